From an optimization exercise on the open Yosys and OpenROAD flow, aimed at small area, a short achievable clock period and few clock cycles; shortcuts taken in it are not production practice.
At most, simulation tests tie the RTL to the original design; equivalence was not proved.
Runs are listed by start time; runs that overlapped did not see each other's results, and the first one shown may already differ from the original design.
The series may have gaps, and a smaller design here may also do less where the tests do not look.
No functional check of the RTL was part of runs 2 to 12, 15 to 22, 28, 37 and 38.
Power and IR drop assume default switching activity.

===== design.v =====
module ECE564MyDesign
	    (
            input  wire               xxx__dut__run            ,             
            output reg                dut__xxx__busy           ,  
            input  wire               clk                      ,
            input  wire               reset_b                  ,
            output reg  [11:0]        dut__sram__write_address  ,
            output reg  [15:0]        dut__sram__write_data     ,
            output reg                dut__sram__write_enable   ,
            output reg  [11:0]        dut__sram__read_address   ,
            input  wire [15:0]        sram__dut__read_data      ,
            output reg  [11:0]        dut__gmem__read_address   ,
            input  wire [15:0]        gmem__dut__read_data      ,   
            output reg  [11:0]        dut__tanhmem__read_address     ,
            input  wire [15:0]        tanhmem__dut__read_data            
            );
reg [51:0] tanh_op_intermediate;
reg [51:0] tanh_op;
reg [35:0] tanhAddr_higher;
reg [35:0] tanhAddr_lower;
reg [35:0] pre_tanh_calc;
reg [35:0] tanh_post_negative;
reg [35:0] tanhAddr_calc;
reg [15:0] post_tanh_op;
reg [35:0] accumulator; 
reg [31:0] product;
reg [3:0] sram_address_increment;
reg [7:0] gmem_counter;
reg [3:0] accumulator_counter;
reg [8:0] tanh_counter;
reg [3:0] sram_counter;
reg [3:0] counter_inner;
reg	restart_calculation;
reg halt_tanh_calc;
reg begin_tanh;
reg tanh_write;
reg halt_op;
reg acc_full;
always@(posedge clk)
begin
	if(!reset_b)
		begin
		pre_tanh_calc <= 0;
		begin_tanh <= 0;
		dut__xxx__busy <= 1'b0;
		sram_counter <= 4'b0;
		tanh_op <= 0;
		restart_calculation <= 1;
		tanh_write <= 0;
		tanh_counter <= 0;
		accumulator_counter <= 4'b0;
		sram_address_increment <= 4'b0;
		accumulator <= 0;
		halt_tanh_calc <= 1;
		halt_op <= 1'b1;
		acc_full <= 1'b0;
		dut__sram__read_address <= 12'b0;
		dut__gmem__read_address <= 12'b0;
		end
	else
		begin
		if(dut__xxx__busy == 1)
			begin
			dut__sram__read_address <= 12'd32 * {8'h00, sram_address_increment};
			if(sram_counter != 0)
				begin
				dut__sram__read_address <= dut__sram__read_address + 2;
				end
			if(gmem_counter >= 255)
				begin
				sram_address_increment <= sram_address_increment + 1;
				end
			if(accumulator_counter == 4'd15)
				begin
				acc_full <= 1'b1;
				end
			sram_counter <= sram_counter + 1;
			if(accumulator_counter > 0)
			begin
				accumulator <= {{4{product[31]}}, product[31:0]} + accumulator;
			end	
			else
			begin
				accumulator <= {{4{product[31]}}, product[31:0]};
			end
			if(accumulator_counter > 0)
			begin
				halt_tanh_calc <= 1;
			end
			else
			begin
				if(acc_full)
				begin
					halt_tanh_calc <= 0;
				end
			end
			if(accumulator_counter == 0 && acc_full)
			begin
				pre_tanh_calc <= accumulator;
			end
			if(halt_tanh_calc == 0)
				begin
				begin_tanh <= 1'b1;
				end
			else
				begin
				begin_tanh <= 1'b0;
				end
			if(begin_tanh == 0)
				begin
				tanh_op <= tanh_op + (64*(tanhmem__dut__read_data*(tanhAddr_calc - tanhAddr_lower)));
				halt_op <= 1'b1;
				end
			else
				begin
				tanh_op <= 64*(tanhmem__dut__read_data*(tanhAddr_higher - tanhAddr_calc));
				halt_op <= 1'b0;
				end
			tanh_write <= ~halt_op;
			if (gmem_counter > 0)
				begin
				restart_calculation <= 0;
				end
end
			if (restart_calculation == 0) 
				begin
				accumulator_counter <= accumulator_counter + 1;
				end
			else 
				begin
				accumulator_counter <= 0;
				end
		end
		if(tanh_counter > 255)
			begin
			dut__xxx__busy <= 1'b0;
			end	
	if(!reset_b)
		begin
		dut__sram__write_address <= 12'b0;
		dut__sram__write_enable <= 1'b0;
		end
	else
		begin	
			if(xxx__dut__run == 1)
			begin
			dut__xxx__busy <= 1'b1;
			dut__sram__write_address <= 12'b000111111110;
			end
			if(tanh_write == 0)
				begin
				dut__sram__write_enable <= 1'b0;    
				end
			else if(tanh_write ==1)
				begin
				dut__sram__write_enable <= 1'b1;    
				end
			else
				begin
			    dut__sram__write_enable <= dut__sram__write_enable;
			    end
			if(tanh_write == 1)
			begin
			dut__sram__write_data <= post_tanh_op;
			end
			if(tanh_write == 1)
			begin
			dut__sram__write_address <= dut__sram__write_address + 2;
			end
			if(tanh_write == 1)
			begin
			tanh_counter <= tanh_counter + 1;    
			end
		end
	if(!reset_b)
		begin
		gmem_counter <= 8'b0;
		end
	else if(dut__xxx__busy == 1)
			begin
			if(gmem_counter > 0)
				begin
				dut__gmem__read_address <= dut__gmem__read_address + 2;
				end
			else
				begin
				dut__gmem__read_address <= 12'b0;
				end
			gmem_counter <= gmem_counter + 1;
			end	
 end
always@(*)
begin
dut__tanhmem__read_address = 0;
tanhAddr_higher = 0;
tanhAddr_lower = 0;
post_tanh_op = 0;
product = 32'b0;
tanh_post_negative = 36'b0;
tanhAddr_calc = 36'b0;
tanh_op_intermediate = 52'b0;
	if(dut__xxx__busy == 1)
		begin
			if (restart_calculation == 0)
			begin
			product = {{16{sram__dut__read_data[15]}}, sram__dut__read_data[15:0]} * {{16{gmem__dut__read_data[15]}}, gmem__dut__read_data[15:0]};
			end
		else 
			begin
			product = 32'b0;
			end
			if(halt_tanh_calc == 1 && pre_tanh_calc[35] == 0)
		        begin
				tanh_post_negative = pre_tanh_calc;
				end
			  else
				begin
				tanh_post_negative = ~pre_tanh_calc + 1;
				 end
              if(halt_tanh_calc == 1 && tanh_post_negative[34:23] > 12'h1ff)
				begin
				dut__tanhmem__read_address = 12'h1ff;
				end
			else if(halt_tanh_calc == 1 && tanh_post_negative[34:23] <= 12'h1ff)
				begin
				dut__tanhmem__read_address = tanh_post_negative[34:23] + 2;
				end			
				if(halt_tanh_calc == 0 && pre_tanh_calc[35] == 0)
				begin
				tanh_post_negative = pre_tanh_calc;
				end
			else
				begin
				tanh_post_negative = ~pre_tanh_calc[35:0] + 1;
				end
				if(halt_tanh_calc == 0 && tanh_post_negative[34:23] > 12'h1ff)
				begin
				dut__tanhmem__read_address = 12'h1ff;
				end
			else if(halt_tanh_calc == 0 && tanh_post_negative[34:23] <= 12'h1ff)
				begin
				dut__tanhmem__read_address = tanh_post_negative[34:23];
				end
			end
	else
		begin
	product = 32'b0;
		end
		if(begin_tanh == 0)
			begin
				if(pre_tanh_calc[35] == 0)
				begin
				tanhAddr_calc = pre_tanh_calc;
				end
			else
				begin
				tanhAddr_calc = ~pre_tanh_calc[35:0] + 1;
				end
			tanhAddr_lower = {tanhAddr_calc[35:24], 24'b0};
			end
		else
			begin
			if(pre_tanh_calc[35] == 0)
				begin
				tanhAddr_calc = pre_tanh_calc;
				end
			else
				begin
				tanhAddr_calc = ~pre_tanh_calc[35:0] + 1;
				end
			tanhAddr_higher = {(tanhAddr_calc[35:24] + 12'd1), 24'b0};
			end
		if(tanh_write == 1)
			begin
			if(pre_tanh_calc[35] == 0)
				begin
				post_tanh_op = tanh_op[45:30];
				end
			else
				begin
				tanh_op_intermediate = ~tanh_op + 1;
				post_tanh_op = tanh_op_intermediate[45:30];
				end
			end
end
endmodule

===== run.sh =====
#!/bin/bash
# synth_recipe.tcl (not shown) runs the flow's synth.tcl, then flattens the netlist and writes it again
# the make line also repeats each setting of config.mk as NAME=value (left out here)
make -C /OpenROAD-flow-scripts/flow DESIGN_CONFIG=/design/flow/config.mk WORK_HOME=/design/flow/orfs CLKGATE_MAP_FILE= SYNTH_SCRIPT=/design/flow/synth_recipe.tcl finish

===== config.mk =====
export PLATFORM = sky130hd
export DESIGN_NAME = ECE564MyDesign
export DESIGN_NICKNAME = ECE564MyDesign
export VERILOG_FILES = /design/flow/design.v
export SDC_FILE = /design/flow/constraint.sdc
export NUM_CORES = 4
export LEC_CHECK = 0
export CAP_MARGIN = 20
export CORE_MARGIN = 2
export CORE_UTILIZATION = 40
export SLEW_MARGIN = 20

===== constraint.sdc =====
create_clock -name core_clock -period 11.0 [get_ports {clk}]
set_input_delay 2.2000 -clock core_clock [delete_from_list [all_inputs] [get_ports {clk}]]
set_output_delay 2.2000 -clock core_clock [all_outputs]
set_load 0.01 [all_outputs]

==> flow_metrics.tcl, run 1 <==
set metrics [dict create \
    clock_sinks 199 \
    nets 8034 \
    antenna_found_initial 8 \
    ys_ff_latch 199 \
    crit_required_ns 11.41 \
    grtUsageTotal_pct 22.9 \
    drtIter0Drc 2936 \
    drive_gt1_share_pct 7.07 \
    path_delay_family "adder cells" \
    tns_ns 0 \
    gr-total-overflow 0 \
    yosysMostFrequentCell "inv_1" \
    path_buf_inv 5 \
    status "finished clean" \
    synthDistinctLibCells 100 \
    area_delta_synth_final_pct 9.69 \
    ys_top_cells_by_count "1162 x inv_1, 1136 x nand2_1, 1096 x fa_1" \
    synth_top_cell_area_share_pct 40.4 \
    vias 43559 \
    post-route-period-util_pct 96.1 \
    synth_top_family_by_area "adder cells" \
    clk_pin_slew_ns 0.10 \
    tightest_slew_ns 1.07 \
    vias_per_cell 5.21 \
    num-fill-cells 13402 \
    crit_path_max_fanout 13 \
    yosys.area_share.adder_pct 47.9 \
    antenna_left 0 \
    yosys.area_share.simple_pct 18.9 \
    yosys_warnings 1 \
    grt_pass1_vias 45391 \
    finalClockSkew_ns 0.0323 \
    vdd_ir_drop_max_v 0.000460 \
    io_pins 117 \
    maxSlewViolCount 0 \
    ys_seq_area_share_pct 7.66 \
    seq_area_um2 4160 \
    start_kind "register" \
    synth_area_leaders "fa_1 40%, inv_1 8.0%, nand2_1 7.9%" \
    crit_top_cell "fa_1" \
    cts_root_buffer "clkbuf_16" \
    worstPathArrival_ns 10.98 \
    ys_async_sr_fraction_pct 0 \
    final_util_pct 44.0 \
    fp.dieH_um 372 \
    dp_hpwl_um 127000 \
    avgRoutedWirePerCell_um 18.3 \
    drc_errors 0 \
    avgSynthCellArea_um2 8.42 \
    rows 135 \
    cap_violations 0 \
    muxShareOfSynthArea_pct 0.263 \
    synth_ff_type "dfxtp_1" \
    drt_wl_total_um 153000 \
    synth-compound-area-share_pct 9.37 \
    cp_slowest_cell "or4_4" \
    multi_input_area_um2 44600 \
    slew_headroom_pct 27.7 \
    powerDensity_nw_per_um2 134 \
    p_leak_nw 26.7 \
    grt_max_degree 78 \
    cts.htree.levels 4 \
    gp_congestion 0.911 \
    syn-instance-count 6443 \
    die_x_um 372 \
    cts_max_path_buffers 2 \
    io_buffers 112 \
    min_path_type "reg2reg" \
    synth_area_leader_cell "fa_1" \
    syn_area_um2 54300 \
    fmax_mhz 94.6 \
    endpoint_kind "register" \
    clk-insertion-delay-late_ns 0.51 \
    setup_viol 0 \
    fin_ws_ns 0.425 \
    core_area_um2 135000 \
    pre_cts_ws_ns -0.240 \
    synth_edf_count 17 \
    grt_pass1_wl_um 251000 \
    start_util_pct 40.2 \
    fp.dieArea_um2 139000 \
    cts_buffers 17 \
    first_pass_iters 6 \
    period_needed_ns 10.58 \
    crit_type "reg2reg" \
    synth_xor_area_share_pct 5.52 \
    critPathMaxStageDelay_ns 0.58 \
    finalHoldViolCount 0 \
    cts_tree "done" \
]
==> worst register-to-register path: cells and delay by family (launching register included) <==
family,cells,cell delay [ns]
xor gates and xnor gates,2,0.47
AOI/OAI and AO/OA,15,3.46
buffers and inverters,5,0.52
DFF,1,0.32
adders and majority gates,8,3.56
and+or+nand+nor,7,2.17
==> kinds of logic (layout without fill, tap and decap cells) <==
group	count (synthesis)	after routing
muxes	14	14
DFF	199	199
AOI/OAI and AO/OA	788	788
adders and majority gates	1418	1418
buffers and inverters	1492	1623
and+or+nand+nor	2198	2198
xor gates and xnor gates	332	332
other	2	11
==> metal layers <==
metal	vias up	part of all wire, %	GRT usage, %
met1	22075	44	31.7
met4	0	2.6	5.89
met5	-	0	0
met2	1239	47	37.9
met3	175	6.1	2.75
li1	20070	-	-
==> final timing paths <==
kind	from	endpoint	slack, ns	cells past startpoint
min reg2reg	accumulator[7]	pre_tanh_calc[7]	0.46	2
max	pre_tanh_calc[0]	tanh_op[45]	0.42	37
min	accumulator[7]	pre_tanh_calc[7]	0.46	2
max reg2reg	pre_tanh_calc[0]	tanh_op[45]	0.42	37
==> power breakdown <==
group	internal, mW	total, mW	switching [mW]
clock	0.338	0.665	0.327
sequential	0.773	0.831	0.0586
combinational	3.03	6.49	3.46
==> metrics by stage <==
stage | cells | cell area (um2) | hold slack [ns] | power (mW)
5_1_grt | 8362 | 59500 | 0.499 | 8.94
3_3_place_gp | 8323 | 58700 | 0.449 | 7.24
4_1_cts | 8355 | 59300 | 0.468 | 8.06
2_1_floorplan | 6447 | 54300 | 0.430 | 5.44
3_5_place_dp | 8323 | 58700 | 0.459 | 7.34
6_report | 8364 | 59500 | 0.460 | 7.99
==> placed cells by master, fill, tap and decap left out, types with 23 or more instances in the layout <==
cell type / netlist / layout
nor2_1: 262 / 261
or3_1: 34 / 34
a21o_1: 65 / 65
nor3_1: 83 / 79
buf_4: 4 / 304
o21a_1: 23 / 23
and3_1: 48 / 48
a31oi_1: 30 / 30
and2_1: 369 / 369
nand2b_1: 54 / 54
xnor2_1: 213 / 201
a211oi_1: 39 / 39
inv_1: 1162 / 1160
ha_1: 322 / 321
o21ai_0: 170 / 164
nand3_1: 61 / 61
clkdlybuf4s50_1: 0 / 93
a21oi_1: 262 / 259
xor2_1: 110 / 108
nand2_1: 1136 / 1136
dfxtp_1: 182 / 179
fa_1: 1096 / 1096
nor2b_1: 37 / 37
==> flip-flops by register name, indices dropped and copies added, names as in the netlist <==
register	count
dut__sram__write_data	16
dut__xxx__busy	1
gmem_counter	8
pre_tanh_calc	36
tanh_counter	9
dut__sram__write_address	11
restart_calculation	1
sram_counter	4
begin_tanh	1
tanh_op	40
sram_address_increment	4
halt_tanh_calc	1
acc_full	1
accumulator_counter	4
halt_op	1
dut__sram__read_address	11
dut__gmem__read_address	12
accumulator	36
tanh_write	1
dut__sram__write_enable	1
==> timing repair <==
item / 4_1_cts / 5_1_grt
hold buffers: 0 / 0
buffers inserted: 0 / 4
endpoints found under the setup margin: 0 / 12
resized for setup: 0 / 39
==> final cells by class <==
class | instances | share of cell area [%]
Inverter | 1164 | 7.35
Antenna cell | 5 | 0.0210
Tap cell | 1781 | 3.74
Clock buffer | 19 | 0.727
Sequential cell | 199 | 6.99
Clock inverter | 13 | 0.246
Timing Repair Buffer | 427 | 5.90
Multi-Input combinational cell | 4756 | 75.0
Testbench counts, summed over its fixed seeds: cycles 98,544.
==> run 2: changes to the inputs <==
==> design.v (replaced) <==
module ECE564MyDesign
	    (
            input  wire               xxx__dut__run            ,
            output reg                dut__xxx__busy           ,
            input  wire               clk                      ,
            input  wire               reset_b                  ,
            output reg  [11:0]        dut__sram__write_address  ,
            output reg  [15:0]        dut__sram__write_data     ,
            output reg                dut__sram__write_enable   ,
            output wire [11:0]        dut__sram__read_address   ,
            input  wire [15:0]        sram__dut__read_data      ,
            output wire [11:0]        dut__gmem__read_address   ,
            input  wire [15:0]        gmem__dut__read_data      ,
            output wire [11:0]        dut__tanhmem__read_address     ,
            input  wire [15:0]        tanhmem__dut__read_data
            );
reg  [12:0] n;
wire [3:0]  p = n[3:0];
wire [8:0]  q = n[12:4];
always @(posedge clk)
	if (!reset_b)
		n <= 13'd0;
	else if (xxx__dut__run | dut__xxx__busy)
		n <= n + 13'd1;
assign dut__sram__read_address = {3'b000, n[11:8], n[3:0], 1'b0};
assign dut__gmem__read_address = {3'b000, n[7:4],  n[3:0], 1'b0};
reg signed [15:0] xr, gr;
reg        [15:0] tr;
always @(posedge clk) begin
	xr <= sram__dut__read_data;
	gr <= gmem__dut__read_data;
	tr <= tanhmem__dut__read_data;
end
reg signed [23:0] ph, pl;
reg signed [35:0] acc;
always @(posedge clk) begin
	ph  <= xr * $signed(gr[15:8]);
	pl  <= xr * $signed({1'b0, gr[7:0]});
	acc <= ((p == 4'd3) ? 36'sd0 : acc) + {{4{ph[23]}}, ph, 8'd0} + {{12{pl[23]}}, pl};
end
wire [35:0] A   = acc[35] ? -acc : acc;
wire        sat = |A[35:32];
reg         neg, sat_r;
reg  [23:0] F;
reg  [8:0]  taddr;
reg  [15:0] tL;
assign dut__tanhmem__read_address = {2'b00, taddr, 1'b0};
always @(posedge clk) begin
	if (p == 4'd3) begin
		neg   <= acc[35];
		sat_r <= sat;
		F     <= A[23:0];
		taddr <= sat ? 9'd255 : {1'b0, A[31:24]};
	end
	if (p == 4'd4 && !sat_r)
		taddr <= taddr + 9'd1;
	if (p == 4'd6)
		tL <= tr;
end
reg  [18:0] Dsh;
reg  signed [24:0] H;
reg         sticky;
wire signed [25:0] Fs = {2'b00, F};
reg  signed [26:0] bm;
always @(*) begin
	case (Dsh[2:0])
		3'b001, 3'b010: bm = Fs;
		3'b011:         bm = Fs <<< 1;
		3'b100:         bm = -(Fs <<< 1);
		3'b101, 3'b110: bm = -Fs;
		default:        bm = 27'sd0;
	endcase
end
wire signed [26:0] T = H + bm;
always @(posedge clk) begin
	if (p == 4'd7) begin
		Dsh    <= {{2{1'b0}}, tr, 1'b0} - {{2{1'b0}}, tL, 1'b0};
		H      <= 25'sd0;
		sticky <= 1'b0;
	end else if (p[3] || p == 4'd0) begin
		Dsh    <= {{2{Dsh[18]}}, Dsh[18:2]};
		H      <= T[26:2];
		sticky <= sticky | (|T[1:0]);
	end
end
wire [15:0] Wh = tL + H[21:6];
wire        st = sticky | (|H[5:0]);
wire [15:0] R  = neg ? ~(Wh + {16{~st}}) : Wh;
always @(posedge clk) begin
	if (!reset_b) begin
		dut__xxx__busy          <= 1'b0;
		dut__sram__write_enable <= 1'b0;
	end else begin
		if (xxx__dut__run)
			dut__xxx__busy <= 1'b1;
		else if (q == 9'd257 && p == 4'd2)
			dut__xxx__busy <= 1'b0;
		dut__sram__write_enable <= dut__xxx__busy && p == 4'd1 && q >= 9'd2 && q <= 9'd257;
	end
	if (p == 4'd1) begin
		dut__sram__write_data    <= R;
		dut__sram__write_address <= {3'b001, q[7:0] - 8'd2, 1'b0};
	end
end
endmodule
==> run 2 against run 1 <==
  * Still clean on timing, DRC and antenna
  * Synthesized cell count decreased by 58%
  * Final area decreased by 54%
  * Utilization increased by 0.87 points
  * Sequential share of layout area increased by 16 points
  * Die area decreased by 54%
  * Worst hold slack got worse by 0.020 ns
  * Clock skew decreased by 0.0028 ns
  * Register-to-register slack improved by 4.3 ns
  * Area after synthesis decreased by 54%
  * Setup slack improved by 4.3 ns
  * Non-clock buffer count decreased by 316
  * Critical endpoint is now acc[35]
==> flow_metrics.tcl, run 2 <==
set metrics [dict create \
    grtUsageTotal_pct 17.9 \
    start_util_pct 40.4 \
    area_delta_synth_final_pct 11.3 \
    synthDistinctLibCells 73 \
    cap_violations 0 \
    cts_root_buffer "clkbuf_16" \
    setup_viol 0 \
    antenna_left 0 \
    rows 91 \
    drive_gt1_share_pct 3.44 \
    tightest_slew_ns 1.02 \
    grt_pass1_vias 19044 \
    clock_sinks 267 \
    most-common-layout-cells "371 x inv_1, 235 x fa_1, 218 x nand2_1" \
    ys_ff_latch 267 \
    layout.cells.most_common "inv_1" \
    cts_tree "done" \
    path_cells "ha_1 -> nand2_1 -> inv_1 -> nor2_1 -> ha_1 -> ha_1 -> fa_1 -> a211oi_1 -> o21ai_0 -> a211oi_1 -> a211oi_1 -> o21ai_1 -> a21oi_1 -> a221oi_1 -> mux2i_1 -> nand4_1" \
    maxSlewViolCount 0 \
    diodes 0 \
    min_path_type "reg2reg" \
    worstPathArrival_ns 6.66 \
    final_util_pct 44.9 \
    finalHoldViolCount 0 \
    synth_area_leader_cell "fa_1" \
    core_area_um2 61500 \
    dp_hpwl_um 43800 \
    path_delay_family "compound AO/OA/AOI/OAI gates" \
    cts_max_path_buffers 3 \
    avgSynthCellArea_um2 9.16 \
    cts_buffers 38 \
    first_pass_iters 5 \
    yosysMostFrequentCell "inv_1" \
    crit_type "reg2reg" \
    fp.dieArea_um2 64000 \
    vias 18338 \
    synth_edf_count 94 \
    ys_top_cells_by_count "371 x inv_1, 235 x fa_1, 218 x nand2_1" \
    io_buffers 101 \
    post-route-period-util_pct 56.7 \
    ys_seq_area_share_pct 25.3 \
    drtIter0Drc 843 \
    gp_congestion 0.881 \
    io_pins 117 \
    crit_path_max_fanout 36 \
    syn-instance-count 2707 \
    syn_area_um2 24800 \
    cp_slowest_cell "inv_1" \
    tns_ns 0 \
    gr-total-overflow 0 \
    die_x_um 253 \
    clk_pin_slew_ns 0.06 \
    rsz0062_at_grt "no" \
    finalClockSkew_ns 0.0295 \
    grtUsageMet3_pct 2.67 \
    antenna_found_initial 0 \
    drc_errors 0 \
    cts_resized 0 \
    nets 3263 \
    grt_util_met2_pct 32.5 \
    avgRoutedWirePerCell_um 15.5 \
    start_kind "register" \
    yosys_warnings 1 \
    path_buf_inv 1 \
    vias_per_cell 5.13 \
    largest_reg_flops 36 \
    synth_area_leaders "fa_1 19%, dfxtp_1 14%, edfxtp_1 11%" \
    grt_pass1_wl_um 94300 \
    drt_wl_total_um 55500 \
    endpoint_kind "register" \
    num-fill-cells 5923 \
    met1_usage_pct 21.3 \
    crit_required_ns 11.42 \
    top_register "acc" \
    fmax_mhz 160 \
    top_usage_layer "met2" \
    slew_headroom_pct 32.1 \
    period_needed_ns 6.23 \
    post_cts_buffers 0 \
    synth_top_cell_area_share_pct 19.0 \
    synth_ff_type "dfxtp_1" \
    ys_async_sr_fraction_pct 0 \
    cts.hold.buffers_added 0 \
    fp.dieH_um 253 \
    status "finished clean" \
    grt_max_degree 44 \
    clk-insertion-delay-late_ns 0.57 \
    critPathMaxStageDelay_ns 0.97 \
    cts.htree.levels 2 \
]
-- run 2: stage by stage --
step	setup slack [ns]	cell area, um2	hold WS [ns]	cells
floorplan	6.08	24900	0.406	2720
global placement	4.88	26400	0.436	3510
detailed placement	4.75	26400	0.441	3510
CTS	4.69	27600	0.448	3577
global route	4.06	27600	0.449	3577
finish	4.77	27600	0.440	3577
-- run 2: worst paths after layout --
kind              cells past startpoint      end  start  slack, ns
hold reg to reg                       0    tL[6]  tr[6]       0.44
hold / removal                        0    tL[6]  tr[6]       0.44
setup reg to reg                     16  acc[35]   n[0]       4.77
setup / recovery                     16  acc[35]   n[0]       4.77
-- run 2: cell families after synthesis --
logic type / Yosys count / synth area share [%]
compound gates: 515 / 13.3
xor+xnor: 213 / 7.52
fa+ha+maj: 452 / 29.9
buf+inv: 482 / 7.82
flops: 267 / 25.3
mux: 8 / 0.338
other cells: 2 / 0.0303
simple gates: 768 / 15.8
-- run 2: worst register-to-register path: stages (launching register included) --
cell and delay (ns):
dfxtp_1 0.47, ha_1 0.30, nand2_1 0.57, inv_1 0.98
nor2_1 0.10, ha_1 0.31, ha_1 0.24, fa_1 0.43
a211oi_1 0.28, o21ai_0 0.15, a211oi_1 0.56, a211oi_1 0.25
o21ai_1 0.31, a21oi_1 0.16, a221oi_1 0.63, mux2i_1 0.28
nand4_1 0.09
-- run 2: cell type report --
cell class              instances  area (um2)  share of cell area (%)
inverters                     371        1390                    5.04
multi-input cells            1971       16600                    60.3
repair buffers                111        1090                    3.93
clock inverters                17         193                   0.698
well taps                     790         988                    3.58
clock buffers                  50        1030                    3.72
flip-flops and latches        267        6290                    22.8
-- run 2: routing by layer --
metal  share of wire [%]  vias to the layer above
li1                    -                     9069
met1                  43                     8822
met2                  50                      353
met3                 3.7                       94
met4                 3.6                        0
met5                   0                        -
Power of run 2 is not shown: the default activity estimate is doubtful for this run.
==> run 3: changes to the inputs <==
--- a/design.v
+++ b/design.v
@@ -15,4 +15,28 @@
             input  wire [15:0]        tanhmem__dut__read_data
             );
+function [23:0] booth4;
+	input [15:0] x;
+	input [8:0]  y;
+	integer k;
+	reg [2:0]  d;
+	reg        ng;
+	reg [16:0] mag, pk;
+	reg [23:0] s;
+	begin
+		s = 24'd0 - 24'h550000;
+		for (k = 0; k < 4; k = k + 1) begin
+			d  = y[2*k +: 3];
+			ng = d[2] & ~(d[1] & d[0]);
+			case (d)
+				3'b001, 3'b010, 3'b101, 3'b110: mag = {x[15], x};
+				3'b011, 3'b100:                 mag = {x, 1'b0};
+				default:                        mag = 17'd0;
+			endcase
+			pk = mag ^ {17{ng}};
+			s  = s + ({7'd0, ~pk[16], pk[15:0]} << (2*k)) + ({23'd0, ng} << (2*k));
+		end
+		booth4 = s;
+	end
+endfunction
 reg  [12:0] n;
 wire [3:0]  p = n[3:0];
@@ -25,6 +49,15 @@
 assign dut__sram__read_address = {3'b000, n[11:8], n[3:0], 1'b0};
 assign dut__gmem__read_address = {3'b000, n[7:4],  n[3:0], 1'b0};
-reg signed [15:0] xr, gr;
-reg        [15:0] tr;
+reg ph_first, ph_cap, ph_up, ph_tl, ph_ld, ph_step, ph_wr;
+always @(posedge clk) begin
+	ph_first <= (p == 4'd2);                
+	ph_cap   <= (p == 4'd2);                
+	ph_up    <= (p == 4'd3);
+	ph_tl    <= (p == 4'd5);
+	ph_ld    <= (p == 4'd6);
+	ph_step  <= p[3] | (p == 4'd7);
+	ph_wr    <= (p == 4'd0);
+end
+reg [15:0] xr, gr, tr;
 always @(posedge clk) begin
 	xr <= sram__dut__read_data;
@@ -32,12 +65,12 @@
 	tr <= tanhmem__dut__read_data;
 end
-reg signed [23:0] ph, pl;
-reg signed [35:0] acc;
+reg  [23:0] h0, h1;
+reg  [35:0] acc;
 always @(posedge clk) begin
-	ph  <= xr * $signed(gr[15:8]);
-	pl  <= xr * $signed({1'b0, gr[7:0]});
-	acc <= ((p == 4'd3) ? 36'sd0 : acc) + {{4{ph[23]}}, ph, 8'd0} + {{12{pl[23]}}, pl};
+	h0  <= booth4(xr, {gr[7:0], 1'b0});
+	h1  <= booth4(xr, gr[15:7]);
+	acc <= (ph_first ? 36'd0 : acc) + {{4{h1[23]}}, h1, 8'd0} + {{12{h0[23]}}, h0};
 end
-wire [35:0] A   = acc[35] ? -acc : acc;
+wire [35:0] A   = acc[35] ? (36'd0 - acc) : acc;
 wire        sat = |A[35:32];
 reg         neg, sat_r;
@@ -47,5 +80,5 @@
 assign dut__tanhmem__read_address = {2'b00, taddr, 1'b0};
 always @(posedge clk) begin
-	if (p == 4'd3) begin
+	if (ph_cap) begin
 		neg   <= acc[35];
 		sat_r <= sat;
@@ -53,7 +86,7 @@
 		taddr <= sat ? 9'd255 : {1'b0, A[31:24]};
 	end
-	if (p == 4'd4 && !sat_r)
+	if (ph_up && !sat_r)
 		taddr <= taddr + 9'd1;
-	if (p == 4'd6)
+	if (ph_tl)
 		tL <= tr;
 end
@@ -74,9 +107,9 @@
 wire signed [26:0] T = H + bm;
 always @(posedge clk) begin
-	if (p == 4'd7) begin
-		Dsh    <= {{2{1'b0}}, tr, 1'b0} - {{2{1'b0}}, tL, 1'b0};
+	if (ph_ld) begin
+		Dsh    <= {2'b00, tr, 1'b0} - {2'b00, tL, 1'b0};
 		H      <= 25'sd0;
 		sticky <= 1'b0;
-	end else if (p[3] || p == 4'd0) begin
+	end else if (ph_step) begin
 		Dsh    <= {{2{Dsh[18]}}, Dsh[18:2]};
 		H      <= T[26:2];
@@ -98,5 +131,5 @@
 		dut__sram__write_enable <= dut__xxx__busy && p == 4'd1 && q >= 9'd2 && q <= 9'd257;
 	end
-	if (p == 4'd1) begin
+	if (ph_wr) begin
 		dut__sram__write_data    <= R;
 		dut__sram__write_address <= {3'b001, q[7:0] - 8'd2, 1'b0};
--- a/config.mk
+++ b/config.mk
@@ -6,6 +6,8 @@
 export NUM_CORES = 4
 export LEC_CHECK = 0
+export ABC_CLOCK_PERIOD_IN_PS = 3500
 export CAP_MARGIN = 20
 export CORE_MARGIN = 2
 export CORE_UTILIZATION = 40
+export SETUP_SLACK_MARGIN = 5
 export SLEW_MARGIN = 20
==> run 3 against run 2 <==
  * Critical path depth increased by 2
  * Sequential cell count increased by 6
  * Global-route usage decreased by 0.88 points
  * Final area decreased by 8.3%
  * Clock-buffer cell count decreased by 4
  * Synthesized cell count decreased by 8.3%
  * Clock skew decreased by 0.013 ns
  * Utilization increased by 0.17 points
  * Maximum frequency increased by 13%
  * Routed wire length decreased by 8.9%
==> flow_metrics.tcl, run 3 <==
set metrics [dict create \
    tns_ns 0 \
    core_area_um2 56200 \
    first_pass_iters 8 \
    nets 2874 \
    internal-power_mw 4.53 \
    fp.dieH_um 242 \
    slew_headroom_pct 27.4 \
    regToRegEndpoint "h1[22]" \
    drive_gt1_share_pct 4.84 \
    r2r_cells 18 \
    p_leak_nw 10.6 \
    combPwrFrac_pct 64.1 \
    rows 87 \
    clk-insertion-delay-late_ns 0.54 \
    gr-total-overflow 0 \
    p_switching_mw 3.47 \
    io_buffers 101 \
    num-fill-cells 5429 \
    ys_ff_latch 273 \
    grtUsageTotal_pct 17.1 \
    fp.dieArea_um2 58500 \
    fmax_mhz 181 \
    rsz0062_at_grt "no" \
    cts_root_buffer "clkbuf_16" \
    cts.htree.levels 2 \
    cts_tree "done" \
    endpoint "h1[22]" \
    finalHoldViolCount 0 \
    ys_top_cells_by_count "239 x ha_1, 219 x xnor2_1, 180 x inv_1" \
    synth_top_cell_area_share_pct 15.8 \
    synth_edf_count 94 \
    grt_pass1_wl_um 84500 \
    powerDensity_nw_per_um2 316 \
    yosys_warnings 1 \
    drc_errors 0 \
    avgSynthCellArea_um2 9.12 \
    area_delta_synth_final_pct 11.9 \
    r2r_setup_slack_ns 5.48 \
    maxSlewViolCount 0 \
    hold_start "tr[15]" \
    switching_share_pct 43.3 \
    top_register "acc" \
    fin_ws_ns 5.48 \
    vdd_ir_drop_max_v 0.000156 \
    gp_congestion 0.857 \
    p_seq_share_pct 20.7 \
    syn_area_um2 22600 \
    pre_cts_ws_ns 4.82 \
    cts_buffers 35 \
    synth_area_leader_cell "dfxtp_1" \
    startpoint "gr[7]" \
    post-route-period-util_pct 50.2 \
    ys_seq_area_share_pct 28.3 \
    setup_viol 0 \
    avgRoutedWirePerCell_um 15.4 \
    crit_path_max_fanout 18 \
    start_util_pct 40.3 \
    crit_required_ns 11.43 \
    stdcell_count 3277 \
    period_needed_ns 5.52 \
    syn-instance-count 2481 \
    layout.cells.most_common "ha_1" \
    antenna_found_initial 0 \
    synth_ff_type "dfxtp_1" \
    drtIter0Drc 912 \
    synthDistinctLibCells 77 \
    p_clk_share_pct 15.2 \
    synth_area_leaders "dfxtp_1 16%, ha_1 13%, edfxtp_1 12%" \
    die_x_um 242 \
    vias_per_cell 5.26 \
    io_pins 117 \
    r2r-start "gr[7]" \
    endpoint_kind "register" \
    diodes 0 \
    grt_max_degree 64 \
    dp_cells 3213 \
    min_path_type "reg2reg" \
    tightest_slew_ns 1.09 \
    crit_type "reg2reg" \
    most-common-layout-cells "238 x ha_1, 219 x xnor2_1, 180 x inv_1" \
    antenna_left 0 \
    finalClockSkew_ns 0.0168 \
    dp_hpwl_um 39000 \
    drt_wl_total_um 50500 \
    cts_max_path_buffers 3 \
    cts.hold.buffers_added 0 \
    clock_sinks 273 \
    vias 17226 \
    ys_async_sr_fraction_pct 0 \
    clk_pin_slew_ns 0.06 \
    largest_reg_flops 36 \
    yosysMostFrequentCell "ha_1" \
    cap_violations 0 \
    grt_pass1_vias 17366 \
    status "finished clean" \
    worstPathArrival_ns 5.96 \
    start_kind "register" \
]
run 3: cell count changes after synthesis, moves of 46 or more:
| cell | change |
|---|---|
| fa_1 | -145 |
| and2_1 | -186 |
| inv_1 | -191 |
| a22oi_1 | +113 |
| xnor2_1 | +73 |
| nand2_1 | -70 |
| xor2_1 | +46 |
run 3: power by group through the flow:
stage	combinational (mW)	sequential, mW	clock, mW
4_1_cts	5.12	1.67	1.25
6_report	5.13	1.66	1.21
5_1_grt	5.81	1.70	1.29
3_3_place_gp	4.99	1.68	0
3_5_place_dp	5.07	1.69	0
2_1_floorplan	4.10	1.62	0
run 3: how the worst min path moves through the flow:
| stage | endpoint | cells past startpoint | slack (ns) |
|---|---|---|---|
| after floorplan | neg | 0 | 0.41 |
| after global placement | tL[14] | 0 | 0.43 |
| after detailed placement | tL[15] | 0 | 0.43 |
| after CTS | tL[15] | 0 | 0.44 |
| after global routing | tL[14] | 0 | 0.46 |
| final | tL[15] | 0 | 0.44 |
run 3: routing by layer:
layer	part of all wire [%]	GRT usage (%)	vias to the layer above
li1	-	-	8707
met1	43	20.2	8117
met2	51	31.7	317
met5	0	0	-
met3	3.3	2.14	85
met4	2.7	5.79	0
run 3: metrics by stage:
| step | utilization [%] | hold WS [ns] | instance area [um2] | total power [mW] |
|---|---|---|---|---|
| after floorplan | - | 0.406 | 22700 | 5.72 |
| after global placement | 42.8 | 0.430 | 24100 | 6.67 |
| after detailed placement | 42.8 | 0.426 | 24100 | 6.76 |
| after CTS | 45.1 | 0.443 | 25300 | 8.04 |
| after global routing | 45.1 | 0.455 | 25300 | 8.80 |
| final | 45.1 | 0.441 | 25300 | 8.00 |
run 3: cell families after synthesis:
kind of cell,share of synthesized area (%)
AOI/OAI and AO/OA,17.6
xor gates and xnor gates,12.9
adders and majority gates,21.2
buffers and inverters,6.04
DFF,28.3
muxes,1.47
other,0.0332
and+or+nand+nor,12.4
run 3: critical path, cell delays in order, from the launching register on:
cell,delay (ns)
dfxtp_1,0.34
ha_1,0.23
nor2_2,0.82
xnor2_1,0.22
fa_1,0.57
inv_1,0.05
fa_1,0.47
fa_1,0.54
inv_1,0.04
ha_1,0.34
a21oi_1,0.16
a21oi_1,0.12
a311o_1,0.40
o22ai_1,0.31
o211ai_1,0.20
a31o_2,0.27
nand4_1,0.09
nand3_1,0.09
xor2_1,0.15
run 3: cell type report:
| type | count | area (um2) | share of cell area, % |
|---|---|---|---|
| multi-input cells | 1890 | 14900 | 59.0 |
| flip-flops and latches | 273 | 6410 | 25.3 |
| inverters | 180 | 676 | 2.67 |
| repair buffers | 114 | 1110 | 4.38 |
| well taps | 756 | 946 | 3.74 |
| clock buffers | 46 | 1030 | 4.07 |
| clock inverters | 18 | 218 | 0.860 |
run 3: timing repair:
item | CTS | global route
setup endpoints to repair | 2 | 3
buffers inserted | 0 | 0
resized for setup | 1 | 4
==> run 4: changes to the inputs <==
--- a/config.mk
+++ b/config.mk
@@ -6,8 +6,6 @@
 export NUM_CORES = 4
 export LEC_CHECK = 0
-export ABC_CLOCK_PERIOD_IN_PS = 3500
 export CAP_MARGIN = 20
 export CORE_MARGIN = 2
 export CORE_UTILIZATION = 40
-export SETUP_SLACK_MARGIN = 5
 export SLEW_MARGIN = 20
==> run 4 against run 3 <==
  * Area after synthesis unchanged
  * Power decreased by 1.3%
  * Via count rose by 0.50%
  * Largest cell class unchanged
  * Global-route usage rose by 0.29 points
==> flow_metrics.tcl, run 4 <==
set metrics [dict create \
    finalHoldViolCount 0 \
    grtUsageTotal_pct 17.3 \
    area_delta_synth_final_pct 11.4 \
    clk-insertion-delay-late_ns 0.55 \
    ys_seq_area_share_pct 28.3 \
    muxShareOfSynthArea_pct 1.47 \
    core_area_um2 56200 \
    gr-total-overflow 0 \
    drt_wl_total_um 50900 \
    synth_top_family_by_area "adder cells" \
    ys_ff_latch 273 \
    grt_pass1_vias 17421 \
    gp_congestion 0.862 \
    maxSlewViolCount 0 \
    p_leak_nw 10.6 \
    p_clk_share_pct 14.2 \
    synth_xor_area_share_pct 12.9 \
    pre_cts_ws_ns 4.84 \
    syn-instance-count 2481 \
    synth_area_leader_cell "dfxtp_1" \
    rsz0062_at_grt "no" \
    vias 17312 \
    fp.dieArea_um2 58500 \
    hold_slack_ns 0.442 \
    avgRoutedWirePerCell_um 15.5 \
    synth_top_cell_area_share_pct 15.8 \
    switching_share_pct 43.9 \
    grt_pass1_wl_um 85600 \
    vias_per_cell 5.28 \
    avgSynthCellArea_um2 9.12 \
    cap_violations 0 \
    synth-compound-area-share_pct 17.6 \
    hold_start "tr[15]" \
    largest_reg_flops 36 \
    synth_edf_count 94 \
    drtIter0Drc 933 \
    status "finished clean" \
    start_util_pct 40.3 \
    r2r-start "gr[1]" \
    p_switching_mw 3.46 \
    syn_area_um2 22600 \
    slew_headroom_pct 25.7 \
    crit_path_max_fanout 20 \
    rows 87 \
    period_needed_ns 6.22 \
    cts_resized 0 \
    powerDensity_nw_per_um2 313 \
    fin_ws_ns 4.78 \
    num-fill-cells 5416 \
    ys_async_sr_fraction_pct 0 \
    yosysMostFrequentCell "ha_1" \
    synth_ff_type "dfxtp_1" \
    endpoint_kind "register" \
    first_pass_iters 6 \
    io_buffers 101 \
    post_cts_buffers 0 \
    top_register "acc" \
    cts_tree "done" \
    ys_top_cells_by_count "239 x ha_1, 219 x xnor2_1, 180 x inv_1" \
    layout.cells.most_common "ha_1" \
    tns_ns 0 \
    nets 2875 \
    yosys.area_share.simple_pct 12.4 \
    die_x_um 242 \
    p_seq_share_pct 20.9 \
    synthDistinctLibCells 77 \
    most-common-layout-cells "239 x ha_1, 219 x xnor2_1, 180 x inv_1" \
    grt_max_degree 64 \
    internal-power_mw 4.43 \
    crit_required_ns 11.48 \
    min_path_type "reg2reg" \
    clock_sinks 273 \
    drive_gt1_share_pct 4.60 \
    clk_pin_slew_ns 0.06 \
    antenna_found_initial 0 \
    yosys.area_share.adder_pct 21.2 \
    post-route-period-util_pct 56.5 \
    cts_buffers 34 \
    yosys_warnings 1 \
    vdd_ir_drop_max_v 0.000162 \
    cts.htree.levels 2 \
    cts_max_path_buffers 3 \
    crit_type "reg2reg" \
    dp_hpwl_um 39100 \
    fp.dieH_um 242 \
    cts_root_buffer "clkbuf_16" \
    worstPathArrival_ns 6.70 \
    fmax_mhz 161 \
    tightest_slew_ns 1.11 \
    cts.hold.buffers_added 0 \
    finalClockSkew_ns 0.0246 \
    combPwrFrac_pct 64.9 \
    startpoint "gr[1]" \
    synth_area_leaders "dfxtp_1 16%, ha_1 13%, edfxtp_1 12%" \
    drc_errors 0 \
    diodes 0 \
    io_pins 117 \
    start_kind "register" \
    antenna_left 0 \
    setup_viol 0 \
    final_util_pct 44.9 \
]
==> run 4: worst max-delay path: stages (launching register included) <==
cell       delay (ns)
dfxtp_1          0.92
inv_1            0.17
ha_1             0.68
a22oi_1          0.19
xnor2_1          0.19
fa_1             0.51
inv_1            0.05
fa_1             0.48
fa_1             0.55
inv_1            0.05
ha_1             0.35
a21oi_1          0.16
a21boi_0         0.13
a311oi_1         0.53
a211oi_1         0.21
o41ai_1          0.35
o2bb2ai_1        0.22
o21bai_1         0.10
a21oi_1          0.18
xnor2_1          0.13
==> run 4: path summary, 6_finish.rpt <==
check | end | slack (ns) | cells past startpoint
max reg2reg | h0[20] | 4.78 | 19
min reg2reg | tL[15] | 0.44 | 0
max | h0[20] | 4.78 | 19
min | tL[15] | 0.44 | 0
==> run 4: final cells by class <==
type | count | area [um2] | share of cell area, %
timing repair buffer | 116 | 1130 | 4.47
clock buffer | 45 | 1010 | 4.00
inverter | 180 | 676 | 2.68
clock inverter | 17 | 125 | 0.496
multi-input combinational | 1890 | 14900 | 59.2
sequential | 273 | 6410 | 25.4
tap | 756 | 946 | 3.75
==> run 4: metal layers <==
metal	GRT usage [%]	wire length, um
met3	2.20	1710
met4	6.23	1500
met5	0	0
met2	31.5	25600
met1	21.0	22100
==> run 4: power by group through the flow <==
stage,Combinational (mW),Clock (mW),Sequential (mW)
finish,5.12,1.12,1.65
global route,5.84,1.20,1.69
CTS,5.13,1.16,1.67
detailed placement,5.07,0,1.69
global placement,4.98,0,1.68
floorplan,4.10,0,1.62
==> run 4: metrics by stage <==
| step | cell area (um2) | instances | total power [mW] |
|---|---|---|---|
| after CTS | 25200 | 3276 | 7.95 |
| after detailed placement | 24100 | 3214 | 6.76 |
| after global routing | 25200 | 3277 | 8.72 |
| after global placement | 24100 | 3214 | 6.67 |
| final | 25200 | 3277 | 7.89 |
| after floorplan | 22700 | 2494 | 5.72 |
==> run 4: logic make-up after synthesis <==
logic type      count (synthesis)
xor+xnor                      333
buf+inv                       331
fa+ha+maj                     329
mux                            31
other cells                     2
simple gates                  569
flops                         273
compound gates                613
==> run 5: changes to the inputs <==
==> flow/run.sh (new file) <==
#!/bin/bash
set -euo pipefail
bash standard.sh SETUP_SLACK_MARGIN=7 finish > flow_standard.log 2>&1
==> standard.sh (new file) <==
#!/bin/bash
# synth_recipe.tcl (not shown) runs the flow's synth.tcl, then flattens the netlist and writes it again
# the make line also repeats each setting of config.mk as NAME=value (left out here)
make -C /OpenROAD-flow-scripts/flow DESIGN_CONFIG=/design/flow/config.mk WORK_HOME=/design/flow/orfs CLKGATE_MAP_FILE= SYNTH_SCRIPT=/design/flow/synth_recipe.tcl "${@:-finish}"
--- a/config.mk
+++ b/config.mk
@@ -6,4 +6,5 @@
 export NUM_CORES = 4
 export LEC_CHECK = 0
+export ABC_CLOCK_PERIOD_IN_PS = 3500
 export CAP_MARGIN = 20
 export CORE_MARGIN = 2
removed: run.sh
==> run 5 against run 4 <==
  * Still clean
  * Routed wire length increased by 9.9%
  * Clock-buffer cell count down 2
  * Die area unchanged
  * Maximum frequency is 32% higher
  * Register-to-register slack gained 1.5 ns
  * Final area increased by 10%
  * Area after synthesis is the same
  * Critical path depth rose by 1
  * Synthesized cell count did not move
  * Non-clock buffer count rose by 152
  * Sequential cell count did not move
  * Setup slack gained 1.5 ns
  * Critical path type unchanged
  * Highest routed layer unchanged
==> flow_metrics.tcl, run 5 <==
set metrics [dict create \
    gp_congestion 0.882 \
    cts.htree.levels 2 \
    antenna_left 0 \
    final_area_um2 27800 \
    drive_gt1_share_pct 18.3 \
    tightest_slew_ns 0.832 \
    yosysMostFrequentCell "ha_1" \
    startpoint "gr[3]" \
    crit_top_cell "fa_1" \
    num-fill-cells 5156 \
    synth_area_leader_cell "dfxtp_1" \
    synth_top_cell_area_share_pct 15.8 \
    drt_wl_total_um 55900 \
    avgRoutedWirePerCell_um 16.3 \
    r2r_setup_slack_ns 6.29 \
    grt_pass1_wl_um 90700 \
    dp_hpwl_um 39200 \
    ys_top_cells_by_count "239 x ha_1, 219 x xnor2_1, 180 x inv_1" \
    ys_ff_latch 273 \
    avgSynthCellArea_um2 9.12 \
    period_needed_ns 4.71 \
    synth_ff_type "dfxtp_1" \
    endpoint "h0[20]" \
    finalHoldViolCount 0 \
    ys_seq_area_share_pct 28.3 \
    crit_required_ns 11.45 \
    syn_area_um2 22600 \
    seq_area_um2 6450 \
    synth_edf_count 94 \
    rows 87 \
    r2r_cells 20 \
    setup_viol 0 \
    start_util_pct 40.3 \
    path_delay_family "adder cells" \
    cts_root_buffer "clkbuf_16" \
    grtUsageTotal_pct 18.4 \
    crit_type "reg2reg" \
    grt_max_degree 39 \
    drtIter0Drc 1078 \
    vias_per_cell 5.34 \
    synthDistinctLibCells 77 \
    path_cells "inv_4 -> ha_4 -> mux2_4 -> a22oi_2 -> xnor2_2 -> fa_1 -> inv_1 -> fa_1 -> fa_1 -> inv_2 -> ha_4 -> a21oi_2 -> a21boi_2 -> a311oi_2 -> a211oi_2 -> o41ai_2 -> o2bb2ai_2 -> o21bai_1 -> a21oi_1 -> xnor2_1" \
    clock_sinks 273 \
    tns_ns 0 \
    min_path_type "reg2reg" \
    place_area_um2 24200 \
    worstPathArrival_ns 5.16 \
    stdcell_count 3433 \
    vias 18324 \
    path_depth 20 \
    yosys_warnings 1 \
    hold_slack_ns 0.438 \
    critPathMaxStageDelay_ns 0.53 \
    top_register "acc" \
    clk-insertion-delay-late_ns 0.56 \
    most-common-layout-cells "208 x ha_1, 204 x xnor2_1, 166 x inv_1" \
    cts_tree "done" \
    layout.cells.most_common "ha_1" \
    clk_pin_slew_ns 0.06 \
    drc_errors 0 \
    crit_path_max_fanout 6 \
    core_area_um2 56200 \
    cts_buffers 35 \
    ys_async_sr_fraction_pct 0 \
    io_pins 117 \
    cap_violations 0 \
    first_pass_iters 5 \
    io_buffers 101 \
    regToRegEndpoint "h0[20]" \
    start_kind "register" \
    fmax_mhz 213 \
    gr-total-overflow 0 \
    path_buf_inv 3 \
    rsz0062_at_grt "yes" \
    status "finished clean" \
    multi_input_area_um2 16100 \
    area_delta_synth_final_pct 22.8 \
    diodes 0 \
    largest_reg_flops 36 \
    grt_pass1_vias 18395 \
    r2r-start "gr[3]" \
    antenna_found_initial 0 \
    cts_max_path_buffers 3 \
    syn-instance-count 2481 \
    die_x_um 242 \
    nets 3032 \
    hold_start "tr[15]" \
    dp_cells 3207 \
    cp_slowest_cell "fa_1" \
    post-route-period-util_pct 42.8 \
    fp.dieH_um 242 \
    endpoint_kind "register" \
    slew_headroom_pct 44.4 \
    finalClockSkew_ns 0.0309 \
    synth_area_leaders "dfxtp_1 16%, ha_1 13%, edfxtp_1 12%" \
    maxSlewViolCount 0 \
    fp.dieArea_um2 58500 \
]
==> run 5: worst min path at each step <==
stage / cells past startpoint / to / slack (ns)
final: 0 / tL[15] / 0.44
after global routing: 0 / tL[14] / 0.46
after CTS: 0 / tL[13] / 0.44
after detailed placement: 0 / tL[10] / 0.43
after global placement: 0 / tL[15] / 0.43
after floorplan: 0 / neg / 0.41
==> run 5: routing by layer <==
metal	vias up	share of wire (%)	track usage, %	wire length, um
met5	-	0	0	0
met4	0	3.1	6.72	1730
met3	121	3.9	2.35	2180
met2	443	51	34.1	28400
met1	8720	42	21.7	23500
li1	9040	-	-	-
==> run 5: area by class of cell <==
cell class	instances	share of cell area [%]
Clock buffer	43	3.48
Clock inverter	19	0.851
Inverter	180	2.50
Multi-Input combinational cell	1894	58.1
Sequential cell	273	23.2
Tap cell	756	3.40
Timing Repair Buffer	268	8.46
==> run 5: through the flow <==
| stage | setup WS, ns | utilization, % |
|---|---|---|
| after floorplan | 6.24 | - |
| after global placement | 5.79 | 43.1 |
| after detailed placement | 5.74 | 43.1 |
| after CTS | 6.32 | 47.9 |
| after global routing | 6.07 | 49.5 |
| final | 6.29 | 49.5 |
==> run 5: cells by family (layout without fill, tap and decap cells) <==
family                   Yosys count  in the layout  synth area share, %
AO/OA/AOI/OAI                    613            613                 17.6
AND/OR/NAND/NOR                  569            569                 12.4
XOR/XNOR                         333            333                 12.9
buffers and inverters            331            510                 6.04
adder cells (fa/ha/maj)          329            329                 21.2
flip-flops                       273            273                 28.3
multiplexers                      31             35                 1.47
other                              2             15               0.0332
==> run 5: what timing repair did <==
| action | CTS | global route |
|---|---|---|
| hold buffers | 0 | 0 |
| cloned | 4 | 0 |
| resized for setup | 160 | 110 |
| pin swaps | 107 | 78 |
| buffers inserted | 108 | 52 |
| setup endpoints to repair | 54 | 49 |
Power of run 5 is not shown: the default activity estimate is doubtful for this run.
==> run 6: changes to the inputs <==
==> design.v (replaced) <==
module ECE564MyDesign
	    (
            input  wire               xxx__dut__run            ,
            output reg                dut__xxx__busy           ,
            input  wire               clk                      ,
            input  wire               reset_b                  ,
            output reg  [11:0]        dut__sram__write_address  ,
            output reg  [15:0]        dut__sram__write_data     ,
            output reg                dut__sram__write_enable   ,
            output wire [11:0]        dut__sram__read_address   ,
            input  wire [15:0]        sram__dut__read_data      ,
            output wire [11:0]        dut__gmem__read_address   ,
            input  wire [15:0]        gmem__dut__read_data      ,
            output wire [11:0]        dut__tanhmem__read_address     ,
            input  wire [15:0]        tanhmem__dut__read_data
            );
function [23:0] booth4;
	input [15:0] x;
	input [8:0]  y;
	integer k;
	reg [2:0]  d;
	reg        ng;
	reg [16:0] mag, pk;
	reg [23:0] s;
	begin
		s = 24'd0 - 24'h550000;
		for (k = 0; k < 4; k = k + 1) begin
			d  = y[2*k +: 3];
			ng = d[2] & ~(d[1] & d[0]);
			case (d)
				3'b001, 3'b010, 3'b101, 3'b110: mag = {x[15], x};
				3'b011, 3'b100:                 mag = {x, 1'b0};
				default:                        mag = 17'd0;
			endcase
			pk = mag ^ {17{ng}};
			s  = s + ({7'd0, ~pk[16], pk[15:0]} << (2*k)) + ({23'd0, ng} << (2*k));
		end
		booth4 = s;
	end
endfunction
function [26:0] bsel;
	input [23:0] f;
	input [2:0]  d;
	begin
		case (d)
			3'b001, 3'b010: bsel = {3'b000, f};
			3'b011:         bsel = {2'b00, f, 1'b0};
			3'b100:         bsel = 27'd0 - {2'b00, f, 1'b0};
			3'b101, 3'b110: bsel = 27'd0 - {3'b000, f};
			default:        bsel = 27'd0;
		endcase
	end
endfunction
reg  [11:0] n;
wire [4:0]  p = n[4:0];
always @(posedge clk)
	if (!reset_b)
		n <= 12'd0;
	else if (xxx__dut__run | dut__xxx__busy)
		n <= n + 12'd1;
assign dut__sram__read_address = {3'b000, n[10:8], n[0], n[4:1], 1'b0};
assign dut__gmem__read_address = {3'b000, n[7:5],  n[0], n[4:1], 1'b0};
reg first0, first1, ld_q12, ld_q3;
reg ph_cap, ph_up, ph_tl, ph_ld, ph_step, ph_wr;
always @(posedge clk) begin
	first0  <= (p == 5'd2) | (p == 5'd3);    
	first1  <= (p == 5'd3) | (p == 5'd4);    
	ld_q12  <= (p == 5'd3);
	ld_q3   <= (p == 5'd4);
	ph_cap  <= (p[2:0] == 3'd2);
	ph_up   <= (p[2:0] == 3'd3);
	ph_tl   <= (p[2:0] == 3'd5);
	ph_ld   <= (p[2:0] == 3'd6);
	ph_step <= (p[2:0] == 3'd7) | (p[2:0] <= 3'd3);
	ph_wr   <= (p[2:0] == 3'd4);
end
reg [15:0] a0, b0, a1, b1, g0h, tr;
always @(posedge clk) begin
	if (n[0]) begin
		a0  <= sram__dut__read_data;
		g0h <= gmem__dut__read_data;
		b1  <= g0h;
	end else begin
		a1  <= sram__dut__read_data;
		b1  <= gmem__dut__read_data;
	end
	b0 <= gmem__dut__read_data;
	tr <= tanhmem__dut__read_data;
end
reg  [23:0] h00, h01, h10, h11;
reg  [35:0] r0a, r0b, r1a, r1b;
always @(posedge clk) begin
	h00 <= booth4(a0, {b0[7:0], 1'b0});
	h01 <= booth4(a0, b0[15:7]);
	h10 <= booth4(a1, {b1[7:0], 1'b0});
	h11 <= booth4(a1, b1[15:7]);
	r0a <= r0b;
	r0b <= (first0 ? 36'd0 : r0a) + {{4{h01[23]}}, h01, 8'd0} + {{12{h00[23]}}, h00};
	r1a <= r1b;
	r1b <= (first1 ? 36'd0 : r1a) + {{4{h11[23]}}, h11, 8'd0} + {{12{h10[23]}}, h10};
end
reg [35:0] q1, q2, q3;
always @(posedge clk) begin
	if (ld_q12) begin
		q1 <= r0a;           
		q2 <= r1a;           
	end
	if (ld_q3)
		q3 <= r1a;           
end
reg [35:0] S;
always @(*) begin
	case (p[4:3])
		2'd0:    S = r0a;    
		2'd1:    S = q1;
		2'd2:    S = q2;
		default: S = q3;
	endcase
end
wire [35:0] A   = S[35] ? (36'd0 - S) : S;
wire        sat = |A[35:32];
reg         neg, sat_r;
reg  [23:0] F;
reg  [8:0]  taddr;
reg  [15:0] tL;
assign dut__tanhmem__read_address = {2'b00, taddr, 1'b0};
always @(posedge clk) begin
	if (ph_cap) begin
		neg   <= S[35];
		sat_r <= sat;
		F     <= A[23:0];
		taddr <= sat ? 9'd255 : {1'b0, A[31:24]};
	end
	if (ph_up && !sat_r)
		taddr <= taddr + 9'd1;
	if (ph_tl)
		tL <= tr;
end
reg  [20:0] Dsh;
reg  [24:0] H;
reg  [23:0] Fb;
reg         negb, sticky;
wire [26:0] bm0 = bsel(Fb, Dsh[2:0]);
wire [26:0] bm1 = bsel(Fb, Dsh[4:2]);
wire [28:0] T   = {{4{H[24]}}, H} + {{2{bm0[26]}}, bm0} + {bm1, 2'b00};
always @(posedge clk) begin
	if (ph_ld) begin
		Dsh    <= {4'b0000, tr, 1'b0} - {4'b0000, tL, 1'b0};
		H      <= 25'd0;
		Fb     <= F;
		negb   <= neg;
		sticky <= 1'b0;
	end else if (ph_step) begin
		Dsh    <= {{4{Dsh[20]}}, Dsh[20:4]};
		H      <= T[28:4];
		sticky <= sticky | (|T[3:0]);
	end
end
wire [15:0] Wh = tL + H[19:4];
wire        st = sticky | (|H[3:0]);
wire [15:0] R  = negb ? ~(Wh + {16{~st}}) : Wh;
wire [1:0] wr_r = p[4:3] - 2'd1;
wire [5:0] wr_B = n[10:5] - 6'd1 - {5'd0, (p[4:3] == 2'd0)};
wire [3:0] wr_i = {wr_B[5:3], wr_r[1]};
wire [3:0] wr_j = {wr_B[2:0], wr_r[1] ^ wr_r[0]};
always @(posedge clk) begin
	if (!reset_b) begin
		dut__xxx__busy          <= 1'b0;
		dut__sram__write_enable <= 1'b0;
	end else begin
		if (xxx__dut__run)
			dut__xxx__busy <= 1'b1;
		else if (n == 12'd2086)
			dut__xxx__busy <= 1'b0;
		dut__sram__write_enable <= dut__xxx__busy && p[2:0] == 3'd5 && n >= 12'd45 && n <= 12'd2085;
	end
	if (ph_wr) begin
		dut__sram__write_data    <= R;
		dut__sram__write_address <= {3'b001, wr_i, wr_j, 1'b0};
	end
end
endmodule
==> run.sh (new file) <==
#!/bin/bash
# synth_recipe.tcl (not shown) runs the flow's synth.tcl, then flattens the netlist and writes it again
# the make line also repeats each setting of config.mk as NAME=value (left out here)
make -C /OpenROAD-flow-scripts/flow DESIGN_CONFIG=/design/flow/config.mk WORK_HOME=/design/flow/orfs CLKGATE_MAP_FILE= SYNTH_SCRIPT=/design/flow/synth_recipe.tcl finish
--- a/config.mk
+++ b/config.mk
@@ -10,3 +10,4 @@
 export CORE_MARGIN = 2
 export CORE_UTILIZATION = 40
+export SETUP_SLACK_MARGIN = 5
 export SLEW_MARGIN = 20
removed: flow/run.sh
removed: standard.sh
==> run 6 against run 5 <==
  * Clock-buffer cell count grew 54
  * Clock skew is 0.0014 ns higher
  * Utilization is 5.0 points lower
  * Routed wire length grew 92%
  * Die area up 91%
  * Critical path type unchanged
  * Critical endpoint is now H[22]
  * Highest routed layer unchanged
==> flow_metrics.tcl, run 6 <==
set metrics [dict create \
    grt_pass1_vias 30928 \
    finalHoldViolCount 0 \
    synth_area_leaders "edfxtp_1 19%, dfxtp_1 15%, ha_1 12%" \
    period_needed_ns 5.75 \
    worstPathArrival_ns 6.31 \
    dp_hpwl_um 79900 \
    start_kind "register" \
    crit_type "reg2reg" \
    tns_ns 0 \
    drt_wl_total_um 107000 \
    fp.dieH_um 335 \
    rsz0062_at_grt "yes" \
    grt_max_degree 73 \
    avgRoutedWirePerCell_um 18.5 \
    ys_top_cells_by_count "429 x ha_1, 378 x xnor2_1, 338 x dfxtp_1" \
    vias_per_cell 5.48 \
    synth_top_family_by_area "adder cells" \
    area_delta_synth_final_pct 10.6 \
    io_buffers 101 \
    core_area_um2 109000 \
    synth_area_leader_cell "edfxtp_1" \
    clk-insertion-delay-late_ns 0.65 \
    yosys.area_share.adder_pct 20.4 \
    avgSynthCellArea_um2 10.0 \
    syn_area_um2 43700 \
    finalClockSkew_ns 0.0323 \
    diodes 0 \
    gr-total-overflow 0 \
    post-route-period-util_pct 52.3 \
    setup_viol 0 \
    min_path_type "reg2reg" \
    yosysMostFrequentCell "ha_1" \
    synth_top_cell_area_share_pct 18.9 \
    cts.htree.levels 3 \
    fp.dieArea_um2 112000 \
    cts_tree "done" \
    nets 4993 \
    cts_root_buffer "clkbuf_16" \
    io_pins 117 \
    cts_buffers 71 \
    syn-instance-count 4357 \
    first_pass_iters 7 \
    drtIter0Drc 2458 \
    tightest_slew_ns 0.995 \
    clk_pin_slew_ns 0.06 \
    gp_congestion 0.861 \
    crit_required_ns 11.55 \
    synth_ff_type "dfxtp_1" \
    crit_path_max_fanout 8 \
    ys_async_sr_fraction_pct 0 \
    antenna_found_initial 0 \
    cp_slowest_cell "edfxtp_1" \
    cts.hold.buffers_added 0 \
    cts_max_path_buffers 3 \
    clock_sinks 613 \
    endpoint_kind "register" \
    drive_gt1_share_pct 7.37 \
    die_x_um 335 \
    muxShareOfSynthArea_pct 2.08 \
    r2r_setup_slack_ns 5.25 \
    start_util_pct 40.2 \
    synth_edf_count 275 \
    synthDistinctLibCells 97 \
    drc_errors 0 \
    grt_pass1_wl_um 171000 \
    yosys_warnings 1 \
    cap_violations 0 \
    synth-compound-area-share_pct 17.3 \
    rows 121 \
    most-common-layout-cells "420 x ha_1, 376 x xnor2_1, 332 x dfxtp_1" \
    synth_xor_area_share_pct 10.9 \
    yosys.area_share.simple_pct 9.98 \
    grtUsageTotal_pct 19.0 \
    fmax_mhz 174 \
    ys_ff_latch 613 \
    status "finished clean" \
    layout.cells.most_common "ha_1" \
    slew_headroom_pct 33.6 \
    maxSlewViolCount 0 \
    antenna_left 0 \
    critPathMaxStageDelay_ns 0.47 \
    ys_seq_area_share_pct 34.4 \
    vias 31845 \
]
run 6: cell types whose count changed after synthesis, moves of 125 or more:
cell,delta
ha_1,+190
edfxtp_1,+181
dfxtp_1,+159
xnor2_1,+159
a21oi_1,+133
a22oi_1,+125
run 6: path summary, 6_finish.rpt:
check | endpoint | cells past startpoint | from
min reg2reg | r0a[34] | 0 | r0b[34]
min | r0a[34] | 0 | r0b[34]
max reg2reg | H[22] | 25 | Fb[0]
max | H[22] | 25 | Fb[0]
run 6: worst max-delay path, delay by kind of cell, from the launching register on:
kind / cells / cell delay [ns]
flip-flops: 1 / 0.47
adder cells (fa/ha/maj): 3 / 0.69
AO/OA/AOI/OAI: 11 / 2.43
buffers and inverters: 1 / 0.14
AND/OR/NAND/NOR: 8 / 1.77
XOR/XNOR: 2 / 0.17
run 6: what timing repair did:
item                       in CTS  in global routing
resized for setup              16                 48
pin swaps                       0                  5
gates cloned                    1                  0
buffers inserted                6                 15
setup endpoints to repair      21                 23
run 6: logic make-up (layout without fill, tap and decap cells):
group,Yosys count,in the layout
xor gates and xnor gates,543,543
buffers and inverters,528,552
and+or+nand+nor,877,877
other,2,15
adders and majority gates,606,606
muxes,86,86
DFF,613,613
AOI/OAI and AO/OA,1102,1102
run 6: final cells by class:
type / instances / area [um2]
inverters: 259 / 976
clock inverters: 34 / 255
multi-input cells: 3229 / 26800
repair inverters: 1 / 5.00
repair buffers: 161 / 1470
clock buffers: 97 / 2010
flip-flops and latches: 613 / 15000
well taps: 1414 / 1770
fillers: 10376 / 60400
run 6: metrics by stage:
step	setup WS, ns	utilization, %	hold slack (ns)	area [um2]	std cells
floorplan	5.22	-	0.310	43800	4370
global placement	3.99	42.0	0.310	45700	5655
detailed placement	3.94	42.0	0.312	45700	5655
CTS	4.98	44.2	0.306	48000	5793
global route	4.90	44.5	0.320	48400	5808
finish	5.25	44.5	0.306	48400	5808
run 6: metal layers:
layer / track usage, % / part of all wire (%) / up-vias
li1: - / - / 15511
met1: 25.3 / 45 / 15275
met2: 31.7 / 47 / 884
met3: 2.31 / 4.5 / 175
met4: 6.64 / 3.3 / 0
met5: 0 / 0 / -
Power of run 6 is not shown: default switching activity piles up to over one toggle a cycle in this logic, so the estimate is an artifact.
==> run 7: changes to the inputs <==
--- a/design.v
+++ b/design.v
@@ -15,17 +15,23 @@
             input  wire [15:0]        tanhmem__dut__read_data
             );
-function [23:0] booth4;
+function [71:0] csa;
+	input [35:0] x, y, z;
+	begin
+		csa = {(x & y) | (x & z) | (y & z), x ^ y ^ z};
+	end
+endfunction
+function [71:0] booth8;
 	input [15:0] x;
-	input [8:0]  y;
+	input [15:0] y;
 	integer k;
 	reg [2:0]  d;
-	reg        ng;
+	reg [7:0]  ng;
 	reg [16:0] mag, pk;
-	reg [23:0] s;
-	begin
-		s = 24'd0 - 24'h550000;
-		for (k = 0; k < 4; k = k + 1) begin
-			d  = y[2*k +: 3];
-			ng = d[2] & ~(d[1] & d[0]);
+	reg [35:0] r0, r1, r2, r3, r4, r5, r6, r7, r8, rk;
+	reg [71:0] a1, a2, a3, b1, b2, c1, e1;
+	begin
+		for (k = 0; k < 8; k = k + 1) begin
+			d  = (k == 0) ? {y[1:0], 1'b0} : y[2*k-1 +: 3];
+			ng[k] = d[2] & ~(d[1] & d[0]);
 			case (d)
 				3'b001, 3'b010, 3'b101, 3'b110: mag = {x[15], x};
@@ -33,21 +39,39 @@
 				default:                        mag = 17'd0;
 			endcase
-			pk = mag ^ {17{ng}};
-			s  = s + ({7'd0, ~pk[16], pk[15:0]} << (2*k)) + ({23'd0, ng} << (2*k));
+			pk = mag ^ {17{ng[k]}};
+			rk = {19'd0, ~pk[16], pk[15:0]} << (2*k);
+			if (k > 0)
+				rk = rk | ({35'd0, ng[k-1]} << (2*k-2));
+			case (k)
+				0: r0 = rk;  1: r1 = rk;  2: r2 = rk;  3: r3 = rk;
+				4: r4 = rk;  5: r5 = rk;  6: r6 = rk;  default: r7 = rk;
+			endcase
 		end
-		booth4 = s;
-	end
-endfunction
-function [26:0] bsel;
+		r8 = 36'hFAAAB0000 | {21'd0, ng[7], 14'd0};
+		a1 = csa(r0, r1, r2);
+		a2 = csa(r3, r4, r5);
+		a3 = csa(r6, r7, r8);
+		b1 = csa(a1[35:0], {a1[70:36], 1'b0}, a2[35:0]);
+		b2 = csa({a2[70:36], 1'b0}, a3[35:0], {a3[70:36], 1'b0});
+		c1 = csa(b1[35:0], {b1[70:36], 1'b0}, b2[35:0]);
+		e1 = csa(c1[35:0], {c1[70:36], 1'b0}, {b2[70:36], 1'b0});
+		booth8 = {e1[70:36], 1'b0, e1[35:0]};
+	end
+endfunction
+function [24:0] bmag;
 	input [23:0] f;
 	input [2:0]  d;
 	begin
 		case (d)
-			3'b001, 3'b010: bsel = {3'b000, f};
-			3'b011:         bsel = {2'b00, f, 1'b0};
-			3'b100:         bsel = 27'd0 - {2'b00, f, 1'b0};
-			3'b101, 3'b110: bsel = 27'd0 - {3'b000, f};
-			default:        bsel = 27'd0;
+			3'b001, 3'b010, 3'b101, 3'b110: bmag = {1'b0, f};
+			3'b011, 3'b100:                 bmag = {f, 1'b0};
+			default:                        bmag = 25'd0;
 		endcase
+	end
+endfunction
+function bneg;
+	input [2:0] d;
+	begin
+		bneg = d[2] & ~(d[1] & d[0]);
 	end
 endfunction
@@ -88,15 +112,13 @@
 	tr <= tanhmem__dut__read_data;
 end
-reg  [23:0] h00, h01, h10, h11;
+reg  [35:0] ms0, mc0, ms1, mc1;
 reg  [35:0] r0a, r0b, r1a, r1b;
 always @(posedge clk) begin
-	h00 <= booth4(a0, {b0[7:0], 1'b0});
-	h01 <= booth4(a0, b0[15:7]);
-	h10 <= booth4(a1, {b1[7:0], 1'b0});
-	h11 <= booth4(a1, b1[15:7]);
+	{mc0, ms0} <= booth8(a0, b0);
+	{mc1, ms1} <= booth8(a1, b1);
 	r0a <= r0b;
-	r0b <= (first0 ? 36'd0 : r0a) + {{4{h01[23]}}, h01, 8'd0} + {{12{h00[23]}}, h00};
+	r0b <= (first0 ? 36'd0 : r0a) + ms0 + mc0;
 	r1a <= r1b;
-	r1b <= (first1 ? 36'd0 : r1a) + {{4{h11[23]}}, h11, 8'd0} + {{12{h10[23]}}, h10};
+	r1b <= (first1 ? 36'd0 : r1a) + ms1 + mc1;
 end
 reg [35:0] q1, q2, q3;
@@ -141,7 +163,9 @@
 reg  [23:0] Fb;
 reg         negb, sticky;
-wire [26:0] bm0 = bsel(Fb, Dsh[2:0]);
-wire [26:0] bm1 = bsel(Fb, Dsh[4:2]);
-wire [28:0] T   = {{4{H[24]}}, H} + {{2{bm0[26]}}, bm0} + {bm1, 2'b00};
+wire        ng0 = bneg(Dsh[2:0]);
+wire        ng1 = bneg(Dsh[4:2]);
+wire [28:0] m0  = {4'd0, bmag(Fb, Dsh[2:0])} ^ {29{ng0}};
+wire [26:0] m1  = {2'd0, bmag(Fb, Dsh[4:2])} ^ {27{ng1}};
+wire [28:0] T   = {{4{H[24]}}, H} + m0 + {m1, 2'b00} + {26'd0, ng1, 1'b0, ng0};
 always @(posedge clk) begin
 	if (ph_ld) begin
@@ -157,7 +181,6 @@
 	end
 end
-wire [15:0] Wh = tL + H[19:4];
 wire        st = sticky | (|H[3:0]);
-wire [15:0] R  = negb ? ~(Wh + {16{~st}}) : Wh;
+wire [15:0] R  = (tL + H[19:4] + {16{negb & ~st}}) ^ {16{negb}};
 wire [1:0] wr_r = p[4:3] - 2'd1;
 wire [5:0] wr_B = n[10:5] - 6'd1 - {5'd0, (p[4:3] == 2'd0)};
==> flow/run.sh (new file) <==
#!/bin/bash
set -euo pipefail
bash standard.sh SETUP_SLACK_MARGIN=7 finish > flow_standard.log 2>&1
==> standard.sh (new file) <==
#!/bin/bash
# synth_recipe.tcl (not shown) runs the flow's synth.tcl, then flattens the netlist and writes it again
# the make line also repeats each setting of config.mk as NAME=value (left out here)
make -C /OpenROAD-flow-scripts/flow DESIGN_CONFIG=/design/flow/config.mk WORK_HOME=/design/flow/orfs CLKGATE_MAP_FILE= SYNTH_SCRIPT=/design/flow/synth_recipe.tcl "${@:-finish}"
--- a/config.mk
+++ b/config.mk
@@ -10,4 +10,3 @@
 export CORE_MARGIN = 2
 export CORE_UTILIZATION = 40
-export SETUP_SLACK_MARGIN = 5
 export SLEW_MARGIN = 20
removed: run.sh
==> run 7 against run 6 <==
  * Still clean
  * First-iteration DRC count shrank 26%
  * Clock skew down 0.0026 ns
  * Worst hold slack worse by 0.0014 ns
  * Clock-buffer cell count increased by 3
  * Maximum frequency increased by 30%
  * Sequential share of layout area up 2.7 points
  * Global-route usage shrank 0.29 points
  * Critical path type unchanged
  * Critical endpoint is now H[19]
==> flow_metrics.tcl, run 7 <==
set metrics [dict create \
    fmax_mhz 226 \
    r2r_cells 18 \
    core_area_um2 99900 \
    ys_ff_latch 637 \
    tns_ns 0 \
    synthDistinctLibCells 81 \
    io_pins 117 \
    endpoint_kind "register" \
    dp_hpwl_um 69600 \
    period_needed_ns 4.42 \
    crit_path_max_fanout 5 \
    ys_async_sr_fraction_pct 0 \
    clock_sinks 637 \
    post-route-period-util_pct 40.1 \
    worstPathArrival_ns 4.94 \
    hold_start "r0b[30]" \
    layout.cells.most_common "dfxtp_1" \
    maxSlewViolCount 0 \
    syn_area_um2 40200 \
    finalClockSkew_ns 0.0297 \
    status "finished clean" \
    finalHoldViolCount 0 \
    drtIter0Drc 1822 \
    setup_viol 0 \
    start_kind "register" \
    io_buffers 101 \
    regToRegEndpoint "H[19]" \
    drive_gt1_share_pct 10.5 \
    clk-insertion-delay-late_ns 0.64 \
    start_util_pct 40.3 \
    ys_seq_area_share_pct 38.6 \
    area_delta_synth_final_pct 14.3 \
    ys_top_cells_by_count "362 x dfxtp_1, 348 x xnor2_1, 321 x ha_1" \
    grt_pass1_wl_um 151000 \
    vias 26391 \
    die_x_um 321 \
    avgRoutedWirePerCell_um 19.2 \
    slew_headroom_pct 24.5 \
    fp.dieArea_um2 103000 \
    fp.dieH_um 321 \
    yosysMostFrequentCell "dfxtp_1" \
    grt_max_degree 73 \
    holdPathEnd "r0a[30]" \
    crit_type "reg2reg" \
    clk_pin_slew_ns 0.06 \
    num-fill-cells 9170 \
    yosys_warnings 1 \
    drt_wl_total_um 97100 \
    cap_violations 0 \
    rsz0062_at_grt "yes" \
    antenna_found_initial 0 \
    cts_root_buffer "clkbuf_16" \
    vias_per_cell 5.21 \
    grtUsageTotal_pct 18.7 \
    antenna_left 0 \
    multi_input_area_um2 23200 \
    nets 4349 \
    gp_congestion 0.877 \
    syn-instance-count 3662 \
    drc_errors 0 \
    synth_edf_count 275 \
    seq_area_um2 15500 \
    synth_area_leader_cell "edfxtp_1" \
    hold_depth 0 \
    min_path_type "reg2reg" \
    synth_ff_type "dfxtp_1" \
    cts_max_path_buffers 3 \
    avgSynthCellArea_um2 11.0 \
    rows 116 \
    gr-total-overflow 0 \
    synth_area_leaders "edfxtp_1 21%, dfxtp_1 18%, fa_1 13%" \
    crit_required_ns 11.52 \
    synth_top_cell_area_share_pct 20.5 \
    first_pass_iters 7 \
    most-common-layout-cells "352 x dfxtp_1, 346 x xnor2_1, 308 x inv_1" \
    r2r-start "Dsh[2]" \
    cts_buffers 74 \
    tightest_slew_ns 1.13 \
    cts.htree.levels 3 \
    r2r_setup_slack_ns 6.58 \
    grt_pass1_vias 26169 \
    cts_tree "done" \
]
-- run 7: cell types whose count changed after synthesis, moves of 35 or more --
cell and change:
a221oi_1 -35, fa_1 +90, nor2_1 -86, ha_1 -108, o21ai_0 -61, inv_1 +58
nand2_1 -77, a21oi_1 -137
-- run 7: cell families (layout without fill, tap and decap cells) --
family / Yosys count / in the layout / synth area share [%]
and+or+nand+nor: 578 / 579 / 7.16
adders and majority gates: 588 / 588 / 23.3
AOI/OAI and AO/OA: 748 / 748 / 13.0
buffers and inverters: 552 / 644 / 5.52
muxes: 68 / 71 / 1.84
other: 2 / 16 / 0.0187
DFF: 637 / 637 / 38.6
xor gates and xnor gates: 489 / 489 / 10.7
-- run 7: worst max-delay path: stages (launching register included) --
cell and delay (ns):
edfxtp_1 0.47, buf_6 0.17, mux2_4 0.33, bufbuf_16 0.28, a22oi_2 0.18, xnor2_2 0.15, fa_1 0.47, ha_4 0.30
ha_4 0.21, a2111oi_4 0.29, o21ai_1 0.13, o21ai_2 0.23, a211oi_4 0.11, o31ai_4 0.31, buf_4 0.17, buf_6 0.10
o31ai_2 0.06, xor2_1 0.14, a22o_1 0.20
-- run 7: routing by layer --
metal  track usage (%)  part of all wire [%]
met5                 0                     0
met3              2.74                   5.1
met4              7.18                   3.9
met2              31.0                    47
met1              24.7                    44
-- run 7: area by class of cell --
type,count,share of cell area (%)
timing repair inverter,1,0.0109
timing repair buffer,184,3.83
multi-input combinational,2490,50.5
clock inverter,37,1.00
tap,1298,3.53
sequential,637,33.8
inverter,322,2.67
clock buffer,100,4.62
antenna,1,0.00545
-- run 7: per-stage QoR --
stage | setup WS (ns) | utilization (%) | hold slack (ns) | instance area (um2) | instances
floorplan | 6.77 | - | 0.310 | 40500 | 3675
finish | 6.58 | 46.0 | 0.304 | 45900 | 5070
global placement | 6.16 | 42.4 | 0.310 | 42300 | 4870
detailed placement | 6.13 | 42.4 | 0.312 | 42300 | 4870
CTS | 6.65 | 45.6 | 0.306 | 45500 | 5038
global route | 6.42 | 46.0 | 0.312 | 45900 | 5069
-- run 7: what timing repair did --
action	CTS	global route
hold endpoints to repair	0	0
hold buffers	0	0
pin swaps	26	28
setup buffers	26	29
endpoints found under the setup margin	128	76
resized for setup	73	49
gates cloned	5	2
-- run 7: worst max-delay path by stage --
stage          startpoint    end  slack [ns]  depth (start not counted)
3_3_place_gp       Dsh[0]  H[22]        6.16                         19
2_1_floorplan      Dsh[1]  H[18]        6.77                         19
4_1_cts            Dsh[2]  H[22]        6.65                         19
5_1_grt            Dsh[2]  H[19]        6.42                         18
6_report           Dsh[2]  H[19]        6.58                         18
3_5_place_dp       Dsh[0]  H[22]        6.13                         19
Power of run 7 is not shown: the default activity estimate is doubtful for this run.
==> run 8: changes to the inputs <==
==> design.v (replaced) <==
module ECE564MyDesign
	    (
            input  wire               xxx__dut__run            ,
            output reg                dut__xxx__busy           ,
            input  wire               clk                      ,
            input  wire               reset_b                  ,
            output reg  [11:0]        dut__sram__write_address  ,
            output reg  [15:0]        dut__sram__write_data     ,
            output reg                dut__sram__write_enable   ,
            output wire [11:0]        dut__sram__read_address   ,
            input  wire [15:0]        sram__dut__read_data      ,
            output wire [11:0]        dut__gmem__read_address   ,
            input  wire [15:0]        gmem__dut__read_data      ,
            output wire [11:0]        dut__tanhmem__read_address     ,
            input  wire [15:0]        tanhmem__dut__read_data
            );
function [71:0] csa;
	input [35:0] x, y, z;
	begin
		csa = {(x & y) | (x & z) | (y & z), x ^ y ^ z};
	end
endfunction
function [71:0] booth8;
	input [15:0] x;
	input [15:0] y;
	integer k;
	reg [2:0]  d;
	reg [7:0]  ng;
	reg [16:0] mag, pk;
	reg [35:0] r0, r1, r2, r3, r4, r5, r6, r7, r8, rk;
	reg [71:0] a1, a2, a3, b1, b2, c1, e1;
	begin
		for (k = 0; k < 8; k = k + 1) begin
			d  = (k == 0) ? {y[1:0], 1'b0} : y[2*k-1 +: 3];
			ng[k] = d[2] & ~(d[1] & d[0]);
			case (d)
				3'b001, 3'b010, 3'b101, 3'b110: mag = {x[15], x};
				3'b011, 3'b100:                 mag = {x, 1'b0};
				default:                        mag = 17'd0;
			endcase
			pk = mag ^ {17{ng[k]}};
			rk = {19'd0, ~pk[16], pk[15:0]} << (2*k);
			if (k > 0)
				rk = rk | ({35'd0, ng[k-1]} << (2*k-2));
			case (k)
				0: r0 = rk;  1: r1 = rk;  2: r2 = rk;  3: r3 = rk;
				4: r4 = rk;  5: r5 = rk;  6: r6 = rk;  default: r7 = rk;
			endcase
		end
		r8 = 36'hFAAAB0000 | {21'd0, ng[7], 14'd0};
		a1 = csa(r0, r1, r2);
		a2 = csa(r3, r4, r5);
		a3 = csa(r6, r7, r8);
		b1 = csa(a1[35:0], {a1[70:36], 1'b0}, a2[35:0]);
		b2 = csa({a2[70:36], 1'b0}, a3[35:0], {a3[70:36], 1'b0});
		c1 = csa(b1[35:0], {b1[70:36], 1'b0}, b2[35:0]);
		e1 = csa(c1[35:0], {c1[70:36], 1'b0}, {b2[70:36], 1'b0});
		booth8 = {e1[70:36], 1'b0, e1[35:0]};
	end
endfunction
reg  [12:0] n;
wire [3:0]  p = n[3:0];
wire [8:0]  q = n[12:4];
always @(posedge clk)
	if (!reset_b)
		n <= 13'd0;
	else if (xxx__dut__run | dut__xxx__busy)
		n <= n + 13'd1;
assign dut__sram__read_address = {3'b000, n[11:8], n[3:0], 1'b0};
assign dut__gmem__read_address = {3'b000, n[7:4],  n[3:0], 1'b0};
reg ph_first, ph_cap, ph_up, ph_tl, ph_ld, ph_step, ph_wr;
always @(posedge clk) begin
	ph_first <= (p == 4'd2);                
	ph_cap   <= (p == 4'd2);                
	ph_up    <= (p == 4'd3);
	ph_tl    <= (p == 4'd5);
	ph_ld    <= (p == 4'd6);
	ph_step  <= p[3] | (p == 4'd7);
	ph_wr    <= (p == 4'd0);
end
reg [15:0] xr, gr, tr;
always @(posedge clk) begin
	xr <= sram__dut__read_data;
	gr <= gmem__dut__read_data;
	tr <= tanhmem__dut__read_data;
end
reg  [35:0] ms, mc;
reg  [35:0] acc;
always @(posedge clk) begin
	{mc, ms} <= booth8(xr, gr);
	acc <= (ph_first ? 36'd0 : acc) + ms + mc;
end
wire [35:0] A   = acc[35] ? (36'd0 - acc) : acc;
wire        sat = |A[35:32];
reg         neg, sat_r;
reg  [23:0] F;
reg  [8:0]  taddr;
reg  [15:0] tL;
assign dut__tanhmem__read_address = {2'b00, taddr, 1'b0};
always @(posedge clk) begin
	if (ph_cap) begin
		neg   <= acc[35];
		sat_r <= sat;
		F     <= A[23:0];
		taddr <= sat ? 9'd255 : {1'b0, A[31:24]};
	end
	if (ph_up && !sat_r)
		taddr <= taddr + 9'd1;
	if (ph_tl)
		tL <= tr;
end
reg  [18:0] Dsh;
reg  [24:0] H;
reg         sticky;
wire        ng0 = Dsh[2] & ~(Dsh[1] & Dsh[0]);
wire [24:0] mg0 = (Dsh[2:0] == 3'b011 || Dsh[2:0] == 3'b100) ? {F, 1'b0} :
                  (Dsh[1] ^ Dsh[0]) ? {1'b0, F} : 25'd0;
wire [26:0] T   = {{2{H[24]}}, H} + ({2'd0, mg0} ^ {27{ng0}}) + {26'd0, ng0};
always @(posedge clk) begin
	if (ph_ld) begin
		Dsh    <= {2'b00, tr, 1'b0} - {2'b00, tL, 1'b0};
		H      <= 25'd0;
		sticky <= 1'b0;
	end else if (ph_step) begin
		Dsh    <= {{2{Dsh[18]}}, Dsh[18:2]};
		H      <= T[26:2];
		sticky <= sticky | (|T[1:0]);
	end
end
wire        st = sticky | (|H[5:0]);
wire [15:0] R  = (tL + H[21:6] + {16{neg & ~st}}) ^ {16{neg}};
always @(posedge clk) begin
	if (!reset_b) begin
		dut__xxx__busy          <= 1'b0;
		dut__sram__write_enable <= 1'b0;
	end else begin
		if (xxx__dut__run)
			dut__xxx__busy <= 1'b1;
		else if (q == 9'd257 && p == 4'd2)
			dut__xxx__busy <= 1'b0;
		dut__sram__write_enable <= dut__xxx__busy && p == 4'd1 && q >= 9'd2 && q <= 9'd257;
	end
	if (ph_wr) begin
		dut__sram__write_data    <= R;
		dut__sram__write_address <= {3'b001, q[7:0] - 8'd2, 1'b0};
	end
end
endmodule
==> run 8 against run 7 <==
  * Still clean on timing, DRC and antenna
  * Sequential cell count down 352
  * Die area is 47% lower
  * Worst hold slack better by 0.14 ns
  * Register-to-register slack gained 0.61 ns
  * Global-route usage down 1.7 points
  * Routed wire length is 53% lower
  * Final area down 48%
  * Non-clock buffer count shrank 67
  * Sequential share of layout area decreased by 6.0 points
  * Synthesized cell count decreased by 42%
  * Largest cell class unchanged
==> flow_metrics.tcl, run 8 <==
set metrics [dict create \
    multi_input_area_um2 13400 \
    antenna_left 0 \
    setup_viol 0 \
    cts_root_buffer "clkbuf_16" \
    diodes 0 \
    worstPathArrival_ns 1.74 \
    drc_errors 0 \
    synth_ff_type "dfxtp_1" \
    status "finished clean" \
    rows 84 \
    first_pass_iters 5 \
    syn-instance-count 2141 \
    synth_top_cell_area_share_pct 18.0 \
    post-route-period-util_pct 35.8 \
    yosys.area_share.simple_pct 10.5 \
    clk_pin_slew_ns 0.06 \
    avgSynthCellArea_um2 9.90 \
    synthDistinctLibCells 84 \
    powerDensity_nw_per_um2 279 \
    avgRoutedWirePerCell_um 16.0 \
    clk-insertion-delay-late_ns 0.58 \
    yosys.area_share.adder_pct 22.5 \
    final_util_pct 45.7 \
    synth_xor_area_share_pct 12.3 \
    finalHoldViolCount 0 \
    period_needed_ns 3.94 \
    fmax_mhz 254 \
    dp_hpwl_um 35400 \
    path_cells "clkdlybuf4s50_1" \
    vias_per_cell 5.19 \
    cts_max_path_buffers 3 \
    critPathMaxStageDelay_ns 0.62 \
    path_delay_family "buffers and inverters" \
    slew_headroom_pct 39.0 \
    synth_area_leaders "dfxtp_1 18%, edfxtp_1 13%, fa_1 12%" \
    path_buf_inv 1 \
    fp.dieH_um 234 \
    rsz0062_at_grt "yes" \
    cts.htree.levels 2 \
    muxShareOfSynthArea_pct 1.41 \
    top_register "acc" \
    finalClockSkew_ns 0.0333 \
    syn_area_um2 21200 \
    core_area_um2 52400 \
    vdd_ir_drop_max_v 0.000171 \
    area_delta_synth_final_pct 13.0 \
    crit_type "reg2out" \
    ys_top_cells_by_count "212 x xnor2_1, 191 x dfxtp_1, 175 x ha_1" \
    grt_pass1_wl_um 75900 \
    clock_sinks 285 \
    cts_buffers 37 \
    gp_congestion 0.882 \
    seq_area_um2 6650 \
    ys_seq_area_share_pct 31.4 \
    maxSlewViolCount 0 \
    layout.cells.most_common "xnor2_1" \
    most-common-layout-cells "212 x xnor2_1, 188 x dfxtp_1, 171 x inv_1" \
    met3_length_um 1770 \
    antenna_found_initial 0 \
    top_layer_used "met4" \
    synth_top_family_by_area "adder cells" \
    largest_reg_flops 36 \
    drive_gt1_share_pct 6.98 \
    io_pins 117 \
    synth-compound-area-share_pct 15.6 \
    crit_path_max_fanout 10 \
    yosysMostFrequentCell "xnor2_1" \
    synth_area_leader_cell "dfxtp_1" \
    fp.dieArea_um2 54800 \
    start_util_pct 40.4 \
    tns_ns 0 \
    dr_wl_met2_um 21900 \
    cts_tree "done" \
    vias 14935 \
    gr-total-overflow 0 \
    yosys_warnings 1 \
    crit_required_ns 8.80 \
    nets 2518 \
    synth_edf_count 94 \
    ys_async_sr_fraction_pct 0 \
    p_leak_nw 9.99 \
    grt_max_degree 64 \
    ys_ff_latch 285 \
    wl_met1_um 20600 \
    die_x_um 234 \
    tightest_slew_ns 0.914 \
    grt_pass1_vias 15193 \
    grtUsageTotal_pct 17.0 \
    min_path_type "reg2reg" \
    num-fill-cells 4940 \
    cp_slowest_cell "clkdlybuf4s50_1" \
    io_buffers 101 \
    start_kind "register" \
    drt_wl_total_um 46000 \
    drtIter0Drc 712 \
    endpoint_kind "output port" \
    cap_violations 0 \
]
run 8: stage by stage:
step | hold slack, ns | instance area, um2 | power (mW) | std cells | worst slack [ns]
final | 0.441 | 23900 | 6.69 | 2879 | 7.06
after detailed placement | 0.430 | 22500 | 5.45 | 2805 | 6.29
after floorplan | 0.408 | 21200 | 4.59 | 2154 | 7.00
after global placement | 0.434 | 22500 | 5.36 | 2805 | 6.42
after global routing | 0.457 | 23900 | 7.35 | 2879 | 6.96
after CTS | 0.444 | 23800 | 6.71 | 2875 | 7.01
run 8: path summary, 6_finish.rpt:
kind / end / startpoint / depth (start not counted) / slack (ns)
max reg2reg: acc[29] / ph_first / 13 / 7.19
min: tL[7] / tr[7] / 0 / 0.44
min reg2reg: tL[7] / tr[7] / 0 / 0.44
max: dut__gmem__read_address[3] / n[2] / 1 / 7.06
run 8: cell families after synthesis:
logic type / after synthesis
adder cells (fa/ha/maj): 304
flip-flops: 285
AO/OA/AOI/OAI: 482
multiplexers: 28
other: 2
XOR/XNOR: 297
buffers and inverters: 323
AND/OR/NAND/NOR: 420
run 8: report_power, final:
| group | total, mW | internal (mW) | switching, mW |
|---|---|---|---|
| sequential | 1.68 | 1.46 | 0.223 |
| clock | 1.19 | 0.707 | 0.488 |
| combinational | 3.81 | 1.70 | 2.11 |
| total | 6.69 | 3.86 | 2.82 |
run 8: cell type report:
type / instances / area share [%]
flip-flops and latches: 285 / 27.8
clock inverters: 15 / 0.669
clock buffers: 52 / 4.44
multi-input cells: 1546 / 56.0
inverters: 176 / 2.78
well taps: 688 / 3.60
repair buffers: 117 / 4.78
run 8: timing repair:
| item | CTS | global route |
|---|---|---|
| hold buffers | 0 | 0 |
| pin swaps | 1 | 3 |
| buffers inserted | 3 | 4 |
| resized for setup | 14 | 23 |
| endpoints found under the setup margin | 59 | 29 |
run 8: routing by layer:
| metal | up-vias | track usage (%) |
|---|---|---|
| met2 | 295 | 29.5 |
| met3 | 86 | 2.30 |
| met4 | 0 | 7.48 |
| li1 | 7435 | - |
| met1 | 7119 | 21.0 |
| met5 | - | 0 |
==> run 9: changes to the inputs <==
--- a/design.v
+++ b/design.v
@@ -65,9 +65,9 @@
 	if (!reset_b)
 		n <= 13'd0;
-	else if (xxx__dut__run | dut__xxx__busy)
-		n <= n + 13'd1;
+	else
+		n <= (n + 13'd1) & {13{xxx__dut__run | dut__xxx__busy}};
 assign dut__sram__read_address = {3'b000, n[11:8], n[3:0], 1'b0};
 assign dut__gmem__read_address = {3'b000, n[7:4],  n[3:0], 1'b0};
-reg ph_first, ph_cap, ph_up, ph_tl, ph_ld, ph_step, ph_wr;
+reg ph_first, ph_cap, ph_up, ph_tl, ph_ld, ph_step;
 always @(posedge clk) begin
 	ph_first <= (p == 4'd2);                
@@ -77,5 +77,4 @@
 	ph_ld    <= (p == 4'd6);
 	ph_step  <= p[3] | (p == 4'd7);
-	ph_wr    <= (p == 4'd0);
 end
 reg [15:0] xr, gr, tr;
@@ -141,8 +140,6 @@
 		dut__sram__write_enable <= dut__xxx__busy && p == 4'd1 && q >= 9'd2 && q <= 9'd257;
 	end
-	if (ph_wr) begin
-		dut__sram__write_data    <= R;
-		dut__sram__write_address <= {3'b001, q[7:0] - 8'd2, 1'b0};
-	end
+	dut__sram__write_data    <= R;
+	dut__sram__write_address <= {3'b001, q[7:0] - 8'd2, 1'b0};
 end
 endmodule
==> run 9 against run 8 <==
  * Clock power hardly changed
  * Setup slack better by 0.045 ns
  * Critical endpoint unchanged
  * Global-route usage hardly changed
  * Worst hold slack worse by 0.0058 ns
  * Routed wire length is 1.5% lower
  * Sequential share of layout area is 0.33 points lower
  * Critical path depth stayed put
  * Maximum frequency is 1.2% higher
  * Sequential cell count is 1 lower
  * Synthesized cell count is 1.3% lower
  * Die area is 2.9% lower
==> flow_metrics.tcl, run 9 <==
set metrics [dict create \
    diodes 0 \
    post-route-period-util_pct 35.4 \
    dp_hpwl_um 34800 \
    synth_area_leader_cell "dfxtp_1" \
    ys_seq_area_share_pct 31.1 \
    final_area_um2 23300 \
    grt_max_degree 64 \
    die_x_um 231 \
    gp_congestion 0.888 \
    slew_headroom_pct 36.3 \
    vdd_ir_drop_max_v 0.000158 \
    layout.cells.most_common "dfxtp_1" \
    finalClockSkew_ns 0.0267 \
    clk_pin_slew_ns 0.05 \
    cts_max_path_buffers 3 \
    crit_type "reg2out" \
    hold_depth 0 \
    grtUsageTotal_pct 17.0 \
    avgRoutedWirePerCell_um 15.9 \
    tns_ns 0 \
    area_delta_synth_final_pct 13.2 \
    syn_area_um2 20600 \
    finalHoldViolCount 0 \
    syn-instance-count 2114 \
    endpoint_kind "output port" \
    yosys_warnings 1 \
    crit_required_ns 8.80 \
    io_buffers 101 \
    synth_area_leaders "dfxtp_1 21%, fa_1 13%, ha_1 11%" \
    min_path_type "reg2reg" \
    grt_pass1_vias 14739 \
    cp_slowest_cell "clkdlybuf4s50_1" \
    path_depth 1 \
    r2r_setup_slack_ns 7.14 \
    fp.dieArea_um2 53200 \
    path_buf_inv 1 \
    period_needed_ns 3.89 \
    nets 2492 \
    fmax_mhz 257 \
    cts.htree.levels 2 \
    cts_tree "done" \
    setup_viol 0 \
    tightest_slew_ns 0.953 \
    ys_async_sr_fraction_pct 0 \
    clk-insertion-delay-late_ns 0.57 \
    cts_buffers 37 \
    fp.dieH_um 231 \
    drtIter0Drc 924 \
    ys_top_cells_by_count "214 x dfxtp_1, 208 x xnor2_1, 176 x inv_1" \
    rows 83 \
    grt_pass1_wl_um 74500 \
    path_cells "clkdlybuf4s50_1" \
    place_area_um2 21900 \
    largest_reg_flops 36 \
    antenna_found_initial 0 \
    most-common-layout-cells "212 x dfxtp_1, 208 x xnor2_1, 176 x inv_1" \
    start_util_pct 40.3 \
    drt_wl_total_um 45300 \
    maxSlewViolCount 0 \
    p_leak_nw 9.74 \
    cts_root_buffer "clkbuf_16" \
    yosysMostFrequentCell "dfxtp_1" \
    synth_ff_type "dfxtp_1" \
    avgSynthCellArea_um2 9.73 \
    clock_sinks 284 \
    top_register "acc" \
    cap_violations 0 \
    drc_errors 0 \
    crit_path_max_fanout 9 \
    synth_edf_count 70 \
    synth_top_cell_area_share_pct 20.8 \
    rsz0062_at_grt "yes" \
    vias 14716 \
    ys_ff_latch 284 \
    worstPathArrival_ns 1.69 \
    r2r_cells 15 \
    vias_per_cell 5.17 \
    path_delay_family "buffers and inverters" \
    io_pins 117 \
    synthDistinctLibCells 74 \
    gr-total-overflow 0 \
    core_area_um2 51100 \
    drive_gt1_share_pct 5.95 \
    antenna_left 0 \
    first_pass_iters 6 \
    start_kind "register" \
    powerDensity_nw_per_um2 274 \
    critPathMaxStageDelay_ns 0.62 \
    status "finished clean" \
]
## run 9: cell types whose count changed after synthesis, sizes merged, moves of 13 or more
cell / change
nor3: +15
and2: -15
nor2: +13
edfxtp: -24
dfxtp: +23
## run 9: worst paths after layout
| check | startpoint | to |
|---|---|---|
| min reg2reg | tr[6] | tL[6] |
| min | tr[6] | tL[6] |
| max reg2reg | Dsh[1] | H[23] |
| max | n[2] | dut__gmem__read_address[3] |
## run 9: logic make-up (layout without fill, tap and decap cells)
family          Yosys count  in the layout  share of synthesized area [%]
compound gates          458            458                           15.1
xor+xnor                290            290                           12.4
fa+ha+maj               303            303                           23.1
buf+inv                 324            364                           6.50
flops                   284            284                           31.1
mux                      26             26                           1.36
other cells               2             15                         0.0365
simple gates            427            427                           10.5
## run 9: what timing repair did
item / 4_1_cts / 5_1_grt
pin swaps: 1 / 1
endpoints found under the setup margin: 50 / 29
gates cloned: 0 / 0
buffers inserted: 2 / 2
gates resized for setup: 11 / 18
hold buffers: 0 / 0
## run 9: cell type report
type / instances / area [um2]
clock buffers: 54 / 1070
well taps: 680 / 851
fillers: 4888 / 27800
clock inverters: 14 / 140
repair buffers: 115 / 1130
flip-flops and latches: 284 / 6390
inverters: 181 / 684
multi-input cells: 1519 / 13000
## run 9: through the flow
stage	total power [mW]	hold slack (ns)	std cells	utilization [%]	worst slack (ns)
floorplan	4.37	0.388	2127	-	7.00
global placement	5.06	0.437	2775	42.9	6.43
detailed placement	5.15	0.427	2775	42.9	6.29
CTS	6.37	0.445	2845	45.3	7.01
global route	7.03	0.460	2847	45.6	6.92
finish	6.38	0.435	2847	45.6	7.11
## run 9: routing by layer
| layer | GRT usage, % | part of all wire (%) | vias to the layer above |
|---|---|---|---|
| li1 | - | - | 7292 |
| met1 | 21.5 | 45 | 7007 |
| met2 | 29.5 | 48 | 335 |
| met3 | 2.45 | 4.5 | 82 |
| met4 | 6.29 | 2.8 | 0 |
| met5 | 0 | 0 | - |
## run 9: where the power goes
part	switching [mW]	internal (mW)	leakage [nW]
Clock	0.473	0.707	0.596
Combinational	2.00	1.62	6.73
Sequential	0.185	1.39	2.42
Total	2.66	3.72	9.74
==> run 10: changes to the inputs <==
==> flow/run.sh (replaced) <==
#!/bin/bash
set -euo pipefail
bash standard.sh SETUP_SLACK_MARGIN=8 finish > flow_standard.log 2>&1
==> run 10 against run 9 <==
  * Power is 21% higher
  * Utilization is 7.0 points higher
  * Routed wire length increased by 15%
  * Sequential power about the same
  * Largest power group unchanged
  * Combinational power increased by 34%
  * Still clean
  * Final area grew 15%
  * Area after synthesis unchanged
  * Critical path type is now reg2reg
  * Highest routed layer unchanged
  * Non-clock buffer count grew 174
  * Clock skew fell by 0.0035 ns
==> flow_metrics.tcl, run 10 <==
set metrics [dict create \
    core_area_um2 51100 \
    cap_violations 0 \
    post-route-period-util_pct 32.3 \
    slew_headroom_pct 36.6 \
    drive_gt1_share_pct 30.8 \
    largest_reg_flops 36 \
    cts.htree.levels 2 \
    maxSlewViolCount 0 \
    grt_pass1_wl_um 84300 \
    crit_required_ns 11.45 \
    setup_viol 0 \
    synth_area_leader_cell "dfxtp_1" \
    drtIter0Drc 862 \
    dp_hpwl_um 35200 \
    ys_ff_latch 284 \
    drt_wl_total_um 52300 \
    cts_root_buffer "clkbuf_16" \
    most-common-layout-cells "185 x xnor2_1, 163 x dfxtp_1, 143 x inv_1" \
    rows 83 \
    synth_ff_type "dfxtp_1" \
    finalHoldViolCount 0 \
    tns_ns 0 \
    grtUsageTotal_pct 19.5 \
    crit_type "reg2reg" \
    cts_buffers 37 \
    area_delta_synth_final_pct 30.5 \
    synthDistinctLibCells 74 \
    cts_tree "done" \
    min_path_type "reg2reg" \
    syn_area_um2 20600 \
    synth_area_leaders "dfxtp_1 21%, fa_1 13%, ha_1 11%" \
    io_buffers 101 \
    clk_pin_slew_ns 0.06 \
    grt_pass1_vias 16297 \
    grt_max_degree 45 \
    diodes 0 \
    vias 15848 \
    first_pass_iters 7 \
    fmax_mhz 281 \
    period_needed_ns 3.56 \
    cts.hold.buffers_added 0 \
    top_register "acc" \
    powerDensity_nw_per_um2 288 \
    layout.cells.most_common "xnor2_1" \
    ys_seq_area_share_pct 31.1 \
    fp.dieArea_um2 53200 \
    synth_edf_count 70 \
    ys_top_cells_by_count "214 x dfxtp_1, 208 x xnor2_1, 176 x inv_1" \
    drc_errors 0 \
    die_x_um 231 \
    syn-instance-count 2114 \
    endpoint_kind "register" \
    antenna_left 0 \
    cts_max_path_buffers 3 \
    avgRoutedWirePerCell_um 17.3 \
    status "finished clean" \
    gp_congestion 0.881 \
    clock_sinks 284 \
    gr-total-overflow 0 \
    start_kind "register" \
    rsz0062_at_grt "yes" \
    worstPathArrival_ns 4.01 \
    fp.dieH_um 231 \
    ys_async_sr_fraction_pct 0 \
    start_util_pct 40.3 \
    antenna_found_initial 0 \
    vdd_ir_drop_max_v 0.000199 \
    avgSynthCellArea_um2 9.73 \
    synth_top_cell_area_share_pct 20.8 \
    crit_path_max_fanout 7 \
    clk-insertion-delay-late_ns 0.57 \
    final_util_pct 52.5 \
    io_pins 117 \
    nets 2671 \
    yosys_warnings 1 \
    vias_per_cell 5.24 \
    yosysMostFrequentCell "dfxtp_1" \
    tightest_slew_ns 0.950 \
    finalClockSkew_ns 0.0232 \
    p_leak_nw 11.0 \
]
-- run 10: where the power goes --
group	internal, mW	switching (mW)
combinational	2.39	2.47
sequential	1.39	0.214
clock	0.775	0.488
total	4.56	3.17
-- run 10: worst max-delay path: stages (launching register included) --
cell,delay (ns)
edfxtp_1,0.45
ha_4,0.23
mux2i_4,0.24
buf_6,0.14
buf_6,0.10
and3_1,0.17
a21oi_2,0.04
xnor2_1,0.22
ha_1,0.28
a21o_1,0.19
a21oi_2,0.15
o21a_1,0.22
nor3b_4,0.24
a21oi_2,0.08
o211ai_1,0.29
a211oi_2,0.12
a311o_1,0.29
-- run 10: final cells by class --
class | instances | area, um2
clock buffers | 52 | 1060
clock inverters | 16 | 218
fillers | 4464 | 24300
inverters | 181 | 704
multi-input cells | 1524 | 14900
flip-flops and latches | 284 | 6500
well taps | 680 | 851
repair buffers | 289 | 2580
-- run 10: logic make-up (layout without fill, tap and decap cells) --
group                      after synthesis  count (layout)  share of synthesized area [%]
AOI/OAI and AO/OA                      458             458                           15.1
and+or+nand+nor                        427             427                           10.5
buffers and inverters                  324             538                           6.50
adders and majority gates              303             303                           23.1
xor gates and xnor gates               290             290                           12.4
DFF                                    284             284                           31.1
muxes                                   26              31                           1.36
other                                    2              15                         0.0365
-- run 10: timing repair --
action | CTS | global route
pin swaps | 174 | 105
cloned | 5 | 0
setup endpoints to repair | 158 | 154
resized for setup | 540 | 124
setup buffers | 134 | 48
-- run 10: through the flow --
step	cell area, um2	power [mW]	hold slack [ns]	instances	setup slack, ns
final	26800	7.73	0.443	3026	7.44
after CTS	25900	7.45	0.446	2978	7.51
after detailed placement	22300	5.35	0.427	2771	6.99
after floorplan	21400	4.56	0.388	2127	7.43
after global placement	22300	5.27	0.431	2771	7.04
after global routing	26800	8.38	0.462	3026	7.30
-- run 10: metal layers --
layer  vias to the layer above  part of all wire, %  wire length (um)  global-route usage, %
met5                         -                    0                 0                      0
met4                         0                  3.8              1990                   7.88
met3                       139                  3.6              1910                   2.41
met2                       386                   50             26300                   35.4
met1                      7664                   42             22100                   23.4
li1                       7659                    -                 -                      -
-- run 10: final timing paths --
path	startpoint	endpoint	slack [ns]	cells after the start
max	Dsh[0]	H[18]	7.44	16
min	tr[2]	tL[2]	0.44	0
max reg2reg	Dsh[0]	H[18]	7.44	16
min reg2reg	tr[2]	tL[2]	0.44	0
==> run 11: changes to the inputs <==
--- a/design.v
+++ b/design.v
@@ -74,13 +74,12 @@
 	ph_cap   <= (p == 4'd2);                
 	ph_up    <= (p == 4'd3);
-	ph_tl    <= (p == 4'd5);
-	ph_ld    <= (p == 4'd6);
-	ph_step  <= p[3] | (p == 4'd7);
+	ph_tl    <= (p == 4'd4);
+	ph_ld    <= (p == 4'd5);
+	ph_step  <= (p >= 4'd6) & (p != 4'd15);
 end
-reg [15:0] xr, gr, tr;
+reg [15:0] xr, gr;
 always @(posedge clk) begin
 	xr <= sram__dut__read_data;
 	gr <= gmem__dut__read_data;
-	tr <= tanhmem__dut__read_data;
 end
 reg  [35:0] ms, mc;
@@ -107,5 +106,5 @@
 		taddr <= taddr + 9'd1;
 	if (ph_tl)
-		tL <= tr;
+		tL <= tanhmem__dut__read_data;
 end
 reg  [18:0] Dsh;
@@ -118,5 +117,5 @@
 always @(posedge clk) begin
 	if (ph_ld) begin
-		Dsh    <= {2'b00, tr, 1'b0} - {2'b00, tL, 1'b0};
+		Dsh    <= {2'b00, tanhmem__dut__read_data, 1'b0} - {2'b00, tL, 1'b0};
 		H      <= 25'd0;
 		sticky <= 1'b0;
@@ -136,7 +135,7 @@
 		if (xxx__dut__run)
 			dut__xxx__busy <= 1'b1;
-		else if (q == 9'd257 && p == 4'd2)
+		else if (q == 9'd257 && p == 4'd1)
 			dut__xxx__busy <= 1'b0;
-		dut__sram__write_enable <= dut__xxx__busy && p == 4'd1 && q >= 9'd2 && q <= 9'd257;
+		dut__sram__write_enable <= dut__xxx__busy && p == 4'd0 && q >= 9'd2 && q <= 9'd257;
 	end
 	dut__sram__write_data    <= R;
==> flow/run.sh (replaced) <==
#!/bin/bash
# Standard layout (standard.sh, the design's constraint.sdc), with
#  - the port buffers made with the smallest plain buffer.
set -euo pipefail
bash standard.sh SETUP_SLACK_MARGIN=6.3 \
  "BUFFER_PORTS_ARGS=-buffer_cell sky130_fd_sc_hd__buf_1" \
  finish > flow_standard.log 2>&1
--- a/config.mk
+++ b/config.mk
@@ -10,3 +10,4 @@
 export CORE_MARGIN = 2
 export CORE_UTILIZATION = 40
+export CTS_BUF_LIST = sky130_fd_sc_hd__clkbuf_4 sky130_fd_sc_hd__clkbuf_8
 export SLEW_MARGIN = 20
==> run 11 against run 10 <==
  * Utilization shrank 8.5 points
  * Sequential cell count shrank 16
  * Sequential power is essentially flat
  * Synthesized cell count shrank 3.2%
  * Critical endpoint is now dut__sram__write_data[15]
  * Clock skew grew 0.011 ns
  * Worst hold slack lost 0.0027 ns
==> flow_metrics.tcl, run 11 <==
set metrics [dict create \
    status "finished clean" \
    post-route-period-util_pct 40.4 \
    period_needed_ns 4.44 \
    grtUsageTotal_pct 16.8 \
    grt_max_degree 64 \
    endpoint_kind "register" \
    cts.hold.buffers_added 0 \
    tightest_slew_ns 1.08 \
    clk-insertion-delay-late_ns 0.65 \
    r2r_setup_slack_ns 6.56 \
    maxSlewViolCount 0 \
    worstPathArrival_ns 5.03 \
    synth_ff_type "dfxtp_1" \
    avgRoutedWirePerCell_um 15.4 \
    setup_viol 0 \
    synth_edf_count 70 \
    p_clk_share_pct 17.3 \
    regToRegEndpoint "dut__sram__write_data[15]" \
    finalHoldViolCount 0 \
    crit_required_ns 11.59 \
    die_x_um 228 \
    slew_headroom_pct 27.8 \
    min_path_type "reg2reg" \
    synth_area_leader_cell "dfxtp_1" \
    fp.dieH_um 228 \
    yosysMostFrequentCell "xnor2_1" \
    p_switching_mw 2.67 \
    holdPathEnd "F[0]" \
    rows 82 \
    crit_type "reg2reg" \
    fmax_mhz 225 \
    multi_input_area_um2 12800 \
    r2r-start "H[0]" \
    avgSynthCellArea_um2 9.81 \
    clock_sinks 268 \
    combPwrFrac_pct 57.7 \
    vdd_ir_drop_max_v 0.000149 \
    rsz0062_at_grt "no" \
    seq_area_um2 6070 \
    io_pins 117 \
    vias_per_cell 5.07 \
    io_buffers 101 \
    grt_pass1_vias 14508 \
    hold_start "acc[0]" \
    fin_ws_ns 6.56 \
    start_kind "register" \
    gp_congestion 0.845 \
    drt_wl_total_um 43000 \
    first_pass_iters 5 \
    ys_ff_latch 268 \
    r2r_cells 15 \
    dp_hpwl_um 32700 \
    top_register "acc" \
    pre_cts_ws_ns 5.87 \
    hold_depth 0 \
    ys_top_cells_by_count "213 x xnor2_1, 198 x dfxtp_1, 175 x ha_1" \
    p_seq_share_pct 25.0 \
    finalClockSkew_ns 0.0340 \
    yosys_warnings 1 \
    largest_reg_flops 36 \
    internal-power_mw 3.72 \
    crit_path_max_fanout 16 \
    most-common-layout-cells "213 x xnor2_1, 195 x dfxtp_1, 174 x ha_1" \
    clk_pin_slew_ns 0.06 \
    diodes 0 \
    start_util_pct 40.3 \
    antenna_found_initial 0 \
    tns_ns 0 \
    cts.htree.levels 2 \
    drc_errors 0 \
    gr-total-overflow 0 \
    ys_async_sr_fraction_pct 0 \
    num-fill-cells 4900 \
    switching_share_pct 41.8 \
    drive_gt1_share_pct 7.47 \
    synth_area_leaders "dfxtp_1 20%, fa_1 13%, ha_1 11%" \
    grt_pass1_wl_um 72300 \
    cts_root_buffer "clkbuf_8" \
    syn-instance-count 2047 \
    fp.dieArea_um2 52000 \
    cts_tree "done" \
    drtIter0Drc 753 \
    synthDistinctLibCells 83 \
    powerDensity_nw_per_um2 291 \
    layout.cells.most_common "xnor2_1" \
    area_delta_synth_final_pct 9.41 \
    p_leak_nw 9.34 \
    vias 14199 \
    core_area_um2 49900 \
    antenna_left 0 \
    cap_violations 0 \
    ys_seq_area_share_pct 30.2 \
    syn_area_um2 20100 \
    nets 2443 \
    synth_top_cell_area_share_pct 19.7 \
    cts_max_path_buffers 3 \
    cts_buffers 50 \
]
run 11: cell count changes in the layout (fill, tap and decap cells not counted), sizes merged, moves of 6 or more:
cell	previous run	this run
clkbuf	52	75
nand2	102	90
nor3	38	17
o31ai	32	26
buf	239	110
clkdlybuf4s50	50	0
and3	38	30
a21oi	105	97
o211ai	9	3
o21ai	55	68
a21o	36	49
nor2b	37	43
dfxtp	214	198
run 11: cell type report:
type | instances | area share, %
multi-input cells | 1480 | 58.2
flip-flops and latches | 268 | 27.6
clock buffers | 74 | 4.21
well taps | 672 | 3.83
inverters | 177 | 3.03
repair buffers | 111 | 2.08
clock inverters | 18 | 1.05
run 11: what timing repair did:
item,4_1_cts,5_1_grt
buffers inserted,0,1
gates cloned,0,0
setup endpoints to repair,26,17
resized for setup,3,2
run 11: worst max-delay path by stage:
stage	slack, ns	to	startpoint	cells after the start
2_1_floorplan	6.33	Dsh[16]	tanhmem__dut__read_data[1]	11
3_3_place_gp	6.06	Dsh[15]	tanhmem__dut__read_data[0]	14
3_5_place_dp	5.87	ms[16]	gr[1]	10
4_1_cts	6.30	dut__sram__write_data[15]	neg	14
5_1_grt	6.34	dut__sram__write_data[15]	H[0]	15
6_report	6.56	dut__sram__write_data[15]	H[0]	15
run 11: worst max-delay path: stages, from the launching register on:
cell and delay (ns):
dfxtp_1 0.35, nor4_1 0.43, and4_2 0.59, fa_1 0.50, ha_1 0.24, fa_1 0.40, a21o_1 0.19, a21o_1 0.20
a21o_1 0.19, a21o_1 0.19, a21o_1 0.20, a41oi_1 0.27, a21oi_1 0.14, a21o_1 0.19, a21oi_1 0.16, xnor2_1 0.13
run 11: cell families after synthesis:
kind of cell | count (synthesis) | synth area share (%)
AO/OA/AOI/OAI | 439 | 14.8
AND/OR/NAND/NOR | 390 | 9.91
buffers and inverters | 312 | 6.45
adder cells (fa/ha/maj) | 304 | 23.8
XOR/XNOR | 297 | 13.0
flip-flops | 268 | 30.2
multiplexers | 35 | 1.86
other | 2 | 0.0374
run 11: per-stage QoR:
step | hold WS (ns) | utilization (%) | total power [mW] | std cells | cell area, um2
floorplan | 0.408 | - | 4.54 | 2060 | 20100
global placement | 0.423 | 41.7 | 5.23 | 2706 | 20800
detailed placement | 0.432 | 41.7 | 5.31 | 2706 | 20800
CTS | 0.447 | 44.0 | 6.47 | 2798 | 21900
global route | 0.467 | 44.1 | 7.08 | 2800 | 22000
finish | 0.440 | 44.1 | 6.39 | 2800 | 22000
run 11: power groups by stage:
| stage | combinational [mW] | sequential [mW] | clock [mW] |
|---|---|---|---|
| after global placement | 3.61 | 1.62 | 0 |
| after CTS | 3.71 | 1.61 | 1.15 |
| after detailed placement | 3.68 | 1.63 | 0 |
| final | 3.68 | 1.60 | 1.11 |
| after global routing | 4.25 | 1.64 | 1.20 |
| after floorplan | 2.98 | 1.56 | 0 |
run 11: metal layers:
metal	share of wire, %	up-vias	track usage, %
li1	-	7066	-
met2	47	287	29.1
met1	45	6772	20.8
met5	0	-	0
met4	2.9	0	5.94
met3	4.8	74	3.04
==> run 12: changes to the inputs <==
==> flow/run.sh (replaced) <==
#!/bin/bash
# Standard layout (standard.sh, the design's constraint.sdc), with
#  - the port buffers made with the smallest plain buffer.
set -euo pipefail
bash standard.sh SETUP_SLACK_MARGIN=7 \
  "BUFFER_PORTS_ARGS=-buffer_cell sky130_fd_sc_hd__buf_1" \
  finish > flow_standard.log 2>&1
==> run 12 against run 11 <==
  * Highest routed layer unchanged
  * Critical path depth down 3
  * Power up 1.3%
  * Still clean on timing, DRC and antenna
  * Utilization rose by 0.97 points
  * Maximum frequency increased by 8.4%
  * Final area up 2.2%
  * Cell count is 0.71% higher
  * Critical path type is now in2reg
  * Sequential power is essentially flat
  * Non-clock buffer count up 19
  * Combinational power up 2%
  * Via count up 1.2%
  * Critical endpoint is now Dsh[16]
  * Global-route usage about the same
==> flow_metrics.tcl, run 12 <==
set metrics [dict create \
    status "finished clean" \
    gp_congestion 0.848 \
    clk-insertion-delay-late_ns 0.66 \
    cap_violations 0 \
    grtUsageTotal_pct 16.7 \
    first_pass_iters 5 \
    num-fill-cells 4826 \
    top_register "acc" \
    area_delta_synth_final_pct 11.8 \
    synthDistinctLibCells 83 \
    grt_pass1_vias 14518 \
    cp_slowest_cell "or4_1" \
    fmax_mhz 244 \
    syn-instance-count 2047 \
    ys_seq_area_share_pct 30.2 \
    largest_reg_flops 36 \
    antenna_found_initial 0 \
    critPathMaxStageDelay_ns 0.41 \
    maxSlewViolCount 0 \
    r2r_setup_slack_ns 7.19 \
    yosysMostFrequentCell "xnor2_1" \
    layout.cells.most_common "xnor2_1" \
    fp.dieArea_um2 52000 \
    clk_pin_slew_ns 0.06 \
    start_kind "input port" \
    drc_errors 0 \
    avgRoutedWirePerCell_um 15.6 \
    synth_edf_count 70 \
    min_path_type "reg2reg" \
    vias_per_cell 5.10 \
    syn_area_um2 20100 \
    core_area_um2 49900 \
    cts_tree "done" \
    post-route-period-util_pct 37.2 \
    finalClockSkew_ns 0.0474 \
    clock_sinks 268 \
    grt_max_degree 50 \
    powerDensity_nw_per_um2 288 \
    rows 82 \
    endpoint_kind "register" \
    seq_area_um2 6080 \
    cts_buffers 51 \
    synth_top_cell_area_share_pct 19.7 \
    crit_required_ns 11.38 \
    setup_viol 0 \
    cts.htree.levels 2 \
    most-common-layout-cells "212 x xnor2_1, 194 x dfxtp_1, 171 x inv_1" \
    io_pins 117 \
    vias 14376 \
    drt_wl_total_um 44000 \
    nets 2463 \
    period_needed_ns 4.09 \
    drtIter0Drc 695 \
    tns_ns 0 \
    gr-total-overflow 0 \
    cts_root_buffer "clkbuf_8" \
    synth_ff_type "dfxtp_1" \
    yosys_warnings 1 \
    finalHoldViolCount 0 \
    fp.dieH_um 228 \
    rsz0062_at_grt "yes" \
    diodes 0 \
    ys_ff_latch 268 \
    start_util_pct 40.3 \
    vdd_ir_drop_max_v 0.000148 \
    dp_hpwl_um 32700 \
    synth_area_leader_cell "dfxtp_1" \
    worstPathArrival_ns 4.48 \
    ys_async_sr_fraction_pct 0 \
    ys_top_cells_by_count "213 x xnor2_1, 198 x dfxtp_1, 175 x ha_1" \
    io_buffers 101 \
    avgSynthCellArea_um2 9.81 \
    drive_gt1_share_pct 10.1 \
    p_leak_nw 9.50 \
    crit_type "in2reg" \
    tightest_slew_ns 1.06 \
    crit_path_max_fanout 3 \
    antenna_left 0 \
    place_area_um2 20900 \
    slew_headroom_pct 29.6 \
    die_x_um 228 \
    multi_input_area_um2 13000 \
    path_cells "buf_8 -> ha_4 -> nor2b_4 -> o21a_4 -> o21ai_4 -> a21oi_2 -> o41a_1 -> a41o_1 -> or4_1 -> a31oi_1 -> xor2_1 -> mux2i_1" \
    grt_pass1_wl_um 72200 \
    final_area_um2 22500 \
    cts_max_path_buffers 3 \
    synth_area_leaders "dfxtp_1 20%, fa_1 13%, ha_1 11%" \
]
-- run 12: worst max-delay path, delay by kind of cell --
| family | cells | cell delay (ns) |
|---|---|---|
| AO/OA/AOI/OAI | 6 | 1.18 |
| adder cells (fa/ha/maj) | 1 | 0.22 |
| AND/OR/NAND/NOR | 2 | 0.53 |
| XOR/XNOR | 1 | 0.16 |
| buffers and inverters | 1 | 0.10 |
| multiplexers | 1 | 0.09 |
-- run 12: area by class of cell --
class                      count  area share [%]
multi-input combinational   1480            57.9
sequential                   268            27.1
clock buffer                  77            4.41
tap                          672            3.74
inverter                     177            3.04
timing repair buffer         130            2.85
clock inverter                16           0.953
-- run 12: logic make-up (layout without fill, tap and decap cells) --
group / Yosys count / in the layout / share of synthesized area [%]
buf+inv: 312 / 400 / 6.45
simple gates: 390 / 390 / 9.91
fa+ha+maj: 304 / 304 / 23.8
compound gates: 439 / 439 / 14.8
other cells: 2 / 15 / 0.0374
flops: 268 / 268 / 30.2
mux: 35 / 35 / 1.86
xor+xnor: 297 / 297 / 13.0
-- run 12: power breakdown --
group / switching (mW) / internal, mW
clock network: 0.446 / 0.674
logic: 2.03 / 1.72
registers: 0.225 / 1.38
total: 2.70 / 3.77
-- run 12: timing repair --
item,CTS,global route
cloned,0,1
hold buffers,0,0
pin swaps,13,16
buffers inserted,10,10
gates resized for setup,24,27
setup endpoints to repair,57,34
-- run 12: path summary, 6_finish.rpt --
check                                   from  endpoint  cells past startpoint
setup / recovery  tanhmem__dut__read_data[1]   Dsh[16]                     12
hold / removal                        acc[0]      F[0]                      0
setup reg to reg                      Dsh[1]     H[21]                     17
hold reg to reg                       acc[0]      F[0]                      0
-- run 12: stage by stage --
step / hold slack [ns] / setup slack (ns) / std cells / power, mW / util [%]
floorplan: 0.408 / 6.44 / 2060 / 4.54 / -
global placement: 0.436 / 5.98 / 2706 / 5.23 / 41.8
detailed placement: 0.434 / 5.97 / 2706 / 5.32 / 41.8
CTS: 0.453 / 6.94 / 2809 / 6.51 / 44.6
global route: 0.472 / 6.84 / 2820 / 7.13 / 45.0
finish: 0.440 / 6.91 / 2820 / 6.47 / 45.0
-- run 12: metal layers --
| layer | vias to the layer above | part of all wire (%) | global-route usage (%) |
|---|---|---|---|
| met5 | - | 0 | 0 |
| met2 | 305 | 50 | 30.1 |
| met3 | 98 | 4.4 | 2.81 |
| met1 | 6866 | 43 | 19.9 |
| li1 | 7107 | - | - |
| met4 | 0 | 3.1 | 6.33 |
==> run 13: changes to the inputs <==
--- a/design.v
+++ b/design.v
@@ -74,12 +74,13 @@
 	ph_cap   <= (p == 4'd2);                
 	ph_up    <= (p == 4'd3);
-	ph_tl    <= (p == 4'd4);
-	ph_ld    <= (p == 4'd5);
-	ph_step  <= (p >= 4'd6) & (p != 4'd15);
+	ph_tl    <= (p == 4'd5);
+	ph_ld    <= (p == 4'd6);
+	ph_step  <= p[3] | (p == 4'd7);
 end
-reg [15:0] xr, gr;
+reg [15:0] xr, gr, tr;
 always @(posedge clk) begin
 	xr <= sram__dut__read_data;
 	gr <= gmem__dut__read_data;
+	tr <= tanhmem__dut__read_data;
 end
 reg  [35:0] ms, mc;
@@ -89,6 +90,7 @@
 	acc <= (ph_first ? 36'd0 : acc) + ms + mc;
 end
-wire [35:0] A   = acc[35] ? (36'd0 - acc) : acc;
-wire        sat = |A[35:32];
+wire        s   = acc[35];
+wire [35:0] Ap  = acc ^ {36{s}};
+wire        sat = (|Ap[35:32]) | (s & (&Ap[31:0]));
 reg         neg, sat_r;
 reg  [23:0] F;
@@ -100,11 +102,11 @@
 		neg   <= acc[35];
 		sat_r <= sat;
-		F     <= A[23:0];
-		taddr <= sat ? 9'd255 : {1'b0, A[31:24]};
+		F     <= Ap[23:0];
+		taddr <= sat ? 9'd255 : {1'b0, Ap[31:24]};
 	end
 	if (ph_up && !sat_r)
 		taddr <= taddr + 9'd1;
 	if (ph_tl)
-		tL <= tanhmem__dut__read_data;
+		tL <= tr;
 end
 reg  [18:0] Dsh;
@@ -115,8 +117,9 @@
                   (Dsh[1] ^ Dsh[0]) ? {1'b0, F} : 25'd0;
 wire [26:0] T   = {{2{H[24]}}, H} + ({2'd0, mg0} ^ {27{ng0}}) + {26'd0, ng0};
+wire [18:0] D2  = {2'b00, tr, 1'b0} - {2'b00, tL, 1'b0};
 always @(posedge clk) begin
 	if (ph_ld) begin
-		Dsh    <= {2'b00, tanhmem__dut__read_data, 1'b0} - {2'b00, tL, 1'b0};
-		H      <= 25'd0;
+		Dsh    <= D2;
+		H      <= {{7{D2[18]}}, D2[18:1]} & {25{neg}};
 		sticky <= 1'b0;
 	end else if (ph_step) begin
@@ -135,7 +138,7 @@
 		if (xxx__dut__run)
 			dut__xxx__busy <= 1'b1;
-		else if (q == 9'd257 && p == 4'd1)
+		else if (q == 9'd257 && p == 4'd2)
 			dut__xxx__busy <= 1'b0;
-		dut__sram__write_enable <= dut__xxx__busy && p == 4'd0 && q >= 9'd2 && q <= 9'd257;
+		dut__sram__write_enable <= dut__xxx__busy && p == 4'd1 && q >= 9'd2 && q <= 9'd257;
 	end
 	dut__sram__write_data    <= R;
--- a/config.mk
+++ b/config.mk
@@ -10,4 +10,3 @@
 export CORE_MARGIN = 2
 export CORE_UTILIZATION = 40
-export CTS_BUF_LIST = sky130_fd_sc_hd__clkbuf_4 sky130_fd_sc_hd__clkbuf_8
 export SLEW_MARGIN = 20
==> run 13 against run 12 <==
  * First-iteration DRC count grew 37%
  * Clock power grew 6%
  * Cell count grew 0.78%
  * Critical endpoint is now H[18]
  * Maximum frequency grew 4.4%
  * Combinational power shrank 8.3%
  * Power shrank 4.0%
  * Area after synthesis grew 3.2%
  * Clock-buffer cell count shrank 25
  * Via count grew 3.8%
  * Critical path depth grew 2
==> flow_metrics.tcl, run 13 <==
set metrics [dict create \
    status "finished clean" \
    r2r_setup_slack_ns 7.08 \
    grt_pass1_wl_um 78600 \
    pre_cts_ws_ns 6.30 \
    largest_reg_flops 36 \
    fp.dieH_um 232 \
    yosys_warnings 1 \
    cts.htree.levels 2 \
    slew_headroom_pct 28.1 \
    tns_ns 0 \
    hold_start "tr[0]" \
    cts_max_path_buffers 3 \
    avgRoutedWirePerCell_um 17.0 \
    drtIter0Drc 951 \
    synth_ff_type "dfxtp_1" \
    top_register "acc" \
    nets 2486 \
    ys_top_cells_by_count "196 x xnor2_1, 189 x dfxtp_1, 176 x inv_1" \
    syn_area_um2 20700 \
    drive_gt1_share_pct 6.34 \
    cap_violations 0 \
    fmax_mhz 255 \
    clk_pin_slew_ns 0.06 \
    ys_async_sr_fraction_pct 0 \
    synthDistinctLibCells 74 \
    most-common-layout-cells "196 x xnor2_1, 185 x dfxtp_1, 176 x inv_1" \
    fp.dieArea_um2 53700 \
    post-route-period-util_pct 35.7 \
    fin_ws_ns 7.08 \
    worstPathArrival_ns 4.20 \
    maxSlewViolCount 0 \
    grtUsageTotal_pct 18.1 \
    drc_errors 0 \
    synth_edf_count 95 \
    regToRegEndpoint "H[18]" \
    grt_pass1_vias 14959 \
    clk-insertion-delay-late_ns 0.56 \
    dp_hpwl_um 36400 \
    crit_path_max_fanout 13 \
    min_path_type "reg2reg" \
    area_delta_synth_final_pct 10.3 \
    antenna_found_initial 0 \
    setup_viol 0 \
    cts_tree "done" \
    rows 83 \
    finalHoldViolCount 0 \
    synth_area_leader_cell "dfxtp_1" \
    io_pins 117 \
    vdd_ir_drop_max_v 0.000149 \
    period_needed_ns 3.92 \
    crit_type "reg2reg" \
    r2r-start "Dsh[0]" \
    finalClockSkew_ns 0.0157 \
    vias_per_cell 5.25 \
    io_buffers 101 \
    ys_ff_latch 284 \
    cts_buffers 37 \
    gp_congestion 0.877 \
    hold_depth 0 \
    tightest_slew_ns 1.08 \
    crit_required_ns 11.27 \
    diodes 0 \
    hold_slack_ns 0.441 \
    powerDensity_nw_per_um2 271 \
    avgSynthCellArea_um2 9.83 \
    ys_seq_area_share_pct 32.0 \
    clock_sinks 284 \
    layout.cells.most_common "xnor2_1" \
    endpoint_kind "register" \
    holdPathEnd "tL[0]" \
    drt_wl_total_um 48400 \
    antenna_left 0 \
    vias 14924 \
    yosysMostFrequentCell "xnor2_1" \
    p_leak_nw 9.52 \
    cts.hold.buffers_added 0 \
    synth_area_leaders "dfxtp_1 18%, edfxtp_1 14%, fa_1 12%" \
    die_x_um 232 \
    first_pass_iters 6 \
    start_util_pct 40.4 \
    r2r_cells 14 \
    gr-total-overflow 0 \
    start_kind "register" \
    cts_root_buffer "clkbuf_16" \
    core_area_um2 51300 \
    rsz0062_at_grt "yes" \
    syn-instance-count 2109 \
    synth_top_cell_area_share_pct 18.2 \
    grt_max_degree 64 \
]
==> run 13: worst max path at each step <==
stage / startpoint / to / slack (ns) / cells after the start
final: Dsh[0] / H[18] / 7.08 / 14
after global routing: Dsh[0] / H[18] / 6.85 / 14
after CTS: gr[1] / ms[16] / 7.00 / 9
after detailed placement: gr[1] / ms[16] / 6.30 / 10
after global placement: gr[1] / ms[14] / 6.39 / 10
after floorplan: gr[1] / ms[14] / 7.00 / 14
==> run 13: worst max-delay path: stages (launching register included) <==
cell	delay [ns]
edfxtp_1	0.40
inv_1	0.10
ha_4	0.21
mux2_4	0.35
a21oi_1	0.20
xnor2_1	0.16
ha_1	0.32
nor2b_1	0.16
o21ai_0	0.33
a21oi_1	0.16
o311a_1	0.38
a21bo_2	0.28
a31oi_1	0.37
xor2_1	0.17
o21ai_0	0.08
==> run 13: kinds of logic (layout without fill, tap and decap cells) <==
kind of cell / Yosys count / count (layout) / share of synthesized area [%]
DFF: 284 / 284 / 32.0
buffers and inverters: 331 / 369 / 6.60
other: 2 / 15 / 0.0362
muxes: 16 / 18 / 0.857
and+or+nand+nor: 421 / 421 / 10.4
adders and majority gates: 302 / 302 / 22.9
AOI/OAI and AO/OA: 451 / 451 / 14.5
xor gates and xnor gates: 302 / 302 / 12.8
==> run 13: through the flow <==
stage	util, %	power [mW]	cell area, um2	cells
after floorplan	-	4.22	20800	2122
after global placement	41.7	4.93	21400	2760
after detailed placement	41.7	5.00	21400	2760
after CTS	44.2	6.25	22700	2834
after global routing	44.6	6.83	22900	2842
final	44.6	6.21	22900	2842
==> run 13: routing by layer <==
metal	part of all wire (%)	GRT usage [%]	vias up
met4	2.5	5.95	0
li1	-	-	7273
met3	4.4	2.49	78
met1	44	22.4	7190
met2	50	32.5	383
met5	0	0	-
==> run 13: area by class of cell <==
cell class | count | area (um2)
clock buffers | 52 | 1050
clock inverters | 16 | 146
fillers | 4959 | 28400
inverters | 180 | 681
multi-input cells | 1509 | 13000
flip-flops and latches | 284 | 6640
well taps | 680 | 851
repair buffers | 121 | 554
==> run 13: power breakdown <==
part | total (mW) | switching [mW] | internal, mW
Sequential | 1.58 | 0.186 | 1.39
Clock | 1.19 | 0.474 | 0.715
Combinational | 3.44 | 1.96 | 1.49
Total | 6.21 | 2.62 | 3.59
==> run 13: repair_timing <==
| action | CTS | global route |
|---|---|---|
| setup buffers | 4 | 8 |
| gates resized for setup | 13 | 27 |
| pin swaps | 1 | 5 |
| endpoints found under the setup margin | 56 | 35 |
| gates cloned | 2 | 0 |
Testbench counts for the RTL of run 13, summed over its fixed seeds: cycles 98,784.
==> run 14: changes to the inputs <==
--- a/config.mk
+++ b/config.mk
@@ -10,3 +10,4 @@
 export CORE_MARGIN = 2
 export CORE_UTILIZATION = 40
+export CTS_BUF_LIST = sky130_fd_sc_hd__clkbuf_4 sky130_fd_sc_hd__clkbuf_8
 export SLEW_MARGIN = 20
==> run 14 against run 13 <==
  * Cell count up 1.1%
  * Sequential share of layout area rose by 0.13 points
  * Worst hold slack lost 0.0052 ns
  * Combinational power about the same
  * Via count is 0.52% higher
  * Sequential cell count stayed put
  * Highest routed layer unchanged
==> flow_metrics.tcl, run 14 <==
set metrics [dict create \
    core_area_um2 51300 \
    holdPathEnd "tL[0]" \
    vias 15002 \
    synth_area_leaders "dfxtp_1 18%, edfxtp_1 14%, fa_1 12%" \
    synth_edf_count 95 \
    nets 2502 \
    first_pass_iters 5 \
    top_register "acc" \
    grt_max_degree 64 \
    hold_start "tr[0]" \
    drtIter0Drc 1047 \
    post-route-period-util_pct 34.9 \
    drive_gt1_share_pct 8.30 \
    start_util_pct 40.4 \
    diodes 0 \
    powerDensity_nw_per_um2 268 \
    synth_area_leader_cell "dfxtp_1" \
    num-fill-cells 4981 \
    vdd_ir_drop_max_v 0.000133 \
    gr-total-overflow 0 \
    min_path_type "reg2reg" \
    final_util_pct 44.4 \
    clock_sinks 284 \
    cts_tree "done" \
    cts_buffers 54 \
    avgSynthCellArea_um2 9.83 \
    rsz0062_at_grt "yes" \
    start_kind "register" \
    worstPathArrival_ns 4.36 \
    tns_ns 0 \
    maxSlewViolCount 0 \
    r2r_cells 13 \
    io_buffers 101 \
    grt_pass1_vias 15108 \
    grtUsageTotal_pct 18.2 \
    r2r-start "ph_first" \
    ys_ff_latch 284 \
    ys_top_cells_by_count "196 x xnor2_1, 189 x dfxtp_1, 176 x inv_1" \
    yosys_warnings 1 \
    ys_seq_area_share_pct 32.0 \
    most-common-layout-cells "196 x xnor2_1, 185 x dfxtp_1, 176 x inv_1" \
    fp.dieArea_um2 53700 \
    die_x_um 232 \
    clk-insertion-delay-late_ns 0.67 \
    ys_async_sr_fraction_pct 0 \
    period_needed_ns 3.84 \
    fmax_mhz 260 \
    crit_type "reg2reg" \
    syn-instance-count 2109 \
    io_pins 117 \
    avgRoutedWirePerCell_um 16.8 \
    clk_pin_slew_ns 0.06 \
    area_delta_synth_final_pct 9.86 \
    cts.htree.levels 2 \
    drc_errors 0 \
    layout.cells.most_common "xnor2_1" \
    synth_ff_type "dfxtp_1" \
    yosysMostFrequentCell "xnor2_1" \
    antenna_left 0 \
    status "finished clean" \
    endpoint_kind "register" \
    cts_root_buffer "clkbuf_8" \
    regToRegEndpoint "acc[31]" \
    cap_violations 0 \
    crit_path_max_fanout 63 \
    largest_reg_flops 36 \
    finalClockSkew_ns 0.0366 \
    cts.hold.buffers_added 0 \
    synth_top_cell_area_share_pct 18.2 \
    p_leak_nw 9.55 \
    fp.dieH_um 232 \
    finalHoldViolCount 0 \
    crit_required_ns 11.52 \
    dp_hpwl_um 36400 \
    setup_viol 0 \
    drt_wl_total_um 48400 \
    gp_congestion 0.877 \
    antenna_found_initial 0 \
    r2r_setup_slack_ns 7.16 \
    cts_max_path_buffers 3 \
    rows 83 \
    grt_pass1_wl_um 78900 \
    syn_area_um2 20700 \
    hold_depth 0 \
    slew_headroom_pct 28.6 \
    synthDistinctLibCells 74 \
    tightest_slew_ns 1.07 \
    vias_per_cell 5.22 \
]
## run 14: cell count changes in the layout (fill, tap and decap cells not counted), sizes merged
| cell | delta |
|---|---|
| buf | -1 |
| bufinv | -1 |
| clkbuf | +32 |
| clkinv | +6 |
| inv | -4 |
## run 14: critical path, cell delays in order, from the launching register on
cell and delay (ns):
dfxtp_2 0.34, buf_12 0.26, nor2b_1 0.09, ha_1 0.28, ha_1 0.23, fa_1 0.48, a21o_1 0.20, a21oi_1 0.27
o21ai_1 0.24, a211oi_2 0.40, o22ai_1 0.21, o31ai_2 0.34, o21ai_0 0.18, xor2_1 0.16
## run 14: worst max-delay path by stage
stage,start,to,depth (start not counted)
3_3_place_gp,gr[1],ms[14],10
6_report,ph_first,acc[31],13
2_1_floorplan,gr[1],ms[14],14
4_1_cts,gr[1],ms[16],9
3_5_place_dp,gr[1],ms[16],10
5_1_grt,Dsh[0],H[23],16
## run 14: report_power, final
part	internal (mW)	leakage, nW	switching, mW
sequential	1.39	2.44	0.186
clock	0.608	0.618	0.474
combinational	1.49	6.50	1.95
total	3.48	9.55	2.61
## run 14: logic make-up after synthesis
| family | after synthesis | share of synthesized area [%] |
|---|---|---|
| adder cells (fa/ha/maj) | 302 | 22.9 |
| AND/OR/NAND/NOR | 421 | 10.4 |
| other | 2 | 0.0362 |
| XOR/XNOR | 302 | 12.8 |
| AO/OA/AOI/OAI | 451 | 14.5 |
| buffers and inverters | 331 | 6.60 |
| flip-flops | 284 | 32.0 |
| multiplexers | 16 | 0.857 |
## run 14: through the flow
step | cell area, um2 | setup slack [ns] | hold WS, ns | std cells | power (mW)
2_1_floorplan | 20800 | 7.00 | 0.388 | 2122 | 4.22
3_3_place_gp | 21400 | 6.39 | 0.418 | 2760 | 4.93
3_5_place_dp | 21400 | 6.30 | 0.433 | 2760 | 5.00
4_1_cts | 22600 | 6.99 | 0.443 | 2868 | 6.14
5_1_grt | 22800 | 6.94 | 0.461 | 2874 | 6.73
6_report | 22800 | 7.16 | 0.436 | 2874 | 6.10
## run 14: metal layers
layer | GRT usage [%] | vias to the layer above | part of all wire (%)
li1 | - | 7315 | -
met1 | 22.3 | 7180 | 43
met3 | 2.67 | 105 | 4.7
met4 | 6.53 | 0 | 3.1
met5 | 0 | - | 0
met2 | 32.4 | 402 | 49
## run 14: timing repair
action	CTS	global route
endpoints found under the setup margin	56	36
cloned	2	0
gates resized for setup	14	20
buffers inserted	5	6
pin swaps	1	3
hold endpoints to repair	0	0
## run 14: layout make-up
cell class	instances	area, um2	share of cell area (%)
sequential	284	6640	29.2
clock inverter	17	134	0.588
clock buffer	84	1010	4.42
timing repair buffer	120	547	2.40
multi-input combinational	1509	12900	56.7
inverter	180	681	2.99
tap	680	851	3.74
==> run 15: changes to the inputs <==
--- a/design.v
+++ b/design.v
@@ -69,18 +69,18 @@
 assign dut__sram__read_address = {3'b000, n[11:8], n[3:0], 1'b0};
 assign dut__gmem__read_address = {3'b000, n[7:4],  n[3:0], 1'b0};
-reg ph_first, ph_cap, ph_up, ph_tl, ph_ld, ph_step;
+reg ph_first, ph_cap, ph_up, ph_tl, ph_tu, ph_ld, ph_step;
 always @(posedge clk) begin
 	ph_first <= (p == 4'd2);                
 	ph_cap   <= (p == 4'd2);                
 	ph_up    <= (p == 4'd3);
-	ph_tl    <= (p == 4'd5);
+	ph_tl    <= (p == 4'd4);
+	ph_tu    <= (p == 4'd5);
 	ph_ld    <= (p == 4'd6);
 	ph_step  <= p[3] | (p == 4'd7);
 end
-reg [15:0] xr, gr, tr;
+reg [15:0] xr, gr;
 always @(posedge clk) begin
 	xr <= sram__dut__read_data;
 	gr <= gmem__dut__read_data;
-	tr <= tanhmem__dut__read_data;
 end
 reg  [35:0] ms, mc;
@@ -108,5 +108,5 @@
 		taddr <= taddr + 9'd1;
 	if (ph_tl)
-		tL <= tr;
+		tL <= tanhmem__dut__read_data;
 end
 reg  [18:0] Dsh;
@@ -117,7 +117,9 @@
                   (Dsh[1] ^ Dsh[0]) ? {1'b0, F} : 25'd0;
 wire [26:0] T   = {{2{H[24]}}, H} + ({2'd0, mg0} ^ {27{ng0}}) + {26'd0, ng0};
-wire [18:0] D2  = {2'b00, tr, 1'b0} - {2'b00, tL, 1'b0};
+wire [18:0] D2  = {2'b00, Dsh[16:1], 1'b0} - {2'b00, tL, 1'b0};
 always @(posedge clk) begin
-	if (ph_ld) begin
+	if (ph_tu) begin
+		Dsh    <= {2'b00, tanhmem__dut__read_data, 1'b0};    
+	end else if (ph_ld) begin
 		Dsh    <= D2;
 		H      <= {{7{D2[18]}}, D2[18:1]} & {25{neg}};
==> run 15 against run 14 <==
  * Register-to-register slack worse by 0.02 ns
  * Utilization down 0.33 points
  * Die area down 0.83%
  * Still clean
  * Setup slack worse by 0.017 ns
  * Sequential share of layout area down 1.1 points
  * Routed wire length down 1.3%
  * Clock skew down 0.0088 ns
==> flow_metrics.tcl, run 15 <==
set metrics [dict create \
    syn-instance-count 2107 \
    vias 14950 \
    avgRoutedWirePerCell_um 16.6 \
    dp_hpwl_um 36200 \
    slew_headroom_pct 25.6 \
    tightest_slew_ns 1.12 \
    final_area_um2 22500 \
    ys_ff_latch 269 \
    io_pins 117 \
    crit_required_ns 11.48 \
    p_seq_share_pct 25.2 \
    crit_type "reg2reg" \
    core_area_um2 51100 \
    die_x_um 231 \
    pre_cts_ws_ns 6.27 \
    cap_violations 0 \
    fp.dieArea_um2 53200 \
    finalClockSkew_ns 0.0278 \
    setup_viol 0 \
    antenna_left 0 \
    min_path_type "reg2reg" \
    drt_wl_total_um 47800 \
    start_util_pct 40.2 \
    num-fill-cells 4928 \
    ys_seq_area_share_pct 30.7 \
    gr-total-overflow 0 \
    tns_ns 0 \
    worstPathArrival_ns 4.34 \
    p_leak_nw 9.44 \
    start_kind "register" \
    drc_errors 0 \
    ys_async_sr_fraction_pct 0 \
    nets 2513 \
    period_needed_ns 3.86 \
    p_switching_mw 2.59 \
    yosys_warnings 1 \
    fp.dieH_um 231 \
    synth_area_leaders "dfxtp_1 17%, edfxtp_1 14%, fa_1 13%" \
    syn_area_um2 20600 \
    most-common-layout-cells "191 x xnor2_1, 184 x inv_1, 172 x dfxtp_1" \
    cts_max_path_buffers 3 \
    rows 83 \
    grt_max_degree 64 \
    gp_congestion 0.869 \
    status "finished clean" \
    combPwrFrac_pct 57.9 \
    ys_top_cells_by_count "191 x xnor2_1, 184 x inv_1, 176 x dfxtp_1" \
    io_buffers 101 \
    grtUsageTotal_pct 17.9 \
    synth_edf_count 93 \
    first_pass_iters 6 \
    cts_tree "done" \
    layout.cells.most_common "xnor2_1" \
    endpoint_kind "register" \
    switching_share_pct 42.8 \
    area_delta_synth_final_pct 9.52 \
    clk-insertion-delay-late_ns 0.62 \
    fmax_mhz 259 \
    grt_pass1_wl_um 77300 \
    antenna_found_initial 0 \
    internal-power_mw 3.47 \
    cts_root_buffer "clkbuf_8" \
    synthDistinctLibCells 84 \
    crit_path_max_fanout 17 \
    maxSlewViolCount 0 \
    fin_ws_ns 7.14 \
    largest_reg_flops 36 \
    yosysMostFrequentCell "xnor2_1" \
    hold_slack_ns 0.459 \
    synth_area_leader_cell "dfxtp_1" \
    rsz0062_at_grt "yes" \
    post-route-period-util_pct 35.1 \
    powerDensity_nw_per_um2 269 \
    synth_ff_type "dfxtp_1" \
    cts_buffers 51 \
    vias_per_cell 5.19 \
    drtIter0Drc 1022 \
    vdd_ir_drop_max_v 0.000147 \
    place_area_um2 21300 \
    clk_pin_slew_ns 0.05 \
    p_clk_share_pct 16.8 \
    cts.htree.levels 2 \
    clock_sinks 269 \
    grt_pass1_vias 15098 \
    diodes 0 \
    finalHoldViolCount 0 \
    top_register "acc" \
    drive_gt1_share_pct 7.45 \
    avgSynthCellArea_um2 9.76 \
    synth_top_cell_area_share_pct 17.1 \
]
[run 15: cell types whose count changed after synthesis, moves of 10 or more]
cell / previous run / this run
a21oi_1: 109 / 97
clkbuf_1: 108 / 92
dfxtp_1: 189 / 176
mux2i_1: 2 / 12
nand2_1: 88 / 107
nand2b_1: 34 / 21
nand3_1: 30 / 40
o21ai_0: 66 / 56
[run 15: final cells by class]
class	instances	area (um2)	area share, %
timing repair buffer	122	543	2.41
inverter	189	714	3.17
tap	680	851	3.78
multi-input combinational	1526	13000	57.8
sequential	269	6320	28.1
clock buffer	74	912	4.05
clock inverter	20	149	0.661
[run 15: worst paths after layout]
path / to / slack, ns / start / cells after the start
min: Dsh[17] / 0.46 / Dsh[17] / 2
min reg2reg: Dsh[17] / 0.46 / Dsh[17] / 2
max reg2reg: ms[13] / 7.14 / gr[9] / 10
max: ms[13] / 7.14 / gr[9] / 10
[run 15: timing repair]
| item | in CTS | in global routing |
|---|---|---|
| setup buffers | 3 | 8 |
| gates resized for setup | 8 | 13 |
| pin swaps | 1 | 0 |
| endpoints found under the setup margin | 43 | 37 |
| hold buffers | 0 | 0 |
| cloned | 0 | 1 |
[run 15: layer usage]
layer / global-route usage [%] / wire [um] / up-vias / part of all wire [%]
met2: 31.3 / 23300 / 401 / 49
met4: 7.06 / 1660 / 0 / 3.5
met1: 22.2 / 20700 / 7082 / 43
met3: 2.67 / 2160 / 122 / 4.5
met5: 0 / 0 / - / 0
li1: - / - / 7345 / -
[run 15: critical path, stage by stage, from the launching register on]
cell and delay, ns:
dfxtp_1 0.44, inv_1 0.08, ha_1 0.71, a22oi_1 0.21
xnor2_1 0.19, fa_1 0.52, inv_1 0.07, fa_1 0.46
fa_1 0.55, inv_1 0.05, fa_1 0.45
[run 15: kinds of logic (layout without fill, tap and decap cells)]
family / after synthesis / count (layout) / share of synthesized area, %
other: 2 / 15 / 0.0365
buffers and inverters: 326 / 405 / 6.60
adders and majority gates: 303 / 303 / 23.2
xor gates and xnor gates: 291 / 291 / 12.4
and+or+nand+nor: 440 / 440 / 10.8
AOI/OAI and AO/OA: 455 / 455 / 15.2
muxes: 21 / 22 / 1.08
DFF: 269 / 269 / 30.7
[run 15: power groups by stage]
stage               logic (mW)  clock network (mW)  registers (mW)
floorplan                 2.82                   0            1.47
global placement          3.43                   0            1.55
detailed placement        3.51                   0            1.56
CTS                       3.53                1.06            1.54
global route              4.03                1.10            1.56
finish                    3.51                1.02            1.53
[run 15: metrics by stage]
step	util, %	cells	power, mW
floorplan	-	2120	4.30
global placement	41.6	2774	4.98
detailed placement	41.7	2774	5.06
CTS	43.8	2871	6.13
global route	44.1	2880	6.68
finish	44.1	2880	6.06
==> run 16: changes to the inputs <==
--- a/design.v
+++ b/design.v
@@ -6,5 +6,5 @@
             input  wire               reset_b                  ,
             output reg  [11:0]        dut__sram__write_address  ,
-            output reg  [15:0]        dut__sram__write_data     ,
+            output wire [15:0]        dut__sram__write_data     ,
             output reg                dut__sram__write_enable   ,
             output wire [11:0]        dut__sram__read_address   ,
@@ -69,5 +69,5 @@
 assign dut__sram__read_address = {3'b000, n[11:8], n[3:0], 1'b0};
 assign dut__gmem__read_address = {3'b000, n[7:4],  n[3:0], 1'b0};
-reg ph_first, ph_cap, ph_up, ph_tl, ph_tu, ph_ld, ph_step;
+reg ph_first, ph_cap, ph_up, ph_tl, ph_tu, ph_ld, ph_step, ph_fin;
 always @(posedge clk) begin
 	ph_first <= (p == 4'd2);                
@@ -78,4 +78,5 @@
 	ph_ld    <= (p == 4'd6);
 	ph_step  <= p[3] | (p == 4'd7);
+	ph_fin   <= (p == 4'd0);
 end
 reg [15:0] xr, gr;
@@ -111,4 +112,5 @@
 end
 reg  [18:0] Dsh;
+wire [15:0] R;
 reg  [24:0] H;
 reg         sticky;
@@ -129,8 +131,11 @@
 		H      <= T[26:2];
 		sticky <= sticky | (|T[1:0]);
+	end else if (ph_fin) begin
+		H[15:0] <= R;                                
 	end
 end
 wire        st = sticky | (|H[5:0]);
-wire [15:0] R  = (tL + H[21:6] + {16{neg & ~st}}) ^ {16{neg}};
+assign      R  = (tL + H[21:6] + {16{neg & ~st}}) ^ {16{neg}};
+assign dut__sram__write_data = H[15:0];
 always @(posedge clk) begin
 	if (!reset_b) begin
@@ -144,5 +149,4 @@
 		dut__sram__write_enable <= dut__xxx__busy && p == 4'd1 && q >= 9'd2 && q <= 9'd257;
 	end
-	dut__sram__write_data    <= R;
 	dut__sram__write_address <= {3'b001, q[7:0] - 8'd2, 1'b0};
 end
--- a/config.mk
+++ b/config.mk
@@ -9,5 +9,5 @@
 export CAP_MARGIN = 20
 export CORE_MARGIN = 2
-export CORE_UTILIZATION = 40
+export CORE_UTILIZATION = 60
 export CTS_BUF_LIST = sky130_fd_sc_hd__clkbuf_4 sky130_fd_sc_hd__clkbuf_8
 export SLEW_MARGIN = 20
==> run 16 against run 15 <==
  * Still clean
  * Clock power fell by 5%
  * Sequential share of layout area is 0.74 points lower
  * Clock skew is 0.0060 ns higher
  * Clock-buffer cell count fell by 10
  * Power up 4.6%
  * Final area shrank 2.2%
  * Global-route usage rose by 8.6 points
  * Die area decreased by 33%
  * First-iteration DRC count decreased by 27%
  * Sequential power barely moved
  * Worst hold slack got worse by 0.0015 ns
  * Area after synthesis fell by 0.64%
==> flow_metrics.tcl, run 16 <==
set metrics [dict create \
    status "finished clean" \
    antenna_left 0 \
    tns_ns 0 \
    p_switching_mw 2.76 \
    finalHoldViolCount 0 \
    top_register "acc" \
    r2r_setup_slack_ns 6.62 \
    start_kind "register" \
    slew_headroom_pct 26.3 \
    dp_hpwl_um 35200 \
    fp.dieH_um 189 \
    cap_violations 0 \
    clk-insertion-delay-late_ns 0.61 \
    endpoint "H[15]" \
    cts_tree "done" \
    area_delta_synth_final_pct 7.85 \
    met3_length_um 2320 \
    ys_ff_latch 254 \
    io_buffers 101 \
    grt_pass1_vias 15113 \
    post-route-period-util_pct 39.8 \
    worstPathArrival_ns 4.73 \
    grt_pass1_wl_um 76400 \
    syn_area_um2 20400 \
    synthDistinctLibCells 80 \
    synth_edf_count 93 \
    most-common-layout-cells "177 x xnor2_1, 176 x inv_1, 165 x ha_1" \
    core_area_um2 33500 \
    yosysMostFrequentCell "xnor2_1" \
    period_needed_ns 4.38 \
    synth_top_cell_area_share_pct 15.8 \
    setup_viol 0 \
    avgSynthCellArea_um2 9.59 \
    gr-total-overflow 0 \
    min_path_type "reg2reg" \
    cts.htree.levels 2 \
    synth_area_leaders "dfxtp_1 16%, edfxtp_1 14%, fa_1 13%" \
    drt_wl_total_um 46500 \
    syn-instance-count 2129 \
    largest_reg_flops 36 \
    rsz0062_at_grt "yes" \
    p_leak_nw 9.27 \
    vdd_ir_drop_max_v 0.000147 \
    nets 2508 \
    die_x_um 189 \
    clock_sinks 254 \
    ys_async_sr_fraction_pct 0 \
    cts_buffers 46 \
    endpoint_kind "register" \
    dr_wl_met2_um 23100 \
    vias_per_cell 5.68 \
    drive_gt1_share_pct 7.82 \
    p_clk_share_pct 15.3 \
    rows 67 \
    cts_max_path_buffers 3 \
    ys_top_cells_by_count "178 x xnor2_1, 176 x inv_1, 174 x ha_1" \
    regToRegEndpoint "H[15]" \
    powerDensity_nw_per_um2 288 \
    fmax_mhz 228 \
    ys_seq_area_share_pct 29.4 \
    diodes 0 \
    maxSlewViolCount 0 \
    internal-power_mw 3.58 \
    antenna_found_initial 0 \
    r2r-start "H[4]" \
    power.total_mw 6.34 \
    tightest_slew_ns 1.11 \
    crit_type "reg2reg" \
    crit_path_max_fanout 4 \
    top_layer_used "met4" \
    crit_required_ns 11.35 \
    grtUsageTotal_pct 26.5 \
    r2r_cells 15 \
    num-fill-cells 2817 \
    layout.cells.most_common "xnor2_1" \
    p_seq_share_pct 24.1 \
    clk_pin_slew_ns 0.06 \
    fp.dieArea_um2 35500 \
    combPwrFrac_pct 60.5 \
    yosys_warnings 1 \
    grt_max_degree 64 \
    io_pins 117 \
    first_pass_iters 6 \
    vias 14949 \
    drtIter0Drc 744 \
    cts_root_buffer "clkbuf_8" \
    switching_share_pct 43.5 \
    drc_errors 0 \
    gp_congestion 0.933 \
    wl_met1_um 19800 \
    startpoint "H[4]" \
    avgRoutedWirePerCell_um 17.7 \
    synth_ff_type "dfxtp_1" \
    finalClockSkew_ns 0.0339 \
    synth_area_leader_cell "dfxtp_1" \
    start_util_pct 60.9 \
]
run 16: cell types whose count changed in the layout (fill, tap and decap cells not counted), moves of 11 or more:
cell,previous run,this run
nand2b_1,18,32
dfxtp_1,172,157
xnor2_1,191,177
nand4_1,7,19
nand3_1,40,29
o21ai_1,8,19
nor2b_1,44,56
run 16: through the flow:
| step | hold slack [ns] | cell area [um2] | setup slack, ns | std cells | util (%) |
|---|---|---|---|---|---|
| 3_3_place_gp | 0.450 | 20800 | 6.41 | 2543 | 61.9 |
| 5_1_grt | 0.480 | 22000 | 6.47 | 2634 | 65.7 |
| 4_1_cts | 0.464 | 21900 | 6.64 | 2630 | 65.3 |
| 2_1_floorplan | 0.410 | 20500 | 6.17 | 2142 | - |
| 6_report | 0.458 | 22000 | 6.62 | 2634 | 65.7 |
| 3_5_place_dp | 0.456 | 20800 | 6.30 | 2543 | 61.9 |
run 16: timing repair:
| item | 4_1_cts | 5_1_grt |
|---|---|---|
| resized for setup | 18 | 27 |
| pin swaps | 8 | 8 |
| hold buffers | 0 | 0 |
| setup endpoints to repair | 48 | 31 |
| setup buffers | 7 | 4 |
run 16: per-layer routing:
metal	track usage, %	up-vias
met5	0	-
met4	9.80	0
met3	4.06	90
met2	47.3	435
met1	32.4	7086
li1	-	7338
run 16: cell families (layout without fill, tap and decap cells):
group | count (synthesis) | count (layout) | synth area share, %
AO/OA/AOI/OAI | 458 | 458 | 15.2
AND/OR/NAND/NOR | 458 | 458 | 11.3
buffers and inverters | 343 | 387 | 7.20
adder cells (fa/ha/maj) | 303 | 303 | 23.3
XOR/XNOR | 286 | 286 | 12.3
flip-flops | 254 | 254 | 29.4
multiplexers | 25 | 25 | 1.28
other | 2 | 15 | 0.0368
run 16: how the worst min path moves through the flow:
stage / startpoint / endpoint / slack (ns) / cells past startpoint
2_1_floorplan: n[4] / dut__sram__write_address[1] / 0.41 / 0
3_3_place_gp: n[4] / dut__sram__write_address[1] / 0.45 / 0
3_5_place_dp: n[4] / dut__sram__write_address[1] / 0.46 / 0
4_1_cts: n[4] / dut__sram__write_address[1] / 0.46 / 0
5_1_grt: n[4] / dut__sram__write_address[1] / 0.48 / 0
6_report: n[4] / dut__sram__write_address[1] / 0.46 / 0
run 16: worst max-delay path: stages (launching register included):
cell and delay, ns:
edfxtp_1 0.39, or4_4 0.58, nor4b_4 0.25, buf_6 0.15
fa_1 0.42, ha_2 0.20, fa_2 0.34, a21o_1 0.17
a21o_1 0.18, a21oi_2 0.16, o21ai_2 0.08, a31o_1 0.24
a31o_1 0.20, or4_1 0.47, a32oi_1 0.21, o21ai_1 0.08
run 16: power by group through the flow:
stage / Combinational [mW] / Clock, mW / Sequential (mW)
global route: 4.40 / 1.03 / 1.56
detailed placement: 3.78 / 0 / 1.55
finish: 3.84 / 0.973 / 1.53
floorplan: 3.08 / 0 / 1.46
global placement: 3.66 / 0 / 1.55
CTS: 3.81 / 0.999 / 1.53
run 16: area by class of cell:
cell class | count | area (um2) | area share [%]
clock buffers | 64 | 812 | 3.69
clock inverters | 16 | 188 | 0.852
inverters | 180 | 681 | 3.09
multi-input cells | 1545 | 13200 | 59.8
flip-flops and latches | 254 | 6020 | 27.3
well taps | 448 | 561 | 2.54
repair buffers | 127 | 602 | 2.73
==> run 17: changes to the inputs <==
--- a/config.mk
+++ b/config.mk
@@ -9,5 +9,5 @@
 export CAP_MARGIN = 20
 export CORE_MARGIN = 2
-export CORE_UTILIZATION = 60
+export CORE_UTILIZATION = 40
 export CTS_BUF_LIST = sky130_fd_sc_hd__clkbuf_4 sky130_fd_sc_hd__clkbuf_8
 export SLEW_MARGIN = 20
==> run 17 against run 16 <==
  * Sequential cell count did not move
  * Area after synthesis did not move
  * Critical endpoint unchanged
  * Combinational power rose by 2%
  * Non-clock buffer count rose by 11
  * Still clean on timing, DRC and antenna
  * Die area rose by 49%
  * First-iteration DRC count rose by 30%
  * Highest routed layer unchanged
  * Critical path depth did not move
  * Utilization fell by 21 points
  * Routed wire length rose by 6.4%
  * Cell count rose by 9.4%
==> flow_metrics.tcl, run 17 <==
set metrics [dict create \
    status "finished clean" \
    finalHoldViolCount 0 \
    synthDistinctLibCells 80 \
    synth_xor_area_share_pct 12.3 \
    fp.dieH_um 230 \
    clk_pin_slew_ns 0.06 \
    drc_errors 0 \
    gp_congestion 0.870 \
    crit_type "reg2reg" \
    period_needed_ns 4.35 \
    start_kind "register" \
    die_x_um 230 \
    min_path_type "reg2reg" \
    syn-instance-count 2129 \
    endpoint_kind "register" \
    grt_pass1_wl_um 80200 \
    tightest_slew_ns 1.08 \
    seq_area_um2 6020 \
    path_cells "or4_4 -> nor4b_4 -> buf_6 -> fa_1 -> ha_2 -> fa_2 -> a21o_1 -> a21o_1 -> a21oi_2 -> o21ai_2 -> a31o_1 -> a31o_1 -> or4_1 -> a32oi_1 -> o21ai_1" \
    critPathMaxStageDelay_ns 0.56 \
    met1_usage_pct 23.1 \
    path_delay_family "compound AO/OA/AOI/OAI gates" \
    cts_max_path_buffers 3 \
    gr-total-overflow 0 \
    dp_hpwl_um 36400 \
    top_usage_layer "met2" \
    cp_slowest_cell "or4_4" \
    grt_util_met2_pct 32.8 \
    drive_gt1_share_pct 8.82 \
    dp_cells 2767 \
    drt_wl_total_um 49500 \
    finalClockSkew_ns 0.0192 \
    grtUsageTotal_pct 18.7 \
    avgRoutedWirePerCell_um 17.2 \
    cts_buffers 50 \
    path_buf_inv 1 \
    clk-insertion-delay-late_ns 0.62 \
    core_area_um2 50300 \
    muxShareOfSynthArea_pct 1.28 \
    antenna_left 0 \
    synth_top_family_by_area "adder cells" \
    yosysMostFrequentCell "xnor2_1" \
    clock_sinks 254 \
    maxSlewViolCount 0 \
    num-fill-cells 4827 \
    largest_reg_flops 36 \
    ys_ff_latch 254 \
    nets 2523 \
    vias 15154 \
    first_pass_iters 5 \
    setup_viol 0 \
    powerDensity_nw_per_um2 288 \
    synth_top_cell_area_share_pct 15.8 \
    multi_input_area_um2 13200 \
    antenna_found_initial 0 \
    synth_area_leader_cell "dfxtp_1" \
    ys_seq_area_share_pct 29.4 \
    yosys.area_share.adder_pct 23.3 \
    stdcell_count 2882 \
    slew_headroom_pct 27.8 \
    crit_path_max_fanout 4 \
    cts.htree.levels 2 \
    vdd_ir_drop_max_v 0.000157 \
    grtUsageMet3_pct 2.98 \
    synth_edf_count 93 \
    crit_required_ns 11.36 \
    rows 82 \
    cts_root_buffer "clkbuf_8" \
    drtIter0Drc 968 \
    start_util_pct 40.6 \
    syn_area_um2 20400 \
    io_pins 117 \
    io_buffers 101 \
    worstPathArrival_ns 4.71 \
    yosys.area_share.simple_pct 11.3 \
    post-route-period-util_pct 39.6 \
    fp.dieArea_um2 52900 \
    ys_top_cells_by_count "178 x xnor2_1, 176 x inv_1, 174 x ha_1" \
    diodes 0 \
    cap_violations 0 \
    ys_async_sr_fraction_pct 0 \
    rsz0062_at_grt "yes" \
    area_delta_synth_final_pct 10.0 \
    fmax_mhz 230 \
    most-common-layout-cells "177 x xnor2_1, 175 x inv_1, 165 x ha_1" \
    synth_ff_type "dfxtp_1" \
    top_register "acc" \
    cts_tree "done" \
    grt_pass1_vias 15246 \
    layout.cells.most_common "xnor2_1" \
    vias_per_cell 5.26 \
    grt_max_degree 64 \
    r2r-start "H[4]" \
    p_leak_nw 9.36 \
    startpoint "H[4]" \
    avgSynthCellArea_um2 9.59 \
    synth-compound-area-share_pct 15.2 \
    hold_start "ms[0]" \
    tns_ns 0 \
    yosys_warnings 1 \
    synth_area_leaders "dfxtp_1 16%, edfxtp_1 14%, fa_1 13%" \
]
[run 17: cell counts after synthesis]
Identical to the previous run, type by type.
[run 17: layout make-up]
| type | instances | area share (%) |
|---|---|---|
| Multi-Input combinational cell | 1545 | 58.6 |
| Sequential cell | 254 | 26.8 |
| Clock buffer | 75 | 4.23 |
| Tap cell | 672 | 3.74 |
| Inverter | 180 | 3.03 |
| Timing Repair Buffer | 138 | 3.02 |
| Clock inverter | 18 | 0.557 |
[run 17: path summary, 6_finish.rpt]
path | to | slack [ns] | cells past startpoint
max reg2reg | H[15] | 6.65 | 15
min reg2reg | acc[0] | 0.46 | 1
max | H[15] | 6.65 | 15
min | acc[0] | 0.46 | 1
[run 17: per-layer routing]
metal  vias up  part of all wire [%]
li1       7360                     -
met1      7290                    43
met2       408                    49
met3        96                   4.9
met4         0                   2.9
met5         -                     0
[run 17: power breakdown]
group          switching, mW  internal (mW)  total [mW]  leakage [nW]
Combinational           2.17           1.73        3.90          6.58
Sequential             0.236           1.31        1.55          2.20
Clock                  0.437          0.579        1.02         0.577
[run 17: through the flow]
| stage | total power, mW | instance area (um2) | hold slack [ns] | util, % | setup slack (ns) |
|---|---|---|---|---|---|
| finish | 6.46 | 22500 | 0.461 | 44.7 | 6.65 |
| detailed placement | 5.38 | 21100 | 0.451 | 41.9 | 6.29 |
| CTS | 6.45 | 22300 | 0.464 | 44.3 | 6.65 |
| global route | 7.12 | 22500 | 0.490 | 44.7 | 6.54 |
| global placement | 5.28 | 21000 | 0.445 | 41.9 | 6.34 |
| floorplan | 4.54 | 20500 | 0.410 | - | 6.17 |
[run 17: worst reg2reg max path, cell delays in order (launching register included)]
cell	delay, ns
edfxtp_1	0.38
or4_4	0.56
nor4b_4	0.24
buf_6	0.15
fa_1	0.42
ha_2	0.21
fa_2	0.34
a21o_1	0.16
a21o_1	0.18
a21oi_2	0.16
o21ai_2	0.08
a31o_1	0.23
a31o_1	0.18
or4_1	0.49
a32oi_1	0.22
o21ai_1	0.09
[run 17: what timing repair did]
action                     CTS  global route
pin swaps                   10             7
hold buffers                 0             0
gates resized for setup     17            26
setup endpoints to repair   49            35
hold endpoints to repair     0             0
gates cloned                 0             1
buffers inserted             7            14
[run 17: cells by family after synthesis]
family / count (synthesis)
and+or+nand+nor: 458
AOI/OAI and AO/OA: 458
adders and majority gates: 303
buffers and inverters: 343
xor gates and xnor gates: 286
DFF: 254
other: 2
muxes: 25
==> run 18: changes to the inputs <==
--- a/design.v
+++ b/design.v
@@ -6,5 +6,5 @@
             input  wire               reset_b                  ,
             output reg  [11:0]        dut__sram__write_address  ,
-            output wire [15:0]        dut__sram__write_data     ,
+            output reg  [15:0]        dut__sram__write_data     ,
             output reg                dut__sram__write_enable   ,
             output wire [11:0]        dut__sram__read_address   ,
@@ -69,5 +69,5 @@
 assign dut__sram__read_address = {3'b000, n[11:8], n[3:0], 1'b0};
 assign dut__gmem__read_address = {3'b000, n[7:4],  n[3:0], 1'b0};
-reg ph_first, ph_cap, ph_up, ph_tl, ph_tu, ph_ld, ph_step, ph_fin;
+reg ph_first, ph_cap, ph_up, ph_tl, ph_tu, ph_ld, ph_step;
 always @(posedge clk) begin
 	ph_first <= (p == 4'd2);                
@@ -78,5 +78,4 @@
 	ph_ld    <= (p == 4'd6);
 	ph_step  <= p[3] | (p == 4'd7);
-	ph_fin   <= (p == 4'd0);
 end
 reg [15:0] xr, gr;
@@ -112,5 +111,4 @@
 end
 reg  [18:0] Dsh;
-wire [15:0] R;
 reg  [24:0] H;
 reg         sticky;
@@ -131,11 +129,8 @@
 		H      <= T[26:2];
 		sticky <= sticky | (|T[1:0]);
-	end else if (ph_fin) begin
-		H[15:0] <= R;                                
 	end
 end
 wire        st = sticky | (|H[5:0]);
-assign      R  = (tL + H[21:6] + {16{neg & ~st}}) ^ {16{neg}};
-assign dut__sram__write_data = H[15:0];
+wire [15:0] R  = (tL + H[21:6] + {16{neg & ~st}}) ^ {16{neg}};
 always @(posedge clk) begin
 	if (!reset_b) begin
@@ -149,4 +144,5 @@
 		dut__sram__write_enable <= dut__xxx__busy && p == 4'd1 && q >= 9'd2 && q <= 9'd257;
 	end
+	dut__sram__write_data    <= R;
 	dut__sram__write_address <= {3'b001, q[7:0] - 8'd2, 1'b0};
 end
--- a/config.mk
+++ b/config.mk
@@ -9,5 +9,5 @@
 export CAP_MARGIN = 20
 export CORE_MARGIN = 2
-export CORE_UTILIZATION = 40
+export CORE_UTILIZATION = 60
 export CTS_BUF_LIST = sky130_fd_sc_hd__clkbuf_4 sky130_fd_sc_hd__clkbuf_8
 export SLEW_MARGIN = 20
==> run 18 against run 17 <==
  * Still clean
  * Combinational power decreased by about 10%
  * Sequential cell count increased by 15
  * Setup slack improved by 0.53 ns
  * Routed wire length decreased by 5.4%
  * Largest cell class unchanged
==> flow_metrics.tcl, run 18 <==
set metrics [dict create \
    endpoint_kind "register" \
    syn-instance-count 2107 \
    layout.cells.most_common "xnor2_1" \
    finalClockSkew_ns 0.0233 \
    min_path_type "reg2reg" \
    vias 15091 \
    antenna_found_initial 0 \
    cts.htree.levels 2 \
    gp_congestion 0.887 \
    dr_wl_met2_um 23100 \
    switching_share_pct 42.6 \
    crit_path_max_fanout 23 \
    ys_seq_area_share_pct 30.7 \
    synth_top_cell_area_share_pct 17.1 \
    p_switching_mw 2.59 \
    period_needed_ns 3.83 \
    cap_violations 0 \
    cts_buffers 50 \
    setup_viol 0 \
    p_seq_share_pct 25.2 \
    combPwrFrac_pct 57.7 \
    ys_async_sr_fraction_pct 0 \
    vias_per_cell 5.72 \
    drc_errors 0 \
    drive_gt1_share_pct 7.40 \
    avgRoutedWirePerCell_um 17.8 \
    clk_pin_slew_ns 0.06 \
    cts_tree "done" \
    synth_area_leaders "dfxtp_1 17%, edfxtp_1 14%, fa_1 13%" \
    met3_length_um 2250 \
    worstPathArrival_ns 4.16 \
    fp.dieH_um 189 \
    yosysMostFrequentCell "xnor2_1" \
    crit_type "reg2reg" \
    antenna_left 0 \
    dp_hpwl_um 35800 \
    core_area_um2 33600 \
    rows 67 \
    grt_max_degree 64 \
    maxSlewViolCount 0 \
    clk-insertion-delay-late_ns 0.63 \
    top_register "acc" \
    rsz0062_at_grt "yes" \
    first_pass_iters 7 \
    cts_root_buffer "clkbuf_8" \
    fmax_mhz 261 \
    largest_reg_flops 36 \
    io_pins 117 \
    grt_pass1_vias 15234 \
    vdd_ir_drop_max_v 0.000149 \
    avgSynthCellArea_um2 9.76 \
    p_clk_share_pct 17.1 \
    yosys_warnings 1 \
    status "finished clean" \
    powerDensity_nw_per_um2 274 \
    die_x_um 189 \
    start_kind "register" \
    finalHoldViolCount 0 \
    most-common-layout-cells "191 x xnor2_1, 184 x inv_1, 173 x dfxtp_1" \
    synthDistinctLibCells 84 \
    crit_required_ns 11.33 \
    p_leak_nw 9.44 \
    grt_pass1_wl_um 77000 \
    fp.dieArea_um2 35800 \
    syn_area_um2 20600 \
    post-route-period-util_pct 34.8 \
    ys_top_cells_by_count "191 x xnor2_1, 184 x inv_1, 176 x dfxtp_1" \
    io_buffers 101 \
    place_area_um2 21000 \
    start_util_pct 61.2 \
    top_layer_used "met4" \
    drt_wl_total_um 46800 \
    wl_met1_um 19100 \
    internal-power_mw 3.49 \
    area_delta_synth_final_pct 8.05 \
    drtIter0Drc 781 \
    tns_ns 0 \
    slew_headroom_pct 26.6 \
    synth_ff_type "dfxtp_1" \
    grtUsageTotal_pct 26.8 \
    nets 2505 \
    gr-total-overflow 0 \
    diodes 0 \
    tightest_slew_ns 1.10 \
    synth_edf_count 93 \
    ys_ff_latch 269 \
    final_area_um2 22200 \
    clock_sinks 269 \
    synth_area_leader_cell "dfxtp_1" \
    cts_max_path_buffers 3 \
]
run 18: cell count changes after synthesis, moves of 8 or more:
cell,change
nand4_1,-12
dfxtp_1,+15
nand2b_1,-13
inv_1,+8
clkbuf_1,-8
xor2_1,-8
nand3_1,+11
buf_4,-17
nor2b_1,-13
a21oi_1,-8
o21ai_1,-11
nor2_1,-11
xnor2_1,+13
run 18: final timing paths:
path	to	slack, ns	startpoint	depth (start not counted)
worst max-delay path	H[24]	7.17	Dsh[1]	15
worst min-delay path	dut__sram__write_address[1]	0.46	n[4]	0
worst max register to register	H[24]	7.17	Dsh[1]	15
worst min register to register	dut__sram__write_address[1]	0.46	n[4]	0
run 18: power by group through the flow:
stage | sequential [mW] | combinational (mW) | clock, mW
after floorplan | 1.47 | 2.82 | 0
after global placement | 1.56 | 3.38 | 0
after detailed placement | 1.56 | 3.49 | 0
after CTS | 1.54 | 3.51 | 1.07
after global routing | 1.56 | 4.02 | 1.11
final | 1.54 | 3.51 | 1.04
run 18: cell families (layout without fill, tap and decap cells):
logic type / Yosys count / in the layout / share of synthesized area [%]
compound gates: 455 / 455 / 15.2
simple gates: 440 / 440 / 10.8
buf+inv: 326 / 396 / 6.60
fa+ha+maj: 303 / 303 / 23.2
xor+xnor: 291 / 291 / 12.4
flops: 269 / 269 / 30.7
mux: 21 / 21 / 1.08
other cells: 2 / 15 / 0.0365
run 18: metal layers:
layer  up-vias  GRT usage, %
li1       7313             -
met1      7172          31.9
met2       470          46.8
met3       136          4.23
met4         0          14.1
met5         -             0
run 18: area by class of cell:
cell class / count / area [um2]
multi-input cells: 1525 / 13000
fillers: 2771 / 11400
clock buffers: 80 / 1010
repair buffers: 116 / 502
inverters: 189 / 714
well taps: 448 / 561
flip-flops and latches: 269 / 6320
clock inverters: 11 / 88.8
run 18: worst max-delay path: stages (launching register included):
cell and delay (ns):
edfxtp_1 0.42, ha_1 0.28, mux2i_1 0.20, buf_6 0.20, and3_1 0.17, a21oi_1 0.05
xnor2_1 0.14, ha_1 0.39, and2_1 0.24, nand3_1 0.11, a211oi_2 0.32, o31ai_2 0.14
a21o_4 0.27, a211oi_4 0.27, o31a_1 0.22, o211ai_1 0.11
run 18: metrics by stage:
| stage | std cells | setup WS (ns) | hold WS (ns) | util, % | total power [mW] |
|---|---|---|---|---|---|
| 2_1_floorplan | 2120 | 7.01 | 0.406 | - | 4.30 |
| 3_3_place_gp | 2544 | 6.43 | 0.449 | 62.5 | 4.94 |
| 3_5_place_dp | 2544 | 6.32 | 0.452 | 62.5 | 5.06 |
| 4_1_cts | 2636 | 7.00 | 0.456 | 65.8 | 6.13 |
| 5_1_grt | 2638 | 6.95 | 0.477 | 66.1 | 6.69 |
| 6_report | 2638 | 7.17 | 0.457 | 66.1 | 6.09 |
run 18: what timing repair did:
action | CTS | global route
pin swaps | 1 | 2
setup buffers | 1 | 2
hold buffers | 0 | 0
endpoints found under the setup margin | 39 | 31
gates resized for setup | 7 | 17
==> run 19: changes to the inputs <==
--- a/design.v
+++ b/design.v
@@ -112,25 +112,21 @@
 reg  [18:0] Dsh;
 reg  [24:0] H;
-reg         sticky;
 wire        ng0 = Dsh[2] & ~(Dsh[1] & Dsh[0]);
 wire [24:0] mg0 = (Dsh[2:0] == 3'b011 || Dsh[2:0] == 3'b100) ? {F, 1'b0} :
                   (Dsh[1] ^ Dsh[0]) ? {1'b0, F} : 25'd0;
-wire [26:0] T   = {{2{H[24]}}, H} + ({2'd0, mg0} ^ {27{ng0}}) + {26'd0, ng0};
-wire [18:0] D2  = {2'b00, Dsh[16:1], 1'b0} - {2'b00, tL, 1'b0};
+wire [27:0] T   = {{2{H[24]}}, H, ng0} + {({2'd0, mg0} ^ {27{ng0}}), ng0};
+wire [17:0] D1  = {2'b00, Dsh[16:1]} + {2'b11, ~tL};           
 always @(posedge clk) begin
 	if (ph_tu) begin
-		Dsh    <= {2'b00, tanhmem__dut__read_data, 1'b0};    
+		Dsh <= {2'b00, tanhmem__dut__read_data, 1'b0};       
 	end else if (ph_ld) begin
-		Dsh    <= D2;
-		H      <= {{7{D2[18]}}, D2[18:1]} & {25{neg}};
-		sticky <= 1'b0;
+		Dsh <= {D1, 1'b1};
+		H   <= {{7{D1[17]}}, D1} & {25{neg}};
 	end else if (ph_step) begin
-		Dsh    <= {{2{Dsh[18]}}, Dsh[18:2]};
-		H      <= T[26:2];
-		sticky <= sticky | (|T[1:0]);
+		Dsh <= {{2{Dsh[18]}}, Dsh[18:2]};
+		H   <= T[27:3];
 	end
 end
-wire        st = sticky | (|H[5:0]);
-wire [15:0] R  = (tL + H[21:6] + {16{neg & ~st}}) ^ {16{neg}};
+wire [15:0] R = (tL + H[21:6]) ^ {16{neg}};
 always @(posedge clk) begin
 	if (!reset_b) begin
--- a/config.mk
+++ b/config.mk
@@ -10,4 +10,6 @@
 export CORE_MARGIN = 2
 export CORE_UTILIZATION = 60
-export CTS_BUF_LIST = sky130_fd_sc_hd__clkbuf_4 sky130_fd_sc_hd__clkbuf_8
+export CTS_BUF_LIST = sky130_fd_sc_hd__clkbuf_8 sky130_fd_sc_hd__clkbuf_16
+export CTS_CLUSTER_DIAMETER = 100
+export CTS_CLUSTER_SIZE = 18
 export SLEW_MARGIN = 20
==> run 19 against run 18 <==
  * Still clean on timing, DRC and antenna
  * Final area down 4.9%
  * Critical path depth is the same
  * Non-clock buffer count increased by 14
  * Maximum frequency decreased by 2.7%
  * Sequential share of layout area increased by 1.3 points
  * Clock skew shrank 0.011 ns
  * Area after synthesis decreased by 3.4%
  * Cell count is 5.7% lower
  * Clock power fell by 35%
  * Routed wire length is 0.67% lower
  * Worst hold slack improved by 0.012 ns
  * Setup slack lost 0.10 ns
  * Largest cell class unchanged
  * Largest power group unchanged
==> flow_metrics.tcl, run 19 <==
set metrics [dict create \
    synth_ff_type "dfxtp_1" \
    fmax_mhz 254 \
    ys_top_cells_by_count "199 x xnor2_1, 180 x inv_1, 176 x dfxtp_1, 176 x ha_1, 113 x fa_1" \
    place_area_um2 20300 \
    powerDensity_nw_per_um2 266 \
    tightest_slew_ns 1.00 \
    synth_edf_count 92 \
    layout.cells.most_common "xnor2_1" \
    clk_pin_slew_ns 0.08 \
    p_switching_mw 2.45 \
    p_seq_share_pct 26.8 \
    min_path_type "reg2reg" \
    synth_top_cell_area_share_pct 17.7 \
    period_needed_ns 3.93 \
    cap_violations 0 \
    synth_area_leaders "dfxtp_1 18%, edfxtp_1 14%, fa_1 11%" \
    start_util_pct 61.1 \
    first_pass_iters 5 \
    grt_max_degree 64 \
    crit_required_ns 11.41 \
    avgSynthCellArea_um2 9.88 \
    vias_per_cell 5.75 \
    crit_path_max_fanout 32 \
    fp.dieArea_um2 34600 \
    cts_root_buffer "clkbuf_16" \
    io_buffers 101 \
    fp.dieH_um 186 \
    hold_slack_ns 0.469 \
    finalClockSkew_ns 0.0121 \
    endpoint_kind "register" \
    drive_gt1_share_pct 5.77 \
    clk-insertion-delay-late_ns 0.52 \
    grt_pass1_wl_um 73800 \
    grt_pass1_vias 14318 \
    post-route-period-util_pct 35.7 \
    avgRoutedWirePerCell_um 18.7 \
    die_x_um 186 \
    setup_viol 0 \
    crit_type "reg2reg" \
    cts.hold.buffers_added 0 \
    vias 14302 \
    synth_area_leader_cell "dfxtp_1" \
    drt_wl_total_um 46500 \
    final_area_um2 21100 \
    start_kind "register" \
    slew_headroom_pct 33.2 \
    clock_sinks 268 \
    cts.htree.levels 1 \
    rows 66 \
    nets 2374 \
    most-common-layout-cells "199 x xnor2_1, 188 x inv_1, 172 x dfxtp_1" \
    finalHoldViolCount 0 \
    rsz0062_at_grt "yes" \
    maxSlewViolCount 0 \
    tns_ns 0 \
    synthDistinctLibCells 79 \
    ys_seq_area_share_pct 31.6 \
    yosysMostFrequentCell "xnor2_1" \
    grtUsageTotal_pct 27.3 \
    drc_errors 0 \
    cts_buffers 19 \
    switching_share_pct 43.5 \
    io_pins 117 \
    largest_reg_flops 36 \
    yosys_warnings 1 \
    status "finished clean" \
    drtIter0Drc 833 \
    syn_area_um2 19900 \
    core_area_um2 32500 \
    p_clk_share_pct 12.0 \
    ys_async_sr_fraction_pct 0 \
    vdd_ir_drop_max_v 0.000243 \
    area_delta_synth_final_pct 6.32 \
    syn-instance-count 2010 \
    internal-power_mw 3.18 \
    top_register "acc" \
    antenna_left 0 \
    worstPathArrival_ns 4.34 \
    dp_hpwl_um 35300 \
    antenna_found_initial 0 \
    ys_ff_latch 268 \
    cts_tree "done" \
    p_leak_nw 8.88 \
    gr-total-overflow 0 \
    combPwrFrac_pct 61.3 \
    cts_max_path_buffers 3 \
    gp_congestion 0.875 \
]
-- run 19: power by group through the flow --
stage / sequential (mW) / combinational [mW] / clock, mW
after floorplan: 1.46 / 2.68 / 0
after detailed placement: 1.53 / 3.40 / 0
after global placement: 1.53 / 3.32 / 0
final: 1.51 / 3.45 / 0.672
after CTS: 1.51 / 3.43 / 0.691
after global routing: 1.53 / 3.95 / 0.724
-- run 19: cells by family after synthesis --
logic type | synth area share (%)
compound gates | 14.2
simple gates | 9.47
buf+inv | 6.85
xor+xnor | 13.5
fa+ha+maj | 22.5
flops | 31.6
mux | 1.78
other cells | 0.0378
-- run 19: area by class of cell --
| type | count | area [um2] |
|---|---|---|
| Antenna cell | 1 | 2.50 |
| Clock buffer | 19 | 475 |
| Clock inverter | 12 | 58.8 |
| Fill cell | 2740 | 11400 |
| Inverter | 184 | 696 |
| Multi-Input combinational cell | 1431 | 12400 |
| Sequential cell | 268 | 6290 |
| Tap cell | 442 | 553 |
| Timing Repair Buffer | 130 | 626 |
-- run 19: repair_timing --
action / CTS / global route
buffers inserted: 0 / 17
gates resized for setup: 14 / 21
pin swaps: 0 / 11
setup endpoints to repair: 50 / 31
gates cloned: 1 / 4
-- run 19: per-layer routing --
metal	wire, um	track usage [%]	vias to the layer above
li1	-	-	6887
met1	18500	31.9	6922
met2	24100	50.8	383
met3	1980	2.82	110
met4	1940	11.3	0
met5	0	0	-
-- run 19: through the flow --
stage	std cells	power, mW	setup slack [ns]	util, %
finish	2487	5.62	7.07	64.9
detailed placement	2433	4.93	6.30	62.3
global route	2486	6.21	6.90	64.9
floorplan	2023	4.13	7.00	-
CTS	2465	5.63	7.01	64.1
global placement	2433	4.85	6.42	62.3
-- run 19: path summary, 6_finish.rpt --
kind                 start  endpoint  slack [ns]  cells past startpoint
setup / recovery  ph_first   acc[33]        7.07                     15
hold / removal       ms[0]    acc[0]        0.47                      1
setup reg to reg  ph_first   acc[33]        7.07                     15
hold reg to reg      ms[0]    acc[0]        0.47                      1
-- run 19: critical path, stage by stage (launching register included) --
cell	delay, ns
dfxtp_2	0.36
buf_12	0.17
nand2b_1	0.17
fa_1	0.49
inv_1	0.04
ha_1	0.35
nand2_1	0.07
o21ai_1	0.30
o311ai_2	0.15
a2111oi_0	0.78
o31ai_1	0.17
a31oi_1	0.25
a21oi_1	0.13
o21bai_1	0.13
a21oi_1	0.09
xnor2_1	0.13
==> run 20: changes to the inputs <==
--- a/config.mk
+++ b/config.mk
@@ -10,6 +10,4 @@
 export CORE_MARGIN = 2
 export CORE_UTILIZATION = 60
-export CTS_BUF_LIST = sky130_fd_sc_hd__clkbuf_8 sky130_fd_sc_hd__clkbuf_16
-export CTS_CLUSTER_DIAMETER = 100
-export CTS_CLUSTER_SIZE = 18
+export CTS_BUF_LIST = sky130_fd_sc_hd__clkbuf_4 sky130_fd_sc_hd__clkbuf_8
 export SLEW_MARGIN = 20
==> run 20 against run 19 <==
  * Clock power is 48% higher
  * Sequential cell count unchanged
  * Routed wire length grew 2.2%
  * Final area increased by 2.4%
  * Critical endpoint is now H[23]
  * Combinational power barely moved
  * Non-clock buffer count shrank 2
  * Critical path type unchanged
  * Synthesized cell count unchanged
  * First-iteration DRC count rose by 10%
  * Die area unchanged
  * Cell count up 2.1%
  * Area after synthesis is the same
==> flow_metrics.tcl, run 20 <==
set metrics [dict create \
    status "finished clean" \
    core_area_um2 32500 \
    fp.dieArea_um2 34600 \
    clk_pin_slew_ns 0.06 \
    period_needed_ns 3.95 \
    rsz0062_at_grt "no" \
    grtUsageMet3_pct 4.27 \
    finalHoldViolCount 0 \
    avgRoutedWirePerCell_um 18.7 \
    switching_share_pct 42.6 \
    combPwrFrac_pct 58.0 \
    grt_max_degree 64 \
    ys_async_sr_fraction_pct 0 \
    nets 2399 \
    largest_reg_flops 36 \
    ys_ff_latch 268 \
    diodes 0 \
    powerDensity_nw_per_um2 276 \
    p_leak_nw 9.12 \
    dp_hpwl_um 35300 \
    antenna_left 0 \
    antenna_found_initial 0 \
    drtIter0Drc 918 \
    grt_util_met2_pct 50.5 \
    fmax_mhz 253 \
    worstPathArrival_ns 4.28 \
    synthDistinctLibCells 79 \
    yosysMostFrequentCell "xnor2_1" \
    gp_congestion 0.875 \
    gr-total-overflow 0 \
    synth_top_cell_area_share_pct 17.7 \
    finalClockSkew_ns 0.0225 \
    drc_errors 0 \
    hold_slack_ns 0.462 \
    cts_tree "done" \
    crit_required_ns 11.33 \
    start_util_pct 61.1 \
    layout.cells.most_common "xnor2_1" \
    setup_viol 0 \
    first_pass_iters 5 \
    top_usage_layer "met2" \
    met1_usage_pct 31.9 \
    rows 66 \
    drt_wl_total_um 47500 \
    vias_per_cell 5.71 \
    maxSlewViolCount 0 \
    tightest_slew_ns 1.02 \
    avgSynthCellArea_um2 9.88 \
    grt_pass1_vias 14578 \
    synth_edf_count 92 \
    p_switching_mw 2.54 \
    tns_ns 0 \
    vdd_ir_drop_max_v 0.000256 \
    area_delta_synth_final_pct 8.86 \
    grt_pass1_wl_um 74600 \
    start_kind "register" \
    fp.dieH_um 186 \
    crit_type "reg2reg" \
    vias 14491 \
    p_clk_share_pct 16.7 \
    ys_seq_area_share_pct 31.6 \
    internal-power_mw 3.43 \
    io_pins 117 \
    grtUsageTotal_pct 27.9 \
    cts.hold.buffers_added 0 \
    cts_buffers 47 \
    yosys_warnings 1 \
    cts.htree.levels 2 \
    syn-instance-count 2010 \
    die_x_um 186 \
    p_seq_share_pct 25.3 \
    synth_area_leaders "dfxtp_1 18%, edfxtp_1 14%, fa_1 11%" \
    endpoint_kind "register" \
    most-common-layout-cells "199 x xnor2_1, 180 x inv_1, 172 x dfxtp_1" \
    ys_top_cells_by_count "199 x xnor2_1, 180 x inv_1, 176 x dfxtp_1, 176 x ha_1, 113 x fa_1" \
    post-route-period-util_pct 35.9 \
    synth_ff_type "dfxtp_1" \
    top_register "acc" \
    cts_root_buffer "clkbuf_8" \
    clock_sinks 268 \
    drive_gt1_share_pct 8.53 \
    syn_area_um2 19900 \
    min_path_type "reg2reg" \
    io_buffers 101 \
    cts_max_path_buffers 3 \
    synth_area_leader_cell "dfxtp_1" \
    cap_violations 0 \
    clk-insertion-delay-late_ns 0.62 \
    crit_path_max_fanout 12 \
    slew_headroom_pct 32.2 \
]
[run 20: what timing repair did]
item,in CTS,in global routing
buffers inserted,0,15
gates resized for setup,14,25
endpoints found under the setup margin,50,30
pin swaps,0,12
endpoints found under the hold margin,0,0
gates cloned,1,3
[run 20: logic make-up after synthesis]
family / Yosys count / synth area share, %
AO/OA/AOI/OAI: 420 / 14.2
XOR/XNOR: 307 / 13.5
adder cells (fa/ha/maj): 289 / 22.5
buffers and inverters: 326 / 6.85
flip-flops: 268 / 31.6
multiplexers: 33 / 1.78
other: 2 / 0.0378
AND/OR/NAND/NOR: 365 / 9.47
[run 20: through the flow]
stage / util [%] / std cells / area, um2 / worst slack, ns / total power, mW
floorplan: - / 2023 / 19900 / 7.00 / 4.13
global placement: 62.3 / 2433 / 20300 / 6.42 / 4.85
detailed placement: 62.3 / 2433 / 20300 / 6.30 / 4.93
CTS: 65.6 / 2522 / 21300 / 7.01 / 5.96
global route: 66.5 / 2540 / 21600 / 6.94 / 6.56
finish: 66.5 / 2540 / 21600 / 7.05 / 5.97
[run 20: power by group through the flow]
stage	Combinational [mW]	Clock [mW]	Sequential, mW
after floorplan	2.68	0	1.46
after global placement	3.32	0	1.53
after detailed placement	3.40	0	1.53
after CTS	3.42	1.02	1.51
after global routing	3.96	1.06	1.54
final	3.46	0.997	1.51
[run 20: final cells by class]
cell class / count / area (um2)
Multi-Input combinational cell: 1430 / 12400
Fill cell: 2691 / 10900
Sequential cell: 268 / 6300
Clock buffer: 67 / 866
Inverter: 184 / 696
Timing Repair Buffer: 128 / 631
Tap cell: 442 / 553
Clock inverter: 21 / 165
[run 20: final timing paths]
kind / startpoint / end / slack [ns] / cells after the start
setup / recovery: Dsh[1] / H[23] / 7.05 / 17
hold / removal: ms[0] / acc[0] / 0.46 / 1
setup reg to reg: Dsh[1] / H[23] / 7.05 / 17
hold reg to reg: ms[0] / acc[0] / 0.46 / 1
[run 20: worst max-delay path: stages, from the launching register on]
cell	delay, ns
edfxtp_1	0.46
inv_1	0.11
ha_4	0.19
mux2i_4	0.16
buf_6	0.17
and3_1	0.16
a21oi_1	0.05
xnor2_1	0.23
ha_2	0.34
or2_2	0.32
a21oi_2	0.18
o21ai_2	0.13
o31ai_4	0.33
a31oi_4	0.17
a21bo_1	0.24
a31oi_2	0.22
xnor2_1	0.15
o21ai_1	0.07
[run 20: per-layer routing]
metal | up-vias | part of all wire (%)
li1 | 6964 | -
met1 | 7037 | 40
met2 | 370 | 51
met3 | 120 | 4.1
met4 | 0 | 4.6
met5 | - | 0
==> run 21: changes to the inputs <==
==> flow/run.sh (replaced) <==
#!/bin/bash
# Standard layout (standard.sh, the design's constraint.sdc), with
#  - the port buffers made with the smallest plain buffer.
set -euo pipefail
bash standard.sh SETUP_SLACK_MARGIN=7.4 \
  "BUFFER_PORTS_ARGS=-buffer_cell sky130_fd_sc_hd__buf_1" \
  finish > flow_standard.log 2>&1
--- a/config.mk
+++ b/config.mk
@@ -10,4 +10,6 @@
 export CORE_MARGIN = 2
 export CORE_UTILIZATION = 60
-export CTS_BUF_LIST = sky130_fd_sc_hd__clkbuf_4 sky130_fd_sc_hd__clkbuf_8
+export CTS_BUF_LIST = sky130_fd_sc_hd__clkbuf_8 sky130_fd_sc_hd__clkbuf_16
+export CTS_CLUSTER_DIAMETER = 100
+export CTS_CLUSTER_SIZE = 18
 export SLEW_MARGIN = 20
==> run 21 against run 20 <==
  * Non-clock buffer count is 61 higher
  * Combinational power is 14% higher
  * Sequential power is 3% higher
  * First-iteration DRC count is 0.87% lower
  * Global-route usage hardly changed
  * Register-to-register slack better by 0.18 ns
  * Area after synthesis stayed put
  * Utilization is 3.3 points higher
  * Power is 3.2% higher
  * Sequential cell count stayed put
  * Final area is 4.9% higher
  * Largest cell class unchanged
==> flow_metrics.tcl, run 21 <==
set metrics [dict create \
    synth_top_cell_area_share_pct 17.7 \
    clk-insertion-delay-late_ns 0.52 \
    fp.dieArea_um2 34600 \
    worstPathArrival_ns 4.02 \
    cts_tree "done" \
    syn-instance-count 2010 \
    drc_errors 0 \
    clk_pin_slew_ns 0.09 \
    fp.dieH_um 186 \
    clock_sinks 268 \
    most-common-layout-cells "187 x xnor2_1, 185 x inv_1, 157 x dfxtp_1" \
    cts_buffers 19 \
    yosysMostFrequentCell "xnor2_1" \
    synth_area_leaders "dfxtp_1 18%, edfxtp_1 14%, fa_1 11%" \
    status "finished clean" \
    first_pass_iters 5 \
    antenna_left 0 \
    crit_required_ns 11.25 \
    cts.htree.levels 1 \
    vias 15051 \
    die_x_um 186 \
    ys_seq_area_share_pct 31.6 \
    dp_hpwl_um 34300 \
    slew_headroom_pct 29.7 \
    min_path_type "reg2reg" \
    finalClockSkew_ns 0.0166 \
    synthDistinctLibCells 79 \
    cts.hold.buffers_added 0 \
    post-route-period-util_pct 34.3 \
    ys_top_cells_by_count "199 x xnor2_1, 180 x inv_1, 176 x dfxtp_1, 176 x ha_1, 113 x fa_1" \
    rows 66 \
    yosys.area_share.simple_pct 9.47 \
    setup_viol 0 \
    synth-compound-area-share_pct 14.2 \
    drive_gt1_share_pct 15.7 \
    vias_per_cell 5.90 \
    top_register "acc" \
    maxSlewViolCount 0 \
    r2r_setup_slack_ns 7.23 \
    synth_ff_type "dfxtp_1" \
    synth_area_leader_cell "dfxtp_1" \
    start_kind "register" \
    finalHoldViolCount 0 \
    hold_depth 0 \
    vdd_ir_drop_max_v 0.000244 \
    io_pins 117 \
    rsz0062_at_grt "yes" \
    gp_congestion 0.860 \
    cts_root_buffer "clkbuf_16" \
    gr-total-overflow 0 \
    largest_reg_flops 36 \
    avgSynthCellArea_um2 9.88 \
    ys_ff_latch 268 \
    synth_edf_count 92 \
    cap_violations 0 \
    synth_xor_area_share_pct 13.5 \
    nets 2440 \
    fmax_mhz 265 \
    yosys.area_share.adder_pct 22.5 \
    diodes 0 \
    io_buffers 101 \
    powerDensity_nw_per_um2 272 \
    area_delta_synth_final_pct 14.2 \
    yosys_warnings 1 \
    start_util_pct 61.1 \
    grtUsageTotal_pct 27.8 \
    synth_top_family_by_area "adder cells" \
    endpoint_kind "register" \
    period_needed_ns 3.77 \
    antenna_found_initial 0 \
    cts_max_path_buffers 3 \
    p_leak_nw 9.41 \
    tns_ns 0 \
    grt_max_degree 58 \
    drt_wl_total_um 49600 \
    tightest_slew_ns 1.05 \
    crit_type "reg2reg" \
    crit_path_max_fanout 12 \
    layout.cells.most_common "xnor2_1" \
    syn_area_um2 19900 \
    avgRoutedWirePerCell_um 19.4 \
    power.total_mw 6.16 \
    core_area_um2 32500 \
    r2r_cells 16 \
    muxShareOfSynthArea_pct 1.78 \
    grt_pass1_wl_um 75500 \
    ys_async_sr_fraction_pct 0 \
    grt_pass1_vias 14619 \
    drtIter0Drc 910 \
]
run 21: layout make-up:
type                    count  area (um2)
multi-input cells        1438       13400
fillers                  2529        9850
flip-flops and latches    268        6320
repair buffers            189        1150
inverters                 184         711
well taps                 442         553
clock buffers              19         475
clock inverters            13        63.8
run 21: logic make-up (layout without fill, tap and decap cells):
group	Yosys count	count (layout)
adder cells (fa/ha/maj)	289	289
AO/OA/AOI/OAI	420	420
AND/OR/NAND/NOR	365	366
other	2	15
XOR/XNOR	307	307
buffers and inverters	326	405
multiplexers	33	41
flip-flops	268	268
run 21: final timing paths:
kind	startpoint	endpoint
setup / recovery	Dsh[1]	H[24]
hold / removal	n[4]	dut__sram__write_address[1]
setup reg to reg	Dsh[1]	H[24]
hold reg to reg	n[4]	dut__sram__write_address[1]
run 21: per-stage QoR:
step	utilization, %	instance area [um2]	instances	hold slack, ns	setup slack, ns
after floorplan	-	20100	2023	0.403	7.39
after global placement	62.5	20300	2431	0.450	6.66
after detailed placement	62.5	20300	2431	0.462	6.67
after CTS	66.1	21500	2506	0.469	7.29
after global routing	69.7	22700	2553	0.502	7.10
final	69.7	22700	2553	0.481	7.23
run 21: metal layers:
metal | wire length [um] | global-route usage, % | share of wire, % | vias up
met3 | 2420 | 3.35 | 4.9 | 123
li1 | - | - | - | 7050
met5 | 0 | 0 | 0 | -
met2 | 25800 | 51.5 | 52 | 488
met1 | 19600 | 33.4 | 39 | 7390
met4 | 1810 | 9.01 | 3.7 | 0
run 21: report_power, final:
| group | switching (mW) | leakage [nW] | internal [mW] | total (mW) |
|---|---|---|---|---|
| Sequential | 0.218 | 2.30 | 1.34 | 1.55 |
| Combinational | 2.11 | 6.81 | 1.82 | 3.93 |
| Clock | 0.360 | 0.294 | 0.317 | 0.677 |
run 21: worst max-delay path, stage by stage, from the launching register on:
cell      delay [ns]
edfxtp_1        0.48
ha_4            0.24
buf_2           0.17
nor2b_4         0.14
buf_12          0.18
xnor2_1         0.10
ha_1            0.39
buf_6           0.14
o31ai_4         0.06
or3_1           0.40
nand4_1         0.11
nand2_1         0.09
and2b_2         0.25
o211ai_4        0.27
a31o_4          0.22
and4_1          0.18
o31ai_1         0.06
run 21: what timing repair did:
| item | 4_1_cts | 5_1_grt |
|---|---|---|
| gates cloned | 5 | 4 |
| buffers inserted | 38 | 43 |
| gates resized for setup | 51 | 176 |
| pin swaps | 20 | 87 |
| setup endpoints to repair | 65 | 48 |
==> run 22: changes to the inputs <==
--- a/design.v
+++ b/design.v
@@ -21,9 +21,21 @@
 	end
 endfunction
+function [23:0] brec;
+	input [15:0] y;
+	integer k;
+	reg [2:0] d;
+	begin
+		for (k = 0; k < 8; k = k + 1) begin
+			d = (k == 0) ? {y[1:0], 1'b0} : y[2*k-1 +: 3];
+			brec[k]      = d[1] ^ d[0];
+			brec[8 + k]  = (d == 3'b011) | (d == 3'b100);
+			brec[16 + k] = d[2] & ~(d[1] & d[0]);
+		end
+	end
+endfunction
 function [71:0] booth8;
 	input [15:0] x;
-	input [15:0] y;
+	input [23:0] yr;
 	integer k;
-	reg [2:0]  d;
 	reg [7:0]  ng;
 	reg [16:0] mag, pk;
@@ -31,12 +43,7 @@
 	reg [71:0] a1, a2, a3, b1, b2, c1, e1;
 	begin
+		ng = yr[23:16];
 		for (k = 0; k < 8; k = k + 1) begin
-			d  = (k == 0) ? {y[1:0], 1'b0} : y[2*k-1 +: 3];
-			ng[k] = d[2] & ~(d[1] & d[0]);
-			case (d)
-				3'b001, 3'b010, 3'b101, 3'b110: mag = {x[15], x};
-				3'b011, 3'b100:                 mag = {x, 1'b0};
-				default:                        mag = 17'd0;
-			endcase
+			mag = ({x[15], x} & {17{yr[k]}}) | ({x, 1'b0} & {17{yr[8 + k]}});
 			pk = mag ^ {17{ng[k]}};
 			rk = {19'd0, ~pk[16], pk[15:0]} << (2*k);
@@ -72,5 +79,5 @@
 always @(posedge clk) begin
 	ph_first <= (p == 4'd2);                
-	ph_cap   <= (p == 4'd2);                
+	ph_cap   <= (p == 4'd2) & dut__xxx__busy;    
 	ph_up    <= (p == 4'd3);
 	ph_tl    <= (p == 4'd4);
@@ -79,8 +86,9 @@
 	ph_step  <= p[3] | (p == 4'd7);
 end
-reg [15:0] xr, gr;
+reg [15:0] xr;
+reg [23:0] gr;                           
 always @(posedge clk) begin
 	xr <= sram__dut__read_data;
-	gr <= gmem__dut__read_data;
+	gr <= brec(gmem__dut__read_data);
 end
 reg  [35:0] ms, mc;
==> flow/run.sh (replaced) <==
#!/bin/bash
# Standard layout (standard.sh, the design's constraint.sdc), with
#  - the port buffers made with the smallest plain buffer.
set -euo pipefail
bash standard.sh SETUP_SLACK_MARGIN=7 \
  "BUFFER_PORTS_ARGS=-buffer_cell sky130_fd_sc_hd__buf_1" \
  finish > flow_standard.log 2>&1
==> run 22 against run 21 <==
  * Still clean
  * Clock power about the same
  * Combinational power decreased by 5.6%
  * Sequential cell count increased by 9
  * Global-route usage decreased by 0.71 points
  * First-iteration DRC count increased by 5.4%
  * Largest power group unchanged
==> flow_metrics.tcl, run 22 <==
set metrics [dict create \
    vias 14798 \
    final_area_um2 21600 \
    io_buffers 101 \
    start_util_pct 60.8 \
    switching_share_pct 43.9 \
    p_seq_share_pct 26.7 \
    period_needed_ns 3.88 \
    pre_cts_ws_ns 6.21 \
    fp.dieArea_um2 35500 \
    combPwrFrac_pct 61.9 \
    place_area_um2 20700 \
    crit_required_ns 11.29 \
    die_x_um 188 \
    p_switching_mw 2.63 \
    hold_start "ms[0]" \
    cts.hold.buffers_added 0 \
    finalClockSkew_ns 0.0323 \
    avgSynthCellArea_um2 9.90 \
    syn-instance-count 2060 \
    worstPathArrival_ns 4.17 \
    fmax_mhz 258 \
    ys_seq_area_share_pct 31.7 \
    cts_tree "done" \
    core_area_um2 33500 \
    grt_pass1_vias 14879 \
    ys_async_sr_fraction_pct 0 \
    cts_buffers 19 \
    most-common-layout-cells "185 x inv_1, 185 x xnor2_1, 181 x dfxtp_1" \
    cp_slowest_cell "edfxtp_1" \
    yosys.area_share.simple_pct 8.83 \
    area_delta_synth_final_pct 5.75 \
    vdd_ir_drop_max_v 0.000252 \
    drtIter0Drc 959 \
    antenna_left 0 \
    drt_wl_total_um 47600 \
    ys_ff_latch 277 \
    dp_cells 2481 \
    endpoint_kind "register" \
    gr-total-overflow 0 \
    cap_violations 0 \
    maxSlewViolCount 0 \
    p_leak_nw 9.15 \
    path_buf_inv 1 \
    synth_area_leaders "dfxtp_1 18%, edfxtp_1 14%, fa_1 11%" \
    syn_area_um2 20400 \
    p_clk_share_pct 11.3 \
    num-fill-cells 2866 \
    path_cells "inv_2 -> ha_4 -> mux2i_4 -> and3_1 -> a21oi_1 -> xnor2_1 -> ha_1 -> and4_1 -> a32o_2 -> a221oi_4 -> o22ai_2 -> o31ai_4 -> o311ai_2 -> a41oi_2 -> xor2_1 -> o21ai_1" \
    stdcell_count 2528 \
    ys_top_cells_by_count "185 x dfxtp_1, 185 x xnor2_1, 180 x ha_1" \
    r2r-start "Dsh[1]" \
    crit_type "reg2reg" \
    start_kind "register" \
    r2r_cells 16 \
    yosys.area_share.adder_pct 22.1 \
    fp.dieH_um 188 \
    critPathMaxStageDelay_ns 0.47 \
    drive_gt1_share_pct 5.48 \
    diodes 0 \
    setup_viol 0 \
    grtUsageTotal_pct 27.1 \
    yosys_warnings 1 \
    grt_pass1_wl_um 77100 \
    synth_top_cell_area_share_pct 18.2 \
    fin_ws_ns 7.12 \
    powerDensity_nw_per_um2 278 \
    slew_headroom_pct 24.1 \
    startpoint "Dsh[1]" \
    nets 2416 \
    tightest_slew_ns 1.14 \
    crit_path_max_fanout 8 \
    synth_xor_area_share_pct 13.2 \
    status "finished clean" \
    rsz0062_at_grt "yes" \
    largest_reg_flops 36 \
    top_register "acc" \
    path_depth 16 \
    synth_edf_count 92 \
    min_path_type "reg2reg" \
    synth-compound-area-share_pct 15.8 \
    final_util_pct 64.3 \
    finalHoldViolCount 0 \
    hold_depth 1 \
    internal-power_mw 3.36 \
    muxShareOfSynthArea_pct 1.39 \
    dp_hpwl_um 35900 \
    cts_max_path_buffers 3 \
    tns_ns 0 \
    synthDistinctLibCells 81 \
    clock_sinks 277 \
    grt_max_degree 48 \
    avgRoutedWirePerCell_um 18.8 \
    path_delay_family "compound AO/OA/AOI/OAI gates" \
    rows 67 \
    clk-insertion-delay-late_ns 0.54 \
    gp_congestion 0.872 \
    cts_root_buffer "clkbuf_16" \
    synth_top_family_by_area "adder cells" \
    first_pass_iters 5 \
    post-route-period-util_pct 35.3 \
    antenna_found_initial 0 \
    cts.htree.levels 1 \
    synth_area_leader_cell "dfxtp_1" \
    clk_pin_slew_ns 0.09 \
    vias_per_cell 5.85 \
    drc_errors 0 \
    io_pins 117 \
    synth_ff_type "dfxtp_1" \
]
-- run 22: cell count changes in the layout (fill, tap and decap cells not counted), moves of 16 or more --
cell,delta
buf_4,-49
a22oi_1,+44
a22oi_2,-28
ha_1,+27
a21oi_1,+24
dfxtp_1,+24
nor2_1,+23
o21ai_0,+20
a21oi_2,-16
-- run 22: final cells by class --
type / instances / area [um2] / area share [%]
clock buffers: 20 / 500 / 2.32
clock inverters: 9 / 43.8 / 0.203
inverters: 180 / 676 / 3.13
multi-input cells: 1467 / 12700 / 59.0
flip-flops and latches: 277 / 6470 / 30.0
well taps: 448 / 561 / 2.60
repair buffers: 127 / 591 / 2.74
-- run 22: power groups by stage --
| stage | Clock [mW] | Combinational (mW) | Sequential, mW |
|---|---|---|---|
| floorplan | 0 | 2.90 | 1.50 |
| global placement | 0 | 3.58 | 1.62 |
| detailed placement | 0 | 3.65 | 1.62 |
| CTS | 0.700 | 3.68 | 1.60 |
| global route | 0.733 | 4.20 | 1.63 |
| finish | 0.679 | 3.71 | 1.60 |
-- run 22: final timing paths --
| check | slack [ns] | end |
|---|---|---|
| worst max-delay path | 7.12 | H[21] |
| worst min-delay path | 0.47 | acc[0] |
| worst max register to register | 7.12 | H[21] |
| worst min register to register | 0.47 | acc[0] |
-- run 22: cells by family (layout without fill, tap and decap cells) --
| kind of cell | after synthesis | count (layout) |
|---|---|---|
| muxes | 26 | 28 |
| AOI/OAI and AO/OA | 466 | 466 |
| other | 2 | 15 |
| DFF | 277 | 277 |
| xor gates and xnor gates | 307 | 307 |
| and+or+nand+nor | 358 | 358 |
| adders and majority gates | 293 | 293 |
| buffers and inverters | 331 | 336 |
-- run 22: metal layers --
layer  vias to the layer above  global-route usage, %  wire [um]
met5                         -                      0          0
met1                      7212                   32.3      19000
li1                       7073                      -          -
met4                         0                   10.2       1890
met3                       101                   2.89       2190
met2                       412                   50.3      24500
-- run 22: repair_timing --
item                                    CTS  global route
buffers inserted                          5            11
endpoints found under the hold margin     0             0
gates cloned                              2             0
endpoints found under the setup margin   20            13
pin swaps                                 0            13
resized for setup                         9            21
-- run 22: through the flow --
stage | hold WS (ns) | power [mW]
3_3_place_gp | 0.439 | 5.20
6_report | 0.468 | 5.99
5_1_grt | 0.498 | 6.56
2_1_floorplan | 0.350 | 4.40
3_5_place_dp | 0.451 | 5.27
4_1_cts | 0.471 | 5.98
==> run 23: changes to the inputs <==
--- a/design.v
+++ b/design.v
@@ -21,21 +21,9 @@
 	end
 endfunction
-function [23:0] brec;
+function [71:0] booth8;
+	input [15:0] x;
 	input [15:0] y;
 	integer k;
-	reg [2:0] d;
-	begin
-		for (k = 0; k < 8; k = k + 1) begin
-			d = (k == 0) ? {y[1:0], 1'b0} : y[2*k-1 +: 3];
-			brec[k]      = d[1] ^ d[0];
-			brec[8 + k]  = (d == 3'b011) | (d == 3'b100);
-			brec[16 + k] = d[2] & ~(d[1] & d[0]);
-		end
-	end
-endfunction
-function [71:0] booth8;
-	input [15:0] x;
-	input [23:0] yr;
-	integer k;
+	reg [2:0]  d;
 	reg [7:0]  ng;
 	reg [16:0] mag, pk;
@@ -43,7 +31,12 @@
 	reg [71:0] a1, a2, a3, b1, b2, c1, e1;
 	begin
-		ng = yr[23:16];
 		for (k = 0; k < 8; k = k + 1) begin
-			mag = ({x[15], x} & {17{yr[k]}}) | ({x, 1'b0} & {17{yr[8 + k]}});
+			d  = (k == 0) ? {y[1:0], 1'b0} : y[2*k-1 +: 3];
+			ng[k] = d[2] & ~(d[1] & d[0]);
+			case (d)
+				3'b001, 3'b010, 3'b101, 3'b110: mag = {x[15], x};
+				3'b011, 3'b100:                 mag = {x, 1'b0};
+				default:                        mag = 17'd0;
+			endcase
 			pk = mag ^ {17{ng[k]}};
 			rk = {19'd0, ~pk[16], pk[15:0]} << (2*k);
@@ -79,5 +72,5 @@
 always @(posedge clk) begin
 	ph_first <= (p == 4'd2);                
-	ph_cap   <= (p == 4'd2) & dut__xxx__busy;    
+	ph_cap   <= (p == 4'd2);                
 	ph_up    <= (p == 4'd3);
 	ph_tl    <= (p == 4'd4);
@@ -86,9 +79,8 @@
 	ph_step  <= p[3] | (p == 4'd7);
 end
-reg [15:0] xr;
-reg [23:0] gr;                           
+reg [15:0] xr, gr;
 always @(posedge clk) begin
 	xr <= sram__dut__read_data;
-	gr <= brec(gmem__dut__read_data);
+	gr <= gmem__dut__read_data;
 end
 reg  [35:0] ms, mc;
@@ -120,9 +112,9 @@
 reg  [18:0] Dsh;
 reg  [24:0] H;
-wire        ng0 = Dsh[2] & ~(Dsh[1] & Dsh[0]);
-wire [24:0] mg0 = (Dsh[2:0] == 3'b011 || Dsh[2:0] == 3'b100) ? {F, 1'b0} :
-                  (Dsh[1] ^ Dsh[0]) ? {1'b0, F} : 25'd0;
-wire [27:0] T   = {{2{H[24]}}, H, ng0} + {({2'd0, mg0} ^ {27{ng0}}), ng0};
+reg  [2:0]  bd;
+wire [24:0] mg0 = bd[1] ? {F, 1'b0} : bd[0] ? {1'b0, F} : 25'd0;
+wire [27:0] T   = {{2{H[24]}}, H, bd[2]} + {({2'd0, mg0} ^ {27{bd[2]}}), bd[2]};
 wire [17:0] D1  = {2'b00, Dsh[16:1]} + {2'b11, ~tL};           
+wire [2:0]  dn  = ph_ld ? {D1[1:0], 1'b1} : Dsh[4:2];        
 always @(posedge clk) begin
 	if (ph_tu) begin
@@ -135,4 +127,6 @@
 		H   <= T[27:3];
 	end
+	if (ph_ld | ph_step)
+		bd <= {dn[2] & ~(dn[1] & dn[0]), (dn == 3'b011) | (dn == 3'b100), dn[1] ^ dn[0]};
 end
 wire [15:0] R = (tL + H[21:6]) ^ {16{neg}};
==> run 23 against run 22 <==
  * Clock skew is 0.018 ns lower
  * Maximum frequency is 0.79% higher
  * Critical path type unchanged
  * Clock power is 7.4% higher
  * Highest routed layer unchanged
  * Sequential share of layout area is 0.093 points higher
  * Critical endpoint is now ms[13]
  * Clock-buffer cell count is 1 higher
  * Still clean on timing, DRC and antenna
  * Area after synthesis is 2.1% lower
  * Worst hold slack worse by 0.0051 ns
==> flow_metrics.tcl, run 23 <==
set metrics [dict create \
    hold_start "n[4]" \
    min_path_type "reg2reg" \
    finalClockSkew_ns 0.0147 \
    layout.cells.most_common "xnor2_1" \
    clock_sinks 270 \
    io_pins 117 \
    finalHoldViolCount 0 \
    synth_top_cell_area_share_pct 17.6 \
    nets 2366 \
    antenna_found_initial 0 \
    cts_root_buffer "clkbuf_16" \
    crit_required_ns 11.47 \
    syn_area_um2 20000 \
    antenna_left 0 \
    die_x_um 186 \
    grtUsageTotal_pct 26.7 \
    grt_max_degree 59 \
    fp.dieArea_um2 34700 \
    holdPathEnd "dut__sram__write_address[1]" \
    dp_hpwl_um 35000 \
    worstPathArrival_ns 4.32 \
    largest_reg_flops 36 \
    top_register "acc" \
    avgRoutedWirePerCell_um 18.6 \
    rsz0062_at_grt "yes" \
    drtIter0Drc 840 \
    vias_per_cell 5.73 \
    yosysMostFrequentCell "xnor2_1" \
    ys_top_cells_by_count "199 x xnor2_1, 176 x ha_1, 175 x dfxtp_1" \
    gp_congestion 0.883 \
    fp.dieH_um 186 \
    r2r_setup_slack_ns 7.15 \
    p_switching_mw 2.43 \
    internal-power_mw 3.19 \
    syn-instance-count 2011 \
    setup_viol 0 \
    crit_path_max_fanout 17 \
    area_delta_synth_final_pct 5.92 \
    grt_pass1_wl_um 74900 \
    hold_depth 0 \
    final_util_pct 64.8 \
    core_area_um2 32600 \
    ys_seq_area_share_pct 31.8 \
    r2r-start "gr[7]" \
    fmax_mhz 260 \
    p_clk_share_pct 13.0 \
    avgSynthCellArea_um2 9.93 \
    ys_async_sr_fraction_pct 0 \
    first_pass_iters 5 \
    period_needed_ns 3.85 \
    num-fill-cells 2799 \
    drive_gt1_share_pct 5.10 \
    clk_pin_slew_ns 0.08 \
    most-common-layout-cells "199 x xnor2_1, 184 x inv_1, 173 x ha_1" \
    synth_area_leader_cell "dfxtp_1" \
    post-route-period-util_pct 35.0 \
    cts_buffers 19 \
    drc_errors 0 \
    vias 14228 \
    cts_max_path_buffers 3 \
    start_kind "register" \
    r2r_cells 10 \
    clk-insertion-delay-late_ns 0.52 \
    endpoint_kind "register" \
    drt_wl_total_um 46100 \
    cap_violations 0 \
    io_buffers 101 \
    ys_ff_latch 270 \
    grt_pass1_vias 14315 \
    p_seq_share_pct 27.1 \
    cts_tree "done" \
    start_util_pct 61.2 \
    gr-total-overflow 0 \
    rows 66 \
    synth_edf_count 95 \
    synth_area_leaders "dfxtp_1 18%, edfxtp_1 14%, fa_1 11%" \
    status "finished clean" \
    tightest_slew_ns 0.963 \
    synth_ff_type "dfxtp_1" \
    tns_ns 0 \
    crit_type "reg2reg" \
    synthDistinctLibCells 69 \
    powerDensity_nw_per_um2 266 \
    slew_headroom_pct 35.8 \
    yosys_warnings 1 \
    switching_share_pct 43.2 \
    startpoint "gr[7]" \
    hold_slack_ns 0.462 \
    maxSlewViolCount 0 \
    cts.htree.levels 1 \
    diodes 0 \
    vdd_ir_drop_max_v 0.000203 \
    power.total_mw 5.62 \
    regToRegEndpoint "ms[13]" \
    p_leak_nw 8.79 \
    combPwrFrac_pct 59.9 \
]
-- run 23: cell count changes after synthesis, sizes merged, moves of 6 or more --
cell    previous run  this run
dfxtp            185       175
a22oi            121       128
nand2b            18        34
o31ai             10        18
xor2             122       109
nor2              88        71
clkbuf           106        99
nand4              6        22
a21oi            102        79
nand2             80        74
and3              35         9
xnor2            185       199
-- run 23: metal layers --
layer  track usage (%)  vias to the layer above  routed length, um
met4              14.1                        0               2660
li1                  -                     6915                  -
met3              3.31                      115               1900
met1              32.3                     6808              19200
met5                 0                        -                  0
met2              46.8                      390              22300
-- run 23: how the worst max path moves through the flow --
stage,endpoint
floorplan,ms[14]
global placement,ms[16]
detailed placement,ms[13]
CTS,H[23]
global route,H[23]
finish,ms[13]
-- run 23: through the flow --
step,instance area (um2),instances,setup WS [ns]
after global routing,21100,2481,6.96
after CTS,21000,2467,7.00
after floorplan,20000,2024,7.00
after detailed placement,20400,2431,6.27
final,21100,2481,7.15
after global placement,20400,2431,6.36
-- run 23: final cells by class --
class | count | area, um2 | share of cell area, %
clock buffers | 21 | 514 | 2.43
repair buffers | 126 | 591 | 2.79
flip-flops and latches | 270 | 6370 | 30.1
inverters | 178 | 673 | 3.18
well taps | 442 | 553 | 2.62
multi-input cells | 1431 | 12400 | 58.5
clock inverters | 13 | 85.1 | 0.402
-- run 23: logic make-up (layout without fill, tap and decap cells) --
kind of cell / count (synthesis) / count (layout) / synth area share (%)
buffers and inverters: 323 / 338 / 6.69
xor gates and xnor gates: 308 / 308 / 13.5
DFF: 270 / 270 / 31.8
other: 2 / 15 / 0.0376
AOI/OAI and AO/OA: 449 / 449 / 15.2
and+or+nand+nor: 341 / 341 / 8.73
adders and majority gates: 289 / 289 / 22.4
muxes: 29 / 29 / 1.58
-- run 23: what timing repair did --
| action | 4_1_cts | 5_1_grt |
|---|---|---|
| setup endpoints to repair | 44 | 24 |
| hold buffers | 0 | 0 |
| pin swaps | 0 | 3 |
| resized for setup | 7 | 9 |
| setup buffers | 2 | 14 |
-- run 23: worst max-delay path: stages (launching register included) --
cell and delay (ns):
dfxtp_1 0.44, inv_1 0.07, ha_1 0.67, a22oi_1 0.21
xor2_1 0.21, fa_1 0.53, inv_1 0.06, fa_1 0.47
fa_1 0.55, inv_1 0.06, fa_1 0.52
-- run 23: power groups by stage --
stage | clock network, mW | logic [mW] | registers [mW]
finish | 0.729 | 3.37 | 1.53
global route | 0.789 | 3.85 | 1.55
CTS | 0.752 | 3.34 | 1.53
detailed placement | 0 | 3.31 | 1.56
global placement | 0 | 3.22 | 1.55
floorplan | 0 | 2.68 | 1.47
Testbench counts for the RTL of run 23, summed over its fixed seeds: cycles 98,784.
==> run 24: changes to the inputs <==
--- a/design.v
+++ b/design.v
@@ -21,9 +21,21 @@
 	end
 endfunction
+function [23:0] brec;
+	input [15:0] y;
+	integer k;
+	reg [2:0] d;
+	begin
+		for (k = 0; k < 8; k = k + 1) begin
+			d = (k == 0) ? {y[1:0], 1'b0} : y[2*k-1 +: 3];
+			brec[k]      = d[1] ^ d[0];
+			brec[8 + k]  = (d == 3'b011) | (d == 3'b100);
+			brec[16 + k] = d[2] & ~(d[1] & d[0]);
+		end
+	end
+endfunction
 function [71:0] booth8;
 	input [15:0] x;
-	input [15:0] y;
+	input [23:0] yr;
 	integer k;
-	reg [2:0]  d;
 	reg [7:0]  ng;
 	reg [16:0] mag, pk;
@@ -31,12 +43,7 @@
 	reg [71:0] a1, a2, a3, b1, b2, c1, e1;
 	begin
+		ng = yr[23:16];
 		for (k = 0; k < 8; k = k + 1) begin
-			d  = (k == 0) ? {y[1:0], 1'b0} : y[2*k-1 +: 3];
-			ng[k] = d[2] & ~(d[1] & d[0]);
-			case (d)
-				3'b001, 3'b010, 3'b101, 3'b110: mag = {x[15], x};
-				3'b011, 3'b100:                 mag = {x, 1'b0};
-				default:                        mag = 17'd0;
-			endcase
+			mag = ({x[15], x} & {17{yr[k]}}) | ({x, 1'b0} & {17{yr[8 + k]}});
 			pk = mag ^ {17{ng[k]}};
 			rk = {19'd0, ~pk[16], pk[15:0]} << (2*k);
@@ -72,5 +79,5 @@
 always @(posedge clk) begin
 	ph_first <= (p == 4'd2);                
-	ph_cap   <= (p == 4'd2);                
+	ph_cap   <= (p == 4'd2) & dut__xxx__busy;    
 	ph_up    <= (p == 4'd3);
 	ph_tl    <= (p == 4'd4);
@@ -79,8 +86,9 @@
 	ph_step  <= p[3] | (p == 4'd7);
 end
-reg [15:0] xr, gr;
+reg [15:0] xr;
+reg [23:0] gr;                           
 always @(posedge clk) begin
 	xr <= sram__dut__read_data;
-	gr <= gmem__dut__read_data;
+	gr <= brec(gmem__dut__read_data);
 end
 reg  [35:0] ms, mc;
--- a/config.mk
+++ b/config.mk
@@ -9,5 +9,5 @@
 export CAP_MARGIN = 20
 export CORE_MARGIN = 2
-export CORE_UTILIZATION = 60
+export CORE_UTILIZATION = 70
 export CTS_BUF_LIST = sky130_fd_sc_hd__clkbuf_8 sky130_fd_sc_hd__clkbuf_16
 export CTS_CLUSTER_DIAMETER = 100
==> run 24 against run 23 <==
  * First-iteration DRC count rose by 32%
  * Area after synthesis is 1.3% higher
  * Sequential share of layout area grew 0.84 points
  * Utilization is 9.2 points higher
  * Non-clock buffer count is 13 lower
  * Critical path depth grew 3
  * Largest power group unchanged
  * Combinational power is essentially flat
  * Setup slack gained 0.083 ns
  * Sequential cell count grew 9
  * Still clean
  * Die area down 13%
  * Sequential power up 4%
  * Routed wire length decreased by 2.0%
==> flow_metrics.tcl, run 24 <==
set metrics [dict create \
    status "finished clean" \
    layout.cells.most_common "xnor2_1" \
    seq_area_um2 6540 \
    cts_root_buffer "clkbuf_16" \
    rsz0062_at_grt "yes" \
    clock_sinks 279 \
    nets 2393 \
    top_register "acc" \
    synth_area_leaders "dfxtp_1 18%, edfxtp_1 14%, fa_1 11%" \
    p_leak_nw 9.04 \
    io_buffers 101 \
    fp.dieH_um 174 \
    drtIter0Drc 1111 \
    maxSlewViolCount 0 \
    cts.htree.levels 1 \
    final_area_um2 21100 \
    finalHoldViolCount 0 \
    rows 62 \
    fp.dieArea_um2 30300 \
    io_pins 117 \
    ys_top_cells_by_count "195 x xnor2_1, 185 x inv_1, 184 x dfxtp_1" \
    cts_tree "done" \
    tns_ns 0 \
    crit_required_ns 11.39 \
    crit_type "reg2reg" \
    cts_max_path_buffers 3 \
    avgSynthCellArea_um2 9.85 \
    yosys_warnings 1 \
    gr-total-overflow 0 \
    vdd_ir_drop_max_v 0.000168 \
    period_needed_ns 3.77 \
    yosysMostFrequentCell "xnor2_1" \
    finalClockSkew_ns 0.0170 \
    most-common-layout-cells "195 x xnor2_1, 194 x inv_1, 182 x dfxtp_1" \
    cts_buffers 19 \
    r2r_setup_slack_ns 7.23 \
    setup_viol 0 \
    multi_input_area_um2 12400 \
    vias_per_cell 5.99 \
    place_area_um2 20500 \
    first_pass_iters 5 \
    power.total_mw 5.66 \
    grt_max_degree 48 \
    core_area_um2 28500 \
    synth_ff_type "dfxtp_1" \
    synth_xor_area_share_pct 13.4 \
    slew_headroom_pct 22.0 \
    clk_pin_slew_ns 0.08 \
    yosys.area_share.simple_pct 8.80 \
    synth_edf_count 95 \
    antenna_left 0 \
    fmax_mhz 265 \
    area_delta_synth_final_pct 4.50 \
    clk-insertion-delay-late_ns 0.52 \
    avgRoutedWirePerCell_um 18.5 \
    powerDensity_nw_per_um2 268 \
    dp_hpwl_um 34400 \
    syn-instance-count 2052 \
    worstPathArrival_ns 4.16 \
    endpoint_kind "register" \
    grtUsageTotal_pct 30.2 \
    syn_area_um2 20200 \
    muxShareOfSynthArea_pct 0.922 \
    largest_reg_flops 36 \
    post-route-period-util_pct 34.2 \
    synthDistinctLibCells 69 \
    drt_wl_total_um 45200 \
    diodes 0 \
    start_util_pct 70.8 \
    drive_gt1_share_pct 3.54 \
    synth_area_leader_cell "dfxtp_1" \
    synth_top_cell_area_share_pct 18.2 \
    min_path_type "reg2reg" \
    antenna_found_initial 0 \
    cap_violations 0 \
    tightest_slew_ns 1.17 \
    synth-compound-area-share_pct 15.5 \
    gp_congestion 0.928 \
    ys_async_sr_fraction_pct 0 \
    grt_pass1_wl_um 74100 \
    yosys.area_share.adder_pct 22.2 \
    num-fill-cells 2167 \
    ys_seq_area_share_pct 32.3 \
    crit_path_max_fanout 4 \
    drc_errors 0 \
    start_kind "register" \
    synth_top_family_by_area "adder cells" \
    vias 14657 \
    ys_ff_latch 279 \
    grt_pass1_vias 14630 \
    die_x_um 174 \
]
## run 24: cell types whose count changed after synthesis, moves of 8 or more
cell      delta
nor2_1      +24
a22oi_1     +16
nor2b_1     -13
o31ai_1     -13
inv_1       +11
nand4_1     -11
a211o_1     +10
nand2_1     +10
and3_1       +9
dfxtp_1      +9
clkbuf_1     +8
## run 24: stage by stage
| step | cells | worst slack, ns | hold slack, ns | util (%) |
|---|---|---|---|---|
| global placement | 2407 | 6.30 | 0.445 | 71.8 |
| detailed placement | 2407 | 6.59 | 0.448 | 71.8 |
| floorplan | 2065 | 7.35 | 0.406 | - |
| finish | 2445 | 7.23 | 0.464 | 74.0 |
| CTS | 2440 | 7.16 | 0.465 | 73.8 |
| global route | 2445 | 6.97 | 0.480 | 74.0 |
## run 24: path summary, 6_finish.rpt
| check | start | end | depth (start not counted) |
|---|---|---|---|
| setup / recovery | acc[1] | acc[33] | 13 |
| hold reg to reg | ms[0] | acc[0] | 1 |
| setup reg to reg | acc[1] | acc[33] | 13 |
| hold / removal | ms[0] | acc[0] | 1 |
## run 24: cell type report
| cell class | instances | share of cell area [%] |
|---|---|---|
| multi-input combinational | 1451 | 58.6 |
| sequential | 279 | 31.0 |
| inverter | 187 | 3.32 |
| tap | 384 | 2.27 |
| timing repair buffer | 113 | 2.26 |
| clock buffer | 19 | 2.25 |
| clock inverter | 12 | 0.379 |
## run 24: repair_timing
item | CTS | global route
hold buffers | 0 | 0
endpoints found under the setup margin | 16 | 6
gates resized for setup | 3 | 1
cloned | 1 | 0
buffers inserted | 1 | 5
## run 24: power breakdown
group / internal (mW) / total (mW) / switching [mW] / leakage, nW
clock network: 0.339 / 0.689 / 0.351 / 0.301
logic: 1.50 / 3.38 / 1.88 / 6.35
registers: 1.36 / 1.59 / 0.225 / 2.40
## run 24: kinds of logic after synthesis
family	count (synthesis)
flops	279
buf+inv	336
mux	17
simple gates	360
compound gates	457
other cells	2
xor+xnor	310
fa+ha+maj	291
## run 24: layer usage
metal,up-vias,wire length (um),global-route usage (%)
met1,7004,18500,38.2
met4,0,1900,13.1
met3,124,2670,3.02
li1,6997,-,-
met5,-,0,0
met2,532,22100,52.8
## run 24: critical path, cell delays in order (launching register included)
cell and delay [ns]:
dfxtp_1 0.44, nor2b_1 0.17, ha_1 0.24, ha_1 0.23, fa_1 0.51, a211oi_2 0.24, o21ai_1 0.15, a31oi_4 0.24
o211ai_2 0.17, a21o_1 0.24, a211o_1 0.36, a221oi_4 0.37, o21bai_1 0.14, xor2_1 0.15
Testbench counts for the RTL of run 24, summed over its fixed seeds: cycles 98,784.
==> run 25: changes to the inputs <==
--- a/config.mk
+++ b/config.mk
@@ -9,5 +9,5 @@
 export CAP_MARGIN = 20
 export CORE_MARGIN = 2
-export CORE_UTILIZATION = 70
+export CORE_UTILIZATION = 60
 export CTS_BUF_LIST = sky130_fd_sc_hd__clkbuf_8 sky130_fd_sc_hd__clkbuf_16
 export CTS_CLUSTER_DIAMETER = 100
==> run 25 against run 24 <==
  * Utilization down 11 points
  * Power shrank 0.90%
  * First-iteration DRC count fell by 16%
  * Maximum frequency is 0.90% lower
  * Setup slack worse by 0.034 ns
  * Non-clock buffer count up 5
  * Die area is 16% higher
  * Critical path type unchanged
==> flow_metrics.tcl, run 25 <==
set metrics [dict create \
    status "finished clean" \
    io_pins 117 \
    num-fill-cells 2877 \
    avgSynthCellArea_um2 9.85 \
    grt_pass1_vias 14489 \
    crit_required_ns 11.40 \
    place_area_um2 20600 \
    vias_per_cell 5.74 \
    tightest_slew_ns 1.17 \
    dp_cells 2474 \
    top_usage_layer "met2" \
    met1_usage_pct 32.6 \
    fp.dieArea_um2 35200 \
    die_x_um 188 \
    hold_start "dut__xxx__busy" \
    worstPathArrival_ns 4.20 \
    fmax_mhz 263 \
    finalClockSkew_ns 0.0254 \
    stdcell_count 2512 \
    ys_async_sr_fraction_pct 0 \
    grtUsageMet3_pct 2.28 \
    r2r-start "ph_first" \
    grt_max_degree 48 \
    io_buffers 101 \
    post-route-period-util_pct 34.6 \
    fp.dieH_um 188 \
    cts.htree.levels 1 \
    powerDensity_nw_per_um2 265 \
    synth_ff_type "dfxtp_1" \
    avgRoutedWirePerCell_um 18.3 \
    syn_area_um2 20200 \
    vdd_ir_drop_max_v 0.000158 \
    synth_top_cell_area_share_pct 18.2 \
    synth_edf_count 95 \
    drtIter0Drc 935 \
    rows 67 \
    rsz0062_at_grt "yes" \
    grt_util_met2_pct 46.8 \
    slew_headroom_pct 22.1 \
    largest_reg_flops 36 \
    grt_pass1_wl_um 74900 \
    multi_input_area_um2 12400 \
    setup_viol 0 \
    ys_seq_area_share_pct 32.3 \
    seq_area_um2 6540 \
    maxSlewViolCount 0 \
    finalHoldViolCount 0 \
    nets 2397 \
    vias 14419 \
    ys_top_cells_by_count "195 x xnor2_1, 185 x inv_1, 184 x dfxtp_1" \
    antenna_left 0 \
    core_area_um2 33400 \
    endpoint_kind "register" \
    cts_max_path_buffers 3 \
    top_register "acc" \
    drive_gt1_share_pct 3.54 \
    syn-instance-count 2052 \
    ys_ff_latch 279 \
    layout.cells.most_common "xnor2_1" \
    drc_errors 0 \
    diodes 0 \
    antenna_found_initial 0 \
    synth_area_leader_cell "dfxtp_1" \
    gp_congestion 0.847 \
    start_util_pct 60.6 \
    startpoint "ph_first" \
    cts_tree "done" \
    period_needed_ns 3.80 \
    synthDistinctLibCells 69 \
    clock_sinks 279 \
    crit_type "reg2reg" \
    cap_violations 0 \
    min_path_type "reg2reg" \
    drt_wl_total_um 46000 \
    p_leak_nw 9.04 \
    synth_area_leaders "dfxtp_1 18%, edfxtp_1 14%, fa_1 11%" \
    final_area_um2 21200 \
    pre_cts_ws_ns 7.03 \
    clk-insertion-delay-late_ns 0.53 \
    grtUsageTotal_pct 26.2 \
    dp_hpwl_um 35200 \
    yosys_warnings 1 \
    gr-total-overflow 0 \
    cts_root_buffer "clkbuf_16" \
    final_util_pct 63.5 \
    first_pass_iters 5 \
    tns_ns 0 \
    start_kind "register" \
    area_delta_synth_final_pct 4.81 \
    crit_path_max_fanout 36 \
    cts_buffers 19 \
    most-common-layout-cells "195 x xnor2_1, 193 x inv_1, 183 x dfxtp_1" \
    fin_ws_ns 7.20 \
    clk_pin_slew_ns 0.08 \
    yosysMostFrequentCell "xnor2_1" \
]
run 25: cell counts after synthesis:
No cell type changed its count.
run 25: per-layer routing:
layer	part of all wire (%)	routed length (um)
met1	42	19300
met2	50	22800
met3	4.3	1980
met4	4.3	1970
met5	0	0
run 25: worst paths after layout:
kind	end	slack, ns	depth (start not counted)
min reg2reg	dut__sram__write_enable	0.49	2
min	dut__sram__write_enable	0.49	2
max	acc[33]	7.20	14
max reg2reg	acc[33]	7.20	14
run 25: cell type report:
class / instances / share of cell area, %
clock inverter: 11 / 0.242
tap: 448 / 2.64
sequential: 279 / 30.8
timing repair buffer: 118 / 2.43
multi-input combinational: 1450 / 58.3
clock buffer: 19 / 2.24
inverter: 187 / 3.31
run 25: logic make-up after synthesis:
family	synth area share, %
compound gates	15.5
fa+ha+maj	22.2
xor+xnor	13.4
flops	32.3
other cells	0.0371
simple gates	8.80
mux	0.922
buf+inv	6.83
run 25: power by group:
group	switching (mW)	internal [mW]	total, mW
registers	0.224	1.36	1.59
logic	1.86	1.49	3.35
clock network	0.351	0.315	0.666
total	2.43	3.17	5.61
run 25: worst max-delay path: stages (launching register included):
cell and delay [ns]:
dfxtp_1 0.34, buf_8 0.22, nor2b_1 0.08, ha_1 0.28, ha_1 0.23, fa_1 0.50, a211oi_2 0.22, o21ai_1 0.14
a31oi_4 0.25, o211ai_2 0.15, a21o_1 0.23, a211o_1 0.37, a221oi_4 0.37, o21bai_1 0.13, xor2_1 0.15
run 25: stage by stage:
step	hold slack (ns)	total power [mW]
5_1_grt	0.511	6.21
3_5_place_dp	0.475	4.97
6_report	0.495	5.61
3_3_place_gp	0.468	4.88
2_1_floorplan	0.406	4.20
4_1_cts	0.489	5.64
run 25: repair_timing:
action / CTS / global route
resized for setup: 0 / 2
setup endpoints to repair: 1 / 6
setup buffers: 1 / 7
hold buffers: 0 / 0
==> run 26: changes to the inputs <==
--- a/config.mk
+++ b/config.mk
@@ -11,5 +11,5 @@
 export CORE_UTILIZATION = 60
 export CTS_BUF_LIST = sky130_fd_sc_hd__clkbuf_8 sky130_fd_sc_hd__clkbuf_16
-export CTS_CLUSTER_DIAMETER = 100
-export CTS_CLUSTER_SIZE = 18
+export CTS_CLUSTER_DIAMETER = 120
+export CTS_CLUSTER_SIZE = 24
 export SLEW_MARGIN = 20
==> run 26 against run 25 <==
  * Critical path type unchanged
  * Register-to-register slack barely moved
  * Largest power group unchanged
  * Synthesized cell count did not move
  * Still clean
  * Non-clock buffer count fell by 1
  * Combinational power barely moved
==> flow_metrics.tcl, run 26 <==
set metrics [dict create \
    cts_buffers 15 \
    post-route-period-util_pct 34.4 \
    synth_top_cell_area_share_pct 18.2 \
    grt_max_degree 48 \
    fin_ws_ns 7.21 \
    r2r-start "ph_first" \
    final_util_pct 63.2 \
    fp.dieH_um 188 \
    yosysMostFrequentCell "xnor2_1" \
    rsz0062_at_grt "no" \
    cts.htree.levels 1 \
    gp_congestion 0.847 \
    cap_violations 0 \
    power.total_mw 5.56 \
    gr-total-overflow 0 \
    period_needed_ns 3.79 \
    crit_path_max_fanout 36 \
    cts_root_buffer "clkbuf_16" \
    dp_hpwl_um 35200 \
    setup_viol 0 \
    worstPathArrival_ns 4.17 \
    drc_errors 0 \
    status "finished clean" \
    io_buffers 101 \
    antenna_found_initial 0 \
    die_x_um 188 \
    synth_xor_area_share_pct 13.4 \
    ys_top_cells_by_count "195 x xnor2_1, 185 x inv_1, 184 x dfxtp_1" \
    fmax_mhz 264 \
    drtIter0Drc 833 \
    most-common-layout-cells "195 x xnor2_1, 190 x inv_1, 183 x dfxtp_1" \
    clock_sinks 279 \
    vias 14350 \
    diodes 0 \
    finalHoldViolCount 0 \
    clk_pin_slew_ns 0.10 \
    grtUsageTotal_pct 26.2 \
    nets 2392 \
    synth_ff_type "dfxtp_1" \
    holdPathEnd "dut__sram__write_address[1]" \
    area_delta_synth_final_pct 4.36 \
    antenna_left 0 \
    endpoint_kind "register" \
    top_register "acc" \
    r2r_cells 14 \
    grt_pass1_wl_um 74800 \
    largest_reg_flops 36 \
    synth_edf_count 95 \
    cts_tree "done" \
    synth_area_leader_cell "dfxtp_1" \
    crit_required_ns 11.38 \
    start_kind "register" \
    r2r_setup_slack_ns 7.21 \
    layout.cells.most_common "xnor2_1" \
    hold_start "n[4]" \
    ys_ff_latch 279 \
    rows 67 \
    syn_area_um2 20200 \
    drive_gt1_share_pct 3.31 \
    muxShareOfSynthArea_pct 0.922 \
    drt_wl_total_um 45800 \
    ys_seq_area_share_pct 32.3 \
    num-fill-cells 2890 \
    clk-insertion-delay-late_ns 0.50 \
    synth_top_family_by_area "adder cells" \
    core_area_um2 33400 \
    first_pass_iters 6 \
    slew_headroom_pct 21.4 \
    vdd_ir_drop_max_v 0.000159 \
    fp.dieArea_um2 35200 \
    ys_async_sr_fraction_pct 0 \
    startpoint "ph_first" \
    io_pins 117 \
    vias_per_cell 5.73 \
    pre_cts_ws_ns 7.03 \
    regToRegEndpoint "acc[33]" \
    maxSlewViolCount 0 \
    yosys.area_share.adder_pct 22.2 \
    synthDistinctLibCells 69 \
    yosys.area_share.simple_pct 8.80 \
    powerDensity_nw_per_um2 264 \
    cts_max_path_buffers 3 \
    grt_pass1_vias 14459 \
    synth_area_leaders "dfxtp_1 18%, edfxtp_1 14%, fa_1 11%" \
    p_leak_nw 8.99 \
    finalClockSkew_ns 0.0107 \
    start_util_pct 60.6 \
    min_path_type "reg2reg" \
    avgRoutedWirePerCell_um 18.3 \
    avgSynthCellArea_um2 9.85 \
    syn-instance-count 2052 \
    hold_depth 0 \
    synth-compound-area-share_pct 15.5 \
    tns_ns 0 \
    crit_type "reg2reg" \
    tightest_slew_ns 1.18 \
    yosys_warnings 1 \
]
==> run 26: through the flow <==
stage | cell area (um2) | hold WS [ns] | instances
after floorplan | 20300 | 0.406 | 2065
after global placement | 20600 | 0.468 | 2474
after detailed placement | 20600 | 0.475 | 2474
after CTS | 21100 | 0.481 | 2498
after global routing | 21100 | 0.504 | 2504
final | 21100 | 0.487 | 2504
==> run 26: what timing repair did <==
action / 4_1_cts / 5_1_grt
setup buffers: 1 / 6
pin swaps: 0 / 0
endpoints found under the setup margin: 1 / 6
hold buffers: 0 / 0
gates cloned: 0 / 0
resized for setup: 0 / 2
==> run 26: metal layers <==
metal	wire [um]	vias up	share of wire, %	global-route usage, %
met5	0	-	0	0
met4	2040	0	4.5	10.8
met3	1950	100	4.3	2.19
met2	22700	418	50	46.8
met1	19100	6857	42	32.8
li1	-	6975	-	-
==> run 26: worst max-delay path by stage <==
stage,cells after the start,end
2_1_floorplan,14,acc[33]
3_3_place_gp,14,H[20]
4_1_cts,14,acc[33]
3_5_place_dp,14,H[20]
5_1_grt,14,H[20]
6_report,14,acc[33]
==> run 26: report_power, final <==
part / total, mW / switching (mW) / leakage (nW) / internal, mW
registers: 1.59 / 0.223 / 2.40 / 1.36
logic: 3.36 / 1.87 / 6.36 / 1.50
clock network: 0.615 / 0.334 / 0.237 / 0.281
==> run 26: kinds of logic (layout without fill, tap and decap cells) <==
family	Yosys count	count (layout)
mux	17	17
other cells	2	15
fa+ha+maj	291	291
xor+xnor	310	310
flops	279	279
buf+inv	336	327
compound gates	457	457
simple gates	360	360
==> run 26: worst max-delay path: stages, from the launching register on <==
cell and delay (ns):
dfxtp_1 0.35, buf_8 0.22, nor2b_1 0.08, ha_1 0.28, ha_1 0.23, fa_1 0.50, a211oi_2 0.22, o21ai_1 0.14
a31oi_4 0.25, o211ai_2 0.15, a21o_1 0.23, a211o_1 0.37, a221oi_4 0.37, o21bai_1 0.13, xor2_1 0.15
==> run 26: cell type report <==
class,instances,area (um2),area share [%]
clock buffers,16,389,1.84
clock inverters,7,53.8,0.255
inverters,187,702,3.33
multi-input cells,1450,12400,58.5
flip-flops and latches,279,6540,31.0
well taps,448,561,2.66
repair buffers,117,507,2.40
==> run 27: changes to the inputs <==
--- a/config.mk
+++ b/config.mk
@@ -14,2 +14,3 @@
 export CTS_CLUSTER_SIZE = 24
 export SLEW_MARGIN = 20
+export TNS_END_PERCENT = 0
==> run 27 against run 26 <==
  * Still clean on timing, DRC and antenna
  * Via count fell by 0.24%
  * Clock power barely moved
  * Worst hold slack barely moved
  * Largest cell class unchanged
  * Largest power group unchanged
  * Highest routed layer unchanged
==> flow_metrics.tcl, run 27 <==
set metrics [dict create \
    status "finished clean" \
    powerDensity_nw_per_um2 264 \
    cts.htree.levels 1 \
    top_layer_used "met4" \
    drtIter0Drc 832 \
    clk-insertion-delay-late_ns 0.50 \
    synthDistinctLibCells 69 \
    tightest_slew_ns 1.18 \
    cts_root_buffer "clkbuf_16" \
    clk_pin_slew_ns 0.10 \
    post-route-period-util_pct 35.3 \
    ys_async_sr_fraction_pct 0 \
    ys_seq_area_share_pct 32.3 \
    synth_area_leader_cell "dfxtp_1" \
    dp_hpwl_um 35200 \
    io_pins 117 \
    cts_tree "done" \
    die_x_um 188 \
    fp.dieH_um 188 \
    fp.dieArea_um2 35200 \
    start_util_pct 60.6 \
    vias 14315 \
    synth_ff_type "dfxtp_1" \
    antenna_found_initial 0 \
    wl_met1_um 19000 \
    path_cells "buf_4 -> nor2b_1 -> ha_1 -> ha_1 -> fa_1 -> a211oi_2 -> o21ai_1 -> a31oi_4 -> o211ai_2 -> a21o_1 -> a211o_1 -> a221oi_4 -> o21bai_1 -> xor2_1" \
    avgRoutedWirePerCell_um 18.3 \
    rsz0062_at_grt "yes" \
    cts_resized 0 \
    finalHoldViolCount 0 \
    antenna_left 0 \
    gr-total-overflow 0 \
    startpoint "ph_first" \
    top_register "acc" \
    nets 2392 \
    hold_start "n[4]" \
    core_area_um2 33400 \
    maxSlewViolCount 0 \
    cts_max_path_buffers 3 \
    grt_pass1_wl_um 74800 \
    drive_gt1_share_pct 3.31 \
    r2r-start "ph_first" \
    power.total_mw 5.56 \
    rows 67 \
    avgSynthCellArea_um2 9.85 \
    largest_reg_flops 36 \
    vias_per_cell 5.72 \
    crit_type "reg2reg" \
    critPathMaxStageDelay_ns 0.50 \
    clock_sinks 279 \
    place_area_um2 20600 \
    drt_wl_total_um 45800 \
    synth_area_leaders "dfxtp_1 18%, edfxtp_1 14%, fa_1 11%" \
    cap_violations 0 \
    yosys_warnings 1 \
    fmax_mhz 258 \
    period_needed_ns 3.88 \
    most-common-layout-cells "195 x xnor2_1, 190 x inv_1, 183 x dfxtp_1" \
    gp_congestion 0.847 \
    slew_headroom_pct 21.4 \
    ys_ff_latch 279 \
    cts.hold.buffers_added 0 \
    path_buf_inv 1 \
    worstPathArrival_ns 4.26 \
    endpoint_kind "register" \
    p_leak_nw 8.99 \
    synth_edf_count 95 \
    vdd_ir_drop_max_v 0.000156 \
    ys_top_cells_by_count "195 x xnor2_1, 185 x inv_1, 184 x dfxtp_1" \
    finalClockSkew_ns 0.0108 \
    hold_slack_ns 0.487 \
    start_kind "register" \
    dr_wl_met2_um 22700 \
    io_buffers 101 \
    drc_errors 0 \
    layout.cells.most_common "xnor2_1" \
    final_util_pct 63.2 \
    synth_top_cell_area_share_pct 18.2 \
    first_pass_iters 5 \
    final_area_um2 21100 \
    grtUsageTotal_pct 26.2 \
    crit_path_max_fanout 36 \
    crit_top_cell "ha_1" \
    diodes 0 \
    min_path_type "reg2reg" \
    crit_required_ns 11.38 \
    syn-instance-count 2052 \
    met3_length_um 2000 \
    grt_max_degree 48 \
    setup_viol 0 \
    area_delta_synth_final_pct 4.32 \
    cts_buffers 15 \
    grt_pass1_vias 14459 \
    tns_ns 0 \
    num-fill-cells 2889 \
    syn_area_um2 20200 \
    yosysMostFrequentCell "xnor2_1" \
    path_delay_family "compound AO/OA/AOI/OAI gates" \
    cp_slowest_cell "fa_1" \
]
run 27: what timing repair did:
action | 4_1_cts | 5_1_grt
pin swaps | 0 | 0
hold endpoints to repair | 0 | 0
endpoints found under the setup margin | 1 | 6
setup buffers | 1 | 6
run 27: cell families after synthesis:
kind of cell               after synthesis  share of synthesized area (%)
other                                    2                         0.0371
xor gates and xnor gates               310                           13.4
adders and majority gates              291                           22.2
buffers and inverters                  336                           6.83
AOI/OAI and AO/OA                      457                           15.5
and+or+nand+nor                        360                           8.80
muxes                                   17                          0.922
DFF                                    279                           32.3
run 27: worst paths after layout:
path                                       to  cells after the start  slack (ns)
hold reg to reg   dut__sram__write_address[1]                      0        0.49
setup / recovery                      acc[33]                     14        7.12
hold / removal    dut__sram__write_address[1]                      0        0.49
setup reg to reg                      acc[33]                     14        7.12
run 27: routing by layer:
metal | track usage, % | vias to the layer above
li1 | - | 6970
met1 | 32.8 | 6838
met2 | 46.8 | 407
met3 | 2.19 | 100
met4 | 10.8 | 0
met5 | 0 | -
run 27: area by class of cell:
| class | count | area [um2] | area share, % |
|---|---|---|---|
| sequential | 279 | 6540 | 31.0 |
| inverter | 187 | 702 | 3.33 |
| tap | 448 | 561 | 2.66 |
| multi-input combinational | 1450 | 12400 | 58.6 |
| clock inverter | 7 | 53.8 | 0.255 |
| timing repair buffer | 117 | 499 | 2.37 |
| clock buffer | 16 | 389 | 1.84 |
run 27: where the power goes:
group,switching (mW),internal (mW)
registers,0.223,1.36
clock network,0.335,0.281
logic,1.86,1.50
total,2.42,3.14
run 27: stage by stage:
step / cells / setup slack (ns)
final: 2504 / 7.12
after global routing: 2504 / 6.90
after global placement: 2474 / 7.06
after detailed placement: 2474 / 7.03
after floorplan: 2065 / 7.35
after CTS: 2498 / 7.11
==> run 28: changes to the inputs <==
--- a/design.v
+++ b/design.v
@@ -76,7 +76,8 @@
 assign dut__sram__read_address = {3'b000, n[11:8], n[3:0], 1'b0};
 assign dut__gmem__read_address = {3'b000, n[7:4],  n[3:0], 1'b0};
-reg ph_first, ph_cap, ph_up, ph_tl, ph_tu, ph_ld, ph_step;
+reg ph_first, ph_first_hi, ph_cap, ph_up, ph_tl, ph_tu, ph_ld, ph_step;
 always @(posedge clk) begin
 	ph_first <= (p == 4'd2);                
+	ph_first_hi <= (p == 4'd2) & (dut__xxx__busy | xxx__dut__run);    
 	ph_cap   <= (p == 4'd2) & dut__xxx__busy;    
 	ph_up    <= (p == 4'd3);
@@ -96,5 +97,5 @@
 always @(posedge clk) begin
 	{mc, ms} <= booth8(xr, gr);
-	acc <= (ph_first ? 36'd0 : acc) + ms + mc;
+	acc <= (acc & {{18{~ph_first_hi}}, {18{~ph_first}}}) + ms + mc;
 end
 wire        s   = acc[35];
--- a/config.mk
+++ b/config.mk
@@ -14,3 +14,2 @@
 export CTS_CLUSTER_SIZE = 24
 export SLEW_MARGIN = 20
-export TNS_END_PERCENT = 0
==> run 28 against run 27 <==
  * Combinational power about the same
  * Synthesized cell count about the same
  * Maximum frequency increased by 1.3%
  * Power increased by 1.4%
  * Sequential power increased by 3%
  * Final area increased by 0.87%
  * Die area increased by 0.90%
  * Global-route usage increased by 0.61 points
  * Utilization increased by 0.23 points
  * Critical path type unchanged
  * Critical endpoint is now H[12]
==> flow_metrics.tcl, run 28 <==
set metrics [dict create \
    status "finished clean" \
    start_kind "register" \
    most-common-layout-cells "205 x inv_1, 179 x dfxtp_1, 178 x ha_1" \
    vias_per_cell 5.79 \
    r2r_setup_slack_ns 7.17 \
    tns_ns 0 \
    top_register "acc" \
    synth_area_leaders "dfxtp_1 18%, edfxtp_1 14%, fa_1 11%" \
    ys_seq_area_share_pct 32.1 \
    period_needed_ns 3.83 \
    yosys.area_share.simple_pct 8.82 \
    rows 67 \
    p_leak_nw 9.00 \
    tightest_slew_ns 1.09 \
    fmax_mhz 261 \
    yosys_warnings 1 \
    vdd_ir_drop_max_v 0.000149 \
    yosys.area_share.adder_pct 22.0 \
    antenna_found_initial 0 \
    hold_start "n[4]" \
    ys_ff_latch 280 \
    grtUsageTotal_pct 26.8 \
    core_area_um2 33500 \
    power.total_mw 5.64 \
    crit_type "reg2reg" \
    post-route-period-util_pct 34.8 \
    synth-compound-area-share_pct 15.3 \
    ys_async_sr_fraction_pct 0 \
    avgRoutedWirePerCell_um 18.8 \
    final_area_um2 21300 \
    area_delta_synth_final_pct 4.27 \
    grt_max_degree 66 \
    rsz0062_at_grt "yes" \
    start_util_pct 60.9 \
    clock_sinks 280 \
    gr-total-overflow 0 \
    cts.htree.levels 1 \
    synth_top_cell_area_share_pct 18.1 \
    r2r_cells 13 \
    place_area_um2 20800 \
    muxShareOfSynthArea_pct 1.74 \
    syn-instance-count 2054 \
    grt_pass1_wl_um 76700 \
    layout.cells.most_common "inv_1" \
    drt_wl_total_um 47100 \
    cts_root_buffer "clkbuf_16" \
    synth_edf_count 95 \
    first_pass_iters 5 \
    antenna_left 0 \
    synth_ff_type "dfxtp_1" \
    ys_top_cells_by_count "199 x inv_1, 185 x dfxtp_1, 178 x ha_1" \
    synth_top_family_by_area "adder cells" \
    holdPathEnd "dut__sram__write_address[1]" \
    dp_hpwl_um 36200 \
    crit_required_ns 11.24 \
    endpoint_kind "register" \
    synth_area_leader_cell "dfxtp_1" \
    grt_pass1_vias 14688 \
    io_pins 117 \
    nets 2391 \
    drtIter0Drc 889 \
    min_path_type "reg2reg" \
    setup_viol 0 \
    cts_max_path_buffers 3 \
    r2r-start "bd[1]" \
    io_buffers 101 \
    synth_xor_area_share_pct 13.0 \
    yosysMostFrequentCell "inv_1" \
    cts.hold.buffers_added 0 \
    cts_buffers 15 \
    die_x_um 188 \
    fp.dieArea_um2 35500 \
    powerDensity_nw_per_um2 265 \
    gp_congestion 0.899 \
    syn_area_um2 20400 \
    cts_tree "done" \
    clk-insertion-delay-late_ns 0.51 \
    drc_errors 0 \
    hold_slack_ns 0.467 \
    drive_gt1_share_pct 3.50 \
    worstPathArrival_ns 4.07 \
    crit_path_max_fanout 12 \
    avgSynthCellArea_um2 9.94 \
    fp.dieH_um 188 \
    slew_headroom_pct 27.1 \
    cap_violations 0 \
    finalClockSkew_ns 0.0204 \
    vias 14484 \
    maxSlewViolCount 0 \
    finalHoldViolCount 0 \
    regToRegEndpoint "H[12]" \
    clk_pin_slew_ns 0.11 \
    synthDistinctLibCells 73 \
    largest_reg_flops 36 \
    diodes 0 \
    hold_depth 0 \
]
[run 28: power breakdown]
part	internal, mW	leakage [nW]	switching (mW)
Combinational	1.51	6.35	1.86
Sequential	1.37	2.40	0.267
Clock	0.297	0.245	0.341
[run 28: final cells by class]
| class | count | area, um2 |
|---|---|---|
| clock buffers | 15 | 375 |
| clock inverters | 8 | 82.6 |
| fillers | 2862 | 12300 |
| inverters | 200 | 751 |
| multi-input cells | 1441 | 12500 |
| flip-flops and latches | 280 | 6560 |
| well taps | 448 | 561 |
| repair buffers | 111 | 454 |
[run 28: repair_timing]
| action | CTS | global route |
|---|---|---|
| setup endpoints to repair | 16 | 19 |
| setup buffers | 1 | 2 |
| resized for setup | 2 | 2 |
[run 28: through the flow]
stage | util (%) | cells | setup WS [ns]
final | 63.5 | 2503 | 7.17
after global routing | 63.5 | 2503 | 6.93
after CTS | 63.4 | 2501 | 7.00
after detailed placement | 62.0 | 2477 | 6.48
after global placement | 62.0 | 2477 | 6.70
after floorplan | - | 2067 | 7.44
[run 28: worst max-delay path: stages, from the launching register on]
cell	delay, ns
edfxtp_1	0.48
nor2b_4	0.28
buf_4	0.23
a22oi_1	0.10
xnor2_1	0.14
ha_1	0.36
a21oi_1	0.28
o211a_1	0.23
o211ai_1	0.23
a41o_1	0.32
o41ai_1	0.49
o21a_1	0.19
xor2_1	0.15
o21ai_1	0.08
[run 28: kinds of logic after synthesis]
kind of cell / Yosys count
simple gates: 355
buf+inv: 346
xor+xnor: 303
fa+ha+maj: 291
compound gates: 444
flops: 280
mux: 33
other cells: 2
[run 28: how the worst max path moves through the flow]
| stage | start | to | depth (start not counted) |
|---|---|---|---|
| floorplan | gr[16] | ms[14] | 9 |
| global placement | bd[1] | H[12] | 13 |
| detailed placement | bd[1] | H[12] | 13 |
| CTS | bd[1] | H[12] | 13 |
| global route | bd[1] | H[12] | 13 |
| finish | bd[1] | H[12] | 13 |
[run 28: per-layer routing]
layer / share of wire (%) / up-vias / wire length [um] / global-route usage (%)
li1: - / 7010 / - / -
met1: 42 / 6903 / 19700 / 33.9
met2: 50 / 461 / 23400 / 47.7
met3: 4.3 / 110 / 2040 / 2.31
met4: 4.2 / 0 / 1990 / 10.5
met5: 0 / - / 0 / 0
==> run 29: changes to the inputs <==
--- a/design.v
+++ b/design.v
@@ -76,8 +76,7 @@
 assign dut__sram__read_address = {3'b000, n[11:8], n[3:0], 1'b0};
 assign dut__gmem__read_address = {3'b000, n[7:4],  n[3:0], 1'b0};
-reg ph_first, ph_first_hi, ph_cap, ph_up, ph_tl, ph_tu, ph_ld, ph_step;
+reg ph_first, ph_cap, ph_up, ph_tl, ph_tu, ph_ld, ph_step;
 always @(posedge clk) begin
 	ph_first <= (p == 4'd2);                
-	ph_first_hi <= (p == 4'd2) & (dut__xxx__busy | xxx__dut__run);    
 	ph_cap   <= (p == 4'd2) & dut__xxx__busy;    
 	ph_up    <= (p == 4'd3);
@@ -97,5 +96,5 @@
 always @(posedge clk) begin
 	{mc, ms} <= booth8(xr, gr);
-	acc <= (acc & {{18{~ph_first_hi}}, {18{~ph_first}}}) + ms + mc;
+	acc <= (ph_first ? 36'd0 : acc) + ms + mc;
 end
 wire        s   = acc[35];
==> flow/run.sh (replaced) <==
#!/bin/bash
# Standard layout (standard.sh, the design's constraint.sdc), with
#  - the port buffers made with the smallest plain buffer.
set -euo pipefail
bash standard.sh SETUP_SLACK_MARGIN=6.8 \
  "BUFFER_PORTS_ARGS=-buffer_cell sky130_fd_sc_hd__buf_1" \
  finish > flow_standard.log 2>&1
==> run 29 against run 28 <==
  * Maximum frequency fell by 0.99%
  * Non-clock buffer count did not move
  * Clock-buffer cell count rose by 1
  * Final area fell by 1.1%
  * Largest power group unchanged
==> flow_metrics.tcl, run 29 <==
set metrics [dict create \
    layout.cells.most_common "xnor2_1" \
    first_pass_iters 5 \
    clk_pin_slew_ns 0.10 \
    synth_ff_type "dfxtp_1" \
    vias_per_cell 5.72 \
    post_cts_buffers 0 \
    crit_top_cell "ha_1" \
    power.total_mw 5.56 \
    die_x_um 188 \
    gr-total-overflow 0 \
    fp.dieArea_um2 35200 \
    crit_type "reg2reg" \
    min_path_type "reg2reg" \
    vias 14281 \
    avgRoutedWirePerCell_um 18.3 \
    drive_gt1_share_pct 3.02 \
    p_leak_nw 8.96 \
    r2r_cells 14 \
    finalClockSkew_ns 0.00997 \
    r2r-start "ph_first" \
    cap_violations 0 \
    combPwrFrac_pct 60.4 \
    r2r_setup_slack_ns 7.13 \
    worstPathArrival_ns 4.25 \
    drt_wl_total_um 45800 \
    cts_resized 0 \
    drtIter0Drc 842 \
    io_pins 117 \
    cts_tree "done" \
    synth_edf_count 95 \
    synth_area_leaders "dfxtp_1 18%, edfxtp_1 14%, fa_1 11%" \
    dp_hpwl_um 35200 \
    antenna_left 0 \
    regToRegEndpoint "acc[33]" \
    cts_root_buffer "clkbuf_16" \
    status "finished clean" \
    tightest_slew_ns 1.18 \
    cts.htree.levels 1 \
    grt_pass1_vias 14441 \
    setup_viol 0 \
    cts_buffers 15 \
    period_needed_ns 3.87 \
    synth_top_cell_area_share_pct 18.2 \
    top_register "acc" \
    fp.dieH_um 188 \
    start_kind "register" \
    grt_pass1_wl_um 74700 \
    gp_congestion 0.847 \
    hold_depth 0 \
    syn_area_um2 20200 \
    synthDistinctLibCells 69 \
    powerDensity_nw_per_um2 264 \
    rsz0062_at_grt "no" \
    final_area_um2 21100 \
    switching_share_pct 43.5 \
    cp_slowest_cell "fa_1" \
    ys_ff_latch 279 \
    place_area_um2 20600 \
    holdPathEnd "dut__sram__write_address[1]" \
    cts_max_path_buffers 3 \
    ys_seq_area_share_pct 32.3 \
    diodes 0 \
    clock_sinks 279 \
    crit_required_ns 11.38 \
    nets 2386 \
    yosys_warnings 1 \
    endpoint_kind "register" \
    p_switching_mw 2.42 \
    path_delay_family "compound AO/OA/AOI/OAI gates" \
    path_buf_inv 1 \
    start_util_pct 60.6 \
    grt_max_degree 48 \
    p_seq_share_pct 28.5 \
    largest_reg_flops 36 \
    maxSlewViolCount 0 \
    core_area_um2 33400 \
    critPathMaxStageDelay_ns 0.50 \
    syn-instance-count 2052 \
    yosysMostFrequentCell "xnor2_1" \
    cts.hold.buffers_added 0 \
    post-route-period-util_pct 35.2 \
    slew_headroom_pct 21.1 \
    avgSynthCellArea_um2 9.85 \
    ys_top_cells_by_count "195 x xnor2_1, 185 x inv_1, 184 x dfxtp_1" \
    hold_slack_ns 0.483 \
    synth_area_leader_cell "dfxtp_1" \
    fmax_mhz 258 \
    internal-power_mw 3.14 \
    antenna_found_initial 0 \
    crit_path_max_fanout 36 \
    p_clk_share_pct 11.0 \
    ys_async_sr_fraction_pct 0 \
    clk-insertion-delay-late_ns 0.50 \
    most-common-layout-cells "195 x xnor2_1, 190 x inv_1, 183 x dfxtp_1" \
    area_delta_synth_final_pct 4.10 \
    io_buffers 101 \
    grtUsageTotal_pct 26.2 \
    vdd_ir_drop_max_v 0.000159 \
    path_cells "buf_4 -> nor2b_1 -> ha_1 -> ha_1 -> fa_1 -> a211oi_2 -> o21ai_1 -> a31oi_4 -> o211ai_2 -> a21o_1 -> a211o_1 -> a221oi_4 -> o21bai_1 -> xor2_1" \
    drc_errors 0 \
    hold_start "n[4]" \
    tns_ns 0 \
    finalHoldViolCount 0 \
    rows 67 \
]
[run 29: changes by cell type after synthesis, moves of 8 or more]
cell      before  now
nand2_1       64   84
o21ai_1       14    2
o21ai_0       42   64
xnor2_1      175  195
a21oi_1       61   82
inv_1        199  185
xor2_1       128  115
o211ai_1       9    1
mux2i_1       14    4
[run 29: routing by layer]
layer	global-route usage [%]	wire (um)	vias to the layer above
li1	-	-	6961
met1	32.8	19300	6874
met2	47.0	22800	353
met3	2.19	1810	93
met4	10.2	1890	0
met5	0	0	-
[run 29: area by class of cell]
cell class / instances / area, um2
multi-input combinational: 1450 / 12400
fill: 2891 / 12300
sequential: 279 / 6540
inverter: 187 / 702
tap: 448 / 561
timing repair buffer: 111 / 454
clock buffer: 16 / 389
clock inverter: 7 / 53.8
[run 29: kinds of logic after synthesis]
kind of cell	count (synthesis)	share of synthesized area, %
multiplexers	17	0.922
adder cells (fa/ha/maj)	291	22.2
AND/OR/NAND/NOR	360	8.80
buffers and inverters	336	6.83
other	2	0.0371
XOR/XNOR	310	13.4
flip-flops	279	32.3
AO/OA/AOI/OAI	457	15.5
[run 29: how the worst max path moves through the flow]
stage	startpoint	end	slack, ns	cells after the start
2_1_floorplan	ph_first	acc[33]	7.35	14
3_3_place_gp	bd[1]	H[20]	7.06	14
3_5_place_dp	bd[1]	H[20]	7.03	14
4_1_cts	bd[1]	H[20]	7.00	14
5_1_grt	bd[1]	H[20]	6.83	14
6_report	ph_first	acc[33]	7.13	14
[run 29: through the flow]
stage	utilization [%]	cells	worst slack [ns]
6_report	63.1	2498	7.13
3_5_place_dp	61.7	2474	7.03
3_3_place_gp	61.7	2474	7.06
4_1_cts	63.1	2497	7.00
5_1_grt	63.1	2498	6.83
2_1_floorplan	-	2065	7.35
[run 29: power by group through the flow]
stage	clock network, mW	logic [mW]	registers [mW]
3_5_place_dp	0	3.35	1.62
3_3_place_gp	0	3.26	1.61
4_1_cts	0.629	3.37	1.59
5_1_grt	0.663	3.88	1.61
2_1_floorplan	0	2.71	1.49
6_report	0.614	3.36	1.59
Testbench counts for the RTL of run 29, summed over its fixed seeds: cycles 98,784.
==> run 30: changes to the inputs <==
==> flow/run.sh (replaced) <==
#!/bin/bash
# Standard layout (standard.sh, the design's constraint.sdc), with
#  - the port buffers made with the smallest plain buffer.
set -euo pipefail
bash standard.sh SETUP_SLACK_MARGIN=7.2 \
  "BUFFER_PORTS_ARGS=-buffer_cell sky130_fd_sc_hd__buf_1" \
  finish > flow_standard.log 2>&1
==> run 30 against run 29 <==
  * Via count is 0.39% higher
  * Power up 0.63%
  * First-iteration DRC count fell by 4.6%
  * Cell count increased by 0.16%
  * Largest power group unchanged
  * Sequential power about the same
  * Final area increased by 0.39%
  * Area after synthesis unchanged
  * Routed wire length rose by 0.46%
==> flow_metrics.tcl, run 30 <==
set metrics [dict create \
    ys_ff_latch 279 \
    syn_area_um2 20200 \
    grt_pass1_vias 14466 \
    ys_top_cells_by_count "195 x xnor2_1, 185 x inv_1, 184 x dfxtp_1" \
    multi_input_area_um2 12400 \
    antenna_left 0 \
    status "finished clean" \
    fp.dieH_um 188 \
    ys_seq_area_share_pct 32.3 \
    stdcell_count 2502 \
    die_x_um 188 \
    top_usage_layer "met2" \
    most-common-layout-cells "195 x xnor2_1, 190 x inv_1, 182 x dfxtp_1" \
    post-route-period-util_pct 33.6 \
    powerDensity_nw_per_um2 265 \
    drive_gt1_share_pct 3.46 \
    dp_cells 2474 \
    cts_tree "done" \
    clk_pin_slew_ns 0.10 \
    rsz0062_at_grt "yes" \
    avgRoutedWirePerCell_um 18.4 \
    largest_reg_flops 36 \
    worstPathArrival_ns 4.06 \
    diodes 0 \
    finalHoldViolCount 0 \
    ys_async_sr_fraction_pct 0 \
    grt_max_degree 48 \
    clock_sinks 279 \
    synth_area_leaders "dfxtp_1 18%, edfxtp_1 14%, fa_1 11%" \
    layout.cells.most_common "xnor2_1" \
    min_path_type "reg2reg" \
    synth_ff_type "dfxtp_1" \
    endpoint_kind "register" \
    drtIter0Drc 803 \
    synthDistinctLibCells 69 \
    met1_usage_pct 32.7 \
    synth_edf_count 95 \
    vias_per_cell 5.73 \
    nets 2390 \
    gp_congestion 0.847 \
    crit_path_max_fanout 18 \
    start_kind "register" \
    tns_ns 0 \
    area_delta_synth_final_pct 4.50 \
    pre_cts_ws_ns 7.03 \
    avgSynthCellArea_um2 9.85 \
    cts.htree.levels 1 \
    yosysMostFrequentCell "xnor2_1" \
    drt_wl_total_um 46000 \
    tightest_slew_ns 1.17 \
    fp.dieArea_um2 35200 \
    slew_headroom_pct 21.7 \
    fmax_mhz 271 \
    first_pass_iters 5 \
    seq_area_um2 6540 \
    setup_viol 0 \
    grtUsageTotal_pct 26.2 \
    fin_ws_ns 7.30 \
    start_util_pct 60.6 \
    synth_top_cell_area_share_pct 18.2 \
    hold_slack_ns 0.490 \
    grt_pass1_wl_um 74800 \
    core_area_um2 33400 \
    cts_root_buffer "clkbuf_16" \
    grtUsageMet3_pct 2.36 \
    rows 67 \
    num-fill-cells 2885 \
    grt_util_met2_pct 46.8 \
    gr-total-overflow 0 \
    maxSlewViolCount 0 \
    io_pins 117 \
    cts_buffers 15 \
    synth_area_leader_cell "dfxtp_1" \
    top_register "acc" \
    crit_type "reg2reg" \
    drc_errors 0 \
    clk-insertion-delay-late_ns 0.50 \
    yosys_warnings 1 \
    vias 14337 \
    dp_hpwl_um 35200 \
    cts.hold.buffers_added 0 \
    p_leak_nw 8.98 \
    finalClockSkew_ns 0.0114 \
    crit_required_ns 11.37 \
    antenna_found_initial 0 \
    r2r_setup_slack_ns 7.30 \
    cap_violations 0 \
    vdd_ir_drop_max_v 0.000158 \
    period_needed_ns 3.70 \
    cts_max_path_buffers 3 \
    syn-instance-count 2052 \
    io_buffers 101 \
]
[run 30: path summary, 6_finish.rpt]
check	from	to	depth (start not counted)
min	n[4]	dut__sram__write_address[1]	0
max	gr[19]	ms[16]	7
max reg2reg	gr[19]	ms[16]	7
min reg2reg	n[4]	dut__sram__write_address[1]	0
[run 30: cell type report]
type	count	share of cell area [%]
Sequential cell	279	31.0
Tap cell	448	2.65
Inverter	187	3.32
Clock buffer	16	1.84
Clock inverter	7	0.255
Multi-Input combinational cell	1450	58.5
Timing Repair Buffer	115	2.43
[run 30: kinds of logic after synthesis]
logic type | synth area share (%)
AO/OA/AOI/OAI | 15.5
XOR/XNOR | 13.4
adder cells (fa/ha/maj) | 22.2
buffers and inverters | 6.83
flip-flops | 32.3
multiplexers | 0.922
other | 0.0371
AND/OR/NAND/NOR | 8.80
[run 30: stage by stage]
stage	utilization, %	instance area, um2	power [mW]
5_1_grt	63.3	21100	6.19
3_3_place_gp	61.7	20600	4.88
4_1_cts	63.1	21100	5.59
2_1_floorplan	-	20300	4.20
6_report	63.3	21100	5.60
3_5_place_dp	61.7	20600	4.97
[run 30: critical path, stage by stage, from the launching register on]
cell     delay, ns
dfxtp_1       1.11
xnor2_1       0.24
fa_1          0.58
inv_1         0.05
fa_1          0.46
fa_1          0.55
inv_1         0.06
fa_1          0.51
[run 30: what timing repair did]
item | in CTS | in global routing
gates cloned | 0 | 1
pin swaps | 0 | 3
setup buffers | 2 | 2
endpoints found under the setup margin | 6 | 7
gates resized for setup | 2 | 11
[run 30: routing by layer]
| metal | up-vias | share of wire [%] |
|---|---|---|
| met1 | 6893 | 42 |
| met3 | 100 | 4.1 |
| met2 | 375 | 50 |
| li1 | 6969 | - |
| met5 | - | 0 |
| met4 | 0 | 4.3 |
[run 30: power breakdown]
group / switching [mW] / total [mW] / internal [mW]
Combinational: 1.88 / 3.39 / 1.52
Sequential: 0.225 / 1.59 / 1.36
Clock: 0.334 / 0.614 / 0.281
==> run 31: changes to the inputs <==
--- a/design.v
+++ b/design.v
@@ -76,13 +76,11 @@
 assign dut__sram__read_address = {3'b000, n[11:8], n[3:0], 1'b0};
 assign dut__gmem__read_address = {3'b000, n[7:4],  n[3:0], 1'b0};
-reg ph_first, ph_cap, ph_up, ph_tl, ph_tu, ph_ld, ph_step;
+reg ph_first, ph_cap, ph_tl, ph_tu, ph_ld;
 always @(posedge clk) begin
 	ph_first <= (p == 4'd2);                
 	ph_cap   <= (p == 4'd2) & dut__xxx__busy;    
-	ph_up    <= (p == 4'd3);
 	ph_tl    <= (p == 4'd4);
 	ph_tu    <= (p == 4'd5);
 	ph_ld    <= (p == 4'd6);
-	ph_step  <= p[3] | (p == 4'd7);
 end
 reg [15:0] xr;
@@ -109,10 +107,9 @@
 	if (ph_cap) begin
 		neg   <= acc[35];
-		sat_r <= sat;
 		F     <= Ap[23:0];
-		taddr <= sat ? 9'd255 : {1'b0, Ap[31:24]};
 	end
-	if (ph_up && !sat_r)
-		taddr <= taddr + 9'd1;
+	sat_r <= sat;                                        
+	taddr <= ph_cap ? (sat ? 9'd255 : {1'b0, Ap[31:24]})   
+	                : taddr + {8'd0, ~sat_r};            
 	if (ph_tl)
 		tL <= tanhmem__dut__read_data;
@@ -126,15 +123,15 @@
 wire [2:0]  dn  = ph_ld ? {D1[1:0], 1'b1} : Dsh[4:2];        
 always @(posedge clk) begin
-	if (ph_tu) begin
+	if (ph_tu)
 		Dsh <= {2'b00, tanhmem__dut__read_data, 1'b0};       
-	end else if (ph_ld) begin
+	else if (ph_ld)
 		Dsh <= {D1, 1'b1};
+	else
+		Dsh <= {{2{Dsh[18]}}, Dsh[18:2]};
+	if (ph_ld)
 		H   <= {{7{D1[17]}}, D1} & {25{neg}};
-	end else if (ph_step) begin
-		Dsh <= {{2{Dsh[18]}}, Dsh[18:2]};
+	else
 		H   <= T[27:3];
-	end
-	if (ph_ld | ph_step)
-		bd <= {dn[2] & ~(dn[1] & dn[0]), (dn == 3'b011) | (dn == 3'b100), dn[1] ^ dn[0]};
+	bd <= {dn[2] & ~(dn[1] & dn[0]), (dn == 3'b011) | (dn == 3'b100), dn[1] ^ dn[0]};
 end
 wire [15:0] R = (tL + H[21:6]) ^ {16{neg}};
==> run 31 against run 30 <==
  * Worst hold slack improved by 0.0094 ns
  * Sequential share of layout area decreased by 1.8 points
  * Cell count decreased by 1.1%
  * First-iteration DRC count increased by 16%
  * Synthesized cell count decreased by 0.88%
  * Final area decreased by 3.1%
  * Utilization decreased by 0.078 points
  * Non-clock buffer count decreased by 8
==> flow_metrics.tcl, run 31 <==
set metrics [dict create \
    status "finished clean" \
    first_pass_iters 5 \
    synth_area_leaders "dfxtp_1 24%, fa_1 11%, ha_1 11%" \
    drive_gt1_share_pct 2.66 \
    cts_max_path_buffers 3 \
    period_needed_ns 3.59 \
    ys_seq_area_share_pct 30.3 \
    start_kind "register" \
    gp_congestion 0.878 \
    diodes 0 \
    cts_buffers 15 \
    synthDistinctLibCells 74 \
    grt_max_degree 57 \
    crit_type "reg2reg" \
    ys_top_cells_by_count "236 x dfxtp_1, 185 x xnor2_1, 179 x ha_1" \
    ys_async_sr_fraction_pct 0 \
    top_register "acc" \
    nets 2370 \
    finalHoldViolCount 0 \
    fmax_mhz 278 \
    drtIter0Drc 933 \
    vias_per_cell 5.78 \
    grtUsageTotal_pct 27.7 \
    dp_hpwl_um 36000 \
    cp_slowest_cell "dfxtp_1" \
    core_area_um2 32400 \
    crit_top_cell "fa_1" \
    post-route-period-util_pct 32.7 \
    cts_root_buffer "clkbuf_16" \
    yosysMostFrequentCell "dfxtp_1" \
    maxSlewViolCount 0 \
    cap_violations 0 \
    finalClockSkew_ns 0.0200 \
    setup_viol 0 \
    largest_reg_flops 36 \
    min_path_type "reg2reg" \
    cts.hold.buffers_added 0 \
    synth_ff_type "dfxtp_1" \
    layout.cells.most_common "dfxtp_1" \
    syn_area_um2 19700 \
    most-common-layout-cells "230 x dfxtp_1, 185 x xnor2_1, 179 x ha_1" \
    synth_edf_count 41 \
    io_buffers 101 \
    worstPathArrival_ns 3.98 \
    num-fill-cells 2818 \
    cts.htree.levels 1 \
    crit_path_max_fanout 18 \
    slew_headroom_pct 22.7 \
    post_cts_buffers 0 \
    crit_required_ns 11.39 \
    yosys_warnings 1 \
    clock_sinks 277 \
    ys_ff_latch 277 \
    synth_top_cell_area_share_pct 24.0 \
    grt_pass1_wl_um 74700 \
    rsz0062_at_grt "yes" \
    r2r_setup_slack_ns 7.41 \
    syn-instance-count 2034 \
    synth_area_leader_cell "dfxtp_1" \
    fp.dieH_um 185 \
    start_util_pct 60.8 \
    tns_ns 0 \
    drc_errors 0 \
    antenna_left 0 \
    grt_pass1_vias 14077 \
    antenna_found_initial 0 \
    rows 66 \
    clk-insertion-delay-late_ns 0.51 \
    clk_pin_slew_ns 0.09 \
    path_cells "xnor2_1 -> fa_1 -> inv_1 -> fa_1 -> fa_1 -> inv_1 -> fa_1" \
    die_x_um 185 \
    critPathMaxStageDelay_ns 1.00 \
    avgRoutedWirePerCell_um 18.9 \
    drt_wl_total_um 46700 \
    endpoint_kind "register" \
    io_pins 117 \
    avgSynthCellArea_um2 9.67 \
    cts_tree "done" \
    area_delta_synth_final_pct 4.10 \
    fp.dieArea_um2 34300 \
    vias 14306 \
    gr-total-overflow 0 \
    hold_slack_ns 0.500 \
    tightest_slew_ns 1.16 \
]
-- run 31: changes by cell type after synthesis, moves of 8 or more --
cell and delta:
a211o_1 -8, a21o_1 -8, clkbuf_1 -9, dfxtp_1 +52, edfxtp_1 -54, inv_1 -14
mux2i_1 +9, nand2_1 -9, nor2_1 -12, nor2b_1 +9, o211ai_1 +8, xnor2_1 -10
-- run 31: critical path, delay by kind of cell, from the launching register on --
family     cells  cell delay, ns
xor+xnor       1            0.26
fa+ha+maj      4            2.11
buf+inv        2            0.11
flops          1            1.00
-- run 31: area by class of cell --
| cell class | instances | area, um2 | area share (%) |
|---|---|---|---|
| clock buffer | 16 | 389 | 1.90 |
| clock inverter | 7 | 33.8 | 0.165 |
| tap | 442 | 553 | 2.70 |
| multi-input combinational | 1454 | 12500 | 60.9 |
| sequential | 277 | 5960 | 29.1 |
| timing repair buffer | 107 | 428 | 2.09 |
| inverter | 172 | 646 | 3.15 |
-- run 31: kinds of logic after synthesis --
group                      Yosys count  synth area share, %
AOI/OAI and AO/OA                  448                 15.6
and+or+nand+nor                    369                 9.58
buffers and inverters              316                 6.68
xor gates and xnor gates           304                 13.5
adders and majority gates          292                 22.9
DFF                                277                 30.3
muxes                               26                 1.41
other                                2               0.0382
-- run 31: worst paths after layout --
check | from | end | cells after the start
max | gr[16] | ms[15] | 7
min | n[4] | dut__sram__write_address[1] | 0
max reg2reg | gr[16] | ms[15] | 7
min reg2reg | n[4] | dut__sram__write_address[1] | 0
-- run 31: through the flow --
step           setup WS (ns)  instances  cell area [um2]  utilization (%)
6_report                7.41       2475            20500             63.3
5_1_grt                 7.17       2475            20500             63.3
4_1_cts                 7.23       2475            20500             63.2
3_5_place_dp            7.11       2452            20000             61.9
3_3_place_gp            7.14       2452            20000             61.9
2_1_floorplan           7.44       2047            19700                -
-- run 31: layer usage --
layer	GRT usage, %	wire length (um)	vias up
li1	-	-	6917
met2	48.3	22900	417
met3	2.32	1970	109
met1	35.7	20000	6863
met4	10.9	1920	0
met5	0	0	-
-- run 31: repair_timing --
action / CTS / global route
endpoints found under the setup margin: 3 / 21
pin swaps: 0 / 0
gates cloned: 0 / 0
gates resized for setup: 1 / 6
Testbench counts for the RTL of run 31, summed over its fixed seeds: cycles 98,784.
Power of run 31 is not shown: the default activity estimate is doubtful for this run.
==> run 32: changes to the inputs <==
==> flow/run.sh (replaced) <==
#!/bin/bash
# Standard layout (standard.sh, the design's constraint.sdc), with
#  - the port buffers made with the smallest plain buffer.
set -euo pipefail
bash standard.sh SETUP_SLACK_MARGIN=7.4 \
  "BUFFER_PORTS_ARGS=-buffer_cell sky130_fd_sc_hd__buf_1" \
  finish > flow_standard.log 2>&1
==> run 32 against run 31 <==
  * Still clean
  * Synthesized cell count is the same
  * Sequential cell count is the same
  * Clock-buffer cell count is the same
==> flow_metrics.tcl, run 32 <==
set metrics [dict create \
    synth_top_cell_area_share_pct 24.0 \
    grt_pass1_vias 14113 \
    grt_pass1_wl_um 74800 \
    syn-instance-count 2034 \
    antenna_left 0 \
    most-common-layout-cells "214 x dfxtp_1, 185 x xnor2_1, 179 x ha_1" \
    fmax_mhz 284 \
    place_area_um2 20000 \
    synthDistinctLibCells 74 \
    finalClockSkew_ns 0.0193 \
    gr-total-overflow 0 \
    ys_top_cells_by_count "236 x dfxtp_1, 185 x xnor2_1, 179 x ha_1" \
    drc_errors 0 \
    start_util_pct 60.8 \
    area_delta_synth_final_pct 4.52 \
    final_util_pct 63.5 \
    status "finished clean" \
    gp_congestion 0.878 \
    syn_area_um2 19700 \
    final_area_um2 20600 \
    post_cts_buffers 0 \
    avgSynthCellArea_um2 9.67 \
    nets 2370 \
    drive_gt1_share_pct 3.89 \
    cts_max_path_buffers 3 \
    drtIter0Drc 846 \
    tns_ns 0 \
    slew_headroom_pct 25.6 \
    io_pins 117 \
    stdcell_count 2475 \
    drt_wl_total_um 46700 \
    synth_ff_type "dfxtp_1" \
    avgRoutedWirePerCell_um 18.9 \
    rows 66 \
    synth_area_leader_cell "dfxtp_1" \
    synth_area_leaders "dfxtp_1 24%, fa_1 11%, ha_1 11%" \
    crit_required_ns 11.46 \
    fp.dieH_um 185 \
    clock_sinks 277 \
    yosysMostFrequentCell "dfxtp_1" \
    ys_seq_area_share_pct 30.3 \
    grt_max_degree 57 \
    io_buffers 101 \
    cts_tree "done" \
    vias 14274 \
    dp_hpwl_um 36000 \
    cap_violations 0 \
    dp_cells 2452 \
    cts_root_buffer "clkbuf_16" \
    clk_pin_slew_ns 0.10 \
    top_register "acc" \
    largest_reg_flops 36 \
    cts_buffers 15 \
    grtUsageTotal_pct 27.7 \
    die_x_um 185 \
    tightest_slew_ns 1.11 \
    diodes 0 \
    antenna_found_initial 0 \
    post-route-period-util_pct 32.0 \
    ys_ff_latch 277 \
    first_pass_iters 5 \
    cts.htree.levels 1 \
    synth_edf_count 41 \
    ys_async_sr_fraction_pct 0 \
    period_needed_ns 3.52 \
    fp.dieArea_um2 34300 \
    crit_path_max_fanout 16 \
    yosys_warnings 1 \
    layout.cells.most_common "dfxtp_1" \
    endpoint_kind "register" \
    rsz0062_at_grt "no" \
    min_path_type "reg2reg" \
    core_area_um2 32400 \
    maxSlewViolCount 0 \
    worstPathArrival_ns 3.97 \
    crit_type "reg2reg" \
    setup_viol 0 \
    clk-insertion-delay-late_ns 0.51 \
    finalHoldViolCount 0 \
    vias_per_cell 5.77 \
    start_kind "register" \
]
run 32: cell counts after synthesis:
No cell type changed its count.
run 32: cell families (layout without fill, tap and decap cells):
kind of cell | after synthesis | after routing | share of synthesized area [%]
buffers and inverters | 316 | 302 | 6.68
muxes | 26 | 26 | 1.41
DFF | 277 | 277 | 30.3
and+or+nand+nor | 369 | 369 | 9.58
adders and majority gates | 292 | 292 | 22.9
other | 2 | 15 | 0.0382
xor gates and xnor gates | 304 | 304 | 13.5
AOI/OAI and AO/OA | 448 | 448 | 15.6
run 32: final cells by class:
| cell class | count | area, um2 |
|---|---|---|
| multi-input cells | 1454 | 12500 |
| fillers | 2806 | 11800 |
| flip-flops and latches | 277 | 5990 |
| inverters | 172 | 646 |
| well taps | 442 | 553 |
| repair buffers | 107 | 435 |
| clock buffers | 16 | 389 |
| clock inverters | 7 | 33.8 |
run 32: layer usage:
layer	track usage, %	up-vias	share of wire, %	wire [um]
li1	-	6919	-	-
met1	35.7	6886	43	20100
met2	48.3	369	49	23000
met3	2.34	100	4.0	1870
met4	11.0	0	3.9	1840
met5	0	-	0	0
run 32: path summary, 6_finish.rpt:
kind	start	to	slack (ns)	cells after the start
worst max register to register	xr[7]	ms[13]	7.48	8
worst max-delay path	xr[7]	ms[13]	7.48	8
worst min-delay path	n[4]	dut__sram__write_address[1]	0.50	0
worst min register to register	n[4]	dut__sram__write_address[1]	0.50	0
run 32: through the flow:
| step | worst slack (ns) | hold WS, ns |
|---|---|---|
| finish | 7.48 | 0.500 |
| CTS | 7.40 | 0.488 |
| floorplan | 7.44 | 0.417 |
| global placement | 7.14 | 0.473 |
| global route | 7.39 | 0.507 |
| detailed placement | 7.11 | 0.475 |
run 32: worst max-delay path, cell delays in order (launching register included):
cell	delay, ns
dfxtp_1	0.86
a22oi_1	0.22
xnor2_1	0.19
fa_1	0.57
inv_1	0.05
fa_1	0.46
fa_1	0.54
inv_1	0.05
fa_1	0.52
run 32: timing repair:
item                       CTS  global route
gates resized for setup      8            30
hold buffers                 0             0
setup endpoints to repair   23            29
Power of run 32 is not shown: the default activity estimate is doubtful for this run.
==> run 33: changes to the inputs <==
==> flow/run.sh (replaced) <==
#!/bin/bash
# Standard layout (standard.sh, the design's constraint.sdc), with
#  - the port buffers made with the smallest plain buffer.
set -euo pipefail
bash standard.sh SETUP_SLACK_MARGIN=8.0 \
  "BUFFER_PORTS_ARGS=-buffer_cell sky130_fd_sc_hd__buf_1" \
  finish > flow_standard.log 2>&1
==> run 33 against run 32 <==
  * Clock skew down 0.0046 ns
  * Via count is 8.3% higher
  * Largest cell class unchanged
  * Critical endpoint is now dut__gmem__read_address[1]
  * Non-clock buffer count up 172
  * Worst hold slack improved by 0.029 ns
  * Clock-buffer cell count fell by 1
  * Die area unchanged
  * Final area grew 16%
  * Routed wire length grew 13%
  * Critical path type is now reg2out
  * Register-to-register slack better by 0.37 ns
  * Synthesized cell count did not move
  * First-iteration DRC count rose by 31%
==> flow_metrics.tcl, run 33 <==
set metrics [dict create \
    status "finished clean" \
    synth_ff_type "dfxtp_1" \
    path_buf_inv 1 \
    syn_area_um2 19700 \
    cts_root_buffer "clkbuf_16" \
    gp_congestion 0.899 \
    yosys.area_share.adder_pct 22.9 \
    cap_violations 0 \
    yosys.area_share.simple_pct 9.58 \
    synth-compound-area-share_pct 15.6 \
    clk_pin_slew_ns 0.10 \
    min_path_type "reg2reg" \
    grt_max_degree 57 \
    grtUsageTotal_pct 29.9 \
    ys_async_sr_fraction_pct 0 \
    avgSynthCellArea_um2 9.67 \
    finalHoldViolCount 0 \
    path_delay_family "flip-flops" \
    vias 15458 \
    grt_pass1_vias 15078 \
    synthDistinctLibCells 74 \
    drc_errors 0 \
    cts_buffers 15 \
    top_register "acc" \
    gr-total-overflow 0 \
    cp_slowest_cell "dfxtp_4" \
    yosys_warnings 1 \
    crit_type "reg2out" \
    worstPathArrival_ns 0.98 \
    die_x_um 185 \
    core_area_um2 32400 \
    drt_wl_total_um 52800 \
    multi_input_area_um2 13700 \
    ys_top_cells_by_count "236 x dfxtp_1, 185 x xnor2_1, 179 x ha_1" \
    fmax_mhz 314 \
    drtIter0Drc 1112 \
    cts.htree.levels 1 \
    cts_max_path_buffers 3 \
    tightest_slew_ns 1.03 \
    path_cells "buf_6" \
    muxShareOfSynthArea_pct 1.41 \
    crit_required_ns 8.80 \
    finalClockSkew_ns 0.0147 \
    layout.cells.most_common "inv_1" \
    clock_sinks 277 \
    num-fill-cells 2289 \
    ys_ff_latch 277 \
    slew_headroom_pct 31.5 \
    most-common-layout-cells "170 x inv_1, 165 x xnor2_1, 152 x ha_1" \
    rsz0062_at_grt "yes" \
    dp_hpwl_um 35800 \
    grt_pass1_wl_um 80500 \
    synth_top_family_by_area "adder cells" \
    cts.hold.buffers_added 0 \
    area_delta_synth_final_pct 20.8 \
    yosysMostFrequentCell "dfxtp_1" \
    synth_xor_area_share_pct 13.5 \
    start_util_pct 60.8 \
    setup_viol 0 \
    fp.dieH_um 185 \
    seq_area_um2 6190 \
    diodes 0 \
    nets 2542 \
    critPathMaxStageDelay_ns 0.37 \
    r2r_setup_slack_ns 7.85 \
    synth_top_cell_area_share_pct 24.0 \
    maxSlewViolCount 0 \
    rows 66 \
    synth_edf_count 41 \
    largest_reg_flops 36 \
    synth_area_leaders "dfxtp_1 24%, fa_1 11%, ha_1 11%" \
    vias_per_cell 5.84 \
    fin_ws_ns 7.82 \
    antenna_found_initial 0 \
    io_buffers 101 \
    fp.dieArea_um2 34300 \
    drive_gt1_share_pct 25.9 \
    pre_cts_ws_ns 7.17 \
    crit_path_max_fanout 3 \
    tns_ns 0 \
    syn-instance-count 2034 \
    clk-insertion-delay-late_ns 0.50 \
    post-route-period-util_pct 28.9 \
    synth_area_leader_cell "dfxtp_1" \
    start_kind "register" \
    first_pass_iters 7 \
    antenna_left 0 \
    cts_tree "done" \
    period_needed_ns 3.18 \
    io_pins 117 \
    endpoint_kind "output port" \
    ys_seq_area_share_pct 30.3 \
    avgRoutedWirePerCell_um 19.9 \
]
run 33: cell count changes in the layout (fill, tap and decap cells not counted), sizes merged:
cell and delta:
buf +172, clkbuf -1, clkinv +1, clkinvlp +1
run 33: layout make-up:
cell class,count,area share (%)
multi-input combinational,1454,57.7
sequential,277,26.1
timing repair buffer,279,9.47
inverter,172,2.72
tap,442,2.33
clock buffer,15,1.58
clock inverter,9,0.179
run 33: timing repair:
item                       CTS  global route
resized for setup          328           174
gates cloned                 2             0
setup buffers              122            49
setup endpoints to repair  143           111
pin swaps                   79           131
hold endpoints to repair     0             0
run 33: cells by family (layout without fill, tap and decap cells):
logic type / count (synthesis) / count (layout)
adders and majority gates: 292 / 292
muxes: 26 / 26
AOI/OAI and AO/OA: 448 / 448
xor gates and xnor gates: 304 / 304
and+or+nand+nor: 369 / 369
other: 2 / 15
DFF: 277 / 277
buffers and inverters: 316 / 475
run 33: final timing paths:
check | startpoint | endpoint | depth (start not counted)
setup / recovery | n[0] | dut__gmem__read_address[1] | 1
hold / removal | ms[0] | acc[0] | 1
hold reg to reg | ms[0] | acc[0] | 1
setup reg to reg | ph_first | acc[34] | 14
run 33: per-stage QoR:
| stage | instance area, um2 | utilization [%] | hold WS (ns) | cells |
|---|---|---|---|---|
| 2_1_floorplan | 20100 | - | 0.417 | 2047 |
| 3_3_place_gp | 20100 | 62.2 | 0.468 | 2451 |
| 3_5_place_dp | 20100 | 62.2 | 0.473 | 2451 |
| 4_1_cts | 22600 | 69.9 | 0.526 | 2599 |
| 5_1_grt | 23800 | 73.4 | 0.538 | 2648 |
| 6_report | 23800 | 73.4 | 0.529 | 2648 |
run 33: routing by layer:
layer / share of wire (%) / up-vias / track usage [%]
li1: - / 7270 / -
met3: 5.6 / 175 / 2.69
met1: 41 / 7410 / 38.2
met5: 0 / - / 0
met2: 48 / 603 / 51.9
met4: 5.3 / 0 / 13.0
Power of run 33 is not shown: the default activity estimate is doubtful for this run.
==> run 34: changes to the inputs <==
==> flow/run.sh (replaced) <==
#!/bin/bash
# Standard layout (standard.sh, the design's constraint.sdc), with
#  - the port buffers made with the smallest plain buffer.
set -euo pipefail
bash standard.sh SETUP_SLACK_MARGIN=8.3 \
  "BUFFER_PORTS_ARGS=-buffer_cell sky130_fd_sc_hd__buf_1" \
  finish > flow_standard.log 2>&1
==> run 34 against run 33 <==
  * Still clean on timing, DRC and antenna
  * Cell count is 2.6% higher
  * Setup slack worse by 0.030 ns
  * Register-to-register slack worse by 0.06 ns
  * Global-route usage is 1.9 points higher
  * Final area is 7.9% higher
  * Highest routed layer unchanged
  * First-iteration DRC count is 17% higher
==> flow_metrics.tcl, run 34 <==
set metrics [dict create \
    status "finished clean" \
    yosysMostFrequentCell "dfxtp_1" \
    cts_max_path_buffers 3 \
    cts_tree "done" \
    first_pass_iters 5 \
    maxSlewViolCount 0 \
    drc_errors 0 \
    io_pins 117 \
    area_delta_synth_final_pct 30.3 \
    slew_headroom_pct 39.9 \
    cap_violations 0 \
    synth_top_family_by_area "adder cells" \
    cts_root_buffer "clkbuf_16" \
    drive_gt1_share_pct 36.1 \
    start_kind "register" \
    ys_top_cells_by_count "236 x dfxtp_1, 185 x xnor2_1, 179 x ha_1" \
    nets 2611 \
    synth_ff_type "dfxtp_1" \
    post-route-period-util_pct 29.2 \
    multi_input_area_um2 14800 \
    synth_xor_area_share_pct 13.5 \
    endpoint_kind "register" \
    critPathMaxStageDelay_ns 0.48 \
    ys_seq_area_share_pct 30.3 \
    yosys.area_share.simple_pct 9.58 \
    drt_wl_total_um 58700 \
    syn-instance-count 2034 \
    vias_per_cell 6.02 \
    crit_required_ns 11.42 \
    syn_area_um2 19700 \
    seq_area_um2 6200 \
    grtUsageTotal_pct 31.9 \
    top_layer_used "met4" \
    vias 16350 \
    num-fill-cells 1995 \
    r2r-start "acc[7]" \
    rsz0062_at_grt "yes" \
    hold_depth 1 \
    start_util_pct 60.8 \
    grt_max_degree 57 \
    diodes 0 \
    grt_pass1_wl_um 85900 \
    most-common-layout-cells "176 x buf_4, 154 x dfxtp_1, 151 x xnor2_1" \
    largest_reg_flops 36 \
    regToRegEndpoint "acc[32]" \
    synth_edf_count 41 \
    finalHoldViolCount 0 \
    clk-insertion-delay-late_ns 0.52 \
    grt_pass1_vias 16047 \
    ys_ff_latch 277 \
    fp.dieArea_um2 34300 \
    gp_congestion 0.909 \
    dr_wl_met2_um 28900 \
    synthDistinctLibCells 74 \
    yosys_warnings 1 \
    die_x_um 185 \
    cp_slowest_cell "a2111oi_4" \
    setup_viol 0 \
    rows 66 \
    finalClockSkew_ns 0.0215 \
    cts_buffers 15 \
    synth-compound-area-share_pct 15.6 \
    top_register "acc" \
    core_area_um2 32400 \
    muxShareOfSynthArea_pct 1.41 \
    r2r_cells 11 \
    clk_pin_slew_ns 0.11 \
    synth_area_leaders "dfxtp_1 24%, fa_1 11%, ha_1 11%" \
    drtIter0Drc 1296 \
    fmax_mhz 311 \
    tightest_slew_ns 0.901 \
    fp.dieH_um 185 \
    min_path_type "reg2reg" \
    yosys.area_share.adder_pct 22.9 \
    path_cells "nor2b_2 -> fa_1 -> ha_4 -> a21oi_2 -> a21oi_4 -> a2111oi_4 -> o21ai_2 -> a21boi_2 -> o31a_1 -> nor2_1 -> a211o_1" \
    antenna_found_initial 0 \
    crit_path_max_fanout 6 \
    dp_hpwl_um 36100 \
    clock_sinks 277 \
    holdPathEnd "acc[0]" \
    gr-total-overflow 0 \
    tns_ns 0 \
    hold_start "ms[0]" \
    crit_type "reg2reg" \
    io_buffers 101 \
    met3_length_um 3490 \
    wl_met1_um 23000 \
    layout.cells.most_common "buf_4" \
    antenna_left 0 \
    synth_area_leader_cell "dfxtp_1" \
    ys_async_sr_fraction_pct 0 \
    period_needed_ns 3.21 \
    avgSynthCellArea_um2 9.67 \
    r2r_setup_slack_ns 7.79 \
    worstPathArrival_ns 3.63 \
    avgRoutedWirePerCell_um 21.6 \
    synth_top_cell_area_share_pct 24.0 \
    cts.htree.levels 1 \
]
-- run 34: cell counts after synthesis --
No cell type changed its count.
-- run 34: routing by layer --
layer  vias to the layer above  track usage (%)
met4                         0             13.6
met5                         -                0
met2                       713             57.1
met1                      7991             38.9
li1                       7415                -
met3                       231             3.30
-- run 34: cells by family (layout without fill, tap and decap cells) --
logic type,after synthesis,after routing
simple gates,369,370
flops,277,277
other cells,2,15
buf+inv,316,544
compound gates,448,448
xor+xnor,304,304
mux,26,26
fa+ha+maj,292,292
-- run 34: worst max path at each step --
stage / startpoint / end / depth (start not counted)
after global placement: bd[1] / H[23] / 12
after floorplan: xr[4] / ms[15] / 9
after CTS: n[1] / dut__sram__read_address[2] / 1
final: acc[7] / acc[32] / 11
after global routing: ph_first / acc[23] / 13
after detailed placement: bd[1] / H[23] / 12
-- run 34: layout make-up --
class	instances	area share, %
Timing Repair Buffer	347	11.3
Multi-Input combinational cell	1455	57.6
Inverter	172	2.93
Clock buffer	15	1.46
Clock inverter	10	0.376
Tap cell	442	2.16
Sequential cell	277	24.2
-- run 34: repair_timing --
item,in CTS,in global routing
pin swaps,196,147
buffers inserted,185,56
resized for setup,468,167
endpoints found under the setup margin,152,141
hold buffers,0,0
cloned,2,0
-- run 34: stage by stage --
stage	area, um2	setup slack [ns]	util, %	hold slack, ns	cells
global route	25600	7.73	79.2	0.532	2718
global placement	20800	7.47	64.2	0.423	2450
CTS	24400	7.78	75.4	0.491	2662
finish	25600	7.79	79.2	0.501	2718
detailed placement	20800	7.40	64.2	0.427	2450
floorplan	21000	8.01	-	0.392	2047
-- run 34: critical path, delay by kind of cell (launching register included) --
family	cells	cell delay, ns
fa+ha+maj	2	0.75
compound gates	7	1.62
flops	1	0.47
simple gates	2	0.28
Power of run 34 is not shown: the default activity estimate is doubtful for this run.
==> run 35: changes to the inputs <==
==> flow/run.sh (replaced) <==
#!/bin/bash
# Standard layout (standard.sh, the design's constraint.sdc), with
#  - the port buffers made with the smallest plain buffer.
set -euo pipefail
bash standard.sh SETUP_SLACK_MARGIN=7.7 \
  "BUFFER_PORTS_ARGS=-buffer_cell sky130_fd_sc_hd__buf_1" \
  finish > flow_standard.log 2>&1
==> run 35 against run 34 <==
  * Still clean
  * Non-clock buffer count is 230 lower
  * Synthesized cell count stayed put
  * Critical path depth is 2 higher
  * Final area shrank 18%
  * Via count down 12%
  * Cell count shrank 8.6%
  * Global-route usage is 4.0 points lower
  * First-iteration DRC count shrank 20%
  * Setup slack got worse by 0.057 ns
==> flow_metrics.tcl, run 35 <==
set metrics [dict create \
    core_area_um2 32400 \
    crit_path_max_fanout 18 \
    rows 66 \
    synthDistinctLibCells 74 \
    yosysMostFrequentCell "dfxtp_1" \
    synth_ff_type "dfxtp_1" \
    synth_top_cell_area_share_pct 24.0 \
    top_register "acc" \
    drtIter0Drc 1036 \
    start_util_pct 60.8 \
    rsz0062_at_grt "yes" \
    layout.cells.most_common "xnor2_1" \
    drive_gt1_share_pct 7.44 \
    most-common-layout-cells "185 x xnor2_1, 178 x inv_1, 176 x dfxtp_1" \
    final_util_pct 64.6 \
    tns_ns 0 \
    crit_type "reg2reg" \
    grt_pass1_vias 14187 \
    hold_slack_ns 0.439 \
    status "finished clean" \
    avgSynthCellArea_um2 9.67 \
    cts.htree.levels 1 \
    ys_async_sr_fraction_pct 0 \
    clk-insertion-delay-late_ns 0.51 \
    io_pins 117 \
    finalClockSkew_ns 0.0139 \
    io_buffers 101 \
    worstPathArrival_ns 3.67 \
    diodes 0 \
    finalHoldViolCount 0 \
    antenna_found_initial 0 \
    post-route-period-util_pct 29.7 \
    avgRoutedWirePerCell_um 19.0 \
    pre_cts_ws_ns 7.12 \
    fp.dieArea_um2 34300 \
    synth_edf_count 41 \
    drc_errors 0 \
    ys_top_cells_by_count "236 x dfxtp_1, 185 x xnor2_1, 179 x ha_1" \
    period_needed_ns 3.27 \
    maxSlewViolCount 0 \
    yosys_warnings 1 \
    vias_per_cell 5.79 \
    first_pass_iters 5 \
    cap_violations 0 \
    syn-instance-count 2034 \
    clock_sinks 277 \
    cp_slowest_cell "fa_1" \
    ys_seq_area_share_pct 30.3 \
    syn_area_um2 19700 \
    nets 2380 \
    tightest_slew_ns 1.01 \
    gp_congestion 0.871 \
    grtUsageTotal_pct 27.9 \
    crit_top_cell "a21oi_1" \
    critPathMaxStageDelay_ns 0.50 \
    start_kind "register" \
    fmax_mhz 306 \
    die_x_um 185 \
    ys_ff_latch 277 \
    vias 14377 \
    clk_pin_slew_ns 0.09 \
    fp.dieH_um 185 \
    grt_pass1_wl_um 75400 \
    cts.hold.buffers_added 0 \
    setup_viol 0 \
    synth_area_leaders "dfxtp_1 24%, fa_1 11%, ha_1 11%" \
    num-fill-cells 2755 \
    gr-total-overflow 0 \
    cts_max_path_buffers 3 \
    cts_tree "done" \
    cts_buffers 15 \
    synth_area_leader_cell "dfxtp_1" \
    dp_hpwl_um 36000 \
    fin_ws_ns 7.73 \
    slew_headroom_pct 32.5 \
    cts_root_buffer "clkbuf_16" \
    path_cells "buf_12 -> nand2b_1 -> fa_1 -> inv_1 -> ha_2 -> nand3_1 -> a21oi_1 -> a2111oi_4 -> o21ai_2 -> a21boi_2 -> o41ai_1 -> a21oi_1 -> xnor2_1" \
    grt_max_degree 57 \
    min_path_type "reg2reg" \
    crit_required_ns 11.40 \
    endpoint_kind "register" \
    drt_wl_total_um 47200 \
    largest_reg_flops 36 \
    antenna_left 0 \
    area_delta_synth_final_pct 6.37 \
]
## run 35: cell types whose count changed in the layout (fill, tap and decap cells not counted), sizes merged
cell	before	now
buf	346	110
bufinv	2	0
clkbuf	15	21
nor2b	47	46
## run 35: worst max-delay path: cells and delay by family (launching register included)
kind | cells | cell delay [ns]
AO/OA/AOI/OAI | 6 | 1.33
adder cells (fa/ha/maj) | 2 | 0.87
flip-flops | 1 | 0.38
AND/OR/NAND/NOR | 2 | 0.24
buffers and inverters | 2 | 0.20
XOR/XNOR | 1 | 0.13
## run 35: final timing paths
| path | startpoint | to | slack [ns] | cells past startpoint |
|---|---|---|---|---|
| worst min register to register | n[4] | dut__sram__write_address[1] | 0.44 | 0 |
| worst max-delay path | ph_first | acc[28] | 7.73 | 13 |
| worst min-delay path | n[4] | dut__sram__write_address[1] | 0.44 | 0 |
| worst max register to register | ph_first | acc[28] | 7.73 | 13 |
## run 35: cells by family (layout without fill, tap and decap cells)
group | after synthesis | count (layout) | share of synthesized area, %
XOR/XNOR | 304 | 304 | 13.5
buffers and inverters | 316 | 312 | 6.68
AND/OR/NAND/NOR | 369 | 369 | 9.58
flip-flops | 277 | 277 | 30.3
multiplexers | 26 | 26 | 1.41
other | 2 | 15 | 0.0382
adder cells (fa/ha/maj) | 292 | 292 | 22.9
AO/OA/AOI/OAI | 448 | 448 | 15.6
## run 35: final cells by class
class | count | area, um2 | area share [%]
repair buffers | 117 | 551 | 2.63
multi-input cells | 1454 | 12700 | 60.6
flip-flops and latches | 277 | 6080 | 29.1
clock buffers | 15 | 375 | 1.79
clock inverters | 8 | 42.5 | 0.203
inverters | 172 | 646 | 3.09
well taps | 442 | 553 | 2.64
## run 35: through the flow
stage,cell area [um2],std cells
floorplan,19700,2047
finish,20900,2485
detailed placement,20000,2452
global route,20900,2485
CTS,20600,2478
global placement,20000,2452
## run 35: metal layers
layer | part of all wire (%) | routed length (um) | global-route usage (%) | up-vias
li1 | - | - | - | 6941
met5 | 0 | 0 | 0 | -
met2 | 49 | 23000 | 48.0 | 403
met3 | 4.0 | 1900 | 3.07 | 96
met4 | 4.4 | 2100 | 11.8 | 0
met1 | 43 | 20200 | 35.6 | 6937
## run 35: what timing repair did
item / in CTS / in global routing
pin swaps: 3 / 14
setup endpoints to repair: 75 / 56
buffers inserted: 2 / 6
gates resized for setup: 69 / 64
cloned: 1 / 1
Power of run 35 is not shown: the default activity estimate is doubtful for this run.
==> run 36: changes to the inputs <==
==> flow/run.sh (replaced) <==
#!/bin/bash
# Standard layout (standard.sh, the design's constraint.sdc), with
#  - the port buffers made with the smallest plain buffer.
set -euo pipefail
bash standard.sh SETUP_SLACK_MARGIN=7.85 \
  "BUFFER_PORTS_ARGS=-buffer_cell sky130_fd_sc_hd__buf_1" \
  finish > flow_standard.log 2>&1
==> run 36 against run 35 <==
  * Routed wire length increased by 2.6%
  * Area after synthesis did not move
  * Clock-buffer cell count increased by 1
  * Synthesized cell count stayed put
  * Sequential share of layout area fell by 1.2 points
  * Maximum frequency is 2.2% higher
  * Final area grew 5.7%
  * Critical path depth fell by 12
  * Non-clock buffer count increased by 55
  * Largest cell class unchanged
  * Register-to-register slack improved by 0.08 ns
  * Sequential cell count stayed put
  * Critical endpoint is now dut__gmem__read_address[2]
==> flow_metrics.tcl, run 36 <==
set metrics [dict create \
    fmax_mhz 313 \
    rsz0062_at_grt "yes" \
    hold_start "Dsh[16]" \
    crit_type "reg2out" \
    grt_pass1_wl_um 75500 \
    grtUsageTotal_pct 27.9 \
    cap_violations 0 \
    cts_root_buffer "clkbuf_16" \
    drc_errors 0 \
    num-fill-cells 2655 \
    ys_seq_area_share_pct 30.3 \
    r2r_cells 13 \
    syn-instance-count 2034 \
    finalClockSkew_ns 0.0167 \
    grt_max_degree 57 \
    hold_depth 2 \
    setup_viol 0 \
    gp_congestion 0.941 \
    drt_wl_total_um 48400 \
    syn_area_um2 19700 \
    status "finished clean" \
    finalHoldViolCount 0 \
    synth_top_cell_area_share_pct 24.0 \
    dp_hpwl_um 35700 \
    vias_per_cell 5.77 \
    synth_edf_count 41 \
    min_path_type "reg2reg" \
    area_delta_synth_final_pct 12.5 \
    nets 2435 \
    tns_ns 0 \
    cts_max_path_buffers 3 \
    path_delay_family "flip-flops" \
    worstPathArrival_ns 1.00 \
    clk-insertion-delay-late_ns 0.51 \
    clock_sinks 277 \
    period_needed_ns 3.20 \
    yosysMostFrequentCell "dfxtp_1" \
    synth_ff_type "dfxtp_1" \
    synthDistinctLibCells 74 \
    drive_gt1_share_pct 15.8 \
    avgSynthCellArea_um2 9.67 \
    grt_pass1_vias 14082 \
    crit_required_ns 8.80 \
    die_x_um 185 \
    gr-total-overflow 0 \
    fp.dieArea_um2 34300 \
    rows 66 \
    r2r_setup_slack_ns 7.81 \
    fp.dieH_um 185 \
    layout.cells.most_common "xnor2_1" \
    r2r-start "ph_first" \
    slew_headroom_pct 33.4 \
    antenna_left 0 \
    clk_pin_slew_ns 0.11 \
    cp_slowest_cell "dfxtp_4" \
    ys_top_cells_by_count "236 x dfxtp_1, 185 x xnor2_1, 179 x ha_1" \
    synth_area_leader_cell "dfxtp_1" \
    antenna_found_initial 0 \
    largest_reg_flops 36 \
    diodes 0 \
    endpoint_kind "output port" \
    post-route-period-util_pct 29.1 \
    ys_ff_latch 277 \
    core_area_um2 32400 \
    cts_buffers 15 \
    maxSlewViolCount 0 \
    tightest_slew_ns 1.00 \
    path_buf_inv 1 \
    cts_tree "done" \
    yosys_warnings 1 \
    io_buffers 101 \
    regToRegEndpoint "acc[32]" \
    vias 14654 \
    drtIter0Drc 1028 \
    synth_area_leaders "dfxtp_1 24%, fa_1 11%, ha_1 11%" \
    avgRoutedWirePerCell_um 19.0 \
    start_util_pct 60.8 \
    io_pins 117 \
    critPathMaxStageDelay_ns 0.37 \
    crit_path_max_fanout 3 \
    path_cells "buf_6" \
    first_pass_iters 5 \
    holdPathEnd "Dsh[14]" \
    start_kind "register" \
    most-common-layout-cells "185 x xnor2_1, 176 x inv_1, 156 x dfxtp_1" \
    ys_async_sr_fraction_pct 0 \
    top_register "acc" \
    cts.htree.levels 1 \
]
[run 36: stage by stage]
step / utilization [%] / hold WS, ns / setup WS [ns] / instance area [um2] / std cells
5_1_grt: 68.4 / 0.569 / 7.68 / 22100 / 2540
6_report: 68.4 / 0.555 / 7.80 / 22100 / 2540
3_5_place_dp: 61.9 / 0.489 / 7.21 / 20000 / 2454
4_1_cts: 65.7 / 0.548 / 7.77 / 21300 / 2498
2_1_floorplan: - / 0.417 / 7.84 / 19800 / 2047
3_3_place_gp: 61.9 / 0.476 / 7.32 / 20000 / 2454
[run 36: logic make-up (layout without fill, tap and decap cells)]
group	count (synthesis)	after routing	synth area share, %
mux	26	26	1.41
xor+xnor	304	304	13.5
fa+ha+maj	292	292	22.9
simple gates	369	369	9.58
flops	277	277	30.3
other cells	2	15	0.0382
compound gates	448	448	15.6
buf+inv	316	367	6.68
[run 36: area by class of cell]
type,count,area [um2],share of cell area (%)
tap,442,553,2.50
clock inverter,7,33.8,0.153
inverter,172,646,2.92
timing repair buffer,172,1300,5.86
clock buffer,16,389,1.76
sequential,277,6170,27.9
multi-input combinational,1454,13000,58.9
[run 36: how the worst max path moves through the flow]
stage             start                    endpoint  slack (ns)  depth (start not counted)
6_report           n[1]  dut__gmem__read_address[2]        7.80                          1
5_1_grt        ph_first                     acc[33]        7.68                         12
4_1_cts            n[6]  dut__gmem__read_address[7]        7.77                          1
3_5_place_dp      bd[1]                       H[23]        7.21                         13
3_3_place_gp   ph_first                     acc[31]        7.32                         12
2_1_floorplan    xr[11]                      ms[14]        7.84                         10
[run 36: layer usage]
metal	global-route usage, %	vias to the layer above	routed length [um]
met3	2.62	98	2010
li1	-	7057	-
met2	48.7	418	23800
met4	11.0	0	2010
met1	35.8	7081	20600
met5	0	-	0
[run 36: timing repair]
item / 4_1_cts / 5_1_grt
pin swaps: 7 / 49
hold buffers: 0 / 0
gates resized for setup: 218 / 125
gates cloned: 1 / 3
setup buffers: 20 / 39
endpoints found under the setup margin: 128 / 99
Power of run 36 is not shown: the default activity estimate is doubtful for this run.
==> run 37: changes to the inputs <==
--- a/design.v
+++ b/design.v
@@ -76,7 +76,8 @@
 assign dut__sram__read_address = {3'b000, n[11:8], n[3:0], 1'b0};
 assign dut__gmem__read_address = {3'b000, n[7:4],  n[3:0], 1'b0};
-reg ph_first, ph_cap, ph_tl, ph_tu, ph_ld;
+reg ph_first, ph_first_hi, ph_cap, ph_tl, ph_tu, ph_ld;
 always @(posedge clk) begin
 	ph_first <= (p == 4'd2);                
+	ph_first_hi <= (p == 4'd2) & (dut__xxx__busy | xxx__dut__run);    
 	ph_cap   <= (p == 4'd2) & dut__xxx__busy;    
 	ph_tl    <= (p == 4'd4);
@@ -94,5 +95,5 @@
 always @(posedge clk) begin
 	{mc, ms} <= booth8(xr, gr);
-	acc <= (ph_first ? 36'd0 : acc) + ms + mc;
+	acc <= (acc & {{18{~ph_first_hi}}, {18{~ph_first}}}) + ms + mc;
 end
 wire        s   = acc[35];
==> flow/run.sh (replaced) <==
#!/bin/bash
# Standard layout (standard.sh, the design's constraint.sdc), with
#  - the port buffers made with the smallest plain buffer.
set -euo pipefail
bash standard.sh SETUP_SLACK_MARGIN=7.7 \
  "BUFFER_PORTS_ARGS=-buffer_cell sky130_fd_sc_hd__buf_1" \
  finish > flow_standard.log 2>&1
==> run 37 against run 36 <==
  * Still clean
  * Area after synthesis decreased by 0.88%
  * Final area down 4.8%
  * Worst hold slack worse by 0.13 ns
  * Clock skew shrank 0.0027 ns
  * Maximum frequency fell by 10%
  * Cell count shrank 3.1%
  * Via count down 4.7%
  * Highest routed layer unchanged
==> flow_metrics.tcl, run 37 <==
set metrics [dict create \
    status "finished clean" \
    fp.dieH_um 184 \
    gp_congestion 0.874 \
    cts.htree.levels 1 \
    synth_top_cell_area_share_pct 24.3 \
    nets 2355 \
    grt_max_degree 51 \
    syn-instance-count 1992 \
    drive_gt1_share_pct 9.91 \
    ys_top_cells_by_count "237 x dfxtp_1, 183 x xnor2_1, 179 x ha_1, 179 x inv_1, 144 x a22oi_1" \
    synthDistinctLibCells 76 \
    r2r_setup_slack_ns 7.44 \
    cts_tree "done" \
    period_needed_ns 3.56 \
    ys_seq_area_share_pct 30.6 \
    layout.cells.most_common "inv_1" \
    cts_root_buffer "clkbuf_16" \
    start_kind "register" \
    post-route-period-util_pct 32.4 \
    setup_viol 0 \
    avgSynthCellArea_um2 9.79 \
    clock_sinks 278 \
    io_buffers 101 \
    cts.hold.buffers_added 0 \
    grtUsageTotal_pct 27.2 \
    synth_area_leaders "dfxtp_1 24%, fa_1 12%, ha_1 11%" \
    first_pass_iters 5 \
    hold_start "n[4]" \
    fp.dieArea_um2 34000 \
    tns_ns 0 \
    cts_max_path_buffers 3 \
    rows 66 \
    synth_edf_count 41 \
    path_buf_inv 1 \
    cap_violations 0 \
    largest_reg_flops 36 \
    rsz0062_at_grt "yes" \
    dp_cells 2413 \
    crit_path_max_fanout 7 \
    endpoint_kind "register" \
    vias 13959 \
    finalClockSkew_ns 0.0140 \
    gr-total-overflow 0 \
    yosysMostFrequentCell "dfxtp_1" \
    drtIter0Drc 726 \
    grt_pass1_vias 13843 \
    finalHoldViolCount 0 \
    start_util_pct 60.4 \
    synth_ff_type "dfxtp_1" \
    drt_wl_total_um 45800 \
    core_area_um2 32300 \
    path_depth 13 \
    antenna_found_initial 0 \
    ys_ff_latch 278 \
    stdcell_count 2462 \
    fmax_mhz 281 \
    critPathMaxStageDelay_ns 0.48 \
    area_delta_synth_final_pct 8.03 \
    clk_pin_slew_ns 0.09 \
    crit_required_ns 11.43 \
    cp_slowest_cell "fa_1" \
    worstPathArrival_ns 3.99 \
    multi_input_area_um2 12600 \
    path_delay_family "compound AO/OA/AOI/OAI gates" \
    clk-insertion-delay-late_ns 0.50 \
    io_pins 117 \
    grt_pass1_wl_um 73200 \
    yosys_warnings 1 \
    path_cells "buf_12 -> nor2b_1 -> fa_1 -> ha_4 -> a211oi_1 -> o21ai_1 -> a32oi_4 -> a221oi_4 -> o41a_1 -> a211oi_4 -> o41ai_4 -> a21boi_2 -> xnor2_1" \
    synth_area_leader_cell "dfxtp_1" \
    cts_buffers 15 \
    slew_headroom_pct 34.4 \
    ys_async_sr_fraction_pct 0 \
    startpoint "ph_first" \
    tightest_slew_ns 0.983 \
    most-common-layout-cells "185 x inv_1, 182 x xnor2_1, 173 x dfxtp_1" \
    die_x_um 184 \
    num-fill-cells 2724 \
    crit_type "reg2reg" \
    antenna_left 0 \
    top_register "acc" \
    regToRegEndpoint "acc[33]" \
    drc_errors 0 \
    dp_hpwl_um 34400 \
    r2r-start "ph_first" \
    hold_slack_ns 0.427 \
    min_path_type "reg2reg" \
    vias_per_cell 5.67 \
    maxSlewViolCount 0 \
    r2r_cells 13 \
    avgRoutedWirePerCell_um 18.6 \
    syn_area_um2 19500 \
    endpoint "acc[33]" \
    seq_area_um2 6140 \
]
## run 37: cell count changes after synthesis, moves of 5 or more
cell       delta
nand3_1      -14
and3_1       -12
o2bb2ai_1     +8
o211ai_1      -5
inv_1         +8
a21o_1        -5
o21a_1        -7
or3_1         -5
a21oi_1       -7
## run 37: final cells by class
class	count	share of cell area (%)
inverters	180	3.21
clock buffers	15	1.78
diodes	1	0.0119
flip-flops and latches	278	29.2
repair buffers	133	3.27
well taps	442	2.63
multi-input cells	1404	59.7
clock inverters	9	0.297
## run 37: worst min-delay path by stage
stage / to / slack [ns] / cells past startpoint
CTS: dut__sram__write_address[1] / 0.43 / 0
floorplan: dut__sram__write_address[1] / 0.41 / 0
detailed placement: dut__sram__write_address[1] / 0.46 / 0
global route: dut__sram__write_address[1] / 0.43 / 0
global placement: dut__sram__write_address[1] / 0.45 / 0
finish: dut__sram__write_address[1] / 0.43 / 0
## run 37: repair_timing
| item | CTS | global route |
|---|---|---|
| endpoints found under the setup margin | 76 | 57 |
| resized for setup | 86 | 91 |
| pin swaps | 6 | 28 |
| buffers inserted | 10 | 12 |
| gates cloned | 1 | 1 |
| hold endpoints to repair | 0 | 0 |
## run 37: cell families after synthesis
kind of cell	Yosys count	synth area share, %
buffers and inverters	323	6.88
DFF	278	30.6
AOI/OAI and AO/OA	432	15.7
xor gates and xnor gates	306	13.7
other	2	0.0385
muxes	27	1.46
and+or+nand+nor	332	8.48
adders and majority gates	292	23.1
## run 37: per-stage QoR
| stage | area (um2) | util, % | setup WS, ns |
|---|---|---|---|
| floorplan | 19600 | - | 7.56 |
| CTS | 20600 | 63.9 | 7.44 |
| detailed placement | 19900 | 61.6 | 7.00 |
| global route | 21100 | 65.2 | 7.27 |
| finish | 21100 | 65.2 | 7.44 |
| global placement | 19900 | 61.6 | 7.03 |
## run 37: layer usage
metal	part of all wire, %	track usage, %	vias to the layer above
met2	49	48.6	401
met4	3.7	9.79	0
met1	43	34.2	6671
met3	4.4	2.55	87
met5	0	0	-
li1	-	-	6800
## run 37: worst register-to-register path, stage by stage (launching register included)
cell,delay [ns]
dfxtp_4,0.37
buf_12,0.13
nor2b_1,0.17
fa_1,0.48
ha_4,0.26
a211oi_1,0.33
o21ai_1,0.17
a32oi_4,0.28
a221oi_4,0.13
o41a_1,0.40
a211oi_4,0.38
o41ai_4,0.12
a21boi_2,0.17
xnor2_1,0.12
Power of run 37 is not shown: the default activity estimate is doubtful for this run.
==> run 38: changes to the inputs <==
==> flow/run.sh (replaced) <==
#!/bin/bash
# Standard layout (standard.sh, the design's constraint.sdc), with
#  - the port buffers made with the smallest plain buffer.
set -euo pipefail
bash standard.sh SETUP_SLACK_MARGIN=7.6 \
  "BUFFER_PORTS_ARGS=-buffer_cell sky130_fd_sc_hd__buf_1" \
  finish > flow_standard.log 2>&1
==> run 38 against run 37 <==
  * Still clean
  * First-iteration DRC count is 6.5% higher
  * Global-route usage is 0.37 points lower
  * Sequential share of layout area is 0.29 points lower
  * Via count is 0.75% higher
  * Maximum frequency is 2.6% higher
  * Sequential cell count stayed put
  * Setup slack better by 0.091 ns
  * Final area is 0.40% lower
  * Cell count is 0.12% higher
  * Highest routed layer unchanged
  * Synthesized cell count stayed put
  * Register-to-register slack better by 0.09 ns
==> flow_metrics.tcl, run 38 <==
set metrics [dict create \
    status "finished clean" \
    cts.hold.buffers_added 0 \
    grt_pass1_vias 14004 \
    area_delta_synth_final_pct 7.60 \
    ys_async_sr_fraction_pct 0 \
    rsz0062_at_grt "yes" \
    antenna_found_initial 0 \
    synth_top_cell_area_share_pct 24.3 \
    period_needed_ns 3.47 \
    layout.cells.most_common "inv_1" \
    finalClockSkew_ns 0.0196 \
    avgSynthCellArea_um2 9.79 \
    cp_slowest_cell "fa_2" \
    crit_required_ns 11.39 \
    ys_seq_area_share_pct 30.6 \
    multi_input_area_um2 12600 \
    vias 14063 \
    ys_ff_latch 278 \
    avgRoutedWirePerCell_um 18.4 \
    gp_congestion 0.861 \
    critPathMaxStageDelay_ns 0.48 \
    fmax_mhz 288 \
    path_cells "buf_8 -> nor2b_4 -> fa_2 -> ha_4 -> and3_4 -> o2111a_1 -> a32oi_4 -> a221oi_2 -> o41a_1 -> a211oi_4 -> buf_6 -> o41ai_4 -> a21boi_2 -> xnor2_1" \
    clock_sinks 278 \
    grt_pass1_wl_um 72300 \
    nets 2358 \
    num-fill-cells 2670 \
    slew_headroom_pct 24.1 \
    rows 66 \
    io_buffers 101 \
    io_pins 117 \
    worstPathArrival_ns 3.86 \
    setup_viol 0 \
    antenna_left 0 \
    grtUsageTotal_pct 26.8 \
    cts.htree.levels 1 \
    drtIter0Drc 773 \
    yosysMostFrequentCell "dfxtp_1" \
    drt_wl_total_um 45300 \
    yosys_warnings 1 \
    first_pass_iters 6 \
    most-common-layout-cells "187 x inv_1, 185 x dfxtp_1, 182 x xnor2_1" \
    post-route-period-util_pct 31.5 \
    drive_gt1_share_pct 8.90 \
    tightest_slew_ns 1.14 \
    dp_hpwl_um 33800 \
    dp_cells 2412 \
    syn-instance-count 1992 \
    die_x_um 184 \
    synthDistinctLibCells 76 \
    start_kind "register" \
    largest_reg_flops 36 \
    top_register "acc" \
    seq_area_um2 6060 \
    vias_per_cell 5.71 \
    finalHoldViolCount 0 \
    drc_errors 0 \
    cts_max_path_buffers 3 \
    start_util_pct 60.4 \
    hold_slack_ns 0.437 \
    cts_tree "done" \
    tns_ns 0 \
    cap_violations 0 \
    clk-insertion-delay-late_ns 0.50 \
    endpoint_kind "register" \
    synth_area_leader_cell "dfxtp_1" \
    min_path_type "reg2reg" \
    cts_buffers 15 \
    core_area_um2 32300 \
    syn_area_um2 19500 \
    stdcell_count 2465 \
    crit_path_max_fanout 6 \
    cts_root_buffer "clkbuf_16" \
    grt_max_degree 51 \
    synth_ff_type "dfxtp_1" \
    fp.dieH_um 184 \
    fp.dieArea_um2 34000 \
    clk_pin_slew_ns 0.10 \
    gr-total-overflow 0 \
    synth_area_leaders "dfxtp_1 24%, fa_1 12%, ha_1 11%" \
    crit_type "reg2reg" \
    maxSlewViolCount 0 \
    synth_edf_count 41 \
    ys_top_cells_by_count "237 x dfxtp_1, 183 x xnor2_1, 179 x ha_1, 179 x inv_1, 144 x a22oi_1" \
]
-- run 38: repair_timing --
action | 4_1_cts | 5_1_grt
buffers inserted | 8 | 17
gates resized for setup | 71 | 56
gates cloned | 1 | 1
setup endpoints to repair | 52 | 43
pin swaps | 18 | 32
-- run 38: area by class of cell --
type | count | share of cell area (%)
well taps | 442 | 2.64
clock buffers | 15 | 1.79
flip-flops and latches | 278 | 28.9
multi-input cells | 1404 | 59.9
diodes | 1 | 0.0119
inverters | 180 | 3.22
clock inverters | 9 | 0.185
repair buffers | 136 | 3.36
-- run 38: final timing paths --
path	slack, ns	to	depth (start not counted)	start
max	7.53	acc[33]	14	ph_first
min reg2reg	0.44	dut__sram__write_address[1]	0	n[4]
max reg2reg	7.53	acc[33]	14	ph_first
min	0.44	dut__sram__write_address[1]	0	n[4]
-- run 38: worst max-delay path, delay by kind of cell (launching register included) --
family,cells,cell delay [ns]
compound gates,7,1.44
fa+ha+maj,2,0.78
flops,1,0.39
simple gates,2,0.33
buf+inv,2,0.29
xor+xnor,1,0.12
-- run 38: per-stage QoR --
stage               instance area, um2  worst slack [ns]  util (%)
floorplan                        19600              7.56         -
global placement                 19900              6.99      61.6
detailed placement               19900              6.92      61.6
CTS                              20600              7.42      63.7
global route                     21000              7.40      65.0
finish                           21000              7.53      65.0
-- run 38: routing by layer --
| metal | vias up | share of wire (%) | track usage (%) |
|---|---|---|---|
| met1 | 6778 | 42 | 32.6 |
| met5 | - | 0 | 0 |
| met2 | 419 | 50 | 48.0 |
| met3 | 80 | 4.5 | 3.34 |
| met4 | 0 | 3.9 | 11.0 |
| li1 | 6786 | - | - |
-- run 38: kinds of logic after synthesis --
| family | Yosys count | share of synthesized area, % |
|---|---|---|
| AOI/OAI and AO/OA | 432 | 15.7 |
| and+or+nand+nor | 332 | 8.48 |
| buffers and inverters | 323 | 6.88 |
| xor gates and xnor gates | 306 | 13.7 |
| adders and majority gates | 292 | 23.1 |
| DFF | 278 | 30.6 |
| muxes | 27 | 1.46 |
| other | 2 | 0.0385 |
Power of run 38 is not shown: the default activity estimate is doubtful for this run.
==> run 39: changes to the inputs <==
--- a/design.v
+++ b/design.v
@@ -76,8 +76,7 @@
 assign dut__sram__read_address = {3'b000, n[11:8], n[3:0], 1'b0};
 assign dut__gmem__read_address = {3'b000, n[7:4],  n[3:0], 1'b0};
-reg ph_first, ph_first_hi, ph_cap, ph_tl, ph_tu, ph_ld;
+reg ph_first, ph_cap, ph_tl, ph_tu, ph_ld;
 always @(posedge clk) begin
 	ph_first <= (p == 4'd2);                
-	ph_first_hi <= (p == 4'd2) & (dut__xxx__busy | xxx__dut__run);    
 	ph_cap   <= (p == 4'd2) & dut__xxx__busy;    
 	ph_tl    <= (p == 4'd4);
@@ -95,5 +94,5 @@
 always @(posedge clk) begin
 	{mc, ms} <= booth8(xr, gr);
-	acc <= (acc & {{18{~ph_first_hi}}, {18{~ph_first}}}) + ms + mc;
+	acc <= (ph_first ? 36'd0 : acc) + ms + mc;
 end
 wire        s   = acc[35];
==> run 39 against run 38 <==
  * Routed wire length is 3.2% higher
  * Critical path depth is 13 lower
  * Via count is 1.4% higher
  * Register-to-register slack better by 0.22 ns
  * Sequential cell count is 1 lower
  * Highest routed layer unchanged
==> flow_metrics.tcl, run 39 <==
set metrics [dict create \
    nets 2374 \
    endpoint_kind "output port" \
    grt_pass1_wl_um 74300 \
    crit_type "reg2out" \
    critPathMaxStageDelay_ns 0.46 \
    vias 14258 \
    path_cells "buf_1" \
    maxSlewViolCount 0 \
    gp_congestion 0.885 \
    rsz0062_at_grt "yes" \
    r2r_setup_slack_ns 7.75 \
    syn-instance-count 2034 \
    worstPathArrival_ns 1.15 \
    diodes 0 \
    top_register "acc" \
    layout.cells.most_common "dfxtp_1" \
    cts.htree.levels 1 \
    avgSynthCellArea_um2 9.67 \
    drive_gt1_share_pct 5.69 \
    syn_area_um2 19700 \
    vias_per_cell 5.75 \
    min_path_type "reg2reg" \
    gr-total-overflow 0 \
    setup_viol 0 \
    hold_depth 0 \
    clk_pin_slew_ns 0.09 \
    post-route-period-util_pct 30.5 \
    holdPathEnd "dut__sram__write_address[1]" \
    r2r-start "xr[14]" \
    cts_tree "done" \
    grt_max_degree 57 \
    drtIter0Drc 1021 \
    fmax_mhz 298 \
    start_util_pct 60.8 \
    most-common-layout-cells "190 x dfxtp_1, 185 x xnor2_1, 178 x inv_1" \
    slew_headroom_pct 25.4 \
    cts_root_buffer "clkbuf_16" \
    io_pins 117 \
    core_area_um2 32400 \
    antenna_left 0 \
    die_x_um 185 \
    cts_max_path_buffers 3 \
    start_kind "register" \
    period_needed_ns 3.35 \
    synthDistinctLibCells 74 \
    synth_ff_type "dfxtp_1" \
    antenna_found_initial 0 \
    tightest_slew_ns 1.12 \
    path_delay_family "flip-flops" \
    yosysMostFrequentCell "dfxtp_1" \
    rows 66 \
    hold_start "n[4]" \
    grtUsageTotal_pct 27.5 \
    synth_area_leader_cell "dfxtp_1" \
    ys_seq_area_share_pct 30.3 \
    cap_violations 0 \
    avgRoutedWirePerCell_um 18.8 \
    clk-insertion-delay-late_ns 0.51 \
    yosys_warnings 1 \
    path_buf_inv 1 \
    status "finished clean" \
    drt_wl_total_um 46700 \
    area_delta_synth_final_pct 5.34 \
    r2r_cells 8 \
    grt_pass1_vias 13898 \
    synth_area_leaders "dfxtp_1 24%, fa_1 11%, ha_1 11%" \
    dp_hpwl_um 35800 \
    regToRegEndpoint "ms[14]" \
    ys_top_cells_by_count "236 x dfxtp_1, 185 x xnor2_1, 179 x ha_1" \
    crit_path_max_fanout 7 \
    synth_top_cell_area_share_pct 24.0 \
    first_pass_iters 5 \
    crit_required_ns 8.80 \
    cts_buffers 15 \
    largest_reg_flops 36 \
    synth_edf_count 41 \
    drc_errors 0 \
    io_buffers 101 \
    cp_slowest_cell "dfxtp_1" \
    fp.dieArea_um2 34300 \
    fp.dieH_um 185 \
    num-fill-cells 2819 \
    tns_ns 0 \
    ys_ff_latch 277 \
    ys_async_sr_fraction_pct 0 \
    finalClockSkew_ns 0.0130 \
    clock_sinks 277 \
    finalHoldViolCount 0 \
]
[run 39: cells by family after synthesis]
group,count (synthesis),synth area share [%]
AO/OA/AOI/OAI,448,15.6
XOR/XNOR,304,13.5
adder cells (fa/ha/maj),292,22.9
buffers and inverters,316,6.68
flip-flops,277,30.3
multiplexers,26,1.41
other,2,0.0382
AND/OR/NAND/NOR,369,9.58
[run 39: metrics by stage]
| step | utilization (%) | instances | area [um2] | hold WS [ns] | worst slack (ns) |
|---|---|---|---|---|---|
| 2_1_floorplan | - | 2047 | 19700 | 0.417 | 7.63 |
| 3_3_place_gp | 61.9 | 2452 | 20000 | 0.473 | 7.14 |
| 3_5_place_dp | 61.9 | 2452 | 20000 | 0.477 | 7.14 |
| 4_1_cts | 63.4 | 2476 | 20500 | 0.436 | 7.60 |
| 5_1_grt | 64.0 | 2480 | 20700 | 0.454 | 7.57 |
| 6_report | 64.0 | 2480 | 20700 | 0.441 | 7.65 |
[run 39: worst max-delay path by stage]
stage          startpoint                         end  slack, ns  cells after the start
2_1_floorplan      gr[16]                      ms[14]       7.63                      9
6_report             n[3]  dut__sram__read_address[4]       7.65                      1
3_5_place_dp     ph_first                     acc[32]       7.14                     13
5_1_grt          ph_first                     acc[32]       7.57                     12
3_3_place_gp     ph_first                     acc[32]       7.14                     13
4_1_cts             gr[5]                      ms[17]       7.60                      7
[run 39: layout make-up]
type / instances / area, um2 / share of cell area [%]
Tap cell: 442 / 553 / 2.67
Multi-Input combinational cell: 1454 / 12600 / 60.8
Inverter: 172 / 646 / 3.12
Clock buffer: 15 / 375 / 1.81
Sequential cell: 277 / 6020 / 29.1
Clock inverter: 9 / 41.3 / 0.199
Timing Repair Buffer: 111 / 485 / 2.34
[run 39: metal layers]
layer | global-route usage [%] | vias to the layer above | share of wire (%)
met5 | 0 | - | 0
met3 | 2.03 | 78 | 3.8
li1 | - | 6922 | -
met4 | 9.05 | 0 | 3.4
met1 | 35.5 | 6886 | 43
met2 | 48.9 | 372 | 50
[run 39: repair_timing]
item,in CTS,in global routing
setup endpoints to repair,52,43
gates resized for setup,39,41
buffers inserted,0,2
pin swaps,0,6
hold buffers,0,0
cloned,0,2
Testbench counts for the RTL of run 39, summed over its fixed seeds: cycles 98,784.
Power of run 39 is not shown: the default activity estimate is doubtful for this run.
==> run 40: changes to the inputs <==
==> flow/run.sh (replaced) <==
#!/bin/bash
# Standard layout (standard.sh, the design's constraint.sdc), with
#  - the port buffers made with the smallest plain buffer.
set -euo pipefail
bash standard.sh SETUP_SLACK_MARGIN=7.7 \
  "BUFFER_PORTS_ARGS=-buffer_cell sky130_fd_sc_hd__buf_1" \
  finish > flow_standard.log 2>&1
--- a/config.mk
+++ b/config.mk
@@ -9,5 +9,5 @@
 export CAP_MARGIN = 20
 export CORE_MARGIN = 2
-export CORE_UTILIZATION = 60
+export CORE_UTILIZATION = 50
 export CTS_BUF_LIST = sky130_fd_sc_hd__clkbuf_8 sky130_fd_sc_hd__clkbuf_16
 export CTS_CLUSTER_DIAMETER = 120
==> run 40 against run 39 <==
  * Global-route usage fell by 4.5 points
  * Sequential cell count did not move
  * Via count rose by 0.34%
  * Critical path depth did not move
  * Clock-buffer cell count rose by 3
  * Utilization fell by 9.1 points
  * Cell count rose by 3.7%
  * Critical endpoint unchanged
  * Highest routed layer unchanged
==> flow_metrics.tcl, run 40 <==
set metrics [dict create \
    synth_top_family_by_area "adder cells" \
    muxShareOfSynthArea_pct 1.41 \
    cts_tree "done" \
    regToRegEndpoint "ms[19]" \
    avgSynthCellArea_um2 9.67 \
    fp.dieArea_um2 40900 \
    status "finished clean" \
    cts.htree.levels 1 \
    area_delta_synth_final_pct 8.10 \
    r2r_setup_slack_ns 7.79 \
    clock_sinks 277 \
    synth_ff_type "dfxtp_1" \
    synth_area_leaders "dfxtp_1 24%, fa_1 11%, ha_1 11%" \
    crit_required_ns 8.80 \
    path_cells "buf_1" \
    vias 14306 \
    finalClockSkew_ns 0.0148 \
    grtUsageTotal_pct 23.0 \
    dp_hpwl_um 35700 \
    drtIter0Drc 951 \
    yosys.area_share.adder_pct 22.9 \
    cp_slowest_cell "dfxtp_4" \
    final_util_pct 54.9 \
    grtUsageMet3_pct 2.50 \
    nets 2388 \
    path_delay_family "flip-flops" \
    rsz0062_at_grt "yes" \
    grt_util_met2_pct 39.1 \
    hold_slack_ns 0.401 \
    min_path_type "reg2reg" \
    start_util_pct 50.8 \
    holdPathEnd "dut__sram__write_address[1]" \
    diodes 0 \
    period_needed_ns 3.26 \
    yosys_warnings 1 \
    syn_area_um2 19700 \
    tns_ns 0 \
    synth-compound-area-share_pct 15.6 \
    start_kind "register" \
    synthDistinctLibCells 74 \
    top_usage_layer "met2" \
    layout.cells.most_common "xnor2_1" \
    antenna_found_initial 0 \
    finalHoldViolCount 0 \
    clk-insertion-delay-late_ns 0.52 \
    tightest_slew_ns 0.950 \
    setup_viol 0 \
    core_area_um2 38700 \
    ys_top_cells_by_count "236 x dfxtp_1, 185 x xnor2_1, 179 x ha_1" \
    post-route-period-util_pct 29.6 \
    met1_usage_pct 31.8 \
    rows 72 \
    gr-total-overflow 0 \
    r2r_cells 6 \
    drt_wl_total_um 47200 \
    num-fill-cells 3549 \
    drc_errors 0 \
    top_register "acc" \
    most-common-layout-cells "184 x xnor2_1, 176 x inv_1, 175 x dfxtp_1" \
    die_x_um 202 \
    synth_xor_area_share_pct 13.5 \
    maxSlewViolCount 0 \
    cts_root_buffer "clkbuf_16" \
    yosys.area_share.simple_pct 9.58 \
    multi_input_area_um2 12700 \
    path_buf_inv 1 \
    worstPathArrival_ns 1.06 \
    gp_congestion 0.869 \
    largest_reg_flops 36 \
    endpoint_kind "output port" \
    synth_edf_count 41 \
    ys_ff_latch 277 \
    avgRoutedWirePerCell_um 18.4 \
    vias_per_cell 5.56 \
    antenna_left 0 \
    cts_buffers 16 \
    fmax_mhz 307 \
    synth_area_leader_cell "dfxtp_1" \
    grt_pass1_vias 14190 \
    critPathMaxStageDelay_ns 0.39 \
    r2r-start "gr[18]" \
    grt_pass1_wl_um 76700 \
    first_pass_iters 5 \
    crit_path_max_fanout 7 \
    io_buffers 101 \
    synth_top_cell_area_share_pct 24.0 \
    hold_start "n[4]" \
    seq_area_um2 6110 \
    slew_headroom_pct 36.6 \
    yosysMostFrequentCell "dfxtp_1" \
    ys_seq_area_share_pct 30.3 \
    hold_depth 0 \
    syn-instance-count 2034 \
    fp.dieH_um 202 \
    io_pins 117 \
    cts.hold.buffers_added 0 \
    drive_gt1_share_pct 9.06 \
    clk_pin_slew_ns 0.09 \
    cts_max_path_buffers 3 \
    crit_type "reg2out" \
    cap_violations 0 \
    ys_async_sr_fraction_pct 0 \
    grt_max_degree 57 \
]
## run 40: changes by cell type in the layout (fill, tap and decap cells not counted), sizes merged
cell	before	now
clkbuf	16	32
buf	110	108
clkinvlp	2	0
bufbuf	0	1
inv	178	179
nor2b	46	47
## run 40: worst max path at each step
stage             start                          to  slack (ns)  cells past startpoint
2_1_floorplan    xr[13]                      ms[14]        7.70                     10
3_3_place_gp   ph_first                     acc[32]        7.18                     13
3_5_place_dp      bd[1]                       H[23]        7.09                     13
6_report           n[3]  dut__sram__read_address[4]        7.74                      1
4_1_cts           bd[1]                       H[23]        7.69                     13
5_1_grt        ph_first                     acc[33]        7.66                     12
## run 40: logic make-up after synthesis
kind of cell,Yosys count
and+or+nand+nor,369
xor gates and xnor gates,304
AOI/OAI and AO/OA,448
buffers and inverters,316
DFF,277
muxes,26
other,2
adders and majority gates,292
## run 40: area by class of cell
class	count	area share, %
clock buffer	18	2.12
clock inverter	8	0.259
inverter	172	3.04
multi-input combinational	1455	59.9
sequential	277	28.7
tap	518	3.05
timing repair buffer	123	2.92
## run 40: timing repair
action                                  4_1_cts  5_1_grt
setup buffers                                 2       11
pin swaps                                     3       13
resized for setup                            94       76
endpoints found under the hold margin         0        0
gates cloned                                  1        1
endpoints found under the setup margin       88       60
## run 40: per-layer routing
layer	up-vias	part of all wire [%]
met4	0	1.8
met2	343	48
met3	71	4.1
li1	6959	-
met1	6933	46
met5	-	0
## run 40: stage by stage
stage,cells,instance area [um2],setup slack (ns)
2_1_floorplan,2047,19700,7.70
3_3_place_gp,2530,20100,7.18
3_5_place_dp,2530,20100,7.09
4_1_cts,2559,20900,7.69
5_1_grt,2571,21300,7.66
6_report,2571,21300,7.74
Power of run 40 is not shown: the default activity estimate is doubtful for this run.
==> run 41: changes to the inputs <==
--- a/config.mk
+++ b/config.mk
@@ -9,5 +9,5 @@
 export CAP_MARGIN = 20
 export CORE_MARGIN = 2
-export CORE_UTILIZATION = 50
+export CORE_UTILIZATION = 70
 export CTS_BUF_LIST = sky130_fd_sc_hd__clkbuf_8 sky130_fd_sc_hd__clkbuf_16
 export CTS_CLUSTER_DIAMETER = 120
==> run 41 against run 40 <==
  * First-iteration DRC count up 19%
  * Utilization up 20 points
  * Sequential share of layout area up 0.48 points
  * Non-clock buffer count down 7
  * Still clean
  * Critical endpoint is now dut__gmem__read_address[5]
  * Via count up 1.3%
  * Register-to-register slack about the same
  * Worst hold slack better by 0.033 ns
  * Routed wire length down 2.7%
  * Setup slack worse by 0.0029 ns
  * Final area down 2.1%
  * Cell count down 5.9%
==> flow_metrics.tcl, run 41 <==
set metrics [dict create \
    clk-insertion-delay-late_ns 0.51 \
    holdPathEnd "dut__sram__write_address[1]" \
    diodes 0 \
    maxSlewViolCount 0 \
    hold_start "n[4]" \
    ys_async_sr_fraction_pct 0 \
    ys_seq_area_share_pct 30.3 \
    ys_top_cells_by_count "236 x dfxtp_1, 185 x xnor2_1, 179 x ha_1" \
    io_pins 117 \
    top_register "acc" \
    tightest_slew_ns 1.04 \
    avgSynthCellArea_um2 9.67 \
    clock_sinks 277 \
    cap_violations 0 \
    post-route-period-util_pct 29.7 \
    synth_top_cell_area_share_pct 24.0 \
    start_util_pct 71.0 \
    finalHoldViolCount 0 \
    clk_pin_slew_ns 0.09 \
    synth-compound-area-share_pct 15.6 \
    drt_wl_total_um 46000 \
    nets 2379 \
    syn_area_um2 19700 \
    endpoint_kind "output port" \
    fmax_mhz 306 \
    cts.htree.levels 1 \
    synth_ff_type "dfxtp_1" \
    hold_depth 0 \
    cts_root_buffer "clkbuf_16" \
    cp_slowest_cell "dfxtp_4" \
    drtIter0Drc 1132 \
    r2r_setup_slack_ns 7.78 \
    grtUsageTotal_pct 31.1 \
    synth_area_leaders "dfxtp_1 24%, fa_1 11%, ha_1 11%" \
    syn-instance-count 2034 \
    path_cells "buf_1" \
    critPathMaxStageDelay_ns 0.40 \
    vias_per_cell 5.99 \
    gr-total-overflow 0 \
    rows 61 \
    die_x_um 172 \
    path_delay_family "flip-flops" \
    drive_gt1_share_pct 7.05 \
    regToRegEndpoint "ms[13]" \
    path_buf_inv 1 \
    avgRoutedWirePerCell_um 19.0 \
    vias 14494 \
    synthDistinctLibCells 74 \
    status "finished clean" \
    startpoint "n[4]" \
    crit_required_ns 8.80 \
    synth_area_leader_cell "dfxtp_1" \
    slew_headroom_pct 30.9 \
    first_pass_iters 6 \
    cts_max_path_buffers 3 \
    cts_buffers 15 \
    synth_xor_area_share_pct 13.5 \
    area_delta_synth_final_pct 5.87 \
    io_buffers 101 \
    synth_edf_count 41 \
    ys_ff_latch 277 \
    start_kind "register" \
    min_path_type "reg2reg" \
    cts_tree "done" \
    crit_path_max_fanout 8 \
    fp.dieH_um 172 \
    worstPathArrival_ns 1.06 \
    period_needed_ns 3.26 \
    tns_ns 0 \
    synth_top_family_by_area "adder cells" \
    setup_viol 0 \
    grt_pass1_vias 14063 \
    largest_reg_flops 36 \
    r2r_cells 8 \
    yosys_warnings 1 \
    yosys.area_share.adder_pct 22.9 \
    fp.dieArea_um2 29500 \
    drc_errors 0 \
    finalClockSkew_ns 0.0255 \
    most-common-layout-cells "185 x xnor2_1, 178 x dfxtp_1, 178 x inv_1" \
    cts.hold.buffers_added 0 \
    yosys.area_share.simple_pct 9.58 \
    dp_hpwl_um 34700 \
    antenna_left 0 \
    core_area_um2 27700 \
    muxShareOfSynthArea_pct 1.41 \
    r2r-start "xr[6]" \
    layout.cells.most_common "xnor2_1" \
    yosysMostFrequentCell "dfxtp_1" \
    grt_pass1_wl_um 72400 \
    gp_congestion 0.931 \
    antenna_found_initial 0 \
    rsz0062_at_grt "yes" \
    grt_max_degree 57 \
    crit_type "reg2out" \
]
==> run 41: cell counts after synthesis <==
No cell type changed its count.
==> run 41: layer usage <==
metal	vias to the layer above	global-route usage, %	share of wire, %
met5	-	0	0
met1	6959	39.4	41
met3	119	2.83	5.0
met4	0	12.3	4.4
li1	6945	-	-
met2	471	54.7	50
==> run 41: worst reg2reg max path: cells and delay by family, from the launching register on <==
kind                       cells  cell delay (ns)
buffers and inverters          2             0.11
AOI/OAI and AO/OA              1             0.16
DFF                            1             0.60
adders and majority gates      4             2.06
xor gates and xnor gates       1             0.19
==> run 41: worst max path at each step <==
stage | end | slack [ns] | cells past startpoint
5_1_grt | acc[34] | 7.64 | 13
4_1_cts | acc[32] | 7.68 | 13
2_1_floorplan | ms[14] | 7.70 | 10
6_report | dut__gmem__read_address[5] | 7.74 | 1
3_3_place_gp | acc[32] | 7.25 | 13
3_5_place_dp | acc[32] | 7.28 | 13
==> run 41: what timing repair did <==
item | CTS | global route
setup endpoints to repair | 73 | 52
cloned | 0 | 2
setup buffers | 2 | 5
pin swaps | 3 | 14
resized for setup | 61 | 68
==> run 41: cell families (layout without fill, tap and decap cells) <==
group	count (synthesis)	after routing
fa+ha+maj	292	292
flops	277	277
compound gates	448	448
buf+inv	316	311
xor+xnor	304	304
simple gates	369	369
mux	26	26
other cells	2	15
==> run 41: final cells by class <==
class	instances	area (um2)
inverter	172	646
timing repair buffer	116	532
fill	2037	6880
clock inverter	8	42.5
clock buffer	15	375
sequential	277	6080
multi-input combinational	1454	12700
tap	378	473
==> run 41: stage by stage <==
stage | cells | setup slack (ns) | hold WS, ns | instance area (um2) | util (%)
after CTS | 2413 | 7.68 | 0.433 | 20500 | 74.0
after floorplan | 2047 | 7.70 | 0.417 | 19700 | -
after global routing | 2420 | 7.64 | 0.441 | 20800 | 75.2
after detailed placement | 2388 | 7.28 | 0.470 | 20000 | 72.0
after global placement | 2388 | 7.25 | 0.469 | 20000 | 72.0
final | 2420 | 7.74 | 0.434 | 20800 | 75.2
Power of run 41 is not shown: the default activity estimate is doubtful for this run.
==> run 42: changes to the inputs <==
--- a/config.mk
+++ b/config.mk
@@ -7,5 +7,5 @@
 export LEC_CHECK = 0
 export ABC_CLOCK_PERIOD_IN_PS = 3500
-export CAP_MARGIN = 20
+export CAP_MARGIN = 5
 export CORE_MARGIN = 2
 export CORE_UTILIZATION = 70
@@ -13,3 +13,3 @@
 export CTS_CLUSTER_DIAMETER = 120
 export CTS_CLUSTER_SIZE = 24
-export SLEW_MARGIN = 20
+export SLEW_MARGIN = 5
==> run 42 against run 41 <==
  * Cell count stayed put
  * Critical path type unchanged
  * Setup slack hardly changed
  * First-iteration DRC count stayed put
  * Die area stayed put
  * Maximum frequency hardly changed
  * Critical path depth stayed put
  * Final area hardly changed
  * Non-clock buffer count stayed put
  * Worst hold slack stayed put
  * Synthesized cell count stayed put
  * Register-to-register slack hardly changed
  * Sequential cell count stayed put
==> flow_metrics.tcl, run 42 <==
set metrics [dict create \
    status "finished clean" \
    yosysMostFrequentCell "dfxtp_1" \
    cts_buffers 15 \
    fp.dieH_um 172 \
    vias 14494 \
    endpoint_kind "output port" \
    start_util_pct 71.0 \
    clock_sinks 277 \
    pre_cts_ws_ns 7.28 \
    path_delay_family "flip-flops" \
    synth_edf_count 41 \
    synth_ff_type "dfxtp_1" \
    tightest_slew_ns 1.12 \
    clk_pin_slew_ns 0.09 \
    antenna_found_initial 0 \
    post-route-period-util_pct 29.7 \
    rows 61 \
    num-fill-cells 2035 \
    synth_top_cell_area_share_pct 24.0 \
    top_register "acc" \
    gp_congestion 0.931 \
    fin_ws_ns 7.74 \
    slew_headroom_pct 25.0 \
    place_area_um2 20000 \
    cts_tree "done" \
    drc_errors 0 \
    area_delta_synth_final_pct 5.86 \
    layout.cells.most_common "xnor2_1" \
    yosys_warnings 1 \
    syn-instance-count 2034 \
    cts.htree.levels 1 \
    synth_area_leaders "dfxtp_1 24%, fa_1 11%, ha_1 11%" \
    clk-insertion-delay-late_ns 0.51 \
    core_area_um2 27700 \
    synthDistinctLibCells 74 \
    start_kind "register" \
    synth_area_leader_cell "dfxtp_1" \
    grtUsageTotal_pct 31.1 \
    dp_hpwl_um 34700 \
    finalClockSkew_ns 0.0255 \
    io_pins 117 \
    ys_ff_latch 277 \
    setup_viol 0 \
    drt_wl_total_um 45900 \
    crit_path_max_fanout 8 \
    ys_async_sr_fraction_pct 0 \
    critPathMaxStageDelay_ns 0.40 \
    drtIter0Drc 1132 \
    crit_type "reg2out" \
    cp_slowest_cell "dfxtp_4" \
    cts.hold.buffers_added 0 \
    vias_per_cell 5.99 \
    antenna_left 0 \
    largest_reg_flops 36 \
    final_area_um2 20800 \
    path_cells "buf_1" \
    worstPathArrival_ns 1.06 \
    first_pass_iters 6 \
    avgSynthCellArea_um2 9.67 \
    crit_required_ns 8.80 \
    min_path_type "reg2reg" \
    drive_gt1_share_pct 7.00 \
    ys_seq_area_share_pct 30.3 \
    syn_area_um2 19700 \
    grt_max_degree 57 \
    diodes 0 \
    finalHoldViolCount 0 \
    gr-total-overflow 0 \
    cts_root_buffer "clkbuf_16" \
    period_needed_ns 3.26 \
    cts_max_path_buffers 3 \
    avgRoutedWirePerCell_um 19.0 \
    die_x_um 172 \
    fmax_mhz 306 \
    rsz0062_at_grt "yes" \
    most-common-layout-cells "185 x xnor2_1, 179 x dfxtp_1, 178 x inv_1" \
    path_buf_inv 1 \
    ys_top_cells_by_count "236 x dfxtp_1, 185 x xnor2_1, 179 x ha_1" \
    maxSlewViolCount 0 \
    grt_pass1_wl_um 72400 \
    nets 2379 \
    fp.dieArea_um2 29500 \
    grt_pass1_vias 14063 \
    io_buffers 101 \
    cap_violations 0 \
    tns_ns 0 \
]
-- run 42: cell counts after synthesis --
No cell type changed its count.
-- run 42: per-layer routing --
metal | GRT usage, % | part of all wire [%]
met2 | 54.7 | 50
met3 | 2.83 | 5.0
met1 | 39.4 | 41
met4 | 12.3 | 4.4
met5 | 0 | 0
-- run 42: cell type report --
cell class              instances  area [um2]  area share, %
multi-input cells            1454       12700           60.9
flip-flops and latches        277        6080           29.2
inverters                     172         646           3.10
repair buffers                116         532           2.55
well taps                     378         473           2.27
clock buffers                  15         375           1.80
clock inverters                 8        42.5          0.204
-- run 42: worst reg2reg max path: stages, from the launching register on --
cell and delay, ns:
dfxtp_2 0.60, a22oi_1 0.16, xnor2_1 0.19, fa_1 0.57, inv_1 0.05, fa_1 0.47, fa_1 0.55, inv_1 0.06
fa_1 0.47
-- run 42: per-stage QoR --
| step | instances | utilization (%) | hold WS [ns] |
|---|---|---|---|
| 2_1_floorplan | 2047 | - | 0.417 |
| 3_3_place_gp | 2388 | 72.0 | 0.469 |
| 3_5_place_dp | 2388 | 72.0 | 0.470 |
| 4_1_cts | 2413 | 74.0 | 0.433 |
| 5_1_grt | 2420 | 75.2 | 0.441 |
| 6_report | 2420 | 75.2 | 0.434 |
-- run 42: timing repair --
action | 4_1_cts | 5_1_grt
gates resized for setup | 61 | 68
endpoints found under the setup margin | 73 | 52
setup buffers | 2 | 5
cloned | 0 | 2
pin swaps | 3 | 14
endpoints found under the hold margin | 0 | 0
-- run 42: path summary, 6_finish.rpt --
kind                                       to  slack (ns)  cells after the start  start
hold reg to reg   dut__sram__write_address[1]        0.43                      0   n[4]
hold / removal    dut__sram__write_address[1]        0.43                      0   n[4]
setup / recovery   dut__gmem__read_address[5]        7.74                      1   n[4]
setup reg to reg                       ms[13]        7.78                      8  xr[6]
-- run 42: kinds of logic after synthesis --
| group | Yosys count | synth area share (%) |
|---|---|---|
| DFF | 277 | 30.3 |
| and+or+nand+nor | 369 | 9.58 |
| buffers and inverters | 316 | 6.68 |
| other | 2 | 0.0382 |
| AOI/OAI and AO/OA | 448 | 15.6 |
| adders and majority gates | 292 | 22.9 |
| muxes | 26 | 1.41 |
| xor gates and xnor gates | 304 | 13.5 |
Power of run 42 is not shown: the default activity estimate is doubtful for this run.

## separate check: timing with driven ports
In the flow no input, the clock included, has a driving cell. The finished layouts below were timed again as built, in two steps. Step 1, drivers: a clkbuf_16 drives clk and a buf_2 each remaining input, both assumed. Step 2 moves the port delays by t, midway between the first and last clock arrival at a register: inputs arrive t later, outputs are due t later. That takes back most of the time a late clock gives input paths. Three values: no drivers, after step 1, after step 2; two values: the first two.
run | t, ns | setup slack, ns | worst slew at a driven data input, ns
run 1 | 0.548 | 0.425 / 0.425 / 0.008 | 0.13
run 2 | 0.611 | 4.766 / 4.766 / 4.766 | 0.04
run 3 | 0.592 | 5.477 / 5.477 / 5.477 | 0.06
run 4 | 0.589 | 4.780 / 4.780 / 4.780 | 0.06
run 5 | 0.603 | 6.295 / 6.295 / 6.295 | 0.06
run 6 | 0.699 | 5.245 / 5.245 / 5.245 | 0.06
run 7 | 0.690 | 6.585 / 6.585 / 6.585 | 0.10
run 8 | 0.615 | 7.061 / 7.005 / 6.903 | 0.05
run 9 | 0.609 | 7.106 / 7.049 / 7.137 | 0.04
run 10 | 0.610 | 7.443 / 7.443 / 7.443 | 0.04
run 11 | 0.690 | 6.560 / 6.560 / 5.991 | 0.04
run 12 | 0.682 | 6.905 / 6.915 / 6.233 | 0.05
run 13 | 0.603 | 7.078 / 7.078 / 7.078 | 0.05
run 14 | 0.703 | 7.157 / 7.157 / 7.157 | 0.05
run 15 | 0.654 | 7.141 / 7.141 / 7.141 | 0.05
run 16 | 0.647 | 6.620 / 6.620 / 6.620 | 0.04
run 17 | 0.663 | 6.649 / 6.649 / 6.649 | 0.05
run 18 | 0.669 | 7.174 / 7.174 / 7.174 | 0.04
run 19 | 0.568 | 7.069 / 7.069 / 7.069 | 0.05
run 20 | 0.657 | 7.050 / 7.050 / 7.050 | 0.09
run 21 | 0.566 | 7.231 / 7.231 / 7.231 | 0.05
run 22 | 0.574 | 7.120 / 7.120 / 7.120 | 0.05
run 23 | 0.573 | 7.151 / 7.151 / 7.151 | 0.05
run 24 | 0.558 | 7.233 / 7.233 / 7.233 | 0.04
run 25 | 0.566 | 7.199 / 7.199 / 7.199 | 0.06
run 26 | 0.546 | 7.211 / 7.211 / 7.211 | 0.06
run 27 | 0.546 | 7.119 / 7.119 / 7.119 | 0.06
run 28 | 0.550 | 7.168 / 7.168 / 7.168 | 0.04
run 29 | 0.546 | 7.130 / 7.130 / 7.130 | 0.06
run 30 | 0.548 | 7.304 / 7.304 / 7.304 | 0.06
run 31 | 0.556 | 7.408 / 7.408 / 7.408 | 0.04
run 32 | 0.558 | 7.482 / 7.482 / 7.482 | 0.04
run 33 | 0.545 | 7.818 / 7.767 / 7.847 | 0.05
run 34 | 0.564 | 7.789 / 7.743 / 7.789 | 0.05
run 35 | 0.554 | 7.732 / 7.690 / 7.732 | 0.04
run 36 | 0.554 | 7.803 / 7.751 / 7.809 | 0.05
run 37 | 0.548 | 7.440 / 7.440 / 7.440 | 0.04
run 38 | 0.550 | 7.531 / 7.531 / 7.531 | 0.04
run 39 | 0.561 | 7.650 / 7.595 / 7.752 | 0.05
run 40 | 0.571 | 7.740 / 7.685 / 7.794 | 0.05
run 41 | 0.546 | 7.737 / 7.683 / 7.779 | 0.05
run 42 | 0.547 | 7.737 / 7.683 / 7.780 | 0.05
After both steps setup and hold are still met in every run listed. The setup slack of run 12, which loses most, moves by +0.010 ns with the drivers and by -0.672 ns with both steps.
